This design comes from an exercise in tuning for small area, a short achievable clock period and few clock cycles per item on the open sky130 flow, not from production work.
Where RTL was checked, it was by simulation tests only, not by an equivalence proof against the original.
The runs stand in the order in which they began. Some may have run side by side, so a run need not build on the results above it, and the first need not be the original design.
The series may have gaps, and a smaller design here may also do less where the tests do not look.
For runs 2 to 9, 12 to 19, 23, 24, 26 to 31, 34, 35, 38 and 39, only the layout was checked, not whether the RTL still works.

File: flow/design.v
module mul(
	input clk,
	input rst_n,
	input [63:0] alu_src1,
	input [63:0] alu_src2,    
	input mul_valid,
	input [1:0] mul_signed,    
	input [3:0] mul_expand_signed,
	output [129:0] mul_res,
	output reg sh_fnsh_flag
    );
reg [129:0] alu_x;
reg [65:0] alu_y;
reg [129:0] no_latch_x;
reg [65:0] no_latch_y;
always@(posedge clk or negedge rst_n)begin
	if(!rst_n)begin
		no_latch_x <= 130'd0;
		no_latch_y <= 66'd0;
	end
	else begin
		no_latch_x <= alu_x;
		no_latch_y <= alu_y;
	end
end
always@(*)begin
	if(mul_valid & ((!delay_mul_valid) | (delay2_sh_fg)))begin
		if(mul_signed == 2'b00)begin
			alu_x = {{66{alu_src1[63]}},alu_src1[63:0]};
			alu_y = {{2{alu_src2[63]}},alu_src2[63:0]};
		end
		else if(mul_signed == 2'b01)begin
			alu_x = {{66{alu_src1[63]}},alu_src1[63:0]};
			alu_y = {{2{1'b0}},alu_src2[63:0]};
		end
		else if(mul_signed == 2'b10)begin
			alu_x = {{66{1'b0}},alu_src1[63:0]};
			alu_y = {{2{alu_src2[63]}},alu_src2[63:0]};
		end
		else begin
			alu_x = {{66{1'b0}},alu_src1[63:0]};
			alu_y = {{2{1'b0}},alu_src2[63:0]};
		end
		end
	else begin
		alu_x = no_latch_x;
		alu_y = no_latch_y;
	end
end
reg delay_mul_valid;
reg delay1_sh_fg;
reg delay2_sh_fg;
always@(posedge clk or negedge rst_n)begin
	if(!rst_n)begin
		delay_mul_valid <= 1'b0;
		delay1_sh_fg <= 1'b0;
		delay2_sh_fg <= 1'b0;
	end
	else begin
		delay_mul_valid <= mul_valid;
		delay1_sh_fg <= sh_fnsh_flag;
		delay2_sh_fg <= delay1_sh_fg;
	end
end		
parameter IDLE = 3'd0,NEXT=3'd1,SHIFT=3'd2,LAST=3'd3;
reg [2:0] present_state,next_state;
always@(posedge clk or negedge rst_n)begin
	if(!rst_n)begin
		present_state <= 3'd0;
	end
	else begin
		present_state <= next_state;
	end
end
always@(*)begin
	case(present_state)
	IDLE:begin
		if(mul_valid & ((!delay_mul_valid) | (delay2_sh_fg)))
			next_state = NEXT;
		else
			next_state = IDLE;
	end
	NEXT:begin
		if((delay_alu_y == 66'b111 && (mul_signed[0] == 1'b0)) || (delay_alu_y == 66'b0 && (mul_signed[0]==1'b1 )))
			next_state = LAST;
		else
			next_state = SHIFT;
	end
	SHIFT:begin
		if((delay_alu_y == 66'b111 && (mul_signed[0] == 1'b0)) || (delay_alu_y == 66'b0 && (mul_signed[0]==1'b1 )))
			next_state = LAST;
		else
			next_state = SHIFT;
	end
	LAST:begin
		next_state = IDLE;
	end
	default : next_state = IDLE;
	endcase
end
reg [129:0] x;
reg [2:0] y;
reg [129:0] add_p;
reg [129:0] reg_alu_y;
reg [129:0] delay_alu_y;
reg [129:0] p;
always@(posedge clk or negedge rst_n)begin
	if(!rst_n)begin
		x <= 130'd0;
		y <= 3'd0;
		sh_fnsh_flag <= 1'd0;
		add_p <= 130'd0;
		p <= 130'd0;
	end
	else begin
		case(present_state)
		IDLE:begin
			x <= 130'd0;
			y <= 3'd0;
			sh_fnsh_flag <= 1'd0;
			add_p <= 130'd0;
			p <= 130'd0;
			reg_alu_y <= alu_y;
			delay_alu_y <= alu_y;
		end
		NEXT:begin
			x <= alu_x;
			y <= {alu_y[1],alu_y[0],1'b0};
			reg_alu_y <= alu_y >>>3'd2;
			delay_alu_y <= reg_alu_y >>> 3'd1;
			sh_fnsh_flag <= 1'd0;
			case(y)
			3'b000,3'b111:begin p <= p + 130'd0;add_p <= 130'd0; end
			3'b001,3'b010:begin p <= p +x;add_p <= x; end
			3'b011: begin p <= p + (x << 1'b1); add_p <= x << 1'b1;end
			3'b100: begin  p <= p +( ~(x<<1'b1)) + 1'b1;add_p <= ( ~(x<<1'b1)) + 1'b1;end
			3'b101,3'b110: begin  p <=p + ~x + 1'b1;add_p <=~x + 1'b1; end
			default : begin p <= p + 130'd0;add_p <= 130'd0;end
			endcase
		end
		SHIFT:begin
			x <= x << 3'd2;
			reg_alu_y <= reg_alu_y >>> 3'd2;
			delay_alu_y <= reg_alu_y >>> 3'd1;
			y <= delay_alu_y[2:0];
			sh_fnsh_flag <= 1'd0;
			case(y)
			3'b000,3'b111:begin p <= p + 130'd0;add_p <= 130'd0; end
			3'b001,3'b010:begin p <= p +x; add_p <= x;end
			3'b011: begin p <=p + (x << 1'b1);add_p <= x << 1'b1;end
			3'b100: begin  p <= p +( ~(x<<1'b1)) + 1'b1;add_p <= ( ~(x<<1'b1)) + 1'b1;end
			3'b101,3'b110: begin  p <=p + ~x + 1'b1;add_p <=~x + 1'b1; end
			default : begin p <= p + 130'd0;add_p <= 130'd0;end
			endcase
		end
		LAST:begin
			x <= 130'd0;
			y <= 66'd0;
			case(y)
			3'b000,3'b111:begin p <= p + 130'd0;add_p <= 130'd0; end
			3'b001,3'b010:begin p <= p +x; add_p <= x;end
			3'b011: begin p <= p + (x << 1'b1); add_p <= x << 1'b1;end
			3'b100: begin  p <= p +( ~(x<<1'b1)) + 1'b1;add_p <= ( ~(x<<1'b1)) + 1'b1;end
			3'b101,3'b110: begin  p <= p + ~x + 1'b1;add_p <=~x + 1'b1; end
			default : begin p <= p + 130'd0; add_p <= 130'd0; end
			endcase
			sh_fnsh_flag <= 1'd1;
			reg_alu_y <= reg_alu_y;
		end
		default: begin
			x <= 130'd0;
			y <= 66'd0;
			p <= 130'd0;
			sh_fnsh_flag <= 1'd1;
			add_p <= 130'd0;
			reg_alu_y <= 130'd0;
		end
		endcase
	end
end
reg [129:0]ex_p;
always @(*) begin
	if(sh_fnsh_flag)begin
    case(mul_expand_signed)
        4'd0:begin
             ex_p =p;    
        end
        4'd1:begin
            ex_p = {{32{p[31]}},p[31:0]};    
        end
        4'd2:begin
            ex_p = p[31:0];             
        end
        4'd3:begin
            ex_p = {{48{ p[15]}},p[15:0]};  
        end
        default:begin
            ex_p = 130'd0;
        end
    endcase
	end
	else 
		ex_p = 130'd0;
end
assign mul_res = (sh_fnsh_flag == 1'd1)? ex_p :130'd0;
endmodule
module ysyx_mulunit (
    input          clk,
    input          rst_n,
    input          mul_valid,
    input  [63:0]  alu_src1,
    input  [63:0]  alu_src2,
    input  [3:0]   mul_expand_signed,
    output [129:0] mul_res,
    output         sh_fnsh_flag
);
mul u_mul (
    .clk(clk),
    .rst_n(rst_n),
    .alu_src1(alu_src1),
    .alu_src2(alu_src2),
    .mul_valid(mul_valid),
    .mul_signed(2'b11),
    .mul_expand_signed(mul_expand_signed),
    .mul_res(mul_res),
    .sh_fnsh_flag(sh_fnsh_flag)
);
endmodule
File: flow/run.sh
#!/bin/bash
# synth_recipe.tcl (not shown) runs the flow's synth.tcl, then flattens the netlist and writes it again
# the make line also repeats each setting of config.mk as NAME=value (left out here)
make -C /OpenROAD-flow-scripts/flow DESIGN_CONFIG=/design/flow/config.mk WORK_HOME=/design/flow/orfs CLKGATE_MAP_FILE= SYNTH_SCRIPT=/design/flow/synth_recipe.tcl finish
File: flow/config.mk
export PLATFORM = sky130hd
export DESIGN_NAME = ysyx_mulunit
export DESIGN_NICKNAME = ysyx_mulunit
export VERILOG_FILES = /design/flow/design.v
export SDC_FILE = /design/flow/constraint.sdc
export NUM_CORES = 8
export LEC_CHECK = 0
export CAP_MARGIN = 20
export CORE_MARGIN = 2
export CORE_UTILIZATION = 40
export SLEW_MARGIN = 20
File: flow/constraint.sdc
create_clock -name core_clock -period 8.0 [get_ports {clk}]
set_input_delay 1.6000 -clock core_clock [delete_from_list [all_inputs] [get_ports {clk}]]
set_output_delay 1.6000 -clock core_clock [all_outputs]
set_load 0.01 [all_outputs]
==> results of run 1 <==
-- cell usage after synthesis, types with 131 or more instances --
cell type / instances / area [um^2]
sky130_fd_sc_hd__xnor2_1: 187 / 1640
sky130_fd_sc_hd__nor4_1: 209 / 1310
sky130_fd_sc_hd__ha_1: 518 / 6480
sky130_fd_sc_hd__a21oi_1: 912 / 4560
sky130_fd_sc_hd__o21bai_1: 161 / 1210
sky130_fd_sc_hd__nand2_1: 556 / 2090
sky130_fd_sc_hd__o31ai_1: 151 / 1130
sky130_fd_sc_hd__nor2_1: 716 / 2690
sky130_fd_sc_hd__a22o_1: 143 / 1250
sky130_fd_sc_hd__nand4_1: 170 / 1060
sky130_fd_sc_hd__clkbuf_1: 417 / 1570
sky130_fd_sc_hd__dfrtp_1: 465 / 11600
sky130_fd_sc_hd__mux2_2: 193 / 2170
sky130_fd_sc_hd__nor3_1: 181 / 906
sky130_fd_sc_hd__o21ai_0: 464 / 2320
sky130_fd_sc_hd__inv_1: 446 / 1670
sky130_fd_sc_hd__edfxtp_1: 131 / 3930
-- cell usage in the layout, fill, tap and decap left out, types with 161 or more instances in the layout --
cell type	count
sky130_fd_sc_hd__a21oi_1	912
sky130_fd_sc_hd__xnor2_1	187
sky130_fd_sc_hd__nor2_1	706
sky130_fd_sc_hd__nor4_1	208
sky130_fd_sc_hd__clkdlybuf4s50_1	264
sky130_fd_sc_hd__nor3_1	181
sky130_fd_sc_hd__inv_1	446
sky130_fd_sc_hd__nand4_1	170
sky130_fd_sc_hd__dfrtp_1	462
sky130_fd_sc_hd__o21ai_0	464
sky130_fd_sc_hd__mux2_2	193
sky130_fd_sc_hd__ha_1	514
sky130_fd_sc_hd__nand2_1	551
sky130_fd_sc_hd__o21bai_1	161
-- worst max path at each step --
| stage | startpoint | end | slack (ns) | cells after the start |
|---|---|---|---|---|
| after floorplan | rst_n | u_mul.delay_alu_y[0] | 0.09 | 1 |
| after CTS | mul_expand_signed[0] | mul_res[81] | 1.71 | 6 |
| after global routing | u_mul.p[31] | u_mul.p[112] | 1.50 | 15 |
| final | mul_expand_signed[0] | mul_res[81] | 1.67 | 6 |
| after detailed placement | mul_expand_signed[0] | mul_res[81] | 1.71 | 6 |
| after global placement | mul_expand_signed[0] | mul_res[81] | 1.71 | 6 |
-- flip-flops by register name, indices dropped and copies added (netlist names) --
| signal | count |
|---|---|
| u_mul.delay_alu_y | 66 |
| u_mul.delay2_sh_fg | 1 |
| u_mul.x | 130 |
| u_mul.delay_mul_valid | 1 |
| u_mul.no_latch_y | 66 |
| u_mul.y | 3 |
| u_mul.sh_fnsh_flag | 1 |
| u_mul.reg_alu_y | 65 |
| u_mul.p | 130 |
| u_mul.present_state | 2 |
| u_mul.no_latch_x | 130 |
| u_mul.delay1_sh_fg | 1 |
-- metrics by stage --
stage          instance area (um^2)  setup slack [ns]  hold WS (ns)  instances
4_1_cts                       67500              1.71         0.357       9778
2_1_floorplan                 60800            0.0882         0.331       7759
5_1_grt                       67500              1.50         0.361       9780
6_report                      67600              1.67         0.361       9786
3_5_place_dp                  65000              1.71         0.344       9643
3_3_place_gp                  64900              1.71         0.332       9642
-- routing by layer --
metal	share of wire, %	up-vias	global-route usage, %
met5	0.045	-	0
met4	5.4	20	16.9
met3	11	796	8.56
met2	42	4150	56.3
met1	41	32700	51.6
li1	-	29000	-
-- kinds of logic after synthesis --
group / after synthesis
compound gates: 2901
simple gates: 2379
buf+inv: 958
flops: 596
fa+ha+maj: 524
mux: 207
xor+xnor: 194
-- area by class of cell --
type / count / area (um^2) / area share (%)
timing repair buffer: 360 / 3380 / 5.00
sequential: 596 / 15600 / 23.1
tap: 2030 / 2540 / 3.76
inverter: 452 / 1700 / 2.51
antenna: 8 / 20.0 / 0.0296
clock buffer: 98 / 2060 / 3.05
clock inverter: 37 / 524 / 0.776
multi-input combinational: 6205 / 41800 / 61.8
==> notes.md, run 1 <==
Outcome:
- The flow ran to the end and the layout has no timing, DRC or antenna violations.

Clocking:
- Once the clock tree was built, the setup fixing pass inserted 0 buffers.
- The H-tree level count is 3.
- The number of buffers between clock root and the deepest sink is 3.
- The clock net in this run drives a total of 596 sinks.
- TritonCTS built the clock tree.
- For this design, the CTS-stage hold fixing added 0 buffers.
- The clock root buffer is sky130_fd_sc_hd__clkbuf_16.
- At the later pin of the worst-skew pair, clock insertion delay measures 0.77 ns.
- The count of instances resized after the clock tree is built is 0.
- The total CTS buffers is 74.
- Clock-pin slew was measured on the worst setup and hold paths at 0.06 ns.

GRT:
- The maximum number of pins on one net before global-route repair is 122.
- The number of antenna violations at the first check in global routing is 19.
- The via count of the first global-routing pass is 62600.
- The sum of overflow across all layers after global routing is 0.
- The global-route wire length before repair is 440 mm.
- Across every metal layer, demand over resource in global routing totals 37.7%.

Synth:
- Multiplexer cells account for 3.80% of the synthesized area.
- The number of distinct library cells after synthesis is 112.
- By area, the combinational part of the netlist is dominated by compound AO/OA/AOI/OAI gates.
- The synthesized netlist devotes 2.79% of its cell area to XOR and XNOR gates.
- The number of synthesized flops with an enable pin is 131.
- Synthesis produced a netlist whose cell count is 7759.
- Counting flops and latches in the post-synthesis netlist gives 596.
- The share of synthesized flip-flops with an asynchronous set or reset is 78.0%.
- The adder-cell share of the synthesized area is 10.8%.
- For this run, the number of Yosys warnings is 1.
- For this run, the leading register cell type out of synthesis is sky130_fd_sc_hd__dfrtp_1.
- For this run, the register share of the synthesized area comes to 25.6%.
- The synthesized netlist devotes 18.9% of its cell area to simple gates.
- The post-synthesis average cell area is 7.84 um^2.
- After synthesis the cells add up to 60800 um^2.
- The complex-gate fraction of the synthesized area is 32.1%.

STA:
- Clock skew on the completed layout was measured at 0.0609 ns.
- Setup repair after global routing left no endpoint under its margin.
- The time the worst path needs with I/O delays and setup is 6.33 ns.
- The number of pins exceeding their max-slew limit in the final report is 0.
- The transition time of the tightest slew-check pin is 1.28 ns.
- The setup total negative slack is 0 ns.
- The setup violation total in the final timing report is 0.
- The worst path uses 79.1% of the clock period.
- The number of hold violations in the final report was 0.
- The achievable frequency is 158 MHz.
- The remaining max-slew budget at the tightest pin is 13.9%.

Route:
- The via-per-instance ratio is 6.81.
- The DRC violations left is 0.
- The number of optimization iterations in the first detailed-route pass is 9.
- The routed layout has 66700 vias.
- The post-detailed-route wirelength per cell is 31.2 um.
- The number of DRC markers in iteration 0 is 9224.
- Wires add up to 306 mm.
- The count of nets left with antenna violations once routing finished came out at 0.

Min path:
- For hold timing, the worst endpoint is u_mul.delay2_sh_fg.
- The min-delay analysis places its worst path in the category flop to flop.
- The hold path startpoint is u_mul.delay1_sh_fg.
- The number of cells on the worst hold path is 0.

Worst setup path:
- By startpoint and endpoint, the worst setup path is classified as input port to output port.
- The worst setup path is captured at an output port.
- STA puts the critical path data arrival time at 4.73 ns.
- The beginning of the worst register-to-register path is u_mul.p[15].
- The type of element launching the critical path is an input port.
- The worst register-to-register path ends at u_mul.p[112].
- Along the worst path, the maximum fanout reaches 59.
- The slowest cell on the critical path is sky130_fd_sc_hd__buf_4.
- The worst path required time is 6.40 ns.
- The depth of the worst register-to-register path is 15.
- The kind of cell with the highest combined delay along the critical path is buffers and inverters.
- The sum of buffers and inverters on the critical path is 4.
- In this design, the stage delay of the slowest critical-path cell is 0.64 ns.
- The register-to-register path setup slack is 1.69 ns.
- The critical path goes through clkdlybuf4s50_1, nor4_2, buf_4, buf_4, and3_1, clkdlybuf4s50_1.

Flow run:
- The max-capacitance violation count is 0.

Floorplan:
- The number of placed I/O pins is 266.
- The region available for standard cell placement spans 152000 um^2.
- The die covers 155000 um^2.
- The initialized floorplan defines 143 standard-cell rows.
- The horizontal die dimension is 394 um.
- The floorplan step set the die height to 394 um.
- The starting density of the core is 40.1%.

Cells and area:
- The filler cells instantiated in the layout total 15400.
- The area growth from synthesis to final layout is 11.0%.
- Cells fill 44.6% of the core in the end.
- The layout net count is 8346.
- The post-route netlist has 6.87% of its cells at a drive strength greater than 1.

Placed design:
- Once detailed placement completed, the half-perimeter wirelength came to 237 mm.
- Port buffering added 265 buffers.
- The congestion estimate from routability-driven global placement came to 1.06.
Testbench counts, summed over its fixed seeds: cycles 103,611, muls 4,800.
Power of run 1 is not shown: the default activity estimate is doubtful for this run.
==> inputs of run 2 (changes only) <==
==> flow/design.v (replaced) <==
module mul #(parameter K = 2) (
    input              clk,
    input              rst_n,
    input              mul_valid,
    input      [63:0]  alu_src1,
    input      [63:0]  alu_src2,
    input      [3:0]   mul_expand_signed,
    output     [129:0] mul_res,
    output reg         sh_fnsh_flag
);
localparam NC = 64 / K;
localparam W  = 64 + K;
wire [3:0] md = mul_expand_signed;
wire e0 = (md == 4'd0);
wire e1 = (md == 4'd1);
wire e2 = (md == 4'd2);
wire e3 = (md == 4'd3);
wire [63:0] mask = {{32{e0}}, {16{e0 | e1 | e2}}, {16{e0 | e1 | e2 | e3}}};
wire [63:0] am = alu_src1 & mask;
wire [63:0] bm = alu_src2 & mask;
wire [NC-1:0] oa, ob, ta, tb;
genvar g;
generate for (g = 0; g < NC; g = g + 1) begin : occ
    assign oa[g] = |am[g*K +: K];
    assign ob[g] = |bm[g*K +: K];
    assign ta[g] = |oa[NC-1:g];
    assign tb[g] = |ob[NC-1:g];
end endgenerate
wire swap = |(tb & ~ta);                
wire [NC-1:0] tn = ta & tb;
wire [NC-1:0] sel_n = tn & ~(tn >> 1);
reg              busy;
reg  [NC-1:0]    cnt;
reg  [NC-1:0]    sel;
reg  [127:0]     P;
reg  [63:0]      M;
reg              f0, f1, f3;
wire start = mul_valid & ~busy & ~sh_fnsh_flag;
reg [K-1:0] c;
reg [63:0]  hi_src;
integer i;
always @(*) begin
    c = {K{1'b0}};
    for (i = 0; i < NC; i = i + 1)
        c = c | (P[64 + i*K +: K] & {K{sel[i]}});
    hi_src = P[127:64];
    for (i = 0; i < NC; i = i + 1)
        if (sel[i]) hi_src[i*K +: K] = {K{1'b0}};
end
wire [W-1:0] rs [0:K-1];
wire [W-1:0] rc [0:K-1];
assign rs[0] = {P[63:0], {K{1'b0}}};
assign rc[0] = {{(W-64){1'b0}}, M & {64{c[0]}}};
generate for (g = 1; g < K; g = g + 1) begin : csa
    wire [W-1:0] pp = {{(W-64-g){1'b0}}, M & {64{c[g]}}, {g{1'b0}}};
    assign rs[g] = rs[g-1] ^ rc[g-1] ^ pp;
    assign rc[g] = {(rs[g-1] & rc[g-1] | rs[g-1] & pp | rc[g-1] & pp), 1'b0};
end endgenerate
wire [W:0]      lo = rs[K-1] + rc[K-1];
wire [63-K:0]   hi = hi_src[63-K:0] + lo[W];
always @(posedge clk or negedge rst_n) begin
    if (!rst_n) begin
        busy         <= 1'b0;
        sh_fnsh_flag <= 1'b0;
        cnt          <= {NC{1'b0}};
    end else begin
        if (start) begin
            busy         <= |tn;
            sh_fnsh_flag <= ~|tn;
            cnt          <= sel_n;
        end else if (busy) begin
            busy         <= ~cnt[0];
            sh_fnsh_flag <= cnt[0];
            cnt          <= cnt >> 1;
        end else begin
            sh_fnsh_flag <= 1'b0;
        end
    end
end
always @(posedge clk) begin
    M   <= swap ? bm : am;
    sel <= sel_n;
    f0  <= e0;
    f1  <= e1;
    f3  <= e3;
    if (start)
        P <= {swap ? am : bm, 64'd0};
    else
        P <= {hi, lo[W-1:0]};
end
assign mul_res[15:0]    = P[15:0];
assign mul_res[31:16]   = f3 ? {16{P[15]}} : P[31:16];
assign mul_res[63:32]   = f0 ? P[63:32] : {32{(P[31] & f1) | (P[15] & f3)}};
assign mul_res[127:64]  = P[127:64];
assign mul_res[129:128] = 2'b00;
endmodule
module ysyx_mulunit (
    input          clk,
    input          rst_n,
    input          mul_valid,
    input  [63:0]  alu_src1,
    input  [63:0]  alu_src2,
    input  [3:0]   mul_expand_signed,
    output [129:0] mul_res,
    output         sh_fnsh_flag
);
mul u_mul (
    .clk(clk),
    .rst_n(rst_n),
    .mul_valid(mul_valid),
    .alu_src1(alu_src1),
    .alu_src2(alu_src2),
    .mul_expand_signed(mul_expand_signed),
    .mul_res(mul_res),
    .sh_fnsh_flag(sh_fnsh_flag)
);
endmodule
--- a/flow/config.mk
+++ b/flow/config.mk
@@ -7,5 +7,6 @@
 export LEC_CHECK = 0
 export CAP_MARGIN = 20
 export CORE_MARGIN = 2
-export CORE_UTILIZATION = 40
+export CORE_UTILIZATION = 50
+export SETUP_SLACK_MARGIN = 5
 export SLEW_MARGIN = 20
==> run 2 against run 1 <==
Synthesized cell count is 70% lower. Cell count shrank 66%. Critical path type is now flop to flop. Worst setup slack worse by 0.36 ns.
==> notes.md, run 2 <==
Worst setup path:
- The slowest stage of the critical path belongs to the cell sky130_fd_sc_hd__or4_4.
- The gate family responsible for the most delay along the worst path is simple AND/OR/NAND/NOR gates.
- The number of buffers and inverters on the critical path is 7.
- The worst setup path is of the flop to flop kind.
- In this run the worst path has a maximum fanout of 6.
- STA classifies the critical path endpoint as a flop.
- The arrival time of data at the critical path endpoint is 7.15 ns.
- Data on the critical path is required at its endpoint by 8.46 ns.
- The register-to-register path setup slack is 1.31 ns.
- In this design, the stage delay of the slowest critical-path cell is 0.65 ns.
- The worst setup path is launched from a flop.
- The worst register-to-register path has a depth of 33.
- The library cell appearing most often on the critical path is sky130_fd_sc_hd__buf_4.
- The endpoint identified for the worst register-to-register timing path is u_mul.P[120].
- The beginning of the worst register-to-register path is u_mul.sel[18].

Synth:
- Among all flip-flop cells after synthesis, the most frequent one is sky130_fd_sc_hd__dfxtp_1.
- By area the synthesized netlist is led by sky130_fd_sc_hd__dfxtp_1 (24%), sky130_fd_sc_hd__mux2i_1 (8.3%), sky130_fd_sc_hd__fa_1 (6.7%), sky130_fd_sc_hd__nand2_1 (4.8%), sky130_fd_sc_hd__dfrtp_1 (4.5%).
- The number of synthesized flops with an enable pin is 0.
- Counting flops and latches in the post-synthesis netlist gives 261.
- After synthesis the cells add up to 18900 um^2.
- The share of synthesized flip-flops with an asynchronous set or reset is 13.0%.
- The sequential fraction of the synthesis area is 28.5%.
- sky130_fd_sc_hd__dfxtp_1 takes more of the synthesized area than any other cell.
- In this run the biggest area consumer among cell types represents 24.0% of the synthesized area.
- By count the netlist is led by sky130_fd_sc_hd__nand2_1 (242), sky130_fd_sc_hd__dfxtp_1 (227), sky130_fd_sc_hd__nor2_1 (216).
- Counting every instance in the synthesized netlist gives 2315.
- The number of distinct library cells after synthesis is 80.
- For this run, the number of Yosys warnings is 1.
- The most common cell in the synthesized netlist is sky130_fd_sc_hd__nand2_1.
- Averaged over all synthesized cells, the footprint is 8.17 um^2.

GRT:
- The number of antenna violations at the first check in global routing is 5.
- The maximum number of pins on one net before global-route repair is 95.
- For this run, the total global-route usage over all layers was measured as 40.5%.
- The via count of the first global-routing pass was 19800.
- The global-route wire length before repair is 120 mm.
- Summed over all layers, the global routing overflow is 0.

STA:
- The number of hold violations in the final report came to 0.
- Setup repair after global routing could not meet its margin everywhere.
- Measured against its own limit, the worst slew margin works out to 39.6%.
- The transition time of the tightest slew-check pin is 0.905 ns.
- The number of pins exceeding their max-slew limit in the final report was 0.
- For the final routed database, the setup TNS stands at 0 ns.
- The post-route fraction of the period consumed by the critical path is 83.6%.
- For the final database, setup skew stands at 0.0165 ns.
- Setup violations remaining at the end of the flow were counted as 0.
- The time the worst path needs with I/O delays and setup is 6.69 ns.
- Static timing analysis puts the maximum clock frequency at 150 MHz.

Placed design:
- The global placement routability congestion is 1.03.
- The half-perimeter wire length of the detailed placement result is 53.7 mm.
- The total cell area at the placement stage is 21900 um^2.
- In this run the tool buffered the top-level ports with 263 buffer cells.

Clocking:
- The clock latency at the later pin of the worst-skew pair is 0.61 ns.
- Counting every sink on the clock net gives 261.
- CTS placed an instance of sky130_fd_sc_hd__clkbuf_16 at the clock tree root.
- The number of buffers between clock root and the deepest sink is 3.
- The number of buffers inserted for hold repair after clock tree synthesis is 0.
- The post-CTS clock slew at the launch and capture registers of the worst setup and hold paths is 0.07 ns.
- The total CTS buffers is 31.
- CTS built an H-tree with a depth of 1.
- TritonCTS built the clock tree.

Cells and area:
- Leaving out fill and tap cells, the most frequent cells in the layout are sky130_fd_sc_hd__nand2_1 (219), sky130_fd_sc_hd__buf_4 (194), sky130_fd_sc_hd__inv_1 (178).
- In the final layout, the registers with the most flip-flops are u_mul.P x128, u_mul.M x64.
- Relative to the synthesized area, the layout overhead comes to 49.7%.
- The most common library cell in the layout ignoring fill and taps is sky130_fd_sc_hd__nand2_1.
- Of the cells placed in the final design, the portion with a size suffix greater than 1 is 34.2%.
- The number of fill cells in the layout is 2515.
- In the final layout, flip-flops and latches occupy 5480 um^2.
- The largest register by flop count is u_mul.P.
- The total non-filler cell area in the finished layout is 28300 um^2.
- The number of flip-flops in the largest register is 128.
- The multi-input combinational cells in the finished layout cover a total of 14500 um^2.
- The final layout contains 3053 nets.

Outcome:
- The run finished with no timing, DRC or antenna violations.

Route:
- The total routed wirelength is 86.3 mm.
- Once detail routing completed, the nets flagged for antenna violations numbered 0.
- In this run, the number of DRC markers left after iteration 0 of detailed routing was 2145.
- The number of optimization iterations in the first detailed-route pass is 7.
- The DRC violations left is 0.
- The via count of the routed design is 20900.
- The post-detailed-route wirelength per cell is 25.9 um.
- The via-per-instance ratio is 6.27.

Floorplan:
- The core region area is 37500 um^2.
- The floorplan has 71 rows.
- The die covers 39400 um^2.
- From bottom edge to top edge, the die measures 198 um.
- For this configuration, the core starts out at a cell density of 50.4%.
- The horizontal die dimension is 198 um.
- 266 I/O pins were placed.

Min path:
- The worst hold path terminates at u_mul.P[0].
- The class of the worst hold path is flop to flop.
- The number of cells on the worst hold path is 1.
- The startpoint identified for the worst hold timing path is u_mul.M[0].

Flow run:
- The max-capacitance violation count is 0.
-- run 2: logic make-up (layout without fill, tap and decap cells) --
| family | Yosys count | after routing | synth area share, % |
|---|---|---|---|
| compound gates | 508 | 508 | 17.7 |
| other cells | 1 | 8 | 0.0198 |
| xor+xnor | 106 | 106 | 4.91 |
| buf+inv | 357 | 845 | 9.12 |
| simple gates | 793 | 800 | 20.2 |
| fa+ha+maj | 131 | 131 | 11.2 |
| mux | 158 | 158 | 8.37 |
| flops | 261 | 261 | 28.5 |
-- run 2: layout make-up --
| type | instances | share of cell area (%) |
|---|---|---|
| multi-input cells | 1705 | 51.4 |
| repair buffers | 607 | 20.8 |
| clock inverters | 15 | 0.606 |
| well taps | 511 | 2.26 |
| clock buffers | 42 | 3.13 |
| inverters | 181 | 2.45 |
| flip-flops and latches | 261 | 19.4 |
| diodes | 6 | 0.0531 |
-- run 2: metal layers --
metal / vias to the layer above / wire length [um] / part of all wire [%] / track usage (%)
met4: 0 / 6380 / 7.4 / 21.9
met3: 418 / 9020 / 10 / 9.31
li1: 8953 / - / - / -
met1: 10000 / 32800 / 38 / 51.3
met2: 1448 / 38000 / 44 / 64.4
met5: - / 0 / 0 / 0
-- run 2: timing repair --
| item | CTS | global route |
|---|---|---|
| resized for setup | 924 | 278 |
| cloned | 26 | 2 |
| setup endpoints to repair | 388 | 322 |
| setup buffers | 217 | 87 |
| endpoints found under the hold margin | 0 | 0 |
| pin swaps | 192 | 113 |
-- run 2: worst register-to-register path, delay by kind of cell (launching register included) --
family | cells | cell delay (ns)
AO/OA/AOI/OAI | 8 | 1.45
XOR/XNOR | 1 | 0.23
adder cells (fa/ha/maj) | 4 | 0.96
buffers and inverters | 7 | 1.01
flip-flops | 1 | 0.33
AND/OR/NAND/NOR | 13 | 2.56
-- run 2: worst max-delay path by stage --
stage	startpoint	to	slack, ns	cells past startpoint
2_1_floorplan	u_mul.sel[11]	u_mul.P[125]	1.89	29
3_3_place_gp	u_mul.P[103]	u_mul.P[125]	0.75	28
3_5_place_dp	u_mul.P[103]	u_mul.P[125]	0.54	28
4_1_cts	u_mul.sel[18]	u_mul.P[123]	1.68	28
5_1_grt	u_mul.sel[18]	u_mul.P[120]	1.14	33
6_report	u_mul.sel[18]	u_mul.P[120]	1.31	33
-- run 2: per-stage QoR --
stage	worst slack, ns	utilization, %	hold WS [ns]	instances
after detailed placement	0.536	58.4	0.459	2932
after CTS	1.68	70.8	0.467	3232
after floorplan	1.89	-	0.444	2316
after global placement	0.755	58.4	0.453	2932
final	1.31	75.5	0.472	3328
after global routing	1.14	75.5	0.494	3327
Power of run 2 is not shown: the default activity estimate is doubtful for this run.
==> run 3: too many edits to list; what changed since run 2 <==
flow/design.v: 117 -> 670 lines; modules unchanged: 1
  mul: edited, 96 -> 649 lines, shown in part
==> module mul, changes in run 3, first 64 of 661 lines <==
@@ -1,4 +1,4 @@
-module mul #(parameter K = 2) (
+module mul (
     input              clk,
     input              rst_n,
     input              mul_valid,
@@ -8,8 +8,9 @@
     output     [129:0] mul_res,
     output reg         sh_fnsh_flag
 );
-localparam NC = 64 / K;
-localparam W  = 64 + K;
+localparam K  = 4;
+localparam NC = 16;
+localparam W  = 72;
 wire [3:0] md = mul_expand_signed;
 wire e0 = (md == 4'd0);
 wire e1 = (md == 4'd1);
@@ -26,41 +27,583 @@
     assign ta[g] = |oa[NC-1:g];
     assign tb[g] = |ob[NC-1:g];
 end endgenerate
+wire [NC-1:0] ha = ta & ~(ta >> 1);
+wire [NC-1:0] hb = tb & ~(tb >> 1);
 wire swap = |(tb & ~ta);                
 wire [NC-1:0] tn = ta & tb;
-wire [NC-1:0] sel_n = tn & ~(tn >> 1);
-reg              busy;
-reg  [NC-1:0]    cnt;
-reg  [NC-1:0]    sel;
-reg  [127:0]     P;
+wire [NC-1:0] sel_n = swap ? ha : hb;   
+reg [K-1:0] qa, qb;
+integer i;
+always @(*) begin
+    qa = {K{1'b0}};
+    qb = {K{1'b0}};
+    for (i = 0; i < NC; i = i + 1) begin
+        qa = qa | (am[i*K +: K] & {K{ha[i]}});
+        qb = qb | (bm[i*K +: K] & {K{hb[i]}});
+    end
+end
+reg              busy;      
+reg              res;       
+reg  [NC-1:0]    cnt;       
+reg  [NC-1:0]    sel;       
+reg  [127:0]     P;         
+reg  [W-1:0]     C;         
 reg  [63:0]      M;
+reg  [K-1:0]     q;
 reg              f0, f1, f3;
-wire start = mul_valid & ~busy & ~sh_fnsh_flag;
-reg [K-1:0] c;
-reg [63:0]  hi_src;
-integer i;
+wire start = mul_valid & ~busy & ~res & ~sh_fnsh_flag;
+reg [127:0] Pm;             
+reg [K-1:0] qn;             
 always @(*) begin
-    c = {K{1'b0}};
-    for (i = 0; i < NC; i = i + 1)
-        c = c | (P[64 + i*K +: K] & {K{sel[i]}});
-    hi_src = P[127:64];
-    for (i = 0; i < NC; i = i + 1)
==> run 3 against run 2 <==
Still clean. Sequential cell count is 44 higher. Register-to-register slack improved by 2.5 ns. Via count up 43%. Wire length grew 45%. Global-route usage up 0.68 points. Fmax rose by 46%. Highest routed layer unchanged.
==> notes.md, run 3 <==
Outcome:
- The flow ran to the end and the layout has no timing, DRC or antenna violations.

GRT:
- The total routing resource utilization after global routing is 41.2%.
- The number of antenna violations at the first check in global routing was 3.
- The first global-routing pass estimated 179 mm of wire.
- The via count of the first global-routing pass is 29400.
- The maximum number of pins on one net before global-route repair is 88.
- After global routing the overflow that remains totals 0.

STA:
- Timing would allow up to 218 MHz.
- Setup repair after global routing could not meet its margin everywhere.
- The setup total negative slack is 0 ns.
- The number of hold violations in the final report is 0.
- The clock arrives with 0.0408 ns of skew.
- Measured against its own limit, the worst slew margin works out to 29.7%.
- The post-route fraction of the period consumed by the critical path is 57.4%.
- The setup violation total in the final timing report is 0.
- The smallest clock period supported by the final layout is computed as 4.59 ns.
- The number of pins exceeding their max-slew limit in the final report is 0.
- The transition time of the tightest slew-check pin is 1.05 ns.

Worst setup path:
- STA classifies the critical path endpoint as a flop.
- At the worst endpoint, the required time is 8.43 ns.
- STA classifies the critical path startpoint as an input port.
- The critical path goes through dlygate4sd2_1, or4_4, a21oi_2, o21ai_2, a222oi_1, o31ai_4, buf_6, o21ba_4, buf_6, buf_8, buf_12, mux2i_2, o22a_1, o21ai_0.
- In this design, the stage delay of the slowest critical-path cell is 0.68 ns.
- At the worst endpoint, the arrival time is 5.02 ns.
- The slowest cell on the critical path is sky130_fd_sc_hd__a222oi_1.
- By instance count, the cell type seen most on the critical path is sky130_fd_sc_hd__buf_6.
- The gate family responsible for the most delay along the worst path is compound AO/OA/AOI/OAI gates.
- The critical path class is input port to flop.
- The maximum fanout along the worst path is 6.
- The sum of buffers and inverters on the critical path is 5.

Synth:
- The synthesized netlist occupies a cell area of 27800 um^2.
- By count the netlist is led by sky130_fd_sc_hd__nand2_1 (744), sky130_fd_sc_hd__inv_1 (356), sky130_fd_sc_hd__a21oi_1 (293).
- Counting distinct cell types in the post-synthesis netlist gives 93.
- Yosys mapped a number of flops with a built-in enable equal to 4.
- The post-synthesis instance total is 3605.
- For this run, the number of Yosys warnings is 1.
- The biggest area contributor in the post-synthesis netlist is sky130_fd_sc_hd__dfxtp_1.
- For this run, asynchronously set or reset flops after synthesis account for 6.23%.
- The post-synthesis average cell area is 7.72 um^2.
- Synthesis inferred 305 register bits.
- After synthesis, the cell types taking the most area are sky130_fd_sc_hd__dfxtp_1 (20%), sky130_fd_sc_hd__fa_1 (18%), sky130_fd_sc_hd__nand2_1 (10%), sky130_fd_sc_hd__a21oi_1 (5.3%), sky130_fd_sc_hd__inv_1 (4.8%).
- In the post-synthesis netlist, the cell with the most instances is sky130_fd_sc_hd__nand2_1.
- The sequential fraction of the synthesis area is 22.4%.
- The most used flip-flop cell after synthesis is sky130_fd_sc_hd__dfxtp_1.
- The fraction of post-synthesis cell area in the top cell type by area is 20.3%.

Placed design:
- The half-perimeter wire length of the detailed placement result is 83.0 mm.
- The number of input and output port buffers inserted is 263.
- The global placement routability congestion is 1.01.

Clocking:
- The number of buffers between clock root and the deepest sink is 3.
- TritonCTS built the clock tree.
- TritonCTS created 40 clock buffers.
- The clock sink count is 305.
- The number of buffers inserted for hold repair after clock tree synthesis is 0.
- The clock latency at the later pin of the worst-skew pair is 0.60 ns.
- Clock-pin slew was measured on the worst setup and hold paths at 0.06 ns.
- The root buffer cell chosen for the clock tree is sky130_fd_sc_hd__clkbuf_16.
- The H-tree level count is 2.

Route:
- The number of DRC markers in iteration 0 is 3048.
- The via count of the routed design is 29800.
- The via-per-instance ratio is 6.32.
- The DRC violations left is 0.
- The count of antenna-violating nets left after detailed routing is 0.
- Before antenna repair, the detailed router went through 6 iterations.
- The post-detailed-route wirelength per cell is 26.4 um.
- The total routed wirelength is 125 mm.

Cells and area:
- The share of final-layout standard cells stronger than drive strength 1 is 26.0%.
- The number of flip-flops in the largest register is 127.
- The library cell used most frequently in the layout, excluding fill and tap cells, is sky130_fd_sc_hd__nand2_1.
- In the final layout, the registers with the most flip-flops are u_mul.P x127, u_mul.C x71, u_mul.M x64.
- The largest register by flop count is u_mul.P.
- The layout net count is 4414.
- From synthesis to final layout, the design area changed by 38.1%.
- The top cell types in the final layout, fill and taps aside, are sky130_fd_sc_hd__nand2_1 (606), sky130_fd_sc_hd__inv_1 (353), sky130_fd_sc_hd__fa_1 (249).

Floorplan:
- 266 I/O pins were placed.
- The die area is 57600 um^2.
- Measured along the x axis, the die boundary spans 240 um.
- The region available for standard cell placement spans 55100 um^2.
- The starting density of the core is 50.5%.
- After floorplanning, the core was divided into 86 placement rows.
- The die height is 240 um.

Flow run:
- Max-cap violations in this run came to 0.

Min path:
- The class of the worst hold path is flop to flop.
## run 3: layout make-up
type,instances,area [um^2]
diodes,2,5.00
clock buffers,46,1060
clock inverters,27,413
fillers,4368,16600
inverters,356,1350
multi-input cells,2717,22500
flip-flops and latches,305,6560
well taps,748,936
repair buffers,524,5640
## run 3: worst paths after layout
| kind | start | to | slack (ns) | depth (start not counted) |
|---|---|---|---|---|
| worst max-delay path | alu_src2[53] | u_mul.P[67] | 3.41 | 14 |
| worst min-delay path | u_mul.C[63] | u_mul.C[63] | 0.50 | 2 |
| worst max register to register | u_mul.sel[1] | u_mul.P[126] | 3.83 | 15 |
| worst min register to register | u_mul.C[63] | u_mul.C[63] | 0.50 | 2 |
| max in group asynchronous | rst_n | u_mul.res | 6.32 | 2 |
| min in group asynchronous | rst_n | u_mul.cnt[4] | 1.38 | 2 |
## run 3: metrics by stage
stage | worst slack [ns] | hold WS, ns | util [%] | area, um^2 | instances
final | 3.41 | 0.499 | 69.8 | 38500 | 4725
after global routing | 3.45 | 0.521 | 69.8 | 38500 | 4724
after CTS | 3.55 | 0.496 | 65.2 | 35900 | 4652
after detailed placement | 1.72 | 0.489 | 55.9 | 30800 | 4421
after global placement | 1.88 | 0.462 | 55.9 | 30800 | 4421
after floorplan | 3.68 | 0.447 | - | 27900 | 3606
## run 3: worst min-delay path: stages (launching register included)
cell                      delay [ns]
sky130_fd_sc_hd__dfxtp_1        0.33
sky130_fd_sc_hd__nand2_1        0.06
sky130_fd_sc_hd__o21ai_0        0.06
## run 3: kinds of logic (layout without fill, tap and decap cells)
kind of cell / Yosys count / count (layout) / synth area share [%]
adder cells (fa/ha/maj): 335 / 335 / 21.8
flip-flops: 305 / 305 / 22.4
buffers and inverters: 586 / 953 / 8.58
AND/OR/NAND/NOR: 1324 / 1325 / 21.8
multiplexers: 23 / 23 / 0.831
XOR/XNOR: 150 / 150 / 4.72
AO/OA/AOI/OAI: 881 / 882 / 19.9
other: 1 / 4 / 0.0135
## run 3: timing repair
| action | in CTS | in global routing |
|---|---|---|
| gates cloned | 27 | 9 |
| setup buffers | 131 | 62 |
| pin swaps | 113 | 197 |
| setup endpoints to repair | 421 | 311 |
| gates resized for setup | 1002 | 540 |
## run 3: routing by layer
layer  GRT usage, %  vias to the layer above  routed length (um)  part of all wire, %
li1               -                    12800                   -                    -
met1           53.2                    14600               48200                   39
met2           63.9                     1934               55600                   45
met3           9.55                      487               12700                   10
met4           22.6                        0                8310                  6.7
met5              0                        -                   0                    0
Power of run 3 is not shown: the default activity estimate is doubtful for this run.
==> inputs of run 4 (changes only) <==
--- a/flow/config.mk
+++ b/flow/config.mk
@@ -8,5 +8,5 @@
 export CAP_MARGIN = 20
 export CORE_MARGIN = 2
 export CORE_UTILIZATION = 50
-export SETUP_SLACK_MARGIN = 5
+export SETUP_SLACK_MARGIN = 4.5
 export SLEW_MARGIN = 20
==> run 4 against run 3 <==
Area after synthesis did not move. Clock skew fell by 0.016 ns. Fmax rose by 2.3%. Register-to-register slack barely moved. Largest cell class unchanged. Wire length fell by 5.1%. Worst hold slack improved by 0.0068 ns. Critical path depth fell by 1. Utilization fell by 3.1 points.
==> notes.md, run 4 <==
Outcome:
- The flow ran to the end and the layout has no timing, DRC or antenna violations.

STA:
- The achievable frequency is 223 MHz.
- The worst hold slack across all endpoints is 0.506 ns.
- The number of pins exceeding their max-slew limit in the final report is 0.
- The time the worst path needs with I/O delays and setup is 4.49 ns.
- In the finished design, the share of the clock period the worst path needs comes to 56.1%.
- For the pin with the worst max-slew slack, the measured transition is 1.09 ns.
- The number of hold violations in the final report is 0.
- For the final routed database, the setup TNS stands at 0 ns.
- Setup repair after global routing could not meet its margin everywhere.
- The remaining max-slew budget at the tightest pin is 27.4%.
- Clock skew on the completed layout was measured at 0.0243 ns.
- Setup violations remaining at the end of the flow were counted as 0.

GRT:
- The number of antenna violations at the first check in global routing was 5.
- The via count of the first global-routing pass is 28800.
- The maximum number of pins on one net before global-route repair is 191.
- For this run, the total global-route usage over all layers was measured as 40.2%.
- After global routing the overflow that remains totals 0.
- The global-route wire length before repair is 175 mm.

Worst setup path:
- For the worst setup path, the data required time is 8.45 ns.
- Along the worst path, the maximum fanout reaches 51.
- The worst setup path is launched from an input port.
- The critical path endpoint category is a flop.
- The worst register-to-register path has a depth of 12.
- The destination of the worst register-to-register timing path is u_mul.P[112].
- The arrival time of data at the critical path endpoint is 4.95 ns.
- Across all register-to-register paths, the minimum setup slack is 3.83 ns.
- The beginning of the worst register-to-register path is u_mul.C[11].
- The critical path in this run is classified as input port to flop.

Floorplan:
- During I/O placement, the number of pins put on the boundary was 266.
- The core region area is 55100 um^2.
- The die is 240 um wide.
- The site row count is 86.
- From bottom edge to top edge, the die measures 240 um.
- The starting density of the core is 50.5%.
- The floorplan step defined a die boundary enclosing 57600 um^2.

Route:
- The count of nets left with antenna violations once routing finished came out at 0.
- The number of DRC markers in iteration 0 is 3387.
- The detailed router placed 29200 vias in this run.
- After detailed routing, the average wire length per cell comes to 25.5 um.
- The final layout contains routed wiring with a total length of 118 mm.
- The via-per-instance ratio is 6.29.
- The DRC violations left is 0.
- The number of optimization iterations in the first detailed-route pass is 8.

Cells and area:
- The number of fill cells in the layout is 4545.
- The share of final-layout standard cells stronger than drive strength 1 is 19.5%.
- In the layout the commonest cells are sky130_fd_sc_hd__nand2_1 (604), sky130_fd_sc_hd__inv_1 (354), sky130_fd_sc_hd__dfxtp_1 (275).
- The most common library cell in the layout ignoring fill and taps is sky130_fd_sc_hd__nand2_1.
- Relative to the synthesized area, the layout overhead comes to 31.9%.
- In the final layout, the registers with the most flip-flops are u_mul.P x127, u_mul.C x71, u_mul.M x64.
- The number of flip-flops in the largest register is 127.
- The antenna cell count is 0.
- The layout net count is 4343.
- The largest register by flop count is u_mul.P.

Placed design:
- After legalization and detailed placement, the total HPWL measured 80.9 mm.
- The number of input and output port buffers inserted is 263.
- The congestion estimate from routability-driven global placement came to 1.00.

Synth:
- The commonest cells after synthesis are sky130_fd_sc_hd__nand2_1 (744), sky130_fd_sc_hd__inv_1 (356), sky130_fd_sc_hd__a21oi_1 (293).
- A synthesized cell averages 7.72 um^2.
- Synthesis inferred 305 register bits.
- The sequential fraction of the synthesis area is 22.4%.
- In this run the biggest area consumer among cell types represents 20.3% of the synthesized area.
- The synthesized netlist contains 93 unique library cells.
- By instance count, the leading cell after synthesis is sky130_fd_sc_hd__nand2_1.
- For this run, the number of Yosys warnings is 1.
- In the synthesized netlist the dominant register cell turns out to be sky130_fd_sc_hd__dfxtp_1.
- Synthesis produced a netlist whose cell count is 3605.
- The number of synthesized flops with an enable pin is 4.
- Of all flip-flops after synthesis, the portion carrying an async set or reset was 6.23%.
- The cell area that synthesis handed to floorplanning was 27800 um^2.
- The cell taking the most area after synthesis is sky130_fd_sc_hd__dfxtp_1.
- Ranked by total cell area, the synthesized netlist is headed by sky130_fd_sc_hd__dfxtp_1 (20%), sky130_fd_sc_hd__fa_1 (18%), sky130_fd_sc_hd__nand2_1 (10%), sky130_fd_sc_hd__a21oi_1 (5.3%), sky130_fd_sc_hd__inv_1 (4.8%).

Clocking:
- After clock tree synthesis, the clock-pin slew on the worst setup and hold paths is 0.06 ns.
- CTS placed an instance of sky130_fd_sc_hd__clkbuf_16 at the clock tree root.
- After clock tree synthesis, the flow added hold-fix buffers numbering 0.
- The clock latency at the later pin of the worst-skew pair is 0.58 ns.
- The clock passes through at most 3 buffers.
- The clock sink count is 305.
- TritonCTS built the clock tree.
- Clock tree synthesis inserted a total of 40 buffers.
- The clock tree synthesis step divided the H-tree into 2 levels.

Min path:
- The destination of the worst hold path is u_mul.C[1].
- The startpoint identified for the worst hold timing path is u_mul.C[1].
- The path class of the tightest hold or removal check is flop to flop.
- The number of cells on the worst hold path is 2.

Flow run:
- Across the run, the number of max-cap violations was 0.
## run 4: area by class of cell
class | count | area [um^2] | share of cell area, %
repair buffers | 449 | 4880 | 13.3
well taps | 748 | 936 | 2.55
clock inverters | 18 | 224 | 0.610
flip-flops and latches | 305 | 6260 | 17.0
multi-input cells | 2721 | 22000 | 59.8
inverters | 356 | 1340 | 3.65
clock buffers | 54 | 1120 | 3.06
## run 4: critical path, cell delays in order
cell and delay [ns]:
sky130_fd_sc_hd__dlygate4sd2_1 0.39, sky130_fd_sc_hd__or3_4 0.27, sky130_fd_sc_hd__buf_12 0.13, sky130_fd_sc_hd__buf_12 0.29
sky130_fd_sc_hd__nor2_4 0.12, sky130_fd_sc_hd__a222oi_1 0.67, sky130_fd_sc_hd__o31ai_4 0.17, sky130_fd_sc_hd__o21ba_4 0.36
sky130_fd_sc_hd__buf_12 0.16, sky130_fd_sc_hd__buf_12 0.10, sky130_fd_sc_hd__mux2i_4 0.21, sky130_fd_sc_hd__o32ai_1 0.08
sky130_fd_sc_hd__or3_1 0.31
## run 4: through the flow
stage	utilization (%)	cells	instance area, um^2	worst slack (ns)
6_report	66.7	4651	36700	3.51
5_1_grt	66.7	4651	36700	3.49
4_1_cts	63.9	4621	35200	3.62
3_5_place_dp	55.9	4421	30800	1.82
3_3_place_gp	55.9	4421	30800	1.92
2_1_floorplan	-	3606	27900	3.68
## run 4: how the worst max path moves through the flow
stage / from / endpoint / slack [ns] / depth (start not counted)
global route: alu_src2[23] / u_mul.P[117] / 3.49 / 13
global placement: mul_expand_signed[3] / u_mul.q[3] / 1.92 / 13
floorplan: alu_src2[40] / u_mul.q[2] / 3.68 / 12
finish: mul_expand_signed[1] / u_mul.P[117] / 3.51 / 13
detailed placement: mul_expand_signed[3] / u_mul.q[3] / 1.82 / 13
CTS: alu_src2[43] / u_mul.P[112] / 3.62 / 11
## run 4: kinds of logic after synthesis
logic type      Yosys count  synth area share (%)
simple gates           1324                  21.8
compound gates          881                  19.9
buf+inv                 586                  8.58
fa+ha+maj               335                  21.8
flops                   305                  22.4
xor+xnor                150                  4.72
mux                      23                 0.831
other cells               1                0.0135
## run 4: metal layers
metal	GRT usage [%]	wire [um]	up-vias
met3	8.84	12100	468
met1	52.4	46600	14300
met2	63.1	52800	1839
li1	-	-	12600
met5	0	50	-
met4	19.5	6920	8
## run 4: what timing repair did
item,in CTS,in global routing
cloned,28,2
endpoints found under the setup margin,239,213
resized for setup,711,382
pin swaps,127,156
setup buffers,100,27
Power of run 4 is not shown: the default activity estimate is doubtful for this run.
==> inputs of run 5 (changes only) <==
--- a/flow/design.v
+++ b/flow/design.v
@@ -16,54 +16,49 @@
 wire e1 = (md == 4'd1);
 wire e2 = (md == 4'd2);
 wire e3 = (md == 4'd3);
-wire [63:0] mask = {{32{e0}}, {16{e0 | e1 | e2}}, {16{e0 | e1 | e2 | e3}}};
-wire [63:0] am = alu_src1 & mask;
-wire [63:0] bm = alu_src2 & mask;
-wire [NC-1:0] oa, ob, ta, tb;
+wire [3:0] mq = {e0, e0, e0 | e1 | e2, e0 | e1 | e2 | e3};    
+wire [NC-1:0] ua, ub, oa, ob, ta, tb;
 genvar g;
 generate for (g = 0; g < NC; g = g + 1) begin : occ
-    assign oa[g] = |am[g*K +: K];
-    assign ob[g] = |bm[g*K +: K];
+    assign ua[g] = |alu_src1[g*K +: K];
+    assign ub[g] = |alu_src2[g*K +: K];
+    assign oa[g] = ua[g] & mq[g*K/16];
+    assign ob[g] = ub[g] & mq[g*K/16];
     assign ta[g] = |oa[NC-1:g];
     assign tb[g] = |ob[NC-1:g];
 end endgenerate
-wire [NC-1:0] ha = ta & ~(ta >> 1);
+wire [NC-1:0] ha = ta & ~(ta >> 1);     
 wire [NC-1:0] hb = tb & ~(tb >> 1);
-wire swap = |(tb & ~ta);                
-wire [NC-1:0] tn = ta & tb;
-wire [NC-1:0] sel_n = swap ? ha : hb;   
+wire swap = ua < ub;
 reg [K-1:0] qa, qb;
 integer i;
 always @(*) begin
     qa = {K{1'b0}};
     qb = {K{1'b0}};
     for (i = 0; i < NC; i = i + 1) begin
-        qa = qa | (am[i*K +: K] & {K{ha[i]}});
-        qb = qb | (bm[i*K +: K] & {K{hb[i]}});
+        qa = qa | (alu_src1[i*K +: K] & {K{ha[i]}});
+        qb = qb | (alu_src2[i*K +: K] & {K{hb[i]}});
     end
 end
 reg              busy;      
 reg              res;       
 reg  [NC-1:0]    cnt;       
-reg  [NC-1:0]    sel;       
+reg              swp;
 reg  [127:0]     P;         
 reg  [W-1:0]     C;         
-reg  [63:0]      M;
+reg  [63:0]      X, Y;
 reg  [K-1:0]     q;
 reg              f0, f1, f3;
 wire start = mul_valid & ~busy & ~res & ~sh_fnsh_flag;
-reg [127:0] Pm;             
-reg [K-1:0] qn;             
+wire [63:0] M = swp ? Y : X;
+wire [63:0] m = swp ? X : Y;
+reg  [K-1:0] qn;            
 always @(*) begin
-    Pm = P;
     qn = {K{1'b0}};
-    for (i = 0; i < NC; i = i + 1) begin
-        if (sel[i]) Pm[64 + i*K +: K] = {K{1'b0}};
-        if (i + 1 < NC)
-            qn = qn | (P[64 + i*K +: K] & {K{sel[i+1]}});
-    end
+    for (i = 0; i + 1 < NC; i = i + 1)
+        qn = qn | (m[i*K +: K] & {K{cnt[i+1]}});
 end
-wire [W-K-1:0] A = Pm[W-K-1:0];
+wire [W-K-1:0] A = P[W-K-1:0];
 wire [W-K-1:0] B = C[W-K-1:0];
 wire [63:0] pp0 = M & {64{q[0]}};
 wire [63:0] pp1 = M & {64{q[1]}};
@@ -584,8 +579,8 @@
 wire [W-1:0] ns = {t511, t509, t507, t505, t503, t501, t499, t497, t495, t493, t491, t489, t487, t485, t483, t481, t479, t477, t475, t473, t471, t469, t467, t465, t463, t461, t459, t457, t455, t453, t451, t449, t447, t445, t443, t441, t439, t437, t435, t433, t431, t429, t427, t425, t423, t421, t419, t417, t415, t413, t411, t409, t407, t405, t403, t401, t399, t397, t395, t393, t391, t389, t387, t385, t383, t381, t379, t377, t375, pp2[0], pp0[1], pp0[0]};
 wire [W-1:0] nc = {t510, t508, t506, t504, t502, t500, t498, t496, t494, t492, t490, t488, t486, t484, t482, t480, t478, t476, t474, t472, t470, t468, t466, t464, t462, t460, t458, t456, t454, t452, t450, t448, t446, t444, t442, t440, t438, t436, t434, t432, t430, t428, t426, t424, t422, t420, t418, t416, t414, t412, t410, t408, t406, t404, t402, t400, t398, t396, t394, t392, t390, t388, t386, t384, t382, t380, t378, t376, t374, t373, pp1[0], 1'b0};
 wire ncout = t512;
-wire [K:0] lowu = Pm[W-1:W-K] + C[W-1:W-K] + ncout;
-wire [127-W-K:0] uhi = Pm[127-K:W];
+wire [K:0] lowu = P[W-1:W-K] + C[W-1:W-K] + ncout;
+wire [127-W-K:0] uhi = P[127-K:W];
 wire [127-W-K:0] all1s;
 assign all1s[0] = 1'b1;
 generate for (g = 1; g <= 127 - W - K; g = g + 1) begin : pa
@@ -608,9 +603,9 @@
         cnt          <= {NC{1'b0}};
     end else begin
         if (start) begin
-            busy         <= |tn;
-            sh_fnsh_flag <= ~|tn;
-            cnt          <= sel_n;
+            busy         <= |ta & |tb;
+            sh_fnsh_flag <= ~(|ta & |tb);
+            cnt          <= swap ? ha : hb;
         end else if (busy) begin
             busy         <= ~cnt[0];
             res          <= cnt[0];
@@ -624,27 +619,28 @@
     end
 end
 always @(posedge clk) begin
-    M   <= swap ? bm : am;
-    sel <= sel_n;
+    X   <= alu_src1;
+    Y   <= alu_src2;
     f0  <= e0;
     f1  <= e1;
     f3  <= e3;
     if (start) begin
-        P <= {swap ? am : bm, 64'd0};
-        C <= {W{1'b0}};
-        q <= swap ? qa : qb;
+        swp <= swap;
+        q   <= swap ? qa : qb;
+        P   <= 128'd0;
+        C   <= {W{1'b0}};
     end else if (res) begin
-        P <= {ures, rsum[W-1:0]};
+        P   <= {ures, rsum[W-1:0]};
     end else begin
-        P <= {ustep, ns};
-        C <= nc;
-        q <= qn;
+        q   <= qn;
+        P   <= {ustep, ns};
+        C   <= nc;
     end
 end
 assign mul_res[15:0]    = P[15:0];
 assign mul_res[31:16]   = f3 ? {16{P[15]}} : P[31:16];
 assign mul_res[63:32]   = f0 ? P[63:32] : {32{(P[31] & f1) | (P[15] & f3)}};
-assign mul_res[127:64]  = P[127:64];
+assign mul_res[127:64]  = P[127:64] & {64{f0}};
 assign mul_res[129:128] = 2'b00;
 endmodule
 module ysyx_mulunit (
==> run 5 against run 4 <==
Sequential share of layout area rose by 3.8 points. Largest cell class unchanged. Via count fell by 13%. Still clean on timing, DRC and antenna. Sequential cell count rose by 49. Worst setup slack improved by 0.73 ns. Clock skew rose by 0.0047 ns. Synthesized cell count fell by 10%. Fmax rose by 19%. Design area fell by 4.7%.
==> notes.md, run 5 <==
Route:
- The pre-antenna-repair detailed-routing pass consisted of 6 iterations.
- Dividing the detail-routed wire length by the instance count gives 23.7 um.
- The total routed wirelength is 102 mm.
- The first routing iteration left 2393 violations.
- The DRC violations left is 0.
- The routed layout has 25500 vias.
- The via-per-instance ratio is 5.90.
- The count of antenna-violating nets left after detailed routing is 0.

Synth:
- The netlist uses 101 different library cells.
- sky130_fd_sc_hd__nand2_1 is the most common cell in the netlist.
- The flip-flop and latch count after synthesis is 354.
- The sequential fraction of the synthesis area is 26.1%.
- For this run, the number of Yosys warnings is 1.
- The cell taking the most area after synthesis is sky130_fd_sc_hd__dfxtp_1.
- The commonest cells after synthesis are sky130_fd_sc_hd__nand2_1 (506), sky130_fd_sc_hd__inv_1 (355), sky130_fd_sc_hd__dfxtp_1 (330).
- The post-synthesis instance total is 3231.
- The fraction of post-synthesis cell area in the top cell type by area is 23.8%.
- The synthesized netlist occupies a cell area of 27700 um^2.
- The synthesized design contains 5 enable-type register cells.
- In the post-synthesis netlist, the biggest area contributors are sky130_fd_sc_hd__dfxtp_1 (24%), sky130_fd_sc_hd__fa_1 (18%), sky130_fd_sc_hd__nand2_1 (6.8%), sky130_fd_sc_hd__inv_1 (4.8%), sky130_fd_sc_hd__ha_1 (4.2%).
- Dividing the synthesized area by the synthesized cell count gives 8.58 um^2.
- For this run, the leading register cell type out of synthesis is sky130_fd_sc_hd__dfxtp_1.
- The share of synthesized flip-flops with an asynchronous set or reset is 5.37%.

Placed design:
- The congestion estimate from routability-driven global placement came to 0.972.
- The half-perimeter wire length of the detailed placement result is 73.2 mm.
- Buffers placed on the I/O ports in this run total 263.
- The worst slack at placement is 2.74 ns.

Floorplan:
- The site row count is 86.
- 266 I/O pins were placed.
- In this run the horizontal extent of the chip is 240 um.
- The die height is 240 um.
- The die covers 57400 um^2.
- The core region area is 55000 um^2.
- For this configuration, the core starts out at a cell density of 50.4%.

Clocking:
- The total CTS buffers is 44.
- The tree built by TritonCTS fans out to 354 sinks.
- The number of buffers between clock root and the deepest sink is 3.
- Clock tree synthesis selected as its root buffer the cell sky130_fd_sc_hd__clkbuf_16.
- Clock-pin slew was measured on the worst setup and hold paths at 0.06 ns.
- The H-tree level count is 2.
- The clock latency at the later pin of the worst-skew pair is 0.60 ns.
- The TritonCTS clock tree is done.
- The number of buffers inserted for hold repair after clock tree synthesis is 0.

Worst setup path:
- The worst path required time is 8.48 ns.
- The gate family responsible for the most delay along the worst path is compound AO/OA/AOI/OAI gates.
- The worst setup path is launched from an input port.
- The worst setup path is captured at a flop.
- Traced cell by cell, the critical path runs through clkdlybuf4s15_2, or4_4, ha_4, o21a_1, o21ai_2, a21oi_2, o2111ai_4, a32o_4, nor4_4, a21oi_2, a221oi_2.
- The critical path class is input port to flop.
- On the critical path, the stage with the largest delay is an instance of sky130_fd_sc_hd__or4_4.
- The number of buffers and inverters on the critical path is 1.
- By instance count, the cell type seen most on the critical path is sky130_fd_sc_hd__a21oi_2.
- The maximum fanout along the worst path is 5.
- The longest individual stage delay on the worst path is 0.53 ns.
- At the worst endpoint, the arrival time is 4.24 ns.
- The register-to-register path setup slack is 4.56 ns.

STA:
- The time the worst path needs with I/O delays and setup is 3.76 ns.
- For this run, the top clock speed supported by timing is 266 MHz.
- Measured against its own limit, the worst slew margin works out to 27.7%.
- Setup repair after global routing could not meet its margin everywhere.
- The transition time of the tightest slew-check pin is 1.08 ns.
- The worst path setup slack after routing is 4.24 ns.
- The worst path uses 47.1% of the clock period.
- Across the routed clock network, the largest skew measured is 0.0290 ns.
- Setup violations remaining at the end of the flow were counted as 0.
- The number of hold violations in the final report came to 0.
- The number of pins exceeding their max-slew limit in the final report came to 0.
- Adding up every negative setup slack in the final design gives 0 ns.

Cells and area:
- Counting the fill cells in the layout gives 4752.
- The top cell types in the final layout, fill and taps aside, are sky130_fd_sc_hd__nand2_1 (499), sky130_fd_sc_hd__inv_1 (346), sky130_fd_sc_hd__dfxtp_1 (303).
- The layout net count is 4024.
- The area growth from synthesis to final layout is 26.2%.
- The library cell used most frequently in the layout, excluding fill and tap cells, is sky130_fd_sc_hd__nand2_1.
- The sequential cells in the finished layout cover a total of 7290 um^2.
- The post-route netlist has 20.4% of its cells at a drive strength greater than 1.
- The largest registers in the layout are u_mul.P x128, u_mul.C x71.
- The largest register by flop count is u_mul.P.
- The number of flip-flops in the largest register is 128.
- The area of the multi-input gates is 20000 um^2.

Flow run:
- The max-capacitance violation count is 0.

GRT:
- The via count of the first global-routing pass is 25600.
- Global routing used 34.9% of the available tracks.
- The global-route wire length before repair is 153 mm.
- The number of antenna violations at the first check in global routing is 3.
- The maximum number of pins on one net before global-route repair is 88.
- Global routing finished with a remaining overflow of 0.

Min path:
- The tightest min-delay check is of the flop to flop type.

Outcome:
- The run finished with no timing, DRC or antenna violations.
run 5: changes by cell type in the layout (fill, tap and decap cells not counted), moves of 50 or more:
cell and change:
sky130_fd_sc_hd__clkdlybuf4s50_1 -114, sky130_fd_sc_hd__xor2_1 +65, sky130_fd_sc_hd__nand2_4 -111, sky130_fd_sc_hd__dlygate4sd2_1 +53
sky130_fd_sc_hd__mux2_2 +96, sky130_fd_sc_hd__and2_1 +50, sky130_fd_sc_hd__a21oi_2 -95, sky130_fd_sc_hd__buf_4 +50
sky130_fd_sc_hd__nand2_1 -105
run 5: cells by family (layout without fill, tap and decap cells):
kind of cell	Yosys count	after routing	share of synthesized area, %
simple gates	1030	1031	17.9
flops	354	354	26.1
fa+ha+maj	343	343	22.2
buf+inv	547	885	8.02
mux	126	126	4.99
other cells	1	5	0.0135
xor+xnor	166	166	5.24
compound gates	664	672	15.5
run 5: per-layer routing:
layer	wire length, um	global-route usage [%]	up-vias
met5	0	0	-
met4	4610	14.3	0
met3	8270	6.42	265
met2	46700	56.0	1151
met1	42900	46.5	12600
li1	-	-	11500
run 5: worst min-delay path: cells and delay by family, from the launching register on:
family	cells	cell delay (ns)
AO/OA/AOI/OAI	1	0.06
flip-flops	1	0.34
AND/OR/NAND/NOR	1	0.06
run 5: layout make-up:
class | instances | area share [%]
Multi-Input combinational cell | 2340 | 57.1
Clock inverter | 27 | 0.876
Antenna cell | 3 | 0.0214
Timing Repair Buffer | 447 | 11.3
Sequential cell | 354 | 20.8
Tap cell | 748 | 2.67
Inverter | 359 | 3.90
Clock buffer | 52 | 3.32
run 5: stage by stage:
stage / area [um^2] / util (%) / hold WS [ns] / cells
detailed placement: 30800 / 56.0 / 0.456 / 4074
CTS: 34100 / 62.0 / 0.476 / 4272
global route: 35000 / 63.7 / 0.517 / 4328
finish: 35000 / 63.7 / 0.484 / 4330
floorplan: 27900 / - / 0.435 / 3232
global placement: 30700 / 55.9 / 0.449 / 4074
run 5: final timing paths:
kind                              start       endpoint  depth (start not counted)
setup reg to reg            u_mul.P[10]    u_mul.P[88]                         13
hold / removal              u_mul.C[71]    u_mul.C[71]                          2
min in group asynchronous         rst_n   u_mul.cnt[1]                          2
setup / recovery           alu_src1[11]  u_mul.cnt[12]                         11
max in group asynchronous         rst_n      u_mul.res                          2
hold reg to reg             u_mul.C[71]    u_mul.C[71]                          2
run 5: what timing repair did:
item                                   4_1_cts  5_1_grt
pin swaps                                   92       73
resized for setup                          581      268
setup buffers                              103       52
setup endpoints to repair                  316      179
endpoints found under the hold margin        0        0
gates cloned                                16        3
Power of run 5 is not shown: the default activity estimate is doubtful for this run.
## Run 6: large edit since run 5, in outline
flow/design.v: 666 -> 1176 lines; modules unchanged: 1
  mul: edited, 645 -> 1155 lines, shown in part
==> module mul as of run 6, first 62 of 1155 lines <==
module mul (
    input              clk,
    input              rst_n,
    input              mul_valid,
    input      [63:0]  alu_src1,
    input      [63:0]  alu_src2,
    input      [3:0]   mul_expand_signed,
    output     [129:0] mul_res,
    output reg         sh_fnsh_flag
);
localparam K  = 8;
localparam NC = 8;
localparam W  = 76;
wire [3:0] md = mul_expand_signed;
wire e0 = (md == 4'd0);
wire e1 = (md == 4'd1);
wire e2 = (md == 4'd2);
wire e3 = (md == 4'd3);
wire [3:0] mq = {e0, e0, e0 | e1 | e2, e0 | e1 | e2 | e3};    
wire [NC-1:0] ua, ub, oa, ob, ta, tb;
genvar g;
generate for (g = 0; g < NC; g = g + 1) begin : occ
    assign ua[g] = |alu_src1[g*K +: K];
    assign ub[g] = |alu_src2[g*K +: K];
    assign oa[g] = ua[g] & mq[g*K/16];
    assign ob[g] = ub[g] & mq[g*K/16];
    assign ta[g] = |oa[NC-1:g];
    assign tb[g] = |ob[NC-1:g];
end endgenerate
wire [NC-1:0] ha = ta & ~(ta >> 1);     
wire [NC-1:0] hb = tb & ~(tb >> 1);
wire swap = ua < ub;
reg [K-1:0] qa, qb;
integer i;
always @(*) begin
    qa = {K{1'b0}};
    qb = {K{1'b0}};
    for (i = 0; i < NC; i = i + 1) begin
        qa = qa | (alu_src1[i*K +: K] & {K{ha[i]}});
        qb = qb | (alu_src2[i*K +: K] & {K{hb[i]}});
    end
end
reg              busy;      
reg              res;       
reg  [NC-1:0]    cnt;       
reg              swp;
reg  [127:0]     P;         
reg  [W-1:0]     C;         
reg  [63:0]      X, Y;
reg  [K-1:0]     q;
reg              f0, f1, f3;
wire start = mul_valid & ~busy & ~res & ~sh_fnsh_flag;
wire [63:0] M = swp ? Y : X;
wire [63:0] m = swp ? X : Y;
reg  [K-1:0] qn;            
always @(*) begin
    qn = {K{1'b0}};
    for (i = 0; i + 1 < NC; i = i + 1)
        qn = qn | (m[i*K +: K] & {K{cnt[i+1]}});
end
wire [W-K-1:0] A = P[W-K-1:0];
wire [W-K-1:0] B = C[W-K-1:0];
==> run 6 against run 5 <==
Fmax down 12%. Still clean on timing, DRC and antenna. Critical endpoint is now u_mul.P[13]. First-iteration DRC count up 15%. Register-to-register slack worse by 0.84 ns. Worst hold slack worse by 0.0082 ns.
==> notes.md, run 6 <==
Synth:
- After synthesis the netlist holds a flip-flop and latch count of 354.
- The sequential fraction of the synthesis area is 20.7%.
- The number of synthesized flops with an enable pin is 9.
- The simple-gate area share of the yosys netlist is 19.2%.
- The synthesized netlist devotes 3.94% of its cell area to XOR and XNOR gates.
- By area, the combinational part of the netlist is dominated by adder cells.
- The number of different library cells used by synthesis comes to 95.
- The adder-cell share of the synthesized area is 31.9%.
- The most common cell in the synthesized netlist is sky130_fd_sc_hd__nand2_1.
- The share of synthesized flip-flops with an asynchronous set or reset is 3.11%.
- Of the post-synthesis cell area, the dominant cell type holds 28.6%.
- In the post-synthesis netlist, the biggest area contributors are sky130_fd_sc_hd__fa_1 (29%), sky130_fd_sc_hd__dfxtp_1 (19%), sky130_fd_sc_hd__and2_1 (6.3%), sky130_fd_sc_hd__nand2_1 (5.9%), sky130_fd_sc_hd__inv_1 (5.5%).
- By count the netlist is led by sky130_fd_sc_hd__nand2_1 (549), sky130_fd_sc_hd__inv_1 (513), sky130_fd_sc_hd__fa_1 (498).
- The share of synthesized area spent on multiplexers is 3.42%.
- The complex-gate fraction of the synthesized area is 12.4%.
- The primary flip-flop cell chosen by synthesis mapping is sky130_fd_sc_hd__dfxtp_1.
- sky130_fd_sc_hd__fa_1 takes more of the synthesized area than any other cell.
- The synthesis warning total is 1.
- Counting every instance in the synthesized netlist gives 3908.
- The cell area after synthesis is 34900 um^2.
- The post-synthesis average cell area is 8.93 um^2.

Placed design:
- The number of placed cells counting well taps is 4901.
- Input and output buffers added on the ports amount to 263.
- The wire-length estimate of the detail-placed layout is 86.8 mm.
- The global placement routability congestion is 0.937.
- The worst slack at placement is 2.53 ns.

GRT:
- The number of antenna violations at the first check in global routing is 2.
- The first global-routing pass estimated 187 mm of wire.
- The sum of overflow across all layers after global routing is 0.
- The maximum number of pins on one net before global-route repair is 87.
- The via count of the first global-routing pass is 30400.
- The total routing resource utilization after global routing is 34.8%.

STA:
- The worst path setup slack after routing is 3.72 ns.
- The remaining max-slew budget at the tightest pin is 28.5%.
- The number of pins exceeding their max-slew limit in the final report was 0.
- Based on the critical path, the design can be clocked at up to 233 MHz.
- The number of hold violations in the final report is 0.
- Setup repair after global routing could not meet its margin everywhere.
- Adding up every negative setup slack in the final design gives 0 ns.
- Setup violations remaining at the end of the flow were counted as 0.
- In the finished design, the share of the clock period the worst path needs comes to 53.5%.
- For the finished layout, the period the worst path requires is 4.28 ns.
- The post-route clock skew is 0.0273 ns.
- The transition time of the tightest slew-check pin is 1.07 ns.

Route:
- The number of optimization iterations in the first detailed-route pass is 10.
- The routed design has 123 mm of wire.
- The DRC violations left is 0.
- The routed layout has 29700 vias.
- Once detail routing completed, the nets flagged for antenna violations numbered 0.
- In the routed layout, each cell is associated on average with a via count of 5.71.
- The first routing iteration left 2753 violations.
- In the final routed layout, each cell accounts on average for 23.7 um.

Cells and area:
- The most common library cell in the layout ignoring fill and taps is sky130_fd_sc_hd__nand2_1.
- The largest register by flop count is u_mul.P.
- The final standard cell count with taps included and fillers excluded is 5203.
- The library cells used most frequently in the layout, excluding fill and tap cells, are sky130_fd_sc_hd__nand2_1 (519), sky130_fd_sc_hd__inv_1 (449), sky130_fd_sc_hd__fa_1 (361).
- In the final layout, the registers with the most flip-flops are u_mul.P x128, u_mul.C x75.
- The number of fill cells in the layout is 5984.
- The layout net count is 4961.
- The area growth from synthesis to final layout is 24.1%.
- The register with the most flip-flops in the layout has 128 of them.
- Cells with a size suffix above 1 make up 23.2% of the layout.

Clocking:
- The H-tree generated during clock tree synthesis spans 2 levels.
- The later pin in the worst-skew pair is clocked with a latency of 0.61 ns.
- The TritonCTS clock tree is done.
- Clock tree synthesis inserted a total of 45 buffers.
- In this run the deepest clock path goes through 3 buffers.
- The post-CTS clock slew at the launch and capture registers of the worst setup and hold paths is 0.06 ns.
- The tree is rooted in a sky130_fd_sc_hd__clkbuf_16.
- The clock sink count is 354.

Floorplan:
- The number of placed I/O pins is 266.
- Once the floorplan was initialized, standard cells occupied 50.7% of the core.
- In this run the horizontal extent of the chip is 268 um.
- The core region area is 68800 um^2.
- The die height is 268 um.
- The die covers 71900 um^2.
- In this run the core area contains 96 standard-cell rows.

Outcome:
- The run finished with no timing, DRC or antenna violations.

Flow run:
- The max-capacitance violation count is 0.

Worst setup path:
- Data on the critical path is required at its endpoint by 8.49 ns.
- The worst setup path is launched from a flop.
- The maximum fanout along the worst path is 6.
- The critical path endpoint category is a flop.
- Data on the critical path arrives at its endpoint at 4.78 ns.
- The critical path is of the flop to flop type.

Min path:
- The worst hold path belongs to the class flop to flop.
==> run 6: through the flow <==
stage	utilization, %	hold WS, ns	instance area, um^2
global route	62.9	0.498	43300
global placement	56.2	0.462	38700
CTS	62.0	0.478	42700
finish	62.9	0.476	43300
detailed placement	56.2	0.465	38700
floorplan	-	0.435	35800
==> run 6: layout make-up <==
class                   count  area (um^2)  share of cell area [%]
well taps                 931         1160                    2.69
repair buffers            501         4880                    11.3
clock inverters            19          178                   0.410
diodes                      1         2.50                 0.00578
multi-input cells        2816        26500                    61.2
inverters                 516         1960                    4.53
flip-flops and latches    354         7270                    16.8
clock buffers              63         1340                    3.08
repair inverters            2         18.8                  0.0433
==> run 6: final timing paths <==
| check | start | endpoint | slack [ns] | cells past startpoint |
|---|---|---|---|---|
| setup / recovery | u_mul.swp | u_mul.P[13] | 3.72 | 13 |
| hold / removal | u_mul.C[73] | u_mul.C[73] | 0.48 | 2 |
| setup reg to reg | u_mul.swp | u_mul.P[13] | 3.72 | 13 |
| hold reg to reg | u_mul.C[73] | u_mul.C[73] | 0.48 | 2 |
| max in group asynchronous | rst_n | u_mul.res | 6.10 | 1 |
| min in group asynchronous | rst_n | u_mul.cnt[6] | 1.40 | 1 |
==> run 6: cell families (layout without fill, tap and decap cells) <==
logic type / Yosys count / count (layout)
buffers and inverters: 743 / 1101
other: 1 / 3
xor gates and xnor gates: 157 / 157
adders and majority gates: 590 / 590
AOI/OAI and AO/OA: 655 / 658
and+or+nand+nor: 1299 / 1300
DFF: 354 / 354
muxes: 109 / 109
==> run 6: what timing repair did <==
item,in CTS,in global routing
pin swaps,144,106
resized for setup,654,253
setup endpoints to repair,308,261
setup buffers,169,26
hold buffers,0,0
cloned,22,2
==> run 6: layer usage <==
metal  track usage, %  routed length [um]  share of wire [%]
met3             6.74               10300                8.4
met1             47.9               53000                 43
met2             54.9               55500                 45
met5                0                   0                  0
met4             12.2                4560                3.7
==> run 6: critical path, cell delays in order (launching register included) <==
cell and delay, ns:
sky130_fd_sc_hd__edfxtp_1 0.41, sky130_fd_sc_hd__buf_6 0.18, sky130_fd_sc_hd__buf_6 0.13, sky130_fd_sc_hd__buf_12 0.13
sky130_fd_sc_hd__mux2_4 0.35, sky130_fd_sc_hd__and2_4 0.18, sky130_fd_sc_hd__fa_1 0.50, sky130_fd_sc_hd__fa_1 0.52
sky130_fd_sc_hd__inv_2 0.04, sky130_fd_sc_hd__fa_2 0.46, sky130_fd_sc_hd__fa_1 0.56, sky130_fd_sc_hd__inv_1 0.05
sky130_fd_sc_hd__fa_2 0.41, sky130_fd_sc_hd__a31o_2 0.25
Power of run 6 is not shown: default switching activity piles up to over one toggle a cycle in this logic, so the estimate is an artifact.
==> run 7: too many edits to list; what changed since run 6 <==
flow/design.v: 1176 -> 651 lines; modules unchanged: 1
  mul: edited, 1155 -> 630 lines, shown in part
==> module mul, changes in run 7, first 51 of 1713 lines <==
@@ -8,36 +8,35 @@
     output     [129:0] mul_res,
     output reg         sh_fnsh_flag
 );
-localparam K  = 8;
-localparam NC = 8;
-localparam W  = 76;
+localparam K  = 4;
+localparam NC = 16;
+localparam W  = 72;
 wire [3:0] md = mul_expand_signed;
 wire e0 = (md == 4'd0);
 wire e1 = (md == 4'd1);
 wire e2 = (md == 4'd2);
 wire e3 = (md == 4'd3);
 wire [3:0] mq = {e0, e0, e0 | e1 | e2, e0 | e1 | e2 | e3};    
-wire [NC-1:0] ua, ub, oa, ob, ta, tb;
+wire [63:0] am = alu_src1 & {{16{mq[3]}}, {16{mq[2]}}, {16{mq[1]}}, {16{mq[0]}}};
+wire [63:0] bm = alu_src2 & {{16{mq[3]}}, {16{mq[2]}}, {16{mq[1]}}, {16{mq[0]}}};
+wire [NC-1:0] oa, ob, ta, tb;
 genvar g;
 generate for (g = 0; g < NC; g = g + 1) begin : occ
-    assign ua[g] = |alu_src1[g*K +: K];
-    assign ub[g] = |alu_src2[g*K +: K];
-    assign oa[g] = ua[g] & mq[g*K/16];
-    assign ob[g] = ub[g] & mq[g*K/16];
+    assign oa[g] = (|alu_src1[g*K +: K]) & mq[g*K/16];
+    assign ob[g] = (|alu_src2[g*K +: K]) & mq[g*K/16];
     assign ta[g] = |oa[NC-1:g];
     assign tb[g] = |ob[NC-1:g];
 end endgenerate
-wire [NC-1:0] ha = ta & ~(ta >> 1);     
-wire [NC-1:0] hb = tb & ~(tb >> 1);
-wire swap = ua < ub;
+wire swap = |(tb & ~ta);                
+wire [NC-1:0] tn = ta & tb;             
 reg [K-1:0] qa, qb;
 integer i;
 always @(*) begin
     qa = {K{1'b0}};
     qb = {K{1'b0}};
     for (i = 0; i < NC; i = i + 1) begin
-        qa = qa | (alu_src1[i*K +: K] & {K{ha[i]}});
-        qb = qb | (alu_src2[i*K +: K] & {K{hb[i]}});
+        qa = qa | (alu_src1[i*K +: K] & {K{ta[i] & ~(i + 1 < NC ? ta[(i+1) % NC] : 1'b0)}});
+        qb = qb | (alu_src2[i*K +: K] & {K{tb[i] & ~(i + 1 < NC ? tb[(i+1) % NC] : 1'b0)}});
     end
 end
 reg              busy;      
@@ -46,17 +45,20 @@
 reg              swp;
==> run 7 against run 6 <==
Cell count decreased by 23%. Clock skew decreased by 0.0039 ns. Worst hold slack got worse by 0.031 ns. Via count decreased by 16%. Non-clock buffer count decreased by 97. Highest routed layer unchanged. Synthesized cell count decreased by 22%.
==> notes.md, run 7 <==
Outcome:
- The flow ran to the end and the layout has no timing, DRC or antenna violations.

Synth:
- The adder-cell share of the synthesized area is 23.5%.
- The most common cell in the synthesized netlist is sky130_fd_sc_hd__nand2_1.
- By count the netlist is led by sky130_fd_sc_hd__nand2_1 (433), sky130_fd_sc_hd__inv_1 (345), sky130_fd_sc_hd__dfxtp_1 (285).
- The top cell type by area accounts for 22.5% of the synthesized area.
- In the post-synthesis netlist, the biggest area contributors are sky130_fd_sc_hd__dfxtp_1 (22%), sky130_fd_sc_hd__fa_1 (20%), sky130_fd_sc_hd__nand2_1 (6.4%), sky130_fd_sc_hd__inv_1 (5.1%), sky130_fd_sc_hd__and2_1 (3.8%).
- The complex-gate fraction of the synthesized area is 18.3%.
- Averaged over all synthesized cells, the footprint is 8.36 um^2.
- The number of distinct library cells after synthesis is 103.
- The share of synthesized flip-flops with an asynchronous set or reset is 1.04%.
- Sequential cells were found to cover 22.9% of the synthesized design area.
- The simple-gate area share of the yosys netlist is 21.0%.
- The cell area after synthesis is 25400 um^2.
- Counting flops with a built-in enable in the synthesized netlist gives 1.
- The synthesis warning total is 1.
- The share of synthesized area spent on multiplexers is 2.60%.
- In this run, synthesis produced a sequential element count of 289.
- The cell taking the most area after synthesis is sky130_fd_sc_hd__dfxtp_1.
- The primary flip-flop cell chosen by synthesis mapping is sky130_fd_sc_hd__dfxtp_1.
- By area, the combinational part of the netlist is dominated by adder cells.
- The xor/xnor cell area share of the yosys netlist is 3.83%.
- The post-synthesis instance total is 3041.

Route:
- The count of antenna-violating nets left after detailed routing is 0.
- Across all layers, the routed design uses 24900 vias.
- Dividing the detail-routed wire length by the instance count gives 24.4 um.
- The number of optimization iterations in the first detailed-route pass is 6.
- The DRC violations left is 0.
- The first routing iteration left 2286 violations.
- After detailed routing, the number of vias per cell comes to 6.19.
- The total routed wirelength is 98.4 mm.

Floorplan:
- For this configuration, the core starts out at a cell density of 50.6%.
- The site row count is 82.
- In this run the standard cell core region covers 50200 um^2.
- The die is 229 um wide.
- The die area is 52600 um^2.
- The die height is 229 um.
- The number of placed I/O pins is 266.

Worst setup path:
- The maximum fanout along the worst path is 6.
- At the worst endpoint, the arrival time is 4.27 ns.
- The register-to-register path setup slack is 4.41 ns.
- At the worst endpoint, the required time is 8.44 ns.
- In this run the critical register-to-register path is captured at u_mul.P[55].
- The critical path endpoint category is a flop.
- Traced cell by cell, the critical path runs through buf_12, or4_4, buf_6, a31oi_4, o41ai_2, a21oi_1, nor2_2, o221ai_4, buf_8, buf_6, buf_12, mux2i_1, nor2_1.
- The worst setup path is launched from an input port.
- The critical path class is input port to flop.
- The slowest cell on the critical path is sky130_fd_sc_hd__or4_4.
- The beginning of the worst register-to-register path is u_mul.P[24].
- The longest individual stage delay on the worst path is 0.67 ns.
- The depth of the worst register-to-register path is 10.

GRT:
- The maximum number of pins on one net before global-route repair is 140.
- The via count of the first global-routing pass is 24800.
- The number of antenna violations at the first check in global routing is 0.
- The sum of overflow across all layers after global routing is 0.
- In the global route stage, overall resource usage came out at 36.5%.
- The first global-routing pass estimated 149 mm of wire.

Clocking:
- The post-CTS clock slew at the launch and capture registers of the worst setup and hold paths is 0.06 ns.
- In this run, post-CTS hold repair placed 0 buffers.
- The total CTS buffers is 38.
- The clock root buffer is sky130_fd_sc_hd__clkbuf_16.
- The longest clock path from root to sink contains 3 buffers.
- The H-tree level count is 2.
- The TritonCTS clock tree is done.
- Clock latency on the worst-skew pair, taken at its later pin, is 0.58 ns.
- The clock sink count is 289.

STA:
- In the post-route analysis, the smallest setup slack over all paths is 4.17 ns.
- The number of hold violations in the final report is 0.
- For the pin with the worst max-slew slack, the measured transition is 0.847 ns.
- For the final routed database, the setup TNS stands at 0 ns.
- The post-route clock skew is 0.0234 ns.
- Setup repair after global routing could not meet its margin everywhere.
- Headroom to the max-slew limit came out at 42.1%.
- The post-route fraction of the period consumed by the critical path is 47.9%.
- The setup violation total in the final timing report is 0.
- The number of pins exceeding their max-slew limit in the final report is 0.
- The time the worst path needs with I/O delays and setup is 3.83 ns.
- Timing would allow up to 261 MHz.

Placed design:
- The half-perimeter wire length of the detailed placement result is 72.0 mm.
- Routability-driven placement finished with a final weighted congestion of 1.03.
- The worst slack at placement is 2.55 ns.
- Port buffering added 263 buffers.

Cells and area:
- The register with the most flip-flops in the layout has 128 of them.
- In the final layout, the share of cells above drive strength 1 is 14.2%.
- The repair_antennas step left the layout with diodes totalling 0.
- The area growth from synthesis to final layout is 26.5%.
- In the final layout, the registers with the most flip-flops are u_mul.P x128, u_mul.C x71, u_mul.M x64.
- The largest register by flop count is u_mul.P.
- The layout net count is 3791.
- The library cell used most frequently in the layout, excluding fill and tap cells, is sky130_fd_sc_hd__nand2_1.
- In the layout the commonest cells are sky130_fd_sc_hd__nand2_1 (427), sky130_fd_sc_hd__inv_1 (345), sky130_fd_sc_hd__dfxtp_1 (277).

Min path:
- The startpoint identified for the worst hold timing path is u_mul.cnt[1].
- The class of the worst hold path is flop to flop.
- For hold timing, the worst endpoint is u_mul.res.
- The number of cells on the worst hold path is 1.

Flow run:
- The max-capacitance violation count is 0.
run 7: cell count changes in the layout (fill, tap and decap cells not counted), moves of 81 or more:
cell and delta:
sky130_fd_sc_hd__nand2_1 -92, sky130_fd_sc_hd__and2_1 -138, sky130_fd_sc_hd__clkdlybuf4s50_1 +90, sky130_fd_sc_hd__fa_1 -112, sky130_fd_sc_hd__inv_1 -104, sky130_fd_sc_hd__fa_2 -136, sky130_fd_sc_hd__o21ai_1 -90, sky130_fd_sc_hd__nor2_1 +81
run 7: worst max-delay path by stage:
stage | start | to | slack [ns] | cells after the start
6_report | mul_expand_signed[3] | u_mul.M[4] | 4.17 | 13
5_1_grt | mul_expand_signed[3] | u_mul.M[43] | 4.12 | 13
4_1_cts | mul_expand_signed[2] | u_mul.q[1] | 4.25 | 11
3_5_place_dp | mul_expand_signed[1] | u_mul.q[0] | 2.55 | 12
3_3_place_gp | mul_expand_signed[0] | u_mul.q[0] | 2.64 | 12
2_1_floorplan | alu_src1[32] | u_mul.q[1] | 4.17 | 8
run 7: timing repair:
action                                  CTS  global route
buffers inserted                         76            36
gates resized for setup                 417           187
pin swaps                                44            61
cloned                                   13             0
endpoints found under the setup margin  188           159
run 7: metrics by stage:
| step | cell area, um^2 | instances | hold WS [ns] | util (%) |
|---|---|---|---|---|
| 2_1_floorplan | 25500 | 3042 | 0.394 | - |
| 3_3_place_gp | 28500 | 3835 | 0.429 | 56.8 |
| 3_5_place_dp | 28500 | 3835 | 0.429 | 56.8 |
| 4_1_cts | 31400 | 3994 | 0.450 | 62.7 |
| 5_1_grt | 32100 | 4030 | 0.477 | 64.1 |
| 6_report | 32100 | 4030 | 0.445 | 64.1 |
run 7: critical path: cells and delay by family:
family                 cells  cell delay (ns)
AO/OA/AOI/OAI              4             0.92
buffers and inverters      5             0.71
multiplexers               1             0.22
AND/OR/NAND/NOR            3             0.81
run 7: per-layer routing:
layer / routed length (um) / part of all wire [%] / track usage (%)
met1: 40600 / 41 / 49.4
met2: 44400 / 45 / 57.6
met3: 8200 / 8.3 / 5.75
met4: 5170 / 5.3 / 16.8
met5: 0 / 0 / 0
run 7: cell type report:
class                      count  area, um^2
tap                          672         841
clock inverter                17         293
inverter                     348        1320
fill                        4253       18000
timing repair buffer         404        3910
timing repair inverter         1        8.76
sequential                   289        5830
multi-input combinational   2246       18900
clock buffer                  53        1060
run 7: cell families (layout without fill, tap and decap cells):
logic type	Yosys count	after routing
fa+ha+maj	328	328
simple gates	1083	1086
mux	66	66
flops	289	289
buf+inv	510	823
other cells	1	2
compound gates	653	653
xor+xnor	111	111
Power of run 7 is not shown: the default activity estimate is doubtful for this run.
==> inputs of run 8 (changes only) <==
--- a/flow/config.mk
+++ b/flow/config.mk
@@ -8,5 +8,5 @@
 export CAP_MARGIN = 20
 export CORE_MARGIN = 2
 export CORE_UTILIZATION = 50
-export SETUP_SLACK_MARGIN = 4.5
+export SETUP_SLACK_MARGIN = 5
 export SLEW_MARGIN = 20
==> run 8 against run 7 <==
First-iteration DRC count grew 17%. Worst hold slack lost 0.0011 ns. Design area grew 9.3%.
==> notes.md, run 8 <==
Outcome:
- The run finished with no timing, DRC or antenna violations.

Synth:
- After synthesis, the mean cell area works out to 8.36 um^2.
- Of the post-synthesis cell area, the part taken by muxes is 2.60%.
- The flip-flop and latch count after synthesis is 289.
- After synthesis, the share of flip-flops with an asynchronous set or reset is 1.04%.
- The most common cell in the synthesized netlist is sky130_fd_sc_hd__nand2_1.
- The cell taking the most area after synthesis is sky130_fd_sc_hd__dfxtp_1.
- After synthesis, the largest area contributor takes up 22.5% of total cell area.
- The synthesized netlist contains 103 unique library cells.
- Summing every instance area after synthesis gives 25400 um^2.
- After synthesis, the largest family of logic cells by area is adder cells.
- The complex-gate fraction of the synthesized area is 18.3%.
- The simple-gate area share of the yosys netlist is 21.0%.
- In the synthesized netlist the dominant register cell turns out to be sky130_fd_sc_hd__dfxtp_1.
- The adder-cell share of the synthesized area is 23.5%.
- Synthesis produced 3041 cells.
- For this run, the number of Yosys warnings is 1.
- By area the synthesized netlist is led by sky130_fd_sc_hd__dfxtp_1 (22%), sky130_fd_sc_hd__fa_1 (20%), sky130_fd_sc_hd__nand2_1 (6.4%), sky130_fd_sc_hd__inv_1 (5.1%), sky130_fd_sc_hd__and2_1 (3.8%).
- The xor/xnor cell area share of the yosys netlist is 3.83%.
- Sorting the synthesized cells by how often they occur yields sky130_fd_sc_hd__nand2_1 (433), sky130_fd_sc_hd__inv_1 (345), sky130_fd_sc_hd__dfxtp_1 (285).
- The sequential fraction of the synthesis area is 22.9%.
- Counting flops with a built-in enable in the synthesized netlist gives 1.

Worst setup path:
- In this design, the critical path's most frequently occurring cell is sky130_fd_sc_hd__buf_12.
- The worst path required time is 8.45 ns.
- STA classifies the critical path endpoint as a flop.
- STA classifies the critical path startpoint as an input port.
- The critical path class is input port to flop.
- The startpoint identified for the worst register-to-register timing path is u_mul.C[1].
- The beginning of the critical path is mul_expand_signed[2].
- The longest individual stage delay on the worst path is 0.67 ns.
- Walking the worst path, the cells encountered are buf_12, or4_4, inv_12, buf_12, o21a_1, a21oi_4, o221ai_4, a221oi_2, buf_4, o221ai_4, buf_12, buf_12, buf_6, buf_16, mux2i_1, nor2_1.
- Data on the critical path arrives at its endpoint at 4.23 ns.
- For this design, the slowest cell found on the critical path is sky130_fd_sc_hd__or4_4.
- Of all nets on the critical path, the largest fanout is 6.

STA:
- The time the worst path needs with I/O delays and setup is 3.78 ns.
- Setup repair after global routing could not meet its margin everywhere.
- The setup violation total in the final timing report is 0.
- The achievable frequency is 265 MHz.
- The setup total negative slack is 0 ns.
- The number of pins exceeding their max-slew limit in the final report is 0.
- The final critical path takes up 47.2% of the cycle.
- For the pin with the worst max-slew slack, the measured transition is 1.27 ns.
- The worst hold slack across all endpoints is 0.444 ns.
- Measured against its own limit, the worst slew margin works out to 14.5%.
- The worst path setup slack after routing is 4.22 ns.
- The number of hold violations in the final report is 0.
- The post-route clock skew is 0.0249 ns.

Clocking:
- The clock root buffer is sky130_fd_sc_hd__clkbuf_16.
- The H-tree level count is 2.
- After clock tree synthesis, the flow added hold-fix buffers numbering 0.
- After clock tree synthesis, the clock-pin slew on the worst setup and hold paths is 0.06 ns.
- For the worst-skew pair, the clock arrives at the later sink with an insertion delay of 0.58 ns.
- TritonCTS built the clock tree.
- The number of buffers between clock root and the deepest sink is 3.
- In this run, CTS created clock tree buffers numbering 37.
- Counting every sink on the clock net gives 289.

Floorplan:
- The number of placed I/O pins is 266.
- The starting density of the core is 50.6%.
- The die height is 229 um.
- The core region area is 50200 um^2.
- The site row count is 82.
- The die is 229 um wide.
- The die area is 52600 um^2.

Cells and area:
- The number of antenna diodes in the final layout is 0.
- Relative to the synthesized area, the layout overhead comes to 38.2%.
- The library cell used most frequently in the layout, excluding fill and tap cells, is sky130_fd_sc_hd__nand2_1.
- In the final layout, the registers with the most flip-flops are u_mul.P x128, u_mul.C x71, u_mul.M x64.
- The number of flip-flops in the largest register is 128.
- Counting the fill cells in the layout gives 3836.
- In the layout the commonest cells are sky130_fd_sc_hd__nand2_1 (418), sky130_fd_sc_hd__inv_1 (342), sky130_fd_sc_hd__fa_1 (248).
- The layout net count is 3910.
- Cells with a size suffix above 1 make up 26.0% of the layout.
- u_mul.P holds more flip-flops than any other register.

GRT:
- The first global-routing pass estimated 157 mm of wire.
- Entering global routing, the biggest net connects 82 pins.
- The via count of the first global-routing pass was 26200.
- The sum of overflow across all layers after global routing is 0.
- The total routing resource utilization after global routing is 38.9%.
- The number of antenna violations at the first check in global routing is 2.

Min path:
- The min-delay analysis places its worst path in the category flop to flop.
- The hold path startpoint is u_mul.cnt[1].

Placed design:
- The number of input and output port buffers inserted is 263.
- The half-perimeter wire length of the detailed placement result is 72.4 mm.
- The global placement routability congestion is 1.06.
- Before CTS, the worst setup slack after placement is 2.08 ns.

Route:
- Dividing the detail-routed wire length by the instance count gives 25.6 um.
- The pre-antenna-repair detailed-routing pass consisted of 6 iterations.
- Detailed routing placed a total of 9.99 mm of wire on met3.
- The detailed router finished its first iteration with 2668 violations.
- The wire length on met2 is 48.2 mm.
- Across all layers, the routed design uses 26100 vias.
- The count of antenna-violating nets left after detailed routing is 0.
- The via-per-instance ratio is 6.30.
- After detailed routing, the wire length on met1 is 41.9 mm.
- The total routed wirelength is 106 mm.
- The top routing layer in use is met5.
- The DRC violations left is 0.

Flow run:
- The tool flagged a number of max-cap violations equal to 0.
[run 8: cell counts after synthesis]
No cell type changed its count.
[run 8: area by class of cell]
type / instances / area (um^2) / share of cell area [%]
clock buffer: 58 / 1160 / 3.30
clock inverter: 6 / 134 / 0.381
inverter: 348 / 1330 / 3.78
multi-input combinational: 2247 / 20400 / 58.2
sequential: 289 / 6030 / 17.2
tap: 672 / 841 / 2.39
timing repair buffer: 523 / 5180 / 14.7
timing repair inverter: 1 / 8.76 / 0.0249
[run 8: what timing repair did]
action,in CTS,in global routing
endpoints found under the setup margin,369,190
gates resized for setup,1037,262
buffers inserted,146,73
pin swaps,138,141
gates cloned,18,3
[run 8: layer usage]
metal  GRT usage (%)  vias up
met1            50.3    12900
met3            8.48      361
met5               0        -
met4            18.3        2
met2            62.0     1529
li1                -    11300
[run 8: cell families after synthesis]
group | Yosys count
and+or+nand+nor | 1083
adders and majority gates | 328
DFF | 289
other | 1
muxes | 66
buffers and inverters | 510
AOI/OAI and AO/OA | 653
xor gates and xnor gates | 111
[run 8: worst paths after layout]
kind | end | slack (ns) | cells after the start
min in group asynchronous | u_mul.busy | 1.22 | 1
worst min-delay path | u_mul.res | 0.44 | 1
worst max register to register | u_mul.P[35] | 4.51 | 13
worst min register to register | u_mul.res | 0.44 | 1
worst max-delay path | u_mul.M[37] | 4.22 | 16
max in group asynchronous | u_mul.busy | 6.62 | 1
[run 8: critical path: cells and delay by family]
family	cells	cell delay, ns
and+or+nand+nor	2	0.72
muxes	1	0.21
AOI/OAI and AO/OA	5	0.59
buffers and inverters	8	1.07
[run 8: per-stage QoR]
stage          instances  utilization, %  instance area [um^2]
2_1_floorplan       3042               -                 25600
3_3_place_gp        3840            57.0                 28600
3_5_place_dp        3840            57.0                 28600
4_1_cts             4068            67.1                 33700
5_1_grt             4144            70.0                 35100
6_report            4144            70.0                 35100
Power of run 8 is not shown: the default activity estimate is doubtful for this run.
--- run 9: outline of the changes from run 8 ---
flow/design.v: 651 -> 1409 lines; modules unchanged: 1
  mul: edited, 630 -> 1388 lines, shown in part
==> module mul, changes in run 9, first 52 of 1900 lines <==
@@ -8,35 +8,59 @@
     output     [129:0] mul_res,
     output reg         sh_fnsh_flag
 );
-localparam K  = 4;
-localparam NC = 16;
-localparam W  = 72;
+localparam K  = 8;
+localparam NC = 9;
+localparam W  = 76;
 wire [3:0] md = mul_expand_signed;
-wire e0 = (md == 4'd0);
-wire e1 = (md == 4'd1);
-wire e2 = (md == 4'd2);
-wire e3 = (md == 4'd3);
-wire [3:0] mq = {e0, e0, e0 | e1 | e2, e0 | e1 | e2 | e3};    
-wire [63:0] am = alu_src1 & {{16{mq[3]}}, {16{mq[2]}}, {16{mq[1]}}, {16{mq[0]}}};
-wire [63:0] bm = alu_src2 & {{16{mq[3]}}, {16{mq[2]}}, {16{mq[1]}}, {16{mq[0]}}};
-wire [NC-1:0] oa, ob, ta, tb;
-genvar g;
-generate for (g = 0; g < NC; g = g + 1) begin : occ
-    assign oa[g] = (|alu_src1[g*K +: K]) & mq[g*K/16];
-    assign ob[g] = (|alu_src2[g*K +: K]) & mq[g*K/16];
-    assign ta[g] = |oa[NC-1:g];
-    assign tb[g] = |ob[NC-1:g];
-end endgenerate
-wire swap = |(tb & ~ta);                
+wire e0  = (md == 4'd0);
+wire e1  = (md == 4'd1);
+wire e2  = (md == 4'd2);
+wire e3  = (md == 4'd3);
+wire e12 = e1 | e2;
+wire [63:0] mask = {{32{e0}}, {16{e0 | e12}}, {16{e0 | e12 | e3}}};
+wire [63:0] am = alu_src1 & mask;
+wire [63:0] bm = alu_src2 & mask;
+function [NC-1:0] therm;
+    input [63:0] x;
+    input [6:0]  w;
+    integer g, j;
+    begin
+        for (g = 0; g < NC; g = g + 1) begin
+            therm[g] = 1'b0;
+            for (j = (g == 0 ? 0 : K*g - 1); j < 64; j = j + 1)
+                if (j < w) therm[g] = therm[g] | x[j];
+        end
+    end
+endfunction
+wire [NC-1:0] ta64 = therm(alu_src1, 7'd64), tb64 = therm(alu_src2, 7'd64);
+wire [NC-1:0] ta32 = therm(alu_src1, 7'd32), tb32 = therm(alu_src2, 7'd32);
+wire [NC-1:0] ta16 = therm(alu_src1, 7'd16), tb16 = therm(alu_src2, 7'd16);
+wire sw64 = |(tb64 & ~ta64);
+wire sw32 = |(tb32 & ~ta32);
--- a/flow/config.mk
+++ b/flow/config.mk
@@ -8,5 +8,5 @@
 export CAP_MARGIN = 20
 export CORE_MARGIN = 2
 export CORE_UTILIZATION = 50
-export SETUP_SLACK_MARGIN = 5
+export SETUP_SLACK_MARGIN = 4.5
 export SLEW_MARGIN = 20
==> run 9 against run 8 <==
Still clean. Utilization fell by 0.34 points. Register-to-register slack got worse by 0.75 ns. First-iteration DRC count grew 49%.
==> notes.md, run 9 <==
Floorplan:
- The starting density of the core is 50.4%.
- The floorplan has 88 rows.
- The number of placed I/O pins is 266.
- The core region is 57500 um^2.
- The die height is 245 um.
- The horizontal die dimension is 245 um.
- The die area is 59800 um^2.

Route:
- In the final routed layout, each cell accounts on average for 29.6 um.
- The via count of the routed design is 30000.
- In this run the remaining antenna-violating nets after routing total 0.
- The routed design has 134 mm of wire.
- After detailed routing, the number of vias per cell comes to 6.62.
- The DRC violations left is 0.
- Before antenna repair, the detailed router went through 7 iterations.
- For this block, the initial DRC count from the detailed router was 3978.

Synth:
- Synthesis produced a netlist whose cell count is 3385.
- By instance count, the leading cell after synthesis is sky130_fd_sc_hd__inv_1.
- The average instance in the mapped netlist occupies 8.55 um^2.
- Yosys mapped a number of flops with a built-in enable equal to 0.
- For this run, asynchronously set or reset flops after synthesis account for 1.03%.
- For this run, the number of Yosys warnings is 1.
- The number of distinct library cells after synthesis is 85.
- The commonest cells after synthesis are sky130_fd_sc_hd__inv_1 (385), sky130_fd_sc_hd__xnor2_1 (349), sky130_fd_sc_hd__a22oi_1 (298).
- The mapped netlist covers 28900 um^2.
- The flip-flop and latch count after synthesis is 291.
- The fraction of post-synthesis cell area in the top cell type by area is 19.9%.
- Sorting the synthesized cells by area gives the leading types as sky130_fd_sc_hd__dfxtp_1 (20%), sky130_fd_sc_hd__fa_1 (18%), sky130_fd_sc_hd__xnor2_1 (11%), sky130_fd_sc_hd__a22oi_1 (7.7%), sky130_fd_sc_hd__inv_1 (5.0%).
- The cell taking the most area after synthesis is sky130_fd_sc_hd__dfxtp_1.
- For this run, the leading register cell type out of synthesis is sky130_fd_sc_hd__dfxtp_1.
- The sequential fraction of the synthesis area is 20.2%.

Cells and area:
- The area growth from synthesis to final layout is 38.3%.
- In the final layout, the share of cells above drive strength 1 is 28.4%.
- The final layout contains 4237 nets.
- In the final layout, the registers with the most flip-flops are u_mul.P x128, u_mul.C x75, u_mul.M x64.
- The register with the most flip-flops in the layout has 128 of them.
- The most common library cell in the layout ignoring fill and taps is sky130_fd_sc_hd__inv_1.
- The number of antenna diodes in the final layout is 0.
- In the layout the commonest cells are sky130_fd_sc_hd__inv_1 (365), sky130_fd_sc_hd__xnor2_1 (292), sky130_fd_sc_hd__fa_1 (251).
- The register with the most flip-flops in the final layout is u_mul.P.
- The final standard cell count with taps included and fillers excluded is 4525.

Clocking:
- The total CTS buffers is 37.
- CTS placed an instance of sky130_fd_sc_hd__clkbuf_16 at the clock tree root.
- The post-CTS clock slew at the launch and capture registers of the worst setup and hold paths is 0.06 ns.
- The clock drives 291 sinks.
- The clock latency at the later pin of the worst-skew pair is 0.59 ns.
- The TritonCTS clock tree is done.
- The H-tree level count is 2.
- The number of buffers between clock root and the deepest sink is 3.

GRT:
- The first global-routing pass estimated 187 mm of wire.
- Summed over all layers, the global routing overflow is 0.
- The number of antenna violations at the first check in global routing is 1.
- The via count of the first global-routing pass is 29400.
- The maximum number of pins on one net before global-route repair is 94.
- The total routing resource utilization after global routing is 41.6%.

Worst setup path:
- Counting cells, the worst reg-to-reg path comes to 19.
- The critical path class is flop to flop.
- The endpoint identified for the worst register-to-register timing path is u_mul.P[96].
- The type of element launching the critical path is a flop.
- The gate family responsible for the most delay along the worst path is compound AO/OA/AOI/OAI gates.
- The worst setup path is captured at a flop.
- On the worst path, the slowest cell contributes a delay of 0.35 ns.
- For flop-to-flop paths, the worst setup slack is 3.76 ns.
- The signal on the critical path passes through ha_4, fa_2, a21o_1, a21oi_4, o21bai_1, a21oi_2, xnor2_2, inv_2, ha_4, nor4_2, o21ai_1, a31o_2, a21o_4, xnor2_4, nand4_1, or2_4, o32ai_4, xnor2_2, o221ai_1.
- The number of buffers and inverters on the critical path is 1.
- The arrival time of data at the critical path endpoint is 4.66 ns.
- The beginning of the worst register-to-register path is u_mul.C[68].
- At the worst endpoint, the required time is 8.42 ns.
- The maximum fanout along the worst path is 5.
- The slowest stage of the critical path is the sky130_fd_sc_hd__or2_4 cell.

Flow run:
- Max-cap violations in this run came to 0.

STA:
- The remaining max-slew budget at the tightest pin is 28.5%.
- The number of hold violations in the final report is 0.
- The worst hold slack across all endpoints is 0.472 ns.
- At the pin with the least slew margin, the transition time is 1.07 ns.
- The setup total negative slack is 0 ns.
- The post-route fraction of the period consumed by the critical path is 53.0%.
- Setup violations remaining at the end of the flow were counted as 0.
- Setup repair after global routing could not meet its margin everywhere.
- The routed design could run at a clock period as short as 4.24 ns.
- For the final database, setup skew stands at 0.0303 ns.
- The number of pins exceeding their max-slew limit in the final report is 0.
- Based on the critical path, the design can be clocked at up to 236 MHz.

Min path:
- Along the worst hold path, the cell count comes to 1.
- The hold path startpoint is u_mul.cnt[1].
- The worst hold path terminates at u_mul.res.
- In this run the worst hold path is classified as flop to flop.

Placed design:
- The global placement routability congestion is 0.979.
- Port buffering added 263 buffers.
- Counting tap cells, the placed design contains a total of 4170 instances.
- The half-perimeter wire length of the detailed placement result is 85.9 mm.

Outcome:
- The run finished with no timing, DRC or antenna violations.
## run 9: cell count changes after synthesis, sizes merged, moves of 41 or more
cell    change
inv        +41
xnor2     +285
clkbuf    +105
nand2     -218
a22oi     +265
and2       -78
o211ai     -41
## run 9: cells by family (layout without fill, tap and decap cells)
kind of cell	after synthesis	after routing	share of synthesized area (%)
buffers and inverters	668	1034	9.05
AO/OA/AOI/OAI	843	843	20.6
adder cells (fa/ha/maj)	370	370	22.7
multiplexers	73	78	2.56
flip-flops	291	291	20.2
AND/OR/NAND/NOR	740	743	12.7
other	1	2	0.0130
XOR/XNOR	399	399	12.1
## run 9: area by class of cell
type	instances	area (um^2)
Tap cell	765	957
Clock buffer	61	1150
Sequential cell	291	5940
Timing Repair Buffer	577	6110
Fill cell	4206	17400
Multi-Input combinational cell	2435	24300
Inverter	390	1480
Clock inverter	6	88.8
## run 9: through the flow
stage	worst slack (ns)	utilization, %	area (um^2)
4_1_cts	3.91	65.3	37500
5_1_grt	3.64	69.7	40000
2_1_floorplan	4.00	-	29300
3_3_place_gp	2.42	55.6	32000
3_5_place_dp	2.43	55.6	32000
6_report	3.76	69.7	40000
## run 9: how the worst max path moves through the flow
stage                               from      endpoint  slack (ns)  cells after the start
floorplan                    u_mul.P[68]   u_mul.P[98]        4.00                     19
global placement            alu_src2[51]   u_mul.M[23]        2.42                     12
detailed placement  mul_expand_signed[0]   u_mul.M[23]        2.43                     10
CTS                          u_mul.C[68]  u_mul.P[125]        3.91                     20
global route                 u_mul.P[68]   u_mul.P[96]        3.64                     19
finish                       u_mul.C[68]   u_mul.P[96]        3.76                     19
## run 9: timing repair
| item | CTS | global route |
|---|---|---|
| hold buffers | 0 | 0 |
| resized for setup | 750 | 457 |
| cloned | 33 | 7 |
| setup endpoints to repair | 261 | 207 |
| pin swaps | 215 | 327 |
| setup buffers | 170 | 78 |
## run 9: per-layer routing
| layer | vias up | track usage [%] | wire [um] |
|---|---|---|---|
| li1 | 12400 | - | - |
| met1 | 14600 | 53.2 | 49100 |
| met2 | 2323 | 65.1 | 59700 |
| met3 | 651 | 8.30 | 14500 |
| met4 | 2 | 24.4 | 10600 |
| met5 | - | 0 | 12 |
Power of run 9 is not shown: the default activity estimate is doubtful for this run.
==> inputs of run 10 (changes only) <==
--- a/flow/design.v
+++ b/flow/design.v
@@ -655,10 +655,17 @@
 wire [W-1:0] ns = {t547, t545, t543, t541, t539, t537, t535, t533, t531, t529, t527, t525, t523, t521, t519, t517, t515, t513, t511, t509, t507, t505, t503, t501, t499, t497, t495, t493, t491, t489, t487, t485, t483, t481, t479, t477, t475, t473, t471, t469, t467, t465, t463, t461, t459, t457, t455, t453, t451, t449, t447, t445, t443, t441, t439, t437, t435, t433, t431, t429, t427, t425, t423, t421, t419, t417, t415, t413, t411, t409, t407, t405, t403, neg1, r0[1], r0[0]};
 wire [W-1:0] nc = {t546, t544, t542, t540, t538, t536, t534, t532, t530, t528, t526, t524, t522, t520, t518, t516, t514, t512, t510, t508, t506, t504, t502, t500, t498, t496, t494, t492, t490, t488, t486, t484, t482, t480, t478, t476, t474, t472, t470, t468, t466, t464, t462, t460, t458, t456, t454, t452, t450, t448, t446, t444, t442, t440, t438, t436, t434, t432, t430, t428, t426, t424, t422, t420, t418, t416, t414, t412, t410, t408, t406, t404, t402, t401, 1'b0, neg0};
 wire [1:0] ncout = {t400, t548};
-wire [K+1:0] lowu = P[W-1:W-K] + C[W-1:W-K] + ncout[0] + ncout[1];
-wire [K+1:0] du   = lowu - 1'b1;
-wire uinc = ~du[K+1] & du[K];           
-wire udec = du[K+1];
+wire [K:0]   e    = P[W-1:W-K] + C[W-1:W-K];
+wire [K:0]   em1  = e - 1'b1;
+wire [K:0]   ep1  = e + 1'b1;
+wire [1:0]   nco  = {ncout[1] & ncout[0], ncout[1] ^ ncout[0]};    
+wire [K-1:0] dlow = nco[1] ? ep1[K-1:0] : nco[0] ? e[K-1:0] : em1[K-1:0];
+wire e0z  = (e == 0);
+wire e2k  = (e == (1 << K));
+wire e2km = (e == (1 << K) - 1);
+wire egt  = (e > (1 << K));
+wire udec = e0z & ~nco[0] & ~nco[1];
+wire uinc = egt | (e2k & (nco[0] | nco[1])) | (e2km & nco[1]);
 wire [127-W:0] ub = P[127:W];
 wire [127-W:0] all1, all0;
 assign all1[0] = 1'b1;
@@ -670,7 +677,7 @@
 end endgenerate
 wire [127-W:0] ustep = {ub[127-W-K:0] ^ ((all1[127-W-K:0] & {(128-W-K){uinc}}) |
                                          (all0[127-W-K:0] & {(128-W-K){udec}})),
-                        du[K-1:0]};
+                        dlow};
 wire [W:0] rsum;
 wire ra_g0_0 = P[0] & C[0];
 wire ra_p0_0 = P[0] ^ C[0];
==> run 10 against run 9 <==
Largest cell class unchanged. Clock-buffer cell count shrank 10. Register-to-register slack improved by 0.44 ns. Still clean. Synthesized cell count increased by 3.2%. Utilization is 1.1 points lower.
==> notes.md, run 10 <==
Synth:
- The average instance in the mapped netlist occupies 8.39 um^2.
- The flip-flop and latch count after synthesis is 291.
- The fraction of post-synthesis cell area in the top cell type by area is 19.7%.
- The share of synthesized flip-flops with an asynchronous set or reset is 1.03%.
- The most common cell in the synthesized netlist is sky130_fd_sc_hd__inv_1.
- The post-synthesis instance total is 3494.
- In the synthesized netlist the dominant register cell turns out to be sky130_fd_sc_hd__dfxtp_1.
- The cell area after synthesis is 29300 um^2.
- The cell taking the most area after synthesis is sky130_fd_sc_hd__dfxtp_1.
- After synthesis, the netlist uses 101 different library cells.
- Counting instances in the post-synthesis netlist gives the leading cell types as sky130_fd_sc_hd__inv_1 (370), sky130_fd_sc_hd__a22oi_1 (329), sky130_fd_sc_hd__xnor2_1 (322).
- By area the synthesized netlist is led by sky130_fd_sc_hd__dfxtp_1 (20%), sky130_fd_sc_hd__fa_1 (18%), sky130_fd_sc_hd__xnor2_1 (9.6%), sky130_fd_sc_hd__a22oi_1 (8.4%), sky130_fd_sc_hd__inv_1 (4.7%).
- Yosys mapped a number of flops with a built-in enable equal to 0.
- The synthesis warning total is 1.
- Sequential elements use 19.9% of the synthesized area.

Clocking:
- CTS saw 291 sinks.
- TritonCTS built the clock tree.
- Clock latency on the worst-skew pair, taken at its later pin, is 0.59 ns.
- The number of buffers inserted for hold repair after clock tree synthesis is 0.
- The post-CTS clock slew at the launch and capture registers of the worst setup and hold paths is 0.07 ns.
- The number of buffers between clock root and the deepest sink is 3.
- The tree is rooted in a sky130_fd_sc_hd__clkbuf_16.
- Counting the buffers created by CTS gives 40.
- The H-tree level count is 2.

STA:
- The number of hold violations in the final report is 0.
- For this run, the top clock speed supported by timing is 259 MHz.
- Between clock sinks in the finished design, the worst skew comes to 0.0229 ns.
- Setup repair after global routing could not meet its margin everywhere.
- The transition time of the tightest slew-check pin is 1.16 ns.
- In this run the tightest slew margin relative to its limit is 22.8%.
- The number of pins exceeding their max-slew limit in the final report is 0.
- The worst path setup slack after routing is 4.15 ns.
- The setup violation total in the final timing report is 0.
- After routing, the total negative slack on setup checks comes to 0 ns.
- The time the worst path needs with I/O delays and setup is 3.85 ns.
- The post-route fraction of the period consumed by the critical path is 48.2%.

Worst setup path:
- The worst setup path is captured at a flop.
- The maximum fanout along the worst path is 7.
- The worst path required time is 8.43 ns.
- The type of element launching the critical path is an input port.
- The critical path class is input port to flop.
- Data arrives at the worst endpoint at 4.28 ns.
- The setup check on the worst reg-to-reg path leaves a slack of 4.20 ns.

Cells and area:
- The finished layout holds 4540 standard cells, fillers aside.
- The largest register by flop count is u_mul.P.
- The post-route netlist has 27.0% of its cells at a drive strength greater than 1.
- The layout net count is 4246.
- For this run, the share of the core covered by cells in the final layout is 68.6%.
- In the layout the commonest cells are sky130_fd_sc_hd__inv_1 (347), sky130_fd_sc_hd__dfxtp_1 (257), sky130_fd_sc_hd__nand2_1 (253), sky130_fd_sc_hd__xnor2_1 (253), sky130_fd_sc_hd__fa_1 (223).
- The register with the most flip-flops in the layout has 128 of them.
- The most common library cell in the layout ignoring fill and taps is sky130_fd_sc_hd__inv_1.
- In the final layout, the registers with the most flip-flops are u_mul.P x128, u_mul.C x75, u_mul.M x64.
- Compared with the post-synthesis result, the final layout area differs by 35.2%.

Route:
- The total routed wirelength is 133 mm.
- Using the TritonRoute via totals, the vias-per-cell ratio works out to 6.65.
- The post-detailed-route wirelength per cell is 29.3 um.
- The routed layout has 30200 vias.
- The detail route stage leaves a number of antenna-violating nets equal to 0.
- After detailed routing, the number of remaining DRC violations is 0.
- The first detailed-routing pass ran for 10 iterations.
- The number of DRC markers in iteration 0 is 4255.

Placed design:
- The global placement routability congestion is 1.07.
- Prior to clock tree synthesis, the placed netlist has a worst setup slack of 2.41 ns.
- Input and output buffers added on the ports amount to 263.
- The number of placed cells counting well taps is 4264.
- The half-perimeter wire length of the detailed placement result is 87.7 mm.

Floorplan:
- The floorplan step set the die width to 246 um.
- For this configuration, the core starts out at a cell density of 50.7%.
- The die area is 60600 um^2.
- The floorplan has 88 rows.
- The number of placed I/O pins is 266.
- The core region area is 57800 um^2.
- The die height is 246 um.

GRT:
- Entering global routing, the biggest net connects 182 pins.
- The via count of the first global-routing pass was 28800.
- The sum of overflow across all layers after global routing is 0.
- Global routing consumed, over all layers together, 41.0% of the routing resources.
- The first global-routing pass estimated 186 mm of wire.
- The number of antenna violations at the first check in global routing was 6.

Flow run:
- The max-capacitance violation count is 0.

Min path:
- The class of the worst hold path is flop to flop.

Outcome:
- The flow ran to the end and the layout has no timing, DRC or antenna violations.
==> run 10: changes by cell type in the layout (fill, tap and decap cells not counted), sizes merged, moves of 25 or more <==
cell	delta
nand3	+28
nand2	+95
clkdlybuf4s15	-25
a21oi	+38
xor2	+34
mux2i	-28
a22oi	+32
dlygate4sd2	+36
a211oi	+26
buf	-106
xnor2	-28
==> run 10: cells by family (layout without fill, tap and decap cells) <==
logic type | Yosys count | after routing | share of synthesized area [%]
and+or+nand+nor | 849 | 850 | 14.2
xor gates and xnor gates | 405 | 405 | 12.1
buffers and inverters | 666 | 940 | 9.01
muxes | 42 | 42 | 1.46
AOI/OAI and AO/OA | 876 | 878 | 21.1
adders and majority gates | 364 | 364 | 22.2
DFF | 291 | 291 | 19.9
other | 1 | 5 | 0.0128
==> run 10: layout make-up <==
class	instances	area (um^2)
Multi-Input combinational cell	2541	24500
Timing Repair inverter	3	47.5
Timing Repair Buffer	493	5390
Antenna cell	3	7.51
Inverter	377	1460
Clock buffer	51	1120
Fill cell	4368	18200
Tap cell	765	957
Clock inverter	16	206
Sequential cell	291	5900
==> run 10: path summary, 6_finish.rpt <==
| kind | from | to | cells after the start |
|---|---|---|---|
| setup / recovery | alu_src2[2] | u_mul.q[3] | 12 |
| hold / removal | u_mul.cnt[1] | u_mul.res | 1 |
| setup reg to reg | u_mul.q[3] | u_mul.P[63] | 15 |
| hold reg to reg | u_mul.cnt[1] | u_mul.res | 1 |
| max in group asynchronous | rst_n | u_mul.busy | 1 |
| min in group asynchronous | rst_n | u_mul.sh_fnsh_flag | 1 |
==> run 10: layer usage <==
| layer | routed length [um] | vias to the layer above | GRT usage [%] |
|---|---|---|---|
| met5 | 29 | - | 0 |
| met3 | 15400 | 515 | 7.23 |
| li1 | - | 12600 | - |
| met2 | 56600 | 2297 | 60.6 |
| met1 | 52800 | 14800 | 57.8 |
| met4 | 8110 | 4 | 19.3 |
==> run 10: per-stage QoR <==
stage | instance area, um^2 | hold slack [ns]
2_1_floorplan | 29500 | 0.394
3_3_place_gp | 32100 | 0.415
3_5_place_dp | 32100 | 0.429
4_1_cts | 36400 | 0.453
5_1_grt | 39600 | 0.467
6_report | 39600 | 0.458
==> run 10: worst max-delay path: stages <==
cell and delay (ns):
sky130_fd_sc_hd__buf_8 0.11, sky130_fd_sc_hd__or4_4 0.54, sky130_fd_sc_hd__buf_6 0.14, sky130_fd_sc_hd__nor4_4 0.29, sky130_fd_sc_hd__or4b_4 0.52, sky130_fd_sc_hd__a21oi_4 0.16, sky130_fd_sc_hd__o21ai_2 0.08, sky130_fd_sc_hd__and2_4 0.22
sky130_fd_sc_hd__a22oi_2 0.31, sky130_fd_sc_hd__nand3_2 0.11, sky130_fd_sc_hd__a21oi_2 0.11, sky130_fd_sc_hd__o31ai_1 0.08
==> run 10: what timing repair did <==
item                                    CTS  global route
resized for setup                       551           587
cloned                                   25            19
pin swaps                               184           433
setup buffers                            96            66
endpoints found under the setup margin  269           217
Testbench counts for the RTL of run 10, summed over its fixed seeds: cycles 30,552, muls 4,800.
Power of run 10 is not shown: the default activity estimate is doubtful for this run.
==> inputs of run 11 (changes only) <==
--- a/flow/config.mk
+++ b/flow/config.mk
@@ -8,5 +8,5 @@
 export CAP_MARGIN = 20
 export CORE_MARGIN = 2
 export CORE_UTILIZATION = 50
-export SETUP_SLACK_MARGIN = 4.5
+export SETUP_SLACK_MARGIN = 4.0
 export SLEW_MARGIN = 20
==> run 11 against run 10 <==
Worst setup slack got worse by 0.24 ns. Sequential share of layout area grew 1.8 points. Cell count down 3.3%. Design area down 12%. Clock skew is 0.0033 ns lower. Largest cell class unchanged. Worst hold slack worse by 0.016 ns. Non-clock buffer count decreased by 149.
==> notes.md, run 11 <==
Route:
- The count of nets left with antenna violations once routing finished came out at 0.
- The via count of the routed design is 28100.
- The total routed wirelength is 119 mm.
- The number of optimization iterations in the first detailed-route pass is 8.
- Dividing the detail-routed via count by the number of cells gives 6.40.
- The first routing iteration left 3009 violations.
- The post-detailed-route wirelength per cell is 27.2 um.
- The DRC violations left is 0.

Synth:
- The number of different library cells used by synthesis comes to 101.
- The cell area after synthesis is 29300 um^2.
- The synthesis warning total is 1.
- In the post-synthesis netlist, the cell with the most instances is sky130_fd_sc_hd__inv_1.
- By count the netlist is led by sky130_fd_sc_hd__inv_1 (370), sky130_fd_sc_hd__a22oi_1 (329), sky130_fd_sc_hd__xnor2_1 (322).
- In the post-synthesis netlist, the biggest area contributors are sky130_fd_sc_hd__dfxtp_1 (20%), sky130_fd_sc_hd__fa_1 (18%), sky130_fd_sc_hd__xnor2_1 (9.6%), sky130_fd_sc_hd__a22oi_1 (8.4%), sky130_fd_sc_hd__inv_1 (4.7%).
- The post-synthesis average cell area is 8.39 um^2.
- The flip-flop and latch count after synthesis is 291.
- The share of synthesized flip-flops with an asynchronous set or reset is 1.03%.
- Counting flops with a built-in enable in the synthesized netlist gives 0.
- The sequential fraction of the synthesis area is 19.9%.
- In the synthesized netlist the dominant register cell turns out to be sky130_fd_sc_hd__dfxtp_1.
- The biggest area contributor in the post-synthesis netlist is sky130_fd_sc_hd__dfxtp_1.
- Summed over its instances, the top area cell type makes up 19.7% of the synthesized netlist area.
- The post-synthesis instance total is 3494.

Cells and area:
- The post-route netlist has 8.95% of its cells at a drive strength greater than 1.
- The library cell used most frequently in the layout, excluding fill and tap cells, is sky130_fd_sc_hd__inv_1.
- The final standard cell count with taps included and fillers excluded is 4388.
- Fill cells in the final layout number 5127.
- The area growth from synthesis to layout is 19.3%.
- The register with the most flip-flops in the layout has 128 of them.
- Summing all non-filler instances in the final layout gives an area of 35000 um^2.
- The top cell types in the final layout, fill and taps aside, are sky130_fd_sc_hd__inv_1 (369), sky130_fd_sc_hd__a22oi_1 (321), sky130_fd_sc_hd__xnor2_1 (320).
- The largest register by flop count is u_mul.P.
- The largest registers in the layout are u_mul.P x128, u_mul.C x75, u_mul.M x64.
- After the last flow step, the layout net total stands at 4090.

Floorplan:
- The die is 246 um wide.
- After floorplanning, the core was divided into 88 placement rows.
- The die area is 60600 um^2.
- Once the floorplan was initialized, standard cells occupied 50.7% of the core.
- The die height is 246 um.
- The number of placed I/O pins is 266.
- The core region area is 57800 um^2.

Placed design:
- The worst slack at placement is 1.95 ns.
- Input and output buffers added on the ports amount to 263.
- The congestion estimate from routability-driven global placement came to 0.998.
- The total cell area at the placement stage is 32000 um^2.
- Once placement completed, the tool counted placed cells totaling 4269.
- Summed over all nets, the half-perimeter wirelength after detailed placement is 87.6 mm.

Worst setup path:
- The signal on the critical path passes through clkdlybuf4s50_1, clkinv_1, a222oi_1, nor2_1, a221oi_1, nand3_1, a21oi_1, o31ai_1.
- The slowest cell on the critical path is sky130_fd_sc_hd__a222oi_1.
- The maximum fanout along the worst path is 9.
- The worst setup path is launched from an input port.
- The critical path endpoint category is a flop.
- Data arrives at the worst endpoint at 4.53 ns.
- The longest individual stage delay on the worst path is 0.87 ns.
- The worst path required time is 8.44 ns.
- The depth of the worst register-to-register path is 12.
- The destination of the worst register-to-register timing path is u_mul.P[91].
- The register-to-register path setup slack is 4.07 ns.
- The critical path class is input port to flop.
- The worst register-to-register path begins at u_mul.P[68].

STA:
- Counting I/O delays and the setup requirement, the final critical path takes 4.10 ns.
- The number of pins exceeding their max-slew limit in the final report is 0.
- Setup violations remaining at the end of the flow were counted as 0.
- The transition time of the tightest slew-check pin is 1.02 ns.
- The number of hold violations in the final report is 0.
- Setup total negative slack on the finished layout was measured at 0 ns.
- The remaining max-slew budget at the tightest pin is 31.4%.
- Clock skew on the completed layout was measured at 0.0196 ns.
- Across all setup checks in the final design, the least slack found is 3.90 ns.
- For this run, the top clock speed supported by timing is 244 MHz.
- Dividing the final minimum period by the clock period gives 51.2%.
- Setup repair after global routing could not meet its margin everywhere.

Clocking:
- The post-CTS clock slew at the launch and capture registers of the worst setup and hold paths is 0.06 ns.
- Counting the buffers created by CTS gives 38.
- In this run the number of H-tree levels came out at 2.
- The clock sink count is 291.
- Counting along the longest clock path gives a buffer depth of 3.
- The clock root buffer is sky130_fd_sc_hd__clkbuf_16.
- The clock latency at the later pin of the worst-skew pair is 0.58 ns.
- TritonCTS built the clock tree.

GRT:
- The total routing resource utilization after global routing is 38.1%.
- The sum of overflow across all layers after global routing is 0.
- The first global-routing pass estimated 175 mm of wire.
- The maximum number of pins on one net before global-route repair is 121.
- The number of antenna violations at the first check in global routing is 6.
- The via count of the first global-routing pass is 27600.

Min path:
- The destination of the worst hold path is u_mul.res.
- The hold path startpoint is u_mul.cnt[1].
- The number of cells on the worst hold path is 1.
- The worst hold path belongs to the class flop to flop.

Flow run:
- The tool flagged a number of max-cap violations equal to 0.

Outcome:
- The flow ran to the end and the layout has no timing, DRC or antenna violations.
## run 11: cell counts after synthesis
Identical to the previous run, type by type.
## run 11: stage by stage
| stage | util (%) | hold WS, ns |
|---|---|---|
| final | 60.5 | 0.442 |
| after global routing | 60.5 | 0.441 |
| after CTS | 59.3 | 0.429 |
| after detailed placement | 55.4 | 0.426 |
| after global placement | 55.4 | 0.414 |
| after floorplan | - | 0.394 |
## run 11: what timing repair did
action | CTS | global route
gates cloned | 5 | 7
setup endpoints to repair | 167 | 144
buffers inserted | 17 | 18
gates resized for setup | 177 | 135
hold buffers | 0 | 0
pin swaps | 24 | 35
## run 11: cells by family after synthesis
logic type / after synthesis / share of synthesized area [%]
buf+inv: 666 / 9.01
simple gates: 849 / 14.2
flops: 291 / 19.9
fa+ha+maj: 364 / 22.2
compound gates: 876 / 21.1
other cells: 1 / 0.0128
xor+xnor: 405 / 12.1
mux: 42 / 1.46
## run 11: worst max-delay path: cells and delay by family
| kind | cells | cell delay, ns |
|---|---|---|
| AOI/OAI and AO/OA | 4 | 1.63 |
| and+or+nand+nor | 2 | 0.25 |
| buffers and inverters | 2 | 1.03 |
## run 11: worst max-delay path by stage
stage,startpoint,endpoint,slack (ns)
3_3_place_gp,alu_src2[54],u_mul.q[7],2.06
2_1_floorplan,u_mul.q[0],u_mul.P[63],4.02
4_1_cts,alu_src1[8],u_mul.q[0],4.00
3_5_place_dp,alu_src2[63],u_mul.q[7],1.95
5_1_grt,alu_src1[32],u_mul.q[1],3.97
6_report,alu_src2[63],u_mul.q[3],3.90
## run 11: layer usage
metal	part of all wire (%)	vias to the layer above	track usage [%]
li1	-	12200	-
met1	42	13900	53.8
met2	44	1743	58.4
met3	11	269	6.90
met4	3.9	4	13.4
met5	0.021	-	0
## run 11: final cells by class
class	instances	area (um^2)	area share (%)
clock buffer	53	1130	3.23
tap	765	957	2.74
multi-input combinational	2539	21700	61.9
antenna	3	7.51	0.0215
inverter	377	1430	4.09
timing repair buffer	344	3690	10.5
sequential	291	5860	16.7
clock inverter	16	264	0.755
Power of run 11 is not shown: the default activity estimate is doubtful for this run.
==> inputs of run 12 (changes only) <==
--- a/flow/design.v
+++ b/flow/design.v
@@ -51,18 +51,24 @@
             chunk[j] = (K*g - 1 + j >= 0 && K*g - 1 + j < 64) ? x[K*g - 1 + j] : 1'b0;
     end
 endfunction
-wire [NC-1:0] ha = ta & ~(ta >> 1);
-wire [NC-1:0] hb = tb & ~(tb >> 1);
-reg [K:0] qa, qb;
-integer i;
-always @(*) begin
-    qa = {(K+1){1'b0}};
-    qb = {(K+1){1'b0}};
-    for (i = 0; i < NC; i = i + 1) begin
-        qa = qa | (chunk(am, i) & {(K+1){ha[i]}});
-        qb = qb | (chunk(bm, i) & {(K+1){hb[i]}});
+function [K:0] top;
+    input [63:0]    x;
+    input [NC-1:0]  t;
+    input [6:0]     w;
+    integer g;
+    begin
+        top = {(K+1){1'b0}};
+        for (g = 0; g < NC; g = g + 1)
+            if (g == NC - 1 || !t[(g + 1) % NC])
+                top = top | (chunk(x & ((w == 64) ? ~64'd0 : ((64'd1 << w) - 1)), g) & {(K+1){t[g]}});
     end
-end
+endfunction
+wire [K:0] qa64 = top(alu_src1, ta64, 7'd64), qb64 = top(alu_src2, tb64, 7'd64);
+wire [K:0] qa32 = top(alu_src1, ta32, 7'd32), qb32 = top(alu_src2, tb32, 7'd32);
+wire [K:0] qa16 = top(alu_src1, ta16, 7'd16), qb16 = top(alu_src2, tb16, 7'd16);
+wire [K:0] qa = e0 ? qa64 : e12 ? qa32 : qa16;
+wire [K:0] qb = e0 ? qb64 : e12 ? qb32 : qb16;
+integer i;
 reg              busy;      
 reg              res;       
 reg  [NC-1:0]    cnt;       
@@ -655,29 +661,32 @@
 wire [W-1:0] ns = {t547, t545, t543, t541, t539, t537, t535, t533, t531, t529, t527, t525, t523, t521, t519, t517, t515, t513, t511, t509, t507, t505, t503, t501, t499, t497, t495, t493, t491, t489, t487, t485, t483, t481, t479, t477, t475, t473, t471, t469, t467, t465, t463, t461, t459, t457, t455, t453, t451, t449, t447, t445, t443, t441, t439, t437, t435, t433, t431, t429, t427, t425, t423, t421, t419, t417, t415, t413, t411, t409, t407, t405, t403, neg1, r0[1], r0[0]};
 wire [W-1:0] nc = {t546, t544, t542, t540, t538, t536, t534, t532, t530, t528, t526, t524, t522, t520, t518, t516, t514, t512, t510, t508, t506, t504, t502, t500, t498, t496, t494, t492, t490, t488, t486, t484, t482, t480, t478, t476, t474, t472, t470, t468, t466, t464, t462, t460, t458, t456, t454, t452, t450, t448, t446, t444, t442, t440, t438, t436, t434, t432, t430, t428, t426, t424, t422, t420, t418, t416, t414, t412, t410, t408, t406, t404, t402, t401, 1'b0, neg0};
 wire [1:0] ncout = {t400, t548};
+reg dlp, dlm;
 wire [K:0]   e    = P[W-1:W-K] + C[W-1:W-K];
-wire [K:0]   em1  = e - 1'b1;
-wire [K:0]   ep1  = e + 1'b1;
-wire [1:0]   nco  = {ncout[1] & ncout[0], ncout[1] ^ ncout[0]};    
-wire [K-1:0] dlow = nco[1] ? ep1[K-1:0] : nco[0] ? e[K-1:0] : em1[K-1:0];
-wire e0z  = (e == 0);
-wire e2k  = (e == (1 << K));
-wire e2km = (e == (1 << K) - 1);
-wire egt  = (e > (1 << K));
-wire udec = e0z & ~nco[0] & ~nco[1];
-wire uinc = egt | (e2k & (nco[0] | nco[1])) | (e2km & nco[1]);
+wire [K+1:0] tz0  = {1'b0, e} - 1'b1;        
+wire [K+1:0] tz1  = {1'b0, e};
+wire [K+1:0] tz2  = {1'b0, e} + 1'b1;
+wire [1:0]   nco  = {ncout[1] & ncout[0], ncout[1] ^ ncout[0]};
+wire [K+1:0] tz   = nco[1] ? tz2 : nco[0] ? tz1 : tz0;
 wire [127-W:0] ub = P[127:W];
-wire [127-W:0] all1, all0;
-assign all1[0] = 1'b1;
-assign all0[0] = 1'b1;
+wire [127-W:K] all1, all0;
+assign all1[K] = 1'b1;
+assign all0[K] = 1'b1;
 genvar g;
-generate for (g = 1; g <= 127 - W; g = g + 1) begin : pa
+generate for (g = K + 1; g <= 127 - W; g = g + 1) begin : pa
     assign all1[g] = all1[g-1] & ub[g-1];
     assign all0[g] = all0[g-1] & ~ub[g-1];
 end endgenerate
-wire [127-W:0] ustep = {ub[127-W-K:0] ^ ((all1[127-W-K:0] & {(128-W-K){uinc}}) |
-                                         (all0[127-W-K:0] & {(128-W-K){udec}})),
-                        dlow};
+wire [127-W:0] ud = {ub[127-W:K] ^ ((all1 & {(128-W-K){dlp}}) | (all0 & {(128-W-K){dlm}})),
+                     ub[K-1:0]};
+wire [127-W:0] ustep = {ud[127-W-K:0], tz[K-1:0]};
+wire tdp = ~tz[K+1] & tz[K];                
+wire tdm = tz[K+1];
+wire [127-W:0] a1d;
+assign a1d[0] = 1'b1;
+generate for (g = 1; g <= 127 - W; g = g + 1) begin : pd
+    assign a1d[g] = a1d[g-1] & ud[g-1];
+end endgenerate
 wire [W:0] rsum;
 wire ra_g0_0 = P[0] & C[0];
 wire ra_p0_0 = P[0] ^ C[0];
@@ -1356,7 +1365,7 @@
 assign rsum[74] = ra_p0_74 ^ ra_G7_73;
 assign rsum[75] = ra_p0_75 ^ ra_G7_74;
 assign rsum[76] = ra_G7_75;
-wire [127-W:0] ures = ub ^ (all1 & {(128-W){rsum[W]}});
+wire [127-W:0] ures = ud ^ (a1d & {(128-W){rsum[W]}});
 wire sx = (f1 & rsum[31]) | (f3 & rsum[15]);
 wire [127:0] rres = {ures, rsum[W-1:64],
                      f0 ? rsum[63:32] : {32{sx}},
@@ -1384,11 +1393,15 @@
         q   <= swp ? qna : qnb;
         P   <= {ustep, ns};
         C   <= nc;
+        dlp <= tdp;
+        dlm <= tdm;
     end else begin
         cnt <= tn;
         q   <= swap ? qa : qb;
         P   <= res ? rres : 128'd0;
         C   <= {W{1'b0}};
+        dlp <= 1'b0;
+        dlm <= 1'b0;
     end
 end
 assign mul_res = {2'b00, P};
==> run 12 against run 11 <==
Worst setup slack gained 0.13 ns. Sequential cell count is 2 higher. Clock-buffer cell count decreased by 5. Synthesized cell count is 5.5% higher. Wire length rose by 0.16%. Register-to-register slack got worse by 0.02 ns. Sequential share of layout area is 0.16 points lower. Design area increased by 1.7%. Clock skew up 0.0024 ns. Cell count grew 4.9%. Fmax up 3.2%. Worst hold slack better by 0.068 ns. Largest cell class unchanged.
==> notes.md, run 12 <==
Outcome:
- The run finished with no timing, DRC or antenna violations.

Synth:
- The synthesis warning total is 1.
- The fraction of post-synthesis cell area in the top cell type by area is 19.3%.
- In the synthesized netlist, mux cells make up 0.458% of the area.
- By area, the combinational part of the netlist is dominated by compound AO/OA/AOI/OAI gates.
- Summing the areas of all fa, ha and maj instances in the mapped netlist gives 21.6% of the synthesized area.
- Yosys mapped the design onto 92 distinct sky130hd cell types.
- Counting instances in the post-synthesis netlist gives the leading cell types as sky130_fd_sc_hd__inv_1 (372), sky130_fd_sc_hd__nand2_1 (346), sky130_fd_sc_hd__xnor2_1 (331).
- The primary flip-flop cell chosen by synthesis mapping is sky130_fd_sc_hd__dfxtp_1.
- In this run the cell area of the synthesized design comes to 30100 um^2.
- Summing the areas of all compound-gate instances in the mapped netlist gives 21.8% of the synthesized area.
- By area the synthesized netlist is led by sky130_fd_sc_hd__dfxtp_1 (19%), sky130_fd_sc_hd__fa_1 (17%), sky130_fd_sc_hd__xnor2_1 (9.6%), sky130_fd_sc_hd__a22oi_1 (7.1%), sky130_fd_sc_hd__inv_1 (4.6%).
- The synthesized design contains 293 register bits.
- Synthesis produced 3685 cells.
- The share of synthesized flip-flops with an asynchronous set or reset is 1.02%.
- Of the synthesized area, sequential elements account for 19.6%.
- Among all cell types in the netlist, the one instantiated most often is sky130_fd_sc_hd__inv_1.
- The synthesized netlist devotes 15.8% of its cell area to simple gates.
- After Yosys synthesis, XOR and XNOR cells account for 12.0% of the synthesized area.
- In this run, synthesis inferred 0 flip-flops with an integrated enable.
- The post-synthesis average cell area is 8.16 um^2.
- The largest total area in the synthesized netlist belongs to sky130_fd_sc_hd__dfxtp_1.

STA:
- The transition time of the tightest slew-check pin is 0.975 ns.
- In the final timing run, aggregate negative setup slack is 0 ns.
- Setup repair after global routing could not meet its margin everywhere.
- The achievable frequency is 252 MHz.
- The setup violation total in the final timing report is 0.
- The number of hold violations in the final report is 0.
- The post-route fraction of the period consumed by the critical path is 49.6%.
- The number of pins exceeding their max-slew limit in the final report is 0.
- The remaining max-slew budget at the tightest pin is 34.9%.
- Setup slack closes at 4.03 ns.
- The time the worst path needs with I/O delays and setup is 3.97 ns.
- For the final database, setup skew stands at 0.0220 ns.

Placed design:
- The count of buffers added on input and output ports is 263.
- OpenSTA, run right after detailed placement, puts the worst setup slack at 1.89 ns.
- The global placement routability congestion is 0.999.
- The wire-length estimate of the detail-placed layout is 88.7 mm.

Clocking:
- The H-tree level count is 2.
- The TritonCTS clock tree is done.
- Counting every sink on the clock net gives 293.
- The tree is rooted in a sky130_fd_sc_hd__clkbuf_16.
- Clock-pin slew was measured on the worst setup and hold paths at 0.06 ns.
- The number of buffers between clock root and the deepest sink is 3.
- Hold repair after CTS inserted 0 buffers.
- The clock reaches the later pin of the worst-skew pair after 0.59 ns.
- Clock tree synthesis inserted a total of 39 buffers.

Route:
- The total routed wirelength is 119 mm.
- Detailed routing inserted a total of 29200 vias.
- The count of antenna-violating nets left after detailed routing is 0.
- After detailed routing, the number of remaining DRC violations is 0.
- The first TritonRoute pass finished after 10 iterations.
- Dividing the detail-routed wire length by the instance count gives 26.0 um.
- After detailed routing, the number of vias per cell comes to 6.34.
- The number of DRC markers in iteration 0 is 3128.

GRT:
- The first global-routing pass estimated 180 mm of wire.
- The maximum number of pins on one net before global-route repair is 89.
- In the global route stage, overall resource usage came out at 37.6%.
- The number of antenna violations at the first check in global routing is 2.
- The sum of overflow across all layers after global routing is 0.
- The via count of the first global-routing pass is 29100.

Cells and area:
- The layout net count is 4294.
- In the layout the commonest cells are sky130_fd_sc_hd__inv_1 (372), sky130_fd_sc_hd__nand2_1 (339), sky130_fd_sc_hd__xnor2_1 (331).
- In the final layout, the registers with the most flip-flops are u_mul.P x128, u_mul.C x75, u_mul.M x64.
- The fraction of the core area covered by cells at the end of the flow is 60.0%.
- Leaving out fill and tap cells, the most frequent cell in the layout is sky130_fd_sc_hd__inv_1.
- The share of final-layout standard cells stronger than drive strength 1 is 9.02%.
- Ranked by flip-flop count, first place goes to u_mul.P.
- The number of flip-flops in the largest register is 128.
- The area growth from synthesis to final layout is 18.3%.

Floorplan:
- The number of placed I/O pins is 266.
- The floorplan step defined a core boundary enclosing 59200 um^2.
- The floorplan step set the die width to 249 um.
- The site row count is 89.
- The die area is 62100 um^2.
- The die height is 249 um.
- The initial utilization of the core area, before any placement, comes to 50.8%.

Worst setup path:
- Data on the critical path is required at its endpoint by 8.44 ns.
- The critical path endpoint category is a flop.
- The critical path class is input port to flop.
- The worst register-to-register path has a depth of 11.
- The worst register-to-register path ends at u_mul.P[126].
- In this run the critical register-to-register path is launched from u_mul.P[100].
- The worst register-to-register path has a setup slack of 4.05 ns.
- Data on the critical path arrives at its endpoint at 4.41 ns.
- In this run the worst path has a maximum fanout of 6.
- The worst setup path is launched from an input port.

Min path:
- The startpoint identified for the worst hold timing path is u_mul.cnt[1].
- The class of the worst hold path is flop to flop.
- Counting instances, the worst hold path has a depth of 1.
- The destination of the worst hold path is u_mul.res.

Flow run:
- The max-capacitance violation count is 0.
run 12: cell types whose count changed after synthesis, sizes merged, moves of 17 or more:
cell and change:
a21o +20, a21oi +80, a22oi -45, mux2i -30, nand2 +35, nand3 +24
o21ai +73, o21bai +17, o22ai -17
run 12: critical path, cell delays in order:
cell and delay [ns]:
sky130_fd_sc_hd__dlygate4sd2_1 0.32, sky130_fd_sc_hd__or4_4 0.56, sky130_fd_sc_hd__nor2_4 0.16, sky130_fd_sc_hd__o211ai_1 0.17, sky130_fd_sc_hd__a221oi_4 0.38, sky130_fd_sc_hd__o221ai_4 0.17
sky130_fd_sc_hd__o211ai_4 0.22, sky130_fd_sc_hd__buf_6 0.16, sky130_fd_sc_hd__buf_12 0.13, sky130_fd_sc_hd__o2111ai_1 0.10, sky130_fd_sc_hd__o21ai_1 0.10, sky130_fd_sc_hd__nor2_1 0.06
sky130_fd_sc_hd__a211oi_1 0.17, sky130_fd_sc_hd__o21ai_1 0.10
run 12: worst max-delay path by stage:
stage / end / slack (ns) / cells after the start / startpoint
global placement: u_mul.q[4] / 1.89 / 13 / alu_src2[47]
CTS: u_mul.q[5] / 3.97 / 13 / alu_src1[37]
floorplan: u_mul.q[5] / 3.87 / 10 / alu_src1[35]
finish: u_mul.q[4] / 4.03 / 14 / alu_src2[39]
detailed placement: u_mul.q[4] / 1.89 / 13 / alu_src2[47]
global route: u_mul.P[117] / 3.93 / 14 / u_mul.P[15]
run 12: area by class of cell:
type                            instances  area (um^2)
Fill cell                            5259        23700
Multi-Input combinational cell       2733        22400
Sequential cell                       293         5900
Timing Repair Buffer                  353         3570
Inverter                              376         1420
Clock buffer                           48         1060
Tap cell                              773          967
Clock inverter                         23          269
Antenna cell                            2         5.00
run 12: kinds of logic (layout without fill, tap and decap cells):
family | after synthesis | after routing
AO/OA/AOI/OAI | 982 | 983
flip-flops | 293 | 293
buffers and inverters | 661 | 800
adder cells (fa/ha/maj) | 363 | 363
other | 1 | 4
XOR/XNOR | 409 | 409
multiplexers | 13 | 13
AND/OR/NAND/NOR | 963 | 963
run 12: metrics by stage:
step,cells,cell area (um^2),hold WS (ns)
detailed placement,4474,32900,0.490
floorplan,3686,30200,0.415
CTS,4576,35000,0.511
finish,4601,35600,0.510
global placement,4474,32900,0.500
global route,4599,35600,0.525
run 12: per-layer routing:
layer  track usage, %  vias up  wire (um)
met5                0        -          0
met4             18.9        0       6760
met3             6.50      318      10600
met2             60.3     1671      54200
met1             48.9    14300      47800
li1                 -    12900          -
run 12: timing repair:
item / in CTS / in global routing
gates cloned: 4 / 1
resized for setup: 236 / 143
buffers inserted: 27 / 22
pin swaps: 37 / 41
endpoints found under the setup margin: 200 / 143
Power of run 12 is not shown: the default activity estimate is doubtful for this run.
==> inputs of run 13 (changes only) <==
==> flow/flow/run.sh (new file) <==
#!/bin/bash
# Layout flow: the standard layout (standard.sh, which also runs the
# standard synthesis) with two resizer settings changed: the port buffers start
# as buf_2 instead of the buffer the resizer picks, and sizing may swap a cell
# for one of another footprint. make's output goes to make.log; each step's
# tool output is in orfs/logs/.
set -euo pipefail
bash standard.sh MATCH_CELL_FOOTPRINT=0 \
    "BUFFER_PORTS_ARGS=-buffer_cell sky130_fd_sc_hd__buf_2" \
    finish > make.log 2>&1
==> flow/standard.sh (new file) <==
#!/bin/bash
# synth_recipe.tcl (not shown) runs the flow's synth.tcl, then flattens the netlist and writes it again
# the make line also repeats each setting of config.mk as NAME=value (left out here)
make -C /OpenROAD-flow-scripts/flow DESIGN_CONFIG=/design/flow/config.mk WORK_HOME=/design/flow/orfs CLKGATE_MAP_FILE= SYNTH_SCRIPT=/design/flow/synth_recipe.tcl "${@:-finish}"
removed: flow/run.sh
==> run 13 against run 12 <==
Critical path depth down 2. Fmax down 1.8%. Synthesized cell count did not move. Cell count fell by 0.24%. Non-clock buffer count fell by 11. Critical path type unchanged. Largest cell class unchanged. Highest routed layer is now met5.
==> notes.md, run 13 <==
Outcome:
- The flow ran to the end and the layout has no timing, DRC or antenna violations.

STA:
- The worst path uses 50.5% of the clock period.
- For the pin with the worst max-slew slack, the measured transition is 1.12 ns.
- The time the worst path needs with I/O delays and setup is 4.04 ns.
- Derived from the worst setup path, the maximum achievable clock frequency is 247 MHz.
- The post-route clock skew is 0.0310 ns.
- The setup violation total in the final timing report is 0.
- Setup repair after global routing could not meet its margin everywhere.
- For the final routed database, the setup TNS stands at 0 ns.
- The number of hold violations in the final report is 0.
- The remaining max-slew budget at the tightest pin is 25.4%.
- The number of pins exceeding their max-slew limit in the final report is 0.

Synth:
- In the synthesized netlist, the cells that appear most often are sky130_fd_sc_hd__inv_1 (372), sky130_fd_sc_hd__nand2_1 (346), sky130_fd_sc_hd__xnor2_1 (331).
- The share of synthesized flip-flops with an asynchronous set or reset is 1.02%.
- The post-synthesis instance total is 3685.
- By area, the combinational part of the netlist is dominated by compound AO/OA/AOI/OAI gates.
- Among all cell types in the netlist, the one instantiated most often is sky130_fd_sc_hd__inv_1.
- The synthesis warning total is 1.
- Summing every instance area after synthesis gives 30100 um^2.
- For this run, the leading register cell type out of synthesis is sky130_fd_sc_hd__dfxtp_1.
- In the post-synthesis netlist, the biggest area contributors are sky130_fd_sc_hd__dfxtp_1 (19%), sky130_fd_sc_hd__fa_1 (17%), sky130_fd_sc_hd__xnor2_1 (9.6%), sky130_fd_sc_hd__a22oi_1 (7.1%), sky130_fd_sc_hd__inv_1 (4.6%).
- The flip-flop and latch count after synthesis is 293.
- The synthesized netlist devotes 12.0% of its cell area to XOR and XNOR gates.
- The post-synthesis average cell area is 8.16 um^2.
- After Yosys synthesis, and, or, nand and nor cells account for 15.8% of the synthesized area.
- For this run, the register share of the synthesized area comes to 19.6%.
- The number of distinct library cells after synthesis is 92.
- The number of synthesized flops with an enable pin is 0.
- In this run the biggest area consumer among cell types represents 19.3% of the synthesized area.
- The cell taking the most area after synthesis is sky130_fd_sc_hd__dfxtp_1.
- The synthesized netlist devotes 21.6% of its cell area to adder and majority cells.
- The complex-gate fraction of the synthesized area is 21.8%.
- Multiplexer cells account for 0.458% of the synthesized area.

Placed design:
- The congestion estimate from routability-driven global placement came to 1.00.
- The half-perimeter wire length of the detailed placement result is 89.8 mm.
- During placement, the flow inserted port buffers numbering 263.

Cells and area:
- The register with the most flip-flops in the layout has 128 of them.
- Registers take 5900 um^2.
- In the final layout, the registers with the most flip-flops are u_mul.P x128, u_mul.C x75, u_mul.M x64.
- The library cells used most frequently in the layout, excluding fill and tap cells, are sky130_fd_sc_hd__inv_1 (371), sky130_fd_sc_hd__nand2_1 (343), sky130_fd_sc_hd__xnor2_1 (331).
- Ranked by flip-flop count, first place goes to u_mul.P.
- The layout net count is 4283.
- The number of fill cells in the layout is 5511.
- The most common library cell in the layout ignoring fill and taps is sky130_fd_sc_hd__inv_1.
- In the final layout, the multi-input gates occupy 22300 um^2.
- The area growth from synthesis to final layout is 13.3%.
- The share of final-layout standard cells stronger than drive strength 1 is 14.3%.

Clocking:
- The cell sitting at the root of the clock tree is a sky130_fd_sc_hd__clkbuf_16.
- The H-tree level count is 2.
- TritonCTS built the clock tree.
- The number of buffers between clock root and the deepest sink is 3.
- After clock tree synthesis, the flow added hold-fix buffers numbering 0.
- The post-CTS clock slew at the launch and capture registers of the worst setup and hold paths is 0.06 ns.
- The total CTS buffers is 38.
- The clock latency at the later pin of the worst-skew pair is 0.58 ns.
- Clock tree synthesis found a total of 293 sinks.

GRT:
- Entering global routing, the biggest net connects 102 pins.
- The via count of the first global-routing pass is 28700.
- For this run the aggregate overflow at the end of global routing stands at 0.
- The first global-routing pass estimated 180 mm of wire.
- The number of antenna violations at the first check in global routing came to 5.
- Across every metal layer, demand over resource in global routing totals 37.6%.

Worst setup path:
- The critical path is of the input port to flop type.
- The longest individual stage delay on the worst path is 0.56 ns.
- The slowest cell on the critical path is sky130_fd_sc_hd__or4_4.
- The worst setup path is captured at a flop.
- The maximum fanout along the worst path is 34.
- The gate family responsible for the most delay along the worst path is compound AO/OA/AOI/OAI gates.
- The sum of buffers and inverters on the critical path is 3.
- The type of element launching the critical path is an input port.
- The arrival time of data at the critical path endpoint is 4.45 ns.
- The critical path goes through buf_8, or4_4, or2_4, a21o_1, a221oi_4, o221ai_4, o211ai_4, buf_4, buf_12, a311oi_1, a221oi_1, o21ai_0.
- STA puts the critical path data required time at 8.41 ns.

Route:
- Dividing the detail-routed wire length by the instance count gives 26.2 um.
- The routed design has 120 mm of wire.
- The number of DRC markers in iteration 0 is 3279.
- The count of antenna-violating nets left after detailed routing is 0.
- Using the TritonRoute via totals, the vias-per-cell ratio works out to 6.37.
- After detailed routing, the number of remaining DRC violations is 0.
- The first detailed-routing pass ran for 6 iterations.
- The routed layout has 29200 vias.

Min path:
- The class of the worst hold path is flop to flop.

Floorplan:
- The die is 249 um wide.
- The number of placed I/O pins is 266.
- In this run the standard cell core region covers 59200 um^2.
- The starting density of the core is 50.8%.
- The die covers 62100 um^2.
- The die height is 249 um.
- Row generation in the floorplan step produced 89 rows.

Flow run:
- The max-capacitance violation count is 0.
==> run 13: cell counts after synthesis <==
No cell type changed its count.
==> run 13: repair_timing <==
item                                    4_1_cts  5_1_grt
resized for setup                           107      102
pin swaps                                    17       24
gates cloned                                  3        0
buffers inserted                             29       20
endpoints found under the setup margin      183      143
==> run 13: cells by family (layout without fill, tap and decap cells) <==
logic type	count (synthesis)	after routing
DFF	293	293
xor gates and xnor gates	409	409
muxes	13	13
and+or+nand+nor	963	964
adders and majority gates	363	363
buffers and inverters	661	787
other	1	5
AOI/OAI and AO/OA	982	983
==> run 13: metal layers <==
| metal | share of wire [%] | global-route usage (%) | vias up |
|---|---|---|---|
| met2 | 46 | 60.5 | 1672 |
| met3 | 8.2 | 5.25 | 366 |
| li1 | - | - | 12800 |
| met1 | 40 | 49.5 | 14400 |
| met4 | 5.7 | 18.8 | 4 |
| met5 | 0.022 | 0 | - |
==> run 13: path summary, 6_finish.rpt <==
| check | from | slack [ns] | depth (start not counted) | end |
|---|---|---|---|---|
| hold / removal | u_mul.cnt[1] | 0.50 | 1 | u_mul.res |
| hold reg to reg | u_mul.cnt[1] | 0.50 | 1 | u_mul.res |
| setup / recovery | alu_src2[59] | 3.96 | 12 | u_mul.q[5] |
| max in group asynchronous | rst_n | 7.07 | 1 | u_mul.busy |
| min in group asynchronous | rst_n | 0.81 | 1 | u_mul.sh_fnsh_flag |
| setup reg to reg | u_mul.q[5] | 4.10 | 10 | u_mul.P[11] |
==> run 13: layout make-up <==
class                           count  area share, %
Antenna cell                        3         0.0220
Clock buffer                       54           3.21
Clock inverter                     15          0.665
Inverter                          376           4.20
Multi-Input combinational cell   2734           65.3
Sequential cell                   293           17.3
Tap cell                          773           2.84
Timing Repair Buffer              342           6.44
==> run 13: per-stage QoR <==
step | setup slack, ns | util (%) | cell area (um^2) | hold slack [ns] | cells
6_report | 3.96 | 57.5 | 34100 | 0.502 | 4590
5_1_grt | 3.92 | 57.5 | 34100 | 0.509 | 4590
2_1_floorplan | 3.87 | - | 30200 | 0.415 | 3686
4_1_cts | 3.94 | 56.5 | 33500 | 0.506 | 4567
3_3_place_gp | 2.08 | 53.2 | 31500 | 0.501 | 4466
3_5_place_dp | 2.04 | 53.2 | 31500 | 0.493 | 4466
Power of run 13 is not shown: the default activity estimate is doubtful for this run.
==> inputs of run 14 (changes only) <==
--- a/flow/config.mk
+++ b/flow/config.mk
@@ -8,5 +8,5 @@
 export CAP_MARGIN = 20
 export CORE_MARGIN = 2
 export CORE_UTILIZATION = 50
-export SETUP_SLACK_MARGIN = 4.0
+export SETUP_SLACK_MARGIN = 4.5
 export SLEW_MARGIN = 20
==> run 14 against run 13 <==
Highest routed layer unchanged. Clock skew is 0.011 ns lower. Cell count is 3.7% higher. Still clean. Critical path depth is 2 lower. Wire length is 15% higher. Worst setup slack better by 0.042 ns. Sequential cell count stayed put. Die area stayed put. Non-clock buffer count is 161 higher. Sequential share of layout area is 2.3 points lower. Area after synthesis stayed put.
==> notes.md, run 14 <==
Floorplan:
- After floorplanning, the core was divided into 89 placement rows.
- The die is 249 um tall.
- In this run the standard cell core region covers 59200 um^2.
- The starting density of the core is 50.8%.
- The horizontal die dimension is 249 um.
- The floorplan step defined a die boundary enclosing 62100 um^2.
- The number of placed I/O pins is 266.

Clocking:
- The clock root buffer is sky130_fd_sc_hd__clkbuf_16.
- The post-CTS clock slew at the launch and capture registers of the worst setup and hold paths is 0.07 ns.
- The later pin in the worst-skew pair is clocked with a latency of 0.59 ns.
- The tree built by TritonCTS fans out to 293 sinks.
- The H-tree level count is 2.
- The number of buffers inserted for hold repair after clock tree synthesis is 0.
- The total CTS buffers is 39.
- The TritonCTS clock tree is done.
- In this run the deepest clock path goes through 3 buffers.

Flow run:
- The tool flagged a number of max-cap violations equal to 0.

Route:
- Using the TritonRoute via totals, the vias-per-cell ratio works out to 6.61.
- The number of DRC markers in iteration 0 is 3855.
- For this block, the routed nets add up to 138 mm of wire.
- For this block, the via count after detailed routing is 31500.
- The post-detailed-route wirelength per cell is 28.9 um.
- The number of optimization iterations in the first detailed-route pass is 9.
- Once detail routing completed, the nets flagged for antenna violations numbered 0.
- The DRC violations left is 0.

Worst setup path:
- STA puts the critical path data arrival time at 4.51 ns.
- In this run the register-to-register setup slack is 4.34 ns.
- The critical path depth in cells is 10.
- The longest individual stage delay on the worst path is 0.92 ns.
- Traced cell by cell, the critical path runs through buf_2, nor2_1, buf_4, nand2_1, buf_4, nor3b_2, a221oi_1, nand3_1, nand3_1, o21ai_1.
- The beginning of the worst register-to-register path is u_mul.q[1].
- The critical path endpoint category is a flop.
- Tracing the worst setup path back leads to its startpoint at mul_expand_signed[3].
- The gate family responsible for the most delay along the worst path is simple AND/OR/NAND/NOR gates.
- The worst setup path is launched from an input port.
- The critical path class is input port to flop.
- Of all nets on the critical path, the largest fanout is 24.
- Counting cells, the worst reg-to-reg path comes to 12.
- The destination of the worst register-to-register timing path is u_mul.P[39].
- The sum of buffers and inverters on the critical path is 3.
- Among all stages on the critical path, the largest delay is contributed by sky130_fd_sc_hd__nor3b_2.
- The worst path required time is 8.51 ns.
- The worst setup path endpoint is u_mul.q[5].

STA:
- Setup slack closes at 4.00 ns.
- The setup total negative slack is 0 ns.
- The number of pins exceeding their max-slew limit in the final report is 0.
- Headroom to the max-slew limit came out at 14.3%.
- The setup violation total in the final timing report is 0.
- Setup repair after global routing could not meet its margin everywhere.
- The final critical path takes up 50.0% of the cycle.
- On the final layout, the worst hold slack is 0.535 ns.
- The transition time of the tightest slew-check pin is 1.28 ns.
- The post-route clock skew is 0.0204 ns.
- The number of hold violations in the final report is 0.
- The achievable frequency is 250 MHz.
- Counting I/O delays and the setup requirement, the final critical path takes 4.00 ns.

Placed design:
- The half-perimeter wire length of the detailed placement result is 88.8 mm.
- The worst slack at placement is 2.27 ns.
- The global placement routability congestion is 1.04.
- Buffers placed on the I/O ports in this run total 263.

Synth:
- The mapped netlist covers 30100 um^2.
- The number of distinct library cells after synthesis is 92.
- The post-synthesis instance total is 3685.
- Ranked by total cell area, the synthesized netlist is headed by sky130_fd_sc_hd__dfxtp_1 (19%), sky130_fd_sc_hd__fa_1 (17%), sky130_fd_sc_hd__xnor2_1 (9.6%), sky130_fd_sc_hd__a22oi_1 (7.1%), sky130_fd_sc_hd__inv_1 (4.6%).
- By count the netlist is led by sky130_fd_sc_hd__inv_1 (372), sky130_fd_sc_hd__nand2_1 (346), sky130_fd_sc_hd__xnor2_1 (331).
- Yosys instantiated no cell more often than sky130_fd_sc_hd__inv_1.
- The share of synthesized flip-flops with an asynchronous set or reset is 1.02%.
- The number of synthesized flops with an enable pin is 0.
- The share of synthesized area in the top cell type comes to 19.3%.
- The cell taking the most area after synthesis is sky130_fd_sc_hd__dfxtp_1.
- The post-synthesis average cell area is 8.16 um^2.
- The primary flip-flop cell chosen by synthesis mapping is sky130_fd_sc_hd__dfxtp_1.
- Counting flops and latches in the post-synthesis netlist gives 293.
- Sequential cells were found to cover 19.6% of the synthesized design area.
- The synthesis warning total is 1.

Cells and area:
- The library cell used most frequently in the layout, excluding fill and tap cells, is sky130_fd_sc_hd__inv_1.
- The share of final-layout standard cells stronger than drive strength 1 is 30.7%.
- Counting flops per register, the top entry is u_mul.P.
- The top cell types in the final layout, fill and taps aside, are sky130_fd_sc_hd__inv_1 (366), sky130_fd_sc_hd__xnor2_1 (284), sky130_fd_sc_hd__nand2_1 (257).
- In the final layout, the registers with the most flip-flops are u_mul.P x128, u_mul.C x75, u_mul.M x64.
- Relative to the synthesized area, the layout overhead comes to 32.4%.
- The layout net count is 4455.
- The number of flip-flops in the largest register is 128.

GRT:
- Summed over all layers, the global routing overflow is 0.
- For this run, the total global-route usage over all layers was measured as 41.0%.
- met2 is the most crowded layer.
- Entering global routing, the biggest net connects 96 pins.
- The number of antenna violations at the first check in global routing is 6.
- For this run, global-route usage on met3 was measured as 9.59%.
- The met1 demand-to-capacity share in global routing is 51.4%.
- The met2 track demand over resource is 64.5%.
- The global-route wire length before repair is 195 mm.
- The via count of the first global-routing pass is 30600.

Outcome:
- The run finished with no timing, DRC or antenna violations.

Min path:
- The class of the worst hold path is flop to flop.
==> run 14: metal layers <==
layer / wire length (um) / vias to the layer above / share of wire, %
met4: 10600 / 8 / 7.7
met1: 50500 / 15300 / 37
met2: 60700 / 2269 / 44
met3: 16000 / 673 / 12
met5: 66 / - / 0.048
li1: - / 13200 / -
==> run 14: through the flow <==
step | std cells | util (%) | cell area [um^2]
finish | 4760 | 67.2 | 39800
global placement | 4465 | 53.2 | 31500
CTS | 4660 | 61.9 | 36700
global route | 4757 | 67.2 | 39800
detailed placement | 4465 | 53.2 | 31500
floorplan | 3686 | - | 30300
==> run 14: cell families (layout without fill, tap and decap cells) <==
kind of cell	after synthesis	in the layout	share of synthesized area [%]
flip-flops	293	293	19.6
buffers and inverters	661	950	8.81
other	1	5	0.0125
AO/OA/AOI/OAI	982	982	21.8
XOR/XNOR	409	409	12.0
multiplexers	13	14	0.458
AND/OR/NAND/NOR	963	971	15.8
adder cells (fa/ha/maj)	363	363	21.6
==> run 14: cell type report <==
| type | instances | area (um^2) |
|---|---|---|
| multi-input combinational | 2741 | 25500 |
| fill | 4756 | 19400 |
| sequential | 293 | 5970 |
| timing repair buffer | 503 | 4530 |
| inverter | 376 | 1450 |
| clock buffer | 47 | 1070 |
| tap | 773 | 967 |
| clock inverter | 21 | 292 |
| timing repair inverter | 3 | 43.8 |
| antenna | 3 | 7.51 |
==> run 14: worst min path at each step <==
stage / start / end / slack, ns / cells past startpoint
floorplan: u_mul.cnt[1] / u_mul.res / 0.42 / 1
global placement: u_mul.P[126] / u_mul.P[126] / 0.53 / 2
detailed placement: u_mul.P[126] / u_mul.P[126] / 0.54 / 2
CTS: u_mul.cnt[1] / u_mul.res / 0.55 / 1
global route: u_mul.P[126] / u_mul.P[126] / 0.58 / 2
finish: u_mul.P[82] / u_mul.P[90] / 0.54 / 2
==> run 14: what timing repair did <==
| item | 4_1_cts | 5_1_grt |
|---|---|---|
| cloned | 45 | 17 |
| setup buffers | 82 | 80 |
| resized for setup | 533 | 481 |
| endpoints found under the setup margin | 263 | 229 |
| pin swaps | 173 | 324 |
| endpoints found under the hold margin | 0 | 0 |
==> run 14: worst register-to-register path: stages, from the launching register on <==
cell and delay [ns]:
sky130_fd_sc_hd__dfxtp_4 0.39, sky130_fd_sc_hd__inv_4 0.04, sky130_fd_sc_hd__ha_4 0.15, sky130_fd_sc_hd__mux2_4 0.31, sky130_fd_sc_hd__buf_12 0.17, sky130_fd_sc_hd__clkbuf_16 0.19
sky130_fd_sc_hd__a22oi_2 0.32, sky130_fd_sc_hd__xnor2_1 0.21, sky130_fd_sc_hd__fa_1 0.49, sky130_fd_sc_hd__fa_1 0.55, sky130_fd_sc_hd__inv_1 0.05, sky130_fd_sc_hd__fa_1 0.49
sky130_fd_sc_hd__a21o_1 0.20
Power of run 14 is not shown: the default activity estimate is doubtful for this run.
==> inputs of run 15 (changes only) <==
--- a/flow/config.mk
+++ b/flow/config.mk
@@ -8,5 +8,5 @@
 export CAP_MARGIN = 20
 export CORE_MARGIN = 2
 export CORE_UTILIZATION = 50
-export SETUP_SLACK_MARGIN = 4.5
+export SETUP_SLACK_MARGIN = 5.0
 export SLEW_MARGIN = 20
==> run 15 against run 14 <==
First-iteration DRC count is 5.4% higher. Sequential share of layout area is 0.51 points lower. Die area stayed put. Global-route usage is 2.9 points higher. Fmax is 3.3% lower. Design area is 4.0% higher. Clock skew is 0.021 ns higher. Via count is 2.1% higher.
==> notes.md, run 15 <==
GRT:
- The number of antenna violations at the first check in global routing is 0.
- The sum of overflow across all layers after global routing is 0.
- The global-route wire length before repair is 206 mm.
- The maximum number of pins on one net before global-route repair is 94.
- The via count of the first global-routing pass is 31700.
- Global routing used 43.9% of the available tracks.

Synth:
- In this run, synthesis produced a sequential element count of 293.
- Counting flops with a built-in enable in the synthesized netlist gives 0.
- After synthesis, the share of flip-flops with an asynchronous set or reset is 1.02%.
- For this run, the number of Yosys warnings is 1.
- In this run the cell area of the synthesized design comes to 30100 um^2.
- After synthesis, the most frequently instantiated cells are sky130_fd_sc_hd__inv_1 (372), sky130_fd_sc_hd__nand2_1 (346), sky130_fd_sc_hd__xnor2_1 (331).
- Sorting the synthesized cells by area gives the leading types as sky130_fd_sc_hd__dfxtp_1 (19%), sky130_fd_sc_hd__fa_1 (17%), sky130_fd_sc_hd__xnor2_1 (9.6%), sky130_fd_sc_hd__a22oi_1 (7.1%), sky130_fd_sc_hd__inv_1 (4.6%).
- The post-synthesis average cell area is 8.16 um^2.
- The most common cell in the synthesized netlist is sky130_fd_sc_hd__inv_1.
- The cell taking the most area after synthesis is sky130_fd_sc_hd__dfxtp_1.
- After synthesis, the netlist uses 92 different library cells.
- The post-synthesis instance total is 3685.
- The fraction of post-synthesis cell area in the top cell type by area is 19.3%.
- Sequential cells were found to cover 19.6% of the synthesized design area.
- Among all flip-flop cells after synthesis, the most frequent one is sky130_fd_sc_hd__dfxtp_1.

Route:
- The final layout contains routed wiring with a total length of 144 mm.
- The number of optimization iterations in the first detailed-route pass is 9.
- The detailed router finished its first iteration with 4063 violations.
- Dividing the detail-routed via count by the number of cells gives 6.65.
- After detailed routing, the number of remaining DRC violations is 0.
- The post-detailed-route wirelength per cell is 29.8 um.
- The routed layout has 32100 vias.
- The count of antenna-violating nets left after detailed routing is 0.

Worst setup path:
- The gate family responsible for the most delay along the worst path is compound AO/OA/AOI/OAI gates.
- Walking the worst path, the cells encountered are buf_12, or4_4, or4_4, nor3_4, o2111ai_2, a21oi_2, o211ai_4, buf_12, clkbuf_16, a221oi_1, a211oi_1, o21ai_0.
- STA classifies the critical path endpoint as a flop.
- The arrival time of data at the critical path endpoint is 4.62 ns.
- Along the worst path, the maximum fanout reaches 5.
- The worst register-to-register path has a depth of 15.
- In this run the critical register-to-register path is captured at u_mul.P[58].
- The worst setup path is launched from an input port.
- The worst path required time is 8.48 ns.
- The beginning of the worst register-to-register path is u_mul.P[19].
- The worst setup path is of the input port to flop kind.
- The largest single stage delay on the critical path is 0.53 ns.
- The largest individual stage delay along the critical path comes from the cell sky130_fd_sc_hd__a221oi_1.
- The beginning of the critical path is alu_src1[35].
- The register-to-register path setup slack is 4.28 ns.
- The number of buffers and inverters on the critical path is 3.

Floorplan:
- In this run the core area contains 89 standard-cell rows.
- The horizontal die dimension is 249 um.
- Once the floorplan was initialized, standard cells occupied 50.8% of the core.
- The total area inside the core boundary comes to 59200 um^2.
- Pin placement for this block handled 266 I/O pins.
- The die area is 62100 um^2.
- The die height is 249 um.

Clocking:
- The number of buffers between clock root and the deepest sink is 3.
- The total CTS buffers is 39.
- The clock sink count is 293.
- TritonCTS built the clock tree.
- The clock root buffer is sky130_fd_sc_hd__clkbuf_16.
- After clock tree synthesis, the clock-pin slew on the worst setup and hold paths is 0.06 ns.
- The H-tree level count is 2.
- The number of buffers inserted for hold repair after clock tree synthesis is 0.
- The clock latency at the later pin of the worst-skew pair is 0.60 ns.

STA:
- The number of hold violations in the final report is 0.
- The achievable frequency is 242 MHz.
- Summed over all failing endpoints, the final setup total negative slack is 0 ns.
- Across the routed clock network, the largest skew measured is 0.0419 ns.
- The number of pins exceeding their max-slew limit in the final report is 0.
- For the finished layout, the period the worst path requires is 4.14 ns.
- The post-route fraction of the period consumed by the critical path is 51.7%.
- Setup repair after global routing could not meet its margin everywhere.
- The remaining max-slew budget at the tightest pin is 31.3%.
- Setup violations remaining at the end of the flow were counted as 0.
- The transition time of the tightest slew-check pin is 1.03 ns.

Outcome:
- The run finished with no timing, DRC or antenna violations.

Placed design:
- The half-perimeter wire length of the detailed placement result is 91.3 mm.
- The global placement routability congestion is 1.03.
- Port buffering added 263 buffers.

Cells and area:
- The share of final-layout standard cells stronger than drive strength 1 is 37.8%.
- The largest register by flop count is u_mul.P.
- Summing all flip-flop and latch instances after layout gives 5990 um^2.
- The most common library cell in the layout ignoring fill and taps is sky130_fd_sc_hd__inv_1.
- The register with the most flip-flops in the layout has 128 of them.
- In the layout the commonest cells are sky130_fd_sc_hd__inv_1 (349), sky130_fd_sc_hd__xnor2_1 (258), sky130_fd_sc_hd__buf_2 (252).
- After the last flow step, the layout net total stands at 4531.
- In the final layout, the multi-input gates occupy 26200 um^2.
- The area growth from synthesis to layout is 37.6%.
- The largest registers in the layout are u_mul.P x128, u_mul.C x75, u_mul.M x64.
- The number of fill cells in the layout is 4333.

Min path:
- Counting instances, the worst hold path has a depth of 1.
- The hold path startpoint is u_mul.cnt[1].
- The worst hold path terminates at u_mul.res.
- The tightest min-delay check is of the flop to flop type.

Flow run:
- Max-cap violations in this run came to 0.
[run 15: per-stage QoR]
stage	instances	setup WS [ns]	hold WS, ns	util [%]	area (um^2)
after floorplan	3686	3.87	0.415	-	32200
after global placement	4464	2.42	0.456	55.7	33000
after detailed placement	4464	2.38	0.471	55.7	33000
after CTS	4760	3.94	0.480	67.0	39700
after global routing	4835	3.83	0.510	69.8	41400
final	4836	3.86	0.473	69.8	41400
[run 15: what timing repair did]
item | in CTS | in global routing
pin swaps | 326 | 208
gates resized for setup | 737 | 233
gates cloned | 51 | 4
endpoints found under the setup margin | 277 | 267
setup buffers | 175 | 71
[run 15: cell families after synthesis]
group / share of synthesized area, %
AOI/OAI and AO/OA: 21.8
xor gates and xnor gates: 12.0
adders and majority gates: 21.6
buffers and inverters: 8.81
DFF: 19.6
muxes: 0.458
other: 0.0125
and+or+nand+nor: 15.8
[run 15: cell type report]
type	instances	area share (%)
Antenna cell	1	0.00605
Timing Repair Buffer	578	13.2
Tap cell	773	2.34
Inverter	376	3.48
Sequential cell	293	14.5
Clock buffer	50	2.53
Timing Repair inverter	4	0.145
Multi-Input combinational cell	2741	63.2
Clock inverter	20	0.653
[run 15: worst max path at each step]
stage | endpoint | cells after the start
2_1_floorplan | u_mul.q[5] | 10
3_3_place_gp | u_mul.q[6] | 12
3_5_place_dp | u_mul.q[4] | 14
4_1_cts | u_mul.q[4] | 14
5_1_grt | u_mul.q[1] | 14
6_report | u_mul.q[1] | 12
[run 15: per-layer routing]
metal	vias to the layer above	global-route usage (%)	wire (um)
met5	-	0	60
met4	2	25.9	11200
met3	693	11.8	17100
met2	2338	67.4	62800
met1	15800	55.4	52900
li1	13400	-	-
Power of run 15 is not shown: the default activity estimate is doubtful for this run.
==> run 16: too many edits to list; what changed since run 15 <==
flow/design.v: 1429 -> 2035 lines; modules unchanged: 1
  mul: edited, 1408 -> 2014 lines, shown in part
==> module mul, changes in run 16, first 56 of 872 lines <==
@@ -11,6 +11,7 @@
 localparam K  = 8;
 localparam NC = 9;
 localparam W  = 76;
+localparam QW = 12;
 wire [3:0] md = mul_expand_signed;
 wire e0  = (md == 4'd0);
 wire e1  = (md == 4'd1);
@@ -23,12 +24,18 @@
 function [NC-1:0] therm;
     input [63:0] x;
     input [6:0]  w;
+    reg   [NC-1:0] c;
     integer g, j;
     begin
         for (g = 0; g < NC; g = g + 1) begin
+            c[g] = 1'b0;
+            for (j = (g == 0 ? 0 : K*g - 1); j < K*g + K - 1; j = j + 1)
+                if (j < w && j < 64) c[g] = c[g] | x[j];
+        end
+        for (g = 0; g < NC; g = g + 1) begin
             therm[g] = 1'b0;
-            for (j = (g == 0 ? 0 : K*g - 1); j < 64; j = j + 1)
-                if (j < w) therm[g] = therm[g] | x[j];
+            for (j = g; j < NC; j = j + 1)
+                therm[g] = therm[g] | c[j];
         end
     end
 endfunction
@@ -42,6 +49,8 @@
 wire [NC-1:0] tb = e0 ? tb64 : e12 ? tb32 : e3 ? tb16 : {NC{1'b0}};
 wire swap = e0 ? sw64 : e12 ? sw32 : e3 & sw16;
 wire [NC-1:0] tn = ta & tb;             
+wire [NC-1:0] ha = ta & ~(ta >> 1);     
+wire [NC-1:0] hb = tb & ~(tb >> 1);
 function [K:0] chunk;
     input [63:0] x;
     input integer g;
@@ -51,37 +60,34 @@
             chunk[j] = (K*g - 1 + j >= 0 && K*g - 1 + j < 64) ? x[K*g - 1 + j] : 1'b0;
     end
 endfunction
-function [K:0] top;
-    input [63:0]    x;
-    input [NC-1:0]  t;
-    input [6:0]     w;
-    integer g;
+function [QW-1:0] booth;
+    input [K:0] c;
+    integer i;
     begin
-        top = {(K+1){1'b0}};
-        for (g = 0; g < NC; g = g + 1)
-            if (g == NC - 1 || !t[(g + 1) % NC])
-                top = top | (chunk(x & ((w == 64) ? ~64'd0 : ((64'd1 << w) - 1)), g) & {(K+1){t[g]}});
+        for (i = 0; i < K/2; i = i + 1) begin
--- a/flow/config.mk
+++ b/flow/config.mk
@@ -8,5 +8,5 @@
 export CAP_MARGIN = 20
 export CORE_MARGIN = 2
 export CORE_UTILIZATION = 50
-export SETUP_SLACK_MARGIN = 5.0
+export SETUP_SLACK_MARGIN = 4.0
 export SLEW_MARGIN = 20
==> run 16 against run 15 <==
Register-to-register slack got worse by 0.15 ns. Non-clock buffer count decreased by 272. First-iteration DRC count fell by 27%. Clock skew down 0.017 ns. Area after synthesis fell by 2.5%. Worst hold slack better by 0.0050 ns. Clock-buffer cell count down 6. Sequential cell count increased by 13. Wire length is 26% lower.
==> notes.md, run 16 <==
Route:
- The first detailed-routing pass took 8 iterations.
- After detailed routing, the wire length on met1 is 45.4 mm.
- The post-detailed-route wirelength per cell is 25.0 um.
- After detailed routing, the number of remaining DRC violations is 0.
- The via-per-instance ratio is 6.15.
- For this block, the routed nets add up to 107 mm of wire.
- The wire length on met2 is 49.4 mm.
- The count of antenna-violating nets left after detailed routing is 0.
- The routed design uses 8.72 mm of met3 wire.
- For this block, the initial DRC count from the detailed router was 2982.
- The highest metal layer carrying signal wires in the routed design is met5.
- For this block, the via count after detailed routing is 26400.

Synth:
- Ranked by instance count, the synthesized netlist is headed by sky130_fd_sc_hd__inv_1 (377), sky130_fd_sc_hd__dfxtp_1 (302), sky130_fd_sc_hd__a22oi_1 (277).
- Yosys attributes the largest share of cell area to sky130_fd_sc_hd__dfxtp_1 (21%), sky130_fd_sc_hd__fa_1 (18%), sky130_fd_sc_hd__xor2_1 (7.3%), sky130_fd_sc_hd__a22oi_1 (7.1%), sky130_fd_sc_hd__xnor2_1 (5.1%).
- Synthesis produced a netlist whose cell count is 3429.
- The cell taking the most area after synthesis is sky130_fd_sc_hd__dfxtp_1.
- The share of synthesized flip-flops with an asynchronous set or reset is 1.31%.
- For this run, the number of Yosys warnings is 1.
- In the synthesized netlist the dominant register cell turns out to be sky130_fd_sc_hd__dfxtp_1.
- The most common cell in the synthesized netlist is sky130_fd_sc_hd__inv_1.
- Counting flops with a built-in enable in the synthesized netlist gives 0.
- The number of distinct library cells after synthesis is 95.
- The cell area after synthesis is 29300 um^2.
- The fraction of post-synthesis cell area in the top cell type by area is 20.6%.
- After synthesis, the mean cell area works out to 8.55 um^2.
- After synthesis the netlist holds a flip-flop and latch count of 306.
- The sequential fraction of the synthesis area is 21.0%.

GRT:
- The first global-routing pass estimated 163 mm of wire.
- For this run, the total global-route usage over all layers was measured as 35.2%.
- The total overflow left after global routing is 0.
- Entering global routing, the biggest net connects 97 pins.
- The via count of the first global-routing pass is 26100.
- The number of antenna violations at the first check in global routing is 5.

Worst setup path:
- The destination of the worst register-to-register timing path is u_mul.P[55].
- The critical path depth in cells is 14.
- In this run the worst setup path terminates at u_mul.q[5].
- The gate family responsible for the most delay along the worst path is simple AND/OR/NAND/NOR gates.
- The arrival time of data at the critical path endpoint is 4.39 ns.
- The beginning of the worst register-to-register path is u_mul.q[9].
- Walking the worst path, the cells encountered are buf_2, or2_4, or3_1, buf_6, inv_4, and2_4, a22oi_1, nand3_1, a221oi_1, and2_1, a21oi_2, inv_1, ha_1, mux2_2.
- The number of buffers and inverters on the critical path is 4.
- In this run the worst path has a maximum fanout of 53.
- The worst setup path is of the input port to flop kind.
- STA classifies the critical path endpoint as a flop.
- The worst path required time is 8.47 ns.
- On the critical path, the stage with the largest delay is an instance of sky130_fd_sc_hd__or2_4.
- The depth of the worst register-to-register path is 9.
- Tracing the worst setup path back leads to its startpoint at mul_expand_signed[3].
- The type of element launching the critical path is an input port.
- For flop-to-flop paths, the worst setup slack is 4.13 ns.
- The longest individual stage delay on the worst path is 0.36 ns.

Cells and area:
- The largest registers in the layout are u_mul.P x128, u_mul.C x75, u_mul.M x64.
- After the last flow step, the layout net total stands at 3994.
- The post-route netlist has 13.7% of its cells at a drive strength greater than 1.
- Relative to the synthesized area, the layout overhead comes to 10.6%.
- The number of fill cells in the layout is 5383.
- Summing all multi-input logic gate instances after layout gives 20800 um^2.
- Leaving out fill and tap cells, the most frequent cell in the layout is sky130_fd_sc_hd__inv_1.
- In the layout the commonest cells are sky130_fd_sc_hd__inv_1 (376), sky130_fd_sc_hd__dfxtp_1 (285), sky130_fd_sc_hd__a22oi_1 (277).
- The sequential cell area is 6190 um^2.
- More flip-flops sit in one register than any other, and that register is u_mul.P.
- The number of flip-flops in the largest register is 128.

Clocking:
- TritonCTS created 39 clock buffers.
- The number of buffers inserted for hold repair after clock tree synthesis is 0.
- The number of buffers between clock root and the deepest sink is 3.
- The clock latency at the later pin of the worst-skew pair is 0.59 ns.
- The clock sink count is 306.
- After clock tree synthesis, the clock-pin slew on the worst setup and hold paths is 0.07 ns.
- The H-tree level count is 2.
- The TritonCTS clock tree is done.
- CTS placed an instance of sky130_fd_sc_hd__clkbuf_16 at the clock tree root.

Outcome:
- The run finished with no timing, DRC or antenna violations.

STA:
- The post-route clock skew is 0.0247 ns.
- Setup violations remaining at the end of the flow were counted as 0.
- The achievable frequency is 255 MHz.
- Subtracting the final worst setup slack from the clock period gives 3.92 ns.
- In the final timing run, aggregate negative setup slack is 0 ns.
- The worst pin sits at a relative slew slack of 31.6%.
- The number of pins exceeding their max-slew limit in the final report is 0.
- The number of hold violations in the final report is 0.
- The post-route fraction of the period consumed by the critical path is 49.0%.
- Setup repair after global routing could not meet its margin everywhere.
- The transition time of the tightest slew-check pin is 1.02 ns.

Floorplan:
- The horizontal die dimension is 246 um.
- The die height is 246 um.
- The die area is 60600 um^2.
- The core region area is 57800 um^2.
- The site row count is 88.
- During I/O placement, the number of pins put on the boundary was 266.
- For this configuration, the core starts out at a cell density of 50.7%.

Placed design:
- The number of input and output port buffers inserted is 263.
- The global placement routability congestion is 1.01.
- The HPWL after detailed placement is 81.9 mm.

Min path:
- The class of the worst hold path is flop to flop.

Flow run:
- The max-capacitance violation count is 0.
## run 16: worst min path at each step
stage / start / to / slack (ns) / depth (start not counted)
after global placement: u_mul.cnt[8] / u_mul.cnt[7] / 0.48 / 2
after CTS: u_mul.cnt[8] / u_mul.cnt[7] / 0.48 / 2
final: u_mul.cnt[8] / u_mul.cnt[7] / 0.48 / 2
after global routing: u_mul.cnt[8] / u_mul.cnt[7] / 0.51 / 2
after floorplan: u_mul.cnt[1] / u_mul.res / 0.40 / 1
after detailed placement: u_mul.cnt[8] / u_mul.cnt[7] / 0.46 / 2
## run 16: cell type report
type	count	area share (%)
clock buffer	44	3.19
clock inverter	27	1.11
multi-input combinational	2465	64.1
sequential	306	19.1
tap	765	2.95
antenna	1	0.00771
timing repair buffer	306	5.10
inverter	379	4.41
## run 16: timing repair
| item | 4_1_cts | 5_1_grt |
|---|---|---|
| pin swaps | 3 | 7 |
| buffers inserted | 2 | 13 |
| endpoints found under the setup margin | 126 | 70 |
| cloned | 0 | 2 |
| resized for setup | 31 | 40 |
## run 16: through the flow
stage	instance area [um^2]	util (%)	hold slack (ns)	worst slack [ns]	cells
3_5_place_dp	30600	53.0	0.463	2.88	4204
5_1_grt	32400	56.1	0.511	3.84	4292
3_3_place_gp	30600	53.0	0.475	2.84	4204
2_1_floorplan	29400	-	0.403	3.99	3430
6_report	32400	56.1	0.478	4.08	4293
4_1_cts	32200	55.6	0.482	4.01	4277
## run 16: cell families (layout without fill, tap and decap cells)
| logic type | Yosys count | count (layout) | synth area share [%] |
|---|---|---|---|
| AOI/OAI and AO/OA | 760 | 760 | 18.2 |
| xor gates and xnor gates | 417 | 417 | 12.5 |
| adders and majority gates | 362 | 362 | 22.1 |
| buffers and inverters | 661 | 756 | 9.06 |
| DFF | 306 | 306 | 21.0 |
| muxes | 76 | 76 | 2.62 |
| other | 1 | 3 | 0.0128 |
| and+or+nand+nor | 846 | 848 | 14.6 |
## run 16: routing by layer
metal	global-route usage [%]	up-vias
li1	-	11800
met1	48.4	13000
met2	56.8	1306
met3	5.35	209
met4	10.6	4
met5	0	-
## run 16: worst reg2reg max path, stage by stage (launching register included)
cell	delay [ns]
sky130_fd_sc_hd__dfxtp_4	0.77
sky130_fd_sc_hd__buf_4	0.69
sky130_fd_sc_hd__xor2_1	0.27
sky130_fd_sc_hd__fa_1	0.46
sky130_fd_sc_hd__fa_1	0.52
sky130_fd_sc_hd__inv_1	0.05
sky130_fd_sc_hd__fa_1	0.53
sky130_fd_sc_hd__nand2_1	0.12
sky130_fd_sc_hd__nand3_1	0.10
sky130_fd_sc_hd__o221a_2	0.25
Power of run 16 is not shown: the default activity estimate is doubtful for this run.
==> inputs of run 17 (changes only) <==
--- a/flow/config.mk
+++ b/flow/config.mk
@@ -8,5 +8,5 @@
 export CAP_MARGIN = 20
 export CORE_MARGIN = 2
 export CORE_UTILIZATION = 50
-export SETUP_SLACK_MARGIN = 4.0
+export SETUP_SLACK_MARGIN = 4.5
 export SLEW_MARGIN = 20
==> run 17 against run 16 <==
Critical path type is now flop to flop. Synthesized cell count unchanged. First-iteration DRC count decreased by 11%. Cell count increased by 2.3%. Highest routed layer is now met4. Still clean on timing, DRC and antenna.
==> notes.md, run 17 <==
Synth:
- The post-synthesis instance total is 3429.
- In the synthesized netlist, the cells that appear most often are sky130_fd_sc_hd__inv_1 (377), sky130_fd_sc_hd__dfxtp_1 (302), sky130_fd_sc_hd__a22oi_1 (277).
- The fraction of post-synthesis cell area in the top cell type by area is 20.6%.
- Among all cell types in the netlist, the one instantiated most often is sky130_fd_sc_hd__inv_1.
- The share of synthesized flip-flops with an asynchronous set or reset is 1.31%.
- For this run, the leading register cell type out of synthesis is sky130_fd_sc_hd__dfxtp_1.
- The cell taking the most area after synthesis is sky130_fd_sc_hd__dfxtp_1.
- After synthesis, the cell types taking the most area are sky130_fd_sc_hd__dfxtp_1 (21%), sky130_fd_sc_hd__fa_1 (18%), sky130_fd_sc_hd__xor2_1 (7.3%), sky130_fd_sc_hd__a22oi_1 (7.1%), sky130_fd_sc_hd__xnor2_1 (5.1%).
- The number of synthesized flops with an enable pin is 0.
- The post-synthesis average cell area is 8.55 um^2.
- The sequential fraction of the synthesis area is 21.0%.
- The flip-flop and latch count after synthesis is 306.
- The number of distinct library cells after synthesis is 95.
- The cell area that synthesis handed to floorplanning was 29300 um^2.
- The synthesis warning total is 1.

GRT:
- The total routing resource utilization after global routing is 36.2%.
- The via count of the first global-routing pass was 27100.
- The sum of overflow across all layers after global routing is 0.
- The first global-routing pass estimated 167 mm of wire.
- The number of antenna violations at the first check in global routing is 1.
- The maximum number of pins on one net before global-route repair is 95.

Min path:
- In this run the worst hold path is classified as flop to flop.
- The startpoint identified for the worst hold timing path is u_mul.cnt[1].
- The number of cells on the worst hold path is 1.
- For hold timing, the worst endpoint is u_mul.res.

STA:
- The number of pins exceeding their max-slew limit in the final report is 0.
- The setup violation total in the final timing report is 0.
- Dividing the final minimum period by the clock period gives 44.4%.
- The achievable frequency is 282 MHz.
- For the pin with the worst max-slew slack, the measured transition is 1.16 ns.
- The post-route clock skew is 0.0312 ns.
- The setup total negative slack is 0 ns.
- The number of hold violations in the final report is 0.
- Setup repair after global routing could not meet its margin everywhere.
- Headroom to the max-slew limit came out at 22.0%.
- For the finished layout, the period the worst path requires is 3.55 ns.

Floorplan:
- The site row count is 88.
- The starting density of the core is 50.7%.
- The die covers 60600 um^2.
- From left edge to right edge, the die measures 246 um.
- The number of placed I/O pins is 266.
- The core region area is 57800 um^2.
- The die is 246 um tall.

Worst setup path:
- In this run the worst path has a maximum fanout of 8.
- The depth of the worst register-to-register path is 12.
- The critical path class is flop to flop.
- Data on the critical path is required at its endpoint by 8.48 ns.
- STA classifies the critical path startpoint as a flop.
- The critical path endpoint category is a flop.
- The setup check on the worst reg-to-reg path leaves a slack of 4.45 ns.
- STA puts the critical path data arrival time at 4.03 ns.
- The worst register-to-register path begins at u_mul.P[37].
- The destination of the worst register-to-register timing path is u_mul.P[126].

Clocking:
- The post-CTS clock slew at the launch and capture registers of the worst setup and hold paths is 0.06 ns.
- The clock root buffer is sky130_fd_sc_hd__clkbuf_16.
- No sink is reached through more buffers than the 3 on the longest clock path.
- The clock tree synthesis step divided the H-tree into 2 levels.
- The clock sink count is 306.
- Clock latency on the worst-skew pair, taken at its later pin, is 0.60 ns.
- The total CTS buffers is 39.
- TritonCTS built the clock tree.

Outcome:
- The run finished with no timing, DRC or antenna violations.

Route:
- The final layout contains routed wiring with a total length of 112 mm.
- After detailed routing, the average wire length per cell comes to 25.6 um.
- The count of antenna-violating nets left after detailed routing is 0.
- The number of DRC markers in iteration 0 is 2666.
- The final route contains 27200 vias.
- The number of optimization iterations in the first detailed-route pass is 6.
- In the routed design, unresolved DRC markers number 0.
- After detailed routing, the number of vias per cell comes to 6.18.

Placed design:
- Routability-driven placement finished with a final weighted congestion of 1.02.
- Buffers placed on the I/O ports in this run total 263.
- Once detailed placement completed, the half-perimeter wirelength came to 82.2 mm.

Flow run:
- The max-capacitance violation count is 0.

Cells and area:
- The antenna cell count is 0.
- In the layout the commonest cells are sky130_fd_sc_hd__inv_1 (374), sky130_fd_sc_hd__a22oi_1 (276), sky130_fd_sc_hd__buf_2 (261).
- The number of flip-flops in the largest register is 128.
- Leaving out fill and tap cells, the most frequent cell in the layout is sky130_fd_sc_hd__inv_1.
- The area growth from synthesis to final layout is 18.3%.
- In the final design database the tool counted 4094 nets.
- In the final layout, the registers with the most flip-flops are u_mul.P x128, u_mul.C x75, u_mul.M x64.
- The largest register by flop count is u_mul.P.
- Cells with a size suffix above 1 make up 21.1% of the layout.
- The layout has 5139 filler cells.
## run 17: routing by layer
metal / up-vias / track usage, % / routed length (um)
li1: 12000 / - / -
met1: 13400 / 48.3 / 45800
met2: 1427 / 58.0 / 51900
met3: 278 / 5.57 / 9340
met4: 0 / 15.8 / 5480
met5: - / 0 / 0
## run 17: area by class of cell
class | instances | area, um^2 | share of cell area, %
Clock buffer | 48 | 1080 | 3.11
Clock inverter | 24 | 375 | 1.08
Inverter | 379 | 1450 | 4.17
Multi-Input combinational cell | 2468 | 21900 | 63.1
Sequential cell | 306 | 6290 | 18.1
Tap cell | 765 | 957 | 2.76
Timing Repair Buffer | 402 | 2650 | 7.63
Timing Repair inverter | 1 | 8.76 | 0.0253
## run 17: kinds of logic after synthesis
| group | share of synthesized area, % |
|---|---|
| other | 0.0128 |
| XOR/XNOR | 12.5 |
| buffers and inverters | 9.06 |
| adder cells (fa/ha/maj) | 22.1 |
| flip-flops | 21.0 |
| AND/OR/NAND/NOR | 14.6 |
| AO/OA/AOI/OAI | 18.2 |
| multiplexers | 2.62 |
## run 17: how the worst max path moves through the flow
stage,start,end,cells past startpoint
after floorplan,mul_expand_signed[3],u_mul.q[5],16
after global placement,mul_expand_signed[3],u_mul.q[11],11
after detailed placement,mul_expand_signed[3],u_mul.q[11],10
after CTS,u_mul.P[37],u_mul.P[106],12
after global routing,u_mul.P[37],u_mul.P[126],12
final,u_mul.P[37],u_mul.P[126],12
## run 17: repair_timing
action                                  in CTS  in global routing
gates cloned                                 3                  6
hold buffers                                 0                  0
hold endpoints to repair                     0                  0
endpoints found under the setup margin     205                 95
pin swaps                                   36                 72
buffers inserted                            60                 51
gates resized for setup                    144                198
## run 17: through the flow
stage               setup slack, ns  std cells  hold WS [ns]  cell area, um^2  utilization (%)
finish                         4.45       4393         0.464            34700             60.0
global route                   4.39       4393         0.482            34700             60.0
CTS                            4.48       4336         0.463            33300             57.6
detailed placement             2.98       4201         0.452            30700             53.2
global placement               2.91       4200         0.429            30700             53.2
floorplan                      4.12       3430         0.403            29600                -
## run 17: critical path, stage by stage, from the launching register on
cell                       delay [ns]
sky130_fd_sc_hd__dfxtp_2         0.35
sky130_fd_sc_hd__ha_4            0.29
sky130_fd_sc_hd__nand4_1         0.23
sky130_fd_sc_hd__nor4_4          0.48
sky130_fd_sc_hd__nand4_1         0.22
sky130_fd_sc_hd__o221ai_4        0.33
sky130_fd_sc_hd__o21ai_4         0.16
sky130_fd_sc_hd__a211oi_4        0.33
sky130_fd_sc_hd__nor2_4          0.12
sky130_fd_sc_hd__o31a_1          0.33
sky130_fd_sc_hd__o32ai_4         0.31
sky130_fd_sc_hd__xnor2_1         0.11
sky130_fd_sc_hd__a22o_1          0.18
Power of run 17 is not shown: the default activity estimate is doubtful for this run.
==> inputs of run 18 (changes only) <==
--- a/flow/design.v
+++ b/flow/design.v
@@ -18,9 +18,6 @@
 wire e2  = (md == 4'd2);
 wire e3  = (md == 4'd3);
 wire e12 = e1 | e2;
-wire [63:0] mask = {{32{e0}}, {16{e0 | e12}}, {16{e0 | e12 | e3}}};
-wire [63:0] am = alu_src1 & mask;
-wire [63:0] bm = alu_src2 & mask;
 function [NC-1:0] therm;
     input [63:0] x;
     input [6:0]  w;
@@ -82,7 +79,10 @@
 reg              dlp, dlm;  
 reg  [63:0]      M;
 reg  [QW-1:0]    q;
-reg              f0, f1, f3;
+reg              f0, f1, f3, f12, fa;
+wire [63:0] mask = {{32{f0}}, {16{f12}}, {16{fa}}};
+wire [63:0] am = alu_src1 & mask;
+wire [63:0] bm = alu_src2 & mask;
 wire idle = ~prep & ~busy & ~res & ~sh_fnsh_flag;
 wire last = ~cnt[1];
 wire [NC-1:0] nxt = prep ? hm : (cnt >> 1) & ~(cnt >> 2);
@@ -1995,6 +1995,8 @@
     f0  <= e0;
     f1  <= e1;
     f3  <= e3;
+    f12 <= e0 | e12;
+    fa  <= e0 | e12 | e3;
     q   <= qn;
     if (busy) begin
         cnt <= cnt >> 1;
==> run 18 against run 17 <==
Area after synthesis grew 0.20%. Via count shrank 2.5%. Critical path type is now input port to flop. Fmax decreased by 5.9%. Synthesized cell count shrank 0.64%. Wire length is 5.0% lower. Clock skew is essentially flat. Highest routed layer is now met5.
==> notes.md, run 18 <==
Outcome:
- The flow ran to the end and the layout has no timing, DRC or antenna violations.

STA:
- Setup violations remaining at the end of the flow were counted as 0.
- The setup total negative slack is 0 ns.
- The achievable frequency is 265 MHz.
- The smallest clock period supported by the final layout is computed as 3.78 ns.
- The number of hold violations in the final report was 0.
- The number of pins exceeding their max-slew limit in the final report was 0.
- Setup repair after global routing could not meet its margin everywhere.
- The post-route clock skew is 0.0314 ns.
- The post-route fraction of the period consumed by the critical path is 47.2%.
- For the pin with the worst max-slew slack, the measured transition is 1.07 ns.
- The worst hold slack across all endpoints is 0.411 ns.
- Measured against its own limit, the worst slew margin works out to 28.5%.

Min path:
- The class of the worst hold path is flop to flop.

Cells and area:
- The top cell types in the final layout, fill and taps aside, are sky130_fd_sc_hd__inv_1 (362), sky130_fd_sc_hd__a22oi_1 (286), sky130_fd_sc_hd__dfxtp_1 (264).
- The most common library cell in the layout ignoring fill and taps is sky130_fd_sc_hd__inv_1.
- The largest register by flop count is u_mul.P.
- The area growth from synthesis to layout is 17.7%.
- In the final layout, the registers with the most flip-flops are u_mul.P x128, u_mul.C x75, u_mul.M x64.
- The number of fill cells in the layout is 5183.
- The share of final-layout standard cells stronger than drive strength 1 is 20.2%.
- After the last flow step, the layout net total stands at 4076.
- The register with the most flip-flops in the layout has 128 of them.
- The fraction of the core area covered by cells at the end of the flow is 59.7%.
- The final standard cell count with taps included and fillers excluded is 4371.
- The repair_antennas step left the layout with diodes totalling 0.

Clocking:
- TritonCTS built the clock tree.
- The clock root buffer is sky130_fd_sc_hd__clkbuf_16.
- The H-tree level count is 2.
- The number of buffers between clock root and the deepest sink is 3.
- The total CTS buffers is 39.
- The clock latency at the later pin of the worst-skew pair is 0.58 ns.
- CTS saw 308 sinks.
- Clock-pin slew was measured on the worst setup and hold paths at 0.06 ns.

Worst setup path:
- The largest individual stage delay along the critical path comes from the cell sky130_fd_sc_hd__or4_4.
- Of all nets on the critical path, the largest fanout is 6.
- The longest individual stage delay on the worst path is 0.54 ns.
- The gate family responsible for the most delay along the worst path is simple AND/OR/NAND/NOR gates.
- The type of element launching the critical path is an input port.
- The signal on the critical path passes through buf_6, or4_4, nor2_4, nand2_4, nor2_4, nand3_2, or3_4, o211a_4, o32ai_4, a21oi_4, buf_12, or3_1, a21oi_2.
- The library cell appearing most often on the critical path is sky130_fd_sc_hd__nor2_4.
- STA classifies the critical path endpoint as a flop.
- Counting both buffers and inverters, the worst setup path holds a total of 2.
- The arrival time of data at the critical path endpoint is 4.26 ns.
- The critical path class is input port to flop.
- The worst path required time is 8.49 ns.

GRT:
- The number of antenna violations at the first check in global routing is 3.
- The maximum number of pins on one net before global-route repair is 101.
- The sum of overflow across all layers after global routing is 0.
- The global-route wire length before repair is 161 mm.
- For this run, the total global-route usage over all layers was measured as 34.6%.
- The via count of the first global-routing pass is 26400.

Synth:
- The most common cell in the synthesized netlist is sky130_fd_sc_hd__inv_1.
- Of the synthesized area, sequential elements account for 21.1%.
- By area the synthesized netlist is led by sky130_fd_sc_hd__dfxtp_1 (21%), sky130_fd_sc_hd__fa_1 (18%), sky130_fd_sc_hd__xor2_1 (7.4%), sky130_fd_sc_hd__a22oi_1 (7.3%), sky130_fd_sc_hd__xnor2_1 (5.0%).
- The fraction of post-synthesis cell area in the top cell type by area is 20.7%.
- sky130_fd_sc_hd__dfxtp_1 takes more of the synthesized area than any other cell.
- The number of synthesized flops with an enable pin is 0.
- The average instance in the mapped netlist occupies 8.62 um^2.
- After synthesis, the most frequently instantiated cells are sky130_fd_sc_hd__inv_1 (363), sky130_fd_sc_hd__dfxtp_1 (304), sky130_fd_sc_hd__a22oi_1 (287).
- In the synthesized netlist the dominant register cell turns out to be sky130_fd_sc_hd__dfxtp_1.
- The cell area after synthesis is 29400 um^2.
- The post-synthesis instance total is 3407.
- Of all flip-flops after synthesis, the portion carrying an async set or reset was 1.30%.
- The flip-flop and latch count after synthesis is 308.
- For this run, the number of Yosys warnings is 1.
- Synthesis instantiated 96 different standard cells from the library.

Route:
- Once detail routing completed, the nets flagged for antenna violations numbered 0.
- In this run, the number of DRC markers left after iteration 0 of detailed routing was 2618.
- The total routed wirelength is 107 mm.
- The via count of the routed design is 26500.
- The DRC violations left is 0.
- The number of optimization iterations in the first detailed-route pass is 6.
- Dividing the detail-routed via count by the number of cells gives 6.06.
- In the final routed layout, each cell accounts on average for 24.5 um.

Floorplan:
- From bottom edge to top edge, the die measures 246 um.
- After floorplanning, the core was divided into 88 placement rows.
- The die area is 60700 um^2.
- The number of placed I/O pins is 266.
- The die is 246 um wide.
- The core region area is 57900 um^2.
- The starting density of the core is 50.7%.

Flow run:
- The tool flagged a number of max-cap violations equal to 0.

Placed design:
- In this run, placement finished with an instance count of 4187.
- During placement, the flow inserted port buffers numbering 263.
- The global placement routability congestion is 0.996.
- Summed over all nets, the half-perimeter wirelength after detailed placement is 80.0 mm.
run 18: cell count changes in the layout (fill, tap and decap cells not counted), sizes merged, moves of 15 or more:
cell    previous run  this run
nor2b             16        53
a21o              14        29
a21oi             95        80
a222oi            15         0
nor2             187       132
run 18: path summary, 6_finish.rpt:
kind	cells past startpoint	to	from	slack, ns
min in group asynchronous	1	u_mul.sh_fnsh_flag	rst_n	0.83
max in group asynchronous	1	u_mul.busy	rst_n	7.00
min reg2reg	1	u_mul.res	u_mul.cnt[1]	0.41
max	13	u_mul.hm[7]	alu_src2[52]	4.22
max reg2reg	16	u_mul.P[127]	u_mul.C[5]	4.43
min	1	u_mul.res	u_mul.cnt[1]	0.41
run 18: kinds of logic (layout without fill, tap and decap cells):
family | Yosys count | after routing | share of synthesized area [%]
mux | 84 | 84 | 2.91
flops | 308 | 308 | 21.1
fa+ha+maj | 362 | 362 | 22.0
xor+xnor | 414 | 414 | 12.3
compound gates | 745 | 745 | 17.7
other cells | 1 | 2 | 0.0128
simple gates | 849 | 850 | 15.2
buf+inv | 644 | 841 | 8.76
run 18: repair_timing:
item                       CTS  global route
cloned                       1             2
pin swaps                   46            97
setup buffers               44            69
setup endpoints to repair  180            93
hold buffers                 0             0
resized for setup          166           184
run 18: layout make-up:
cell class,instances,area [um^2],share of cell area (%)
clock inverter,16,135,0.391
timing repair buffer,405,2760,7.99
multi-input combinational,2457,21900,63.3
sequential,308,6290,18.2
clock buffer,52,1170,3.37
inverter,368,1380,4.00
tap,765,957,2.77
run 18: stage by stage:
stage / instance area [um^2] / worst slack [ns]
global placement: 30800 / 3.20
global route: 34600 / 4.14
CTS: 33300 / 4.25
detailed placement: 30800 / 3.09
finish: 34600 / 4.22
floorplan: 29500 / 4.02
run 18: worst register-to-register path: stages (launching register included):
cell and delay (ns):
sky130_fd_sc_hd__dfxtp_4 0.36, sky130_fd_sc_hd__ha_4 0.24, sky130_fd_sc_hd__o21a_1 0.22, sky130_fd_sc_hd__o2111a_1 0.27
sky130_fd_sc_hd__a2111oi_2 0.37, sky130_fd_sc_hd__buf_4 0.21, sky130_fd_sc_hd__buf_6 0.11, sky130_fd_sc_hd__nor4_4 0.05
sky130_fd_sc_hd__buf_4 0.18, sky130_fd_sc_hd__o2111ai_4 0.30, sky130_fd_sc_hd__nand3_4 0.18, sky130_fd_sc_hd__nand4_4 0.16
sky130_fd_sc_hd__nor4_4 0.05, sky130_fd_sc_hd__buf_6 0.15, sky130_fd_sc_hd__a41oi_4 0.24, sky130_fd_sc_hd__mux2_4 0.33
sky130_fd_sc_hd__nand3_2 0.06
run 18: routing by layer:
metal  up-vias  part of all wire [%]  global-route usage (%)
li1      11900                     -                       -
met1     13100                    42                    47.5
met2      1222                    46                    55.4
met3       237                   7.4                    5.32
met4         4                   4.0                    12.4
met5         -                 0.028                       0
Power of run 18 is not shown: the default activity estimate is doubtful for this run.
==> inputs of run 19 (changes only) <==
--- a/flow/config.mk
+++ b/flow/config.mk
@@ -8,5 +8,5 @@
 export CAP_MARGIN = 20
 export CORE_MARGIN = 2
 export CORE_UTILIZATION = 50
-export SETUP_SLACK_MARGIN = 4.5
+export SETUP_SLACK_MARGIN = 5.0
 export SLEW_MARGIN = 20
==> run 19 against run 18 <==
Non-clock buffer count increased by 97. Largest cell class unchanged. Worst hold slack improved by 0.020 ns. Design area rose by 6.5%. Critical path depth unchanged. Synthesized cell count unchanged. First-iteration DRC count rose by 11%. Register-to-register slack better by 0.17 ns. Global-route usage up 1.6 points.
==> notes.md, run 19 <==
Clocking:
- Counting every sink on the clock net gives 308.
- TritonCTS built the clock tree.
- Counting the buffers created by CTS gives 38.
- The clock root buffer is sky130_fd_sc_hd__clkbuf_16.
- The clock tree synthesis step divided the H-tree into 2 levels.
- Clock latency on the worst-skew pair, taken at its later pin, is 0.59 ns.
- The clock passes through at most 3 buffers.
- The post-CTS clock slew at the launch and capture registers of the worst setup and hold paths is 0.06 ns.

Synth:
- For this run, the number of Yosys warnings is 1.
- The cell area that synthesis handed to floorplanning was 29400 um^2.
- sky130_fd_sc_hd__inv_1 is the most common cell in the netlist.
- Sequential cells were found to cover 21.1% of the synthesized design area.
- Yosys mapped a number of flops with a built-in enable equal to 0.
- Synthesis inferred 308 register bits.
- In the synthesized netlist, the cells that appear most often are sky130_fd_sc_hd__inv_1 (363), sky130_fd_sc_hd__dfxtp_1 (304), sky130_fd_sc_hd__a22oi_1 (287).
- The synthesized design spends more area on one cell type than any other, namely sky130_fd_sc_hd__dfxtp_1.
- The netlist uses 96 different library cells.
- After synthesis, the largest area contributor takes up 20.7% of total cell area.
- For this run, asynchronously set or reset flops after synthesis account for 1.30%.
- The post-synthesis average cell area is 8.62 um^2.
- Among all flip-flop cells after synthesis, the most frequent one is sky130_fd_sc_hd__dfxtp_1.
- After technology mapping, the gate count stands at 3407.
- Yosys attributes the largest share of cell area to sky130_fd_sc_hd__dfxtp_1 (21%), sky130_fd_sc_hd__fa_1 (18%), sky130_fd_sc_hd__xor2_1 (7.4%), sky130_fd_sc_hd__a22oi_1 (7.3%), sky130_fd_sc_hd__xnor2_1 (5.0%).

Worst setup path:
- For the worst setup path, the data required time is 8.49 ns.
- The type of element launching the critical path is an input port.
- The maximum fanout along the worst path is 5.
- The critical path class is input port to flop.
- STA puts the critical path data arrival time at 4.28 ns.
- STA classifies the critical path endpoint as a flop.

Cells and area:
- After routing the design area is 36800 um^2.
- The largest registers in the layout are u_mul.P x128, u_mul.C x75, u_mul.M x64.
- The largest register by flop count is u_mul.P.
- Fill cells in the final layout number 4940.
- Leaving out fill and tap cells, the most frequent cell in the layout is sky130_fd_sc_hd__inv_1.
- The share of final-layout standard cells stronger than drive strength 1 is 26.9%.
- In the layout the commonest cells are sky130_fd_sc_hd__inv_1 (363), sky130_fd_sc_hd__fa_1 (255), sky130_fd_sc_hd__buf_2 (255).
- The register with the most flip-flops in the layout has 128 of them.
- Compared with the post-synthesis result, the final layout area differs by 25.3%.
- The layout net count is 4174.

STA:
- The worst hold slack across all endpoints is 0.431 ns.
- Headroom to the max-slew limit came out at 33.1%.
- Setup repair after global routing could not meet its margin everywhere.
- On the final layout, the worst clock skew is 0.0341 ns.
- The setup total negative slack is 0 ns.
- The number of pins exceeding their max-slew limit in the final report is 0.
- The achievable frequency is 264 MHz.
- Setup slack on the critical path of the routed design comes to 4.20 ns.
- The setup violation total in the final timing report is 0.
- Dividing the final minimum period by the clock period gives 47.4%.
- The worst path in the final design needs a cycle of 3.80 ns, including I/O delays and setup.
- For the pin with the worst max-slew slack, the measured transition is 0.996 ns.
- The number of hold violations in the final report is 0.

Route:
- For this run, design rule violations remaining after detail routing come to 0.
- The number of optimization iterations in the first detailed-route pass is 6.
- The via-per-instance ratio is 6.24.
- The via count of the routed design is 27900.
- The total routed wirelength is 121 mm.
- The number of DRC markers in iteration 0 is 2905.
- The post-detailed-route wirelength per cell is 27.0 um.
- The count of antenna-violating nets left after detailed routing is 0.

Outcome:
- The flow ran to the end and the layout has no timing, DRC or antenna violations.

GRT:
- The maximum number of pins on one net before global-route repair is 90.
- The first global-routing pass estimated 168 mm of wire.
- The number of antenna violations at the first check in global routing is 2.
- The sum of overflow across all layers after global routing is 0.
- Global routing used 36.3% of the available tracks.
- The via count of the first global-routing pass was 27200.

Floorplan:
- The die height is 246 um.
- 266 I/O pins were placed.
- Once the floorplan was initialized, standard cells occupied 50.7% of the core.
- The floorplan has 88 rows.
- The core region area is 57900 um^2.
- The die area is 60700 um^2.
- The die is 246 um wide.

Placed design:
- The half-perimeter wire length of the detailed placement result is 81.0 mm.
- The total cell area at the placement stage is 31100 um^2.
- At the end of routability-driven placement, the weighted congestion stood at 1.02.
- Port buffering added 263 buffers.
- At the placement stage, the worst setup path has a slack of 3.16 ns.

Min path:
- In this run the worst hold path is classified as flop to flop.

Flow run:
- The max-capacitance violation count is 0.
## run 19: what timing repair did
item,CTS,global route
setup endpoints to repair,224,153
pin swaps,77,154
setup buffers,103,81
resized for setup,284,308
cloned,5,25
hold buffers,0,0
## run 19: layout make-up
type | instances | area (um^2) | share of cell area (%)
antenna | 1 | 2.50 | 0.00680
inverter | 368 | 1400 | 3.81
clock inverter | 13 | 166 | 0.452
timing repair buffer | 502 | 4050 | 11.0
tap | 765 | 957 | 2.60
multi-input combinational | 2458 | 22800 | 61.8
sequential | 308 | 6360 | 17.3
clock buffer | 55 | 1120 | 3.03
timing repair inverter | 1 | 5.00 | 0.0136
## run 19: worst paths after layout
kind,startpoint,end,slack [ns],depth (start not counted)
worst max-delay path,alu_src2[47],u_mul.hm[7],4.20,13
worst min-delay path,u_mul.cnt[1],u_mul.res,0.43,1
worst max register to register,u_mul.P[0],u_mul.P[39],4.60,16
worst min register to register,u_mul.cnt[1],u_mul.res,0.43,1
max in group asynchronous,rst_n,u_mul.prep,7.02,1
min in group asynchronous,rst_n,u_mul.res,0.83,1
## run 19: metal layers
| layer | share of wire (%) | global-route usage (%) | vias to the layer above |
|---|---|---|---|
| met5 | 0.051 | 0 | - |
| met2 | 45 | 58.0 | 1575 |
| met4 | 4.9 | 13.3 | 6 |
| met1 | 40 | 48.9 | 13900 |
| met3 | 10 | 6.62 | 357 |
| li1 | - | - | 12100 |
## run 19: cells by family after synthesis
group,Yosys count,synth area share [%]
AO/OA/AOI/OAI,745,17.7
XOR/XNOR,414,12.3
adder cells (fa/ha/maj),362,22.0
buffers and inverters,644,8.76
flip-flops,308,21.1
multiplexers,84,2.91
other,1,0.0128
AND/OR/NAND/NOR,849,15.2
## run 19: critical path: stages
cell and delay (ns):
sky130_fd_sc_hd__buf_8 0.09, sky130_fd_sc_hd__or4_4 0.55, sky130_fd_sc_hd__nor2_4 0.20, sky130_fd_sc_hd__nand2_4 0.07
sky130_fd_sc_hd__nor2_4 0.12, sky130_fd_sc_hd__nand3_2 0.08, sky130_fd_sc_hd__or3_4 0.37, sky130_fd_sc_hd__o211a_1 0.25
sky130_fd_sc_hd__o32ai_4 0.27, sky130_fd_sc_hd__a21oi_4 0.07, sky130_fd_sc_hd__buf_6 0.15, sky130_fd_sc_hd__or3_1 0.32
sky130_fd_sc_hd__a21oi_2 0.13
## run 19: per-stage QoR
step                util, %  cells
global route           63.6   4470
global placement       53.6   4187
floorplan                 -   3408
finish                 63.6   4471
CTS                    59.3   4364
detailed placement     53.6   4188
Power of run 19 is not shown: the default activity estimate is doubtful for this run.
==> inputs of run 20 (changes only) <==
--- a/flow/design.v
+++ b/flow/design.v
@@ -72,7 +72,7 @@
 reg              busy;      
 reg              res;       
 reg  [NC-1:0]    cnt;       
-reg  [NC-1:0]    hm;        
+reg  [NC-1:0]    hra, hrb;  
 reg              swp;
 reg  [127:0]     P;         
 reg  [W-1:0]     C;         
@@ -85,7 +85,7 @@
 wire [63:0] bm = alu_src2 & mask;
 wire idle = ~prep & ~busy & ~res & ~sh_fnsh_flag;
 wire last = ~cnt[1];
-wire [NC-1:0] nxt = prep ? hm : (cnt >> 1) & ~(cnt >> 2);
+wire [NC-1:0] nxt = prep ? (swp ? hra : hrb) : (cnt >> 1) & ~(cnt >> 2);
 reg  [K:0] qna, qnb;
 integer i;
 always @(*) begin
@@ -1990,7 +1990,8 @@
 end
 always @(posedge clk) begin
     swp <= swap;
-    hm  <= swap ? ha : hb;
+    hra <= ha;
+    hrb <= hb;
     M   <= swp ? bm : am;
     f0  <= e0;
     f1  <= e1;
==> flow/flow/run.sh (replaced) <==
#!/bin/bash
# Layout flow: the standard layout (standard.sh, which also runs the
# standard synthesis) with these settings changed:
#  - the port buffers start as buf_2 instead of the buffer the resizer picks;
#  - sizing may swap a cell for one of another footprint;
#  - clock tree synthesis inserts no dummy loads.
# make's output goes to make.log; each step's tool output is in orfs/logs/.
set -euo pipefail
bash standard.sh MATCH_CELL_FOOTPRINT=0 \
    "BUFFER_PORTS_ARGS=-buffer_cell sky130_fd_sc_hd__buf_2" \
    "CTS_ARGS=-sink_clustering_enable -repair_clock_nets -dont_use_dummy_load" \
    finish > make.log 2>&1
==> run 20 against run 19 <==
Via count down 4.2%. Synthesized cell count is 1.6% lower. Still clean. Worst setup slack better by 0.16 ns. Sequential share of layout area grew 1.0 points. Die area up 0.10%. Clock skew increased by 0.013 ns. Highest routed layer unchanged. Critical path depth grew 4.
==> notes.md, run 20 <==
Synth:
- Sequential cells were found to cover 21.6% of the synthesized design area.
- After synthesis, the largest family of logic cells by area is adder cells.
- By count the netlist is led by sky130_fd_sc_hd__inv_1 (367), sky130_fd_sc_hd__dfxtp_1 (313), sky130_fd_sc_hd__a22oi_1 (281).
- The complex-gate fraction of the synthesized area is 17.8%.
- Ranked by total cell area, the synthesized netlist is headed by sky130_fd_sc_hd__dfxtp_1 (21%), sky130_fd_sc_hd__fa_1 (18%), sky130_fd_sc_hd__xor2_1 (7.6%), sky130_fd_sc_hd__a22oi_1 (7.2%), sky130_fd_sc_hd__xnor2_1 (5.1%).
- After Yosys synthesis, and, or, nand and nor cells account for 13.9% of the synthesized area.
- After synthesis the cells add up to 29400 um^2.
- The synthesized design contains 0 enable-type register cells.
- The post-synthesis average cell area is 8.77 um^2.
- The synthesized design devotes to its leading area cell type 21.3% of total area.
- After technology mapping, the gate count stands at 3353.
- The share of synthesized area spent on multiplexers is 3.09%.
- The xor/xnor cell area share of the yosys netlist is 12.8%.
- The share of synthesized flip-flops with an asynchronous set or reset is 1.26%.
- Among all flip-flop cells after synthesis, the most frequent one is sky130_fd_sc_hd__dfxtp_1.
- Counting distinct cell types in the post-synthesis netlist gives 99.
- For this run, the number of Yosys warnings is 1.
- The adder-cell share of the synthesized area is 22.0%.
- The cell taking the most area after synthesis is sky130_fd_sc_hd__dfxtp_1.
- The most common cell in the synthesized netlist is sky130_fd_sc_hd__inv_1.
- The flip-flop and latch count after synthesis is 317.

Route:
- The via-per-instance ratio is 6.19.
- The number of DRC markers in iteration 0 is 2884.
- In the routed design, unresolved DRC markers number 0.
- The via count of the routed design is 26700.
- The number of optimization iterations in the first detailed-route pass is 10.
- The post-detailed-route wirelength per cell is 26.4 um.
- The final layout contains routed wiring with a total length of 114 mm.
- The detail route stage leaves a number of antenna-violating nets equal to 0.

STA:
- Setup repair after global routing could not meet its margin everywhere.
- The post-route clock skew is 0.0467 ns.
- The transition time of the tightest slew-check pin is 1.05 ns.
- Adding up every negative setup slack in the final design gives 0 ns.
- Static timing analysis puts the maximum clock frequency at 275 MHz.
- The setup violation total in the final timing report is 0.
- The post-route fraction of the period consumed by the critical path is 45.4%.
- The number of pins exceeding their max-slew limit in the final report is 0.
- Headroom to the max-slew limit came out at 29.9%.
- The number of hold violations in the final report is 0.
- The time the worst path needs with I/O delays and setup is 3.63 ns.

Floorplan:
- The die area is 60800 um^2.
- The die is 247 um wide.
- The number of placed I/O pins is 266.
- The site row count is 88.
- The die height is 247 um.
- The starting density of the core is 50.8%.
- The core region is 57900 um^2.

Cells and area:
- The most common library cell in the layout ignoring fill and taps is sky130_fd_sc_hd__inv_1.
- The register with the most flip-flops in the layout has 128 of them.
- Cells with a size suffix above 1 make up 22.5% of the layout.
- From synthesis to final layout, the design area changed by 20.3%.
- In the layout the commonest cells are sky130_fd_sc_hd__inv_1 (365), sky130_fd_sc_hd__dfxtp_1 (263), sky130_fd_sc_hd__fa_1 (256), sky130_fd_sc_hd__buf_2 (256), sky130_fd_sc_hd__a22oi_1 (252).
- The filler cells instantiated in the layout total 5062.
- The largest register by flop count is u_mul.P.
- The layout net count is 4049.
- The antenna cell count is 0.
- The largest registers in the layout are u_mul.P x128, u_mul.C x75, u_mul.M x64.

Clocking:
- The post-CTS clock slew at the launch and capture registers of the worst setup and hold paths is 0.06 ns.
- The tree is rooted in a sky130_fd_sc_hd__clkbuf_16.
- The clock sink count is 317.
- The total CTS buffers is 41.
- CTS built an H-tree with a depth of 2.
- The number of hold buffers added after CTS was 0.
- The TritonCTS clock tree is done.
- The clock latency at the later pin of the worst-skew pair is 0.59 ns.
- The number of buffers between clock root and the deepest sink is 3.

Worst setup path:
- The maximum fanout along the worst path is 7.
- The worst setup path endpoint is u_mul.P[123].
- The endpoint identified for the worst register-to-register timing path is u_mul.P[123].
- STA puts the critical path data arrival time at 4.16 ns.
- The critical path class is flop to flop.
- The worst register-to-register path has a setup slack of 4.37 ns.
- The type of element launching the critical path is a flop.
- The worst path required time is 8.53 ns.
- The worst register-to-register path begins at u_mul.P[0].
- STA classifies the critical path endpoint as a flop.
- The number of cells on the worst reg-to-reg path is 17.
- The beginning of the critical path is u_mul.P[0].

Min path:
- The class of the worst hold path is flop to flop.
- Along the worst hold path, the cell count comes to 2.

Outcome:
- The flow ran to the end and the layout has no timing, DRC or antenna violations.

GRT:
- Global routing finished with a remaining overflow of 0.
- The number of antenna violations at the first check in global routing is 2.
- The first global-routing pass estimated 164 mm of wire.
- The via count of the first global-routing pass is 26500.
- The maximum number of pins on one net before global-route repair is 92.
- The total routing resource utilization after global routing is 35.3%.

Placed design:
- Detailed placement finished with a half-perimeter wire length of 75.6 mm.
- In this run the tool buffered the top-level ports with 263 buffer cells.
- Routability-driven placement finished with a final weighted congestion of 0.987.

Flow run:
- The tool flagged a number of max-cap violations equal to 0.
==> run 20: logic make-up after synthesis <==
kind of cell | after synthesis
simple gates | 780
buf+inv | 638
compound gates | 737
xor+xnor | 428
flops | 317
fa+ha+maj | 363
other cells | 1
mux | 89
==> run 20: through the flow <==
step | setup slack [ns] | instance area [um^2] | instances | utilization, % | hold slack (ns)
final | 4.37 | 35400 | 4315 | 61.1 | 0.474
after global routing | 4.28 | 35400 | 4315 | 61.1 | 0.515
after CTS | 4.32 | 33900 | 4247 | 58.6 | 0.477
after detailed placement | 3.35 | 31200 | 4135 | 53.8 | 0.465
after global placement | 3.38 | 31200 | 4135 | 53.8 | 0.454
after floorplan | 4.84 | 29900 | 3354 | - | 0.402
==> run 20: how the worst min path moves through the flow <==
stage | from | to | slack, ns
6_report | u_mul.cnt[2] | u_mul.cnt[1] | 0.47
5_1_grt | u_mul.cnt[4] | u_mul.cnt[3] | 0.51
4_1_cts | u_mul.cnt[2] | u_mul.cnt[1] | 0.48
3_5_place_dp | u_mul.cnt[1] | u_mul.res | 0.46
3_3_place_gp | u_mul.cnt[1] | u_mul.res | 0.45
2_1_floorplan | u_mul.cnt[1] | u_mul.res | 0.40
==> run 20: routing by layer <==
metal | global-route usage [%] | wire length [um] | vias up
li1 | - | - | 11700
met1 | 47.3 | 45000 | 13100
met5 | 0 | 27 | -
met2 | 55.3 | 50500 | 1502
met3 | 6.42 | 11900 | 369
met4 | 16.2 | 6620 | 4
==> run 20: repair_timing <==
action,CTS,global route
gates cloned,10,24
endpoints found under the hold margin,0,0
pin swaps,88,118
buffers inserted,61,44
gates resized for setup,257,194
setup endpoints to repair,210,152
==> run 20: worst max-delay path, cell delays in order (launching register included) <==
cell and delay, ns:
sky130_fd_sc_hd__dfxtp_4 0.35, sky130_fd_sc_hd__ha_4 0.16, sky130_fd_sc_hd__ha_4 0.17, sky130_fd_sc_hd__a211oi_4 0.27
sky130_fd_sc_hd__o21ai_4 0.14, sky130_fd_sc_hd__a2111oi_4 0.46, sky130_fd_sc_hd__buf_4 0.19, sky130_fd_sc_hd__o221a_4 0.27
sky130_fd_sc_hd__o32ai_4 0.10, sky130_fd_sc_hd__buf_12 0.16, sky130_fd_sc_hd__o2111ai_4 0.30, sky130_fd_sc_hd__a2111oi_4 0.13
sky130_fd_sc_hd__buf_6 0.18, sky130_fd_sc_hd__buf_6 0.13, sky130_fd_sc_hd__nand4_1 0.11, sky130_fd_sc_hd__xor2_1 0.19
sky130_fd_sc_hd__nand4b_1 0.14, sky130_fd_sc_hd__nand3_1 0.11
==> run 20: area by class of cell <==
cell class | count | area (um^2) | share of cell area (%)
multi-input combinational | 2399 | 22100 | 62.5
clock buffer | 41 | 1030 | 2.90
inverter | 368 | 1400 | 3.95
sequential | 317 | 6470 | 18.3
tap | 765 | 957 | 2.70
timing repair inverter | 1 | 8.76 | 0.0247
timing repair buffer | 424 | 3410 | 9.64
Testbench counts for the RTL of run 20, summed over its fixed seeds: cycles 34,522, muls 4,800.
Power of run 20 is not shown: the default activity estimate is doubtful for this run.
==> inputs of run 21 (changes only) <==
--- a/flow/config.mk
+++ b/flow/config.mk
@@ -8,5 +8,5 @@
 export CAP_MARGIN = 20
 export CORE_MARGIN = 2
 export CORE_UTILIZATION = 50
-export SETUP_SLACK_MARGIN = 5.0
+export SETUP_SLACK_MARGIN = 4.5
 export SLEW_MARGIN = 20
==> run 21 against run 20 <==
Fmax shrank 0.42%. Critical path depth shrank 1. Clock-buffer cell count is the same. Design area shrank 5.8%. Worst hold slack lost 0.010 ns. First-iteration DRC count shrank 11%. Via count shrank 3.8%. Non-clock buffer count shrank 82. Register-to-register slack lost 0.02 ns. Critical path type unchanged.
==> notes.md, run 21 <==
Synth:
- The synthesized netlist devotes 17.8% of its cell area to compound gates.
- After synthesis, the mean cell area works out to 8.77 um^2.
- The number of distinct library cells after synthesis is 99.
- The most common cell in the synthesized netlist is sky130_fd_sc_hd__inv_1.
- After Yosys synthesis, XOR and XNOR cells account for 12.8% of the synthesized area.
- Counting flops with an async set or reset pin after synthesis yields a share of 1.26%.
- The simple-gate area share of the yosys netlist is 13.9%.
- The share of synthesized area spent on multiplexers is 3.09%.
- The share of the Yosys chip area taken by registers is 21.6%.
- By count the netlist is led by sky130_fd_sc_hd__inv_1 (367), sky130_fd_sc_hd__dfxtp_1 (313), sky130_fd_sc_hd__a22oi_1 (281).
- Counting flops and latches in the post-synthesis netlist gives 317.
- After synthesis, the cell types taking the most area are sky130_fd_sc_hd__dfxtp_1 (21%), sky130_fd_sc_hd__fa_1 (18%), sky130_fd_sc_hd__xor2_1 (7.6%), sky130_fd_sc_hd__a22oi_1 (7.2%), sky130_fd_sc_hd__xnor2_1 (5.1%).
- The number of synthesized flops with an enable pin is 0.
- The synthesis warning total is 1.
- The combinational family with the most area after synthesis is adder cells.
- The fraction of post-synthesis cell area in the top cell type by area is 21.3%.
- The primary flip-flop cell chosen by synthesis mapping is sky130_fd_sc_hd__dfxtp_1.
- The post-synthesis instance total is 3353.
- The synthesized design spends more area on one cell type than any other, namely sky130_fd_sc_hd__dfxtp_1.
- The synthesized netlist devotes 22.0% of its cell area to adder and majority cells.
- In this run the cell area of the synthesized design comes to 29400 um^2.

GRT:
- The global-route wire length before repair is 157 mm.
- The via count of the first global-routing pass came to 25600.
- Entering global routing, the biggest net connects 98 pins.
- The total routing resource utilization after global routing is 33.7%.
- For this run the aggregate overflow at the end of global routing stands at 0.
- The number of antenna violations at the first check in global routing was 2.

STA:
- The post-route fraction of the period consumed by the critical path is 45.6%.
- The transition time of the tightest slew-check pin is 1.06 ns.
- The worst pin sits at a relative slew slack of 29.2%.
- The worst path setup slack after routing is 4.35 ns.
- Across the routed clock network, the largest skew measured is 0.0393 ns.
- The number of hold violations in the final report came to 0.
- The number of pins exceeding their max-slew limit in the final report is 0.
- Setup repair after global routing could not meet its margin everywhere.
- The achievable frequency is 274 MHz.
- Setup violations remaining at the end of the flow were counted as 0.
- The time the worst path needs with I/O delays and setup is 3.65 ns.
- The setup total negative slack is 0 ns.

Worst setup path:
- In this run the critical register-to-register path is captured at u_mul.P[55].
- The arrival time of data at the critical path endpoint is 4.12 ns.
- The slowest cell on the critical path is sky130_fd_sc_hd__o22ai_4.
- The worst setup path is launched from a flop.
- The critical path class is flop to flop.
- The sum of buffers and inverters on the critical path is 4.
- The worst path required time is 8.47 ns.
- By instance count, the cell type seen most on the critical path is sky130_fd_sc_hd__buf_4.
- The cell family contributing the most delay on the critical path is compound AO/OA/AOI/OAI gates.
- The beginning of the worst register-to-register path is u_mul.C[0].
- The register-to-register path setup slack is 4.35 ns.
- Traced cell by cell, the critical path runs through ha_4, ha_4, a211oi_4, o21ai_2, a2111oi_4, buf_4, o21ai_4, a2111oi_4, buf_4, o21a_4, buf_4, a311o_2, a21oi_4, o22ai_4, clkbuf_16, a22o_1.
- Of all nets on the critical path, the largest fanout is 8.
- The depth of the worst register-to-register path is 16.
- The critical path endpoint category is a flop.
- The longest individual stage delay on the worst path is 0.42 ns.

Route:
- The via count of the routed design is 25700.
- In the routed layout, each cell is associated on average with a via count of 6.07.
- The total routed wirelength is 104 mm.
- The count of nets left with antenna violations once routing finished came out at 0.
- The first detailed-routing pass ran for 8 iterations.
- The post-detailed-route wirelength per cell is 24.6 um.
- In the routed design, unresolved DRC markers number 0.
- In this run, the number of DRC markers left after iteration 0 of detailed routing was 2558.

Cells and area:
- The most common library cell in the layout ignoring fill and taps is sky130_fd_sc_hd__inv_1.
- The register with the most flip-flops in the layout has 128 of them.
- The post-route netlist has 16.7% of its cells at a drive strength greater than 1.
- The largest registers in the layout are u_mul.P x128, u_mul.C x75, u_mul.M x64.
- In the layout the commonest cells are sky130_fd_sc_hd__inv_1 (367), sky130_fd_sc_hd__a22oi_1 (281), sky130_fd_sc_hd__dfxtp_1 (269).
- Compared with the post-synthesis result, the final layout area differs by 13.3%.
- The layout has 5291 filler cells.
- The largest register by flop count is u_mul.P.
- The layout net count is 3966.

Floorplan:
- The die area is 60800 um^2.
- The core region area is 57900 um^2.
- The die is 247 um wide.
- In this run the core area contains 88 standard-cell rows.
- The number of placed I/O pins is 266.
- The initial utilization of the core area, before any placement, comes to 50.8%.
- The die is 247 um tall.

Clocking:
- Clock tree synthesis inserted a total of 41 buffers.
- The root buffer cell chosen for the clock tree is sky130_fd_sc_hd__clkbuf_16.
- The H-tree level count is 2.
- The TritonCTS clock tree is done.
- The number of buffers inserted for hold repair after clock tree synthesis is 0.
- The clock reaches the later pin of the worst-skew pair after 0.58 ns.
- The clock passes through at most 3 buffers.
- CTS saw 317 sinks.
- After clock tree synthesis, the clock-pin slew on the worst setup and hold paths is 0.05 ns.

Placed design:
- The congestion estimate from routability-driven global placement came to 0.980.
- The half-perimeter wire length of the detailed placement result is 77.3 mm.
- Port buffering added 263 buffers.
- The worst slack at placement is 3.43 ns.

Min path:
- The class of the worst hold path is flop to flop.
- The number of cells on the worst hold path is 1.
- The hold path startpoint is u_mul.cnt[1].
- The path with the worst hold slack has its endpoint at u_mul.res.

Outcome:
- The run finished with no timing, DRC or antenna violations.

Flow run:
- Across the run, the number of max-cap violations was 0.
-- run 21: cell count changes in the layout (fill, tap and decap cells not counted), moves of 17 or more --
cell	before	now
sky130_fd_sc_hd__o21ai_1	67	11
sky130_fd_sc_hd__buf_6	33	10
sky130_fd_sc_hd__o21ai_0	44	109
sky130_fd_sc_hd__buf_4	85	59
sky130_fd_sc_hd__a22oi_1	252	281
sky130_fd_sc_hd__a22oi_2	30	1
sky130_fd_sc_hd__clkbuf_16	61	44
-- run 21: routing by layer --
metal / part of all wire (%) / vias up / global-route usage [%]
met5: 0 / - / 0
met4: 4.7 / 0 / 13.9
met3: 7.3 / 251 / 4.63
met2: 46 / 1202 / 54.5
met1: 42 / 12700 / 45.5
li1: - / 11500 / -
-- run 21: how the worst max path moves through the flow --
stage	start	endpoint	slack, ns	cells past startpoint
floorplan	u_mul.P[0]	u_mul.P[60]	4.53	14
global placement	u_mul.P[44]	u_mul.P[126]	3.48	12
detailed placement	u_mul.P[44]	u_mul.P[113]	3.43	12
CTS	u_mul.C[0]	u_mul.P[39]	4.38	16
global route	u_mul.P[84]	u_mul.P[126]	4.21	11
finish	u_mul.C[0]	u_mul.P[55]	4.35	16
-- run 21: final cells by class --
| type | count | area (um^2) | area share (%) |
|---|---|---|---|
| antenna | 2 | 5.00 | 0.0150 |
| clock buffer | 41 | 1030 | 3.08 |
| inverter | 368 | 1390 | 4.16 |
| multi-input combinational | 2399 | 21400 | 64.3 |
| sequential | 317 | 6450 | 19.3 |
| tap | 765 | 957 | 2.87 |
| timing repair buffer | 342 | 2090 | 6.28 |
-- run 21: stage by stage --
step           std cells  hold WS (ns)  area [um^2]  utilization [%]
5_1_grt             4234         0.485        33300             57.6
4_1_cts             4198         0.468        32600             56.3
3_5_place_dp        4135         0.463        30700             53.1
3_3_place_gp        4135         0.436        30700             53.1
2_1_floorplan       3354         0.402        29400                -
6_report            4234         0.464        33300             57.6
-- run 21: cell families after synthesis --
logic type	after synthesis
AO/OA/AOI/OAI	737
XOR/XNOR	428
adder cells (fa/ha/maj)	363
buffers and inverters	638
flip-flops	317
multiplexers	89
other	1
AND/OR/NAND/NOR	780
-- run 21: what timing repair did --
| item | CTS | global route |
|---|---|---|
| endpoints found under the setup margin | 173 | 112 |
| setup buffers | 19 | 33 |
| pin swaps | 29 | 33 |
| gates cloned | 3 | 1 |
| gates resized for setup | 114 | 89 |
Power of run 21 is not shown: the default activity estimate is doubtful for this run.
==> inputs of run 22 (changes only) <==
--- a/flow/config.mk
+++ b/flow/config.mk
@@ -7,6 +7,7 @@
 export LEC_CHECK = 0
 export CAP_MARGIN = 20
 export CORE_MARGIN = 2
-export CORE_UTILIZATION = 50
+export CORE_UTILIZATION = 65
+export PLACE_DENSITY = 0.75
 export SETUP_SLACK_MARGIN = 4.5
 export SLEW_MARGIN = 20
==> run 22 against run 21 <==
Still clean on timing, DRC and antenna. Critical path depth down 2. Area after synthesis is the same. Design area fell by 1.3%. Global-route usage grew 9.0 points. Synthesized cell count is the same. Wire length fell by 2.8%. Non-clock buffer count shrank 4. Cell count decreased by 4.2%. Worst hold slack worse by 0.020 ns. Critical path type unchanged. Largest cell class unchanged.
==> notes.md, run 22 <==
GRT:
- Global routing finished with a remaining overflow of 0.
- The maximum number of pins on one net before global-route repair is 99.
- The via count of the first global-routing pass is 26400.
- Global routing consumed, over all layers together, 42.7% of the routing resources.
- The global-route wire length before repair is 155 mm.
- The number of antenna violations at the first check in global routing came to 4.

Synth:
- The cell area after synthesis is 29400 um^2.
- The primary flip-flop cell chosen by synthesis mapping is sky130_fd_sc_hd__dfxtp_1.
- Synthesis inferred 317 register bits.
- The post-synthesis average cell area is 8.77 um^2.
- The fraction of post-synthesis cell area in the top cell type by area is 21.3%.
- In the synthesized netlist, the number of instances is 3353.
- The sequential fraction of the synthesis area is 21.6%.
- For this run, the number of Yosys warnings is 1.
- Yosys attributes the largest share of cell area to sky130_fd_sc_hd__dfxtp_1 (21%), sky130_fd_sc_hd__fa_1 (18%), sky130_fd_sc_hd__xor2_1 (7.6%), sky130_fd_sc_hd__a22oi_1 (7.2%), sky130_fd_sc_hd__xnor2_1 (5.1%).
- In the synthesized netlist, the cells that appear most often are sky130_fd_sc_hd__inv_1 (367), sky130_fd_sc_hd__dfxtp_1 (313), sky130_fd_sc_hd__a22oi_1 (281).
- In the synthesized netlist the async set-or-reset flop fraction comes to 1.26%.
- Of all cell types, the one taking the most synthesized area is sky130_fd_sc_hd__dfxtp_1.
- The most common cell in the synthesized netlist is sky130_fd_sc_hd__inv_1.
- The number of distinct library cells after synthesis is 99.
- The number of synthesized flops with an enable pin is 0.

Clocking:
- The longest clock path from root to sink contains 3 buffers.
- The post-CTS clock slew at the launch and capture registers of the worst setup and hold paths is 0.06 ns.
- The tree built by TritonCTS fans out to 317 sinks.
- The number of buffers inserted for hold repair after clock tree synthesis is 0.
- The later pin in the worst-skew pair is clocked with a latency of 0.58 ns.
- TritonCTS built the clock tree.
- The clock tree synthesis step divided the H-tree into 2 levels.
- In this run, CTS created clock tree buffers numbering 39.
- Clock tree synthesis selected as its root buffer the cell sky130_fd_sc_hd__clkbuf_16.

Cells and area:
- Leaving out fill and tap cells, the most frequent cells in the layout are sky130_fd_sc_hd__inv_1 (367), sky130_fd_sc_hd__a22oi_1 (281), sky130_fd_sc_hd__dfxtp_1 (272).
- The largest registers in the layout are u_mul.P x128, u_mul.C x75, u_mul.M x64.
- The total non-filler cell area in the finished layout is 32900 um^2.
- u_mul.P holds more flip-flops than any other register.
- The number of flip-flops in the largest register is 128.
- The final layout contains 3960 nets.
- Cells with a size suffix above 1 make up 16.6% of the layout.
- The area growth from synthesis to final layout is 11.9%.
- Leaving out fill and tap cells, the most frequent cell in the layout is sky130_fd_sc_hd__inv_1.
- The final standard cell count with taps included and fillers excluded is 4055.
- The number of fill cells in the layout is 3277.

Route:
- Dividing the detail-routed wire length by the instance count gives 25.0 um.
- Before antenna repair, the detailed router went through 9 iterations.
- In the routed layout, each cell is associated on average with a via count of 6.54.
- The total routed wirelength is 101 mm.
- Detailed routing inserted a total of 26500 vias.
- The first routing iteration left 3646 violations.
- The DRC violations left is 0.
- The count of nets left with antenna violations once routing finished came out at 0.

Floorplan:
- The die height is 217 um.
- The core region area is 44400 um^2.
- The number of placed I/O pins is 266.
- The die area is 47000 um^2.
- In this run the horizontal extent of the chip is 217 um.
- After floorplanning, the core was divided into 77 placement rows.
- For this configuration, the core starts out at a cell density of 66.2%.

STA:
- The time the worst path needs with I/O delays and setup is 3.73 ns.
- After routing, the total negative slack on setup checks comes to 0 ns.
- The post-route fraction of the period consumed by the critical path is 46.6%.
- The number of hold violations in the final report came to 0.
- The post-route clock skew is 0.0318 ns.
- The transition time of the tightest slew-check pin is 1.12 ns.
- In this run the tightest slew margin relative to its limit is 25.5%.
- The number of pins exceeding their max-slew limit in the final report is 0.
- Setup slack on the critical path of the routed design comes to 4.27 ns.
- The achievable frequency is 268 MHz.
- The setup violation total in the final timing report is 0.
- Setup repair after global routing could not meet its margin everywhere.

Min path:
- The hold path startpoint is u_mul.cnt[1].
- The number of cells on the worst hold path is 1.
- The class of the worst hold path is flop to flop.
- The worst hold path terminates at u_mul.res.

Worst setup path:
- In this run the worst path has a maximum fanout of 7.
- The worst setup path is launched from a flop.
- For the worst setup path, the data arrival time is 4.17 ns.
- The register-to-register path setup slack is 4.27 ns.
- The critical path class is flop to flop.
- STA classifies the critical path endpoint as a flop.
- The startpoint identified for the worst register-to-register timing path is u_mul.P[17].
- The destination of the worst register-to-register timing path is u_mul.P[126].
- STA puts the critical path data required time at 8.44 ns.
- The depth of the worst register-to-register path is 14.

Placed design:
- Before CTS, the worst setup slack after placement is 3.46 ns.
- The number of placed instances, taps included, is 3963.
- Routability-driven placement finished with a final weighted congestion of 1.04.
- The HPWL after detailed placement is 73.9 mm.
- Summing all placed instances gives a cell area of 30500 um^2.
- The number of input and output port buffers inserted is 263.

Flow run:
- The max-capacitance violation count is 0.

Outcome:
- The flow ran to the end and the layout has no timing, DRC or antenna violations.
-- run 22: cell type report --
class	count	area, um^2	share of cell area, %
diodes	2	5.00	0.0152
clock buffers	39	976	2.97
inverters	368	1380	4.20
multi-input cells	2399	21400	64.9
flip-flops and latches	317	6440	19.6
well taps	592	741	2.25
repair buffers	338	1990	6.04
-- run 22: metal layers --
layer | track usage (%) | wire, um | part of all wire (%) | up-vias
met5 | 0 | 9 | 0.0089 | -
met4 | 21.2 | 6290 | 6.2 | 2
met3 | 8.34 | 10700 | 11 | 370
met2 | 67.2 | 45400 | 45 | 1813
met1 | 56.4 | 38800 | 38 | 12800
li1 | - | - | - | 11500
-- run 22: logic make-up (layout without fill, tap and decap cells) --
| kind of cell | after synthesis | after routing | synth area share [%] |
|---|---|---|---|
| simple gates | 780 | 780 | 13.9 |
| xor+xnor | 428 | 428 | 12.8 |
| compound gates | 737 | 737 | 17.8 |
| buf+inv | 638 | 745 | 8.68 |
| other cells | 1 | 4 | 0.0127 |
| flops | 317 | 317 | 21.6 |
| fa+ha+maj | 363 | 363 | 22.0 |
| mux | 89 | 89 | 3.09 |
-- run 22: metrics by stage --
step | hold WS [ns] | util, %
CTS | 0.435 | 73.0
floorplan | 0.402 | -
global route | 0.466 | 74.1
detailed placement | 0.451 | 68.8
global placement | 0.428 | 68.7
finish | 0.444 | 74.1
-- run 22: worst max-delay path by stage --
stage                     slack [ns]            to   startpoint
after floorplan                 4.53   u_mul.P[60]   u_mul.P[0]
after global placement          3.46   u_mul.P[51]   u_mul.P[0]
after detailed placement        3.46  u_mul.P[126]   u_mul.P[0]
after CTS                       4.41   u_mul.P[48]   u_mul.P[0]
after global routing            4.18  u_mul.P[126]  u_mul.P[96]
final                           4.27  u_mul.P[126]  u_mul.P[17]
-- run 22: worst max-delay path: stages, from the launching register on --
cell and delay, ns:
sky130_fd_sc_hd__dfxtp_1 0.34, sky130_fd_sc_hd__ha_2 0.37, sky130_fd_sc_hd__nor2_1 0.08, sky130_fd_sc_hd__nor2_2 0.21, sky130_fd_sc_hd__o41ai_4 0.12, sky130_fd_sc_hd__buf_4 0.18, sky130_fd_sc_hd__o221a_4 0.31, sky130_fd_sc_hd__o32ai_4 0.42
sky130_fd_sc_hd__o2111ai_4 0.22, sky130_fd_sc_hd__a2111oi_4 0.43, sky130_fd_sc_hd__buf_6 0.20, sky130_fd_sc_hd__o2111ai_4 0.20, sky130_fd_sc_hd__nor3b_4 0.31, sky130_fd_sc_hd__xnor2_1 0.16, sky130_fd_sc_hd__o21ai_1 0.07
-- run 22: timing repair --
| action | 4_1_cts | 5_1_grt |
|---|---|---|
| gates resized for setup | 111 | 86 |
| buffers inserted | 36 | 13 |
| setup endpoints to repair | 125 | 94 |
| pin swaps | 39 | 20 |
| gates cloned | 2 | 0 |
Power of run 22 is not shown: the default activity estimate is doubtful for this run.
==> inputs of run 23 (changes only) <==
--- a/flow/design.v
+++ b/flow/design.v
@@ -42,12 +42,12 @@
 wire sw64 = |(tb64 & ~ta64);
 wire sw32 = |(tb32 & ~ta32);
 wire sw16 = |(tb16 & ~ta16);
-wire [NC-1:0] ta = e0 ? ta64 : e12 ? ta32 : e3 ? ta16 : {NC{1'b0}};
-wire [NC-1:0] tb = e0 ? tb64 : e12 ? tb32 : e3 ? tb16 : {NC{1'b0}};
 wire swap = e0 ? sw64 : e12 ? sw32 : e3 & sw16;
-wire [NC-1:0] tn = ta & tb;             
-wire [NC-1:0] ha = ta & ~(ta >> 1);     
-wire [NC-1:0] hb = tb & ~(tb >> 1);
+wire [NC-1:0] tn = e0 ? ta64 & tb64 : e12 ? ta32 & tb32 : e3 ? ta16 & tb16 : {NC{1'b0}};
+wire [NC-1:0] ha = e0 ? ta64 & ~(ta64 >> 1) : e12 ? ta32 & ~(ta32 >> 1) :
+                   e3 ? ta16 & ~(ta16 >> 1) : {NC{1'b0}};
+wire [NC-1:0] hb = e0 ? tb64 & ~(tb64 >> 1) : e12 ? tb32 & ~(tb32 >> 1) :
+                   e3 ? tb16 & ~(tb16 >> 1) : {NC{1'b0}};
 function [K:0] chunk;
     input [63:0] x;
     input integer g;
--- a/flow/config.mk
+++ b/flow/config.mk
@@ -7,7 +7,6 @@
 export LEC_CHECK = 0
 export CAP_MARGIN = 20
 export CORE_MARGIN = 2
-export CORE_UTILIZATION = 65
-export PLACE_DENSITY = 0.75
+export CORE_UTILIZATION = 50
 export SETUP_SLACK_MARGIN = 4.5
 export SLEW_MARGIN = 20
==> run 23 against run 22 <==
Synthesized cell count increased by 0.95%. Design area increased by 3.0%. Critical path depth decreased by 2. Worst setup slack improved by 0.016 ns. Worst hold slack improved by 0.055 ns. Utilization decreased by 16 points. Cell count increased by 5.5%. Clock skew decreased by 0.0055 ns. Register-to-register slack improved by 0.02 ns. Global-route usage decreased by 8.6 points. Critical path type unchanged. Critical endpoint is now u_mul.P[125].
==> notes.md, run 23 <==
Outcome:
- The flow ran to the end and the layout has no timing, DRC or antenna violations.

Route:
- Across all layers, the routed design uses 26100 vias.
- The number of optimization iterations in the first detailed-route pass is 10.
- In the final routed layout, each cell accounts on average for 24.8 um.
- Wires add up to 106 mm.
- Dividing the detail-routed via count by the number of cells gives 6.11.
- In the routed design, unresolved DRC markers number 0.
- The number of DRC markers in iteration 0 is 2489.
- The count of antenna-violating nets left after detailed routing is 0.

Synth:
- Sorting the synthesized cells by how often they occur yields sky130_fd_sc_hd__inv_1 (377), sky130_fd_sc_hd__dfxtp_1 (313), sky130_fd_sc_hd__a22oi_1 (279).
- Summing the areas of all compound-gate instances in the mapped netlist gives 17.9% of the synthesized area.
- The sequential fraction of the synthesis area is 21.6%.
- The primary flip-flop cell chosen by synthesis mapping is sky130_fd_sc_hd__dfxtp_1.
- For this run, asynchronously set or reset flops after synthesis account for 1.26%.
- The portion of synthesized area spent on multiplexers is 3.00%.
- After synthesis, the largest area contributor takes up 21.2% of total cell area.
- The number of distinct library cells after synthesis is 90.
- Yosys mapped a number of flops with a built-in enable equal to 0.
- The cell taking the most area after synthesis is sky130_fd_sc_hd__dfxtp_1.
- In this run, synthesis produced a sequential element count of 317.
- The synthesized netlist devotes 14.3% of its cell area to simple gates.
- The most common cell in the synthesized netlist is sky130_fd_sc_hd__inv_1.
- Synthesis produced a netlist whose cell count is 3385.
- Summing the areas of all fa, ha and maj instances in the mapped netlist gives 21.9% of the synthesized area.
- Summing the areas of all xor and xnor instances in the mapped netlist gives 12.4% of the synthesized area.
- The cell area after synthesis is 29500 um^2.
- For this run, the number of Yosys warnings is 1.
- The combinational family with the most area after synthesis is adder cells.
- The post-synthesis average cell area is 8.72 um^2.
- By area the synthesized netlist is led by sky130_fd_sc_hd__dfxtp_1 (21%), sky130_fd_sc_hd__fa_1 (18%), sky130_fd_sc_hd__xor2_1 (7.5%), sky130_fd_sc_hd__a22oi_1 (7.1%), sky130_fd_sc_hd__xnor2_1 (4.8%).

Placed design:
- The worst slack at placement is 3.23 ns.
- The global placement routability congestion is 0.966.
- The number of input and output port buffers inserted is 263.
- The half-perimeter wire length of the detailed placement result is 78.0 mm.
- The number of placed instances, taps included, is 4164.

Cells and area:
- The layout net count is 4001.
- The largest registers in the layout are u_mul.P x128, u_mul.C x75, u_mul.M x64.
- In the final layout, the share of cells above drive strength 1 is 18.2%.
- The library cells used most frequently in the layout, excluding fill and tap cells, are sky130_fd_sc_hd__inv_1 (375), sky130_fd_sc_hd__a22oi_1 (279), sky130_fd_sc_hd__dfxtp_1 (269).
- Relative to the synthesized area, the layout overhead comes to 14.8%.
- The library cell used most frequently in the layout, excluding fill and tap cells, is sky130_fd_sc_hd__inv_1.
- u_mul.P holds more flip-flops than any other register.
- The number of fill cells in the layout is 5303.
- The finished layout holds 4276 standard cells, fillers aside.
- The number of flip-flops in the largest register is 128.

Clocking:
- The tree is rooted in a sky130_fd_sc_hd__clkbuf_16.
- The H-tree level count is 2.
- The total CTS buffers is 42.
- In this run the deepest clock path goes through 3 buffers.
- After clock tree synthesis, the clock-pin slew on the worst setup and hold paths is 0.05 ns.
- The number of buffers inserted for hold repair after clock tree synthesis is 0.
- CTS saw 317 sinks.
- TritonCTS built the clock tree.
- For the worst-skew pair, the clock arrives at the later sink with an insertion delay of 0.58 ns.

Worst setup path:
- The critical path depth in cells is 12.
- For flop-to-flop paths, the worst setup slack is 4.29 ns.
- The arrival time of data at the critical path endpoint is 4.16 ns.
- Data on the critical path is required at its endpoint by 8.44 ns.
- For the worst flop-to-flop path, the logic depth is 12.
- For this design, the slowest cell found on the critical path is sky130_fd_sc_hd__or4b_4.
- Counting both buffers and inverters, the worst setup path holds a total of 1.
- By instance count, the cell type seen most on the critical path is sky130_fd_sc_hd__or4_4.
- The maximum fanout along the worst path is 5.
- Grouping stages by cell kind, the critical path spends the most delay in simple AND/OR/NAND/NOR gates.
- STA classifies the critical path endpoint as a flop.
- The worst setup path endpoint is u_mul.P[125].
- The type of element launching the critical path is a flop.
- On the worst path, the slowest cell contributes a delay of 0.55 ns.
- The destination of the worst register-to-register timing path is u_mul.P[125].
- Walking the worst path, the cells encountered are or4_4, or4_4, nand4b_1, nor2_2, o32ai_2, or4b_4, or3_4, a211oi_4, buf_6, nand4_1, xor2_1, o21ai_1.
- The beginning of the critical path is u_mul.P[100].
- The beginning of the worst register-to-register path is u_mul.P[100].
- By startpoint and endpoint, the worst setup path is classified as flop to flop.

GRT:
- The total routing resource utilization after global routing is 34.1%.
- The global-route wire length before repair is 160 mm.
- Entering global routing, the biggest net connects 170 pins.
- The number of antenna violations at the first check in global routing is 1.
- Global routing finished with a remaining overflow of 0.
- The via count of the first global-routing pass is 26000.

Floorplan:
- For this design the top-level I/O count stands at 266.
- The initialized floorplan defines 89 standard-cell rows.
- The die area is 61000 um^2.
- The initial utilization of the core area, before any placement, comes to 50.3%.
- The die is 247 um tall.
- The core region area is 58700 um^2.
- The horizontal die dimension is 247 um.

STA:
- The achievable frequency is 269 MHz.
- The number of pins exceeding their max-slew limit in the final report is 0.
- The worst pin sits at a relative slew slack of 38.8%.
- The number of hold violations in the final report is 0.
- Dividing the final minimum period by the clock period gives 46.4%.
- The post-route clock skew is 0.0263 ns.
- The setup total negative slack is 0 ns.
- Setup violations remaining at the end of the flow were counted as 0.
- For the finished layout, the period the worst path requires is 3.71 ns.
- Final hold analysis gives a worst-case slack of 0.498 ns.
- Setup repair after global routing could not meet its margin everywhere.
- Setup slack closes at 4.29 ns.
- The transition time of the tightest slew-check pin is 0.910 ns.

Min path:
- The worst hold path was traced through 2 stages.
- The class of the worst hold path is flop to flop.

Flow run:
- The max-capacitance violation count is 0.
## run 23: repair_timing
item,4_1_cts,5_1_grt
hold endpoints to repair,0,0
pin swaps,30,48
resized for setup,138,144
cloned,0,4
buffers inserted,38,27
endpoints found under the setup margin,144,110
## run 23: cell type report
class	instances	area [um^2]	share of cell area [%]
repair buffers	357	2330	6.87
clock buffers	42	1050	3.10
flip-flops and latches	317	6460	19.1
well taps	773	967	2.85
diodes	1	2.50	0.00739
multi-input cells	2408	21700	63.9
inverters	378	1420	4.20
## run 23: cells by family after synthesis
family,count (synthesis)
mux,87
compound gates,745
fa+ha+maj,362
simple gates,795
buf+inv,661
flops,317
other cells,1
xor+xnor,417
## run 23: metal layers
metal  part of all wire (%)  GRT usage (%)
met4                    4.2           13.4
met3                    7.0           5.22
met5                      0              0
met1                     42           46.0
met2                     47           55.0
## run 23: how the worst min path moves through the flow
stage                      start           end  slack [ns]
global placement    u_mul.cnt[7]  u_mul.cnt[6]        0.47
global route        u_mul.cnt[3]  u_mul.cnt[2]        0.51
finish              u_mul.cnt[7]  u_mul.cnt[6]        0.50
floorplan           u_mul.cnt[1]     u_mul.res        0.40
CTS                 u_mul.cnt[7]  u_mul.cnt[6]        0.49
detailed placement  u_mul.cnt[7]  u_mul.cnt[6]        0.49
## run 23: through the flow
stage / utilization (%) / instance area [um^2]
finish: 57.7 / 33900
global route: 57.7 / 33900
CTS: 56.0 / 32900
detailed placement: 52.7 / 30900
global placement: 52.7 / 30900
floorplan: - / 29600
## run 23: worst register-to-register path: cells and delay by family, from the launching register on
family | cells | cell delay [ns]
AO/OA/AOI/OAI | 3 | 0.44
XOR/XNOR | 1 | 0.18
buffers and inverters | 1 | 0.16
flip-flops | 1 | 0.33
AND/OR/NAND/NOR | 7 | 2.47
Power of run 23 is not shown: the default activity estimate is doubtful for this run.
==> inputs of run 24 (changes only) <==
--- a/flow/design.v
+++ b/flow/design.v
@@ -11,13 +11,16 @@
 localparam K  = 8;
 localparam NC = 9;
 localparam W  = 76;
-localparam QW = 12;
+localparam QW = K + 1;
 wire [3:0] md = mul_expand_signed;
 wire e0  = (md == 4'd0);
 wire e1  = (md == 4'd1);
 wire e2  = (md == 4'd2);
 wire e3  = (md == 4'd3);
 wire e12 = e1 | e2;
+wire [63:0] mask = {{32{e0}}, {16{e0 | e12}}, {16{e0 | e12 | e3}}};
+wire [63:0] am = alu_src1 & mask;
+wire [63:0] bm = alu_src2 & mask;
 function [NC-1:0] therm;
     input [63:0] x;
     input [6:0]  w;
@@ -44,10 +47,6 @@
 wire sw16 = |(tb16 & ~ta16);
 wire swap = e0 ? sw64 : e12 ? sw32 : e3 & sw16;
 wire [NC-1:0] tn = e0 ? ta64 & tb64 : e12 ? ta32 & tb32 : e3 ? ta16 & tb16 : {NC{1'b0}};
-wire [NC-1:0] ha = e0 ? ta64 & ~(ta64 >> 1) : e12 ? ta32 & ~(ta32 >> 1) :
-                   e3 ? ta16 & ~(ta16 >> 1) : {NC{1'b0}};
-wire [NC-1:0] hb = e0 ? tb64 & ~(tb64 >> 1) : e12 ? tb32 & ~(tb32 >> 1) :
-                   e3 ? tb16 & ~(tb16 >> 1) : {NC{1'b0}};
 function [K:0] chunk;
     input [63:0] x;
     input integer g;
@@ -57,35 +56,35 @@
             chunk[j] = (K*g - 1 + j >= 0 && K*g - 1 + j < 64) ? x[K*g - 1 + j] : 1'b0;
     end
 endfunction
-function [QW-1:0] booth;
-    input [K:0] c;
-    integer i;
-    begin
-        for (i = 0; i < K/2; i = i + 1) begin
-            booth[3*i]     = c[2*i+2] & ~(c[2*i+1] & c[2*i]);
-            booth[3*i + 1] = c[2*i+1] ^ c[2*i];
-            booth[3*i + 2] = c[2*i+2] ? ~c[2*i+1] & ~c[2*i] : c[2*i+1] & c[2*i];
-        end
-    end
-endfunction
-reg              prep;      
 reg              busy;      
 reg              res;       
 reg  [NC-1:0]    cnt;       
-reg  [NC-1:0]    hra, hrb;  
 reg              swp;
 reg  [127:0]     P;         
 reg  [W-1:0]     C;         
 reg              dlp, dlm;  
 reg  [63:0]      M;
 reg  [QW-1:0]    q;
-reg              f0, f1, f3, f12, fa;
-wire [63:0] mask = {{32{f0}}, {16{f12}}, {16{fa}}};
-wire [63:0] am = alu_src1 & mask;
-wire [63:0] bm = alu_src2 & mask;
-wire idle = ~prep & ~busy & ~res & ~sh_fnsh_flag;
+reg              f0, f1, f3;
+wire idle = ~busy & ~res & ~sh_fnsh_flag;
 wire last = ~cnt[1];
-wire [NC-1:0] nxt = prep ? (swp ? hra : hrb) : (cnt >> 1) & ~(cnt >> 2);
+function [K:0] topc;
+    input [63:0]    x;
+    input [NC-1:0]  h;
+    integer g;
+    begin
+        topc = {(K+1){1'b0}};
+        for (g = 0; g < NC; g = g + 1)
+            topc = topc | (chunk(x, g) & {(K+1){h[g]}});
+    end
+endfunction
+wire [63:0] a32 = {32'd0, alu_src1[31:0]}, b32 = {32'd0, alu_src2[31:0]};
+wire [63:0] a16 = {48'd0, alu_src1[15:0]}, b16 = {48'd0, alu_src2[15:0]};
+wire [K:0] q64 = sw64 ? topc(alu_src1, ta64 & ~(ta64 >> 1)) : topc(alu_src2, tb64 & ~(tb64 >> 1));
+wire [K:0] q32 = sw32 ? topc(a32, ta32 & ~(ta32 >> 1)) : topc(b32, tb32 & ~(tb32 >> 1));
+wire [K:0] q16 = sw16 ? topc(a16, ta16 & ~(ta16 >> 1)) : topc(b16, tb16 & ~(tb16 >> 1));
+wire [K:0] qf  = e0 ? q64 : e12 ? q32 : q16;
+wire [NC-1:0] nxt = (cnt >> 1) & ~(cnt >> 2);
 reg  [K:0] qna, qnb;
 integer i;
 always @(*) begin
@@ -96,26 +95,26 @@
         qnb = qnb | (chunk(bm, i) & {(K+1){nxt[i]}});
     end
 end
-wire [QW-1:0] qn = booth(swp ? qna : qnb);
+wire [K:0] qn = swp ? qna : qnb;
 wire [W-K-1:0] A = P[W-K-1:0];
 wire [W-K-1:0] B = C[W-K-1:0];
 wire [64:0] M1 = {1'b0, M};
 wire [64:0] M2 = {M, 1'b0};
-wire neg0 = q[0];
-wire one0 = q[1];
-wire two0 = q[2];
+wire neg0 = q[2] & ~(q[1] & q[0]);
+wire one0 = q[1] ^ q[0];
+wire two0 = q[2] ? ~q[1] & ~q[0] : q[1] & q[0];
 wire [64:0] r0 = ((M1 & {65{one0}}) | (M2 & {65{two0}})) ^ {65{neg0}};
-wire neg1 = q[3];
-wire one1 = q[4];
-wire two1 = q[5];
+wire neg1 = q[4] & ~(q[3] & q[2]);
+wire one1 = q[3] ^ q[2];
+wire two1 = q[4] ? ~q[3] & ~q[2] : q[3] & q[2];
 wire [64:0] r1 = ((M1 & {65{one1}}) | (M2 & {65{two1}})) ^ {65{neg1}};
-wire neg2 = q[6];
-wire one2 = q[7];
-wire two2 = q[8];
+wire neg2 = q[6] & ~(q[5] & q[4]);
+wire one2 = q[5] ^ q[4];
+wire two2 = q[6] ? ~q[5] & ~q[4] : q[5] & q[4];
 wire [64:0] r2 = ((M1 & {65{one2}}) | (M2 & {65{two2}})) ^ {65{neg2}};
-wire neg3 = q[9];
-wire one3 = q[10];
-wire two3 = q[11];
+wire neg3 = q[8] & ~(q[7] & q[6]);
+wire one3 = q[7] ^ q[6];
+wire two3 = q[8] ? ~q[7] & ~q[6] : q[7] & q[6];
 wire [64:0] r3 = ((M1 & {65{one3}}) | (M2 & {65{two3}})) ^ {65{neg3}};
 wire t1 = A[57] ^ B[57];
 wire t2 = A[57] & B[57];
@@ -1977,28 +1976,22 @@
                      rsum[15:0]};
 always @(posedge clk or negedge rst_n) begin
     if (!rst_n) begin
-        prep         <= 1'b0;
         busy         <= 1'b0;
         res          <= 1'b0;
         sh_fnsh_flag <= 1'b0;
     end else begin
-        prep         <= idle & mul_valid & tn[0];
-        busy         <= prep | (busy & ~last);
+        busy         <= busy ? ~last : (idle & mul_valid & tn[0]);
         res          <= busy & last;
         sh_fnsh_flag <= res | (idle & mul_valid & ~tn[0]);
     end
 end
 always @(posedge clk) begin
     swp <= swap;
-    hra <= ha;
-    hrb <= hb;
-    M   <= swp ? bm : am;
+    M   <= swap ? bm : am;
     f0  <= e0;
     f1  <= e1;
     f3  <= e3;
-    f12 <= e0 | e12;
-    fa  <= e0 | e12 | e3;
-    q   <= qn;
+    q   <= busy ? qn : qf;
     if (busy) begin
         cnt <= cnt >> 1;
         P   <= {ustep, ns};
==> run 24 against run 23 <==
Cell count increased by 8.8%. Clock-buffer cell count down 3. Highest routed layer is now met5. Area after synthesis rose by 2.7%. Largest cell class unchanged. Design area rose by 11%. Utilization grew 4.8 points. Still clean on timing, DRC and antenna. Critical path depth up 1.
==> notes.md, run 24 <==
Outcome:
- The run finished with no timing, DRC or antenna violations.

Synth:
- The synthesis warning total is 1.
- The post-synthesis average cell area is 8.32 um^2.
- By area the synthesized netlist is led by sky130_fd_sc_hd__dfxtp_1 (19%), sky130_fd_sc_hd__fa_1 (17%), sky130_fd_sc_hd__xnor2_1 (9.7%), sky130_fd_sc_hd__a22oi_1 (7.2%), sky130_fd_sc_hd__inv_1 (4.6%).
- Sequential cells were found to cover 19.4% of the synthesized design area.
- The post-synthesis instance total is 3642.
- The primary flip-flop cell chosen by synthesis mapping is sky130_fd_sc_hd__dfxtp_1.
- The cell area after synthesis is 30300 um^2.
- The number of distinct library cells after synthesis is 87.
- The fraction of post-synthesis cell area in the top cell type by area is 19.2%.
- In the synthesized netlist the async set-or-reset flop fraction comes to 1.02%.
- The cell taking the most area after synthesis is sky130_fd_sc_hd__dfxtp_1.
- By instance count, the leading cell after synthesis is sky130_fd_sc_hd__inv_1.
- The flip-flop and latch count after synthesis is 293.
- The number of synthesized flops with an enable pin is 0.
- Sorting the synthesized cells by how often they occur yields sky130_fd_sc_hd__inv_1 (372), sky130_fd_sc_hd__xnor2_1 (334), sky130_fd_sc_hd__dfxtp_1 (290).

Clocking:
- The clock net in this run drives a total of 293 sinks.
- The number of buffers between clock root and the deepest sink is 3.
- The clock latency at the later pin of the worst-skew pair is 0.59 ns.
- The H-tree level count is 2.
- After clock tree synthesis, the clock-pin slew on the worst setup and hold paths is 0.06 ns.
- CTS placed an instance of sky130_fd_sc_hd__clkbuf_16 at the clock tree root.
- Buffers inserted during clock tree synthesis total 39.
- TritonCTS built the clock tree.
- The number of hold buffers added after CTS was 0.

Worst setup path:
- For the worst flop-to-flop path, the logic depth is 14.
- The signal on the critical path passes through buf_8, or4_4, or3_4, nor4_4, and3_4, o22a_1, o22ai_4, o311ai_4, o21ai_4, buf_12, clkbuf_16, mux2i_1, nor2_1.
- The sum of buffers and inverters on the critical path is 3.
- The gate family responsible for the most delay along the worst path is simple AND/OR/NAND/NOR gates.
- The largest single stage delay on the critical path is 0.54 ns.
- The worst setup path is launched from an input port.
- The maximum fanout along the worst path is 4.
- The register-to-register path setup slack is 4.27 ns.
- In this run the critical register-to-register path is captured at u_mul.P[120].
- The slowest cell on the critical path is sky130_fd_sc_hd__or4_4.
- The worst path required time is 8.44 ns.
- In this run the critical register-to-register path is launched from u_mul.P[2].
- At the worst endpoint, the arrival time is 4.41 ns.
- The worst setup path is captured at a flop.
- The critical path in this run is classified as input port to flop.

Cells and area:
- The layout net count is 4368.
- The total non-filler cell area in the finished layout is 37600 um^2.
- The area growth from synthesis to final layout is 24.1%.
- The filler cells instantiated in the layout total 5051.
- The fraction of the core area covered by cells at the end of the flow is 62.5%.
- Registers take 6000 um^2.
- The register with the most flip-flops in the layout has 128 of them.
- The finished layout holds 4652 standard cells, fillers aside.
- The share of final-layout standard cells stronger than drive strength 1 is 25.9%.
- The most common library cell in the layout ignoring fill and taps is sky130_fd_sc_hd__inv_1.
- The largest register by flop count is u_mul.P.
- Summing all multi-input logic gate instances after layout gives 24600 um^2.
- In the layout the commonest cells are sky130_fd_sc_hd__inv_1 (360), sky130_fd_sc_hd__xnor2_1 (302), sky130_fd_sc_hd__buf_2 (257).
- The largest registers in the layout are u_mul.P x128, u_mul.C x75, u_mul.M x64.

Route:
- The number of optimization iterations in the first detailed-route pass is 7.
- In the final routed layout, each cell accounts on average for 28.8 um.
- The count of nets left with antenna violations once routing finished came out at 0.
- The total routed wirelength is 134 mm.
- The via count of the routed design is 30800.
- The first routing iteration left 3085 violations.
- The via-per-instance ratio is 6.63.
- The DRC violations left is 0.

Floorplan:
- During I/O placement, the number of pins put on the boundary was 266.
- The core region area is 60100 um^2.
- The floorplan step defined a die boundary enclosing 62600 um^2.
- The initial utilization of the core area, before any placement, comes to 50.4%.
- The horizontal die dimension is 250 um.
- The site row count is 90.
- The die height is 250 um.

STA:
- Setup violations remaining at the end of the flow were counted as 0.
- Setup repair after global routing could not meet its margin everywhere.
- The worst path uses 49.7% of the clock period.
- At the pin with the least slew margin, the transition time is 1.03 ns.
- The smallest clock period supported by the final layout is computed as 3.98 ns.
- After routing, the total negative slack on setup checks comes to 0 ns.
- In this run the tightest slew margin relative to its limit is 31.4%.
- The number of pins exceeding their max-slew limit in the final report is 0.
- The number of hold violations in the final report is 0.
- Derived from the worst setup path, the maximum achievable clock frequency is 251 MHz.
- For the final database, setup skew stands at 0.0391 ns.

GRT:
- The total overflow left after global routing is 0.
- The first global-routing pass estimated 191 mm of wire.
- The total routing resource utilization after global routing is 40.0%.
- The maximum number of pins on one net before global-route repair is 77.
- The number of antenna violations at the first check in global routing is 4.
- The via count of the first global-routing pass is 30700.

Placed design:
- The global placement routability congestion is 1.08.
- The HPWL after detailed placement is 91.1 mm.
- The number of placed instances, taps included, is 4427.
- Buffers placed on the I/O ports in this run total 263.
- Once placement finished, the instance area stood at 31800 um^2.

Min path:
- The number of cells on the worst hold path is 2.
- The startpoint identified for the worst hold timing path is u_mul.P[77].
- The path with the worst hold slack has its endpoint at u_mul.P[85].
- The class of the worst hold path is flop to flop.

Flow run:
- The tool flagged a number of max-cap violations equal to 0.
-- run 24: cell types whose count changed after synthesis, sizes merged, moves of 24 or more --
cell,delta
xor2,-185
xnor2,+171
nor2,+114
nor2b,-68
a21oi,+43
buf,+37
nand2,+36
o21ai,+25
a221oi,+24
-- run 24: cell type report --
cell class / instances / area share, %
Clock buffer: 39 / 2.59
Tap cell: 782 / 2.60
Antenna cell: 1 / 0.00665
Timing Repair Buffer: 467 / 9.63
Inverter: 377 / 3.79
Multi-Input combinational cell: 2693 / 65.4
Sequential cell: 293 / 15.9
-- run 24: how the worst max path moves through the flow --
stage | start | slack (ns) | depth (start not counted) | to
floorplan | alu_src2[51] | 3.80 | 13 | u_mul.M[63]
global placement | alu_src1[19] | 2.38 | 12 | u_mul.M[22]
detailed placement | alu_src1[19] | 2.33 | 12 | u_mul.M[6]
CTS | alu_src2[48] | 4.00 | 13 | u_mul.M[6]
global route | alu_src2[51] | 4.00 | 13 | u_mul.M[0]
finish | alu_src2[51] | 4.02 | 13 | u_mul.M[0]
-- run 24: kinds of logic (layout without fill, tap and decap cells) --
family,Yosys count,after routing,synth area share [%]
simple gates,918,923,15.2
compound gates,906,908,20.9
buf+inv,674,883,8.65
xor+xnor,403,403,11.6
fa+ha+maj,362,362,21.4
flops,293,293,19.4
mux,85,95,2.84
other cells,1,3,0.0124
-- run 24: layer usage --
layer,vias to the layer above,GRT usage [%],wire (um)
li1,13100,-,-
met1,15100,48.1,49000
met2,2030,64.6,60200
met3,639,9.41,13900
met4,8,25.1,10700
met5,-,0,49
-- run 24: timing repair --
item                                    in CTS  in global routing
hold endpoints to repair                     0                  0
endpoints found under the setup margin     261                202
buffers inserted                            69                 79
resized for setup                          264                426
cloned                                      26                 11
pin swaps                                   54                301
-- run 24: metrics by stage --
| step | setup WS, ns | hold slack, ns |
|---|---|---|
| after CTS | 4.00 | 0.545 |
| final | 4.02 | 0.551 |
| after floorplan | 3.80 | 0.427 |
| after global routing | 4.00 | 0.574 |
| after global placement | 2.38 | 0.521 |
| after detailed placement | 2.33 | 0.536 |
-- run 24: worst reg2reg max path, delay by kind of cell, from the launching register on --
kind | cells | cell delay, ns
compound gates | 7 | 2.20
buf+inv | 3 | 0.36
fa+ha+maj | 1 | 0.25
flops | 1 | 0.37
simple gates | 2 | 0.24
mux | 1 | 0.18
Power of run 24 is not shown: the default activity estimate is doubtful for this run.
--- run 25: outline of the changes from run 24 ---
flow/design.v: 2031 -> 2452 lines; modules unchanged: 1
  mul: edited, 2010 -> 2431 lines, shown in part
==> module mul, changes in run 25, first 40 of 629 lines <==
@@ -11,42 +11,160 @@
 localparam K  = 8;
 localparam NC = 9;
 localparam W  = 76;
-localparam QW = K + 1;
+localparam QW = 12;
 wire [3:0] md = mul_expand_signed;
 wire e0  = (md == 4'd0);
 wire e1  = (md == 4'd1);
 wire e2  = (md == 4'd2);
 wire e3  = (md == 4'd3);
 wire e12 = e1 | e2;
-wire [63:0] mask = {{32{e0}}, {16{e0 | e12}}, {16{e0 | e12 | e3}}};
-wire [63:0] am = alu_src1 & mask;
-wire [63:0] bm = alu_src2 & mask;
-function [NC-1:0] therm;
-    input [63:0] x;
-    input [6:0]  w;
-    reg   [NC-1:0] c;
-    integer g, j;
-    begin
-        for (g = 0; g < NC; g = g + 1) begin
-            c[g] = 1'b0;
-            for (j = (g == 0 ? 0 : K*g - 1); j < K*g + K - 1; j = j + 1)
-                if (j < w && j < 64) c[g] = c[g] | x[j];
-        end
-        for (g = 0; g < NC; g = g + 1) begin
-            therm[g] = 1'b0;
-            for (j = g; j < NC; j = j + 1)
-                therm[g] = therm[g] | c[j];
-        end
-    end
-endfunction
-wire [NC-1:0] ta64 = therm(alu_src1, 7'd64), tb64 = therm(alu_src2, 7'd64);
-wire [NC-1:0] ta32 = therm(alu_src1, 7'd32), tb32 = therm(alu_src2, 7'd32);
-wire [NC-1:0] ta16 = therm(alu_src1, 7'd16), tb16 = therm(alu_src2, 7'd16);
+wire ca64_0 = alu_src1[0] | alu_src1[1] | alu_src1[2] | alu_src1[3] | alu_src1[4] | alu_src1[5] | alu_src1[6];
+wire ca64_1 = alu_src1[7] | alu_src1[8] | alu_src1[9] | alu_src1[10] | alu_src1[11] | alu_src1[12] | alu_src1[13] | alu_src1[14];
+wire ca64_2 = alu_src1[15] | alu_src1[16] | alu_src1[17] | alu_src1[18] | alu_src1[19] | alu_src1[20] | alu_src1[21] | alu_src1[22];
+wire ca64_3 = alu_src1[23] | alu_src1[24] | alu_src1[25] | alu_src1[26] | alu_src1[27] | alu_src1[28] | alu_src1[29] | alu_src1[30];
==> run 25 against run 24 <==
Non-clock buffer count fell by 106. Worst setup slack better by 0.51 ns. Still clean on timing, DRC and antenna. Global-route usage fell by 5.7 points. Via count down 15%. Worst hold slack lost 0.098 ns. Utilization is 4.9 points lower. Synthesized cell count is 7.3% lower. Critical path depth decreased by 2. Largest cell class unchanged.
==> notes.md, run 25 <==
Worst setup path:
- The library cell appearing most often on the critical path is sky130_fd_sc_hd__or4_4.
- In this design, the stage delay of the slowest critical-path cell is 0.53 ns.
- The sum of buffers and inverters on the critical path is 1.
- On the critical path the largest part of the delay comes from simple AND/OR/NAND/NOR gates.
- The critical path class is flop to flop.
- The type of element launching the critical path is a flop.
- The critical path endpoint category is a flop.
- STA puts the critical path data arrival time at 3.91 ns.
- On the critical path, the stage with the largest delay is an instance of sky130_fd_sc_hd__or4_4.
- In this run the worst path has a maximum fanout of 9.
- For the worst setup path, the data required time is 8.45 ns.
- The signal on the critical path passes through nand4_1, or4_4, or4_4, a21oi_4, a2bb2o_4, nor4_4, buf_6, o2111ai_4, or4_4, nand3b_2, o211ai_2.

Cells and area:
- The most common library cell in the layout ignoring fill and taps is sky130_fd_sc_hd__inv_1.
- At the end of the flow, the number of nets in the layout was 4005.
- The share of final-layout standard cells stronger than drive strength 1 is 16.3%.
- Leaving out filler cells and counting taps, the final layout contains 4271.
- The library cells used most frequently in the layout, excluding fill and tap cells, are sky130_fd_sc_hd__inv_1 (379), sky130_fd_sc_hd__dfxtp_1 (280), sky130_fd_sc_hd__a22oi_1 (276).
- After filler insertion, the fill cell instance count of the layout stands at 5319.
- Relative to the synthesized area, the layout overhead comes to 13.3%.
- The largest registers in the layout are u_mul.P x128, u_mul.C x75, u_mul.M x64.
- The number of flip-flops in the largest register is 128.
- The sequential cell area is 6430 um^2.
- The largest register by flop count is u_mul.P.
- The area of the multi-input gates is 21300 um^2.
- The repair_antennas step left the layout with diodes totalling 0.
- The total non-filler cell area in the finished layout is 33400 um^2.

STA:
- The setup violation total in the final timing report is 0.
- Measured against its own limit, the worst slew margin works out to 42.7%.
- The number of pins exceeding their max-slew limit in the final report is 0.
- Timing would allow up to 289 MHz.
- Setup repair after global routing could not meet its margin everywhere.
- The number of hold violations in the final report is 0.
- The transition time of the tightest slew-check pin is 0.859 ns.
- Of the available clock period, the critical path in the final layout requires 43.3%.
- The post-route clock skew is 0.0491 ns.
- The setup total negative slack is 0 ns.
- The time the worst path needs with I/O delays and setup is 3.46 ns.

Synth:
- The number of distinct library cells after synthesis is 91.
- The share of synthesized flip-flops with an asynchronous set or reset is 1.26%.
- The number of synthesized flops with an enable pin is 0.
- The sequential fraction of the synthesis area is 21.6%.
- The synthesis warning total is 1.
- The post-synthesis instance total is 3375.
- Counting instances in the post-synthesis netlist gives the leading cell types as sky130_fd_sc_hd__inv_1 (379), sky130_fd_sc_hd__dfxtp_1 (313), sky130_fd_sc_hd__a22oi_1 (276).
- The most used flip-flop cell after synthesis is sky130_fd_sc_hd__dfxtp_1.
- Summing every instance area after synthesis gives 29500 um^2.
- In the post-synthesis netlist, the cell with the most instances is sky130_fd_sc_hd__inv_1.
- The post-synthesis average cell area is 8.73 um^2.
- The fraction of post-synthesis cell area in the top cell type by area is 21.3%.
- Summed over all instances, the cell type with the most area after synthesis is sky130_fd_sc_hd__dfxtp_1.
- By area the synthesized netlist is led by sky130_fd_sc_hd__dfxtp_1 (21%), sky130_fd_sc_hd__fa_1 (18%), sky130_fd_sc_hd__a22oi_1 (7.0%), sky130_fd_sc_hd__xor2_1 (6.9%), sky130_fd_sc_hd__xnor2_1 (5.3%).
- The flip-flop and latch count after synthesis is 317.

Route:
- The count of antenna-violating nets left after detailed routing is 0.
- The pre-antenna-repair detailed-routing pass consisted of 9 iterations.
- The total routed wirelength is 107 mm.
- The via count of the routed design is 26300.
- In this run, the number of DRC markers left after iteration 0 of detailed routing was 2670.
- The via-per-instance ratio is 6.16.
- The post-detailed-route wirelength per cell is 25.0 um.
- The DRC violations left is 0.

GRT:
- The number of antenna violations at the first check in global routing is 0.
- The first global-routing pass estimated 159 mm of wire.
- The total routing resource utilization after global routing is 34.3%.
- Entering global routing, the biggest net connects 76 pins.
- The sum of overflow across all layers after global routing is 0.
- The via count of the first global-routing pass is 25800.

Flow run:
- The max-capacitance violation count is 0.

Floorplan:
- The die height is 247 um.
- The die is 247 um wide.
- The number of placed I/O pins is 266.
- The core region area is 57900 um^2.
- The die area is 60900 um^2.
- The starting density of the core is 50.9%.
- Row generation in the floorplan step produced 88 rows.

Clocking:
- The TritonCTS clock tree is done.
- The clock sink count is 317.
- The post-CTS clock slew at the launch and capture registers of the worst setup and hold paths is 0.06 ns.
- The number of buffers inserted for hold repair after clock tree synthesis is 0.
- The clock root buffer is sky130_fd_sc_hd__clkbuf_16.
- Counting along the longest clock path gives a buffer depth of 3.
- At the later pin of the worst-skew pair, clock insertion delay measures 0.58 ns.
- The total CTS buffers is 40.
- The H-tree level count is 2.

Placed design:
- The number of input and output port buffers inserted is 263.
- Including well taps, the total number of placed cells is 4157.
- The total cell area at the placement stage is 30800 um^2.
- The global placement routability congestion is 1.03.
- The half-perimeter wire length of the detailed placement result is 79.0 mm.

Outcome:
- The flow ran to the end and the layout has no timing, DRC or antenna violations.

Min path:
- The class of the worst hold path is flop to flop.
-- run 25: changes by cell type after synthesis, sizes merged, moves of 32 or more --
cell	previous run	this run
buf	99	63
a21oi	131	99
xnor2	334	180
nand2	243	189
xor2	69	233
nor2	227	138
nor2b	12	78
-- run 25: worst paths after layout --
kind	startpoint	to	slack [ns]	cells past startpoint
setup / recovery	u_mul.P[87]	u_mul.P[127]	4.54	11
hold / removal	u_mul.cnt[1]	u_mul.res	0.45	1
setup reg to reg	u_mul.P[87]	u_mul.P[127]	4.54	11
hold reg to reg	u_mul.cnt[1]	u_mul.res	0.45	1
max in group asynchronous	rst_n	u_mul.res	6.99	1
min in group asynchronous	rst_n	u_mul.prep	0.84	1
-- run 25: timing repair --
action,CTS,global route
buffers inserted,32,38
pin swaps,23,34
endpoints found under the setup margin,138,82
cloned,0,4
hold endpoints to repair,0,0
gates resized for setup,89,104
-- run 25: per-layer routing --
| layer | up-vias | part of all wire, % | GRT usage (%) |
|---|---|---|---|
| met2 | 1236 | 47 | 56.4 |
| met3 | 242 | 7.7 | 5.20 |
| met5 | - | 0 | 0 |
| met4 | 0 | 4.1 | 11.6 |
| met1 | 13100 | 41 | 46.1 |
| li1 | 11700 | - | - |
-- run 25: logic make-up after synthesis --
kind of cell    synth area share [%]
simple gates                    13.9
compound gates                  18.4
buf+inv                         8.77
xor+xnor                        12.3
fa+ha+maj                       22.0
flops                           21.6
mux                             2.97
other cells                   0.0127
-- run 25: worst register-to-register path: cells and delay by family, from the launching register on --
family	cells	cell delay (ns)
flops	1	0.44
simple gates	6	2.06
buf+inv	1	0.17
compound gates	4	0.67
-- run 25: stage by stage --
stage	setup slack (ns)	hold slack, ns	utilization (%)
2_1_floorplan	4.54	0.402	-
3_3_place_gp	3.58	0.429	53.2
3_5_place_dp	3.52	0.440	53.2
4_1_cts	4.49	0.460	56.0
5_1_grt	4.39	0.476	57.6
6_report	4.54	0.452	57.6
-- run 25: layout make-up --
cell class | count | area share [%]
multi-input combinational | 2408 | 63.7
sequential | 317 | 19.3
timing repair buffer | 361 | 6.86
inverter | 380 | 4.27
clock buffer | 40 | 3.00
tap | 765 | 2.87
Testbench counts for the RTL of run 25, summed over its fixed seeds: cycles 34,522, muls 4,800.
Power of run 25 is not shown: the default activity estimate is doubtful for this run.
--- run 26: outline of the changes from run 25 ---
flow/design.v: 2452 -> 2460 lines; modules unchanged: 1
  mul: edited, 2431 -> 2431 lines, shown in part
  csa_fa: new, 4 lines
  csa_ha: new, 4 lines
==> module mul, changes in run 26, first 42 of 1079 lines <==
@@ -234,546 +234,546 @@
 wire one3 = q[10];
 wire two3 = q[11];
 wire [64:0] r3 = ((M1 & {65{one3}}) | (M2 & {65{two3}})) ^ {65{neg3}};
-wire t1 = A[57] ^ B[57];
-wire t2 = A[57] & B[57];
-wire t3 = A[58] ^ B[58];
-wire t4 = A[58] & B[58];
-wire t5 = r0[6] ^ r1[4];
-wire t6 = r0[6] & r1[4];
-wire t7 = r0[7] ^ r1[5];
-wire t8 = r0[7] & r1[5];
-wire t9 = A[0] ^ B[0] ^ r0[8];
-wire t10 = (A[0] & B[0]) | (A[0] & r0[8]) | (B[0] & r0[8]);
-wire t11 = r1[6] ^ r2[4];
-wire t12 = r1[6] & r2[4];
-wire t13 = A[1] ^ B[1] ^ r0[9];
-wire t14 = (A[1] & B[1]) | (A[1] & r0[9]) | (B[1] & r0[9]);
-wire t15 = r1[7] ^ r2[5] ^ r3[3];
-wire t16 = (r1[7] & r2[5]) | (r1[7] & r3[3]) | (r2[5] & r3[3]);
-wire t17 = A[2] ^ B[2] ^ r0[10];
-wire t18 = (A[2] & B[2]) | (A[2] & r0[10]) | (B[2] & r0[10]);
-wire t19 = r1[8] ^ r2[6] ^ r3[4];
-wire t20 = (r1[8] & r2[6]) | (r1[8] & r3[4]) | (r2[6] & r3[4]);
-wire t21 = A[3] ^ B[3] ^ r0[11];
-wire t22 = (A[3] & B[3]) | (A[3] & r0[11]) | (B[3] & r0[11]);
-wire t23 = r1[9] ^ r2[7] ^ r3[5];
-wire t24 = (r1[9] & r2[7]) | (r1[9] & r3[5]) | (r2[7] & r3[5]);
-wire t25 = A[4] ^ B[4] ^ r0[12];
-wire t26 = (A[4] & B[4]) | (A[4] & r0[12]) | (B[4] & r0[12]);
-wire t27 = r1[10] ^ r2[8] ^ r3[6];
-wire t28 = (r1[10] & r2[8]) | (r1[10] & r3[6]) | (r2[8] & r3[6]);
-wire t29 = A[5] ^ B[5] ^ r0[13];
-wire t30 = (A[5] & B[5]) | (A[5] & r0[13]) | (B[5] & r0[13]);
-wire t31 = r1[11] ^ r2[9] ^ r3[7];
-wire t32 = (r1[11] & r2[9]) | (r1[11] & r3[7]) | (r2[9] & r3[7]);
-wire t33 = A[6] ^ B[6] ^ r0[14];
-wire t34 = (A[6] & B[6]) | (A[6] & r0[14]) | (B[6] & r0[14]);
-wire t35 = r1[12] ^ r2[10] ^ r3[8];
-wire t36 = (r1[12] & r2[10]) | (r1[12] & r3[8]) | (r2[10] & r3[8]);
-wire t37 = A[7] ^ B[7] ^ r0[15];
-wire t38 = (A[7] & B[7]) | (A[7] & r0[15]) | (B[7] & r0[15]);
==> module csa_fa as of run 26 <==
module csa_fa (input a, input b, input c, output s, output co);
assign s  = a ^ b ^ c;
assign co = (a & b) | (a & c) | (b & c);
endmodule
==> module csa_ha as of run 26 <==
module csa_ha (input a, input b, output s, output co);
assign s  = a ^ b;
assign co = a & b;
endmodule
--- a/flow/config.mk
+++ b/flow/config.mk
@@ -10,3 +10,4 @@
 export CORE_UTILIZATION = 50
 export SETUP_SLACK_MARGIN = 4.5
 export SLEW_MARGIN = 20
+export SYNTH_HIERARCHICAL = 1
==> run 26 against run 25 <==
Global-route usage grew 0.56 points. Area after synthesis shrank 3.4%. Die area down 3.3%. Critical endpoint is now u_mul.P[117].
==> notes.md, run 26 <==
Outcome:
- The flow ran to the end and the layout has no timing, DRC or antenna violations.

Worst setup path:
- The maximum fanout along the worst path is 7.
- The critical path class is flop to flop.
- In this run the critical register-to-register path is captured at u_mul.P[117].
- For the worst flop-to-flop path, the logic depth is 18.
- The register-to-register path setup slack is 4.44 ns.
- On the critical path, the stage with the largest delay is an instance of sky130_fd_sc_hd__dfxtp_2.
- The library cell appearing most often on the critical path is sky130_fd_sc_hd__buf_6.
- The startpoint identified for the worst register-to-register timing path is u_mul.C[0].
- The critical path endpoint category is a flop.
- On the worst path, the slowest cell contributes a delay of 0.33 ns.
- Walking the worst path, the cells encountered are ha_4, ha_4, a211oi_4, o211ai_1, a211oi_2, buf_4, o41ai_4, buf_6, o211ai_1, nand3_2, buf_6, a41oi_4, nor4_4, buf_6, buf_6, nand2_2, xor2_1, o22ai_1.
- For the worst setup path, the data required time is 8.39 ns.
- At the worst endpoint, the arrival time is 3.95 ns.
- The type of element launching the critical path is a flop.

Clocking:
- The clock passes through at most 3 buffers.
- The tree is rooted in a sky130_fd_sc_hd__clkbuf_16.
- Clock latency on the worst-skew pair, taken at its later pin, is 0.58 ns.
- The H-tree level count is 2.
- The number of buffers inserted for hold repair after clock tree synthesis is 0.
- TritonCTS built the clock tree.
- The number of clock buffers added by TritonCTS is 41.
- The clock sink count is 317.
- After clock tree synthesis, the clock-pin slew on the worst setup and hold paths is 0.06 ns.

STA:
- The number of hold violations in the final report is 0.
- The time the worst path needs with I/O delays and setup is 3.56 ns.
- The number of pins exceeding their max-slew limit in the final report is 0.
- In the post-route analysis, the smallest setup slack over all paths is 4.44 ns.
- Setup repair after global routing could not meet its margin everywhere.
- Static timing analysis puts the maximum clock frequency at 281 MHz.
- The remaining max-slew budget at the tightest pin is 31.2%.
- Setup violations remaining at the end of the flow were counted as 0.
- Hold is met by 0.487 ns.
- Dividing the final minimum period by the clock period gives 44.5%.
- The transition time of the tightest slew-check pin is 1.02 ns.
- For the final routed database, the setup TNS stands at 0 ns.
- Between clock sinks in the finished design, the worst skew comes to 0.0541 ns.

Synth:
- After synthesis, the largest area contributor takes up 22.0% of total cell area.
- The cell area after synthesis is 28500 um^2.
- In this run, synthesis produced a sequential element count of 317.
- The synthesis warning total is 7.
- Yosys mapped the design onto 81 distinct sky130hd cell types.
- Of the synthesized area, sequential elements account for 22.4%.
- The share of synthesized flip-flops with an asynchronous set or reset is 1.26%.
- By area the synthesized netlist is led by sky130_fd_sc_hd__dfxtp_1 (22%), sky130_fd_sc_hd__fa_1 (18%), sky130_fd_sc_hd__xnor2_1 (11%), sky130_fd_sc_hd__a22oi_1 (7.3%), sky130_fd_sc_hd__ha_1 (4.8%).
- The post-synthesis instance total is 3145.
- The number of synthesized flops with an enable pin is 0.
- The post-synthesis average cell area is 9.05 um^2.
- The most common cell in the synthesized netlist is sky130_fd_sc_hd__xnor2_1.
- Sorting the synthesized cells by how often they occur yields sky130_fd_sc_hd__xnor2_1 (347), sky130_fd_sc_hd__dfxtp_1 (313), sky130_fd_sc_hd__a22oi_1 (278).
- The largest total area in the synthesized netlist belongs to sky130_fd_sc_hd__dfxtp_1.
- For this run, the leading register cell type out of synthesis is sky130_fd_sc_hd__dfxtp_1.

GRT:
- The busiest metal layer after global routing is met2.
- Entering global routing, the biggest net connects 97 pins.
- For this run the aggregate overflow at the end of global routing stands at 0.
- The first global-routing pass estimated 159 mm of wire.
- The number of antenna violations at the first check in global routing is 3.
- For this run, global-route usage on met3 was measured as 5.89%.
- The via count of the first global-routing pass is 25200.
- Global routing consumed, over all layers together, 34.8% of the routing resources.
- In the global route stage, met2 resource usage came out at 57.4%.
- Global routing used 47.1% of the available met1 tracks.

Min path:
- In this run the worst hold path is classified as flop to flop.
- In this run the most critical hold path is launched from u_mul.cnt[3].
- Counting instances, the worst hold path has a depth of 1.
- The destination of the worst hold path is u_mul.cnt[2].

Floorplan:
- The die area is 58800 um^2.
- The site row count is 87.
- After floorplanning, the core was sized to cover 56300 um^2.
- The initial utilization of the core area, before any placement, comes to 50.6%.
- Measured along the y axis, the die boundary spans 243 um.
- The number of placed I/O pins is 266.
- The horizontal die dimension is 243 um.

Cells and area:
- The share of final-layout standard cells stronger than drive strength 1 is 17.7%.
- In the final layout, the registers with the most flip-flops are u_mul.P x128, u_mul.C x75, u_mul.M x64.
- The most common library cell in the layout ignoring fill and taps is sky130_fd_sc_hd__xnor2_1.
- The area growth from synthesis to layout is 13.9%.
- The register with the most flip-flops in the layout has 128 of them.
- The sequential cell area is 6440 um^2.
- The layout net count is 3772.
- Ranked by flip-flop count, first place goes to u_mul.P.
- The top cell types in the final layout, fill and taps aside, are sky130_fd_sc_hd__xnor2_1 (341), sky130_fd_sc_hd__dfxtp_1 (277), sky130_fd_sc_hd__a22oi_1 (276).
- After filler insertion, the fill cell instance count of the layout stands at 5100.
- The total non-filler cell area in the finished layout is 32400 um^2.
- The area of the multi-input gates is 21400 um^2.

Placed design:
- The wire-length estimate of the detail-placed layout is 78.7 mm.
- The global placement routability congestion is 0.956.
- Port buffering added 263 buffers.
- The worst slack at placement is 3.51 ns.
- After detailed placement, the total cell area comes to 29800 um^2.

Flow run:
- The tool flagged a number of max-cap violations equal to 0.

Route:
- The number of DRC markers in iteration 0 is 2534.
- After detailed routing, the number of remaining DRC violations is 0.
- The count of nets left with antenna violations once routing finished came out at 0.
- Before antenna repair, the detailed router went through 6 iterations.
- After detailed routing, the number of vias per cell comes to 6.35.
- The total routed wirelength is 106 mm.
- The post-detailed-route wirelength per cell is 26.2 um.
- The via count of the routed design is 25600.
==> run 26: worst max-delay path by stage <==
stage / startpoint / endpoint / slack [ns] / depth (start not counted)
global placement: u_mul.P[0] / u_mul.P[124] / 3.17 / 13
CTS: u_mul.C[0] / u_mul.P[124] / 4.44 / 15
global route: u_mul.C[0] / u_mul.P[122] / 4.31 / 17
detailed placement: u_mul.P[0] / u_mul.P[124] / 3.51 / 13
finish: u_mul.C[0] / u_mul.P[117] / 4.44 / 18
floorplan: alu_src1[57] / u_mul.swp / 4.49 / 9
==> run 26: routing by layer <==
layer	vias to the layer above	wire [um]
li1	11300	-
met1	12700	43600
met3	212	8560
met5	-	41
met2	1303	49900
met4	4	3360
==> run 26: final cells by class <==
| class | instances | area share [%] |
|---|---|---|
| well taps | 756 | 2.92 |
| inverters | 84 | 0.973 |
| flip-flops and latches | 317 | 19.9 |
| clock buffers | 41 | 3.17 |
| multi-input cells | 2467 | 66.1 |
| diodes | 2 | 0.0154 |
| repair buffers | 357 | 6.90 |
==> run 26: cell families after synthesis <==
| family | synth area share, % |
|---|---|
| AOI/OAI and AO/OA | 19.0 |
| muxes | 2.88 |
| other | 0.0132 |
| adders and majority gates | 23.1 |
| xor gates and xnor gates | 12.6 |
| buffers and inverters | 5.29 |
| DFF | 22.4 |
| and+or+nand+nor | 14.7 |
==> run 26: stage by stage <==
step,util [%],cells
after global placement,53.0,3910
final,57.6,4024
after global routing,57.6,4022
after floorplan,-,3147
after detailed placement,53.0,3910
after CTS,56.5,3993
==> run 26: Yosys stat by module (local to each module, per instance), excerpt <==
module / flip-flops and latches / cells inside
csa_fa: 0 / 1
mul: 317 / 2879
csa_ha: 0 / 1
==> run 26: critical path, delay by kind of cell, from the launching register on <==
family | cells | cell delay (ns)
AND/OR/NAND/NOR | 3 | 0.33
AO/OA/AOI/OAI | 7 | 1.45
buffers and inverters | 5 | 0.80
XOR/XNOR | 1 | 0.15
flip-flops | 1 | 0.33
adder cells (fa/ha/maj) | 2 | 0.33
==> run 26: what timing repair did <==
action,in CTS,in global routing
pin swaps,34,36
resized for setup,127,95
buffers inserted,40,28
gates cloned,2,1
endpoints found under the setup margin,142,78
Power of run 26 is not shown: the default activity estimate is doubtful for this run.
==> inputs of run 27 (changes only) <==
--- a/flow/design.v
+++ b/flow/design.v
@@ -11,13 +11,16 @@
 localparam K  = 8;
 localparam NC = 9;
 localparam W  = 76;
-localparam QW = 12;
+localparam QW = K + 1;
 wire [3:0] md = mul_expand_signed;
 wire e0  = (md == 4'd0);
 wire e1  = (md == 4'd1);
 wire e2  = (md == 4'd2);
 wire e3  = (md == 4'd3);
 wire e12 = e1 | e2;
+wire [63:0] mask = {{32{e0}}, {16{e0 | e12}}, {16{e0 | e12 | e3}}};
+wire [63:0] am = alu_src1 & mask;
+wire [63:0] bm = alu_src2 & mask;
 wire ca64_0 = alu_src1[0] | alu_src1[1] | alu_src1[2] | alu_src1[3] | alu_src1[4] | alu_src1[5] | alu_src1[6];
 wire ca64_1 = alu_src1[7] | alu_src1[8] | alu_src1[9] | alu_src1[10] | alu_src1[11] | alu_src1[12] | alu_src1[13] | alu_src1[14];
 wire ca64_2 = alu_src1[15] | alu_src1[16] | alu_src1[17] | alu_src1[18] | alu_src1[19] | alu_src1[20] | alu_src1[21] | alu_src1[22];
@@ -161,10 +164,6 @@
 wire sw16 = |(tb16 & ~ta16);
 wire swap = e0 ? sw64 : e12 ? sw32 : e3 & sw16;
 wire [NC-1:0] tn = e0 ? ta64 & tb64 : e12 ? ta32 & tb32 : e3 ? ta16 & tb16 : {NC{1'b0}};
-wire [NC-1:0] ha = e0 ? ta64 & ~(ta64 >> 1) : e12 ? ta32 & ~(ta32 >> 1) :
-                   e3 ? ta16 & ~(ta16 >> 1) : {NC{1'b0}};
-wire [NC-1:0] hb = e0 ? tb64 & ~(tb64 >> 1) : e12 ? tb32 & ~(tb32 >> 1) :
-                   e3 ? tb16 & ~(tb16 >> 1) : {NC{1'b0}};
 function [K:0] chunk;
     input [63:0] x;
     input integer g;
@@ -174,35 +173,35 @@
             chunk[j] = (K*g - 1 + j >= 0 && K*g - 1 + j < 64) ? x[K*g - 1 + j] : 1'b0;
     end
 endfunction
-function [QW-1:0] booth;
-    input [K:0] c;
-    integer i;
-    begin
-        for (i = 0; i < K/2; i = i + 1) begin
-            booth[3*i]     = c[2*i+2] & ~(c[2*i+1] & c[2*i]);
-            booth[3*i + 1] = c[2*i+1] ^ c[2*i];
-            booth[3*i + 2] = c[2*i+2] ? ~c[2*i+1] & ~c[2*i] : c[2*i+1] & c[2*i];
-        end
-    end
-endfunction
-reg              prep;      
 reg              busy;      
 reg              res;       
 reg  [NC-1:0]    cnt;       
-reg  [NC-1:0]    hra, hrb;  
 reg              swp;
 reg  [127:0]     P;         
 reg  [W-1:0]     C;         
 reg              dlp, dlm;  
 reg  [63:0]      M;
-reg  [QW-1:0]    q;
-reg              f0, f1, f3, f12, fa;
-wire [63:0] mask = {{32{f0}}, {16{f12}}, {16{fa}}};
-wire [63:0] am = alu_src1 & mask;
-wire [63:0] bm = alu_src2 & mask;
-wire idle = ~prep & ~busy & ~res & ~sh_fnsh_flag;
+reg  [K:0]       qa, qb;    
+reg              f0, f1, f3;
+wire idle = ~busy & ~res & ~sh_fnsh_flag;
 wire last = ~cnt[1];
-wire [NC-1:0] nxt = prep ? (swp ? hra : hrb) : (cnt >> 1) & ~(cnt >> 2);
+function [K:0] topc;
+    input [63:0]    x;
+    input [NC-1:0]  h;
+    integer g;
+    begin
+        topc = {(K+1){1'b0}};
+        for (g = 0; g < NC; g = g + 1)
+            topc = topc | (chunk(x, g) & {(K+1){h[g]}});
+    end
+endfunction
+wire [63:0] a32 = {32'd0, alu_src1[31:0]}, b32 = {32'd0, alu_src2[31:0]};
+wire [63:0] a16 = {48'd0, alu_src1[15:0]}, b16 = {48'd0, alu_src2[15:0]};
+wire [K:0] qfa = e0 ? topc(alu_src1, ta64 & ~(ta64 >> 1)) :
+                 e12 ? topc(a32, ta32 & ~(ta32 >> 1)) : topc(a16, ta16 & ~(ta16 >> 1));
+wire [K:0] qfb = e0 ? topc(alu_src2, tb64 & ~(tb64 >> 1)) :
+                 e12 ? topc(b32, tb32 & ~(tb32 >> 1)) : topc(b16, tb16 & ~(tb16 >> 1));
+wire [NC-1:0] nxt = (cnt >> 1) & ~(cnt >> 2);
 reg  [K:0] qna, qnb;
 integer i;
 always @(*) begin
@@ -213,26 +212,26 @@
         qnb = qnb | (chunk(bm, i) & {(K+1){nxt[i]}});
     end
 end
-wire [QW-1:0] qn = booth(swp ? qna : qnb);
+wire [K:0] q = swp ? qa : qb;
 wire [W-K-1:0] A = P[W-K-1:0];
 wire [W-K-1:0] B = C[W-K-1:0];
 wire [64:0] M1 = {1'b0, M};
 wire [64:0] M2 = {M, 1'b0};
-wire neg0 = q[0];
-wire one0 = q[1];
-wire two0 = q[2];
+wire neg0 = q[2] & ~(q[1] & q[0]);
+wire one0 = q[1] ^ q[0];
+wire two0 = q[2] ? ~q[1] & ~q[0] : q[1] & q[0];
 wire [64:0] r0 = ((M1 & {65{one0}}) | (M2 & {65{two0}})) ^ {65{neg0}};
-wire neg1 = q[3];
-wire one1 = q[4];
-wire two1 = q[5];
+wire neg1 = q[4] & ~(q[3] & q[2]);
+wire one1 = q[3] ^ q[2];
+wire two1 = q[4] ? ~q[3] & ~q[2] : q[3] & q[2];
 wire [64:0] r1 = ((M1 & {65{one1}}) | (M2 & {65{two1}})) ^ {65{neg1}};
-wire neg2 = q[6];
-wire one2 = q[7];
-wire two2 = q[8];
+wire neg2 = q[6] & ~(q[5] & q[4]);
+wire one2 = q[5] ^ q[4];
+wire two2 = q[6] ? ~q[5] & ~q[4] : q[5] & q[4];
 wire [64:0] r2 = ((M1 & {65{one2}}) | (M2 & {65{two2}})) ^ {65{neg2}};
-wire neg3 = q[9];
-wire one3 = q[10];
-wire two3 = q[11];
+wire neg3 = q[8] & ~(q[7] & q[6]);
+wire one3 = q[7] ^ q[6];
+wire two3 = q[8] ? ~q[7] & ~q[6] : q[7] & q[6];
 wire [64:0] r3 = ((M1 & {65{one3}}) | (M2 & {65{two3}})) ^ {65{neg3}};
 wire t1, t2;
 csa_ha t1_i (.a(A[57]), .b(B[57]), .s(t1), .co(t2));
@@ -2391,28 +2390,23 @@
                      rsum[15:0]};
 always @(posedge clk or negedge rst_n) begin
     if (!rst_n) begin
-        prep         <= 1'b0;
         busy         <= 1'b0;
         res          <= 1'b0;
         sh_fnsh_flag <= 1'b0;
     end else begin
-        prep         <= idle & mul_valid & tn[0];
-        busy         <= prep | (busy & ~last);
+        busy         <= busy ? ~last : (idle & mul_valid & tn[0]);
         res          <= busy & last;
         sh_fnsh_flag <= res | (idle & mul_valid & ~tn[0]);
     end
 end
 always @(posedge clk) begin
     swp <= swap;
-    hra <= ha;
-    hrb <= hb;
-    M   <= swp ? bm : am;
+    M   <= swap ? bm : am;
     f0  <= e0;
     f1  <= e1;
     f3  <= e3;
-    f12 <= e0 | e12;
-    fa  <= e0 | e12 | e3;
-    q   <= qn;
+    qa  <= busy ? qna : qfa;
+    qb  <= busy ? qnb : qfb;
     if (busy) begin
         cnt <= cnt >> 1;
         P   <= {ustep, ns};
==> run 27 against run 26 <==
Sequential cell count down 15. Via count up 22%. Still clean on timing, DRC and antenna. Global-route usage up 10 points. Critical endpoint is now u_mul.P[22].
==> notes.md, run 27 <==
Outcome:
- The run finished with no timing, DRC or antenna violations.

Clocking:
- The H-tree level count is 2.
- The clock sink count is 302.
- The post-CTS clock slew at the launch and capture registers of the worst setup and hold paths is 0.06 ns.
- The number of buffers between clock root and the deepest sink is 3.
- The TritonCTS clock tree is done.
- Clock tree synthesis inserted a total of 38 buffers.
- The clock root buffer is sky130_fd_sc_hd__clkbuf_16.
- The clock latency at the later pin of the worst-skew pair is 0.59 ns.

Synth:
- Counting flops with a built-in enable in the synthesized netlist gives 0.
- The flip-flop and latch count after synthesis is 302.
- After synthesis, the mean cell area works out to 8.90 um^2.
- The synthesis warning total is 7.
- After synthesis, the cell types taking the most area are sky130_fd_sc_hd__dfxtp_1 (20%), sky130_fd_sc_hd__fa_1 (18%), sky130_fd_sc_hd__xnor2_1 (9.9%), sky130_fd_sc_hd__a22oi_1 (7.2%), sky130_fd_sc_hd__ha_1 (4.7%).
- Yosys mapped the design onto 101 distinct sky130hd cell types.
- The share of synthesized flip-flops with an asynchronous set or reset is 0.993%.
- By count the netlist is led by sky130_fd_sc_hd__xnor2_1 (329), sky130_fd_sc_hd__dfxtp_1 (299), sky130_fd_sc_hd__a22oi_1 (279).
- The cell area after synthesis is 29200 um^2.
- sky130_fd_sc_hd__dfxtp_1 takes more of the synthesized area than any other cell.
- The fraction of post-synthesis cell area in the top cell type by area is 20.5%.
- The primary flip-flop cell chosen by synthesis mapping is sky130_fd_sc_hd__dfxtp_1.
- The sequential fraction of the synthesis area is 20.7%.
- The post-synthesis instance total is 3284.
- The most common cell in the synthesized netlist is sky130_fd_sc_hd__xnor2_1.

GRT:
- The global-route wire length before repair is 202 mm.
- Summed over all layers, the global routing overflow is 0.
- Entering global routing, the biggest net connects 114 pins.
- The via count of the first global-routing pass came to 30500.
- Across every metal layer, demand over resource in global routing totals 45.2%.
- The number of antenna violations at the first check in global routing is 3.

Cells and area:
- The share of final-layout standard cells stronger than drive strength 1 is 38.1%.
- Counting the fill cells in the layout gives 4280.
- u_mul.P holds more flip-flops than any other register.
- In the layout the commonest cells are sky130_fd_sc_hd__xnor2_1 (263), sky130_fd_sc_hd__buf_2 (251), sky130_fd_sc_hd__dfxtp_1 (244).
- The fraction of the core area covered by cells at the end of the flow is 67.4%.
- From synthesis to final layout, the design area changed by 33.1%.
- The largest registers in the layout are u_mul.P x128, u_mul.C x75, u_mul.M x64.
- The register with the most flip-flops in the layout has 128 of them.
- The final layout contains 4131 nets.
- The most common library cell in the layout ignoring fill and taps is sky130_fd_sc_hd__xnor2_1.

STA:
- The worst path meets setup with 3.48 ns of slack.
- The setup total negative slack is 0 ns.
- Setup violations remaining at the end of the flow were counted as 0.
- The post-route fraction of the period consumed by the critical path is 56.5%.
- At the pin with the least slew margin, the transition time is 1.18 ns.
- The remaining max-slew budget at the tightest pin is 20.6%.
- On the final layout, the worst clock skew is 0.0502 ns.
- Setup repair after global routing could not meet its margin everywhere.
- The smallest clock period supported by the final layout is computed as 4.52 ns.
- The achievable frequency is 221 MHz.
- The number of pins exceeding their max-slew limit in the final report is 0.
- The number of hold violations in the final report was 0.

Flow run:
- The max-capacitance violation count is 0.

Route:
- The number of DRC markers in iteration 0 is 3854.
- For this run, design rule violations remaining after detail routing come to 0.
- The final route contains 31200 vias.
- The count of nets left with antenna violations once routing finished came out at 0.
- After detailed routing, the average wire length per cell comes to 33.1 um.
- The via-per-instance ratio is 7.10.
- The routed design has 145 mm of wire.
- The number of optimization iterations in the first detailed-route pass is 9.

Floorplan:
- The initialized floorplan defines 88 standard-cell rows.
- The number of placed I/O pins is 266.
- The die area is 60400 um^2.
- The floorplan step defined a core boundary enclosing 57700 um^2.
- Measured along the x axis, the die boundary spans 246 um.
- The die height is 246 um.
- For this configuration, the core starts out at a cell density of 50.6%.

Worst setup path:
- The worst register-to-register path ends at u_mul.P[22].
- The worst path required time is 8.49 ns.
- For this run, the slowest stage of the critical path takes 0.71 ns.
- The cell family contributing the most delay on the critical path is adder cells.
- The library cell appearing most often on the critical path is sky130_fd_sc_hd__buf_6.
- The beginning of the worst register-to-register path is u_mul.swp.
- The worst setup path endpoint is u_mul.P[22].
- STA classifies the critical path endpoint as a flop.
- In this run the register-to-register setup slack is 3.48 ns.
- The beginning of the critical path is u_mul.swp.
- For this design, the slowest cell found on the critical path is sky130_fd_sc_hd__fa_1.
- The maximum fanout along the worst path is 6.
- The critical path class is flop to flop.
- Walking the worst path, the cells encountered are buf_12, mux2i_4, inv_2, ha_4, mux2_4, buf_6, buf_6, buf_6, clkbuf_16, a22oi_2, xnor2_1, fa_1, fa_2, fa_2, nand2_1, o211ai_1.
- The sum of buffers and inverters on the critical path is 6.
- The critical path crosses 16 cells after its start point.
- For the worst setup path, the data arrival time is 5.01 ns.
- The type of element launching the critical path is a flop.
- The depth of the worst register-to-register path is 16.

Placed design:
- The worst slack at placement is 2.57 ns.
- Detailed placement finished with a half-perimeter wire length of 91.8 mm.
- The number of input and output port buffers inserted is 263.
- The global placement routability congestion is 1.03.

Min path:
- The class of the worst hold path is flop to flop.
## run 27: changes by cell type after synthesis, sizes merged, moves of 22 or more
cell	delta
a21oi	+69
a22o	-22
nor2	+46
clkbuf	+22
nor2b	-36
nand2	-23
## run 27: final cells by class
| type | instances | area, um^2 | area share (%) |
|---|---|---|---|
| Inverter | 86 | 327 | 0.840 |
| Tap cell | 765 | 957 | 2.46 |
| Clock buffer | 38 | 951 | 2.44 |
| Timing Repair Buffer | 565 | 4690 | 12.1 |
| Antenna cell | 1 | 2.50 | 0.00643 |
| Sequential cell | 302 | 6170 | 15.9 |
| Multi-Input combinational cell | 2634 | 25800 | 66.3 |
## run 27: per-layer routing
metal  track usage [%]  wire length [um]
met5                 0                10
met4              31.1             13500
met3              11.3             16900
met2              71.2             63700
met1              54.4             51100
## run 27: stage by stage
stage               instance area, um^2  instances  hold slack (ns)
global route                      38900       4390            0.524
global placement                  31900       4069            0.458
detailed placement                31900       4069            0.478
floorplan                         30900       3286            0.427
CTS                               36900       4286            0.491
finish                            38900       4391            0.494
## run 27: how the worst min path moves through the flow
| stage | slack, ns | from | depth (start not counted) | end |
|---|---|---|---|---|
| 4_1_cts | 0.49 | u_mul.cnt[1] | 1 | u_mul.res |
| 3_3_place_gp | 0.46 | u_mul.cnt[1] | 1 | u_mul.res |
| 3_5_place_dp | 0.48 | u_mul.cnt[1] | 1 | u_mul.res |
| 2_1_floorplan | 0.43 | u_mul.cnt[1] | 1 | u_mul.res |
| 6_report | 0.49 | u_mul.cnt[1] | 1 | u_mul.res |
| 5_1_grt | 0.52 | u_mul.P[83] | 2 | u_mul.P[91] |
## run 27: timing repair
item / CTS / global route
pin swaps: 239 / 203
gates resized for setup: 493 / 266
gates cloned: 35 / 4
hold buffers: 0 / 0
buffers inserted: 144 / 100
endpoints found under the setup margin: 279 / 259
## run 27: modules after synthesis (local to each module, per instance), excerpt
module | copies in the design | cell area [um^2] | flops+latches | cells inside
csa_fa | 252 | 20.0 | 0 | 1
mul | 1 | 24000 | 302 | 3018
csa_ha | 14 | 12.5 | 0 | 1
## run 27: cell families after synthesis
group / count (synthesis) / synth area share [%]
AOI/OAI and AO/OA: 908 / 21.5
xor gates and xnor gates: 396 / 11.9
adders and majority gates: 369 / 22.5
buffers and inverters: 368 / 5.22
DFF: 302 / 20.7
muxes: 100 / 3.46
other: 1 / 0.0128
and+or+nand+nor: 840 / 14.7
Power of run 27 is not shown: the default activity estimate is doubtful for this run.
--- run 28: outline of the changes from run 27 ---
flow/design.v: 2454 -> 2464 lines; modules unchanged: 3
  mul: edited, 2425 -> 2432 lines, shown in part
  pmux: new, 3 lines
==> module mul, changes in run 28, first 43 of 1008 lines <==
@@ -11,16 +11,13 @@
 localparam K  = 8;
 localparam NC = 9;
 localparam W  = 76;
-localparam QW = K + 1;
+localparam QW = 12;
 wire [3:0] md = mul_expand_signed;
 wire e0  = (md == 4'd0);
 wire e1  = (md == 4'd1);
 wire e2  = (md == 4'd2);
 wire e3  = (md == 4'd3);
 wire e12 = e1 | e2;
-wire [63:0] mask = {{32{e0}}, {16{e0 | e12}}, {16{e0 | e12 | e3}}};
-wire [63:0] am = alu_src1 & mask;
-wire [63:0] bm = alu_src2 & mask;
 wire ca64_0 = alu_src1[0] | alu_src1[1] | alu_src1[2] | alu_src1[3] | alu_src1[4] | alu_src1[5] | alu_src1[6];
 wire ca64_1 = alu_src1[7] | alu_src1[8] | alu_src1[9] | alu_src1[10] | alu_src1[11] | alu_src1[12] | alu_src1[13] | alu_src1[14];
 wire ca64_2 = alu_src1[15] | alu_src1[16] | alu_src1[17] | alu_src1[18] | alu_src1[19] | alu_src1[20] | alu_src1[21] | alu_src1[22];
@@ -164,6 +161,10 @@
 wire sw16 = |(tb16 & ~ta16);
 wire swap = e0 ? sw64 : e12 ? sw32 : e3 & sw16;
 wire [NC-1:0] tn = e0 ? ta64 & tb64 : e12 ? ta32 & tb32 : e3 ? ta16 & tb16 : {NC{1'b0}};
+wire [NC-1:0] ha = e0 ? ta64 & ~(ta64 >> 1) : e12 ? ta32 & ~(ta32 >> 1) :
+                   e3 ? ta16 & ~(ta16 >> 1) : {NC{1'b0}};
+wire [NC-1:0] hb = e0 ? tb64 & ~(tb64 >> 1) : e12 ? tb32 & ~(tb32 >> 1) :
+                   e3 ? tb16 & ~(tb16 >> 1) : {NC{1'b0}};
 function [K:0] chunk;
     input [63:0] x;
     input integer g;
@@ -173,35 +174,35 @@
             chunk[j] = (K*g - 1 + j >= 0 && K*g - 1 + j < 64) ? x[K*g - 1 + j] : 1'b0;
     end
 endfunction
+function [QW-1:0] booth;
+    input [K:0] c;
+    integer i;
+    begin
+        for (i = 0; i < K/2; i = i + 1) begin
+            booth[3*i]     = c[2*i+2] & ~(c[2*i+1] & c[2*i]);
+            booth[3*i + 1] = c[2*i+1] ^ c[2*i];
+            booth[3*i + 2] = c[2*i+2] ? ~c[2*i+1] & ~c[2*i] : c[2*i+1] & c[2*i];
+        end
+    end
==> module pmux as of run 28 <==
module pmux (input s, input r, input a, input b, output y);
assign y = s ? a : (r & b);
endmodule
==> run 28 against run 27 <==
Critical endpoint is now u_mul.P[119]. Synthesized cell count up 0.46%. Area after synthesis down 0.75%. Worst setup slack better by 0.71 ns. Sequential cell count up 15. Critical path depth unchanged. First-iteration DRC count down 37%. Via count down 16%. Utilization down 9.2 points. Wire length down 28%. Sequential share of layout area up 3.5 points. Critical path type unchanged. Global-route usage down 11 points.
==> notes.md, run 28 <==
Floorplan:
- The floorplan has 88 rows.
- From bottom edge to top edge, the die measures 245 um.
- 266 I/O pins were placed.
- The die area is 59900 um^2.
- After floorplanning, the core was sized to cover 57500 um^2.
- The starting density of the core is 50.5%.
- From left edge to right edge, the die measures 245 um.

Route:
- The via count of the routed design is 26200.
- The number of DRC markers in iteration 0 is 2441.
- The count of antenna-violating nets left after detailed routing is 0.
- The DRC violations left is 0.
- After detailed routing, the number of vias per cell comes to 6.21.
- The post-detailed-route wirelength per cell is 24.9 um.
- Before antenna repair, the detailed router went through 6 iterations.
- The total routed wirelength is 105 mm.

Clocking:
- The total CTS buffers is 41.
- The clock latency at the later pin of the worst-skew pair is 0.58 ns.
- The H-tree level count is 2.
- TritonCTS built the clock tree.
- The number of buffers inserted for hold repair after clock tree synthesis is 0.
- Clock tree synthesis selected as its root buffer the cell sky130_fd_sc_hd__clkbuf_16.
- After clock tree synthesis, the clock-pin slew on the worst setup and hold paths is 0.05 ns.
- The longest clock path from root to sink contains 3 buffers.
- The clock sink count is 317.

STA:
- In the final timing run, aggregate negative setup slack is 0 ns.
- The number of pins exceeding their max-slew limit in the final report is 0.
- Setup violations remaining at the end of the flow were counted as 0.
- The worst pin sits at a relative slew slack of 22.9%.
- The achievable frequency is 263 MHz.
- Across the routed clock network, the largest skew measured is 0.0482 ns.
- The time the worst path needs with I/O delays and setup is 3.81 ns.
- The transition time of the tightest slew-check pin is 1.15 ns.
- The post-route fraction of the period consumed by the critical path is 47.6%.
- The number of hold violations in the final report was 0.
- Setup repair after global routing could not meet its margin everywhere.

GRT:
- The via count of the first global-routing pass is 26200.
- In the global route stage, met1 resource usage came out at 47.4%.
- The total routing resource utilization after global routing is 34.4%.
- The maximum number of pins on one net before global-route repair is 111.
- met2 is the most crowded layer.
- The number of antenna violations at the first check in global routing was 4.
- The first global-routing pass estimated 159 mm of wire.
- For met2 alone, demand over resource in global routing was 54.9%.
- The global-route met3 utilization is 5.29%.
- For this run the aggregate overflow at the end of global routing stands at 0.

Cells and area:
- The final standard cell count with taps included and fillers excluded is 4224.
- The library cell used most frequently in the layout, excluding fill and tap cells, is sky130_fd_sc_hd__nand2_1.
- Cells fill 58.2% of the core in the end.
- The total non-filler cell area in the finished layout is 33500 um^2.
- After the last flow step, the layout net total stands at 3961.
- Counting flops per register, the top entry is u_mul.P.
- The post-route netlist has 18.8% of its cells at a drive strength greater than 1.
- Leaving out fill and tap cells, the most frequent cells in the layout are sky130_fd_sc_hd__nand2_1 (391), sky130_fd_sc_hd__xnor2_1 (341), sky130_fd_sc_hd__a22oi_1 (278).
- In the final layout, the registers with the most flip-flops are u_mul.P x128, u_mul.C x75, u_mul.M x64.
- The area growth from synthesis to final layout is 15.4%.
- The register with the most flip-flops in the layout has 128 of them.

Outcome:
- The flow ran to the end and the layout has no timing, DRC or antenna violations.

Placed design:
- The half-perimeter wire length of the detailed placement result is 76.9 mm.
- The total cell area at the placement stage is 30500 um^2.
- After detailed placement, the design holds a cell count of 4093.
- The global placement routability congestion is 1.00.
- The number of input and output port buffers inserted is 263.

Synth:
- After technology mapping, the gate count stands at 3299.
- Synthesis inferred 317 register bits.
- The synthesis warning total is 7.
- The primary flip-flop cell chosen by synthesis mapping is sky130_fd_sc_hd__dfxtp_1.
- The post-synthesis average cell area is 8.79 um^2.
- The cell area after synthesis is 29000 um^2.
- The sequential fraction of the synthesis area is 22.0%.
- Counting flops with a built-in enable in the synthesized netlist gives 0.
- Yosys attributes the largest share of cell area to sky130_fd_sc_hd__dfxtp_1 (22%), sky130_fd_sc_hd__fa_1 (18%), sky130_fd_sc_hd__xnor2_1 (11%), sky130_fd_sc_hd__a22oi_1 (7.2%), sky130_fd_sc_hd__nand2_1 (5.1%).
- sky130_fd_sc_hd__dfxtp_1 takes more of the synthesized area than any other cell.
- Among all cell types in the netlist, the one instantiated most often is sky130_fd_sc_hd__nand2_1.
- The share of synthesized flip-flops with an asynchronous set or reset is 1.26%.
- Sorting the synthesized cells by how often they occur yields sky130_fd_sc_hd__nand2_1 (395), sky130_fd_sc_hd__xnor2_1 (348), sky130_fd_sc_hd__dfxtp_1 (313).
- The synthesized netlist contains 85 unique library cells.
- The fraction of post-synthesis cell area in the top cell type by area is 21.6%.

Worst setup path:
- The slowest cell on the critical path is sky130_fd_sc_hd__or4_4.
- By startpoint and endpoint, the worst setup path is classified as flop to flop.
- The maximum fanout along the worst path is 7.
- For the worst setup path, the data arrival time is 4.27 ns.
- The library cell appearing most often on the critical path is sky130_fd_sc_hd__buf_4.
- STA classifies the critical path startpoint as a flop.
- For the worst setup path, the data required time is 8.46 ns.
- Traced cell by cell, the critical path runs through buf_4, buf_4, nor3b_1, a31oi_1, xnor2_1, nand4_1, or4_4, buf_4, o2bb2ai_4, buf_4, buf_6, nand3_4, nor2_2, xor2_1, nand2_1, o21ai_1.
- For this run, the slowest stage of the critical path takes 0.59 ns.
- In this run the register-to-register setup slack is 4.19 ns.
- The critical path endpoint category is a flop.

Flow run:
- The max-capacitance violation count is 0.

Min path:
- The tightest min-delay check is of the flop to flop type.
run 28: changes by cell type after synthesis, moves of 22 or more:
cell	before	now
sky130_fd_sc_hd__o221ai_1	23	1
sky130_fd_sc_hd__nand2_1	207	395
sky130_fd_sc_hd__a21oi_1	172	84
sky130_fd_sc_hd__o22ai_1	34	9
sky130_fd_sc_hd__nor2b_1	12	43
sky130_fd_sc_hd__buf_1	33	56
sky130_fd_sc_hd__o21ai_1	10	128
sky130_fd_sc_hd__o21ai_0	130	66
sky130_fd_sc_hd__clkbuf_1	173	143
sky130_fd_sc_hd__nor2_1	223	145
sky130_fd_sc_hd__a21o_1	18	43
run 28: logic make-up (layout without fill, tap and decap cells):
| group | Yosys count | count (layout) | synth area share (%) |
|---|---|---|---|
| AOI/OAI and AO/OA | 772 | 772 | 18.1 |
| and+or+nand+nor | 982 | 982 | 16.7 |
| adders and majority gates | 367 | 367 | 22.6 |
| muxes | 89 | 89 | 3.14 |
| xor gates and xnor gates | 414 | 414 | 12.5 |
| buffers and inverters | 357 | 513 | 5.06 |
| other | 1 | 5 | 0.0129 |
| DFF | 317 | 317 | 22.0 |
run 28: path summary, 6_finish.rpt:
path,start,endpoint,cells after the start
setup reg to reg,u_mul.P[84],u_mul.P[119],16
max in group asynchronous,rst_n,u_mul.res,1
hold / removal,u_mul.cnt[1],u_mul.res,1
min in group asynchronous,rst_n,u_mul.busy,1
hold reg to reg,u_mul.cnt[1],u_mul.res,1
setup / recovery,u_mul.P[84],u_mul.P[119],16
run 28: cell type report:
cell class | count | area [um^2]
antenna | 2 | 5.00
tap | 765 | 957
multi-input combinational | 2627 | 22300
inverter | 97 | 364
fill | 5250 | 24000
clock buffer | 41 | 1030
timing repair buffer | 375 | 2340
sequential | 317 | 6480
run 28: metal layers:
layer	share of wire [%]	wire, um
met5	0.022	23
met4	3.6	3830
met3	7.3	7730
met2	46	48700
met1	43	44900
run 28: repair_timing:
item                                    in CTS  in global routing
gates cloned                                 2                  0
pin swaps                                   45                 56
endpoints found under the hold margin        0                  0
endpoints found under the setup margin     146                114
gates resized for setup                    117                135
setup buffers                               49                 37
run 28: modules after synthesis (local to each module, per instance), excerpt:
| module | cells | copies in the design |
|---|---|---|
| mul | 2649 | 1 |
| csa_fa | 1 | 254 |
| csa_ha | 1 | 12 |
| pmux | 3 | 128 |
run 28: worst max-delay path, delay by kind of cell, from the launching register on:
kind,cells,cell delay [ns]
AOI/OAI and AO/OA,3,0.58
xor gates and xnor gates,2,0.60
DFF,1,0.34
buffers and inverters,5,0.75
and+or+nand+nor,6,1.43
run 28: metrics by stage:
stage          hold WS, ns  worst slack (ns)
6_report             0.460              4.19
5_1_grt              0.483              4.05
3_3_place_gp         0.443              3.52
3_5_place_dp         0.440              3.47
4_1_cts              0.448              4.10
2_1_floorplan        0.402              4.19
Power of run 28 is not shown: the default activity estimate is doubtful for this run.
==> inputs of run 29 (changes only) <==
--- a/flow/design.v
+++ b/flow/design.v
@@ -2385,12 +2385,6 @@
                      f0 ? rsum[63:32] : {32{sx}},
                      f3 ? {16{rsum[15]}} : rsum[31:16],
                      rsum[15:0]};
-wire [127:0] pstep = {ustep, ns};
-wire [127:0] pnext;
-genvar gp;
-generate for (gp = 0; gp < 128; gp = gp + 1) begin : pm
-    pmux pmux_i (.s(busy), .r(res), .a(pstep[gp]), .b(rres[gp]), .y(pnext[gp]));
-end endgenerate
 always @(posedge clk or negedge rst_n) begin
     if (!rst_n) begin
         prep         <= 1'b0;
@@ -2415,14 +2409,15 @@
     f12 <= e0 | e12;
     fa  <= e0 | e12 | e3;
     q   <= qn;
-    P   <= pnext;
     if (busy) begin
         cnt <= cnt >> 1;
+        P   <= {ustep, ns};
         C   <= nc;
         dlp <= tdp;
         dlm <= tdm;
     end else begin
         cnt <= tn;
+        P   <= res ? rres : 128'd0;
         C   <= {W{1'b0}};
         dlp <= 1'b0;
         dlm <= 1'b0;
@@ -2438,9 +2433,6 @@
 assign s  = a ^ b;
 assign co = a & b;
 endmodule
-module pmux (input s, input r, input a, input b, output y);
-assign y = s ? a : (r & b);
-endmodule
 module ysyx_mulunit (
     input          clk,
     input          rst_n,
==> run 29 against run 28 <==
Worst hold slack worse by 0.026 ns. Via count up 1.8%. Register-to-register slack better by 0.29 ns. Still clean. Worst setup slack better by 0.29 ns. Synthesized cell count down 2.5%. Clock skew up 0.0028 ns. Clock-buffer cell count up 1. Cell count down 2.9%. Critical path depth down 4.
==> notes.md, run 29 <==
Worst setup path:
- The sum of buffers and inverters on the critical path is 1.
- The longest individual stage delay on the worst path is 0.52 ns.
- The kind of cell with the highest combined delay along the critical path is compound AO/OA/AOI/OAI gates.
- Among all stages on the critical path, the largest delay is contributed by sky130_fd_sc_hd__o211ai_1.
- STA puts the critical path data required time at 8.44 ns.
- Walking the worst path, the cells encountered are ha_4, o211ai_1, o211ai_1, and3_4, o21ai_4, a211oi_4, buf_4, o31a_4, nand3_4, o31ai_4, xor2_1, a311o_1.
- The critical path is of the flop to flop type.
- The worst setup path is launched from a flop.
- The maximum fanout along the worst path is 10.
- Data arrives at the worst endpoint at 3.96 ns.
- Among the stages of the critical path, the cell type that occurs most often is sky130_fd_sc_hd__o211ai_1.
- The critical path endpoint category is a flop.

Synth:
- Counting every instance in the synthesized netlist gives 3217.
- The share of synthesized area in the top cell type comes to 21.6%.
- The synthesized design contains 0 enable-type register cells.
- The post-synthesis average cell area is 9.00 um^2.
- The most common cell in the synthesized netlist is sky130_fd_sc_hd__xnor2_1.
- The simple-gate area share of the yosys netlist is 15.3%.
- By area the synthesized netlist is led by sky130_fd_sc_hd__dfxtp_1 (22%), sky130_fd_sc_hd__fa_1 (18%), sky130_fd_sc_hd__xnor2_1 (10%), sky130_fd_sc_hd__a22oi_1 (7.1%), sky130_fd_sc_hd__ha_1 (4.5%).
- The synthesized netlist devotes 22.6% of its cell area to adder and majority cells.
- After synthesis, the netlist uses 93 different library cells.
- The cell area that synthesis handed to floorplanning was 29000 um^2.
- The combinational family with the most area after synthesis is adder cells.
- The xor/xnor cell area share of the yosys netlist is 12.3%.
- The synthesized design spends more area on one cell type than any other, namely sky130_fd_sc_hd__dfxtp_1.
- The sequential fraction of the synthesis area is 22.0%.
- Counting flops with an async set or reset pin after synthesis yields a share of 1.26%.
- Counting flops and latches in the post-synthesis netlist gives 317.
- After synthesis, the share of cell area in mux cells is 3.10%.
- For this run, the leading register cell type out of synthesis is sky130_fd_sc_hd__dfxtp_1.
- The synthesis warning total is 7.
- The complex-gate fraction of the synthesized area is 19.2%.
- The commonest cells after synthesis are sky130_fd_sc_hd__xnor2_1 (333), sky130_fd_sc_hd__dfxtp_1 (313), sky130_fd_sc_hd__a22oi_1 (273).

Floorplan:
- The site row count is 88.
- The die height is 245 um.
- The number of placed I/O pins is 266.
- The floorplan step defined a die boundary enclosing 59900 um^2.
- Once the floorplan was initialized, standard cells occupied 50.4% of the core.
- The horizontal die dimension is 245 um.
- The region available for standard cell placement spans 57500 um^2.

STA:
- The number of hold violations in the final report is 0.
- In the final timing run, aggregate negative setup slack is 0 ns.
- Setup violations remaining at the end of the flow were counted as 0.
- Static timing analysis puts the maximum clock frequency at 284 MHz.
- The remaining max-slew budget at the tightest pin is 30.6%.
- The final critical path takes up 44.0% of the cycle.
- The smallest clock period supported by the final layout is computed as 3.52 ns.
- Setup repair after global routing could not meet its margin everywhere.
- At the pin with the least slew margin, the transition time is 1.04 ns.
- The number of pins exceeding their max-slew limit in the final report is 0.
- Across the routed clock network, the largest skew measured is 0.0511 ns.

GRT:
- The sum of overflow across all layers after global routing is 0.
- The first global-routing pass estimated 165 mm of wire.
- The met2 track demand over resource is 57.8%.
- The number of antenna violations at the first check in global routing came to 0.
- Entering global routing, the biggest net connects 196 pins.
- The via count of the first global-routing pass is 26400.
- The busiest metal layer after global routing is met2.
- For this run, global-route usage on met1 was measured as 47.4%.
- Across every metal layer, demand over resource in global routing totals 36.1%.
- For met3 alone, demand over resource in global routing was 7.62%.

Placed design:
- Routability-driven placement finished with a final weighted congestion of 0.986.
- In this run, placement finished with an instance count of 3976.
- Once placement finished, the instance area stood at 30300 um^2.
- The half-perimeter wire length of the detailed placement result is 79.9 mm.
- The number of input and output port buffers inserted is 263.

Clocking:
- The clock latency at the later pin of the worst-skew pair is 0.58 ns.
- CTS placed an instance of sky130_fd_sc_hd__clkbuf_16 at the clock tree root.
- Buffers inserted during clock tree synthesis total 42.
- TritonCTS built the clock tree.
- Hold repair after CTS inserted 0 buffers.
- The post-CTS clock slew at the launch and capture registers of the worst setup and hold paths is 0.05 ns.
- The clock drives 317 sinks.
- In this run the number of H-tree levels came out at 2.
- The longest clock path from root to sink contains 3 buffers.

Cells and area:
- Leaving out fill and tap cells, the most frequent cell in the layout is sky130_fd_sc_hd__xnor2_1.
- In the final layout, the share of cells above drive strength 1 is 17.9%.
- The largest registers in the layout are u_mul.P x128, u_mul.C x75, u_mul.M x64.
- In the layout the commonest cells are sky130_fd_sc_hd__xnor2_1 (331), sky130_fd_sc_hd__a22oi_1 (273), sky130_fd_sc_hd__dfxtp_1 (269).
- The number of flip-flops in the largest register is 128.
- Once layout is done, the placed cells without fillers occupy 33000 um^2.
- The layout net count is 3841.
- After the flow finishes, the layout carries non-filler instances totaling 4103.
- Counting the fill cells in the layout gives 5240.
- From synthesis to final layout, the design area changed by 13.9%.
- u_mul.P holds more flip-flops than any other register.

Min path:
- The min-delay analysis places its worst path in the category flop to flop.

Flow run:
- The max-capacitance violation count is 0.

Route:
- The total routed wirelength is 113 mm.
- The post-detailed-route wirelength per cell is 27.6 um.
- The DRC violations left is 0.
- The via count of the routed design is 26700.
- The number of optimization iterations in the first detailed-route pass is 9.
- The via-per-instance ratio is 6.50.
- The count of antenna-violating nets left after detailed routing is 0.
- The number of DRC markers in iteration 0 is 2941.

Outcome:
- The run finished with no timing, DRC or antenna violations.
[run 29: cell types whose count changed after synthesis, sizes merged, moves of 13 or more]
cell and change:
a21o -21, a21oi +23, a221o +13, a31oi +13, and4 +13, clkbuf +38, nand2 -155, nor2 +45
nor2b -16, nor4 +18, o21ai -71, o22ai +16, or4 -13, xnor2 -15
[run 29: final timing paths]
check	startpoint	end	slack [ns]	cells after the start
min in group asynchronous	rst_n	u_mul.res	0.85	1
worst max-delay path	u_mul.C[3]	u_mul.P[122]	4.48	12
worst min register to register	u_mul.cnt[1]	u_mul.res	0.43	1
worst min-delay path	u_mul.cnt[1]	u_mul.res	0.43	1
max in group asynchronous	rst_n	u_mul.busy	7.01	1
worst max register to register	u_mul.C[3]	u_mul.P[122]	4.48	12
[run 29: repair_timing]
action | in CTS | in global routing
resized for setup | 117 | 87
pin swaps | 16 | 30
gates cloned | 0 | 3
buffers inserted | 28 | 53
endpoints found under the setup margin | 146 | 85
[run 29: cell families (layout without fill, tap and decap cells)]
| group | after synthesis | after routing |
|---|---|---|
| muxes | 88 | 88 |
| other | 1 | 4 |
| buffers and inverters | 380 | 497 |
| adders and majority gates | 367 | 367 |
| AOI/OAI and AO/OA | 789 | 790 |
| and+or+nand+nor | 868 | 868 |
| xor gates and xnor gates | 407 | 407 |
| DFF | 317 | 317 |
[run 29: layout make-up]
type	instances	area [um^2]	share of cell area, %
multi-input combinational	2523	21700	65.9
inverter	86	327	0.990
sequential	317	6480	19.6
antenna	1	2.50	0.00759
timing repair buffer	369	2440	7.41
tap	765	957	2.90
clock buffer	42	1050	3.19
[run 29: modules after synthesis (local to each module, per instance), excerpt]
| module | area, um^2 | flops+latches | cells inside | times used |
|---|---|---|---|---|
| csa_fa | 20.0 | 0 | 1 | 254 |
| mul | 23700 | 317 | 2951 | 1 |
| csa_ha | 12.5 | 0 | 1 | 12 |
[run 29: routing by layer]
metal	routed length, um	vias to the layer above
met2	51200	1525
met4	5390	0
met5	0	-
met1	45800	13200
li1	-	11600
met3	11000	294
[run 29: through the flow]
stage | hold slack (ns) | utilization, % | worst slack, ns
after global placement | 0.422 | 52.6 | 3.46
after CTS | 0.436 | 55.8 | 4.45
after floorplan | 0.402 | - | 4.51
final | 0.435 | 57.4 | 4.48
after detailed placement | 0.428 | 52.7 | 3.38
after global routing | 0.469 | 57.4 | 4.38
Power of run 29 is not shown: the default activity estimate is doubtful for this run.
## Run 30: large edit since run 29, in outline
flow/design.v: 2456 -> 2024 lines; modules unchanged: 3
  mul: edited, 2427 -> 1995 lines, shown in part
==> module mul, changes in run 30, first 55 of 995 lines <==
@@ -1098,7 +1098,7 @@
 wire [127-W:0] ud = {ub[127-W:K] ^ ((all1 & {(128-W-K){dlp}}) | (all0 & {(128-W-K){dlm}})),
                      ub[K-1:0]};
 wire [127-W:0] ustep = {ud[127-W-K:0], tz[K-1:0]};
-wire [128:0] rsum;
+wire [W:0] rsw;
 wire ra_g0_0 = P[0] & C[0];
 wire ra_p0_0 = P[0] ^ C[0];
 wire ra_g0_1 = P[1] & C[1];
@@ -1251,110 +1251,6 @@
 wire ra_p0_74 = P[74] ^ C[74];
 wire ra_g0_75 = P[75] & C[75];
 wire ra_p0_75 = P[75] ^ C[75];
-wire ra_g0_76 = ud[0] & 1'b0;
-wire ra_p0_76 = ud[0] ^ 1'b0;
-wire ra_g0_77 = ud[1] & 1'b0;
-wire ra_p0_77 = ud[1] ^ 1'b0;
-wire ra_g0_78 = ud[2] & 1'b0;
-wire ra_p0_78 = ud[2] ^ 1'b0;
-wire ra_g0_79 = ud[3] & 1'b0;
-wire ra_p0_79 = ud[3] ^ 1'b0;
-wire ra_g0_80 = ud[4] & 1'b0;
-wire ra_p0_80 = ud[4] ^ 1'b0;
-wire ra_g0_81 = ud[5] & 1'b0;
-wire ra_p0_81 = ud[5] ^ 1'b0;
-wire ra_g0_82 = ud[6] & 1'b0;
-wire ra_p0_82 = ud[6] ^ 1'b0;
-wire ra_g0_83 = ud[7] & 1'b0;
-wire ra_p0_83 = ud[7] ^ 1'b0;
-wire ra_g0_84 = ud[8] & 1'b0;
-wire ra_p0_84 = ud[8] ^ 1'b0;
-wire ra_g0_85 = ud[9] & 1'b0;
-wire ra_p0_85 = ud[9] ^ 1'b0;
-wire ra_g0_86 = ud[10] & 1'b0;
-wire ra_p0_86 = ud[10] ^ 1'b0;
-wire ra_g0_87 = ud[11] & 1'b0;
-wire ra_p0_87 = ud[11] ^ 1'b0;
-wire ra_g0_88 = ud[12] & 1'b0;
-wire ra_p0_88 = ud[12] ^ 1'b0;
-wire ra_g0_89 = ud[13] & 1'b0;
-wire ra_p0_89 = ud[13] ^ 1'b0;
-wire ra_g0_90 = ud[14] & 1'b0;
-wire ra_p0_90 = ud[14] ^ 1'b0;
-wire ra_g0_91 = ud[15] & 1'b0;
-wire ra_p0_91 = ud[15] ^ 1'b0;
-wire ra_g0_92 = ud[16] & 1'b0;
-wire ra_p0_92 = ud[16] ^ 1'b0;
-wire ra_g0_93 = ud[17] & 1'b0;
-wire ra_p0_93 = ud[17] ^ 1'b0;
-wire ra_g0_94 = ud[18] & 1'b0;
-wire ra_p0_94 = ud[18] ^ 1'b0;
-wire ra_g0_95 = ud[19] & 1'b0;
-wire ra_p0_95 = ud[19] ^ 1'b0;
-wire ra_g0_96 = ud[20] & 1'b0;
-wire ra_p0_96 = ud[20] ^ 1'b0;
==> run 30 against run 29 <==
Utilization is 0.80 points higher. Still clean. First-iteration DRC count decreased by 7.3%. Die area decreased by 0.74%. Sequential cell count stayed put. Via count fell by 1.9%. Cell count fell by 0.97%. Critical path depth grew 3. Worst setup slack got worse by 0.065 ns.
==> notes.md, run 30 <==
Cells and area:
- The largest registers in the layout are u_mul.P x128, u_mul.C x75, u_mul.M x64.
- The register with the most flip-flops in the layout has 128 of them.
- Counting the fill cells in the layout gives 5077.
- The layout net count is 3811.
- The area growth from synthesis to final layout is 14.6%.
- The largest register by flop count is u_mul.P.
- With fillers left out, the area of the finished cells amounts to 32900 um^2.
- The most common library cell in the layout ignoring fill and taps is sky130_fd_sc_hd__xnor2_1.
- Leaving out fill and tap cells, the most frequent cells in the layout are sky130_fd_sc_hd__xnor2_1 (355), sky130_fd_sc_hd__dfxtp_1 (282), sky130_fd_sc_hd__a22oi_1 (281).
- The share of final-layout standard cells stronger than drive strength 1 is 17.6%.

Clocking:
- The post-CTS clock slew at the launch and capture registers of the worst setup and hold paths is 0.05 ns.
- TritonCTS built the clock tree.
- The H-tree was split into 2 levels.
- The clock passes through at most 3 buffers.
- The clock sink count is 317.
- Clock latency on the worst-skew pair, taken at its later pin, is 0.57 ns.
- The number of hold buffers added after CTS was 0.
- The clock root buffer is sky130_fd_sc_hd__clkbuf_16.
- Buffers inserted during clock tree synthesis total 42.

STA:
- The clock arrives with 0.0214 ns of skew.
- The setup violation total in the final timing report is 0.
- Setup repair after global routing could not meet its margin everywhere.
- The tightest hold path in the finished design has a slack of 0.453 ns.
- The transition time of the tightest slew-check pin is 0.893 ns.
- The setup total negative slack is 0 ns.
- The worst path uses 44.8% of the clock period.
- The time the worst path needs with I/O delays and setup is 3.58 ns.
- The number of hold violations in the final report came to 0.
- The number of pins exceeding their max-slew limit in the final report is 0.
- The remaining max-slew budget at the tightest pin is 40.4%.
- The achievable frequency is 279 MHz.

Worst setup path:
- The worst path required time is 8.41 ns.
- Grouping stages by cell kind, the critical path spends the most delay in compound AO/OA/AOI/OAI gates.
- The worst setup path is captured at a flop.
- Traced cell by cell, the critical path runs through ha_4, o211ai_1, o211ai_1, buf_4, nand3_4, a21oi_4, o2111ai_4, a2111oi_4, buf_4, o21ai_4, buf_12, buf_4, a211oi_4, xnor2_1, o21ai_1.
- The largest single stage delay on the critical path is 0.48 ns.
- The slowest cell on the critical path is sky130_fd_sc_hd__a2111oi_4.
- In this run the worst path has a maximum fanout of 8.
- Counting stages on the worst path, the most repeated cell is sky130_fd_sc_hd__buf_4.
- The arrival time of data at the critical path endpoint is 3.99 ns.
- Together, buffers and inverters on the worst path number 4.
- The type of element launching the critical path is a flop.
- The worst setup path is of the flop to flop kind.

Route:
- The post-detailed-route wirelength per cell is 27.1 um.
- The detailed router finished its first iteration with 2727 violations.
- The DRC violations left is 0.
- The via count of the routed design is 26200.
- After detailed routing, the number of vias per cell comes to 6.45.
- The first TritonRoute pass finished after 8 iterations.
- For this block, the routed nets add up to 110 mm of wire.
- The count of antenna-violating nets left after detailed routing is 0.

GRT:
- The via count of the first global-routing pass is 25900.
- Entering global routing, the biggest net connects 94 pins.
- For this run the aggregate overflow at the end of global routing stands at 0.
- Global routing used 35.7% of the available tracks.
- The number of antenna violations at the first check in global routing is 1.
- The global-route wire length before repair is 163 mm.

Synth:
- The adder-cell share of the synthesized area is 22.9%.
- The share of synthesized flip-flops with an asynchronous set or reset is 1.26%.
- The Yosys step of the flow raised 7 warnings.
- The primary flip-flop cell chosen by synthesis mapping is sky130_fd_sc_hd__dfxtp_1.
- Synthesis handed over a netlist of 3182 instances.
- The simple-gate area share of the yosys netlist is 14.9%.
- The biggest area contributor in the post-synthesis netlist is sky130_fd_sc_hd__dfxtp_1.
- Summing the sequential cell areas from Yosys gives 22.1% of the chip area.
- The complex-gate fraction of the synthesized area is 19.4%.
- The xor/xnor cell area share of the yosys netlist is 12.4%.
- The share of synthesized area in the top cell type comes to 21.8%.
- A synthesized cell averages 9.03 um^2.
- The combinational family with the most area after synthesis is adder cells.
- After synthesis the netlist holds a flip-flop and latch count of 317.
- In this run, distinct cell masters in the synthesized netlist total 81.
- By count the netlist is led by sky130_fd_sc_hd__xnor2_1 (356), sky130_fd_sc_hd__dfxtp_1 (313), sky130_fd_sc_hd__a22oi_1 (281).
- The number of synthesized flops with an enable pin is 0.
- The cell area after synthesis is 28700 um^2.
- The portion of synthesized area spent on multiplexers is 3.16%.
- The most common cell in the synthesized netlist is sky130_fd_sc_hd__xnor2_1.
- Yosys attributes the largest share of cell area to sky130_fd_sc_hd__dfxtp_1 (22%), sky130_fd_sc_hd__fa_1 (18%), sky130_fd_sc_hd__xnor2_1 (11%), sky130_fd_sc_hd__a22oi_1 (7.3%), sky130_fd_sc_hd__ha_1 (4.6%).

Flow run:
- The max-capacitance violation count is 0.

Placed design:
- Routability-driven placement finished with a final weighted congestion of 1.01.
- The half-perimeter wire length of the detailed placement result is 78.0 mm.
- Port buffering added 263 buffers.
- Summing all placed instances gives a cell area of 30100 um^2.

Min path:
- The min-delay analysis places its worst path in the category flop to flop.

Floorplan:
- The initial utilization of the core area, before any placement, comes to 50.8%.
- Measured along the x axis, the die boundary spans 244 um.
- The site row count is 87.
- The die area is 59400 um^2.
- The die height is 244 um.
- During I/O placement, the number of pins put on the boundary was 266.
- In this run the standard cell core region covers 56600 um^2.

Outcome:
- The run finished with no timing, DRC or antenna violations.
run 30: changes by cell type after synthesis, moves of 9 or more:
cell / before / now
sky130_fd_sc_hd__o21bai_1: 4 / 18
sky130_fd_sc_hd__nor2b_1: 27 / 83
sky130_fd_sc_hd__nor2_1: 191 / 124
sky130_fd_sc_hd__a221oi_1: 19 / 7
sky130_fd_sc_hd__buf_4: 13 / 4
sky130_fd_sc_hd__o21a_1: 16 / 6
sky130_fd_sc_hd__nand4_1: 31 / 41
sky130_fd_sc_hd__nor4_1: 52 / 39
sky130_fd_sc_hd__a21o_1: 22 / 31
sky130_fd_sc_hd__xor2_1: 73 / 50
sky130_fd_sc_hd__nor3_1: 57 / 40
sky130_fd_sc_hd__and4_1: 18 / 7
sky130_fd_sc_hd__or3_1: 9 / 25
sky130_fd_sc_hd__xnor2_1: 333 / 356
run 30: worst register-to-register path: cells and delay by family, from the launching register on:
| family | cells | cell delay, ns |
|---|---|---|
| xor+xnor | 1 | 0.15 |
| flops | 1 | 0.35 |
| compound gates | 8 | 1.82 |
| fa+ha+maj | 1 | 0.27 |
| buf+inv | 4 | 0.73 |
| simple gates | 1 | 0.11 |
run 30: routing by layer:
metal / routed length [um] / track usage, % / share of wire (%)
met5: 0 / 0 / 0
met4: 4820 / 13.4 / 4.4
met3: 10000 / 7.50 / 9.1
met2: 50200 / 57.3 / 46
met1: 45200 / 47.3 / 41
run 30: cell type report:
class / instances / area [um^2] / share of cell area (%)
multi-input combinational: 2500 / 21800 / 66.1
sequential: 317 / 6440 / 19.6
timing repair buffer: 364 / 2410 / 7.33
clock buffer: 42 / 1050 / 3.19
tap: 756 / 946 / 2.87
inverter: 82 / 313 / 0.950
timing repair inverter: 1 / 6.26 / 0.0190
antenna: 1 / 2.50 / 0.00760
run 30: per-module statistics from Yosys (local to each module, per instance), excerpt:
module / cells / times used
csa_ha: 1 / 12
csa_fa: 1 / 254
mul: 2916 / 1
run 30: logic make-up after synthesis:
family	after synthesis
mux	89
xor+xnor	406
simple gates	836
other cells	1
fa+ha+maj	368
compound gates	798
flops	317
buf+inv	367
run 30: metrics by stage:
stage                     std cells  setup WS, ns  util (%)
after floorplan                3184          4.51         -
after global placement         3947          3.16      53.2
after detailed placement       3947          3.01      53.2
after CTS                      4016          4.50      56.2
after global routing           4062          4.31      58.2
final                          4063          4.42      58.2
run 30: path summary, 6_finish.rpt:
check	end	cells past startpoint	start	slack, ns
min in group asynchronous	u_mul.prep	1	rst_n	0.83
max	u_mul.P[86]	15	u_mul.P[5]	4.42
min	u_mul.res	1	u_mul.cnt[1]	0.45
min reg2reg	u_mul.res	1	u_mul.cnt[1]	0.45
max in group asynchronous	u_mul.busy	1	rst_n	7.01
max reg2reg	u_mul.P[86]	15	u_mul.P[5]	4.42
run 30: what timing repair did:
action,in CTS,in global routing
pin swaps,21,51
gates resized for setup,81,162
endpoints found under the setup margin,149,97
cloned,2,3
buffers inserted,25,43
Power of run 30 is not shown: the default activity estimate is doubtful for this run.
==> inputs of run 31 (changes only) <==
--- a/flow/config.mk
+++ b/flow/config.mk
@@ -8,6 +8,6 @@
 export CAP_MARGIN = 20
 export CORE_MARGIN = 2
 export CORE_UTILIZATION = 50
-export SETUP_SLACK_MARGIN = 4.5
+export SETUP_SLACK_MARGIN = 4.2
 export SLEW_MARGIN = 20
 export SYNTH_HIERARCHICAL = 1
==> run 31 against run 30 <==
Worst hold slack worse by 0.0027 ns. Sequential cell count unchanged. Fmax fell by 7.2%. First-iteration DRC count increased by 0.92%. Clock skew increased by 0.040 ns. Worst setup slack worse by 0.28 ns. Wire length fell by 3.6%. Critical endpoint is now u_mul.P[85]. Highest routed layer unchanged.
==> notes.md, run 31 <==
Outcome:
- The flow ran to the end and the layout has no timing, DRC or antenna violations.

Synth:
- The cell area after synthesis is 28700 um^2.
- Synthesis produced a netlist whose cell count is 3182.
- After synthesis, the cell types taking the most area are sky130_fd_sc_hd__dfxtp_1 (22%), sky130_fd_sc_hd__fa_1 (18%), sky130_fd_sc_hd__xnor2_1 (11%), sky130_fd_sc_hd__a22oi_1 (7.3%), sky130_fd_sc_hd__ha_1 (4.6%).
- Of the post-synthesis cell area, the dominant cell type holds 21.8%.
- The cell taking the most area after synthesis is sky130_fd_sc_hd__dfxtp_1.
- Summing the sequential cell areas from Yosys gives 22.1% of the chip area.
- In this run, synthesis produced a sequential element count of 317.
- The post-synthesis average cell area is 9.03 um^2.
- The number of synthesized flops with an enable pin is 0.
- The share of synthesized flip-flops with an asynchronous set or reset is 1.26%.
- After synthesis, the netlist uses 81 different library cells.
- The most common cell in the synthesized netlist is sky130_fd_sc_hd__xnor2_1.
- Yosys printed 7 warnings.
- In the synthesized netlist the dominant register cell turns out to be sky130_fd_sc_hd__dfxtp_1.
- By count the netlist is led by sky130_fd_sc_hd__xnor2_1 (356), sky130_fd_sc_hd__dfxtp_1 (313), sky130_fd_sc_hd__a22oi_1 (281).

Worst setup path:
- The register-to-register path setup slack is 4.14 ns.
- In this run the critical register-to-register path is launched from u_mul.P[49].
- The arrival time of data at the critical path endpoint is 4.27 ns.
- The worst setup path endpoint is u_mul.P[85].
- The critical path class is flop to flop.
- Tracing the worst setup path back leads to its startpoint at u_mul.P[49].
- The endpoint identified for the worst register-to-register timing path is u_mul.P[85].
- Data on the critical path is required at its endpoint by 8.41 ns.
- STA classifies the critical path endpoint as a flop.
- The worst register-to-register path has a depth of 12.
- The worst setup path is launched from a flop.
- The maximum fanout along the worst path is 18.

STA:
- The worst hold slack across all endpoints is 0.450 ns.
- Setup repair after global routing could not meet its margin everywhere.
- The setup total negative slack is 0 ns.
- The achievable frequency is 259 MHz.
- The number of hold violations in the final report was 0.
- For the finished layout, the period the worst path requires is 3.86 ns.
- For the final database, setup skew stands at 0.0609 ns.
- The number of pins exceeding their max-slew limit in the final report is 0.
- The worst path uses 48.3% of the clock period.
- At the pin with the least slew margin, the transition time is 0.975 ns.
- The remaining max-slew budget at the tightest pin is 34.7%.
- Setup violations remaining at the end of the flow were counted as 0.

Placed design:
- The congestion estimate from routability-driven global placement came to 1.02.
- The half-perimeter wire length of the detailed placement result is 78.7 mm.
- The number of input and output port buffers inserted is 263.

Clocking:
- The longest clock path from root to sink contains 3 buffers.
- The H-tree was split into 2 levels.
- The root buffer cell chosen for the clock tree is sky130_fd_sc_hd__clkbuf_16.
- Clock-pin slew was measured on the worst setup and hold paths at 0.05 ns.
- The number of buffers inserted for hold repair after clock tree synthesis is 0.
- The total CTS buffers is 41.
- Counting every sink on the clock net gives 317.
- The TritonCTS clock tree is done.
- At the later pin of the worst-skew pair, clock insertion delay measures 0.58 ns.

Route:
- Dividing the detail-routed via count by the number of cells gives 6.46.
- The via count of the routed design is 25900.
- The wire length on met2 is 49.2 mm.
- The highest layer touched by signal routing is met4.
- The met1 wire length is 44.2 mm.
- The first TritonRoute pass finished after 8 iterations.
- After detailed routing, the met3 layer carries 9.52 mm of wire.
- In this run, the number of DRC markers left after iteration 0 of detailed routing was 2752.
- The DRC violations left is 0.
- For this block, the routed nets add up to 106 mm of wire.
- The detail route stage leaves a number of antenna-violating nets equal to 0.
- In the final routed layout, each cell accounts on average for 26.5 um.

Cells and area:
- Counting the fill cells in the layout gives 5217.
- The register with the most flip-flops in the layout has 128 of them.
- The sequential cell area is 6410 um^2.
- The top cell types in the final layout, fill and taps aside, are sky130_fd_sc_hd__xnor2_1 (356), sky130_fd_sc_hd__dfxtp_1 (297), sky130_fd_sc_hd__a22oi_1 (281).
- The largest register by flop count is u_mul.P.
- Summing all multi-input logic gate instances after layout gives 21100 um^2.
- The layout net count is 3759.
- The largest registers in the layout are u_mul.P x128, u_mul.C x75, u_mul.M x64.
- The most common library cell in the layout ignoring fill and taps is sky130_fd_sc_hd__xnor2_1.
- The area growth from synthesis to final layout is 10.0%.
- The share of final-layout standard cells stronger than drive strength 1 is 13.5%.

GRT:
- The first global-routing pass estimated 161 mm of wire.
- Global routing used 35.0% of the available tracks.
- The via count of the first global-routing pass was 25600.
- The number of antenna violations at the first check in global routing came to 1.
- Entering global routing, the biggest net connects 77 pins.
- The sum of overflow across all layers after global routing is 0.

Floorplan:
- The starting density of the core is 50.8%.
- The die area is 59400 um^2.
- 266 I/O pins were placed.
- The site row count is 87.
- After floorplanning, the core was sized to cover 56600 um^2.
- The die is 244 um wide.
- The die is 244 um tall.

Flow run:
- The max-capacitance violation count is 0.

Min path:
- The class of the worst hold path is flop to flop.
## run 31: how the worst min path moves through the flow
stage            startpoint         to  slack [ns]  depth (start not counted)
2_1_floorplan  u_mul.cnt[1]  u_mul.res        0.40                          1
3_3_place_gp   u_mul.cnt[1]  u_mul.res        0.43                          1
3_5_place_dp   u_mul.cnt[1]  u_mul.res        0.44                          1
4_1_cts        u_mul.cnt[1]  u_mul.res        0.45                          1
5_1_grt        u_mul.cnt[1]  u_mul.res        0.49                          1
6_report       u_mul.cnt[1]  u_mul.res        0.45                          1
## run 31: kinds of logic (layout without fill, tap and decap cells)
kind of cell    after synthesis  after routing  synth area share, %
simple gates                836            836                 14.9
compound gates              798            798                 19.4
xor+xnor                    406            406                 12.4
fa+ha+maj                   368            368                 22.9
buf+inv                     367            437                 5.14
flops                       317            317                 22.1
mux                          89             89                 3.16
other cells                   1              5               0.0130
## run 31: critical path, stage by stage, from the launching register on
cell and delay (ns):
sky130_fd_sc_hd__dfxtp_1 0.40, sky130_fd_sc_hd__ha_1 0.30, sky130_fd_sc_hd__a21o_1 0.17, sky130_fd_sc_hd__a21o_1 0.17, sky130_fd_sc_hd__a21o_1 0.29, sky130_fd_sc_hd__a221o_1 0.49
sky130_fd_sc_hd__a21oi_1 0.29, sky130_fd_sc_hd__o211ai_1 0.30, sky130_fd_sc_hd__o21ai_4 0.40, sky130_fd_sc_hd__buf_6 0.26, sky130_fd_sc_hd__mux2_2 0.36, sky130_fd_sc_hd__a31oi_1 0.15
sky130_fd_sc_hd__o21ai_0 0.10
## run 31: through the flow
step / util (%) / instances / setup slack (ns) / cell area, um^2
after floorplan: - / 3184 / 4.26 / 28700
after global placement: 53.2 / 3945 / 3.43 / 30100
after detailed placement: 53.2 / 3945 / 3.19 / 30100
after CTS: 55.4 / 3995 / 4.18 / 31400
after global routing: 55.9 / 4010 / 4.03 / 31600
final: 55.9 / 4012 / 4.14 / 31600
## run 31: per-module statistics from Yosys, one instance, submodules excluded, excerpt
module | cells | flip-flops and latches | area, um^2 | times used
mul | 2916 | 317 | 23500 | 1
csa_ha | 1 | 0 | 12.5 | 12
csa_fa | 1 | 0 | 20.0 | 254
## run 31: routing by layer
metal	vias to the layer above	GRT usage, %
met5	-	0
met4	0	10.4
met3	207	6.20
met2	1398	56.4
met1	12900	48.0
li1	11400	-
## run 31: timing repair
| action | 4_1_cts | 5_1_grt |
|---|---|---|
| gates resized for setup | 33 | 25 |
| pin swaps | 6 | 9 |
| gates cloned | 1 | 1 |
| buffers inserted | 8 | 14 |
| setup endpoints to repair | 108 | 77 |
## run 31: layout make-up
type,count,area share [%]
diodes,2,0.0158
clock buffers,41,3.24
inverters,82,0.973
multi-input cells,2500,66.8
flip-flops and latches,317,20.3
well taps,756,2.99
repair buffers,314,5.68
Power of run 31 is not shown: the default activity estimate is doubtful for this run.
==> inputs of run 32 (changes only) <==
--- a/flow/design.v
+++ b/flow/design.v
@@ -18,6 +18,7 @@
 wire e2  = (md == 4'd2);
 wire e3  = (md == 4'd3);
 wire e12 = e1 | e2;
+wire e123 = e12 | e3;                   
 wire ca64_0 = alu_src1[0] | alu_src1[1] | alu_src1[2] | alu_src1[3] | alu_src1[4] | alu_src1[5] | alu_src1[6];
 wire ca64_1 = alu_src1[7] | alu_src1[8] | alu_src1[9] | alu_src1[10] | alu_src1[11] | alu_src1[12] | alu_src1[13] | alu_src1[14];
 wire ca64_2 = alu_src1[15] | alu_src1[16] | alu_src1[17] | alu_src1[18] | alu_src1[19] | alu_src1[20] | alu_src1[21] | alu_src1[22];
@@ -64,29 +65,6 @@
 wire sa32_3_7 = sa32_2_7 | sa32_2_3;
 wire sa32_4_8 = ca32_0 | sa32_3_7;
 wire [NC-1:0] ta32 = {ca32_8, sa32_1_1, sa32_2_2, sa32_2_3, sa32_3_4, sa32_3_5, sa32_3_6, sa32_3_7, sa32_4_8};
-wire ca16_0 = alu_src1[0] | alu_src1[1] | alu_src1[2] | alu_src1[3] | alu_src1[4] | alu_src1[5] | alu_src1[6];
-wire ca16_1 = alu_src1[7] | alu_src1[8] | alu_src1[9] | alu_src1[10] | alu_src1[11] | alu_src1[12] | alu_src1[13] | alu_src1[14];
-wire ca16_2 = alu_src1[15];
-wire ca16_3 = 1'b0;
-wire ca16_4 = 1'b0;
-wire ca16_5 = 1'b0;
-wire ca16_6 = 1'b0;
-wire ca16_7 = 1'b0;
-wire ca16_8 = 1'b0;
-wire sa16_1_1 = ca16_7 | ca16_8;
-wire sa16_1_3 = ca16_5 | ca16_6;
-wire sa16_1_5 = ca16_3 | ca16_4;
-wire sa16_1_7 = ca16_1 | ca16_2;
-wire sa16_2_2 = ca16_6 | sa16_1_1;
-wire sa16_2_3 = sa16_1_3 | sa16_1_1;
-wire sa16_2_6 = ca16_2 | sa16_1_5;
-wire sa16_2_7 = sa16_1_7 | sa16_1_5;
-wire sa16_3_4 = ca16_4 | sa16_2_3;
-wire sa16_3_5 = sa16_1_5 | sa16_2_3;
-wire sa16_3_6 = sa16_2_6 | sa16_2_3;
-wire sa16_3_7 = sa16_2_7 | sa16_2_3;
-wire sa16_4_8 = ca16_0 | sa16_3_7;
-wire [NC-1:0] ta16 = {ca16_8, sa16_1_1, sa16_2_2, sa16_2_3, sa16_3_4, sa16_3_5, sa16_3_6, sa16_3_7, sa16_4_8};
 wire cb64_0 = alu_src2[0] | alu_src2[1] | alu_src2[2] | alu_src2[3] | alu_src2[4] | alu_src2[5] | alu_src2[6];
 wire cb64_1 = alu_src2[7] | alu_src2[8] | alu_src2[9] | alu_src2[10] | alu_src2[11] | alu_src2[12] | alu_src2[13] | alu_src2[14];
 wire cb64_2 = alu_src2[15] | alu_src2[16] | alu_src2[17] | alu_src2[18] | alu_src2[19] | alu_src2[20] | alu_src2[21] | alu_src2[22];
@@ -133,38 +111,12 @@
 wire sb32_3_7 = sb32_2_7 | sb32_2_3;
 wire sb32_4_8 = cb32_0 | sb32_3_7;
 wire [NC-1:0] tb32 = {cb32_8, sb32_1_1, sb32_2_2, sb32_2_3, sb32_3_4, sb32_3_5, sb32_3_6, sb32_3_7, sb32_4_8};
-wire cb16_0 = alu_src2[0] | alu_src2[1] | alu_src2[2] | alu_src2[3] | alu_src2[4] | alu_src2[5] | alu_src2[6];
-wire cb16_1 = alu_src2[7] | alu_src2[8] | alu_src2[9] | alu_src2[10] | alu_src2[11] | alu_src2[12] | alu_src2[13] | alu_src2[14];
-wire cb16_2 = alu_src2[15];
-wire cb16_3 = 1'b0;
-wire cb16_4 = 1'b0;
-wire cb16_5 = 1'b0;
-wire cb16_6 = 1'b0;
-wire cb16_7 = 1'b0;
-wire cb16_8 = 1'b0;
-wire sb16_1_1 = cb16_7 | cb16_8;
-wire sb16_1_3 = cb16_5 | cb16_6;
-wire sb16_1_5 = cb16_3 | cb16_4;
-wire sb16_1_7 = cb16_1 | cb16_2;
-wire sb16_2_2 = cb16_6 | sb16_1_1;
-wire sb16_2_3 = sb16_1_3 | sb16_1_1;
-wire sb16_2_6 = cb16_2 | sb16_1_5;
-wire sb16_2_7 = sb16_1_7 | sb16_1_5;
-wire sb16_3_4 = cb16_4 | sb16_2_3;
-wire sb16_3_5 = sb16_1_5 | sb16_2_3;
-wire sb16_3_6 = sb16_2_6 | sb16_2_3;
-wire sb16_3_7 = sb16_2_7 | sb16_2_3;
-wire sb16_4_8 = cb16_0 | sb16_3_7;
-wire [NC-1:0] tb16 = {cb16_8, sb16_1_1, sb16_2_2, sb16_2_3, sb16_3_4, sb16_3_5, sb16_3_6, sb16_3_7, sb16_4_8};
 wire sw64 = |(tb64 & ~ta64);
 wire sw32 = |(tb32 & ~ta32);
-wire sw16 = |(tb16 & ~ta16);
-wire swap = e0 ? sw64 : e12 ? sw32 : e3 & sw16;
-wire [NC-1:0] tn = e0 ? ta64 & tb64 : e12 ? ta32 & tb32 : e3 ? ta16 & tb16 : {NC{1'b0}};
-wire [NC-1:0] ha = e0 ? ta64 & ~(ta64 >> 1) : e12 ? ta32 & ~(ta32 >> 1) :
-                   e3 ? ta16 & ~(ta16 >> 1) : {NC{1'b0}};
-wire [NC-1:0] hb = e0 ? tb64 & ~(tb64 >> 1) : e12 ? tb32 & ~(tb32 >> 1) :
-                   e3 ? tb16 & ~(tb16 >> 1) : {NC{1'b0}};
+wire swap = e0 ? sw64 : e123 & sw32;
+wire nz = e0 ? ta64[0] & tb64[0] : e123 & ta32[0] & tb32[0];
+wire [NC-1:0] ha = e0 ? ta64 & ~(ta64 >> 1) : e123 ? ta32 & ~(ta32 >> 1) : {NC{1'b0}};
+wire [NC-1:0] hb = e0 ? tb64 & ~(tb64 >> 1) : e123 ? tb32 & ~(tb32 >> 1) : {NC{1'b0}};
 function [K:0] chunk;
     input [63:0] x;
     input integer g;
@@ -196,15 +148,22 @@
 reg              dlp, dlm;  
 reg  [63:0]      M;
 reg  [QW-1:0]    q;
-reg              f0, f1, f3, f12, fa;
-wire [63:0] mask = {{32{f0}}, {16{f12}}, {16{fa}}};
+reg              f0, f1, f3, fa;
+wire [63:0] mask = {{32{f0}}, {32{fa}}};
 wire [63:0] am = alu_src1 & mask;
 wire [63:0] bm = alu_src2 & mask;
 wire idle = ~prep & ~busy & ~res & ~sh_fnsh_flag;
 wire last = ~cnt[1];
-wire [NC-1:0] nxt = prep ? (swp ? hra : hrb) : (cnt >> 1) & ~(cnt >> 2);
-reg  [K:0] qna, qnb;
 integer i;
+wire [NC-1:0] hm  = swp ? hra : hrb;    
+wire [NC-1:0] nxt = prep ? hm : (cnt >> 1) & ~(cnt >> 2);
+reg  [NC-1:0] tn;
+always @(*) begin
+    tn[NC-1] = hm[NC-1];
+    for (i = NC - 2; i >= 0; i = i - 1)
+        tn[i] = tn[i+1] | hm[i];
+end
+reg  [K:0] qna, qnb;
 always @(*) begin
     qna = {(K+1){1'b0}};
     qnb = {(K+1){1'b0}};
@@ -1960,10 +1919,10 @@
         res          <= 1'b0;
         sh_fnsh_flag <= 1'b0;
     end else begin
-        prep         <= idle & mul_valid & tn[0];
+        prep         <= idle & mul_valid & nz;
         busy         <= prep | (busy & ~last);
         res          <= busy & last;
-        sh_fnsh_flag <= res | (idle & mul_valid & ~tn[0]);
+        sh_fnsh_flag <= res | (idle & mul_valid & ~nz);
     end
 end
 always @(posedge clk) begin
@@ -1974,8 +1933,7 @@
     f0  <= e0;
     f1  <= e1;
     f3  <= e3;
-    f12 <= e0 | e12;
-    fa  <= e0 | e12 | e3;
+    fa  <= e0 | e123;
     q   <= qn;
     if (busy) begin
         cnt <= cnt >> 1;
--- a/flow/config.mk
+++ b/flow/config.mk
@@ -8,6 +8,6 @@
 export CAP_MARGIN = 20
 export CORE_MARGIN = 2
 export CORE_UTILIZATION = 50
-export SETUP_SLACK_MARGIN = 4.2
+export SETUP_SLACK_MARGIN = 4.7
 export SLEW_MARGIN = 20
 export SYNTH_HIERARCHICAL = 1
==> run 32 against run 31 <==
Wire length rose by 5.8%. Via count rose by 0.50%. Worst setup slack improved by 0.54 ns. Die area fell by 0.90%. Sequential share of layout area fell by 0.46 points. Utilization rose by 2.0 points.
==> notes.md, run 32 <==
Cells and area:
- In the final layout, the registers with the most flip-flops are u_mul.P x128, u_mul.C x75, u_mul.M x64.
- Leaving out fill and tap cells, the most frequent cell in the layout is sky130_fd_sc_hd__xnor2_1.
- In the final design database the tool counted 3770 nets.
- Cells fill 57.9% of the core in the end.
- The number of flip-flops in the largest register is 128.
- The share of final-layout standard cells stronger than drive strength 1 is 18.5%.
- From synthesis to final layout, the design area changed by 14.6%.
- The largest register by flop count is u_mul.P.
- In the layout the commonest cells are sky130_fd_sc_hd__xnor2_1 (351), sky130_fd_sc_hd__a22oi_1 (289), sky130_fd_sc_hd__buf_2 (263).
- The total non-filler cell area in the finished layout is 32600 um^2.

Worst setup path:
- The destination of the worst register-to-register timing path is u_mul.P[85].
- Measured in cells, the most critical reg-to-reg path has a length of 11.
- For flop-to-flop paths, the worst setup slack is 4.68 ns.
- Following the worst setup path forward leads to its endpoint at u_mul.P[85].
- The beginning of the critical path is u_mul.P[41].
- The arrival time of data at the critical path endpoint is 3.75 ns.
- For the worst setup path, the data required time is 8.43 ns.
- The worst setup path is launched from a flop.
- The critical path in this run is classified as flop to flop.
- The critical path endpoint category is a flop.
- In this run the worst path has a maximum fanout of 6.
- The beginning of the worst register-to-register path is u_mul.P[41].

STA:
- Static timing analysis puts the maximum clock frequency at 301 MHz.
- Setup violations remaining at the end of the flow were counted as 0.
- Setup repair after global routing could not meet its margin everywhere.
- The time the worst path needs with I/O delays and setup is 3.32 ns.
- The number of pins exceeding their max-slew limit in the final report is 0.
- The transition time of the tightest slew-check pin is 0.989 ns.
- The setup total negative slack is 0 ns.
- The number of hold violations in the final report is 0.
- The post-route clock skew is 0.0530 ns.
- After layout, the worst path uses 41.5% of the clock period.
- Measured against its own limit, the worst slew margin works out to 34.1%.

Clocking:
- The clock sink count is 316.
- The tree is rooted in a sky130_fd_sc_hd__clkbuf_16.
- The clock latency at the later pin of the worst-skew pair is 0.57 ns.
- TritonCTS built the clock tree.
- In this run the deepest clock path goes through 3 buffers.
- The post-CTS clock slew at the launch and capture registers of the worst setup and hold paths is 0.06 ns.
- The total CTS buffers is 40.
- The number of buffers inserted for hold repair after clock tree synthesis is 0.
- The H-tree level count is 2.

Route:
- The first detailed-routing pass ran for 8 iterations.
- Dividing the detail-routed wire length by the instance count gives 27.9 um.
- The total routed wirelength is 112 mm.
- After the first detailed-routing iteration, the DRC count stood at 2430.
- The DRC violations left is 0.
- The count of nets left with antenna violations once routing finished came out at 0.
- The routed layout has 26100 vias.
- The via-per-instance ratio is 6.48.

Floorplan:
- The starting density of the core is 50.5%.
- The core region is 56400 um^2.
- The number of placed I/O pins is 266.
- The horizontal die dimension is 243 um.
- The die is 243 um tall.
- The die area is 58900 um^2.
- The initialized floorplan defines 87 standard-cell rows.

GRT:
- Global routing finished with a remaining overflow of 0.
- The maximum number of pins on one net before global-route repair is 204.
- The number of antenna violations at the first check in global routing is 2.
- The via count of the first global-routing pass was 25800.
- The global-route wire length before repair is 162 mm.
- Global routing used 36.0% of the available tracks.

Synth:
- Of all cell types, the one taking the most synthesized area is sky130_fd_sc_hd__dfxtp_1.
- The netlist uses 93 different library cells.
- The number of synthesized flops with an enable pin is 0.
- The cell count after synthesis came out at 3160.
- Ranked by total cell area, the synthesized netlist is headed by sky130_fd_sc_hd__dfxtp_1 (22%), sky130_fd_sc_hd__fa_1 (18%), sky130_fd_sc_hd__xnor2_1 (11%), sky130_fd_sc_hd__a22oi_1 (7.6%), sky130_fd_sc_hd__ha_1 (4.7%).
- The synthesized design contains 316 register bits.
- The primary flip-flop cell chosen by synthesis mapping is sky130_fd_sc_hd__dfxtp_1.
- After synthesis, the share of flip-flops with an asynchronous set or reset is 1.27%.
- The sequential fraction of the synthesis area is 22.3%.
- The synthesis warning total is 7.
- Dividing the synthesized area by the synthesized cell count gives 9.01 um^2.
- The top cell type by area accounts for 21.9% of the synthesized area.
- By count the netlist is led by sky130_fd_sc_hd__xnor2_1 (352), sky130_fd_sc_hd__dfxtp_1 (312), sky130_fd_sc_hd__a22oi_1 (290).
- The cell area after synthesis is 28500 um^2.
- By instance count, the leading cell after synthesis is sky130_fd_sc_hd__xnor2_1.

Min path:
- The number of cells on the worst hold path is 1.
- The worst hold path belongs to the class flop to flop.

Placed design:
- Detailed placement ended at an HPWL of 79.4 mm.
- The total cell area at the placement stage is 29900 um^2.
- The global placement routability congestion is 1.08.
- The number of input and output port buffers inserted is 263.

Flow run:
- The max-capacitance violation count is 0.

Outcome:
- The run finished with no timing, DRC or antenna violations.
[run 32: worst min path at each step]
stage,start,end,slack (ns)
after global routing,u_mul.cnt[1],u_mul.res,0.46
final,u_mul.cnt[1],u_mul.res,0.43
after CTS,u_mul.cnt[1],u_mul.res,0.44
after floorplan,u_mul.cnt[1],u_mul.res,0.40
after global placement,u_mul.cnt[1],u_mul.res,0.42
after detailed placement,u_mul.cnt[1],u_mul.res,0.43
[run 32: kinds of logic (layout without fill, tap and decap cells)]
| kind of cell | Yosys count | count (layout) | synth area share [%] |
|---|---|---|---|
| AO/OA/AOI/OAI | 808 | 808 | 19.3 |
| buffers and inverters | 340 | 443 | 4.82 |
| other | 1 | 4 | 0.0132 |
| AND/OR/NAND/NOR | 832 | 832 | 14.7 |
| multiplexers | 88 | 88 | 3.19 |
| XOR/XNOR | 407 | 407 | 12.6 |
| adder cells (fa/ha/maj) | 368 | 368 | 23.1 |
| flip-flops | 316 | 316 | 22.3 |
[run 32: through the flow]
| step | cells | setup WS, ns | hold slack (ns) |
|---|---|---|---|
| 3_5_place_dp | 3937 | 3.89 | 0.426 |
| 3_3_place_gp | 3937 | 3.95 | 0.418 |
| 4_1_cts | 3991 | 4.64 | 0.436 |
| 2_1_floorplan | 3162 | 4.59 | 0.402 |
| 5_1_grt | 4021 | 4.55 | 0.459 |
| 6_report | 4022 | 4.68 | 0.435 |
[run 32: what timing repair did]
| item | CTS | global route |
|---|---|---|
| gates resized for setup | 87 | 180 |
| endpoints found under the setup margin | 179 | 106 |
| buffers inserted | 14 | 26 |
| pin swaps | 11 | 31 |
| cloned | 0 | 4 |
[run 32: cell type report]
type | count | area (um^2)
inverter | 72 | 270
antenna | 1 | 2.50
timing repair buffer | 331 | 2230
tap | 756 | 946
sequential | 316 | 6460
clock buffer | 40 | 1000
multi-input combinational | 2506 | 21700
fill | 5073 | 23800
[run 32: critical path, stage by stage, from the launching register on]
cell                       delay, ns
sky130_fd_sc_hd__dfxtp_1        0.37
sky130_fd_sc_hd__ha_1           0.46
sky130_fd_sc_hd__nand4_1        0.26
sky130_fd_sc_hd__nor2_1         0.22
sky130_fd_sc_hd__nand3_2        0.20
sky130_fd_sc_hd__o311ai_4       0.38
sky130_fd_sc_hd__o31ai_4        0.15
sky130_fd_sc_hd__a21oi_4        0.31
sky130_fd_sc_hd__o21a_4         0.21
sky130_fd_sc_hd__o21ai_0        0.10
sky130_fd_sc_hd__or3_1          0.32
sky130_fd_sc_hd__a32o_1         0.24
[run 32: metal layers]
| layer | vias to the layer above | wire length (um) | GRT usage [%] | share of wire, % |
|---|---|---|---|---|
| li1 | 11300 | - | - | - |
| met1 | 13000 | 46200 | 48.1 | 41 |
| met2 | 1482 | 50500 | 57.4 | 45 |
| met3 | 279 | 10500 | 7.59 | 9.4 |
| met4 | 4 | 5150 | 13.5 | 4.6 |
| met5 | - | 27 | 0 | 0.024 |
[run 32: modules after synthesis, one instance, submodules excluded, excerpt]
| module | cells | copies in the design |
|---|---|---|
| mul | 2894 | 1 |
| csa_fa | 1 | 254 |
| csa_ha | 1 | 12 |
Testbench counts for the RTL of run 32, summed over its fixed seeds: cycles 34,590, muls 4,800.
Power of run 32 is not shown: the default activity estimate is doubtful for this run.
==> inputs of run 33 (changes only) <==
--- a/flow/config.mk
+++ b/flow/config.mk
@@ -8,6 +8,6 @@
 export CAP_MARGIN = 20
 export CORE_MARGIN = 2
 export CORE_UTILIZATION = 50
-export SETUP_SLACK_MARGIN = 4.7
+export SETUP_SLACK_MARGIN = 4.5
 export SLEW_MARGIN = 20
 export SYNTH_HIERARCHICAL = 1
==> run 33 against run 32 <==
Still clean. Die area did not move. Area after synthesis is the same. Sequential share of layout area increased by 0.44 points. Non-clock buffer count fell by 24. Critical path type unchanged. Critical endpoint is now u_mul.P[30]. Highest routed layer unchanged.
==> notes.md, run 33 <==
Floorplan:
- The die height is 243 um.
- The die covers 58900 um^2.
- The site row count is 87.
- The region available for standard cell placement spans 56400 um^2.
- The horizontal die dimension is 243 um.
- 266 I/O pins were placed.
- For this configuration, the core starts out at a cell density of 50.5%.

Synth:
- Summing the sequential cell areas from Yosys gives 22.3% of the chip area.
- Of the total synthesized cell area, the portion taken by XOR and XNOR cells is 12.6%.
- After synthesis, the largest family of logic cells by area is adder cells.
- Counting flops with an async set or reset pin after synthesis yields a share of 1.27%.
- Counting distinct cell types in the post-synthesis netlist gives 93.
- The portion of synthesized area spent on multiplexers is 3.19%.
- The cell area after synthesis is 28500 um^2.
- The simple-gate area share of the yosys netlist is 14.7%.
- In the post-synthesis netlist, the biggest area contributors are sky130_fd_sc_hd__dfxtp_1 (22%), sky130_fd_sc_hd__fa_1 (18%), sky130_fd_sc_hd__xnor2_1 (11%), sky130_fd_sc_hd__a22oi_1 (7.6%), sky130_fd_sc_hd__ha_1 (4.7%).
- The synthesized design contains 0 enable-type register cells.
- The post-synthesis average cell area is 9.01 um^2.
- Of the total synthesized cell area, the portion taken by full adders, half adders and majority gates is 23.1%.
- The most common cell in the synthesized netlist is sky130_fd_sc_hd__xnor2_1.
- The flip-flop and latch count after synthesis is 316.
- The complex-gate fraction of the synthesized area is 19.3%.
- After synthesis, the most frequently instantiated cells are sky130_fd_sc_hd__xnor2_1 (352), sky130_fd_sc_hd__dfxtp_1 (312), sky130_fd_sc_hd__a22oi_1 (290).
- The synthesis warning total is 7.
- The top cell type by area accounts for 21.9% of the synthesized area.
- The post-synthesis instance total is 3160.
- The cell taking the most area after synthesis is sky130_fd_sc_hd__dfxtp_1.
- For this run, the leading register cell type out of synthesis is sky130_fd_sc_hd__dfxtp_1.

Clocking:
- The post-CTS clock slew at the launch and capture registers of the worst setup and hold paths is 0.06 ns.
- The number of buffers between clock root and the deepest sink is 3.
- The clock latency at the later pin of the worst-skew pair is 0.58 ns.
- The H-tree level count is 2.
- The clock sink count is 316.
- TritonCTS built the clock tree.
- The total CTS buffers is 41.
- The cell sitting at the root of the clock tree is a sky130_fd_sc_hd__clkbuf_16.

STA:
- The number of pins exceeding their max-slew limit in the final report is 0.
- The setup violation total in the final timing report is 0.
- The remaining max-slew budget at the tightest pin is 28.6%.
- Setup repair after global routing could not meet its margin everywhere.
- The number of hold violations in the final report is 0.
- The transition time of the tightest slew-check pin is 1.06 ns.
- Clock skew on the completed layout was measured at 0.0627 ns.
- After layout, the minimum clock period comes to 3.43 ns.
- The achievable frequency is 292 MHz.
- The worst path uses 42.8% of the clock period.
- Setup total negative slack on the finished layout was measured at 0 ns.
- The worst path setup slack after routing is 4.57 ns.

Cells and area:
- At the end of the flow the core is filled with cells to 55.9%.
- The most common library cell in the layout ignoring fill and taps is sky130_fd_sc_hd__xnor2_1.
- The area growth from synthesis to final layout is 10.7%.
- The layout net count is 3747.
- The number of flip-flops in the largest register is 128.
- Counting the fill cells in the layout gives 5183.
- The share of final-layout standard cells stronger than drive strength 1 is 14.5%.
- In the final layout, the registers with the most flip-flops are u_mul.P x128, u_mul.C x75, u_mul.M x64.
- In the final layout, the multi-input gates occupy 21100 um^2.
- The largest register by flop count is u_mul.P.
- The library cells used most frequently in the layout, excluding fill and tap cells, are sky130_fd_sc_hd__xnor2_1 (352), sky130_fd_sc_hd__dfxtp_1 (293), sky130_fd_sc_hd__a22oi_1 (289).
- The sequential cell area is 6390 um^2.
- The total non-filler cell area in the finished layout is 31500 um^2.

GRT:
- The met1 demand-to-capacity share in global routing is 47.5%.
- Global routing finished with a remaining overflow of 0.
- The number of antenna violations at the first check in global routing is 7.
- For met3 alone, demand over resource in global routing was 5.88%.
- The met2 track demand over resource is 55.1%.
- met2 is the most crowded layer.
- The total routing resource utilization after global routing is 34.6%.
- The global-route wire length before repair is 157 mm.
- The via count of the first global-routing pass is 25100.
- The maximum number of pins on one net before global-route repair is 204.

Placed design:
- The worst slack at placement is 3.93 ns.
- The placed instances occupy a cell area of 29900 um^2.
- The global placement routability congestion is 1.02.
- The half-perimeter wire length of the detailed placement result is 78.1 mm.
- Input and output buffers added on the ports amount to 263.

Route:
- The total routed wirelength is 105 mm.
- Using the TritonRoute via totals, the vias-per-cell ratio works out to 6.38.
- The first TritonRoute pass finished after 7 iterations.
- After detailed routing, the average wire length per cell comes to 26.2 um.
- For this block, the initial DRC count from the detailed router was 2284.
- In the routed design, unresolved DRC markers number 0.
- The routed layout has 25500 vias.
- Once detail routing completed, the nets flagged for antenna violations numbered 0.

Worst setup path:
- In this run the critical register-to-register path is launched from u_mul.q[9].
- The maximum fanout along the worst path is 49.
- The beginning of the critical path is u_mul.q[9].
- The type of element launching the critical path is a flop.
- By instance count, the cell type seen most on the critical path is sky130_fd_sc_hd__fa_1.
- For the worst setup path, the data required time is 8.41 ns.
- STA classifies the critical path endpoint as a flop.
- The arrival time of data at the critical path endpoint is 3.84 ns.
- The endpoint identified for the worst register-to-register timing path is u_mul.P[30].
- The register-to-register path setup slack is 4.57 ns.
- The critical path runs through a total of 6 cells.
- Following the worst setup path forward leads to its endpoint at u_mul.P[30].
- The sum of buffers and inverters on the critical path is 1.
- The critical path class is flop to flop.
- Among cell families on the critical path, the largest total delay comes from adder cells.
- In this design, the stage delay of the slowest critical-path cell is 0.58 ns.
- The slowest cell on the critical path is sky130_fd_sc_hd__dfxtp_4.
- The signal on the critical path passes through buf_6, xnor2_1, fa_1, fa_1, fa_1, a221o_1.
- The depth of the worst register-to-register path is 6.

Min path:
- The class of the worst hold path is flop to flop.

Flow run:
- Across the run, the number of max-cap violations was 0.

Outcome:
- The flow ran to the end and the layout has no timing, DRC or antenna violations.
run 33: cell counts after synthesis:
Identical to the previous run, type by type.
run 33: timing repair:
action                                  4_1_cts  5_1_grt
gates resized for setup                      26       73
hold buffers                                  0        0
buffers inserted                              8       12
pin swaps                                     6       14
endpoints found under the setup margin      118       90
run 33: cell families (layout without fill, tap and decap cells):
| group | count (synthesis) | count (layout) |
|---|---|---|
| buffers and inverters | 340 | 420 |
| other | 1 | 5 |
| xor gates and xnor gates | 407 | 407 |
| muxes | 88 | 88 |
| adders and majority gates | 368 | 368 |
| AOI/OAI and AO/OA | 808 | 808 |
| DFF | 316 | 316 |
| and+or+nand+nor | 832 | 832 |
run 33: layout make-up:
cell class              instances  area share [%]
clock buffers                  41            3.25
multi-input cells            2506            67.0
repair buffers                307            5.59
flip-flops and latches        316            20.3
well taps                     756            3.00
diodes                          2          0.0159
inverters                      72           0.857
run 33: worst min-delay path by stage:
stage	cells past startpoint	endpoint	from	slack, ns
after global placement	1	u_mul.res	u_mul.cnt[1]	0.42
after CTS	1	u_mul.res	u_mul.cnt[1]	0.41
after global routing	1	u_mul.res	u_mul.cnt[1]	0.44
after detailed placement	1	u_mul.res	u_mul.cnt[1]	0.42
final	1	u_mul.res	u_mul.cnt[1]	0.42
after floorplan	1	u_mul.res	u_mul.cnt[1]	0.40
run 33: Yosys stat by module (local to each module, per instance), a selection:
module	area, um^2	flip-flops and latches
csa_ha	12.5	0
mul	23200	316
csa_fa	20.0	0
run 33: per-stage QoR:
| stage | hold slack (ns) | instances |
|---|---|---|
| 2_1_floorplan | 0.402 | 3162 |
| 3_3_place_gp | 0.418 | 3937 |
| 6_report | 0.419 | 4000 |
| 5_1_grt | 0.435 | 3998 |
| 4_1_cts | 0.415 | 3986 |
| 3_5_place_dp | 0.418 | 3937 |
run 33: metal layers:
layer	wire length, um	up-vias	part of all wire (%)
li1	-	11300	-
met2	47900	1312	46
met5	46	-	0.044
met3	8920	243	8.5
met4	4070	8	3.9
met1	44000	12700	42
Power of run 33 is not shown: the default activity estimate is doubtful for this run.
==> inputs of run 34 (changes only) <==
--- a/flow/design.v
+++ b/flow/design.v
@@ -114,7 +114,12 @@
 wire sw64 = |(tb64 & ~ta64);
 wire sw32 = |(tb32 & ~ta32);
 wire swap = e0 ? sw64 : e123 & sw32;
-wire nz = e0 ? ta64[0] & tb64[0] : e123 & ta32[0] & tb32[0];
+wire nza64, nzb64, nza32, nzb32;
+nonzero64 nz_a64 (.x(alu_src1), .y(nza64));
+nonzero64 nz_b64 (.x(alu_src2), .y(nzb64));
+nonzero32 nz_a32 (.x(alu_src1[31:0]), .y(nza32));
+nonzero32 nz_b32 (.x(alu_src2[31:0]), .y(nzb32));
+wire nz = e0 ? nza64 & nzb64 : e123 & nza32 & nzb32;
 wire [NC-1:0] ha = e0 ? ta64 & ~(ta64 >> 1) : e123 ? ta32 & ~(ta32 >> 1) : {NC{1'b0}};
 wire [NC-1:0] hb = e0 ? tb64 & ~(tb64 >> 1) : e123 ? tb32 & ~(tb32 >> 1) : {NC{1'b0}};
 function [K:0] chunk;
@@ -1959,6 +1964,12 @@
 assign s  = a ^ b;
 assign co = a & b;
 endmodule
+module nonzero64 (input [63:0] x, output y);
+assign y = |x;
+endmodule
+module nonzero32 (input [31:0] x, output y);
+assign y = |x;
+endmodule
 module ysyx_mulunit (
     input          clk,
     input          rst_n,
==> run 34 against run 33 <==
Via count grew 2.9%. Clock skew down 0.028 ns. Largest cell class unchanged. Cell count rose by 0.25%. Die area rose by 0.18%. Design area increased by 0.74%. Wire length increased by 5.8%. Area after synthesis grew 0.18%. Critical path type unchanged.
==> notes.md, run 34 <==
Floorplan:
- The die area is 59000 um^2.
- The die is 243 um tall.
- The floorplan has 87 rows.
- The number of placed I/O pins is 266.
- Once the floorplan was initialized, standard cells occupied 50.6% of the core.
- The core region area is 56400 um^2.
- The horizontal die dimension is 243 um.

Route:
- Summed over all layers, the routed wires come to 111 mm.
- The DRC violations left is 0.
- The via count of the routed design is 26300.
- Before antenna repair, the detailed router went through 9 iterations.
- The count of antenna-violating nets left after detailed routing is 0.
- The post-detailed-route wirelength per cell is 27.7 um.
- The detailed router finished its first iteration with 3045 violations.
- Dividing the detail-routed via count by the number of cells gives 6.55.

Worst setup path:
- The beginning of the critical path is u_mul.C[33].
- The critical path endpoint category is a flop.
- STA classifies the critical path startpoint as a flop.
- The worst path required time is 8.44 ns.
- Data arrives at the worst endpoint at 3.86 ns.
- The critical path is of the flop to flop type.
- The maximum fanout along the worst path is 4.
- The beginning of the worst register-to-register path is u_mul.C[33].

STA:
- The number of pins exceeding their max-slew limit in the final report came to 0.
- The setup total negative slack is 0 ns.
- The worst path needs 3.42 ns of the cycle, external delays included.
- The clock arrives with 0.0349 ns of skew.
- Measured against its own limit, the worst slew margin works out to 28.9%.
- For this run, the top clock speed supported by timing is 292 MHz.
- Setup repair after global routing could not meet its margin everywhere.
- For the pin with the worst max-slew slack, the measured transition is 1.07 ns.
- Setup violations remaining at the end of the flow were counted as 0.
- The number of hold violations in the final report is 0.
- Dividing the final minimum period by the clock period gives 42.8%.

Synth:
- The post-synthesis instance total is 3167.
- The share of synthesized flip-flops with an asynchronous set or reset is 1.27%.
- The cell taking the most area after synthesis is sky130_fd_sc_hd__dfxtp_1.
- The fraction of post-synthesis cell area in the top cell type by area is 21.9%.
- After synthesis, flip-flops and latches occupy 22.2% of the total area.
- The most used flip-flop cell after synthesis is sky130_fd_sc_hd__dfxtp_1.
- In the synthesized netlist, the cells that appear most often are sky130_fd_sc_hd__xnor2_1 (339), sky130_fd_sc_hd__dfxtp_1 (312), sky130_fd_sc_hd__a22oi_1 (276).
- In this run, distinct cell masters in the synthesized netlist total 82.
- By area the synthesized netlist is led by sky130_fd_sc_hd__dfxtp_1 (22%), sky130_fd_sc_hd__fa_1 (18%), sky130_fd_sc_hd__xnor2_1 (10%), sky130_fd_sc_hd__a22oi_1 (7.3%), sky130_fd_sc_hd__ha_1 (4.6%).
- The cell area that synthesis handed to floorplanning was 28500 um^2.
- Averaged over all synthesized cells, the footprint is 9.01 um^2.
- The most common cell in the synthesized netlist is sky130_fd_sc_hd__xnor2_1.
- Yosys printed 7 warnings.
- Yosys mapped a number of flops with a built-in enable equal to 0.
- The flip-flop and latch count after synthesis is 316.

Clocking:
- TritonCTS created 39 clock buffers.
- The clock root buffer is sky130_fd_sc_hd__clkbuf_16.
- The post-CTS clock slew at the launch and capture registers of the worst setup and hold paths is 0.06 ns.
- Clock tree synthesis found a total of 316 sinks.
- The clock passes through at most 3 buffers.
- The later pin in the worst-skew pair is clocked with a latency of 0.57 ns.
- The H-tree was split into 2 levels.
- TritonCTS built the clock tree.

Placed design:
- At the end of routability-driven placement, the weighted congestion stood at 0.997.
- The number of input and output port buffers inserted is 263.
- The half-perimeter wire length of the detailed placement result is 80.9 mm.

GRT:
- The via count of the first global-routing pass is 25800.
- The sum of overflow across all layers after global routing is 0.
- The number of antenna violations at the first check in global routing is 1.
- The maximum number of pins on one net before global-route repair is 77.
- The first global-routing pass estimated 163 mm of wire.
- Global routing used 35.9% of the available tracks.

Cells and area:
- The most common library cell in the layout ignoring fill and taps is sky130_fd_sc_hd__xnor2_1.
- The register with the most flip-flops in the layout has 128 of them.
- u_mul.P holds more flip-flops than any other register.
- The top cell types in the final layout, fill and taps aside, are sky130_fd_sc_hd__xnor2_1 (338), sky130_fd_sc_hd__dfxtp_1 (283), sky130_fd_sc_hd__a22oi_1 (276).
- In the final layout, the registers with the most flip-flops are u_mul.P x128, u_mul.C x75, u_mul.M x64.
- The post-route netlist has 14.6% of its cells at a drive strength greater than 1.
- The fraction of the core area covered by cells at the end of the flow is 56.3%.
- The area growth from synthesis to final layout is 11.3%.
- In the final design database the tool counted 3759 nets.
- The antenna cell count is 0.

Flow run:
- Max-cap violations in this run came to 0.

Min path:
- The tightest min-delay check is of the flop to flop type.
- The hold path startpoint is u_mul.cnt[1].

Outcome:
- The flow ran to the end and the layout has no timing, DRC or antenna violations.
[run 34: cell count changes in the layout (fill, tap and decap cells not counted), moves of 10 or more]
cell	previous run	this run
sky130_fd_sc_hd__nand3_1	48	69
sky130_fd_sc_hd__nand4_1	21	44
sky130_fd_sc_hd__and2_1	92	81
sky130_fd_sc_hd__nor2_1	171	159
sky130_fd_sc_hd__a21oi_1	132	109
sky130_fd_sc_hd__a22oi_1	289	276
sky130_fd_sc_hd__xnor2_1	352	338
sky130_fd_sc_hd__nand2_1	242	230
sky130_fd_sc_hd__xor2_1	53	71
sky130_fd_sc_hd__o21a_1	17	7
sky130_fd_sc_hd__dfxtp_1	293	283
sky130_fd_sc_hd__nor4_1	32	72
[run 34: cells by family (layout without fill, tap and decap cells)]
group | Yosys count | in the layout | synth area share (%)
adders and majority gates | 368 | 368 | 23.0
other | 1 | 3 | 0.0131
DFF | 316 | 316 | 22.2
xor gates and xnor gates | 410 | 410 | 12.6
AOI/OAI and AO/OA | 772 | 772 | 18.6
and+or+nand+nor | 864 | 864 | 15.5
buffers and inverters | 348 | 433 | 4.90
muxes | 88 | 88 | 3.13
[run 34: path summary, 6_finish.rpt]
check / endpoint / slack (ns) / cells after the start
setup / recovery: u_mul.P[77] / 4.58 / 14
hold / removal: u_mul.res / 0.44 / 1
setup reg to reg: u_mul.P[77] / 4.58 / 14
hold reg to reg: u_mul.res / 0.44 / 1
max in group asynchronous: u_mul.busy / 7.02 / 1
min in group asynchronous: u_mul.sh_fnsh_flag / 0.85 / 1
[run 34: critical path: stages, from the launching register on]
cell                      delay [ns]
sky130_fd_sc_hd__dfxtp_1        0.43
sky130_fd_sc_hd__ha_4           0.25
sky130_fd_sc_hd__a21oi_1        0.12
sky130_fd_sc_hd__o21ai_1        0.11
sky130_fd_sc_hd__a211o_1        0.32
sky130_fd_sc_hd__a221o_1        0.36
sky130_fd_sc_hd__a211o_1        0.38
sky130_fd_sc_hd__buf_4          0.16
sky130_fd_sc_hd__a31o_4         0.23
sky130_fd_sc_hd__a31oi_4        0.21
sky130_fd_sc_hd__o21ai_2        0.10
sky130_fd_sc_hd__a21o_1         0.20
sky130_fd_sc_hd__ha_1           0.19
sky130_fd_sc_hd__xnor2_1        0.14
sky130_fd_sc_hd__o22ai_1        0.09
[run 34: routing by layer]
metal / up-vias / GRT usage [%] / part of all wire [%]
li1: 11400 / - / -
met1: 13000 / 48.9 / 41
met2: 1543 / 55.6 / 45
met3: 296 / 7.60 / 9.7
met4: 0 / 14.0 / 4.3
met5: - / 0 / 0
[run 34: modules after synthesis (local to each module, per instance), excerpt]
module     area (um^2)  flops+latches  times used  cells inside
csa_ha            12.5              0          12             1
mul              22900            316           1          2837
csa_fa            20.0              0         254             1
nonzero64          139              0           2            21
nonzero32         75.1              0           2            11
[run 34: timing repair]
action	in CTS	in global routing
gates resized for setup	47	94
pin swaps	1	15
buffers inserted	3	19
hold buffers	0	0
endpoints found under the hold margin	0	0
gates cloned	0	4
setup endpoints to repair	114	79
[run 34: per-stage QoR]
stage | std cells | worst slack (ns) | hold slack [ns] | cell area, um^2
detailed placement | 3945 | 3.43 | 0.438 | 29900
global placement | 3945 | 3.52 | 0.430 | 29900
global route | 4010 | 4.44 | 0.473 | 31800
floorplan | 3169 | 4.51 | 0.402 | 28500
finish | 4010 | 4.58 | 0.444 | 31800
CTS | 3987 | 4.48 | 0.446 | 31100
[run 34: layout make-up]
cell class / instances / area, um^2
multi-input combinational: 2505 / 21200
fill: 5190 / 24600
timing repair buffer: 316 / 1980
inverter: 78 / 297
tap: 756 / 946
sequential: 316 / 6410
clock buffer: 39 / 976
Power of run 34 is not shown: the default activity estimate is doubtful for this run.
==> inputs of run 35 (changes only) <==
--- a/flow/design.v
+++ b/flow/design.v
@@ -152,7 +152,6 @@
 reg  [W-1:0]     C;         
 reg              dlp, dlm;  
 reg  [63:0]      M;
-reg  [QW-1:0]    q;
 reg              f0, f1, f3, fa;
 wire [63:0] mask = {{32{f0}}, {32{fa}}};
 wire [63:0] am = alu_src1 & mask;
@@ -178,26 +177,25 @@
     end
 end
 wire [QW-1:0] qn = booth(swp ? qna : qnb);
+wire [QW-1:0] ql, qh;
+qreg q_lo (.clk(clk), .d(qn), .q(ql));
+qreg q_hi (.clk(clk), .d(qn), .q(qh));
 wire [W-K-1:0] A = P[W-K-1:0];
 wire [W-K-1:0] B = C[W-K-1:0];
 wire [64:0] M1 = {1'b0, M};
 wire [64:0] M2 = {M, 1'b0};
-wire neg0 = q[0];
-wire one0 = q[1];
-wire two0 = q[2];
-wire [64:0] r0 = ((M1 & {65{one0}}) | (M2 & {65{two0}})) ^ {65{neg0}};
-wire neg1 = q[3];
-wire one1 = q[4];
-wire two1 = q[5];
-wire [64:0] r1 = ((M1 & {65{one1}}) | (M2 & {65{two1}})) ^ {65{neg1}};
-wire neg2 = q[6];
-wire one2 = q[7];
-wire two2 = q[8];
-wire [64:0] r2 = ((M1 & {65{one2}}) | (M2 & {65{two2}})) ^ {65{neg2}};
-wire neg3 = q[9];
-wire one3 = q[10];
-wire two3 = q[11];
-wire [64:0] r3 = ((M1 & {65{one3}}) | (M2 & {65{two3}})) ^ {65{neg3}};
+wire [64:0] r0 = {((M1[64:33] & {32{qh[1]}}) | (M2[64:33] & {32{qh[2]}})) ^ {32{qh[0]}},
+                   ((M1[32:0] & {33{ql[1]}}) | (M2[32:0] & {33{ql[2]}})) ^ {33{ql[0]}}};
+wire neg0 = ql[0];
+wire [64:0] r1 = {((M1[64:33] & {32{qh[4]}}) | (M2[64:33] & {32{qh[5]}})) ^ {32{qh[3]}},
+                   ((M1[32:0] & {33{ql[4]}}) | (M2[32:0] & {33{ql[5]}})) ^ {33{ql[3]}}};
+wire neg1 = ql[3];
+wire [64:0] r2 = {((M1[64:33] & {32{qh[7]}}) | (M2[64:33] & {32{qh[8]}})) ^ {32{qh[6]}},
+                   ((M1[32:0] & {33{ql[7]}}) | (M2[32:0] & {33{ql[8]}})) ^ {33{ql[6]}}};
+wire neg2 = ql[6];
+wire [64:0] r3 = {((M1[64:33] & {32{qh[10]}}) | (M2[64:33] & {32{qh[11]}})) ^ {32{qh[9]}},
+                   ((M1[32:0] & {33{ql[10]}}) | (M2[32:0] & {33{ql[11]}})) ^ {33{ql[9]}}};
+wire neg3 = ql[9];
 wire t1, t2;
 csa_ha t1_i (.a(r0[6]), .b(r1[4]), .s(t1), .co(t2));
 wire t3, t4;
@@ -1939,7 +1937,6 @@
     f1  <= e1;
     f3  <= e3;
     fa  <= e0 | e123;
-    q   <= qn;
     if (busy) begin
         cnt <= cnt >> 1;
         P   <= {ustep, ns};
@@ -1964,6 +1961,9 @@
 assign s  = a ^ b;
 assign co = a & b;
 endmodule
+module qreg (input clk, input [11:0] d, output reg [11:0] q);
+always @(posedge clk) q <= d;
+endmodule
 module nonzero64 (input [63:0] x, output y);
 assign y = |x;
 endmodule
==> run 35 against run 34 <==
Still clean on timing, DRC and antenna. First-iteration DRC count is 18% lower. Clock skew is 0.0029 ns higher. Utilization is 0.47 points higher. Cell count is 1.4% higher. Global-route usage is 0.18 points higher. Die area is 1.6% higher. Largest cell class unchanged.
==> notes.md, run 35 <==
Synth:
- The Yosys step of the flow raised 8 warnings.
- The primary flip-flop cell chosen by synthesis mapping is sky130_fd_sc_hd__dfxtp_1.
- Ranked by instance count, the synthesized netlist is headed by sky130_fd_sc_hd__xnor2_1 (359), sky130_fd_sc_hd__dfxtp_1 (324), sky130_fd_sc_hd__a22oi_1 (284).
- The share of synthesized flip-flops with an asynchronous set or reset is 1.22%.
- The cell area after synthesis is 29000 um^2.
- The cell taking the most area after synthesis is sky130_fd_sc_hd__dfxtp_1.
- The cell count after synthesis came out at 3185.
- The fraction of post-synthesis cell area in the top cell type by area is 22.4%.
- Counting flops and latches in the post-synthesis netlist gives 328.
- The most common cell in the synthesized netlist is sky130_fd_sc_hd__xnor2_1.
- The post-synthesis average cell area is 9.10 um^2.
- In this run, synthesis inferred 0 flip-flops with an integrated enable.
- The netlist uses 90 different library cells.
- Sequential elements use 22.7% of the synthesized area.
- By area the synthesized netlist is led by sky130_fd_sc_hd__dfxtp_1 (22%), sky130_fd_sc_hd__fa_1 (18%), sky130_fd_sc_hd__xnor2_1 (11%), sky130_fd_sc_hd__a22oi_1 (7.4%), sky130_fd_sc_hd__ha_1 (4.6%).

Route:
- In this run the remaining antenna-violating nets after routing total 0.
- Detailed routing inserted a total of 26200 vias.
- The number of DRC markers in iteration 0 is 2494.
- For this run, design rule violations remaining after detail routing come to 0.
- The post-detailed-route wirelength per cell is 27.1 um.
- The total routed wirelength is 110 mm.
- The first detailed-routing pass ran for 7 iterations.
- The via-per-instance ratio is 6.45.

Cells and area:
- The largest registers in the layout are u_mul.P x128, u_mul.C x75, u_mul.M x64.
- At the end of the flow, the number of nets in the layout was 3804.
- The number of flip-flops in the largest register is 128.
- The final standard cell count with taps included and fillers excluded is 4067.
- The post-route netlist has 16.7% of its cells at a drive strength greater than 1.
- Leaving out fill and tap cells, the most frequent cell in the layout is sky130_fd_sc_hd__xnor2_1.
- The area growth from synthesis to final layout is 12.7%.
- The number of fill cells in the layout is 5298.
- In the layout the commonest cells are sky130_fd_sc_hd__xnor2_1 (357), sky130_fd_sc_hd__a22oi_1 (283), sky130_fd_sc_hd__dfxtp_1 (278).
- Ranked by flip-flop count, first place goes to u_mul.P.

STA:
- The time the worst path needs with I/O delays and setup is 3.52 ns.
- Based on the critical path, the design can be clocked at up to 284 MHz.
- The remaining max-slew budget at the tightest pin is 15.9%.
- Between clock sinks in the finished design, the worst skew comes to 0.0379 ns.
- The number of pins exceeding their max-slew limit in the final report is 0.
- The setup violation total in the final timing report is 0.
- Setup repair after global routing could not meet its margin everywhere.
- Dividing the final minimum period by the clock period gives 44.0%.
- At the pin with the least slew margin, the transition time is 1.26 ns.
- The setup total negative slack is 0 ns.
- The number of hold violations in the final report is 0.

Floorplan:
- 266 I/O pins were placed.
- The initial utilization of the core area, before any placement, comes to 50.4%.
- The die covers 59900 um^2.
- The horizontal die dimension is 245 um.
- The core region area is 57500 um^2.
- The die height is 245 um.
- The site row count is 88.

Worst setup path:
- The worst setup path is captured at a flop.
- The worst setup path is launched from a flop.
- In this run the worst path has a maximum fanout of 7.
- Data on the critical path is required at its endpoint by 8.41 ns.
- The arrival time of data at the critical path endpoint is 3.93 ns.
- The critical path class is flop to flop.

Placed design:
- Once placement completed, the tool counted placed cells totaling 3988.
- Input and output buffers added on the ports amount to 263.
- The half-perimeter wire length of the detailed placement result is 82.7 mm.
- The congestion estimate from routability-driven global placement came to 1.06.

Flow run:
- The tool flagged a number of max-cap violations equal to 0.

GRT:
- The via count of the first global-routing pass is 26200.
- The sum of overflow across all layers after global routing is 0.
- The total routing resource utilization after global routing is 36.0%.
- The number of antenna violations at the first check in global routing is 3.
- The first global-routing pass estimated 165 mm of wire.
- Entering global routing, the biggest net connects 100 pins.

Clocking:
- TritonCTS built the clock tree.
- The clock root buffer is sky130_fd_sc_hd__clkbuf_16.
- The clock tree synthesis step divided the H-tree into 2 levels.
- Clock-pin slew was measured on the worst setup and hold paths at 0.06 ns.
- In this run the deepest clock path goes through 3 buffers.
- The total CTS buffers is 41.
- The clock sink count is 328.
- The later pin in the worst-skew pair is clocked with a latency of 0.56 ns.

Outcome:
- The flow ran to the end and the layout has no timing, DRC or antenna violations.

Min path:
- The min-delay analysis places its worst path in the category flop to flop.
-- run 35: cell count changes after synthesis, moves of 9 or more --
| cell | change |
|---|---|
| sky130_fd_sc_hd__o21ai_0 | -18 |
| sky130_fd_sc_hd__dfxtp_1 | +12 |
| sky130_fd_sc_hd__xor2_1 | -18 |
| sky130_fd_sc_hd__and2_1 | +13 |
| sky130_fd_sc_hd__or4_1 | +10 |
| sky130_fd_sc_hd__xnor2_1 | +20 |
| sky130_fd_sc_hd__nand3_1 | -17 |
| sky130_fd_sc_hd__clkbuf_1 | +17 |
| sky130_fd_sc_hd__buf_1 | -17 |
| sky130_fd_sc_hd__nand2_1 | -12 |
| sky130_fd_sc_hd__clkbuf_2 | -9 |
| sky130_fd_sc_hd__and3_1 | +16 |
| sky130_fd_sc_hd__nor2_1 | -9 |
-- run 35: area by class of cell --
class	instances	area [um^2]	share of cell area, %
multi-input combinational	2515	21600	66.3
sequential	328	6670	20.4
inverter	74	278	0.851
tap	765	957	2.93
timing repair buffer	341	2080	6.36
clock buffer	41	1030	3.14
antenna	3	7.51	0.0230
-- run 35: logic make-up after synthesis --
logic type      share of synthesized area, %
simple gates                            15.7
compound gates                          18.3
xor+xnor                                12.5
fa+ha+maj                               22.7
buf+inv                                 4.90
flops                                   22.7
mux                                     3.12
other cells                           0.0129
-- run 35: worst paths after layout --
path,start,to,slack (ns),cells after the start
max in group asynchronous,rst_n,u_mul.busy,7.00,1
min in group asynchronous,rst_n,u_mul.res,0.86,1
min reg2reg,u_mul.cnt[1],u_mul.res,0.45,1
max reg2reg,u_mul.P[94],u_mul.P[127],4.48,10
max,u_mul.P[94],u_mul.P[127],4.48,10
min,u_mul.cnt[1],u_mul.res,0.45,1
-- run 35: through the flow --
stage	utilization [%]	area, um^2	worst slack [ns]	hold slack, ns
3_3_place_gp	53.0	30500	3.48	0.422
6_report	56.8	32700	4.48	0.448
5_1_grt	56.8	32600	4.38	0.459
4_1_cts	55.4	31800	4.41	0.441
3_5_place_dp	53.0	30500	3.34	0.433
2_1_floorplan	-	29000	4.48	0.402
-- run 35: critical path, cell delays in order, from the launching register on --
cell and delay (ns):
sky130_fd_sc_hd__dfxtp_1 0.37, sky130_fd_sc_hd__or4_4 0.55, sky130_fd_sc_hd__or4_4 0.50, sky130_fd_sc_hd__or4_4 0.57, sky130_fd_sc_hd__or3_4 0.39, sky130_fd_sc_hd__or2_4 0.29, sky130_fd_sc_hd__nor4_4 0.17, sky130_fd_sc_hd__a31oi_2 0.10
sky130_fd_sc_hd__xnor2_2 0.18, sky130_fd_sc_hd__xnor2_1 0.18, sky130_fd_sc_hd__o31ai_2 0.07
-- run 35: routing by layer --
| metal | up-vias | part of all wire, % | routed length [um] | GRT usage (%) |
|---|---|---|---|---|
| li1 | 11500 | - | - | - |
| met1 | 13000 | 41 | 44800 | 48.0 |
| met2 | 1496 | 46 | 50900 | 58.5 |
| met3 | 264 | 8.9 | 9850 | 6.47 |
| met4 | 0 | 4.3 | 4690 | 13.3 |
| met5 | - | 0 | 0 | 0 |
-- run 35: per-module statistics from Yosys, one instance, submodules excluded, a selection --
module     flops+latches  times used  area [um^2]  cells inside
mul                  304           1        22800          2831
nonzero64              0           2          139            21
qreg                  12           2          240            12
csa_fa                 0         254         20.0             1
csa_ha                 0          12         12.5             1
nonzero32              0           2         75.1            11
-- run 35: timing repair --
action                     CTS  global route
hold buffers                 0             0
buffers inserted            14            20
gates resized for setup     53           137
setup endpoints to repair  103            75
pin swaps                   12            30
hold endpoints to repair     0             0
cloned                       0             1
Power of run 35 is not shown: the default activity estimate is doubtful for this run.
==> inputs of run 36 (changes only) <==
==> flow/design.v: back to that of run 32 <==
==> flow/flow/run.sh (replaced) <==
#!/bin/bash
# Layout flow: the standard layout (standard.sh, which also runs the
# standard synthesis) with these settings changed:
#  - the port buffers start as buf_1 instead of the buffer the resizer picks;
#  - sizing may swap a cell for one of another footprint;
#  - clock tree synthesis inserts no dummy loads.
# make's output goes to make.log; each step's tool output is in orfs/logs/.
set -euo pipefail
bash standard.sh MATCH_CELL_FOOTPRINT=0 \
    "BUFFER_PORTS_ARGS=-buffer_cell sky130_fd_sc_hd__buf_1" \
    "CTS_ARGS=-sink_clustering_enable -repair_clock_nets -dont_use_dummy_load" \
    finish > make.log 2>&1
==> run 36 against run 35 <==
Worst hold slack worse by 0.022 ns. Sequential cell count decreased by 12. Non-clock buffer count shrank 33. Highest routed layer unchanged. Utilization decreased by 1.4 points. Critical path depth is the same. Fmax up 2.5%. Die area fell by 1.7%. Area after synthesis fell by 1.7%. Cell count down 1.7%. Critical endpoint is now u_mul.prep. First-iteration DRC count is 0.36% higher. Register-to-register slack improved by 0.08 ns.
==> notes.md, run 36 <==
Worst setup path:
- The critical path goes through buf_1, nor4_1, nand3_2, nor2_4, and3_1, nand2_1, nand2_1, a21oi_1, a311o_1, nor3b_1.
- The type of element launching the critical path is an input port.
- The maximum fanout along the worst path is 4.
- The critical path endpoint category is a flop.
- The critical path class is input port to flop.
- At the worst endpoint, the required time is 8.41 ns.
- Counting both buffers and inverters, the worst setup path holds a total of 1.
- STA puts the critical path data arrival time at 3.85 ns.
- The library cell appearing most often on the critical path is sky130_fd_sc_hd__nand2_1.
- The longest individual stage delay on the worst path is 0.63 ns.
- Among cell families on the critical path, the largest total delay comes from simple AND/OR/NAND/NOR gates.
- The slowest cell on the critical path is sky130_fd_sc_hd__nor4_1.

Clocking:
- The clock latency at the later pin of the worst-skew pair is 0.56 ns.
- The number of clock buffers added by TritonCTS is 39.
- Clock-pin slew was measured on the worst setup and hold paths at 0.06 ns.
- Clock tree synthesis found a total of 316 sinks.
- The H-tree was split into 2 levels.
- The number of buffers between clock root and the deepest sink is 3.
- The clock root buffer is sky130_fd_sc_hd__clkbuf_16.
- The TritonCTS clock tree is done.
- For this design, the CTS-stage hold fixing added 0 buffers.

Synth:
- The synthesized netlist devotes 14.7% of its cell area to simple gates.
- The post-synthesis instance total is 3160.
- The sequential fraction of the synthesis area is 22.3%.
- Multiplexer cells account for 3.19% of the synthesized area.
- sky130_fd_sc_hd__xnor2_1 is the most common cell in the netlist.
- For this run, the number of Yosys warnings is 7.
- The cell area after synthesis is 28500 um^2.
- The number of different library cells used by synthesis comes to 93.
- The number of synthesized flops with an enable pin is 0.
- The xor/xnor cell area share of the yosys netlist is 12.6%.
- The flip-flop and latch count after synthesis is 316.
- After synthesis, the largest family of logic cells by area is adder cells.
- The adder-cell share of the synthesized area is 23.1%.
- The primary flip-flop cell chosen by synthesis mapping is sky130_fd_sc_hd__dfxtp_1.
- A synthesized cell averages 9.01 um^2.
- Summing the areas of all compound-gate instances in the mapped netlist gives 19.3% of the synthesized area.
- Counting instances in the post-synthesis netlist gives the leading cell types as sky130_fd_sc_hd__xnor2_1 (352), sky130_fd_sc_hd__dfxtp_1 (312), sky130_fd_sc_hd__a22oi_1 (290).
- The share of synthesized flip-flops with an asynchronous set or reset is 1.27%.
- Of the post-synthesis cell area, the dominant cell type holds 21.9%.
- The cell taking the most area after synthesis is sky130_fd_sc_hd__dfxtp_1.
- Ranked by total cell area, the synthesized netlist is headed by sky130_fd_sc_hd__dfxtp_1 (22%), sky130_fd_sc_hd__fa_1 (18%), sky130_fd_sc_hd__xnor2_1 (11%), sky130_fd_sc_hd__a22oi_1 (7.6%), sky130_fd_sc_hd__ha_1 (4.7%).

GRT:
- The first global-routing pass estimated 158 mm of wire.
- The sum of overflow across all layers after global routing is 0.
- The total routing resource utilization after global routing is 34.8%.
- The number of antenna violations at the first check in global routing is 1.
- The via count of the first global-routing pass is 25200.
- The maximum number of pins on one net before global-route repair is 98.

Cells and area:
- The fraction of the core area covered by cells at the end of the flow is 55.4%.
- The top cell types in the final layout, fill and taps aside, are sky130_fd_sc_hd__xnor2_1 (352), sky130_fd_sc_hd__a22oi_1 (289), sky130_fd_sc_hd__dfxtp_1 (284).
- The share of final-layout standard cells stronger than drive strength 1 is 6.94%.
- The area growth from synthesis to layout is 9.78%.
- The largest register by flop count is u_mul.P.
- In the final design database the tool counted 3746 nets.
- The most common library cell in the layout ignoring fill and taps is sky130_fd_sc_hd__xnor2_1.
- 0 antenna diodes ended up in the layout.
- The largest registers in the layout are u_mul.P x128, u_mul.C x75, u_mul.M x64.
- The register with the most flip-flops in the layout has 128 of them.

Flow run:
- The max-capacitance violation count is 0.

STA:
- The post-route clock skew is 0.0271 ns.
- In this run the tightest slew margin relative to its limit is 35.7%.
- Static timing analysis puts the maximum clock frequency at 291 MHz.
- Setup repair after global routing left no endpoint under its margin.
- The number of hold violations in the final report is 0.
- After routing, the total negative slack on setup checks comes to 0 ns.
- The time the worst path needs with I/O delays and setup is 3.43 ns.
- Setup violations remaining at the end of the flow were counted as 0.
- The transition time of the tightest slew-check pin is 0.964 ns.
- The worst hold slack across all endpoints is 0.426 ns.
- The number of pins exceeding their max-slew limit in the final report is 0.
- The post-route fraction of the period consumed by the critical path is 42.9%.

Route:
- Detailed routing inserted a total of 25400 vias.
- The via-per-instance ratio is 6.36.
- The total routed wirelength is 106 mm.
- The count of antenna-violating nets left after detailed routing is 0.
- For this run, design rule violations remaining after detail routing come to 0.
- The number of optimization iterations in the first detailed-route pass is 6.
- In the final routed layout, each cell accounts on average for 26.4 um.
- The number of DRC markers in iteration 0 is 2503.

Floorplan:
- The starting density of the core is 50.5%.
- The die area is 58900 um^2.
- The number of placed I/O pins is 266.
- The die height is 243 um.
- The horizontal die dimension is 243 um.
- The floorplan step defined a core boundary enclosing 56400 um^2.
- The initialized floorplan defines 87 standard-cell rows.

Placed design:
- The half-perimeter wire length of the detailed placement result is 79.2 mm.
- Input and output buffers added on the ports amount to 263.
- The global placement routability congestion is 1.05.

Min path:
- The class of the worst hold path is flop to flop.

Outcome:
- The run finished with no timing, DRC or antenna violations.
## run 36: cell count changes in the layout (fill, tap and decap cells not counted), moves of 14 or more
cell                      delta
sky130_fd_sc_hd__or4_1      -17
sky130_fd_sc_hd__nand4_1    -15
sky130_fd_sc_hd__a21oi_1    +15
sky130_fd_sc_hd__nand2_1    +26
sky130_fd_sc_hd__o21ai_0    +20
sky130_fd_sc_hd__ha_4       -14
sky130_fd_sc_hd__nor2_1     +16
sky130_fd_sc_hd__buf_2     -263
sky130_fd_sc_hd__buf_1     +263
sky130_fd_sc_hd__buf_4      -30
sky130_fd_sc_hd__nor4_1     -36
## run 36: logic make-up after synthesis
group / after synthesis
xor gates and xnor gates: 407
other: 1
DFF: 316
AOI/OAI and AO/OA: 808
and+or+nand+nor: 832
buffers and inverters: 340
adders and majority gates: 368
muxes: 88
## run 36: what timing repair did
action | 4_1_cts | 5_1_grt
resized for setup | 49 | 88
setup buffers | 6 | 13
setup endpoints to repair | 138 | 80
cloned | 0 | 1
pin swaps | 5 | 14
## run 36: layout make-up
class | count | area (um^2)
Timing Repair Buffer | 308 | 1490
Fill cell | 5245 | 25100
Tap cell | 756 | 946
Sequential cell | 316 | 6400
Inverter | 72 | 270
Multi-Input combinational cell | 2506 | 21200
Clock buffer | 39 | 976
## run 36: metrics by stage
step	worst slack, ns	area, um^2	std cells
6_report	4.57	31300	3997
5_1_grt	4.46	31300	3997
4_1_cts	4.50	30800	3982
3_5_place_dp	3.76	29500	3937
3_3_place_gp	3.81	29500	3937
2_1_floorplan	4.51	28500	3162
## run 36: per-module statistics from Yosys (local to each module, per instance), excerpt
module | flip-flops and latches | cells | copies in the design | cell area (um^2)
csa_ha | 0 | 1 | 12 | 12.5
csa_fa | 0 | 1 | 254 | 20.0
mul | 316 | 2894 | 1 | 23200
## run 36: layer usage
layer | vias up | part of all wire (%) | track usage [%]
met5 | - | 0 | 0
li1 | 11300 | - | -
met4 | 0 | 3.6 | 10.8
met1 | 12700 | 42 | 47.8
met3 | 195 | 8.4 | 6.42
met2 | 1257 | 46 | 55.7
## run 36: worst paths after layout
| check | cells after the start | startpoint | slack (ns) | endpoint |
|---|---|---|---|---|
| setup / recovery | 10 | alu_src1[25] | 4.57 | u_mul.prep |
| hold / removal | 1 | u_mul.cnt[1] | 0.43 | u_mul.res |
| setup reg to reg | 7 | u_mul.q[3] | 4.57 | u_mul.P[23] |
| hold reg to reg | 1 | u_mul.cnt[1] | 0.43 | u_mul.res |
| max in group asynchronous | 1 | rst_n | 6.91 | u_mul.busy |
| min in group asynchronous | 1 | rst_n | 0.88 | u_mul.sh_fnsh_flag |
Testbench counts for the RTL of run 36, summed over its fixed seeds: cycles 34,590, muls 4,800.
Power of run 36 is not shown: the default activity estimate is doubtful for this run.
==> inputs of run 37 (changes only) <==
==> flow/flow/run.sh (replaced) <==
#!/bin/bash
# Layout flow: the standard layout (standard.sh, which also runs the
# standard synthesis) with these settings changed:
#  - the port buffers start as buf_2 instead of the buffer the resizer picks;
#  - sizing may swap a cell for one of another footprint;
#  - clock tree synthesis inserts no dummy loads.
# make's output goes to make.log; each step's tool output is in orfs/logs/.
set -euo pipefail
bash standard.sh MATCH_CELL_FOOTPRINT=0 \
    "BUFFER_PORTS_ARGS=-buffer_cell sky130_fd_sc_hd__buf_2" \
    "CTS_ARGS=-sink_clustering_enable -repair_clock_nets -dont_use_dummy_load" \
    finish > make.log 2>&1
--- a/flow/config.mk
+++ b/flow/config.mk
@@ -7,7 +7,7 @@
 export LEC_CHECK = 0
 export CAP_MARGIN = 20
 export CORE_MARGIN = 2
-export CORE_UTILIZATION = 50
+export CORE_UTILIZATION = 57
 export SETUP_SLACK_MARGIN = 4.5
 export SLEW_MARGIN = 20
 export SYNTH_HIERARCHICAL = 1
==> run 37 against run 36 <==
Die area fell by 12%. Critical path depth is 3 higher. Non-clock buffer count is 9 higher. Area after synthesis is the same. Utilization grew 8.3 points. Wire length shrank 0.72%. Critical path type is now flop to flop. Largest cell class unchanged.
==> notes.md, run 37 <==
Outcome:
- The flow ran to the end and the layout has no timing, DRC or antenna violations.

Synth:
- Counting instances in the post-synthesis netlist gives the leading cell types as sky130_fd_sc_hd__xnor2_1 (352), sky130_fd_sc_hd__dfxtp_1 (312), sky130_fd_sc_hd__a22oi_1 (290).
- The most common cell in the synthesized netlist is sky130_fd_sc_hd__xnor2_1.
- The Yosys step of the flow raised 7 warnings.
- Sequential cells were found to cover 22.3% of the synthesized design area.
- Of all cell types, the one taking the most synthesized area is sky130_fd_sc_hd__dfxtp_1.
- The number of different library cells used by synthesis comes to 93.
- After synthesis, the largest area contributor takes up 21.9% of total cell area.
- The share of synthesized flip-flops with an asynchronous set or reset is 1.27%.
- The flip-flop and latch count after synthesis is 316.
- In this run the mean area of a mapped cell was 9.01 um^2.
- In the synthesized netlist, the number of instances is 3160.
- The primary flip-flop cell chosen by synthesis mapping is sky130_fd_sc_hd__dfxtp_1.
- In this run, synthesis inferred 0 flip-flops with an integrated enable.
- The cell area after synthesis is 28500 um^2.
- Yosys attributes the largest share of cell area to sky130_fd_sc_hd__dfxtp_1 (22%), sky130_fd_sc_hd__fa_1 (18%), sky130_fd_sc_hd__xnor2_1 (11%), sky130_fd_sc_hd__a22oi_1 (7.6%), sky130_fd_sc_hd__ha_1 (4.7%).

Worst setup path:
- Data on the critical path is required at its endpoint by 8.42 ns.
- The critical path endpoint category is a flop.
- The depth of the worst register-to-register path is 13.
- The startpoint identified for the worst register-to-register timing path is u_mul.C[23].
- The worst setup path is launched from a flop.
- The destination of the worst register-to-register timing path is u_mul.P[103].
- The arrival time of data at the critical path endpoint is 3.92 ns.
- The setup path with the least slack is of type flop to flop.
- Along the worst path, the maximum fanout reaches 10.
- The register-to-register path setup slack is 4.50 ns.

Placed design:
- The half-perimeter wire length of the detailed placement result is 76.9 mm.
- The number of input and output port buffers inserted is 263.
- At the end of routability-driven placement, the weighted congestion stood at 1.04.

Cells and area:
- The number of flip-flops in the largest register is 128.
- The share of final-layout standard cells stronger than drive strength 1 is 14.6%.
- The largest register by flop count is u_mul.P.
- The most common library cell in the layout ignoring fill and taps is sky130_fd_sc_hd__xnor2_1.
- The largest registers in the layout are u_mul.P x128, u_mul.C x75, u_mul.M x64.
- In the layout the commonest cells are sky130_fd_sc_hd__xnor2_1 (352), sky130_fd_sc_hd__dfxtp_1 (294), sky130_fd_sc_hd__a22oi_1 (290).
- The layout net count is 3754.
- The filler cells instantiated in the layout total 4199.
- The area growth from synthesis to final layout is 10.1%.

STA:
- The achievable frequency is 285 MHz.
- The time the worst path needs with I/O delays and setup is 3.50 ns.
- Setup violations remaining at the end of the flow were counted as 0.
- The worst path uses 43.8% of the clock period.
- The number of pins exceeding their max-slew limit in the final report is 0.
- The setup total negative slack is 0 ns.
- Measured against its own limit, the worst slew margin works out to 41.6%.
- The number of hold violations in the final report is 0.
- The transition time of the tightest slew-check pin is 0.877 ns.
- Setup repair after global routing could not meet its margin everywhere.
- The post-route clock skew is 0.0705 ns.

GRT:
- For this run, the total global-route usage over all layers was measured as 39.8%.
- The met1 demand-to-capacity share in global routing is 51.6%.
- The global-route wire length before repair is 156 mm.
- The via count of the first global-routing pass is 25500.
- The global routing stage identified its most utilized layer as met2.
- Summed over all layers, the global routing overflow is 0.
- The met2 track demand over resource is 63.3%.
- The maximum number of pins on one net before global-route repair is 89.
- The number of antenna violations at the first check in global routing is 3.
- In the global route stage, met3 resource usage came out at 9.96%.

Floorplan:
- The number of placed I/O pins is 266.
- The floorplan step defined a die boundary enclosing 51800 um^2.
- The die height is 228 um.
- The core region area is 49200 um^2.
- The initial utilization of the core area, before any placement, comes to 57.9%.
- The site row count is 81.
- The floorplan step set the die width to 228 um.

Route:
- After detailed routing, the average wire length per cell comes to 26.8 um.
- The number of optimization iterations in the first detailed-route pass is 6.
- Wires add up to 105 mm.
- In this run the remaining antenna-violating nets after routing total 0.
- For this run, design rule violations remaining after detail routing come to 0.
- The via-per-instance ratio is 6.73.
- The via count of the routed design is 26300.
- The first routing iteration left 2980 violations.

Clocking:
- The clock tree synthesis step divided the H-tree into 2 levels.
- The clock latency at the later pin of the worst-skew pair is 0.58 ns.
- After clock tree synthesis, the clock-pin slew on the worst setup and hold paths is 0.05 ns.
- TritonCTS built the clock tree.
- The clock root buffer is sky130_fd_sc_hd__clkbuf_16.
- In this run the deepest clock path goes through 3 buffers.
- The clock sink count is 316.
- The number of clock buffers added by TritonCTS is 38.
- Hold repair after CTS inserted 0 buffers.

Min path:
- The class of the worst hold path is flop to flop.
- The hold path startpoint is u_mul.cnt[1].
- The number of cells on the worst hold path is 1.
- The destination of the worst hold path is u_mul.res.

Flow run:
- The max-capacitance violation count is 0.
[run 37: changes by cell type in the layout (fill, tap and decap cells not counted), moves of 3 or more]
cell / delta
sky130_fd_sc_hd__buf_2: +264
sky130_fd_sc_hd__buf_1: -263
sky130_fd_sc_hd__dfxtp_1: +10
sky130_fd_sc_hd__dfxtp_2: -10
sky130_fd_sc_hd__buf_4: +9
sky130_fd_sc_hd__buf_6: +8
sky130_fd_sc_hd__buf_8: -8
sky130_fd_sc_hd__and2_1: +5
sky130_fd_sc_hd__and2_2: -5
sky130_fd_sc_hd__ha_4: -5
sky130_fd_sc_hd__ha_1: +3
[run 37: repair_timing]
item	CTS	global route
buffers inserted	6	19
pin swaps	2	20
setup endpoints to repair	107	97
resized for setup	13	73
cloned	0	1
[run 37: metrics by stage]
step                      utilization [%]  setup slack, ns  cell area [um^2]  cells  hold WS, ns
after floorplan                         -             4.51             28500   3162        0.402
after global placement               60.6             3.98             29800   3849        0.419
after detailed placement             60.6             3.95             29800   3849        0.431
after CTS                            62.8             4.37             30900   3893        0.444
after global routing                 63.8             4.35             31300   3913        0.486
final                                63.8             4.50             31300   3914        0.448
[run 37: how the worst max path moves through the flow]
stage                             from           end  cells after the start  slack [ns]
after global routing       u_mul.P[31]  u_mul.P[103]                     13        4.35
after detailed placement  alu_src1[30]    u_mul.prep                     10        3.95
after floorplan           alu_src1[18]    u_mul.prep                     10        4.51
after CTS                  u_mul.P[20]   u_mul.P[85]                     11        4.37
final                      u_mul.C[23]  u_mul.P[103]                     13        4.50
after global placement    alu_src1[30]    u_mul.prep                     10        3.98
[run 37: area by class of cell]
cell class              instances  area [um^2]  share of cell area [%]
clock buffers                  38          951                    3.03
diodes                          1         2.50                 0.00798
well taps                     664          831                    2.65
repair buffers                317         1840                    5.88
inverters                      72          270                   0.862
multi-input cells            2506        21100                    67.2
flip-flops and latches        316         6380                    20.4
[run 37: per-module statistics from Yosys (local to each module, per instance), a selection]
module	times used	cell area, um^2	cells
mul	1	23200	2894
csa_ha	12	12.5	1
csa_fa	254	20.0	1
[run 37: logic make-up after synthesis]
| kind of cell | Yosys count | share of synthesized area (%) |
|---|---|---|
| other cells | 1 | 0.0132 |
| xor+xnor | 407 | 12.6 |
| flops | 316 | 22.3 |
| compound gates | 808 | 19.3 |
| fa+ha+maj | 368 | 23.1 |
| mux | 88 | 3.19 |
| buf+inv | 340 | 4.82 |
| simple gates | 832 | 14.7 |
[run 37: per-layer routing]
| layer | vias up | part of all wire (%) |
|---|---|---|
| li1 | 11300 | - |
| met1 | 12900 | 39 |
| met2 | 1766 | 46 |
| met3 | 360 | 11 |
| met4 | 4 | 4.8 |
| met5 | - | 0.026 |
[run 37: worst max-delay path: stages (launching register included)]
cell and delay (ns):
sky130_fd_sc_hd__dfxtp_1 0.34, sky130_fd_sc_hd__ha_1 0.37, sky130_fd_sc_hd__nand4_1 0.29, sky130_fd_sc_hd__nor4_2 0.29, sky130_fd_sc_hd__o2bb2ai_1 0.20, sky130_fd_sc_hd__o31a_1 0.39
sky130_fd_sc_hd__o31ai_4 0.10, sky130_fd_sc_hd__buf_4 0.17, sky130_fd_sc_hd__a21oi_4 0.26, sky130_fd_sc_hd__o21ai_2 0.14, sky130_fd_sc_hd__buf_2 0.27, sky130_fd_sc_hd__nor3b_2 0.27
sky130_fd_sc_hd__xnor2_1 0.14, sky130_fd_sc_hd__o21ai_0 0.09
Power of run 37 is not shown: the default activity estimate is doubtful for this run.
## Run 38: large edit since run 37, in outline
flow/design.v: 1982 -> 1986 lines; modules unchanged: 3
  mul: edited, 1953 -> 1957 lines, shown in part
==> module mul, changes in run 38, first 43 of 502 lines <==
@@ -10,7 +10,7 @@
 );
 localparam K  = 8;
 localparam NC = 9;
-localparam W  = 76;
+localparam W  = 72;
 localparam QW = 12;
 wire [3:0] md = mul_expand_signed;
 wire e0  = (md == 4'd0);
@@ -582,164 +582,148 @@
 wire t387, t388;
 csa_fa t387_i (.a(A[63]), .b(B[63]), .c(~neg3), .s(t387), .co(t388));
 wire t389, t390;
-csa_ha t389_i (.a(A[64]), .b(B[64]), .s(t389), .co(t390));
+csa_ha t389_i (.a(r0[2]), .b(r1[0]), .s(t389), .co(t390));
 wire t391, t392;
-csa_ha t391_i (.a(A[65]), .b(B[65]), .s(t391), .co(t392));
+csa_ha t391_i (.a(r0[3]), .b(r1[1]), .s(t391), .co(t392));
 wire t393, t394;
-csa_ha t393_i (.a(A[66]), .b(B[66]), .s(t393), .co(t394));
+csa_fa t393_i (.a(r2[0]), .b(neg2), .c(t253), .s(t393), .co(t394));
 wire t395, t396;
-csa_ha t395_i (.a(A[67]), .b(B[67]), .s(t395), .co(t396));
+csa_fa t395_i (.a(r2[1]), .b(t255), .c(t254), .s(t395), .co(t396));
 wire t397, t398;
-csa_ha t397_i (.a(r0[2]), .b(r1[0]), .s(t397), .co(t398));
+csa_fa t397_i (.a(t1), .b(t257), .c(t256), .s(t397), .co(t398));
 wire t399, t400;
-csa_ha t399_i (.a(r0[3]), .b(r1[1]), .s(t399), .co(t400));
+csa_fa t399_i (.a(t2), .b(t259), .c(t258), .s(t399), .co(t400));
 wire t401, t402;
-csa_fa t401_i (.a(r2[0]), .b(neg2), .c(t253), .s(t401), .co(t402));
+csa_fa t401_i (.a(t4), .b(t261), .c(t260), .s(t401), .co(t402));
 wire t403, t404;
-csa_fa t403_i (.a(r2[1]), .b(t255), .c(t254), .s(t403), .co(t404));
+csa_fa t403_i (.a(t8), .b(t263), .c(t262), .s(t403), .co(t404));
 wire t405, t406;
-csa_fa t405_i (.a(t1), .b(t257), .c(t256), .s(t405), .co(t406));
+csa_fa t405_i (.a(t12), .b(t265), .c(t264), .s(t405), .co(t406));
 wire t407, t408;
-csa_fa t407_i (.a(t2), .b(t259), .c(t258), .s(t407), .co(t408));
+csa_fa t407_i (.a(t16), .b(t267), .c(t266), .s(t407), .co(t408));
 wire t409, t410;
--- a/flow/config.mk
+++ b/flow/config.mk
@@ -7,7 +7,7 @@
 export LEC_CHECK = 0
 export CAP_MARGIN = 20
 export CORE_MARGIN = 2
-export CORE_UTILIZATION = 57
+export CORE_UTILIZATION = 50
 export SETUP_SLACK_MARGIN = 4.5
 export SLEW_MARGIN = 20
 export SYNTH_HIERARCHICAL = 1
==> run 38 against run 37 <==
Still clean. Non-clock buffer count increased by 34. Worst setup slack worse by 0.17 ns. Fmax is 4.6% lower. Sequential cell count fell by 4. Area after synthesis decreased by 1.3%. Die area is 12% higher. Utilization shrank 5.6 points. Via count fell by 0.74%. Clock-buffer cell count grew 2. Global-route usage decreased by 2.9 points. First-iteration DRC count down 1.6%. Largest cell class unchanged.
==> notes.md, run 38 <==
Route:
- In this run the remaining antenna-violating nets after routing total 0.
- The via count of the routed design is 26100.
- After detailed routing, the total wire length is 110 mm.
- Dividing the detail-routed wire length by the instance count gives 27.7 um.
- After detailed routing, the number of remaining DRC violations is 0.
- The first routing iteration left 2933 violations.
- The via-per-instance ratio is 6.57.
- The number of optimization iterations in the first detailed-route pass is 8.

Clocking:
- The number of buffers between clock root and the deepest sink is 3.
- The clock root buffer is sky130_fd_sc_hd__clkbuf_16.
- The clock drives 312 sinks.
- The number of hold buffers added after CTS was 0.
- The clock latency at the later pin of the worst-skew pair is 0.57 ns.
- The H-tree was split into 2 levels.
- The TritonCTS clock tree is done.
- The post-CTS clock slew at the launch and capture registers of the worst setup and hold paths is 0.06 ns.
- TritonCTS created 40 clock buffers.

GRT:
- Entering global routing, the biggest net connects 72 pins.
- Global routing used 57.6% of the available met2 tracks.
- The total routing resource utilization after global routing is 36.9%.
- The first global-routing pass estimated 161 mm of wire.
- Global routing consumed, on the met1 layer, 50.7% of the routing resources.
- After global routing, the most crowded layer is met2.
- The global-route met3 utilization is 6.20%.
- The number of antenna violations at the first check in global routing came to 3.
- The via count of the first global-routing pass came to 25500.
- The sum of overflow across all layers after global routing is 0.

Floorplan:
- The horizontal die dimension is 241 um.
- The number of placed I/O pins is 266.
- Once the floorplan was initialized, standard cells occupied 50.8% of the core.
- The floorplan step defined a die boundary enclosing 58100 um^2.
- The die height is 241 um.
- In this run the standard cell core region covers 55300 um^2.
- Row generation in the floorplan step produced 86 rows.

Worst setup path:
- The beginning of the worst register-to-register path is u_mul.C[9].
- The critical path class is flop to flop.
- The type of element launching the critical path is a flop.
- The worst path required time is 8.42 ns.
- In this design, the largest share of critical-path delay is due to compound AO/OA/AOI/OAI gates.
- In this run the register-to-register setup slack is 4.33 ns.
- The slowest stage of the critical path is the sky130_fd_sc_hd__a2111oi_4 cell.
- The worst setup path is captured at a flop.
- The critical path goes through ha_4, nand4_1, nor3_4, o2111ai_4, a2111oi_4, o2111ai_2, a211oi_4, buf_6, buf_8, o21ai_4, buf_4, nor2_2, mux2i_1, o21ai_1.
- The worst register-to-register path ends at u_mul.P[87].
- The critical path depth in cells is 14.
- The arrival time of data at the critical path endpoint is 4.09 ns.
- Counting cells, the worst reg-to-reg path comes to 14.
- The critical path contains buffers and inverters numbering 3 combined.
- Of all nets on the critical path, the largest fanout is 6.
- On the worst path, the slowest cell contributes a delay of 0.70 ns.

Synth:
- The cell area after synthesis is 28100 um^2.
- Yosys attributes the largest share of cell area to sky130_fd_sc_hd__dfxtp_1 (22%), sky130_fd_sc_hd__fa_1 (19%), sky130_fd_sc_hd__xnor2_1 (11%), sky130_fd_sc_hd__a22oi_1 (7.5%), sky130_fd_sc_hd__ha_1 (4.2%).
- Sequential cells were found to cover 22.3% of the synthesized design area.
- The synthesized netlist devotes 19.1% of its cell area to compound gates.
- In this run the biggest area consumer among cell types represents 21.9% of the synthesized area.
- The combinational family with the most area after synthesis is adder cells.
- The most used flip-flop cell after synthesis is sky130_fd_sc_hd__dfxtp_1.
- Measured against the total synthesized area, the mux share comes to 3.06%.
- After synthesis the netlist holds a flip-flop and latch count of 312.
- The biggest area contributor in the post-synthesis netlist is sky130_fd_sc_hd__dfxtp_1.
- Counting instances in the post-synthesis netlist gives the leading cell types as sky130_fd_sc_hd__xnor2_1 (355), sky130_fd_sc_hd__dfxtp_1 (308), sky130_fd_sc_hd__a22oi_1 (281).
- The number of synthesized flops with an enable pin is 0.
- The number of distinct library cells after synthesis is 86.
- Of the total synthesized cell area, the portion taken by full adders, half adders and majority gates is 22.9%.
- After Yosys synthesis, XOR and XNOR cells account for 12.8% of the synthesized area.
- The post-synthesis average cell area is 9.05 um^2.
- Among all cell types in the netlist, the one instantiated most often is sky130_fd_sc_hd__xnor2_1.
- The post-synthesis instance total is 3106.
- The simple-gate area share of the yosys netlist is 14.8%.
- The share of synthesized flip-flops with an asynchronous set or reset is 1.28%.
- The synthesis warning total is 7.

Placed design:
- The worst slack at placement is 3.22 ns.
- The global placement routability congestion is 1.01.
- The number of input and output port buffers inserted is 263.
- The half-perimeter wire length of the detailed placement result is 77.6 mm.
- The total cell area at the placement stage is 29500 um^2.

Cells and area:
- The area growth from synthesis to final layout is 14.5%.
- The number of flip-flops in the largest register is 128.
- Ranked by flip-flop count, first place goes to u_mul.P.
- Leaving out fill and tap cells, the most frequent cell in the layout is sky130_fd_sc_hd__xnor2_1.
- The share of final-layout standard cells stronger than drive strength 1 is 17.8%.
- The total non-filler cell area in the finished layout is 32200 um^2.
- The largest registers in the layout are u_mul.P x128, u_mul.C x71, u_mul.M x64.
- In the layout the commonest cells are sky130_fd_sc_hd__xnor2_1 (349), sky130_fd_sc_hd__dfxtp_1 (281), sky130_fd_sc_hd__a22oi_1 (279).
- For this run, the post-layout net count is 3724.

STA:
- Setup repair after global routing could not meet its margin everywhere.
- The number of pins exceeding their max-slew limit in the final report is 0.
- The number of hold violations in the final report is 0.
- After layout, the worst setup slack is 4.33 ns.
- The time the worst path needs with I/O delays and setup is 3.67 ns.
- For the final routed database, the setup TNS stands at 0 ns.
- The transition time of the tightest slew-check pin is 0.960 ns.
- In this run the tightest slew margin relative to its limit is 35.4%.
- Setup violations remaining at the end of the flow were counted as 0.
- The achievable frequency is 272 MHz.
- The final critical path takes up 45.9% of the cycle.
- Between clock sinks in the finished design, the worst skew comes to 0.0294 ns.
- The worst hold slack across all endpoints is 0.445 ns.

Min path:
- In this run the most critical hold path is launched from u_mul.cnt[1].
- Counting instances, the worst hold path has a depth of 1.
- The class of the worst hold path is flop to flop.
- For hold timing, the worst endpoint is u_mul.res.

Flow run:
- The tool flagged a number of max-cap violations equal to 0.

Outcome:
- The flow ran to the end and the layout has no timing, DRC or antenna violations.
## run 38: worst max path at each step
stage / end / from
detailed placement: u_mul.P[126] / u_mul.P[0]
finish: u_mul.P[87] / u_mul.C[9]
floorplan: u_mul.P[55] / u_mul.q[6]
global route: u_mul.P[122] / u_mul.P[35]
global placement: u_mul.P[126] / u_mul.P[0]
CTS: u_mul.P[122] / u_mul.C[64]
## run 38: kinds of logic after synthesis
family,count (synthesis)
simple gates,821
compound gates,774
xor+xnor,411
fa+ha+maj,357
buf+inv,345
flops,312
mux,85
other cells,1
## run 38: modules after synthesis (local to each module, per instance), excerpt
module	flip-flops and latches	times used	cell area (um^2)
csa_fa	0	254	20.0
csa_ha	0	8	12.5
mul	312	1	22900
## run 38: metal layers
layer	up-vias	wire length, um
met2	1535	49600
met1	13100	45700
li1	11200	-
met5	-	41
met4	6	5070
met3	310	9930
## run 38: what timing repair did
action                                  in CTS  in global routing
hold endpoints to repair                     0                  0
resized for setup                          123                130
setup buffers                               21                 39
gates cloned                                 3                  3
endpoints found under the setup margin     150                125
pin swaps                                   42                 54
## run 38: cell type report
| class | instances | area, um^2 |
|---|---|---|
| Fill cell | 5022 | 23100 |
| Multi-Input combinational cell | 2455 | 21300 |
| Timing Repair Buffer | 351 | 2310 |
| Clock buffer | 40 | 1000 |
| Inverter | 72 | 274 |
| Sequential cell | 312 | 6340 |
| Antenna cell | 1 | 2.50 |
| Tap cell | 748 | 936 |
## run 38: per-stage QoR
step	instances	util, %
4_1_cts	3936	56.6
5_1_grt	3978	58.2
6_report	3979	58.2
3_5_place_dp	3872	53.3
2_1_floorplan	3108	-
3_3_place_gp	3872	53.3
Power of run 38 is not shown: the default activity estimate is doubtful for this run.
==> inputs of run 39 (changes only) <==
==> flow/flow/run.sh (replaced) <==
#!/bin/bash
# Layout flow: the standard layout (standard.sh, which also runs the
# standard synthesis) with these settings changed:
#  - the port buffers start as buf_1 instead of the buffer the resizer picks;
#  - sizing may swap a cell for one of another footprint;
#  - clock tree synthesis inserts no dummy loads.
# make's output goes to make.log; each step's tool output is in orfs/logs/.
set -euo pipefail
bash standard.sh MATCH_CELL_FOOTPRINT=0 \
    "BUFFER_PORTS_ARGS=-buffer_cell sky130_fd_sc_hd__buf_1" \
    "CTS_ARGS=-sink_clustering_enable -repair_clock_nets -dont_use_dummy_load" \
    finish > make.log 2>&1
==> run 39 against run 38 <==
Highest routed layer is now met4. Clock-buffer cell count unchanged. Cell count increased by 0.45%. Critical path depth is 2 lower. Worst setup slack better by 0.19 ns. Die area unchanged.
==> notes.md, run 39 <==
Floorplan:
- The site row count is 86.
- The die is 241 um wide.
- 266 I/O pins were placed.
- The floorplan step set the die height to 241 um.
- The die covers 58100 um^2.
- The core region is 55300 um^2.
- The initial utilization of the core area, before any placement, comes to 50.8%.

GRT:
- Entering global routing, the biggest net connects 74 pins.
- The via count of the first global-routing pass is 25500.
- The number of antenna violations at the first check in global routing is 0.
- Global routing used 36.6% of the available tracks.
- The first global-routing pass estimated 160 mm of wire.
- The sum of overflow across all layers after global routing is 0.

Clocking:
- The number of buffers between clock root and the deepest sink is 3.
- The H-tree was split into 2 levels.
- In this run, CTS created clock tree buffers numbering 40.
- The clock net in this run drives a total of 312 sinks.
- For this design, the CTS-stage hold fixing added 0 buffers.
- The later pin in the worst-skew pair is clocked with a latency of 0.56 ns.
- The TritonCTS clock tree is done.
- The post-CTS clock slew at the launch and capture registers of the worst setup and hold paths is 0.06 ns.
- The clock root buffer is sky130_fd_sc_hd__clkbuf_16.

Flow run:
- The tool flagged a number of max-cap violations equal to 0.

Synth:
- Counting flops with a built-in enable in the synthesized netlist gives 0.
- Sorting the synthesized cells by how often they occur yields sky130_fd_sc_hd__xnor2_1 (355), sky130_fd_sc_hd__dfxtp_1 (308), sky130_fd_sc_hd__a22oi_1 (281).
- Ranked by total cell area, the synthesized netlist is headed by sky130_fd_sc_hd__dfxtp_1 (22%), sky130_fd_sc_hd__fa_1 (19%), sky130_fd_sc_hd__xnor2_1 (11%), sky130_fd_sc_hd__a22oi_1 (7.5%), sky130_fd_sc_hd__ha_1 (4.2%).
- Synthesis inferred 312 register bits.
- The cell area after synthesis is 28100 um^2.
- Of all flip-flops after synthesis, the portion carrying an async set or reset was 1.28%.
- Counting every instance in the synthesized netlist gives 3106.
- The post-synthesis average cell area is 9.05 um^2.
- The sequential fraction of the synthesis area is 22.3%.
- The most common cell in the synthesized netlist is sky130_fd_sc_hd__xnor2_1.
- The primary flip-flop cell chosen by synthesis mapping is sky130_fd_sc_hd__dfxtp_1.
- Of the post-synthesis cell area, the dominant cell type holds 21.9%.
- The number of distinct library cells after synthesis is 86.
- The cell taking the most area after synthesis is sky130_fd_sc_hd__dfxtp_1.
- The Yosys step of the flow raised 7 warnings.

Cells and area:
- In the final layout, the registers with the most flip-flops are u_mul.P x128, u_mul.C x71, u_mul.M x64.
- At the end of the flow, the number of nets in the layout was 3743.
- The library cell used most frequently in the layout, excluding fill and tap cells, is sky130_fd_sc_hd__xnor2_1.
- In the layout the commonest cells are sky130_fd_sc_hd__xnor2_1 (352), sky130_fd_sc_hd__a22oi_1 (281), sky130_fd_sc_hd__dfxtp_1 (267).
- The register with the most flip-flops in the layout has 128 of them.
- Cells fill 57.4% of the core in the end.
- The final standard cell count with taps included and fillers excluded is 3997.
- The sequential cell area is 6370 um^2.
- 0 antenna diodes ended up in the layout.
- Relative to the synthesized area, the layout overhead comes to 12.9%.
- The area of the multi-input gates is 21000 um^2.
- The share of final-layout standard cells stronger than drive strength 1 is 9.79%.
- The number of fill cells in the layout is 5070.
- The register with the most flip-flops in the final layout is u_mul.P.

Placed design:
- The number of placed instances, taps included, is 3872.
- The global placement routability congestion is 1.02.
- The number of input and output port buffers inserted is 263.
- The wire-length estimate of the detail-placed layout is 77.7 mm.

Route:
- Across all layers, the routed design uses 25800 vias.
- For this run, design rule violations remaining after detail routing come to 0.
- For this block, the initial DRC count from the detailed router was 2737.
- The post-detailed-route wirelength per cell is 27.3 um.
- After detailed routing, the total wire length is 109 mm.
- After detailed routing, the number of vias per cell comes to 6.46.
- The detail route stage leaves a number of antenna-violating nets equal to 0.
- The number of optimization iterations in the first detailed-route pass is 8.

Outcome:
- The flow ran to the end and the layout has no timing, DRC or antenna violations.

Worst setup path:
- The maximum fanout along the worst path is 6.
- STA classifies the critical path endpoint as a flop.
- Counting stages on the worst path, the most repeated cell is sky130_fd_sc_hd__or4_4.
- The arrival time of data at the critical path endpoint is 3.90 ns.
- The slowest cell on the critical path is sky130_fd_sc_hd__or4_4.
- The critical path class is flop to flop.
- The type of element launching the critical path is a flop.
- For the worst setup path, the data required time is 8.42 ns.
- The signal on the critical path passes through or4b_4, or4_4, buf_6, nor4_4, buf_4, nand4_4, or4_4, nor3_4, o21ai_1, a21oi_2, xnor2_1, o31ai_2.
- The longest individual stage delay on the worst path is 0.58 ns.

Min path:
- The class of the worst hold path is flop to flop.

STA:
- Between clock sinks in the finished design, the worst skew comes to 0.0224 ns.
- Measured against its own limit, the worst slew margin works out to 35.3%.
- The transition time of the tightest slew-check pin is 0.961 ns.
- In the finished design, the share of the clock period the worst path needs comes to 43.6%.
- The number of pins exceeding their max-slew limit in the final report is 0.
- Setup violations remaining at the end of the flow were counted as 0.
- Setup repair after global routing could not meet its margin everywhere.
- The setup total negative slack is 0 ns.
- The number of hold violations in the final report is 0.
- The clock period could shrink to 3.48 ns.
- Timing would allow up to 287 MHz.
- On the final layout, the worst hold slack is 0.440 ns.
run 39: cell counts after synthesis:
Identical to the previous run, type by type.
run 39: timing repair:
| item | in CTS | in global routing |
|---|---|---|
| buffers inserted | 37 | 45 |
| pin swaps | 23 | 36 |
| setup endpoints to repair | 159 | 126 |
| cloned | 2 | 1 |
| gates resized for setup | 102 | 93 |
run 39: cell families (layout without fill, tap and decap cells):
logic type,count (synthesis),count (layout),share of synthesized area [%]
DFF,312,312,22.3
muxes,85,85,3.06
and+or+nand+nor,821,822,14.8
other,1,3,0.0133
buffers and inverters,345,484,5.00
xor gates and xnor gates,411,411,12.8
adders and majority gates,357,357,22.9
AOI/OAI and AO/OA,774,775,19.1
run 39: worst max-delay path, delay by kind of cell, from the launching register on:
| kind | cells | cell delay (ns) |
|---|---|---|
| and+or+nand+nor | 6 | 2.12 |
| AOI/OAI and AO/OA | 3 | 0.37 |
| buffers and inverters | 2 | 0.36 |
| DFF | 1 | 0.35 |
| xor gates and xnor gates | 1 | 0.15 |
run 39: path summary, 6_finish.rpt:
check | startpoint | end | slack, ns | cells after the start
hold reg to reg | u_mul.cnt[1] | u_mul.res | 0.44 | 1
max in group asynchronous | rst_n | u_mul.busy | 6.78 | 1
setup reg to reg | u_mul.P[80] | u_mul.P[127] | 4.52 | 12
hold / removal | u_mul.cnt[1] | u_mul.res | 0.44 | 1
min in group asynchronous | rst_n | u_mul.sh_fnsh_flag | 0.92 | 1
setup / recovery | u_mul.P[80] | u_mul.P[127] | 4.52 | 12
run 39: layout make-up:
type	count	area share [%]
clock buffers	40	3.15
inverters	72	0.863
multi-input cells	2453	66.3
flip-flops and latches	312	20.1
well taps	748	2.95
repair buffers	372	6.68
run 39: modules after synthesis, one instance, submodules excluded, a selection:
module,times used,cell area [um^2],cells
csa_ha,8,12.5,1
mul,1,22900,2844
csa_fa,254,20.0,1
run 39: routing by layer:
| metal | global-route usage (%) | vias up | part of all wire (%) |
|---|---|---|---|
| li1 | - | 11200 | - |
| met1 | 50.1 | 12800 | 41 |
| met2 | 57.1 | 1435 | 45 |
| met3 | 6.85 | 289 | 9.1 |
| met4 | 14.5 | 0 | 4.2 |
| met5 | 0 | - | 0 |
run 39: metrics by stage:
step / cell area [um^2] / setup WS (ns)
after floorplan: 28100 / 4.50
after CTS: 31000 / 4.43
final: 31700 / 4.52
after global routing: 31700 / 4.40
after detailed placement: 29100 / 3.14
after global placement: 29100 / 3.28
Power of run 39 is not shown: the default activity estimate is doubtful for this run.
==> inputs of run 40 (changes only) <==
==> flow/design.v: back to that of run 32 <==
==> flow/flow/run.sh (replaced) <==
#!/bin/bash
# Layout flow: the standard layout (standard.sh, which also runs the
# standard synthesis) with these settings changed:
#  - the port buffers start as buf_2 instead of the buffer the resizer picks;
#  - sizing may swap a cell for one of another footprint;
#  - clock tree synthesis inserts no dummy loads.
# make's output goes to make.log; each step's tool output is in orfs/logs/.
set -euo pipefail
bash standard.sh MATCH_CELL_FOOTPRINT=0 \
    "BUFFER_PORTS_ARGS=-buffer_cell sky130_fd_sc_hd__buf_2" \
    "CTS_ARGS=-sink_clustering_enable -repair_clock_nets -dont_use_dummy_load" \
    finish > make.log 2>&1
--- a/flow/config.mk
+++ b/flow/config.mk
@@ -8,6 +8,6 @@
 export CAP_MARGIN = 20
 export CORE_MARGIN = 2
 export CORE_UTILIZATION = 50
-export SETUP_SLACK_MARGIN = 4.5
+export SETUP_SLACK_MARGIN = 4.6
 export SLEW_MARGIN = 20
 export SYNTH_HIERARCHICAL = 1
==> run 40 against run 39 <==
Area after synthesis is 1.3% higher. Global-route usage is 1.2 points lower. Sequential cell count is 4 higher. Fmax is 1.9% higher. Largest cell class unchanged. Non-clock buffer count is 62 lower. First-iteration DRC count is 1.6% lower. Utilization is 0.93 points lower. Via count is 0.33% lower. Design area is 0.30% higher. Die area is 1.3% higher.
==> notes.md, run 40 <==
Cells and area:
- The number of antenna diodes in the final layout is 0.
- Counting flops per register, the top entry is u_mul.P.
- In the layout the commonest cells are sky130_fd_sc_hd__xnor2_1 (352), sky130_fd_sc_hd__a22oi_1 (289), sky130_fd_sc_hd__dfxtp_1 (284).
- The register with the most flip-flops in the layout has 128 of them.
- At the end of the flow the core is filled with cells to 56.5%.
- The total non-filler cell area in the finished layout is 31800 um^2.
- Leaving out fill and tap cells, the most frequent cell in the layout is sky130_fd_sc_hd__xnor2_1.
- The sequential cells in the finished layout cover a total of 6400 um^2.
- For this run, the post-layout net count is 3749.
- The number of fill cells in the layout is 5207.
- The largest registers in the layout are u_mul.P x128, u_mul.C x75, u_mul.M x64.
- The area growth from synthesis to final layout is 11.8%.
- In the final layout, the share of cells above drive strength 1 is 15.7%.
- In the final layout, the multi-input gates occupy 21300 um^2.

Synth:
- The synthesized design contains 316 register bits.
- sky130_fd_sc_hd__dfxtp_1 takes more of the synthesized area than any other cell.
- The complex-gate fraction of the synthesized area is 19.3%.
- The sequential fraction of the synthesis area is 22.3%.
- The fraction of post-synthesis cell area in the top cell type by area is 21.9%.
- In the synthesized netlist the dominant register cell turns out to be sky130_fd_sc_hd__dfxtp_1.
- Each instance of the synthesized netlist takes up on average 9.01 um^2.
- The simple-gate area share of the yosys netlist is 14.7%.
- Ranked by instance count, the synthesized netlist is headed by sky130_fd_sc_hd__xnor2_1 (352), sky130_fd_sc_hd__dfxtp_1 (312), sky130_fd_sc_hd__a22oi_1 (290).
- The synthesis warning total is 7.
- The share of synthesized flip-flops with an asynchronous set or reset is 1.27%.
- After synthesis, the netlist uses 93 different library cells.
- Summing every instance area after synthesis gives 28500 um^2.
- After synthesis, the largest family of logic cells by area is adder cells.
- The adder-cell share of the synthesized area is 23.1%.
- The xor/xnor cell area share of the yosys netlist is 12.6%.
- In the post-synthesis netlist, the biggest area contributors are sky130_fd_sc_hd__dfxtp_1 (22%), sky130_fd_sc_hd__fa_1 (18%), sky130_fd_sc_hd__xnor2_1 (11%), sky130_fd_sc_hd__a22oi_1 (7.6%), sky130_fd_sc_hd__ha_1 (4.7%).
- The portion of synthesized area spent on multiplexers is 3.19%.
- Counting every instance in the synthesized netlist gives 3160.
- By instance count, the leading cell after synthesis is sky130_fd_sc_hd__xnor2_1.
- Counting flops with a built-in enable in the synthesized netlist gives 0.

Clocking:
- The clock passes through at most 3 buffers.
- The clock latency at the later pin of the worst-skew pair is 0.57 ns.
- The H-tree was split into 2 levels.
- The total CTS buffers is 40.
- Clock-pin slew was measured on the worst setup and hold paths at 0.06 ns.
- The root buffer cell chosen for the clock tree is sky130_fd_sc_hd__clkbuf_16.
- TritonCTS built the clock tree.
- CTS saw 316 sinks.
- The number of buffers inserted for hold repair after clock tree synthesis is 0.

STA:
- The post-route fraction of the period consumed by the critical path is 42.7%.
- The transition time of the tightest slew-check pin is 0.978 ns.
- Setup violations remaining at the end of the flow were counted as 0.
- Measured against its own limit, the worst slew margin works out to 34.7%.
- Setup repair after global routing could not meet its margin everywhere.
- The setup total negative slack is 0 ns.
- The number of pins exceeding their max-slew limit in the final report is 0.
- Clock skew on the completed layout was measured at 0.0446 ns.
- The clock period could shrink to 3.42 ns.
- The achievable frequency is 292 MHz.
- The number of hold violations in the final report was 0.

Floorplan:
- The initial utilization of the core area, before any placement, comes to 50.5%.
- The floorplan step set the die height to 243 um.
- The die covers 58900 um^2.
- The core region area is 56400 um^2.
- 266 I/O pins were placed.
- The initialized floorplan defines 87 standard-cell rows.
- Measured along the x axis, the die boundary spans 243 um.

GRT:
- Global routing consumed, over all layers together, 35.4% of the routing resources.
- The maximum number of pins on one net before global-route repair is 78.
- The via count of the first global-routing pass was 25500.
- For this run the aggregate overflow at the end of global routing stands at 0.
- The first global-routing pass estimated 161 mm of wire.
- The number of antenna violations at the first check in global routing was 8.

Route:
- The total routed wirelength is 107 mm.
- The post-detailed-route wirelength per cell is 26.8 um.
- After detailed routing, the number of vias per cell comes to 6.43.
- Detailed routing inserted a total of 25700 vias.
- The DRC violations left is 0.
- The detail route stage leaves a number of antenna-violating nets equal to 0.
- Before antenna repair, the detailed router went through 6 iterations.
- The number of DRC markers in iteration 0 is 2693.

Placed design:
- The placed instances occupy a cell area of 29900 um^2.
- At the end of routability-driven placement, the weighted congestion stood at 0.989.
- In this run the tool buffered the top-level ports with 263 buffer cells.
- The half-perimeter wire length of the detailed placement result is 80.0 mm.

Worst setup path:
- The critical path class is input port to flop.
- For this design, the slowest cell found on the critical path is sky130_fd_sc_hd__nor4_1.
- STA classifies the critical path endpoint as a flop.
- Along the worst path, the maximum fanout reaches 4.
- The worst path required time is 8.41 ns.
- The longest individual stage delay on the worst path is 0.49 ns.
- The critical path goes through buf_2, nor4_1, nand2_1, nor3_2, and3_4, nand2_4, nand2_2, a21oi_2, a311o_1, nor3b_2.
- The type of element launching the critical path is an input port.
- The arrival time of data at the critical path endpoint is 3.83 ns.

Flow run:
- Max-cap violations in this run came to 0.

Outcome:
- The flow ran to the end and the layout has no timing, DRC or antenna violations.

Min path:
- The tightest min-delay check is of the flop to flop type.
## run 40: metrics by stage
step / hold slack (ns) / setup slack, ns / cells
2_1_floorplan: 0.402 / 4.58 / 3162
3_3_place_gp: 0.427 / 3.90 / 3938
3_5_place_dp: 0.419 / 3.86 / 3938
4_1_cts: 0.425 / 4.52 / 3983
5_1_grt: 0.460 / 4.55 / 4000
6_report: 0.430 / 4.58 / 4000
## run 40: routing by layer
metal | track usage [%] | vias to the layer above | wire, um
met3 | 6.59 | 270 | 9660
met4 | 13.9 | 10 | 4840
met5 | 0 | - | 61
li1 | - | 11300 | -
met1 | 48.0 | 12800 | 44600
met2 | 55.8 | 1398 | 48200
## run 40: worst max-delay path, delay by kind of cell
family	cells	cell delay [ns]
buffers and inverters	1	0.14
AO/OA/AOI/OAI	2	0.47
AND/OR/NAND/NOR	7	1.62
## run 40: area by class of cell
cell class,count,share of cell area [%]
repair buffers,310,5.99
flip-flops and latches,316,20.1
well taps,756,2.97
multi-input cells,2506,67.0
inverters,72,0.849
clock buffers,40,3.14
## run 40: repair_timing
action	CTS	global route
pin swaps	7	25
setup endpoints to repair	172	97
gates resized for setup	57	115
setup buffers	5	17
## run 40: logic make-up (layout without fill, tap and decap cells)
family | count (synthesis) | after routing
fa+ha+maj | 368 | 368
compound gates | 808 | 808
buf+inv | 340 | 422
simple gates | 832 | 832
mux | 88 | 88
flops | 316 | 316
other cells | 1 | 3
xor+xnor | 407 | 407
## run 40: path summary, 6_finish.rpt
kind,from,end,slack (ns),cells past startpoint
worst max-delay path,alu_src1[61],u_mul.prep,4.58,10
worst min-delay path,u_mul.cnt[1],u_mul.res,0.43,1
worst max register to register,u_mul.q[9],u_mul.P[30],4.60,6
worst min register to register,u_mul.cnt[1],u_mul.res,0.43,1
max in group asynchronous,rst_n,u_mul.busy,6.97,1
min in group asynchronous,rst_n,u_mul.busy,0.88,1
## run 40: modules after synthesis, one instance, submodules excluded, a selection
module / area, um^2 / flip-flops and latches / copies in the design
csa_fa: 20.0 / 0 / 254
csa_ha: 12.5 / 0 / 12
mul: 23200 / 316 / 1
Testbench counts for the RTL of run 40, summed over its fixed seeds: cycles 34,590, muls 4,800.
Power of run 40 is not shown: the default activity estimate is doubtful for this run.
==> inputs of run 41 (changes only) <==
--- a/flow/config.mk
+++ b/flow/config.mk
@@ -8,6 +8,7 @@
 export CAP_MARGIN = 20
 export CORE_MARGIN = 2
 export CORE_UTILIZATION = 50
-export SETUP_SLACK_MARGIN = 4.6
+export GPL_ROUTABILITY_DRIVEN = 0
+export SETUP_SLACK_MARGIN = 4.5
 export SLEW_MARGIN = 20
 export SYNTH_HIERARCHICAL = 1
==> run 41 against run 40 <==
Worst setup slack worse by 0.064 ns. Cell count hardly changed. Register-to-register slack worse by 0.08 ns. Critical endpoint is now u_mul.P[75]. Largest cell class unchanged. Highest routed layer unchanged.
==> notes.md, run 41 <==
Route:
- The count of antenna-violating nets left after detailed routing is 0.
- The number of DRC markers in iteration 0 is 2740.
- After detailed routing, the average wire length per cell comes to 25.7 um.
- The total routed wirelength is 103 mm.
- The number of optimization iterations in the first detailed-route pass is 7.
- After detailed routing, the number of remaining DRC violations is 0.
- In the routed layout, each cell is associated on average with a via count of 6.45.
- The routed layout has 25800 vias.

Cells and area:
- The number of fill cells in the layout is 5118.
- The largest registers in the layout are u_mul.P x128, u_mul.C x75, u_mul.M x64.
- The area growth from synthesis to final layout is 10.8%.
- Of the cells placed in the final design, the portion with a size suffix greater than 1 is 15.0%.
- The library cell used most frequently in the layout, excluding fill and tap cells, is sky130_fd_sc_hd__xnor2_1.
- The total non-filler cell area in the finished layout is 31500 um^2.
- The area of the multi-input gates is 21100 um^2.
- The number of antenna diodes in the final layout is 0.
- The register with the most flip-flops in the final layout is u_mul.P.
- The sequential cell area is 6410 um^2.
- The register with the most flip-flops in the layout has 128 of them.
- In the layout the commonest cells are sky130_fd_sc_hd__xnor2_1 (352), sky130_fd_sc_hd__a22oi_1 (289), sky130_fd_sc_hd__dfxtp_1 (276).
- After the last flow step, the layout net total stands at 3747.

STA:
- The number of pins exceeding their max-slew limit in the final report came to 0.
- The worst hold slack across all endpoints is 0.441 ns.
- The post-route fraction of the period consumed by the critical path is 43.6%.
- Static timing analysis puts the maximum clock frequency at 287 MHz.
- The setup total negative slack is 0 ns.
- The worst path setup slack after routing is 4.52 ns.
- The time the worst path needs with I/O delays and setup is 3.48 ns.
- The remaining max-slew budget at the tightest pin is 36.9%.
- For the final database, setup skew stands at 0.0469 ns.
- The transition time of the tightest slew-check pin is 0.947 ns.
- Setup repair after global routing could not meet its margin everywhere.
- The number of hold violations in the final report was 0.
- Setup violations remaining at the end of the flow were counted as 0.

Synth:
- The cell area that synthesis handed to floorplanning was 28500 um^2.
- By area the synthesized netlist is led by sky130_fd_sc_hd__dfxtp_1 (22%), sky130_fd_sc_hd__fa_1 (18%), sky130_fd_sc_hd__xnor2_1 (11%), sky130_fd_sc_hd__a22oi_1 (7.6%), sky130_fd_sc_hd__ha_1 (4.7%).
- The synthesis warning total is 7.
- The biggest area contributor in the post-synthesis netlist is sky130_fd_sc_hd__dfxtp_1.
- After technology mapping, the gate count stands at 3160.
- The number of synthesized flops with an enable pin is 0.
- The sequential fraction of the synthesis area is 22.3%.
- The number of distinct library cells after synthesis is 93.
- The share of synthesized area in the top cell type comes to 21.9%.
- The post-synthesis average cell area is 9.01 um^2.
- The commonest cells after synthesis are sky130_fd_sc_hd__xnor2_1 (352), sky130_fd_sc_hd__dfxtp_1 (312), sky130_fd_sc_hd__a22oi_1 (290).
- Of all flip-flops after synthesis, the portion carrying an async set or reset was 1.27%.
- Yosys instantiated no cell more often than sky130_fd_sc_hd__xnor2_1.
- Synthesis inferred 316 register bits.
- For this run, the leading register cell type out of synthesis is sky130_fd_sc_hd__dfxtp_1.

Worst setup path:
- The critical path in this run is classified as flop to flop.
- The worst path required time is 8.44 ns.
- On the critical path, the stage with the largest delay is an instance of sky130_fd_sc_hd__a221oi_2.
- The worst setup path is captured at a flop.
- The maximum fanout along the worst path is 4.
- Walking the worst path, the cells encountered are ha_1, a21oi_2, o21ai_0, a221oi_2, a21oi_4, o31ai_4, buf_4, a21boi_4, o211ai_1, a21oi_1, or3_1, a32o_1.
- STA classifies the critical path startpoint as a flop.
- In this design, the stage delay of the slowest critical-path cell is 0.58 ns.
- STA puts the critical path data arrival time at 3.92 ns.

Clocking:
- The TritonCTS clock tree is done.
- In this run, post-CTS hold repair placed 0 buffers.
- The longest clock path from root to sink contains 3 buffers.
- The cell sitting at the root of the clock tree is a sky130_fd_sc_hd__clkbuf_16.
- The total CTS buffers is 41.
- The H-tree was split into 2 levels.
- The post-CTS clock slew at the launch and capture registers of the worst setup and hold paths is 0.06 ns.
- At the later pin of the worst-skew pair, clock insertion delay measures 0.58 ns.
- CTS saw 316 sinks.

Placed design:
- After legalization and detailed placement, the total HPWL measured 74.6 mm.
- Buffers placed on the I/O ports in this run total 263.
- The worst slack at placement is 3.75 ns.
- The total cell area at the placement stage is 29900 um^2.

Flow run:
- The max-capacitance violation count is 0.

Floorplan:
- Pin placement for this block handled 266 I/O pins.
- The core region area is 56400 um^2.
- The site row count is 87.
- In this run the vertical extent of the chip is 243 um.
- Once the floorplan was initialized, standard cells occupied 50.5% of the core.
- The floorplan step defined a die boundary enclosing 58900 um^2.
- The horizontal die dimension is 243 um.

GRT:
- The maximum number of pins on one net before global-route repair is 91.
- The first global-routing pass estimated 154 mm of wire.
- The total routing resource utilization after global routing is 33.7%.
- The via count of the first global-routing pass is 25100.
- The number of antenna violations at the first check in global routing is 1.
- Global routing finished with a remaining overflow of 0.

Outcome:
- The run finished with no timing, DRC or antenna violations.

Min path:
- The tightest min-delay check is of the flop to flop type.
[run 41: cell counts after synthesis]
Identical to the previous run, type by type.
[run 41: area by class of cell]
class,count,area share (%)
Inverter,72,0.869
Sequential cell,316,20.3
Multi-Input combinational cell,2506,66.9
Timing Repair Buffer,307,5.65
Clock buffer,41,3.25
Tap cell,756,3.00
[run 41: cell families after synthesis]
| logic type | share of synthesized area, % |
|---|---|
| buffers and inverters | 4.82 |
| adders and majority gates | 23.1 |
| xor gates and xnor gates | 12.6 |
| other | 0.0132 |
| and+or+nand+nor | 14.7 |
| AOI/OAI and AO/OA | 19.3 |
| muxes | 3.19 |
| DFF | 22.3 |
[run 41: modules after synthesis (local to each module, per instance), a selection]
module	flip-flops and latches	copies in the design
csa_fa	0	254
csa_ha	0	12
mul	316	1
[run 41: layer usage]
layer | global-route usage, % | vias to the layer above | part of all wire [%] | routed length, um
met1 | 46.0 | 12700 | 41 | 42300
met3 | 6.65 | 298 | 9.5 | 9760
met2 | 52.5 | 1542 | 45 | 45900
li1 | - | 11300 | - | -
met5 | 0 | - | 0.013 | 13
met4 | 13.4 | 2 | 4.6 | 4710
[run 41: final timing paths]
kind                         startpoint          end  slack [ns]  cells past startpoint
setup / recovery             u_mul.C[9]  u_mul.P[75]        4.52                     12
hold / removal             u_mul.cnt[1]    u_mul.res        0.44                      1
setup reg to reg             u_mul.C[9]  u_mul.P[75]        4.52                     12
hold reg to reg            u_mul.cnt[1]    u_mul.res        0.44                      1
max in group asynchronous         rst_n   u_mul.busy        6.95                      1
min in group asynchronous         rst_n   u_mul.busy        0.87                      1
[run 41: what timing repair did]
| item | in CTS | in global routing |
|---|---|---|
| setup buffers | 6 | 16 |
| resized for setup | 30 | 92 |
| setup endpoints to repair | 134 | 117 |
| pin swaps | 5 | 15 |
[run 41: through the flow]
step	util, %	instances
finish	55.9	3998
global route	55.9	3998
CTS	55.1	3982
detailed placement	53.0	3935
global placement	53.0	3935
floorplan	-	3162
[run 41: worst max-delay path, delay by kind of cell (launching register included)]
family / cells / cell delay (ns)
AND/OR/NAND/NOR: 1 / 0.33
buffers and inverters: 1 / 0.18
AO/OA/AOI/OAI: 9 / 2.13
adder cells (fa/ha/maj): 1 / 0.36
flip-flops: 1 / 0.33
Power of run 41 is not shown: the default activity estimate is doubtful for this run.
==> inputs of run 42 (changes only) <==
--- a/flow/config.mk
+++ b/flow/config.mk
@@ -8,7 +8,7 @@
 export CAP_MARGIN = 20
 export CORE_MARGIN = 2
 export CORE_UTILIZATION = 50
-export GPL_ROUTABILITY_DRIVEN = 0
 export SETUP_SLACK_MARGIN = 4.5
 export SLEW_MARGIN = 20
 export SYNTH_HIERARCHICAL = 1
+export TNS_END_PERCENT = 10
==> run 42 against run 41 <==
Sequential cell count did not move. Area after synthesis unchanged. Cell count about the same. Non-clock buffer count is 4 lower. Fmax fell by 2.4%. Utilization is 0.089 points lower. Clock-buffer cell count did not move. Worst hold slack got worse by 0.023 ns. Die area is the same. Worst setup slack got worse by 0.086 ns. Critical path type unchanged.
==> notes.md, run 42 <==
Clocking:
- The post-CTS clock slew at the launch and capture registers of the worst setup and hold paths is 0.06 ns.
- The H-tree level count is 2.
- The TritonCTS clock tree is done.
- Buffers inserted to repair hold after CTS numbered 0.
- The clock root buffer is sky130_fd_sc_hd__clkbuf_16.
- The clock latency at the later pin of the worst-skew pair is 0.58 ns.
- The clock sink count is 316.
- Clock tree synthesis inserted a total of 41 buffers.
- The number of buffers between clock root and the deepest sink is 3.

GRT:
- For this run the aggregate overflow at the end of global routing stands at 0.
- The number of antenna violations at the first check in global routing is 7.
- The total routing resource utilization after global routing is 34.5%.
- The via count of the first global-routing pass is 25000.
- Entering global routing, the biggest net connects 204 pins.
- The first global-routing pass estimated 157 mm of wire.

Cells and area:
- The final standard cell count with taps included and fillers excluded is 3996.
- The register with the most flip-flops in the layout has 128 of them.
- The largest register by flop count is u_mul.P.
- The number of fill cells in the layout is 5185.
- Leaving out fill and tap cells, the most frequent cell in the layout is sky130_fd_sc_hd__xnor2_1.
- Of the cells placed in the final design, the portion with a size suffix greater than 1 is 14.1%.
- In the final layout, flip-flops and latches occupy 6380 um^2.
- The final layout contains 3743 nets.
- The area of the multi-input gates is 21100 um^2.
- Compared with the post-synthesis result, the final layout area differs by 10.6%.
- The total non-filler cell area in the finished layout is 31500 um^2.
- The largest registers in the layout are u_mul.P x128, u_mul.C x75, u_mul.M x64.
- In the layout the commonest cells are sky130_fd_sc_hd__xnor2_1 (352), sky130_fd_sc_hd__dfxtp_1 (295), sky130_fd_sc_hd__a22oi_1 (289).

Synth:
- The portion of synthesized area spent on multiplexers is 3.19%.
- The synthesized netlist devotes 23.1% of its cell area to adder and majority cells.
- In the synthesized netlist, the number of instances is 3160.
- Counting flops and latches in the post-synthesis netlist gives 316.
- Summing the areas of all compound-gate instances in the mapped netlist gives 19.3% of the synthesized area.
- In this run, synthesis inferred 0 flip-flops with an integrated enable.
- The combinational family with the most area after synthesis is adder cells.
- The number of distinct library cells after synthesis is 93.
- The sequential fraction of the synthesis area is 22.3%.
- The synthesized netlist devotes 12.6% of its cell area to XOR and XNOR gates.
- Sorting the synthesized cells by area gives the leading types as sky130_fd_sc_hd__dfxtp_1 (22%), sky130_fd_sc_hd__fa_1 (18%), sky130_fd_sc_hd__xnor2_1 (11%), sky130_fd_sc_hd__a22oi_1 (7.6%), sky130_fd_sc_hd__ha_1 (4.7%).
- The simple-gate area share of the yosys netlist is 14.7%.
- The Yosys step of the flow raised 7 warnings.
- In this run the biggest area consumer among cell types represents 21.9% of the synthesized area.
- The primary flip-flop cell chosen by synthesis mapping is sky130_fd_sc_hd__dfxtp_1.
- In the synthesized netlist the async set-or-reset flop fraction comes to 1.27%.
- The post-synthesis average cell area is 9.01 um^2.
- Summed over all instances, the cell type with the most area after synthesis is sky130_fd_sc_hd__dfxtp_1.
- The cell area that synthesis handed to floorplanning was 28500 um^2.
- In the post-synthesis netlist, the cell with the most instances is sky130_fd_sc_hd__xnor2_1.
- By count the netlist is led by sky130_fd_sc_hd__xnor2_1 (352), sky130_fd_sc_hd__dfxtp_1 (312), sky130_fd_sc_hd__a22oi_1 (290).

Route:
- The first detailed-routing pass took 6 iterations.
- Using the TritonRoute via totals, the vias-per-cell ratio works out to 6.37.
- The total routed wirelength is 105 mm.
- For this run, design rule violations remaining after detail routing come to 0.
- The via count of the routed design is 25500.
- After the first detailed-routing iteration, the DRC count stood at 2404.
- In this run the remaining antenna-violating nets after routing total 0.
- The post-detailed-route wirelength per cell is 26.2 um.

Min path:
- The destination of the worst hold path is u_mul.res.
- The tightest min-delay check is of the flop to flop type.
- The hold path startpoint is u_mul.cnt[1].
- Along the worst hold path, the cell count comes to 1.

STA:
- For the pin with the worst max-slew slack, the measured transition is 1.05 ns.
- The setup total negative slack is 0 ns.
- The setup violation total in the final timing report is 0.
- The number of pins exceeding their max-slew limit in the final report was 0.
- The worst path in the final design needs a cycle of 3.57 ns, including I/O delays and setup.
- The post-route fraction of the period consumed by the critical path is 44.6%.
- The post-route clock skew is 0.0596 ns.
- The worst pin sits at a relative slew slack of 29.3%.
- The number of hold violations in the final report is 0.
- On the final layout, the worst hold slack is 0.418 ns.
- The achievable frequency is 280 MHz.
- Setup repair after global routing could not meet its margin everywhere.

Worst setup path:
- The arrival time of data at the critical path endpoint is 3.99 ns.
- Along the worst path, the maximum fanout reaches 19.
- The destination of the worst register-to-register timing path is u_mul.q[5].
- The depth of the worst register-to-register path is 10.
- The beginning of the worst register-to-register path is u_mul.swp.
- Across all register-to-register paths, the minimum setup slack is 4.43 ns.
- STA puts the critical path data required time at 8.42 ns.
- The type of element launching the critical path is a flop.
- The worst setup path is of the flop to flop kind.
- STA classifies the critical path endpoint as a flop.

Placed design:
- Once placement completed, the tool counted placed cells totaling 3937.
- Input and output buffers added on the ports amount to 263.
- After detailed placement, the total cell area comes to 29900 um^2.
- Detailed placement finished with a half-perimeter wire length of 78.1 mm.
- The congestion estimate from routability-driven global placement came to 1.02.

Flow run:
- The tool flagged a number of max-cap violations equal to 0.

Floorplan:
- Row generation in the floorplan step produced 87 rows.
- The die height is 243 um.
- The starting density of the core is 50.5%.
- The number of placed I/O pins is 266.
- The core region area is 56400 um^2.
- The die covers 58900 um^2.
- The horizontal die dimension is 243 um.

Outcome:
- The run finished with no timing, DRC or antenna violations.
## run 42: cell counts after synthesis
Identical to the previous run, type by type.
## run 42: critical path: stages (launching register included)
cell and delay (ns):
sky130_fd_sc_hd__dfxtp_4 0.54, sky130_fd_sc_hd__mux2_2 0.39, sky130_fd_sc_hd__nand2_1 0.07, sky130_fd_sc_hd__o31ai_1 0.13, sky130_fd_sc_hd__and2_1 0.41, sky130_fd_sc_hd__a222oi_1 0.63
sky130_fd_sc_hd__nand3_1 0.16, sky130_fd_sc_hd__a211oi_1 0.41, sky130_fd_sc_hd__a21oi_1 0.19, sky130_fd_sc_hd__ha_1 0.26, sky130_fd_sc_hd__mux2_2 0.25
## run 42: worst max-delay path by stage
stage                               to         start
final                       u_mul.q[5]     u_mul.swp
after global routing      u_mul.P[121]   u_mul.P[84]
after CTS                  u_mul.P[30]    u_mul.P[0]
after detailed placement  u_mul.P[105]   u_mul.C[11]
after global placement    u_mul.P[105]   u_mul.C[11]
after floorplan             u_mul.prep  alu_src1[18]
## run 42: modules after synthesis, one instance, submodules excluded, excerpt
module,copies in the design,flops+latches,cells inside
csa_fa,254,0,1
csa_ha,12,0,1
mul,1,316,2894
## run 42: final cells by class
type                            instances  area share [%]
Timing Repair Buffer                  303            5.51
Multi-Input combinational cell       2506            67.1
Tap cell                              756            3.00
Clock buffer                           41            3.26
Inverter                               72           0.858
Sequential cell                       316            20.3
Antenna cell                            2          0.0159
## run 42: timing repair
action | CTS | global route
setup endpoints to repair | 118 | 113
pin swaps | 6 | 11
setup buffers | 7 | 9
resized for setup | 19 | 70
## run 42: per-stage QoR
stage	util (%)	worst slack, ns
after floorplan	-	4.51
after global placement	53.0	3.96
after detailed placement	53.0	3.93
after CTS	55.1	4.38
after global routing	55.8	4.40
final	55.9	4.43
## run 42: cell families (layout without fill, tap and decap cells)
logic type,after synthesis,after routing
and+or+nand+nor,832,832
AOI/OAI and AO/OA,808,808
xor gates and xnor gates,407,407
adders and majority gates,368,368
buffers and inverters,340,416
DFF,316,316
muxes,88,88
other,1,5
## run 42: per-layer routing
layer	global-route usage, %	up-vias	part of all wire, %
li1	-	11300	-
met1	47.4	12700	42
met2	55.0	1255	46
met3	5.96	242	8.2
met4	11.9	8	4.1
met5	0	-	0.049
Power of run 42 is not shown: the default activity estimate is doubtful for this run.
==> inputs of run 43 (changes only) <==
--- a/flow/config.mk
+++ b/flow/config.mk
@@ -11,4 +11,4 @@
 export SETUP_SLACK_MARGIN = 4.5
 export SLEW_MARGIN = 20
 export SYNTH_HIERARCHICAL = 1
-export TNS_END_PERCENT = 10
+export TNS_END_PERCENT = 30
==> run 43 against run 42 <==
Critical path type unchanged. First-iteration DRC count rose by 1.7%. Synthesized cell count unchanged. Worst hold slack worse by 0.00058 ns. Sequential share of layout area hardly changed. Non-clock buffer count unchanged. Clock skew about the same. Utilization increased by 0.089 points. Die area unchanged. Sequential cell count did not move.
==> notes.md, run 43 <==
Outcome:
- The run finished with no timing, DRC or antenna violations.

Synth:
- The number of synthesized flops with an enable pin is 0.
- In the synthesized netlist the async set-or-reset flop fraction comes to 1.27%.
- The cell taking the most area after synthesis is sky130_fd_sc_hd__dfxtp_1.
- The cell area after synthesis is 28500 um^2.
- Synthesis handed over a netlist of 3160 instances.
- The synthesis warning total is 7.
- The flip-flop and latch count after synthesis is 316.
- By count the netlist is led by sky130_fd_sc_hd__xnor2_1 (352), sky130_fd_sc_hd__dfxtp_1 (312), sky130_fd_sc_hd__a22oi_1 (290).
- In the post-synthesis netlist, the cell with the most instances is sky130_fd_sc_hd__xnor2_1.
- The fraction of post-synthesis cell area in the top cell type by area is 21.9%.
- After synthesis, the mean cell area works out to 9.01 um^2.
- Yosys mapped the design onto 93 distinct sky130hd cell types.
- The primary flip-flop cell chosen by synthesis mapping is sky130_fd_sc_hd__dfxtp_1.
- Sorting the synthesized cells by area gives the leading types as sky130_fd_sc_hd__dfxtp_1 (22%), sky130_fd_sc_hd__fa_1 (18%), sky130_fd_sc_hd__xnor2_1 (11%), sky130_fd_sc_hd__a22oi_1 (7.6%), sky130_fd_sc_hd__ha_1 (4.7%).
- The sequential fraction of the synthesis area is 22.3%.

Route:
- The count of antenna-violating nets left after detailed routing is 0.
- The via-per-instance ratio is 6.38.
- The post-detailed-route wirelength per cell is 26.2 um.
- For this block, the routed nets add up to 105 mm of wire.
- The number of DRC markers in iteration 0 is 2445.
- In the routed design, unresolved DRC markers number 0.
- Across all layers, the routed design uses 25500 vias.
- The number of optimization iterations in the first detailed-route pass is 10.

Floorplan:
- The number of placed I/O pins is 266.
- The horizontal die dimension is 243 um.
- The core region area is 56400 um^2.
- The floorplan step defined a die boundary enclosing 58900 um^2.
- The site row count is 87.
- The die height is 243 um.
- The initial utilization of the core area, before any placement, comes to 50.5%.

STA:
- Setup violations remaining at the end of the flow were counted as 0.
- Measured against its own limit, the worst slew margin works out to 27.8%.
- After routing, the total negative slack on setup checks comes to 0 ns.
- Setup repair after global routing could not meet its margin everywhere.
- The number of pins exceeding their max-slew limit in the final report is 0.
- The achievable frequency is 291 MHz.
- Hold is met by 0.417 ns.
- The transition time of the tightest slew-check pin is 1.08 ns.
- The time the worst path needs with I/O delays and setup is 3.43 ns.
- Between clock sinks in the finished design, the worst skew comes to 0.0597 ns.
- The number of hold violations in the final report is 0.
- The worst path uses 42.9% of the clock period.

GRT:
- The total routing resource utilization after global routing is 34.5%.
- The number of antenna violations at the first check in global routing is 7.
- The sum of overflow across all layers after global routing is 0.
- The global-route wire length before repair is 157 mm.
- The maximum number of pins on one net before global-route repair is 204.
- The via count of the first global-routing pass is 25000.

Clocking:
- Counting every sink on the clock net gives 316.
- The number of buffers between clock root and the deepest sink is 3.
- The total CTS buffers is 41.
- The clock root buffer is sky130_fd_sc_hd__clkbuf_16.
- The TritonCTS clock tree is done.
- The H-tree level count is 2.
- The number of buffers inserted for hold repair after clock tree synthesis is 0.
- After clock tree synthesis, the clock-pin slew on the worst setup and hold paths is 0.06 ns.
- The clock latency at the later pin of the worst-skew pair is 0.58 ns.

Min path:
- Along the worst hold path, the cell count comes to 1.
- The destination of the worst hold path is u_mul.res.
- The class of the worst hold path is flop to flop.
- The startpoint identified for the worst hold timing path is u_mul.cnt[1].

Worst setup path:
- The worst path required time is 8.42 ns.
- The arrival time of data at the critical path endpoint is 3.85 ns.
- The type of element launching the critical path is a flop.
- In this run the worst path has a maximum fanout of 49.
- For the worst flop-to-flop path, the logic depth is 6.
- In this run the critical register-to-register path is captured at u_mul.P[30].
- The setup path with the least slack is of type flop to flop.
- The register-to-register path setup slack is 4.57 ns.
- The worst setup path is captured at a flop.
- The beginning of the worst register-to-register path is u_mul.q[9].

Placed design:
- Summed over all nets, the half-perimeter wirelength after detailed placement is 78.1 mm.
- The global placement routability congestion is 1.02.
- Buffers placed on the I/O ports in this run total 263.

Cells and area:
- The net count of the finished layout is 3743.
- The register with the most flip-flops in the layout has 128 of them.
- Once layout is complete, the utilization of the core stands at 55.9%.
- The largest registers in the layout are u_mul.P x128, u_mul.C x75, u_mul.M x64.
- The number of fill cells in the layout is 5174.
- The top cell types in the final layout, fill and taps aside, are sky130_fd_sc_hd__xnor2_1 (352), sky130_fd_sc_hd__dfxtp_1 (295), sky130_fd_sc_hd__a22oi_1 (289).
- The largest register by flop count is u_mul.P.
- The most common library cell in the layout ignoring fill and taps is sky130_fd_sc_hd__xnor2_1.
- Cells with a size suffix above 1 make up 14.4% of the layout.
- The area of the multi-input gates is 21200 um^2.
- Across the whole layout, storage elements account for 6380 um^2.
- The area growth from synthesis to final layout is 10.8%.

Flow run:
- Across the run, the number of max-cap violations was 0.
==> run 43: modules after synthesis (local to each module, per instance), a selection <==
module	cells	flops+latches
csa_fa	1	0
csa_ha	1	0
mul	2894	316
==> run 43: worst max-delay path: stages (launching register included) <==
cell and delay, ns:
sky130_fd_sc_hd__dfxtp_4 0.58, sky130_fd_sc_hd__buf_6 0.56, sky130_fd_sc_hd__xnor2_1 0.21, sky130_fd_sc_hd__fa_1 0.46, sky130_fd_sc_hd__fa_1 0.49, sky130_fd_sc_hd__fa_1 0.52, sky130_fd_sc_hd__a221o_1 0.38
==> run 43: per-layer routing <==
layer / vias up / part of all wire, % / track usage [%]
met5: - / 0.049 / 0
met3: 230 / 8.1 / 5.96
li1: 11300 / - / -
met4: 8 / 3.9 / 11.9
met1: 12700 / 42 / 47.5
met2: 1263 / 46 / 54.9
==> run 43: cell type report <==
class	instances	area share, %
timing repair buffer	303	5.54
antenna	2	0.0159
multi-input combinational	2506	67.1
inverter	72	0.857
sequential	316	20.2
tap	756	3.00
clock buffer	41	3.25
==> run 43: cell families after synthesis <==
kind of cell | synth area share, %
AO/OA/AOI/OAI | 19.3
XOR/XNOR | 12.6
adder cells (fa/ha/maj) | 23.1
buffers and inverters | 4.82
flip-flops | 22.3
multiplexers | 3.19
other | 0.0132
AND/OR/NAND/NOR | 14.7
==> run 43: worst max-delay path by stage <==
stage                 startpoint            to  slack (ns)  cells past startpoint
finish                u_mul.q[9]   u_mul.P[30]        4.57                      6
global route         u_mul.P[84]  u_mul.P[121]        4.40                     10
CTS                   u_mul.P[0]   u_mul.P[30]        4.38                     12
detailed placement   u_mul.C[11]  u_mul.P[105]        3.93                     11
global placement     u_mul.C[11]  u_mul.P[105]        3.96                     11
floorplan           alu_src1[18]    u_mul.prep        4.51                     10
==> run 43: what timing repair did <==
item	4_1_cts	5_1_grt
resized for setup	22	76
endpoints found under the setup margin	118	109
buffers inserted	7	9
pin swaps	6	13
==> run 43: through the flow <==
stage / worst slack (ns) / area (um^2) / std cells
floorplan: 4.51 / 28500 / 3162
global placement: 3.96 / 29900 / 3937
detailed placement: 3.93 / 29900 / 3937
CTS: 4.38 / 31100 / 3985
global route: 4.40 / 31500 / 3994
finish: 4.57 / 31500 / 3996
Power of run 43 is not shown: the default activity estimate is doubtful for this run.
==> inputs of run 44 (changes only) <==
--- a/flow/config.mk
+++ b/flow/config.mk
@@ -5,10 +5,10 @@
 export SDC_FILE = /design/flow/constraint.sdc
 export NUM_CORES = 8
 export LEC_CHECK = 0
+export ABC_AREA = 1
 export CAP_MARGIN = 20
 export CORE_MARGIN = 2
 export CORE_UTILIZATION = 50
 export SETUP_SLACK_MARGIN = 4.5
 export SLEW_MARGIN = 20
 export SYNTH_HIERARCHICAL = 1
-export TNS_END_PERCENT = 30
==> run 44 against run 43 <==
Via count grew 18%. Fmax rose by 0.96%. Sequential cell count did not move. Cell count up 30%. Design area rose by 6.2%. Highest routed layer is now met4. Worst hold slack improved by 0.0032 ns. Clock-buffer cell count stayed put. Critical endpoint is now u_mul.P[21]. Critical path depth is 3 higher. Synthesized cell count rose by 36%.
==> notes.md, run 44 <==
Outcome:
- The run finished with no timing, DRC or antenna violations.

STA:
- The number of hold violations in the final report is 0.
- After layout, the worst path uses 42.5% of the clock period.
- On the final layout, the worst clock skew is 0.0198 ns.
- The time the worst path needs with I/O delays and setup is 3.40 ns.
- Setup violations remaining at the end of the flow were counted as 0.
- The achievable frequency is 294 MHz.
- The worst pin sits at a relative slew slack of 22.5%.
- Adding up every negative setup slack in the final design gives 0 ns.
- The number of pins exceeding their max-slew limit in the final report came to 0.
- For the pin with the worst max-slew slack, the measured transition is 1.16 ns.
- Setup repair after global routing left no endpoint under its margin.

Synth:
- The simple-gate area share of the yosys netlist is 26.9%.
- Summing the areas of all xor and xnor instances in the mapped netlist gives 8.63% of the synthesized area.
- The cell area after synthesis is 30600 um^2.
- In this run, distinct cell masters in the synthesized netlist total 60.
- The synthesis warning total is 7.
- The synthesized netlist devotes 13.2% of its cell area to compound gates.
- The share of synthesized flip-flops with an asynchronous set or reset is 1.27%.
- The flip-flop and latch count after synthesis is 316.
- The combinational family with the most area after synthesis is simple AND/OR/NAND/NOR gates.
- The share of synthesized area spent on multiplexers is 0%.
- The sequential fraction of the synthesis area is 20.7%.
- The post-synthesis average cell area is 7.15 um^2.
- Sorting the synthesized cells by area gives the leading types as sky130_fd_sc_hd__dfxtp_1 (20%), sky130_fd_sc_hd__fa_1 (17%), sky130_fd_sc_hd__nand2_1 (13%), sky130_fd_sc_hd__xor2_1 (8.5%), sky130_fd_sc_hd__nand3_1 (6.5%).
- The adder-cell share of the synthesized area is 21.4%.
- Summed over all instances, the cell type with the most area after synthesis is sky130_fd_sc_hd__dfxtp_1.
- The cell count after synthesis came out at 4284.
- The commonest cells after synthesis are sky130_fd_sc_hd__nand2_1 (1033), sky130_fd_sc_hd__inv_1 (470), sky130_fd_sc_hd__nand3_1 (398).
- In the synthesized netlist the dominant register cell turns out to be sky130_fd_sc_hd__dfxtp_1.
- Yosys mapped a number of flops with a built-in enable equal to 0.
- The most common cell in the synthesized netlist is sky130_fd_sc_hd__nand2_1.
- Summed over its instances, the top area cell type makes up 20.4% of the synthesized netlist area.

Worst setup path:
- The arrival time of data at the critical path endpoint is 3.89 ns.
- The type of element launching the critical path is a flop.
- The worst path required time is 8.49 ns.
- STA classifies the critical path endpoint as a flop.
- The critical path class is flop to flop.
- The maximum fanout along the worst path is 39.

GRT:
- The via count of the first global-routing pass is 29100.
- Entering global routing, the biggest net connects 91 pins.
- The number of antenna violations at the first check in global routing is 0.
- For this run, the total global-route usage over all layers was measured as 34.9%.
- The sum of overflow across all layers after global routing is 0.
- The global-route wire length before repair is 171 mm.

Route:
- The via count of the routed design is 30000.
- For this block, the initial DRC count from the detailed router was 2658.
- The via-per-instance ratio is 5.78.
- Summed over all layers, the routed wires come to 111 mm.
- The count of antenna-violating nets left after detailed routing is 0.
- The pre-antenna-repair detailed-routing pass consisted of 6 iterations.
- For this run, design rule violations remaining after detail routing come to 0.
- The post-detailed-route wirelength per cell is 21.4 um.

Cells and area:
- The post-route netlist has 10.1% of its cells at a drive strength greater than 1.
- The sequential cell area is 6370 um^2.
- The multi-input combinational cells in the finished layout cover a total of 21600 um^2.
- In the layout the commonest cells are sky130_fd_sc_hd__nand2_1 (1032), sky130_fd_sc_hd__inv_1 (469), sky130_fd_sc_hd__nand3_1 (398).
- The largest register by flop count is u_mul.P.
- The number of flip-flops in the largest register is 128.
- The library cell used most frequently in the layout, excluding fill and tap cells, is sky130_fd_sc_hd__nand2_1.
- The final layout contains 4920 nets.
- The number of fill cells in the layout is 6157.
- The largest registers in the layout are u_mul.P x128, u_mul.C x75, u_mul.M x64.
- The antenna cell count is 0.
- The area growth from synthesis to final layout is 9.28%.

Clocking:
- The clock latency at the later pin of the worst-skew pair is 0.57 ns.
- After clock tree synthesis, the clock-pin slew on the worst setup and hold paths is 0.05 ns.
- The clock sink count is 316.
- The tree is rooted in a sky130_fd_sc_hd__clkbuf_16.
- The total CTS buffers is 41.
- The number of buffers between clock root and the deepest sink is 3.
- The clock tree synthesis step divided the H-tree into 2 levels.
- Hold repair after CTS inserted 0 buffers.
- TritonCTS built the clock tree.

Floorplan:
- The die is 252 um wide.
- The site row count is 90.
- The die height is 252 um.
- After floorplanning, the core was sized to cover 60500 um^2.
- The die covers 63300 um^2.
- The starting density of the core is 50.7%.
- During I/O placement, the number of pins put on the boundary was 266.

Placed design:
- Buffers placed on the I/O ports in this run total 263.
- The global placement routability congestion is 1.00.
- Once detailed placement completed, the half-perimeter wirelength came to 83.8 mm.

Flow run:
- Across the run, the number of max-cap violations was 0.

Min path:
- The class of the worst hold path is flop to flop.
run 44: cell count changes after synthesis, moves of 43 or more:
cell	before	now
sky130_fd_sc_hd__a22oi_1	290	3
sky130_fd_sc_hd__clkbuf_2	59	1
sky130_fd_sc_hd__nor2b_1	43	0
sky130_fd_sc_hd__xnor2_1	352	3
sky130_fd_sc_hd__o22ai_1	18	289
sky130_fd_sc_hd__nand3_1	49	398
sky130_fd_sc_hd__nand2_1	245	1033
sky130_fd_sc_hd__nor2_1	174	283
sky130_fd_sc_hd__xor2_1	53	299
sky130_fd_sc_hd__inv_1	69	470
sky130_fd_sc_hd__and2_1	95	4
sky130_fd_sc_hd__mux2i_1	74	0
run 44: routing by layer:
layer / track usage, % / vias to the layer above / part of all wire (%)
met3: 4.47 / 258 / 7.1
met5: 0 / - / 0
met4: 17.3 / 0 / 5.3
li1: - / 14300 / -
met2: 57.5 / 1383 / 46
met1: 45.2 / 14100 / 41
run 44: repair_timing:
action                     in CTS  in global routing
buffers inserted                1                  3
setup endpoints to repair      77                104
cloned                          2                  0
resized for setup              17                 28
pin swaps                       1                  0
run 44: cell type report:
cell class,count,share of cell area [%]
tap,782,2.92
inverter,490,5.56
multi-input combinational,3272,64.5
clock buffer,41,3.06
sequential,316,19.0
timing repair buffer,296,4.91
run 44: kinds of logic (layout without fill, tap and decap cells):
logic type / count (synthesis) / after routing
AND/OR/NAND/NOR: 1916 / 1918
buffers and inverters: 700 / 827
AO/OA/AOI/OAI: 681 / 681
adder cells (fa/ha/maj): 368 / 368
flip-flops: 316 / 316
XOR/XNOR: 302 / 302
other: 1 / 3
run 44: modules after synthesis, one instance, submodules excluded, excerpt:
module | area (um^2) | cells | flops+latches
csa_fa | 20.0 | 1 | 0
csa_ha | 12.5 | 1 | 0
mul | 25400 | 4018 | 316
run 44: through the flow:
step | setup slack (ns) | hold slack [ns] | instance area (um^2) | utilization [%] | std cells
after floorplan | 4.86 | 0.387 | 30700 | - | 4286
after global placement | 4.14 | 0.417 | 32300 | 53.3 | 5150
after detailed placement | 4.04 | 0.415 | 32300 | 53.3 | 5150
after CTS | 4.48 | 0.423 | 33400 | 55.2 | 5194
after global routing | 4.50 | 0.440 | 33500 | 55.4 | 5197
final | 4.60 | 0.421 | 33500 | 55.4 | 5197
run 44: path summary, 6_finish.rpt:
| kind | startpoint | end | slack [ns] | depth (start not counted) |
|---|---|---|---|---|
| hold reg to reg | u_mul.cnt[1] | u_mul.res | 0.42 | 1 |
| max in group asynchronous | rst_n | u_mul.busy | 7.01 | 1 |
| setup / recovery | u_mul.q[1] | u_mul.P[21] | 4.60 | 9 |
| hold / removal | u_mul.cnt[1] | u_mul.res | 0.42 | 1 |
| min in group asynchronous | rst_n | u_mul.busy | 0.84 | 1 |
| setup reg to reg | u_mul.q[1] | u_mul.P[21] | 4.60 | 9 |
run 44: critical path: stages, from the launching register on:
cell and delay, ns:
sky130_fd_sc_hd__dfxtp_1 0.33, sky130_fd_sc_hd__inv_4 0.26, sky130_fd_sc_hd__buf_6 0.34, sky130_fd_sc_hd__o22ai_1 0.17
sky130_fd_sc_hd__xor2_1 0.30, sky130_fd_sc_hd__fa_1 0.51, sky130_fd_sc_hd__fa_1 0.53, sky130_fd_sc_hd__fa_1 0.55
sky130_fd_sc_hd__nand2_1 0.15, sky130_fd_sc_hd__nand2_1 0.14
Power of run 44 is not shown: the default activity estimate is doubtful for this run.
==> inputs of run 45 (changes only) <==
--- a/flow/config.mk
+++ b/flow/config.mk
@@ -5,10 +5,9 @@
 export SDC_FILE = /design/flow/constraint.sdc
 export NUM_CORES = 8
 export LEC_CHECK = 0
-export ABC_AREA = 1
 export CAP_MARGIN = 20
 export CORE_MARGIN = 2
-export CORE_UTILIZATION = 50
+export CORE_UTILIZATION = 44
 export SETUP_SLACK_MARGIN = 4.5
 export SLEW_MARGIN = 20
 export SYNTH_HIERARCHICAL = 1
==> run 45 against run 44 <==
Utilization shrank 6.3 points. Global-route usage shrank 3.4 points. Worst setup slack lost 0.074 ns. Critical path type unchanged. Fmax shrank 2.1%. Critical path depth grew 1. Wire length shrank 3.5%. Worst hold slack gained 0.0049 ns. Clock-buffer cell count is the same. Register-to-register slack lost 0.07 ns. Area after synthesis shrank 7.1%. Die area grew 5.5%. Sequential cell count is the same.
==> notes.md, run 45 <==
Outcome:
- The run finished with no timing, DRC or antenna violations.

Route:
- Before antenna repair, the detailed router went through 6 iterations.
- The total routed wirelength is 107 mm.
- Dividing the detail-routed wire length by the instance count gives 26.1 um.
- In the routed layout, each cell is associated on average with a via count of 6.20.
- The count of antenna-violating nets left after detailed routing is 0.
- Summing over every cut layer, the via total after detailed routing is 25400.
- The first routing iteration left 2752 violations.
- The DRC violations left is 0.

Min path:
- The number of cells on the worst hold path is 1.
- For hold timing, the worst endpoint is u_mul.res.
- The class of the worst hold path is flop to flop.
- The startpoint identified for the worst hold timing path is u_mul.cnt[1].

STA:
- Setup repair after global routing could not meet its margin everywhere.
- The time the worst path needs with I/O delays and setup is 3.47 ns.
- Adding up every negative setup slack in the final design gives 0 ns.
- The worst path setup slack after routing is 4.53 ns.
- The number of hold violations in the final report is 0.
- The post-route clock skew is 0.0491 ns.
- The setup violation total in the final timing report is 0.
- The remaining max-slew budget at the tightest pin is 30.0%.
- Based on the critical path, the design can be clocked at up to 288 MHz.
- The post-route fraction of the period consumed by the critical path is 43.4%.
- The transition time of the tightest slew-check pin is 1.05 ns.
- The number of pins exceeding their max-slew limit in the final report is 0.

Worst setup path:
- By startpoint and endpoint, the worst setup path is classified as flop to flop.
- The maximum fanout along the worst path is 16.
- At the worst endpoint, the required time is 8.45 ns.
- The destination of the worst register-to-register timing path is u_mul.q[11].
- Counting cells, the worst reg-to-reg path comes to 10.
- The worst register-to-register path begins at u_mul.swp.
- At the worst endpoint, the arrival time is 3.93 ns.
- STA classifies the critical path endpoint as a flop.
- The type of element launching the critical path is a flop.
- Setup slack on the worst reg-to-reg path comes out at 4.53 ns.

Synth:
- The cell area after synthesis is 28500 um^2.
- The netlist uses 93 different library cells.
- Synthesis produced 3160 cells.
- Sorting the synthesized cells by how often they occur yields sky130_fd_sc_hd__xnor2_1 (352), sky130_fd_sc_hd__dfxtp_1 (312), sky130_fd_sc_hd__a22oi_1 (290).
- The number of synthesized flops with an enable pin is 0.
- The cell taking the most area after synthesis is sky130_fd_sc_hd__dfxtp_1.
- Each instance of the synthesized netlist takes up on average 9.01 um^2.
- The most common cell in the synthesized netlist is sky130_fd_sc_hd__xnor2_1.
- In the synthesized netlist the async set-or-reset flop fraction comes to 1.27%.
- After synthesis the netlist holds a flip-flop and latch count of 316.
- Sorting the synthesized cells by area gives the leading types as sky130_fd_sc_hd__dfxtp_1 (22%), sky130_fd_sc_hd__fa_1 (18%), sky130_fd_sc_hd__xnor2_1 (11%), sky130_fd_sc_hd__a22oi_1 (7.6%), sky130_fd_sc_hd__ha_1 (4.7%).
- Of the post-synthesis cell area, the dominant cell type holds 21.9%.
- Yosys printed 7 warnings.
- The sequential fraction of the synthesis area is 22.3%.
- The primary flip-flop cell chosen by synthesis mapping is sky130_fd_sc_hd__dfxtp_1.

GRT:
- The global-route wire length before repair is 161 mm.
- Global routing used 31.5% of the available tracks.
- Entering global routing, the biggest net connects 86 pins.
- The number of antenna violations at the first check in global routing is 3.
- In the global route stage, met2 resource usage came out at 52.2%.
- In the global route stage, met1 resource usage came out at 40.6%.
- After global routing, the most crowded layer is met2.
- The global-route met3 utilization is 5.62%.
- For this run the aggregate overflow at the end of global routing stands at 0.
- The via count of the first global-routing pass is 25500.

Flow run:
- The max-capacitance violation count is 0.

Cells and area:
- The post-route netlist has 14.1% of its cells at a drive strength greater than 1.
- The layout net count is 3747.
- In the layout the commonest cells are sky130_fd_sc_hd__xnor2_1 (352), sky130_fd_sc_hd__a22oi_1 (290), sky130_fd_sc_hd__dfxtp_1 (289).
- The area growth from synthesis to final layout is 10.7%.
- After routing the design area is 31500 um^2.
- Fill cells in the final layout number 6171.
- The largest registers in the layout are u_mul.P x128, u_mul.C x75, u_mul.M x64.
- u_mul.P holds more flip-flops than any other register.
- The most common library cell in the layout ignoring fill and taps is sky130_fd_sc_hd__xnor2_1.
- The register with the most flip-flops in the layout has 128 of them.

Placed design:
- Prior to clock tree synthesis, the placed netlist has a worst setup slack of 3.78 ns.
- The half-perimeter wire length of the detailed placement result is 80.7 mm.
- Routability-driven placement finished with a final weighted congestion of 0.989.
- The number of input and output port buffers inserted is 263.
- In this run the cell area measured after placement is 30000 um^2.

Clocking:
- The H-tree was split into 2 levels.
- The clock drives 316 sinks.
- In this run the deepest clock path goes through 3 buffers.
- The TritonCTS clock tree is done.
- The post-CTS clock slew at the launch and capture registers of the worst setup and hold paths is 0.06 ns.
- The clock latency at the later pin of the worst-skew pair is 0.58 ns.
- CTS placed an instance of sky130_fd_sc_hd__clkbuf_16 at the clock tree root.
- The total CTS buffers is 41.

Floorplan:
- The die area is 66800 um^2.
- The die height is 258 um.
- The starting density of the core is 44.3%.
- The site row count is 93.
- For this design the top-level I/O count stands at 266.
- The horizontal die dimension is 258 um.
- The core region area is 64200 um^2.
-- run 45: changes by cell type in the layout (fill, tap and decap cells not counted), sizes merged, moves of 93 or more --
cell and change:
a22oi +287, o22ai -271, xnor2 +350, nand2 -810, inv -417, nor2 -129
xor2 -245, nand3 -354, and2 +93
-- run 45: logic make-up after synthesis --
family	after synthesis	share of synthesized area, %
other cells	1	0.0132
buf+inv	340	4.82
mux	88	3.19
fa+ha+maj	368	23.1
simple gates	832	14.7
flops	316	22.3
compound gates	808	19.3
xor+xnor	407	12.6
-- run 45: critical path: stages (launching register included) --
cell	delay [ns]
sky130_fd_sc_hd__dfxtp_4	0.49
sky130_fd_sc_hd__mux2_2	0.39
sky130_fd_sc_hd__nand2_1	0.07
sky130_fd_sc_hd__o31ai_1	0.12
sky130_fd_sc_hd__and2_1	0.41
sky130_fd_sc_hd__a222oi_1	0.65
sky130_fd_sc_hd__nand3_1	0.17
sky130_fd_sc_hd__a211oi_2	0.37
sky130_fd_sc_hd__a21oi_1	0.17
sky130_fd_sc_hd__ha_1	0.27
sky130_fd_sc_hd__mux2_2	0.25
-- run 45: routing by layer --
metal | share of wire (%) | vias up | wire length [um]
met5 | 0.011 | - | 12
met3 | 8.0 | 227 | 8610
li1 | - | 11300 | -
met2 | 47 | 1288 | 50600
met4 | 4.5 | 2 | 4850
met1 | 40 | 12600 | 43100
-- run 45: metrics by stage --
| stage | hold WS [ns] | cells | utilization [%] |
|---|---|---|---|
| finish | 0.425 | 4100 | 49.1 |
| global route | 0.462 | 4097 | 49.1 |
| CTS | 0.426 | 4088 | 48.7 |
| detailed placement | 0.422 | 4038 | 46.7 |
| global placement | 0.419 | 4038 | 46.7 |
| floorplan | 0.402 | 3162 | - |
-- run 45: per-module statistics from Yosys (local to each module, per instance), a selection --
module	cell area, um^2	cells inside	flip-flops and latches	times used
mul	23200	2894	316	1
csa_fa	20.0	1	0	254
csa_ha	12.5	1	0	12
-- run 45: cell type report --
class / count / area (um^2) / share of cell area, %
clock buffer: 41 / 1030 / 3.25
inverter: 72 / 270 / 0.857
sequential: 316 / 6390 / 20.3
antenna: 3 / 7.51 / 0.0238
multi-input combinational: 2506 / 21000 / 66.5
tap: 855 / 1070 / 3.39
timing repair buffer: 307 / 1780 / 5.65
-- run 45: how the worst max path moves through the flow --
| stage | from | end | slack (ns) | cells past startpoint |
|---|---|---|---|---|
| 6_report | u_mul.swp | u_mul.q[11] | 4.53 | 10 |
| 5_1_grt | u_mul.P[48] | u_mul.P[110] | 4.39 | 14 |
| 4_1_cts | u_mul.P[45] | u_mul.P[85] | 4.46 | 13 |
| 3_5_place_dp | alu_src1[26] | u_mul.sh_fnsh_flag | 3.78 | 10 |
| 3_3_place_gp | alu_src1[26] | u_mul.prep | 3.81 | 10 |
| 2_1_floorplan | alu_src1[18] | u_mul.prep | 4.51 | 10 |
-- run 45: what timing repair did --
item | CTS | global route
endpoints found under the setup margin | 133 | 93
gates cloned | 0 | 1
buffers inserted | 9 | 8
gates resized for setup | 34 | 54
pin swaps | 7 | 10
hold buffers | 0 | 0
Power of run 45 is not shown: the default activity estimate is doubtful for this run.
==> inputs of run 46 (changes only) <==
--- a/flow/config.mk
+++ b/flow/config.mk
@@ -7,7 +7,8 @@
 export LEC_CHECK = 0
 export CAP_MARGIN = 20
 export CORE_MARGIN = 2
-export CORE_UTILIZATION = 44
+export CORE_UTILIZATION = 50
+export PLACE_DENSITY = 0.7
 export SETUP_SLACK_MARGIN = 4.5
 export SLEW_MARGIN = 20
 export SYNTH_HIERARCHICAL = 1
==> run 46 against run 45 <==
First-iteration DRC count shrank 8.8%. Design area about the same. Worst setup slack got worse by 0.0025 ns. Fmax is essentially flat. Area after synthesis unchanged. Still clean on timing, DRC and antenna. Cell count down 2.4%. Utilization rose by 6.9 points. Global-route usage rose by 5.2 points. Wire length is 3.2% higher.
==> notes.md, run 46 <==
Route:
- The total routed wirelength is 111 mm.
- The count of antenna-violating nets left after detailed routing is 0.
- The first TritonRoute pass finished after 6 iterations.
- The number of DRC markers in iteration 0 is 2509.
- The via-per-instance ratio is 6.55.
- The post-detailed-route wirelength per cell is 27.7 um.
- For this run, design rule violations remaining after detail routing come to 0.
- The detailed router placed 26200 vias in this run.

Synth:
- In the post-synthesis netlist, the biggest area contributors are sky130_fd_sc_hd__dfxtp_1 (22%), sky130_fd_sc_hd__fa_1 (18%), sky130_fd_sc_hd__xnor2_1 (11%), sky130_fd_sc_hd__a22oi_1 (7.6%), sky130_fd_sc_hd__ha_1 (4.7%).
- The sequential fraction of the synthesis area is 22.3%.
- The number of synthesized flops with an enable pin is 0.
- The mapped netlist covers 28500 um^2.
- After technology mapping, the gate count stands at 3160.
- During synthesis, Yosys emitted a total of 7 warnings.
- In the synthesized netlist the async set-or-reset flop fraction comes to 1.27%.
- In this run the biggest area consumer among cell types represents 21.9% of the synthesized area.
- The most common cell in the synthesized netlist is sky130_fd_sc_hd__xnor2_1.
- After synthesis, the netlist uses 93 different library cells.
- The cell taking the most area after synthesis is sky130_fd_sc_hd__dfxtp_1.
- The post-synthesis average cell area is 9.01 um^2.
- Synthesis inferred 316 register bits.
- The commonest cells after synthesis are sky130_fd_sc_hd__xnor2_1 (352), sky130_fd_sc_hd__dfxtp_1 (312), sky130_fd_sc_hd__a22oi_1 (290).
- The primary flip-flop cell chosen by synthesis mapping is sky130_fd_sc_hd__dfxtp_1.

Worst setup path:
- The worst setup path is of the flop to flop kind.
- The worst path required time is 8.49 ns.
- The critical path endpoint category is a flop.
- The type of element launching the critical path is a flop.
- The maximum fanout along the worst path is 8.
- For the worst setup path, the data arrival time is 3.96 ns.

STA:
- The number of hold violations in the final report is 0.
- The achievable frequency is 288 MHz.
- The post-route fraction of the period consumed by the critical path is 43.4%.
- Setup violations remaining at the end of the flow were counted as 0.
- The remaining max-slew budget at the tightest pin is 40.7%.
- The worst path needs 3.48 ns of the cycle, external delays included.
- The setup total negative slack is 0 ns.
- The worst path setup slack after routing is 4.52 ns.
- Clock skew on the completed layout was measured at 0.0280 ns.
- Setup repair after global routing could not meet its margin everywhere.
- At the pin with the least slew margin, the transition time is 0.889 ns.
- The number of pins exceeding their max-slew limit in the final report is 0.

GRT:
- The maximum number of pins on one net before global-route repair is 88.
- The met2 track demand over resource is 59.9%.
- The total routing resource utilization after global routing is 36.7%.
- The global-route wire length before repair is 165 mm.
- The via count of the first global-routing pass is 26100.
- The number of antenna violations at the first check in global routing is 1.
- The layer flagged by global routing as most heavily used is met2.
- The global-route met3 utilization is 5.69%.
- Summed over all layers, the global routing overflow is 0.
- For met1 alone, demand over resource in global routing was 47.6%.

Placed design:
- The number of placed instances, taps included, is 3942.
- Port buffering added 263 buffers.
- The congestion estimate from routability-driven global placement came to 1.09.
- Timing analysis after detailed placement gives a worst setup slack of 3.64 ns.
- Detailed placement ended at an HPWL of 82.9 mm.

Cells and area:
- Once layout is complete, the cells apart from fillers number 4000.
- Leaving out fill and tap cells, the most frequent cells in the layout are sky130_fd_sc_hd__xnor2_1 (351), sky130_fd_sc_hd__a22oi_1 (289), sky130_fd_sc_hd__dfxtp_1 (287).
- The most common library cell in the layout ignoring fill and taps is sky130_fd_sc_hd__xnor2_1.
- The register with the most flip-flops in the layout has 128 of them.
- More flip-flops sit in one register than any other, and that register is u_mul.P.
- The final layout contains 3749 nets.
- The post-route netlist has 14.9% of its cells at a drive strength greater than 1.
- 0 antenna diodes ended up in the layout.
- In the final layout, the registers with the most flip-flops are u_mul.P x128, u_mul.C x75, u_mul.M x64.
- The area growth from synthesis to layout is 10.8%.

Flow run:
- The max-capacitance violation count is 0.

Clocking:
- The clock latency at the later pin of the worst-skew pair is 0.56 ns.
- The H-tree was split into 2 levels.
- The TritonCTS clock tree is done.
- After clock tree synthesis, the clock-pin slew on the worst setup and hold paths is 0.06 ns.
- Buffers inserted to repair hold after CTS numbered 0.
- The clock sink count is 316.
- The number of buffers between clock root and the deepest sink is 3.
- The total CTS buffers is 38.
- The cell sitting at the root of the clock tree is a sky130_fd_sc_hd__clkbuf_16.

Floorplan:
- The die covers 58900 um^2.
- The floorplan step set the die width to 243 um.
- The die height is 243 um.
- The core region is 56400 um^2.
- The starting density of the core is 50.5%.
- The site row count is 87.
- In this run the count of I/O pins placed on the die edge is 266.

Outcome:
- The run finished with no timing, DRC or antenna violations.

Min path:
- The tightest min-delay check is of the flop to flop type.
-- run 46: changes by cell type in the layout (fill, tap and decap cells not counted), moves of 3 or more --
cell,change
sky130_fd_sc_hd__ha_1,-10
sky130_fd_sc_hd__o21ai_0,-4
sky130_fd_sc_hd__ha_4,+5
sky130_fd_sc_hd__diode_2,-3
sky130_fd_sc_hd__ha_2,+5
sky130_fd_sc_hd__buf_4,+6
sky130_fd_sc_hd__buf_6,-4
-- run 46: area by class of cell --
class | instances | area, um^2
multi-input cells | 2507 | 21100
repair buffers | 311 | 1840
fillers | 5108 | 24800
well taps | 756 | 946
clock buffers | 38 | 951
flip-flops and latches | 316 | 6390
inverters | 72 | 270
-- run 46: worst max-delay path, stage by stage, from the launching register on --
cell and delay (ns):
sky130_fd_sc_hd__dfxtp_1 0.37, sky130_fd_sc_hd__ha_1 0.42, sky130_fd_sc_hd__nand4_1 0.25, sky130_fd_sc_hd__nor4_4 0.25, sky130_fd_sc_hd__o2bb2ai_2 0.15, sky130_fd_sc_hd__o31a_1 0.35
sky130_fd_sc_hd__o31ai_2 0.12, sky130_fd_sc_hd__buf_4 0.17, sky130_fd_sc_hd__a21oi_4 0.29, sky130_fd_sc_hd__o211ai_1 0.13, sky130_fd_sc_hd__buf_4 0.22, sky130_fd_sc_hd__buf_4 0.14
sky130_fd_sc_hd__or4_1 0.45, sky130_fd_sc_hd__nand3_1 0.09
-- run 46: worst paths after layout --
path | startpoint | endpoint | slack, ns | cells after the start
setup / recovery | u_mul.C[30] | u_mul.P[110] | 4.52 | 13
hold / removal | u_mul.cnt[1] | u_mul.res | 0.46 | 1
setup reg to reg | u_mul.C[30] | u_mul.P[110] | 4.52 | 13
hold reg to reg | u_mul.cnt[1] | u_mul.res | 0.46 | 1
max in group asynchronous | rst_n | u_mul.busy | 6.96 | 1
min in group asynchronous | rst_n | u_mul.busy | 0.87 | 1
-- run 46: through the flow --
| stage | area [um^2] | hold WS, ns | utilization (%) |
|---|---|---|---|
| 4_1_cts | 31100 | 0.464 | 55.2 |
| 2_1_floorplan | 28500 | 0.402 | - |
| 3_5_place_dp | 29900 | 0.452 | 53.0 |
| 3_3_place_gp | 29900 | 0.440 | 53.0 |
| 5_1_grt | 31500 | 0.478 | 55.9 |
| 6_report | 31500 | 0.456 | 55.9 |
-- run 46: kinds of logic (layout without fill, tap and decap cells) --
group	Yosys count	in the layout	synth area share, %
AO/OA/AOI/OAI	808	809	19.3
XOR/XNOR	407	407	12.6
adder cells (fa/ha/maj)	368	368	23.1
buffers and inverters	340	421	4.82
flip-flops	316	316	22.3
multiplexers	88	88	3.19
other	1	3	0.0132
AND/OR/NAND/NOR	832	832	14.7
-- run 46: per-layer routing --
layer | routed length (um) | part of all wire (%)
met1 | 43600 | 39
met2 | 51300 | 46
met3 | 9520 | 8.6
met4 | 6130 | 5.5
met5 | 15 | 0.014
-- run 46: Yosys stat by module (local to each module, per instance), a selection --
module	cells inside	flip-flops and latches
mul	2894	316
csa_ha	1	0
csa_fa	1	0
-- run 46: timing repair --
| item | in CTS | in global routing |
|---|---|---|
| gates resized for setup | 36 | 87 |
| buffers inserted | 9 | 10 |
| endpoints found under the setup margin | 137 | 89 |
| gates cloned | 1 | 0 |
| pin swaps | 11 | 15 |
Power of run 46 is not shown: the default activity estimate is doubtful for this run.

## what the ideal ports hide
How much do the figures lean on ideal ports? The routed layouts below were timed once more, with nothing changed but the port constraints. Step 1 sets driving cells, clkbuf_16 on the clock port and buf_2 on the other inputs (assumed; they add their load-dependent delay and slew). Step 2 times the ports against the registers' clock, not the clock port: input delays grow and output delays shrink by t, the midpoint of the rising clock arrivals with the driver on. Three values: no drivers, after step 1, after step 2; two values: the first two.
run	shift t [ns]	setup WS [ns]	worst setup path at the end
run 1	0.822	1.674 / 1.652 / 1.652	input to output
run 2	0.661	1.311 / 1.311 / 1.311	register to register
run 3	0.645	3.407 / 3.441 / 2.796	input to register
run 4	0.626	3.509 / 3.541 / 2.915	input to register
run 5	0.647	4.236 / 4.271 / 3.625	input to register
run 6	0.667	3.716 / 3.716 / 3.716	register to register
run 7	0.631	4.171 / 4.184 / 3.553	input to register
run 8	0.628	4.225 / 4.242 / 3.614	input to register
run 9	0.642	3.762 / 3.762 / 3.395	input to register
run 10	0.653	4.146 / 4.169 / 3.516	input to register
run 11	0.634	3.905 / 3.908 / 3.274	input to register
run 12	0.643	4.030 / 4.048 / 3.431	input to register
run 13	0.621	3.957 / 3.958 / 3.337	input to register
run 14	0.645	3.999 / 4.003 / 3.357	input to register
run 15	0.645	3.863 / 3.885 / 3.240	input to register
run 16	0.641	4.077 / 4.118 / 3.478	input to register
run 17	0.644	4.449 / 4.449 / 3.925	input to register
run 18	0.631	4.224 / 4.253 / 3.622	input to register
run 19	0.634	4.205 / 4.227 / 3.593	input to register
run 20	0.633	4.366 / 4.366 / 4.366	register to register
run 21	0.621	4.351 / 4.351 / 3.924	input to register
run 22	0.625	4.271 / 4.271 / 3.908	input to register
run 23	0.634	4.287 / 4.287 / 3.880	input to register
run 24	0.633	4.023 / 4.043 / 3.411	input to register
run 25	0.621	4.538 / 4.538 / 4.017	input to register
run 26	0.619	4.438 / 4.438 / 3.882	input to register
run 27	0.633	3.480 / 3.480 / 3.480	register to register
run 28	0.619	4.191 / 4.191 / 3.939	input to register
run 29	0.625	4.482 / 4.482 / 4.005	input to register
run 30	0.625	4.417 / 4.417 / 4.015	input to register
run 31	0.619	4.140 / 4.140 / 3.707	input to register
run 32	0.611	4.677 / 4.677 / 4.180	input to register
run 33	0.611	4.572 / 4.572 / 4.038	input to register
run 34	0.623	4.579 / 4.579 / 4.058	input to register
run 35	0.605	4.480 / 4.480 / 3.921	input to register
run 36	0.605	4.565 / 4.574 / 4.001	input to register
run 37	0.605	4.496 / 4.496 / 4.053	input to register
run 38	0.621	4.328 / 4.328 / 3.923	input to register
run 39	0.615	4.516 / 4.516 / 4.040	input to register
run 40	0.610	4.580 / 4.597 / 4.007	input to register
run 41	0.627	4.516 / 4.516 / 3.995	input to register
run 42	0.609	4.430 / 4.430 / 4.005	input to register
run 43	0.612	4.569 / 4.569 / 4.050	input to register
run 44	0.625	4.602 / 4.602 / 4.231	input to register
run 45	0.620	4.527 / 4.527 / 4.109	input to register
run 46	0.611	4.525 / 4.525 / 3.988	input to register
After both steps every run listed still meets setup and hold. For run 14, which loses most, drivers alone change the setup slack by +0.004 ns; drivers and shift together by -0.642 ns.
